Context: an optimization exercise on an open-source flow, tuned for small area and a short achievable clock period. The choices shown serve that exercise and are no tape-out recipe.
At most, simulation tests tie the RTL to the original design; equivalence was not proved.
Runs are listed by start time; runs that overlapped did not see each other's results, and the first one shown may already differ from the original design.
Some runs may be left out. An edit can pass the tests and still lose a function that they never use.
The RTL of runs 2 to 14, 20 to 24, 26, 28, 29 and 31 was laid out without a check of its function.
The clock port is modelled as an ideal driver, which makes a skipped or thinned clock tree look cheaper than it is; a real chip needs a root buffer or a tree.
Power and IR drop assume default switching activity.

==> design.v <==
module alu (
        input logic [11:0] a_in,
        input logic [11:0] b_in,
        input logic carry_in,
        input logic [2:0] func_code,
        output logic [11:0] a_out,
        output logic carry_out,
        output logic equ_out,
        output logic overflow_out
    );
    wire [12:0] add_res, sub_res;
    wire add_overflow, sub_overflow;
    wire [11:0] rot_l, rot_r;
    assign equ_out = (a_in == b_in);
    assign add_res = {1'b0, a_in} + {1'b0, b_in} + carry_in;
    assign sub_res = {1'b0, a_in} - {1'b0, b_in} - carry_in;
    assign add_overflow = (a_in[11] & b_in[11] & ~add_res[11]) | 
                         (~a_in[11] & ~b_in[11] & add_res[11]);
    assign sub_overflow = (a_in[11] & ~b_in[11] & ~sub_res[11]) | 
                         (~a_in[11] & b_in[11] & sub_res[11]);
    assign rot_l = (a_in << b_in[3:0]) | (a_in >> (12 - b_in[3:0]));
    assign rot_r = (a_in >> b_in[3:0]) | (a_in << (12 - b_in[3:0]));
    always @(*) begin
        a_out = 12'd0;
        carry_out = 1'b0;
        overflow_out = 1'b0;
        case (func_code) 
            6'd0 : begin
                a_out = add_res[11:0];
                carry_out = add_res[12];
                overflow_out = add_overflow;
            end
            6'd1 : begin 
                a_out = sub_res[11:0];
                carry_out = sub_res[12];
                overflow_out = sub_overflow;
            end
            6'd2 : begin
                a_out = rot_l;
            end
            6'd3 : begin
                a_out = rot_r;
            end
            6'd4 : begin
                a_out = a_in ^ b_in;
            end
            6'd5 : begin 
                a_out = a_in & b_in;
            end
            6'd6 : begin 
                a_out = a_in | b_in;
            end
            6'd7 : begin 
                a_out = ~a_in;
            end
        endcase
    end
endmodule
module alu_top (
        input  logic        clk,
        input  logic [11:0] a_in,
        input  logic [11:0] b_in,
        input  logic        carry_in,
        input  logic [2:0]  func_code,
        output logic [11:0] a_out,
        output logic        carry_out,
        output logic        equ_out,
        output logic        overflow_out
    );
    logic [11:0] a_q, b_q;
    logic        carry_q;
    logic [2:0]  func_q;
    wire  [11:0] res;
    wire         res_carry, res_equ, res_overflow;
    always_ff @(posedge clk) begin
        a_q     <= a_in;
        b_q     <= b_in;
        carry_q <= carry_in;
        func_q  <= func_code;
    end
    alu core_alu (
        .a_in(a_q),
        .b_in(b_q),
        .carry_in(carry_q),
        .func_code(func_q),
        .a_out(res),
        .carry_out(res_carry),
        .equ_out(res_equ),
        .overflow_out(res_overflow)
    );
    always_ff @(posedge clk) begin
        a_out        <= res;
        carry_out    <= res_carry;
        equ_out      <= res_equ;
        overflow_out <= res_overflow;
    end
endmodule
==> run.sh <==
#!/bin/bash
# synth_recipe.tcl (not shown) runs the flow's synth.tcl, then flattens the netlist and writes it again
# the make line also repeats each setting of config.mk as NAME=value (left out here)
make -C /OpenROAD-flow-scripts/flow DESIGN_CONFIG=/design/flow/config.mk WORK_HOME=/design/flow/orfs CLKGATE_MAP_FILE= SYNTH_SCRIPT=/design/flow/synth_recipe.tcl finish
==> config.mk <==
export PLATFORM = sky130hd
export DESIGN_NAME = alu_top
export DESIGN_NICKNAME = alu_top
export VERILOG_FILES = /design/flow/design.v
export SDC_FILE = /design/flow/constraint.sdc
export NUM_CORES = 4
export LEC_CHECK = 0
export CAP_MARGIN = 20
export CORE_MARGIN = 2
export CORE_UTILIZATION = 40
export SLEW_MARGIN = 20
==> constraint.sdc <==
create_clock -name core_clock -period 4.0 [get_ports {clk}]
set_input_delay 0.8000 -clock core_clock [delete_from_list [all_inputs] [get_ports {clk}]]
set_output_delay 0.8000 -clock core_clock [all_outputs]
set_load 0.01 [all_outputs]
==> results.json, run 1 <==
{
  "crit_buf_inv": 2,
  "antenna_found_initial": 0,
  "path_delay_family": "adder cells",
  "antenna_left": 0,
  "postLayoutSetupSlackWorst_ns": 0.412,
  "status": "finished clean",
  "hpwl_um": 12700,
  "critPathKind": "register to register",
  "yosysUniqueCellTypes": 64,
  "final_cells": 816,
  "cts_setup_buffers": 0,
  "synth_mux_area_share_pct": 19.7,
  "synth_common_cells": "51 x nand2_1, 49 x ha_1, 49 x inv_1",
  "final_max_slew_viol_count": 0,
  "rows": 41,
  "placed_cell_area_sq_mm": 0.00575,
  "synth_top_cell_area_share_pct": 16.8,
  "worst_slew_pin_slew_ns": 0.886,
  "clkLatencyLatePin_ns": 0.30,
  "hold_path_class": "register to register",
  "synth_area_leader_cell": "dfxtp_1",
  "cp.required_ns": 4.23,
  "synth_simple_gate_area_share_pct": 12.6,
  "wirelength_um": 17800,
  "synth_edf_count": 0,
  "startpoint_type": "register",
  "synth_cells": 617,
  "max-slew-margin-rel_pct": 40.5,
  "ys_top_cells_by_area": "dfxtp_1 17%, mux4_2 14%, ha_1 12%",
  "synthMostInstantiatedCell": "nand2_1",
  "portBuffers": 43,
  "start_util_pct": 40.9,
  "ctsHoldBuffers": 0,
  "tns_ns": 0,
  "crit_path_max_incr_delay_ns": 0.61,
  "final-hold-violation-count": 0,
  "clockBufferDepth": 2,
  "synth_seq_area_share_pct": 16.8,
  "crit_path_top_delay_cell": "fa_1",
  "cts_resized": 0,
  "period_minus_slack_ns": 3.59,
  "ir_drop_v": 0.000234,
  "synth-seq-cells": 43,
  "io-pin-count": 44,
  "synth_top_family_by_area": "compound AO/OA/AOI/OAI gates",
  "finClkSkew_ns": 0.00597,
  "ys_async_sr_fraction_pct": 0,
  "overflow": 0,
  "setup_violations": 0,
  "synth_area_sq_mm": 0.00514,
  "period_share_pct": 89.7,
  "synth-xor-area-share_pct": 3.75,
  "endpoint_kind": "register",
  "grt_pass1_wl_um": 27600,
  "grt_max_degree": 64,
  "cts_num_sinks": 43,
  "intPower_uw": 1120,
  "syn_avg_cell_area_sq_um": 8.33,
  "clkTransAtPathRegs_ns": 0.06,
  "insertedDiodeCount": 0,
  "htreeDepth": 2,
  "post-place-cells": 808,
  "seqPwrFrac_pct": 28.5,
  "path_cells": "inv_1 > fa_1 > inv_1 > ha_1 > or2_4 > fa_1 > or2_2 > a31o_2 > a41oi_2 > o21bai_1 > a221oi_2 > xor2_1 > o2bb2ai_1",
  "dp_slack_ns": 0.472,
  "area_growth_pct": 15.3,
  "rsz0062_at_grt": "no",
  "fin_nets": 725,
  "first_iter_violations": 599,
  "clockRootBuffer": "clkbuf_16",
  "layout-drive-gt1-share_pct": 12.4,
  "synth_flop_cell": "dfxtp_1",
  "coreArea_sq_mm": 0.0126,
  "grt_usage_pct": 25.6,
  "numCtsBuffers": 5,
  "power_switching_uw": 643,
  "synth_compound_area_share_pct": 25.8,
  "sw_frac_of_total_pct": 36.5,
  "yosysWarnings": 2,
  "cap_violations": 0,
  "drt-wirelength-per-cell_um": 21.8,
  "firstDrtPassIters": 5,
  "synth_fa_ha_area_share_pct": 13.5,
  "via_per_inst": 6.19,
  "worstPathArrival_ns": 3.82,
  "place_congestion": 0.963,
  "design_area_sq_mm": 0.00592,
  "fmax_mhz": 279,
  "grt_pass1_vias": 4727,
  "die_area_sq_mm": 0.0138,
  "p_leak_uw": 0.00240,
  "drc": 0,
  "synthesis.nets": 699,
  "die_h_um": 117,
  "crit_fanout": 4,
  "pwr-share-comb_pct": 43.8,
  "fp.dieW_um": 117,
  "p_clk_share_pct": 27.8,
  "p_per_area_mw_per_mm2": 297,
  "cts_tree": "built",
  "vias": 5055
}
==> power groups by stage <==
| stage | combinational [uW] | clock [uW] | sequential [uW] |
|---|---|---|---|
| global placement | 747 | 0 | 510 |
| detailed placement | 749 | 0 | 511 |
| global route | 830 | 516 | 506 |
| floorplan | 512 | 0 | 508 |
| CTS | 756 | 501 | 501 |
| finish | 770 | 489 | 501 |
==> per-stage QoR <==
step                      hold WS, ns  power, uW  utilization, %
after floorplan                 0.639       1020               -
after global routing            0.813       1850            47.1
after global placement          0.734       1260            45.7
final                           0.777       1760            47.1
after CTS                       0.769       1760            47.1
after detailed placement        0.756       1260            45.7
==> area by class of cell <==
cell class	instances	area, sq um
fillers	1220	6650
multi-input cells	474	3870
flip-flops and latches	43	862
repair buffers	65	596
well taps	172	215
inverters	54	203
clock buffers	6	139
clock inverters	2	35.0
==> state kept, by name, summed over array words and instances, names as in the netlist <==
name          count
func_q            3
b_q              12
carry_q           1
overflow_out      1
a_out            12
a_q              12
equ_out           1
carry_out         1
==> path summary, 6_finish.rpt <==
check | from | end | slack [ns] | cells past startpoint
hold reg to reg | b_q[0] | a_out[0] | 0.78 | 3
hold / removal | b_q[0] | a_out[0] | 0.78 | 3
setup / recovery | a_q[0] | carry_out | 0.41 | 13
setup reg to reg | a_q[0] | carry_out | 0.41 | 13
==> routing by layer <==
layer  track usage (%)  vias up  wire length, um  share of wire (%)
li1                  -     2334                -                  -
met1              35.8     2376             7360                 41
met2              38.3      303             7820                 44
met3              5.06       42             1850                 10
met4              11.0        0              760                4.3
met5                 0        -                0                  0
==> layout by cell type, fill, tap and decap left out, drive strengths merged, types with 3 or more instances in the layout <==
cell / instances
mux2: 6
ha: 49
nor2b: 3
nor2: 43
nand2b: 7
dfxtp: 43
a211o: 4
a221oi: 9
o2bb2ai: 3
a32oi: 4
a22oi: 8
o21bai: 4
clkinv: 4
mux4: 33
xor2: 10
o211ai: 14
o21a: 6
nand3: 3
a211oi: 10
o22ai: 9
clkbuf: 6
buf: 22
nor4: 4
o21ai: 44
nand2: 51
mux2i: 20
nor3: 14
xnor2: 12
a21o: 5
inv: 51
or3: 5
clkdlybuf4s50: 43
fa: 4
a31oi: 11
a21oi: 45
and3: 4
or2: 3
o32ai: 3
==> worst min-delay path, stage by stage, from the launching register on <==
cell and delay, ns:
dfxtp_2 0.32, clkinv_1 0.07, fa_1 0.22, a32oi_1 0.11
==> cell families (layout without fill, tap and decap cells) <==
logic type               Yosys count  count (layout)
flip-flops                        43              43
XOR/XNOR                          22              22
multiplexers                      59              59
buffers and inverters            100             127
AND/OR/NAND/NOR                  143             143
AO/OA/AOI/OAI                    197             197
adder cells (fa/ha/maj)           53              53
==> run 2, diff against run 1 <==
==> design.v (replaced) <==
module alu (
        input logic [11:0] a_in,
        input logic [11:0] b_in,
        input logic carry_in,
        input logic [2:0] func_code,
        output logic [11:0] a_out,
        output logic carry_out,
        output logic equ_out,
        output logic overflow_out
    );
    wire sub = (func_code == 6'd1);
    wire arith = (func_code[2:1] == 2'b00);
    wire [11:0] bx = b_in ^ {12{sub}};
    wire [12:0] sum = {1'b0, a_in} + {1'b0, bx} + {12'd0, carry_in ^ sub};
    wire [3:0] n = b_in[3:0];
    logic [3:0] m;
    always_comb begin
        if (func_code[0] && n != 4'd0 && n <= 4'd11) m = 4'd12 - n;
        else if (!func_code[0] && n <= 4'd11) m = n;
        else m = 4'd0;
    end
    wire rot_zero = n[3] & n[2] & (n[1] | n[0]);
    wire [23:0] dbl = {a_in, a_in} << m;
    wire [11:0] rot = rot_zero ? 12'd0 : dbl[23:12];
    assign equ_out = (a_in == b_in);
    always_comb begin
        case (func_code)
            6'd0, 6'd1: a_out = sum[11:0];
            6'd2, 6'd3: a_out = rot;
            6'd4: a_out = a_in ^ b_in;
            6'd5: a_out = a_in & b_in;
            6'd6: a_out = a_in | b_in;
            default: a_out = ~a_in;
        endcase
    end
    assign carry_out = arith & (sum[12] ^ sub);
    assign overflow_out = arith & (a_in[11] == bx[11]) & (sum[11] != a_in[11]);
endmodule
module alu_top (
        input  logic        clk,
        input  logic [11:0] a_in,
        input  logic [11:0] b_in,
        input  logic        carry_in,
        input  logic [2:0]  func_code,
        output logic [11:0] a_out,
        output logic        carry_out,
        output logic        equ_out,
        output logic        overflow_out
    );
    logic [11:0] a_q, b_q;
    logic        carry_q;
    logic [2:0]  func_q;
    wire  [11:0] res;
    wire         res_carry, res_equ, res_overflow;
    always_ff @(posedge clk) begin
        a_q     <= a_in;
        b_q     <= b_in;
        carry_q <= carry_in;
        func_q  <= func_code;
    end
    alu core_alu (
        .a_in(a_q),
        .b_in(b_q),
        .carry_in(carry_q),
        .func_code(func_q),
        .a_out(res),
        .carry_out(res_carry),
        .equ_out(res_equ),
        .overflow_out(res_overflow)
    );
    always_ff @(posedge clk) begin
        a_out        <= res;
        carry_out    <= res_carry;
        equ_out      <= res_equ;
        overflow_out <= res_overflow;
    end
endmodule
==> run 2 against run 1 <==
Effect of this change:
- sequential share of layout area rose by 7.4 points
- total power fell by 24%
- combinational power fell by 43%
- synthesized area fell by 36%
- sequential cell count did not move
- non-clock buffer count fell by 15
- largest cell class unchanged
- die area fell by 35%
- via count fell by 45%
- core utilization rose by 1.2 points
- clock power fell by 18%
- still clean on timing, DRC and antenna
- worst setup slack improved by 0.47 ns
- sequential power fell by 1%
==> results.json, run 2 <==
{
  "period_share_pct": 78.0,
  "setup_violations": 0,
  "start_util_pct": 40.5,
  "first_iter_violations": 123,
  "via_per_inst": 5.50,
  "wirelength_um": 8330,
  "final_cells": 509,
  "clockBufferDepth": 2,
  "critPathKind": "register to register",
  "io-pin-count": 44,
  "synth_flop_cell": "dfxtp_1",
  "rows": 33,
  "final_cell_mix": "43 x dfxtp_1, 43 x clkdlybuf4s50_1, 36 x ha_1",
  "insertedDiodeCount": 0,
  "synth_area_sq_mm": 0.00328,
  "cts_num_sinks": 43,
  "antenna_found_initial": 0,
  "htreeDepth": 2,
  "hpwl_um": 6390,
  "synth_common_cells": "43 x dfxtp_1, 36 x ha_1, 31 x inv_1",
  "status": "finished clean",
  "fp.dieW_um": 94.5,
  "crit_cells": 12,
  "clkLatencyLatePin_ns": 0.30,
  "finClkSkew_ns": 0.00863,
  "grt_pass1_wl_um": 13600,
  "synth_cells": 361,
  "worstPathArrival_ns": 3.29,
  "synth_top_cell_area_share_pct": 26.3,
  "syn_avg_cell_area_sq_um": 9.08,
  "hold_path_class": "register to register",
  "synthesis.nets": 428,
  "place_congestion": 0.892,
  "final-hold-violation-count": 0,
  "endpoint_kind": "register",
  "cts_resized": 0,
  "path_cells": "inv_1 > nor3_2 > buf_4 > xnor2_1 > ha_1 > a21o_1 > o21ai_0 > a311o_1 > nor2b_1 > xnor2_1 > a221oi_1 > a22oi_2",
  "clkTransAtPathRegs_ns": 0.09,
  "period_minus_slack_ns": 3.12,
  "crit_path_top_delay_cell": "a221oi_1",
  "cts_setup_buffers": 0,
  "synth-seq-cells": 43,
  "p_per_area_mw_per_mm2": 342,
  "grt_usage_pct": 19.9,
  "ys_async_sr_fraction_pct": 0,
  "top_regs": "a_out (12), a_q (12), b_q (12)",
  "synth_seq_area_share_pct": 26.3,
  "tns_ns": 0,
  "yosysWarnings": 2,
  "coreArea_sq_mm": 0.00809,
  "nFillCells": 806,
  "cap_violations": 0,
  "cpMostUsedCell": "xnor2_1",
  "startpoint_type": "register",
  "synthMostInstantiatedCell": "dfxtp_1",
  "crit_fanout": 11,
  "firstDrtPassIters": 5,
  "crit_buf_inv": 2,
  "grt_pass1_vias": 2667,
  "max-slew-margin-rel_pct": 47.5,
  "numCtsBuffers": 5,
  "ys_top_cells_by_area": "dfxtp_1 26%, ha_1 14%, mux2i_1 7.0%",
  "portBuffers": 43,
  "final_max_slew_viol_count": 0,
  "die_area_sq_mm": 0.00893,
  "layout-drive-gt1-share_pct": 8.42,
  "cts_tree": "built",
  "p_leak_uw": 0.00170,
  "area_growth_pct": 19.4,
  "vias": 2801,
  "synth_edf_count": 0,
  "ctsHoldBuffers": 0,
  "ir_drop_v": 0.000151,
  "p_total_uw": 1340,
  "drt-wirelength-per-cell_um": 16.4,
  "worst_slew_pin_slew_ns": 0.786,
  "grt_max_degree": 30,
  "overflow": 0,
  "clockRootBuffer": "clkbuf_8",
  "crit_path_max_incr_delay_ns": 0.40,
  "cp.required_ns": 4.17,
  "path_delay_family": "compound AO/OA/AOI/OAI gates",
  "rsz0062_at_grt": "no",
  "post-place-cells": 501,
  "fmax_mhz": 320,
  "r2r.worst_path.cells": 12,
  "hold_depth": 1,
  "die_h_um": 94.5,
  "synth_area_leader_cell": "dfxtp_1",
  "fin_nets": 470,
  "yosysUniqueCellTypes": 60,
  "drc": 0,
  "antenna_left": 0
}
run 2: final cells by class:
cell class	instances	area, sq um	share of cell area, %
sequential	43	861	22.0
multi-input combinational	272	2190	55.9
clock buffer	6	72.6	1.85
tap	105	131	3.36
clock inverter	2	60.1	1.54
timing repair buffer	50	483	12.3
inverter	31	116	2.97
run 2: kinds of logic after synthesis:
group	Yosys count	share of synthesized area [%]
AND/OR/NAND/NOR	75	11.6
multiplexers	38	13.1
adder cells (fa/ha/maj)	38	15.0
buffers and inverters	46	6.95
XOR/XNOR	23	6.15
AO/OA/AOI/OAI	98	21.0
flip-flops	43	26.3
run 2: worst paths after layout:
check	start	endpoint	slack, ns
worst min register to register	a_q[8]	a_out[8]	0.60
worst max-delay path	func_q[0]	a_out[9]	0.88
worst max register to register	func_q[0]	a_out[9]	0.88
worst min-delay path	a_q[8]	a_out[8]	0.60
run 2: stage by stage:
stage	util, %	cell area [sq um]	hold WS, ns	setup slack, ns
after floorplan	-	3280	0.507	0.561
after global placement	46.7	3780	0.586	0.999
after detailed placement	46.7	3780	0.592	0.942
after CTS	48.3	3910	0.600	0.883
after global routing	48.3	3910	0.645	0.510
final	48.3	3910	0.605	0.879
run 2: metal layers:
metal	up-vias	part of all wire, %	wire length [um]	global-route usage, %
li1	1379	-	-	-
met1	1350	48	3990	27.7
met2	68	48	3960	32.6
met3	4	3.8	318	2.87
met4	0	0.65	54	4.47
met5	-	0	0	0
run 2: power by group:
part | switching [uW] | internal, uW
Clock | 153 | 250
Combinational | 219 | 219
Sequential | 29.8 | 466
Total | 402 | 935
==> run 3, diff against run 2 <==
--- a/config.mk
+++ b/config.mk
@@ -8,4 +8,5 @@
 export CAP_MARGIN = 20
 export CORE_MARGIN = 2
 export CORE_UTILIZATION = 40
+export SETUP_SLACK_MARGIN = 2.4
 export SLEW_MARGIN = 20
==> run 3 against run 2 <==
Effect of this change:
- sequential share of layout area decreased by 0.85 points
- die area unchanged
- count of clock-buffer cells in the layout unchanged
- synthesized cell count unchanged
- synthesized area unchanged
- fmax increased by 11%
- final cell count increased by 4.1%
- first-iteration DRC count increased by 46%
- non-clock buffer count grew 22
- worst hold slack better by 0.0035 ns
- largest cell class unchanged
- largest power group unchanged
- highest routed layer unchanged
==> results.json, run 3 <==
{
  "status": "finished clean",
  "nFillCells": 767,
  "postLayoutSetupSlackWorst_ns": 1.19,
  "portBuffers": 43,
  "use_met3_pct": 2.87,
  "grt.met1_usage_pct": 28.7,
  "antenna_found_initial": 0,
  "place_congestion": 0.898,
  "max-slew-margin-rel_pct": 57.0,
  "top_regs": "a_out (12), a_q (12), b_q (12)",
  "grt_pass1_wl_um": 14400,
  "clkTransAtPathRegs_ns": 0.09,
  "insertedDiodeCount": 0,
  "synth-seq-cells": 43,
  "layout-drive-gt1-share_pct": 26.6,
  "first_iter_violations": 179,
  "clockBufferDepth": 2,
  "final_util_pct": 51.2,
  "overflow": 0,
  "final_max_slew_viol_count": 0,
  "die_area_sq_mm": 0.00893,
  "synth_area_sq_mm": 0.00328,
  "busiest_layer": "met2",
  "start_util_pct": 40.5,
  "cts_num_sinks": 43,
  "coreArea_sq_mm": 0.00809,
  "hold_path_class": "register to register",
  "die_h_um": 94.5,
  "setup_violations": 0,
  "synth_seq_area_share_pct": 26.3,
  "vias": 2883,
  "via_per_inst": 5.44,
  "worst_slew_pin_slew_ns": 0.643,
  "syn_avg_cell_area_sq_um": 9.08,
  "endpoint_kind": "register",
  "ys_async_sr_fraction_pct": 0,
  "fin_nets": 492,
  "rows": 33,
  "numCtsBuffers": 5,
  "fp.dieW_um": 94.5,
  "area_growth_pct": 26.3,
  "hpwl_um": 6410,
  "period_minus_slack_ns": 2.81,
  "ir_drop_v": 0.000135,
  "drt-wirelength-per-cell_um": 16.6,
  "ctsHoldBuffers": 0,
  "worstPathArrival_ns": 2.97,
  "antenna_left": 0,
  "grt_usage_pct": 20.9,
  "clkLatencyLatePin_ns": 0.30,
  "io-pin-count": 44,
  "rsz0062_at_grt": "yes",
  "drc": 0,
  "p_leak_uw": 0.00184,
  "startpoint_type": "register",
  "period_share_pct": 70.2,
  "grt_max_degree": 30,
  "final-hold-violation-count": 0,
  "synth_area_leader_cell": "dfxtp_1",
  "synthesis.nets": 428,
  "htreeDepth": 2,
  "critPathKind": "register to register",
  "crit_fanout": 3,
  "cap_violations": 0,
  "synth_top_cell_area_share_pct": 26.3,
  "final_cell_mix": "33 x ha_1, 33 x dfxtp_1, 28 x clkdlybuf4s50_1",
  "finClkSkew_ns": 0.0104,
  "firstDrtPassIters": 5,
  "clockRootBuffer": "clkbuf_8",
  "fmax_mhz": 356,
  "synthMostInstantiatedCell": "dfxtp_1",
  "yosysWarnings": 2,
  "grt_use_met2_pct": 34.2,
  "synth_flop_cell": "dfxtp_1",
  "synth_cells": 361,
  "ys_top_cells_by_area": "dfxtp_1 26%, ha_1 14%, mux2i_1 7.0%",
  "grt_pass1_vias": 2795,
  "synth_common_cells": "43 x dfxtp_1, 36 x ha_1, 31 x inv_1",
  "fin_hold_ws_ns": 0.608,
  "yosysUniqueCellTypes": 60,
  "cp.required_ns": 4.16,
  "wirelength_um": 8780,
  "synth_edf_count": 0,
  "dp_slack_ns": 0.687,
  "cts_tree": "built",
  "p_per_area_mw_per_mm2": 307,
  "tns_ns": 0
}
## run 3: cell types whose count changed in the layout (fill, tap and decap cells not counted), sizes merged
| cell | change |
|---|---|
| clkinv | +1 |
| buf | +37 |
| clkdlybuf4s50 | -15 |
| bufinv | -2 |
## run 3: path summary, 6_finish.rpt
path                            startpoint         to  slack [ns]  cells past startpoint
worst max-delay path             func_q[1]  a_out[10]        1.19                     14
worst min-delay path                a_q[1]   a_out[1]        0.61                      1
worst max register to register   func_q[1]  a_out[10]        1.19                     14
worst min register to register      a_q[1]   a_out[1]        0.61                      1
## run 3: report_power, final
part,internal (uW),switching (uW)
sequential,467,31.0
clock,136,149
combinational,240,246
## run 3: layout make-up
type,count,area [sq um],share of cell area (%)
multi-input cells,272,2330,56.2
well taps,105,131,3.17
repair buffers,72,596,14.4
inverters,31,121,2.93
clock buffers,6,82.6,1.99
clock inverters,1,5.00,0.121
flip-flops and latches,43,876,21.2
## run 3: logic make-up (layout without fill, tap and decap cells)
group,after synthesis,count (layout),synth area share (%)
muxes,38,38,13.1
buffers and inverters,46,110,6.95
AOI/OAI and AO/OA,98,98,21.0
xor gates and xnor gates,23,23,6.15
and+or+nand+nor,75,75,11.6
adders and majority gates,38,38,15.0
DFF,43,43,26.3
## run 3: worst max-delay path, cell delays in order (launching register included)
cell and delay (ns):
dfxtp_2 0.34, nor3_4 0.26, buf_6 0.14, xor2_2 0.14, fa_2 0.22, inv_2 0.04, fa_2 0.34, nor2b_2 0.14
o211ai_1 0.14, a31oi_1 0.23, a31oi_1 0.14, buf_4 0.17, xnor2_2 0.13, a21oi_2 0.14, a32oi_1 0.10
## run 3: layer usage
| layer | vias up | part of all wire [%] |
|---|---|---|
| met2 | 74 | 47 |
| met4 | 0 | 1.3 |
| met1 | 1373 | 47 |
| met3 | 10 | 4.6 |
| li1 | 1426 | - |
| met5 | - | 0 |
## run 3: metrics by stage
stage / cell area [sq um] / std cells / total power [uW]
after floorplan: 3330 / 361 / 811
after global placement: 3810 / 500 / 945
after detailed placement: 3810 / 500 / 948
after CTS: 4080 / 528 / 1260
after global routing: 4140 / 530 / 1350
final: 4140 / 530 / 1270
## run 3: repair_timing
action / CTS / global route
setup endpoints to repair: 29 / 16
setup buffers: 21 / 2
resized for setup: 82 / 15
pin swaps: 30 / 30
==> run 4, diff against run 3 <==
--- a/design.v
+++ b/design.v
@@ -8,32 +8,64 @@
         output logic equ_out,
         output logic overflow_out
     );
-    wire sub = (func_code == 6'd1);
+    wire sub   = (func_code == 6'd1);
     wire arith = (func_code[2:1] == 2'b00);
     wire [11:0] bx = b_in ^ {12{sub}};
-    wire [12:0] sum = {1'b0, a_in} + {1'b0, bx} + {12'd0, carry_in ^ sub};
+    wire [11:0] g  = a_in & bx;
+    wire [11:0] p  = a_in ^ bx;
+    wire        c0 = carry_in ^ sub;
+    logic [11:0] gl [0:4];
+    logic [11:0] pl [0:4];
+    always_comb begin
+        gl[0] = g;
+        pl[0] = p;
+        gl[0][0] = g[0] | (p[0] & c0);
+        for (int l = 0; l < 4; l++) begin
+            for (int i = 0; i < 12; i++) begin
+                if ((i >> l) & 1) begin
+                    int j;
+                    j = ((i >> l) << l) - 1;
+                    gl[l+1][i] = gl[l][i] | (pl[l][i] & gl[l][j]);
+                    pl[l+1][i] = pl[l][i] & pl[l][j];
+                end else begin
+                    gl[l+1][i] = gl[l][i];
+                    pl[l+1][i] = pl[l][i];
+                end
+            end
+        end
+    end
+    wire [12:0] carry = {gl[4], c0};    
+    wire [11:0] sum = p ^ carry[11:0];
     wire [3:0] n = b_in[3:0];
     logic [3:0] m;
     always_comb begin
-        if (func_code[0] && n != 4'd0 && n <= 4'd11) m = 4'd12 - n;
-        else if (!func_code[0] && n <= 4'd11) m = n;
-        else m = 4'd0;
+        if (n >= 4'd12) m = 4'd0;
+        else if (func_code[0] && n != 4'd0) m = 4'd12 - n;
+        else m = n;
     end
     wire rot_zero = n[3] & n[2] & (n[1] | n[0]);
-    wire [23:0] dbl = {a_in, a_in} << m;
-    wire [11:0] rot = rot_zero ? 12'd0 : dbl[23:12];
+    wire [3:0] s1 = 4'b0001 << m[1:0];
+    wire [2:0] s2 = rot_zero ? 3'b000 : (3'b001 << m[3:2]);
+    logic [11:0] y, rot;
+    always_comb begin
+        for (int i = 0; i < 12; i++) begin
+            y[i] = (s1[0] & a_in[i]) | (s1[1] & a_in[(i + 11) % 12]) |
+                   (s1[2] & a_in[(i + 10) % 12]) | (s1[3] & a_in[(i + 9) % 12]);
+            rot[i] = (s2[0] & y[i]) | (s2[1] & y[(i + 8) % 12]) | (s2[2] & y[(i + 4) % 12]);
+        end
+    end
     assign equ_out = (a_in == b_in);
     always_comb begin
         case (func_code)
-            6'd0, 6'd1: a_out = sum[11:0];
+            6'd0, 6'd1: a_out = sum;
             6'd2, 6'd3: a_out = rot;
-            6'd4: a_out = a_in ^ b_in;
-            6'd5: a_out = a_in & b_in;
-            6'd6: a_out = a_in | b_in;
+            6'd4: a_out = p;
+            6'd5: a_out = g;
+            6'd6: a_out = p | g;
             default: a_out = ~a_in;
         endcase
     end
-    assign carry_out = arith & (sum[12] ^ sub);
+    assign carry_out = arith & (carry[12] ^ sub);
     assign overflow_out = arith & (a_in[11] == bx[11]) & (sum[11] != a_in[11]);
 endmodule
 module alu_top (
==> flow/run.sh (new file) <==
#!/bin/bash
# Own layout flow: the standard ORFS flow (standard.sh), unchanged synthesis,
# with the port buffers inserted as plain buffers (BUF_CELL) instead of the
# delay cells that buffer_ports picks by default. Each step's output goes to
# a log file in the work folder; ORFS's own logs stay under orfs/logs.
set -euo pipefail
BUF_CELL=${BUF_CELL:-sky130_fd_sc_hd__buf_1}
bash standard.sh synth > synth.log 2>&1
bash standard.sh "BUFFER_PORTS_ARGS=-buffer_cell $BUF_CELL" finish > layout.log 2>&1
==> standard.sh (new file) <==
#!/bin/bash
# synth_recipe.tcl (not shown) runs the flow's synth.tcl, then flattens the netlist and writes it again
# the make line also repeats each setting of config.mk as NAME=value (left out here)
make -C /OpenROAD-flow-scripts/flow DESIGN_CONFIG=/design/flow/config.mk WORK_HOME=/design/flow/orfs CLKGATE_MAP_FILE= SYNTH_SCRIPT=/design/flow/synth_recipe.tcl "${@:-finish}"
--- a/config.mk
+++ b/config.mk
@@ -8,5 +8,5 @@
 export CAP_MARGIN = 20
 export CORE_MARGIN = 2
 export CORE_UTILIZATION = 40
-export SETUP_SLACK_MARGIN = 2.4
+export SETUP_SLACK_MARGIN = 2.5
 export SLEW_MARGIN = 20
removed: run.sh
==> run 4 against run 3 <==
Effect of this change:
- largest power group is now combinational logic
- worst hold slack got worse by 0.028 ns
- critical endpoint is now a_out[9]
- via count increased by 8.1%
- clock power increased by 31%
- still clean
- largest cell class unchanged
- count of clock-buffer cells in the layout did not move
- final cell count is 2.3% higher
==> results.json, run 4 <==
{
  "status": "finished clean",
  "antenna_found_initial": 0,
  "cts_num_sinks": 43,
  "final_max_slew_viol_count": 0,
  "p_clk_share_pct": 25.8,
  "intPower_uw": 947,
  "final-hold-violation-count": 0,
  "power_switching_uw": 504,
  "clkTransAtPathRegs_ns": 0.09,
  "synth_simple_gate_area_share_pct": 13.9,
  "cp.required_ns": 4.22,
  "synth_mux_area_share_pct": 10.0,
  "clockRootBuffer": "clkbuf_8",
  "fin_nets": 498,
  "coreArea_sq_mm": 0.00777,
  "final_cell_mix": "34 x dfxtp_1, 29 x inv_1, 29 x buf_4",
  "setup_violations": 0,
  "synth_flop_cell": "dfxtp_1",
  "yosysWarnings": 4,
  "rows": 32,
  "synth_compound_area_share_pct": 21.2,
  "sw_frac_of_total_pct": 34.7,
  "r2r_end": "a_out[9]",
  "reg2reg_slack_ns": 0.84,
  "synth_cells": 360,
  "drt-wirelength-per-cell_um": 18.6,
  "fmax_mhz": 317,
  "syn_avg_cell_area_sq_um": 8.97,
  "via_per_inst": 5.75,
  "fp.dieW_um": 93.9,
  "clkLatencyLatePin_ns": 0.30,
  "synth-xor-area-share_pct": 8.41,
  "synth_area_leader_cell": "dfxtp_1",
  "critPathKind": "register to register",
  "worstPathArrival_ns": 3.38,
  "final_common_cell": "dfxtp_1",
  "p_per_area_mw_per_mm2": 324,
  "wirelength_um": 10100,
  "multi_input_area_sq_mm": 0.00258,
  "seqPwrFrac_pct": 34.6,
  "synth_area_sq_mm": 0.00323,
  "cts_tree": "built",
  "grt_pass1_vias": 3036,
  "post-place-cells": 496,
  "ys_top_cells_by_area": "dfxtp_1 27%, ha_1 9.7%, mux2i_1 7.4%",
  "endpoint_kind": "register",
  "crit_fanout": 4,
  "worst_slew_pin_slew_ns": 1.01,
  "endpoint": "a_out[9]",
  "register_area_sq_um": 875,
  "grt_pass1_wl_um": 15700,
  "drc": 0,
  "cp-startpoint": "func_q[2]",
  "numCtsBuffers": 5,
  "worstReg2RegStart": "func_q[2]",
  "clockBufferDepth": 2,
  "r2r.worst_path.cells": 17,
  "vias": 3116,
  "synth-seq-cells": 43,
  "p_leak_uw": 0.00193,
  "top_regs": "a_out (12), a_q (12), b_q (12)",
  "ys_async_sr_fraction_pct": 0,
  "final_cells": 542,
  "die_h_um": 93.9,
  "synth_top_family_by_area": "compound AO/OA/AOI/OAI gates",
  "overflow": 0,
  "synth_edf_count": 0,
  "ir_drop_v": 0.000169,
  "synthMostInstantiatedCell": "dfxtp_1",
  "portBuffers": 43,
  "place_congestion": 0.908,
  "first_iter_violations": 210,
  "grt_max_degree": 26,
  "pwr-share-comb_pct": 39.6,
  "cap_violations": 0,
  "io-pin-count": 44,
  "firstDrtPassIters": 5,
  "synth_top_cell_area_share_pct": 26.7,
  "die_area_sq_mm": 0.00881,
  "synthesis.nets": 419,
  "grt_usage_pct": 23.3,
  "start_util_pct": 41.6,
  "tns_ns": 0,
  "max-slew-margin-rel_pct": 31.9,
  "synth_seq_area_share_pct": 26.7,
  "hold_path_class": "primary input to register",
  "period_minus_slack_ns": 3.16,
  "nFillCells": 670,
  "htreeDepth": 2,
  "finClkSkew_ns": 0.00848,
  "hpwl_um": 7010,
  "startpoint_type": "register",
  "layout-drive-gt1-share_pct": 34.5,
  "area_growth_pct": 38.5,
  "synth_fa_ha_area_share_pct": 12.8,
  "antenna_left": 0,
  "yosysUniqueCellTypes": 62,
  "insertedDiodeCount": 0,
  "rsz0062_at_grt": "yes",
  "period_share_pct": 78.9,
  "synth_common_cells": "43 x dfxtp_1, 32 x inv_1, 25 x ha_1"
}
[run 4: cells by family (layout without fill, tap and decap cells)]
kind of cell    count (synthesis)  after routing
buf+inv                        50            130
simple gates                   88             88
xor+xnor                       31             31
fa+ha+maj                      30             30
compound gates                 90             90
mux                            28             28
flops                          43             43
[run 4: critical path, stage by stage, from the launching register on]
cell and delay, ns:
dfxtp_2 0.37, clkinv_4 0.06, nand2_4 0.06, nor2_4 0.04, buf_12 0.13, xor2_4 0.15, fa_2 0.37, fa_2 0.39
a21oi_2 0.16, nand4b_1 0.19, a21boi_2 0.09, o21ai_2 0.15, nor2b_4 0.16, fa_2 0.20, xnor2_1 0.12, a21o_1 0.16
inv_2 0.04, a221oi_2 0.23
[run 4: power by group through the flow]
stage	combinational (uW)	sequential [uW]	clock [uW]
floorplan	308	511	0
global route	618	506	399
detailed placement	415	508	0
finish	574	502	374
global placement	416	508	0
CTS	500	498	384
[run 4: how the worst min path moves through the flow]
stage | start | endpoint | slack, ns | depth (start not counted)
global route | a_in[5] | a_q[5] | 0.57 | 1
detailed placement | a_q[9] | a_out[9] | 0.57 | 1
finish | b_in[2] | b_q[2] | 0.58 | 1
floorplan | a_q[9] | a_out[9] | 0.50 | 1
CTS | b_in[3] | b_q[3] | 0.58 | 1
global placement | a_q[9] | a_out[9] | 0.57 | 1
[run 4: final cells by class]
class | instances | share of cell area (%)
Clock buffer | 6 | 1.85
Clock inverter | 2 | 0.867
Inverter | 34 | 3.16
Multi-Input combinational cell | 267 | 57.6
Sequential cell | 43 | 19.6
Tap cell | 102 | 2.85
Timing Repair Buffer | 88 | 14.1
[run 4: per-layer routing]
metal	track usage (%)	part of all wire, %
met1	30.2	43
met2	37.6	46
met3	5.38	7.8
met4	8.70	3.2
met5	0	0
[run 4: timing repair]
action,4_1_cts,5_1_grt
pin swaps,26,26
setup buffers,28,10
resized for setup,73,40
hold buffers,0,0
setup endpoints to repair,29,29
[run 4: stage by stage]
step                cell area [sq um]  hold WS (ns)  util (%)  total power, uW  worst slack, ns
floorplan                        3340         0.500         -              819            0.846
global placement                 3540         0.571      45.6              924            0.706
detailed placement               3540         0.570      45.6              924            0.623
CTS                              4200         0.576      54.1             1380            0.888
global route                     4470         0.567      57.6             1520            0.730
finish                           4470         0.580      57.6             1450            0.843
==> run 5, diff against run 4 <==
==> design.v (replaced) <==
module alu_prep (
        input  logic [11:0] b_in,
        input  logic        carry_in,
        input  logic [2:0]  func_code,
        output logic [11:0] bx,
        output logic        cx
    );
    wire sub   = (func_code == 6'd1);
    wire arith = (func_code[2:1] == 2'b00);
    assign bx = b_in ^ {12{sub}};
    assign cx = arith & (carry_in ^ sub);
endmodule
module alu_dec (
        input  logic [2:0] func_code,
        input  logic [3:0] n,
        output logic       sub,
        output logic       arith,
        output logic       sel_p,
        output logic       sel_g,
        output logic       sel_n,
        output logic [3:0] s1,
        output logic [2:0] s2
    );
    assign sub   = (func_code == 6'd1);
    assign arith = (func_code[2:1] == 2'b00);
    assign sel_p = arith | (func_code == 6'd4) | (func_code == 6'd6);
    assign sel_g = (func_code == 6'd5) | (func_code == 6'd6);
    assign sel_n = (func_code == 6'd7);
    wire rot = (func_code[2:1] == 2'b01);
    logic [3:0] m;
    always_comb begin
        if (n >= 4'd12) m = 4'd0;
        else if (func_code[0] && n != 4'd0) m = 4'd12 - n;
        else m = n;
    end
    wire rot_zero = n[3] & n[2] & (n[1] | n[0]);
    assign s1 = 4'b0001 << m[1:0];
    assign s2 = (rot && !rot_zero) ? (3'b001 << m[3:2]) : 3'b000;
endmodule
module alu_pg (
        input  logic a,
        input  logic b,
        input  logic arith,
        output logic p,
        output logic g,
        output logic gk
    );
    assign p  = a ^ b;
    assign g  = a & b;
    assign gk = g & arith;
endmodule
module alu_carry (
        input  logic [11:0] g,
        input  logic [11:0] p,
        input  logic        c0,
        output logic [12:0] carry
    );
    wire [12:0] gl [0:4];
    wire [12:0] pl [0:4];
    assign gl[0] = {g, c0};
    assign pl[0] = {p, 1'b0};
    genvar l, i;
    generate
        for (l = 0; l < 4; l++) begin : lvl
            for (i = 0; i < 13; i++) begin : pos
                if (i >= (1 << l)) begin : merge
                    assign gl[l+1][i] = gl[l][i] | (pl[l][i] & gl[l][i - (1 << l)]);
                    assign pl[l+1][i] = pl[l][i] & pl[l][i - (1 << l)];
                end else begin : pass
                    assign gl[l+1][i] = gl[l][i];
                    assign pl[l+1][i] = pl[l][i];
                end
            end
        end
    endgenerate
    assign carry = gl[4];
endmodule
module alu_mux4 (
        input  logic [3:0] d,
        input  logic [3:0] s,
        output logic       y
    );
    assign y = |(d & s);
endmodule
module alu_out (
        input  logic       p,
        input  logic       g,
        input  logic       a,
        input  logic       carry,
        input  logic       sel_p,
        input  logic       sel_g,
        input  logic       sel_n,
        input  logic [2:0] y,
        input  logic [2:0] s2,
        output logic       r
    );
    wire q = (p & sel_p) | (g & sel_g) | (~a & sel_n) | (|(y & s2));
    assign r = q ^ carry;
endmodule
module alu_equ (
        input  logic [11:0] p,
        input  logic        sub,
        output logic        equ
    );
    assign equ = sub ? (&p) : ~(|p);
endmodule
module alu (
        input logic [11:0] a_in,
        input logic [11:0] bx,
        input logic cx,
        input logic [2:0] func_code,
        output logic [11:0] a_out,
        output logic carry_out,
        output logic equ_out,
        output logic overflow_out
    );
    wire sub, arith, sel_p, sel_g, sel_n;
    wire [3:0] s1;
    wire [2:0] s2;
    alu_dec dec (
        .func_code(func_code), .n(bx[3:0]), .sub(sub), .arith(arith),
        .sel_p(sel_p), .sel_g(sel_g), .sel_n(sel_n), .s1(s1), .s2(s2)
    );
    wire [11:0] p, g, gk, y;
    wire [12:0] carry;
    genvar i;
    generate
        for (i = 0; i < 12; i++) begin : bit_pg
            alu_pg pg (.a(a_in[i]), .b(bx[i]), .arith(arith), .p(p[i]), .g(g[i]), .gk(gk[i]));
            alu_mux4 m1 (
                .d({a_in[(i + 9) % 12], a_in[(i + 10) % 12], a_in[(i + 11) % 12], a_in[i]}),
                .s(s1), .y(y[i])
            );
        end
    endgenerate
    alu_carry adder (.g(gk), .p(p), .c0(cx), .carry(carry));
    generate
        for (i = 0; i < 12; i++) begin : bit_out
            alu_out o (
                .p(p[i]), .g(g[i]), .a(a_in[i]), .carry(carry[i]),
                .sel_p(sel_p), .sel_g(sel_g), .sel_n(sel_n),
                .y({y[(i + 4) % 12], y[(i + 8) % 12], y[i]}), .s2(s2), .r(a_out[i])
            );
        end
    endgenerate
    alu_equ equ (.p(p), .sub(sub), .equ(equ_out));
    assign carry_out = carry[12] ^ sub;
    assign overflow_out = arith & ~p[11] & (carry[11] ^ a_in[11]);
endmodule
module alu_top (
        input  logic        clk,
        input  logic [11:0] a_in,
        input  logic [11:0] b_in,
        input  logic        carry_in,
        input  logic [2:0]  func_code,
        output logic [11:0] a_out,
        output logic        carry_out,
        output logic        equ_out,
        output logic        overflow_out
    );
    logic [11:0] a_q, b_q;
    logic        carry_q;
    logic [2:0]  func_q;
    wire  [11:0] bx;
    wire         cx;
    wire  [11:0] res;
    wire         res_carry, res_equ, res_overflow;
    alu_prep core_prep (
        .b_in(b_in),
        .carry_in(carry_in),
        .func_code(func_code),
        .bx(bx),
        .cx(cx)
    );
    always_ff @(posedge clk) begin
        a_q     <= a_in;
        b_q     <= bx;
        carry_q <= cx;
        func_q  <= func_code;
    end
    alu core_alu (
        .a_in(a_q),
        .bx(b_q),
        .cx(carry_q),
        .func_code(func_q),
        .a_out(res),
        .carry_out(res_carry),
        .equ_out(res_equ),
        .overflow_out(res_overflow)
    );
    always_ff @(posedge clk) begin
        a_out        <= res;
        carry_out    <= res_carry;
        equ_out      <= res_equ;
        overflow_out <= res_overflow;
    end
endmodule
--- a/config.mk
+++ b/config.mk
@@ -8,5 +8,6 @@
 export CAP_MARGIN = 20
 export CORE_MARGIN = 2
 export CORE_UTILIZATION = 40
-export SETUP_SLACK_MARGIN = 2.5
+export SETUP_SLACK_MARGIN = 2.4
 export SLEW_MARGIN = 20
+export SYNTH_HIERARCHICAL = 1
==> run 5 against run 4 <==
Effect of this change:
- fmax up 37%
- wire length shrank 18%
- synthesized cell count decreased by 20%
- clock power decreased by 11%
- core utilization rose by 1.0 points
- critical path depth is 5 lower
- worst hold slack got worse by 0.051 ns
- non-clock buffer count is 12 lower
- global-route usage is 1.5 points lower
- critical path type unchanged
- register-to-register slack gained 0.85 ns
- count of clock-buffer cells in the layout down 1
==> results.json, run 5 <==
{
  "grt_pass1_wl_um": 12500,
  "start_util_pct": 41.2,
  "htreeDepth": 2,
  "final_common_cell": "buf_1",
  "cap_violations": 0,
  "startpoint_type": "register",
  "drc": 0,
  "worst_slew_pin_slew_ns": 0.717,
  "synthesis.nets": 329,
  "synth_area_leader_cell": "dfxtp_1",
  "via_per_inst": 6.08,
  "fmax_mhz": 433,
  "max-slew-margin-rel_pct": 52.2,
  "worstPathArrival_ns": 2.50,
  "antenna_found_initial": 0,
  "synth_top_cell_area_share_pct": 32.9,
  "synth_cells": 287,
  "rsz0062_at_grt": "yes",
  "synth_seq_area_share_pct": 32.9,
  "insertedDiodeCount": 0,
  "period_share_pct": 57.8,
  "drt-wirelength-per-cell_um": 18.7,
  "synth_area_sq_mm": 0.00261,
  "ir_drop_v": 0.000194,
  "top_regs": "a_out (12), a_q (12), b_q (12)",
  "antenna_left": 0,
  "nFillCells": 538,
  "clockRootBuffer": "clkbuf_8",
  "tns_ns": 0,
  "place_congestion": 0.933,
  "period_minus_slack_ns": 2.31,
  "numCtsBuffers": 5,
  "ys_top_cells_by_area": "dfxtp_1 33%, a22oi_1 11%, xor2_1 8.7%",
  "hpwl_um": 5170,
  "vias": 2693,
  "final_max_slew_viol_count": 0,
  "fp.dieW_um": 84.8,
  "grt_usage_pct": 21.7,
  "crit_fanout": 6,
  "final_cell_mix": "42 x buf_1, 30 x a22oi_2, 29 x dfxtp_1",
  "setup_violations": 0,
  "synth_edf_count": 0,
  "grt_max_degree": 14,
  "synth_common_cells": "43 x dfxtp_1, 37 x a22oi_1, 36 x nand2_1",
  "firstDrtPassIters": 7,
  "status": "finished clean",
  "endpoint_kind": "register",
  "cts_tree": "built",
  "coreArea_sq_mm": 0.00635,
  "p_per_area_mw_per_mm2": 377,
  "clkLatencyLatePin_ns": 0.30,
  "hold_path_class": "register to register",
  "worstReg2RegStart": "b_q[0]",
  "cp.required_ns": 4.19,
  "area_growth_pct": 42.3,
  "fin_nets": 408,
  "cp-startpoint": "b_q[0]",
  "grt_pass1_vias": 2465,
  "overflow": 0,
  "synth_flop_cell": "dfxtp_1",
  "clockBufferDepth": 2,
  "final-hold-violation-count": 0,
  "ys_async_sr_fraction_pct": 0,
  "synthMostInstantiatedCell": "dfxtp_1",
  "min-delay-start": "carry_q",
  "die_area_sq_mm": 0.00720,
  "portBuffers": 43,
  "yosysWarnings": 9,
  "final_util_pct": 58.6,
  "rows": 29,
  "critPathKind": "register to register",
  "finClkSkew_ns": 0.00499,
  "p_leak_uw": 0.00144,
  "yosysUniqueCellTypes": 45,
  "synth-seq-cells": 43,
  "syn_avg_cell_area_sq_um": 9.11,
  "clkTransAtPathRegs_ns": 0.08,
  "wirelength_um": 8280,
  "io-pin-count": 44,
  "layout-drive-gt1-share_pct": 39.1,
  "first_iter_violations": 277,
  "cts_num_sinks": 43,
  "die_h_um": 84.8
}
-- run 5: path summary, 6_finish.rpt --
check | cells after the start | to | slack [ns]
worst min register to register | 1 | a_out[0] | 0.53
worst min-delay path | 1 | a_out[0] | 0.53
worst max-delay path | 12 | a_out[2] | 1.69
worst max register to register | 12 | a_out[2] | 1.69
-- run 5: layer usage --
| metal | GRT usage (%) | share of wire [%] | up-vias |
|---|---|---|---|
| li1 | - | - | 1242 |
| met1 | 30.8 | 42 | 1255 |
| met2 | 33.4 | 45 | 157 |
| met3 | 3.02 | 8.2 | 39 |
| met4 | 9.09 | 4.4 | 0 |
| met5 | 0 | 0 | - |
-- run 5: kinds of logic (layout without fill, tap and decap cells) --
group | Yosys count | in the layout | synth area share (%)
AND/OR/NAND/NOR | 111 | 112 | 23.6
AO/OA/AOI/OAI | 83 | 83 | 25.8
flip-flops | 43 | 43 | 32.9
XOR/XNOR | 28 | 28 | 9.38
adder cells (fa/ha/maj) | 13 | 13 | 6.22
buffers and inverters | 9 | 87 | 2.11
-- run 5: cell type report --
class / count / area (sq um) / area share (%)
multi-input combinational: 236 / 2090 / 56.2
sequential: 43 / 888 / 23.9
timing repair buffer: 76 / 524 / 14.1
tap: 77 / 96.3 / 2.59
clock buffer: 5 / 68.8 / 1.85
clock inverter: 2 / 37.5 / 1.01
inverter: 4 / 15.0 / 0.404
-- run 5: power by group --
part / internal (uW) / total [uW] / switching, uW
Combinational: 247 / 543 / 296
Sequential: 485 / 527 / 42.4
Clock: 183 / 333 / 151
Total: 914 / 1400 / 489
-- run 5: timing repair --
action,4_1_cts,5_1_grt
buffers inserted,20,10
setup endpoints to repair,27,16
gates resized for setup,60,26
pin swaps,45,27
hold buffers,0,0
cloned,2,1
-- run 5: Yosys stat by module (local to each module, per instance) --
| module | flip-flops and latches | cell area, sq um |
|---|---|---|
| alu_top | 43 | 861 |
| alu_dec | 0 | 272 |
| alu_carry | 0 | 251 |
| alu_prep | 0 | 149 |
| alu_equ | 0 | 60.1 |
| alu_out | 0 | 45.0 |
| alu | 0 | 30.0 |
| alu_mux4 | 0 | 18.8 |
| alu_pg | 0 | 18.8 |
-- run 5: critical path, cell delays in order (launching register included) --
cell and delay (ns):
dfxtp_2 0.35, inv_2 0.06, ha_4 0.24, nor2b_4 0.11, a21boi_4 0.21, buf_6 0.13, nor3_4 0.05, buf_16 0.17
a22oi_2 0.17, nand2_2 0.11, a22oi_2 0.22, nand4_1 0.19, xor2_1 0.19
-- run 5: through the flow --
| stage | total power (uW) | hold slack, ns | setup WS (ns) | cells | area (sq um) |
|---|---|---|---|---|---|
| final | 1400 | 0.529 | 1.69 | 443 | 3720 |
| after global placement | 910 | 0.498 | 1.68 | 403 | 2940 |
| after detailed placement | 910 | 0.504 | 1.68 | 403 | 2940 |
| after CTS | 1340 | 0.512 | 1.80 | 432 | 3510 |
| after global routing | 1470 | 0.539 | 1.62 | 443 | 3720 |
| after floorplan | 800 | 0.501 | 2.02 | 287 | 2720 |
==> run 6, diff against run 5 <==
--- a/config.mk
+++ b/config.mk
@@ -8,6 +8,5 @@
 export CAP_MARGIN = 20
 export CORE_MARGIN = 2
 export CORE_UTILIZATION = 40
-export SETUP_SLACK_MARGIN = 2.4
 export SLEW_MARGIN = 20
 export SYNTH_HIERARCHICAL = 1
==> run 6 against run 5 <==
Effect of this change:
- worst hold slack worse by 0.068 ns
- core utilization is 12 points lower
- clock power is 7.5% lower
- via count is 10% lower
- register-to-register slack worse by 0.41 ns
- clock skew hardly changed
- total power is 14% lower
- synthesized area stayed put
- wire length is 17% lower
- worst setup slack worse by 0.41 ns
- highest routed layer unchanged
==> results.json, run 6 <==
{
  "setup_violations": 0,
  "final_cell_mix": "43 x dfxtp_1, 43 x buf_1, 37 x a22oi_1",
  "die_area_sq_mm": 0.00720,
  "htreeDepth": 2,
  "worstReg2RegStart": "b_q[0]",
  "rsz0062_at_grt": "no",
  "overflow": 0,
  "ir_drop_v": 0.000189,
  "synthesis.nets": 329,
  "min-delay-start": "carry_q",
  "yosysWarnings": 9,
  "design_area_sq_mm": 0.00298,
  "postLayoutSetupSlackWorst_ns": 1.27,
  "io-pin-count": 44,
  "place_congestion": 0.914,
  "via_per_inst": 5.82,
  "numCtsBuffers": 5,
  "synth-seq-cells": 43,
  "crit_path_top_delay_cell": "a21oi_1",
  "cap_violations": 0,
  "fin_nets": 379,
  "post-place-cells": 407,
  "clkTransAtPathRegs_ns": 0.08,
  "startpoint_type": "register",
  "synth_edf_count": 0,
  "critPathKind": "register to register",
  "area_growth_pct": 13.8,
  "final-hold-violation-count": 0,
  "firstDrtPassIters": 5,
  "period_share_pct": 68.2,
  "coreArea_sq_mm": 0.00635,
  "cts_tree": "built",
  "fmax_mhz": 367,
  "register_area_sq_um": 861,
  "hpwl_um": 5250,
  "final_max_slew_viol_count": 0,
  "final_cells": 415,
  "worst_slew_pin_slew_ns": 0.891,
  "crit_path_max_incr_delay_ns": 0.72,
  "synth_seq_area_share_pct": 32.9,
  "layout-drive-gt1-share_pct": 10.7,
  "finClkSkew_ns": 0.00449,
  "cp-startpoint": "b_q[0]",
  "nFillCells": 618,
  "synth_cells": 287,
  "antenna_found_initial": 0,
  "multi_input_area_sq_mm": 0.00170,
  "portBuffers": 43,
  "cts_setup_buffers": 0,
  "grt_pass1_wl_um": 11300,
  "synth_common_cells": "43 x dfxtp_1, 37 x a22oi_1, 36 x nand2_1",
  "synth_flop_cell": "dfxtp_1",
  "fin_hold_ws_ns": 0.461,
  "p_leak_uw": 0.00124,
  "yosysUniqueCellTypes": 45,
  "clkLatencyLatePin_ns": 0.30,
  "dp_slack_ns": 1.32,
  "die_h_um": 84.8,
  "cp.required_ns": 4.23,
  "tns_ns": 0,
  "drt-wirelength-per-cell_um": 16.6,
  "ys_top_cells_by_area": "dfxtp_1 33%, a22oi_1 11%, xor2_1 8.7%",
  "endpoint_kind": "register",
  "synthMostInstantiatedCell": "dfxtp_1",
  "antenna_left": 0,
  "path_cells": "inv_1 > ha_1 > nand2b_1 > o31a_2 > a21oi_1 > a22oi_1 > nand2_1 > a22oi_2 > nand4_1 > xor2_1",
  "syn_avg_cell_area_sq_um": 9.11,
  "fp.dieW_um": 84.8,
  "rows": 29,
  "hold_path_class": "register to register",
  "crit_fanout": 12,
  "insertedDiodeCount": 0,
  "cts_resized": 0,
  "wirelength_um": 6900,
  "synth_area_leader_cell": "dfxtp_1",
  "start_util_pct": 41.2,
  "max-slew-margin-rel_pct": 40.6,
  "clockRootBuffer": "clkbuf_8",
  "ctsHoldBuffers": 0,
  "synth_top_cell_area_share_pct": 32.9,
  "placed_cell_area_sq_mm": 0.00288,
  "first_iter_violations": 240,
  "ys_async_sr_fraction_pct": 0,
  "worstPathArrival_ns": 2.96,
  "status": "finished clean",
  "grt_max_degree": 15,
  "drc": 0,
  "cts_num_sinks": 43,
  "vias": 2415,
  "grt_usage_pct": 19.8,
  "synth_area_sq_mm": 0.00261,
  "grt_pass1_vias": 2178,
  "p_per_area_mw_per_mm2": 404,
  "top_regs": "a_out (12), a_q (12), b_q (12)",
  "period_minus_slack_ns": 2.73,
  "clockBufferDepth": 2
}
[run 6: metal layers]
metal | share of wire, % | up-vias | GRT usage [%]
li1 | - | 1176 | -
met1 | 48 | 1123 | 28.4
met2 | 44 | 104 | 30.5
met3 | 6.0 | 12 | 3.40
met4 | 1.8 | 0 | 5.92
met5 | 0 | - | 0
[run 6: through the flow]
stage	total power (uW)	util [%]
6_report	1200	46.9
5_1_grt	1270	46.9
4_1_cts	1200	46.9
3_5_place_dp	897	45.3
3_3_place_gp	897	45.3
2_1_floorplan	778	-
[run 6: worst paths after layout]
check	endpoint	slack, ns	cells after the start
worst max-delay path	a_out[11]	1.27	10
worst min-delay path	a_out[0]	0.46	1
worst max register to register	a_out[11]	1.27	10
worst min register to register	a_out[0]	0.46	1
[run 6: cells by family (layout without fill, tap and decap cells)]
kind of cell | count (synthesis) | after routing | synth area share [%]
simple gates | 111 | 111 | 23.6
compound gates | 83 | 83 | 25.8
flops | 43 | 43 | 32.9
xor+xnor | 28 | 28 | 9.38
fa+ha+maj | 13 | 13 | 6.22
buf+inv | 9 | 60 | 2.11
[run 6: layout make-up]
type	instances	area share (%)
multi-input combinational	235	57.3
sequential	43	28.9
timing repair buffer	48	6.69
clock buffer	8	3.36
tap	77	3.24
inverter	4	0.505
[run 6: per-module statistics from Yosys, one instance, submodules excluded]
module | flops+latches | cells inside | cell area, sq um
alu_pg | 0 | 2 | 18.8
alu_carry | 0 | 40 | 251
alu_mux4 | 0 | 3 | 18.8
alu_prep | 0 | 16 | 149
alu_dec | 0 | 42 | 272
alu | 0 | 3 | 30.0
alu_top | 43 | 43 | 861
alu_out | 0 | 6 | 45.0
alu_equ | 0 | 11 | 60.1
[run 6: worst max-delay path: cells and delay by family (launching register included)]
family	cells	cell delay (ns)
AOI/OAI and AO/OA	4	1.33
xor gates and xnor gates	1	0.16
adders and majority gates	1	0.23
buffers and inverters	1	0.08
DFF	1	0.35
and+or+nand+nor	3	0.50
[run 6: power by group]
group / internal (uW) / total (uW) / leakage (uW) / switching, uW
Sequential: 483 / 521 / 0.000362 / 37.5
Clock: 158 / 308 / 0.0000515 / 151
Combinational: 143 / 372 / 0.000823 / 228
Total: 785 / 1200 / 0.00124 / 416
==> run 7, diff against run 6 <==
==> design.v (replaced) <==
module alu_dec (
        input  logic [2:0] func_code,
        input  logic [3:0] n,
        output logic       sub,
        output logic       ya,
        output logic       ys,
        output logic [3:0] k,
        output logic [3:0] s1,
        output logic [2:0] s2
    );
    wire arith = (func_code[2:1] == 2'b00);
    assign sub = (func_code == 6'd1);
    assign ya  = (func_code == 6'd0);
    assign ys  = sub;
    always_comb begin
        case (func_code)
            6'd4: k = 4'b0110;
            6'd5: k = 4'b1000;
            6'd6:  k = 4'b1110;
            6'd7: k = 4'b0011;
            default: k = arith ? 4'b1100 : 4'b0000;
        endcase
    end
    wire rot = (func_code[2:1] == 2'b01);
    logic [3:0] m;
    always_comb begin
        if (n >= 4'd12) m = 4'd0;
        else if (func_code[0] && n != 4'd0) m = 4'd12 - n;
        else m = n;
    end
    wire rot_zero = n[3] & n[2] & (n[1] | n[0]);
    assign s1 = 4'b0001 << m[1:0];
    assign s2 = (rot && !rot_zero) ? (3'b001 << m[3:2]) : 3'b000;
endmodule
module alu_mux4 (
        input  logic [3:0] d,
        input  logic [3:0] s,
        output logic       y
    );
    assign y = |(d & s);
endmodule
module alu_bit (
        input  logic       a,
        input  logic       b,
        input  logic [3:0] k,
        input  logic [2:0] r,
        input  logic [2:0] s2,
        input  logic       ya,
        input  logic       ys,
        output logic       x,
        output logic       y,
        output logic       d
    );
    assign x = k[{a, b}] | (|(r & s2));
    assign y = (b & ya) | (~b & ys);
    assign d = a ^ b;
endmodule
module alu_pre (
        input  logic [11:0] a_in,
        input  logic [11:0] b_in,
        input  logic        carry_in,
        input  logic [2:0]  func_code,
        output logic [11:0] x,
        output logic [11:0] y,
        output logic        c,
        output logic        sub,
        output logic        equ
    );
    wire ya, ys;
    wire [3:0] k, s1;
    wire [2:0] s2;
    alu_dec dec (
        .func_code(func_code), .n(b_in[3:0]), .sub(sub), .ya(ya), .ys(ys),
        .k(k), .s1(s1), .s2(s2)
    );
    wire [11:0] r, d;
    genvar i;
    generate
        for (i = 0; i < 12; i++) begin : bits
            alu_mux4 m1 (
                .d({a_in[(i + 9) % 12], a_in[(i + 10) % 12], a_in[(i + 11) % 12], a_in[i]}),
                .s(s1), .y(r[i])
            );
        end
        for (i = 0; i < 12; i++) begin : outs
            alu_bit bo (
                .a(a_in[i]), .b(b_in[i]), .k(k),
                .r({r[(i + 4) % 12], r[(i + 8) % 12], r[i]}), .s2(s2),
                .ya(ya), .ys(ys), .x(x[i]), .y(y[i]), .d(d[i])
            );
        end
    endgenerate
    assign c = (carry_in & ya) | (~carry_in & ys);
    assign equ = ~(|d);
endmodule
module pfx_rc (input logic [12:0] g, input logic [12:0] p, output logic [12:0] c);
    assign c[0] = g[0];
    assign c[1] = g[1] | (p[1] & c[0]);
    assign c[2] = g[2] | (p[2] & c[1]);
    assign c[3] = g[3] | (p[3] & c[2]);
    assign c[4] = g[4] | (p[4] & c[3]);
    assign c[5] = g[5] | (p[5] & c[4]);
    assign c[6] = g[6] | (p[6] & c[5]);
    assign c[7] = g[7] | (p[7] & c[6]);
    assign c[8] = g[8] | (p[8] & c[7]);
    assign c[9] = g[9] | (p[9] & c[8]);
    assign c[10] = g[10] | (p[10] & c[9]);
    assign c[11] = g[11] | (p[11] & c[10]);
    assign c[12] = g[12] | (p[12] & c[11]);
endmodule
module alu_pg (
        input  logic a,
        input  logic b,
        output logic p,
        output logic g
    );
    assign p = a ^ b;
    assign g = a & b;
endmodule
module alu_post (
        input  logic [11:0] x,
        input  logic [11:0] y,
        input  logic        c,
        input  logic        sub,
        output logic [11:0] s,
        output logic        carry_out,
        output logic        overflow_out
    );
    wire [11:0] p, g;
    wire [12:0] cy;
    genvar i;
    generate
        for (i = 0; i < 12; i++) begin : bits
            alu_pg pg (.a(x[i]), .b(y[i]), .p(p[i]), .g(g[i]));
        end
    endgenerate
    pfx_rc carries (.g({g, c}), .p({p, 1'b0}), .c(cy));
    assign s = p ^ cy[11:0];
    assign carry_out = cy[12] ^ sub;
    assign overflow_out = ~p[11] & (cy[11] ^ x[11]);
endmodule
module alu_top (
        input  logic        clk,
        input  logic [11:0] a_in,
        input  logic [11:0] b_in,
        input  logic        carry_in,
        input  logic [2:0]  func_code,
        output logic [11:0] a_out,
        output logic        carry_out,
        output logic        equ_out,
        output logic        overflow_out
    );
    wire  [11:0] x_d, y_d;
    wire         c_d, sub_d, equ_d;
    logic [11:0] x_q, y_q;
    logic        c_q, sub_q, equ_q;
    alu_pre pre (
        .a_in(a_in), .b_in(b_in), .carry_in(carry_in), .func_code(func_code),
        .x(x_d), .y(y_d), .c(c_d), .sub(sub_d), .equ(equ_d)
    );
    always_ff @(posedge clk) begin
        x_q   <= x_d;
        y_q   <= y_d;
        c_q   <= c_d;
        sub_q <= sub_d;
        equ_q <= equ_d;
    end
    wire [11:0] res;
    wire        res_carry, res_overflow;
    alu_post post (
        .x(x_q), .y(y_q), .c(c_q), .sub(sub_q),
        .s(res), .carry_out(res_carry), .overflow_out(res_overflow)
    );
    always_ff @(posedge clk) begin
        a_out        <= res;
        carry_out    <= res_carry;
        equ_out      <= equ_q;
        overflow_out <= res_overflow;
    end
endmodule
==> run 7 against run 6 <==
Effect of this change:
- global-route usage shrank 3.6 points
- core utilization is 0.50 points higher
- synthesized cell count shrank 15%
- via count is 11% lower
- critical endpoint is now x_q[1]
==> results.json, run 7 <==
{
  "drt-wirelength-per-cell_um": 15.3,
  "cts_num_sinks": 42,
  "clkLatencyLatePin_ns": 0.29,
  "finClkSkew_ns": 0.0108,
  "fmax_mhz": 339,
  "synth_cells": 244,
  "wirelength_um": 5710,
  "multi_input_area_sq_mm": 0.00169,
  "die_area_sq_mm": 0.00708,
  "place_congestion": 0.928,
  "cts_tree": "built",
  "clockRootBuffer": "clkbuf_8",
  "fp.dieW_um": 84.1,
  "startpoint_type": "primary input",
  "period_minus_slack_ns": 2.95,
  "die_h_um": 84.1,
  "worst_slew_pin_slew_ns": 0.900,
  "dp_slack_ns": 0.660,
  "area_growth_pct": 15.8,
  "coreArea_sq_mm": 0.00628,
  "grt_max_degree": 17,
  "antenna_found_initial": 0,
  "io-pin-count": 44,
  "status": "finished clean",
  "synthesis.nets": 286,
  "syn_avg_cell_area_sq_um": 10.5,
  "final_util_pct": 47.4,
  "cts_resized": 0,
  "final_cell_mix": "43 x buf_1, 42 x dfxtp_1, 25 x xor2_1",
  "final-hold-violation-count": 0,
  "start_util_pct": 40.9,
  "portBuffers": 43,
  "drc": 0,
  "overflow": 0,
  "setup_violations": 0,
  "cp.required_ns": 4.23,
  "sw_frac_of_total_pct": 30.1,
  "ir_drop_v": 0.000196,
  "max-slew-margin-rel_pct": 40.0,
  "antenna_left": 0,
  "grt_usage_pct": 16.2,
  "htreeDepth": 2,
  "endpoint_kind": "register",
  "clockBufferDepth": 2,
  "yosysWarnings": 8,
  "rows": 29,
  "insertedDiodeCount": 0,
  "pwr-share-comb_pct": 28.3,
  "postLayoutSetupSlackWorst_ns": 1.05,
  "grt_pass1_vias": 1852,
  "intPower_uw": 817,
  "vias": 2146,
  "nFillCells": 597,
  "cts_setup_buffers": 0,
  "power_switching_uw": 351,
  "p_clk_share_pct": 28.7,
  "layout-drive-gt1-share_pct": 14.8,
  "synth_area_sq_mm": 0.00257,
  "seqPwrFrac_pct": 43.0,
  "cap_violations": 0,
  "final_common_cell": "buf_1",
  "top_regs": "a_out (12), x_q (12), y_q (12)",
  "firstDrtPassIters": 7,
  "register_area_sq_um": 841,
  "ctsHoldBuffers": 0,
  "critPathKind": "primary input to register",
  "hpwl_um": 4360,
  "numCtsBuffers": 5,
  "p_leak_uw": 0.00130,
  "fin_hold_ws_ns": 0.334,
  "final_max_slew_viol_count": 0,
  "via_per_inst": 5.74,
  "clkTransAtPathRegs_ns": 0.09,
  "crit_fanout": 12,
  "period_share_pct": 73.8,
  "p_per_area_mw_per_mm2": 393,
  "hold_path_class": "register to register",
  "fin_nets": 338,
  "tns_ns": 0,
  "grt_pass1_wl_um": 9140,
  "worstPathArrival_ns": 3.18,
  "first_iter_violations": 220,
  "rsz0062_at_grt": "no"
}
==> run 7: cell types whose count changed in the layout (fill, tap and decap cells not counted), moves of 13 or more <==
| cell | before | now |
|---|---|---|
| a22oi_1 | 37 | 24 |
| and2_1 | 15 | 1 |
| mux2_2 | 0 | 13 |
| nand2_1 | 36 | 14 |
| nand4_1 | 16 | 0 |
==> run 7: power groups by stage <==
stage | logic (uW) | clock network, uW | registers [uW]
after floorplan | 206 | 0 | 532
after global placement | 325 | 0 | 513
after detailed placement | 327 | 0 | 513
after CTS | 329 | 349 | 503
after global routing | 368 | 364 | 509
final | 331 | 335 | 502
==> run 7: cell type report <==
cell class | instances | area share [%]
inverter | 6 | 0.758
clock inverter | 3 | 1.64
timing repair buffer | 49 | 6.94
tap | 77 | 3.24
clock buffer | 5 | 2.31
multi-input combinational | 192 | 56.8
sequential | 42 | 28.3
==> run 7: worst max-delay path, cell delays in order <==
cell and delay, ns:
buf_1 0.31, inv_1 0.11, ha_1 0.31, nor2b_1 0.14
o21ai_0 0.13, a21oi_1 0.72, a22oi_1 0.21, nand2_1 0.17
a222oi_1 0.12, nand2b_1 0.13
==> run 7: routing by layer <==
layer  GRT usage [%]  part of all wire, %  vias up
li1                -                    -     1064
met1            22.5                   45      990
met2            25.1                   47       88
met3            3.07                  6.6        4
met4            6.30                  1.4        0
met5               0                    0        -
==> run 7: stage by stage <==
step | power, uW | std cells | area (sq um)
finish | 1170 | 374 | 2970
CTS | 1180 | 374 | 2960
global placement | 838 | 366 | 2850
global route | 1240 | 374 | 2970
detailed placement | 840 | 366 | 2850
floorplan | 738 | 244 | 2570
==> run 7: worst paths after layout <==
path	startpoint	endpoint	slack, ns	cells past startpoint
min	equ_q	equ_out	0.33	0
max	b_in[0]	x_q[1]	1.05	10
min reg2reg	equ_q	equ_out	0.33	0
max reg2reg	x_q[0]	a_out[10]	1.99	6
==> run 8, diff against run 7 <==
--- a/design.v
+++ b/design.v
@@ -93,20 +93,107 @@
     assign c = (carry_in & ya) | (~carry_in & ys);
     assign equ = ~(|d);
 endmodule
-module pfx_rc (input logic [12:0] g, input logic [12:0] p, output logic [12:0] c);
-    assign c[0] = g[0];
-    assign c[1] = g[1] | (p[1] & c[0]);
-    assign c[2] = g[2] | (p[2] & c[1]);
-    assign c[3] = g[3] | (p[3] & c[2]);
-    assign c[4] = g[4] | (p[4] & c[3]);
-    assign c[5] = g[5] | (p[5] & c[4]);
-    assign c[6] = g[6] | (p[6] & c[5]);
-    assign c[7] = g[7] | (p[7] & c[6]);
-    assign c[8] = g[8] | (p[8] & c[7]);
-    assign c[9] = g[9] | (p[9] & c[8]);
-    assign c[10] = g[10] | (p[10] & c[9]);
-    assign c[11] = g[11] | (p[11] & c[10]);
-    assign c[12] = g[12] | (p[12] & c[11]);
+module pfx_ks (input logic [12:0] g, input logic [12:0] p, output logic [12:0] c);
+    wire g0_0 = g[0]; wire p0_0 = p[0];
+    wire g1_0 = g[1]; wire p1_0 = p[1];
+    wire g2_0 = g[2]; wire p2_0 = p[2];
+    wire g3_0 = g[3]; wire p3_0 = p[3];
+    wire g4_0 = g[4]; wire p4_0 = p[4];
+    wire g5_0 = g[5]; wire p5_0 = p[5];
+    wire g6_0 = g[6]; wire p6_0 = p[6];
+    wire g7_0 = g[7]; wire p7_0 = p[7];
+    wire g8_0 = g[8]; wire p8_0 = p[8];
+    wire g9_0 = g[9]; wire p9_0 = p[9];
+    wire g10_0 = g[10]; wire p10_0 = p[10];
+    wire g11_0 = g[11]; wire p11_0 = p[11];
+    wire g12_0 = g[12]; wire p12_0 = p[12];
+    wire g1_1 = g1_0 | (p1_0 & g0_0);
+    wire p1_1 = p1_0 & p0_0;
+    wire g2_1 = g2_0 | (p2_0 & g1_1);
+    wire p2_1 = p2_0 & p1_1;
+    wire g3_1 = g3_0 | (p3_0 & g2_1);
+    wire p3_1 = p3_0 & p2_1;
+    wire g4_1 = g4_0 | (p4_0 & g3_1);
+    wire p4_1 = p4_0 & p3_1;
+    wire g5_1 = g5_0 | (p5_0 & g4_1);
+    wire p5_1 = p5_0 & p4_1;
+    wire g6_1 = g6_0 | (p6_0 & g5_1);
+    wire p6_1 = p6_0 & p5_1;
+    wire g7_1 = g7_0 | (p7_0 & g6_1);
+    wire p7_1 = p7_0 & p6_1;
+    wire g8_1 = g8_0 | (p8_0 & g7_1);
+    wire p8_1 = p8_0 & p7_1;
+    wire g9_1 = g9_0 | (p9_0 & g8_1);
+    wire p9_1 = p9_0 & p8_1;
+    wire g10_1 = g10_0 | (p10_0 & g9_1);
+    wire p10_1 = p10_0 & p9_1;
+    wire g11_1 = g11_0 | (p11_0 & g10_1);
+    wire p11_1 = p11_0 & p10_1;
+    wire g12_1 = g12_0 | (p12_0 & g11_1);
+    wire p12_1 = p12_0 & p11_1;
+    wire g2_2 = g2_1 | (p2_1 & g0_0);
+    wire p2_2 = p2_1 & p0_0;
+    wire g3_2 = g3_1 | (p3_1 & g1_1);
+    wire p3_2 = p3_1 & p1_1;
+    wire g4_2 = g4_1 | (p4_1 & g2_2);
+    wire p4_2 = p4_1 & p2_2;
+    wire g5_2 = g5_1 | (p5_1 & g3_2);
+    wire p5_2 = p5_1 & p3_2;
+    wire g6_2 = g6_1 | (p6_1 & g4_2);
+    wire p6_2 = p6_1 & p4_2;
+    wire g7_2 = g7_1 | (p7_1 & g5_2);
+    wire p7_2 = p7_1 & p5_2;
+    wire g8_2 = g8_1 | (p8_1 & g6_2);
+    wire p8_2 = p8_1 & p6_2;
+    wire g9_2 = g9_1 | (p9_1 & g7_2);
+    wire p9_2 = p9_1 & p7_2;
+    wire g10_2 = g10_1 | (p10_1 & g8_2);
+    wire p10_2 = p10_1 & p8_2;
+    wire g11_2 = g11_1 | (p11_1 & g9_2);
+    wire p11_2 = p11_1 & p9_2;
+    wire g12_2 = g12_1 | (p12_1 & g10_2);
+    wire p12_2 = p12_1 & p10_2;
+    wire g4_3 = g4_2 | (p4_2 & g0_0);
+    wire p4_3 = p4_2 & p0_0;
+    wire g5_3 = g5_2 | (p5_2 & g1_1);
+    wire p5_3 = p5_2 & p1_1;
+    wire g6_3 = g6_2 | (p6_2 & g2_2);
+    wire p6_3 = p6_2 & p2_2;
+    wire g7_3 = g7_2 | (p7_2 & g3_2);
+    wire p7_3 = p7_2 & p3_2;
+    wire g8_3 = g8_2 | (p8_2 & g4_3);
+    wire p8_3 = p8_2 & p4_3;
+    wire g9_3 = g9_2 | (p9_2 & g5_3);
+    wire p9_3 = p9_2 & p5_3;
+    wire g10_3 = g10_2 | (p10_2 & g6_3);
+    wire p10_3 = p10_2 & p6_3;
+    wire g11_3 = g11_2 | (p11_2 & g7_3);
+    wire p11_3 = p11_2 & p7_3;
+    wire g12_3 = g12_2 | (p12_2 & g8_3);
+    wire p12_3 = p12_2 & p8_3;
+    wire g8_4 = g8_3 | (p8_3 & g0_0);
+    wire p8_4 = p8_3 & p0_0;
+    wire g9_4 = g9_3 | (p9_3 & g1_1);
+    wire p9_4 = p9_3 & p1_1;
+    wire g10_4 = g10_3 | (p10_3 & g2_2);
+    wire p10_4 = p10_3 & p2_2;
+    wire g11_4 = g11_3 | (p11_3 & g3_2);
+    wire p11_4 = p11_3 & p3_2;
+    wire g12_4 = g12_3 | (p12_3 & g4_3);
+    wire p12_4 = p12_3 & p4_3;
+    assign c[0] = g0_0;
+    assign c[1] = g1_1;
+    assign c[2] = g2_2;
+    assign c[3] = g3_2;
+    assign c[4] = g4_3;
+    assign c[5] = g5_3;
+    assign c[6] = g6_3;
+    assign c[7] = g7_3;
+    assign c[8] = g8_4;
+    assign c[9] = g9_4;
+    assign c[10] = g10_4;
+    assign c[11] = g11_4;
+    assign c[12] = g12_4;
 endmodule
 module alu_pg (
         input  logic a,
@@ -134,7 +221,7 @@
             alu_pg pg (.a(x[i]), .b(y[i]), .p(p[i]), .g(g[i]));
         end
     endgenerate
-    pfx_rc carries (.g({g, c}), .p({p, 1'b0}), .c(cy));
+    pfx_ks carries (.g({g, c}), .p({p, 1'b0}), .c(cy));
     assign s = p ^ cy[11:0];
     assign carry_out = cy[12] ^ sub;
     assign overflow_out = ~p[11] & (cy[11] ^ x[11]);
==> run 8 against run 7 <==
Effect of this change:
- still clean on timing, DRC and antenna
- die area rose by 2.0%
- sequential cell count stayed put
- combinational power hardly changed
- critical path type unchanged
- largest cell class unchanged
==> results.json, run 8 <==
{
  "p_leak_uw": 0.00127,
  "worstPathArrival_ns": 3.13,
  "period_minus_slack_ns": 2.90,
  "insertedDiodeCount": 0,
  "syn_avg_cell_area_sq_um": 10.5,
  "htreeDepth": 2,
  "design_area_sq_mm": 0.00290,
  "clockBufferDepth": 2,
  "nFillCells": 607,
  "portBuffers": 43,
  "wirelength_um": 6050,
  "grt_pass1_wl_um": 9920,
  "critPathKind": "primary input to register",
  "cts_tree": "built",
  "antenna_found_initial": 0,
  "synthesis.nets": 292,
  "clkLatencyLatePin_ns": 0.28,
  "hpwl_um": 4480,
  "hold_path_class": "register to register",
  "fp.dieW_um": 85.0,
  "rsz0062_at_grt": "no",
  "yosysWarnings": 8,
  "tns_ns": 0,
  "final_max_slew_viol_count": 0,
  "final-hold-violation-count": 0,
  "worst_slew_pin_slew_ns": 0.919,
  "first_iter_violations": 243,
  "layout-drive-gt1-share_pct": 13.4,
  "overflow": 0,
  "place_congestion": 0.860,
  "cts_num_sinks": 42,
  "coreArea_sq_mm": 0.00635,
  "clkTransAtPathRegs_ns": 0.07,
  "p_clk_share_pct": 23.1,
  "status": "finished clean",
  "fin_nets": 332,
  "endpoint_kind": "register",
  "die_h_um": 85.0,
  "antenna_left": 0,
  "clockRootBuffer": "clkbuf_8",
  "cts_resized": 0,
  "final_common_cell": "buf_1",
  "start_util_pct": 41.3,
  "numCtsBuffers": 5,
  "via_per_inst": 5.83,
  "period_share_pct": 72.5,
  "vias": 2138,
  "post-place-cells": 360,
  "rows": 29,
  "ir_drop_v": 0.000197,
  "area_growth_pct": 10.6,
  "synth_area_sq_mm": 0.00262,
  "grt_usage_pct": 17.2,
  "power_switching_uw": 339,
  "startpoint_type": "primary input",
  "firstDrtPassIters": 10,
  "pwr-share-comb_pct": 30.4,
  "crit_fanout": 12,
  "synth_cells": 250,
  "register_area_sq_um": 841,
  "grt_pass1_vias": 1976,
  "p_per_area_mw_per_mm2": 374,
  "seqPwrFrac_pct": 46.4,
  "final_cell_mix": "43 x buf_1, 42 x dfxtp_1, 25 x xor2_1",
  "placed_cell_area_sq_mm": 0.00281,
  "ctsHoldBuffers": 0,
  "sw_frac_of_total_pct": 31.2,
  "multi_input_area_sq_mm": 0.00167,
  "setup_violations": 0,
  "die_area_sq_mm": 0.00722,
  "cap_violations": 0,
  "fmax_mhz": 345,
  "intPower_uw": 745,
  "finClkSkew_ns": 0.00248,
  "drt-wirelength-per-cell_um": 16.5,
  "top_regs": "a_out (12), x_q (12), y_q (12)",
  "io-pin-count": 44,
  "cp.required_ns": 4.23,
  "drc": 0,
  "final_cells": 367,
  "cts_setup_buffers": 0,
  "max-slew-margin-rel_pct": 38.3,
  "grt_max_degree": 17
}
## run 8: worst paths after layout
check / startpoint / endpoint / slack, ns / cells past startpoint
worst max-delay path: b_in[1] / x_q[11] / 1.10 / 10
worst min-delay path: equ_q / equ_out / 0.34 / 0
worst max register to register: x_q[0] / a_out[7] / 1.83 / 7
worst min register to register: equ_q / equ_out / 0.34 / 0
## run 8: through the flow
step                      setup slack [ns]  util, %  power, uW  hold slack (ns)
after global placement               0.638     44.2        838            0.311
after CTS                            0.890     45.4       1090            0.339
after floorplan                       1.38        -        749            0.310
after global routing                 0.896     45.7       1160            0.343
final                                 1.10     45.7       1080            0.336
after detailed placement             0.600     44.2        839            0.322
## run 8: metal layers
| metal | track usage, % | up-vias | share of wire, % |
|---|---|---|---|
| li1 | - | 1038 | - |
| met2 | 28.3 | 117 | 48 |
| met3 | 3.21 | 11 | 8.2 |
| met1 | 22.4 | 972 | 42 |
| met5 | 0 | - | 0 |
| met4 | 6.93 | 0 | 2.2 |
## run 8: worst max-delay path, stage by stage
cell,delay [ns]
buf_1,0.32
inv_1,0.09
ha_1,0.28
nor2b_1,0.14
o21ai_0,0.13
a21oi_1,0.73
a22oi_1,0.18
nand2_1,0.18
a222oi_1,0.14
nand2b_1,0.13
## run 8: power by group through the flow
| stage | combinational [uW] | sequential (uW) | clock [uW] |
|---|---|---|---|
| 2_1_floorplan | 215 | 534 | 0 |
| 3_3_place_gp | 325 | 513 | 0 |
| 3_5_place_dp | 325 | 514 | 0 |
| 4_1_cts | 327 | 505 | 261 |
| 5_1_grt | 367 | 511 | 284 |
| 6_report | 330 | 504 | 251 |
## run 8: cell type report
class	instances	share of cell area, %
Multi-Input combinational cell	188	57.4
Clock buffer	7	2.63
Inverter	4	0.518
Sequential cell	42	29.0
Timing Repair Buffer	49	7.12
Tap cell	77	3.32
==> run 9, diff against run 8 <==
--- a/design.v
+++ b/design.v
@@ -1,13 +1,41 @@
-module alu_dec (
-        input  logic [2:0] func_code,
-        input  logic [3:0] n,
-        output logic       sub,
-        output logic       ya,
-        output logic       ys,
-        output logic [3:0] k,
-        output logic [3:0] s1,
-        output logic [2:0] s2
-    );
+module alu_mux4 (
+        input  logic [3:0] d,
+        input  logic [3:0] s,
+        output logic       y
+    );
+    assign y = |(d & s);
+endmodule
+module alu_bit (
+        input  logic       a,
+        input  logic       b,
+        input  logic [3:0] k,
+        input  logic [2:0] r,
+        input  logic [2:0] s2,
+        input  logic       ya,
+        input  logic       ys,
+        output logic       x,
+        output logic       y,
+        output logic       d
+    );
+    assign x = k[{a, b}] | (|(r & s2));
+    assign y = (b & ya) | (~b & ys);
+    assign d = a ^ b;
+endmodule
+module alu_pre (
+        input  logic [11:0] a_in,
+        input  logic [11:0] b_in,
+        input  logic        carry_in,
+        input  logic [2:0]  func_code,
+        output logic [11:0] x,
+        output logic [11:0] y,
+        output logic        c,
+        output logic        sub,
+        output logic        equ
+    );
+    wire ya, ys;
+    logic [3:0] k, s1;
+    logic [2:0] s2;
+    wire [3:0] n = b_in[3:0];
     wire arith = (func_code[2:1] == 2'b00);
     assign sub = (func_code == 6'd1);
     assign ya  = (func_code == 6'd0);
@@ -21,58 +49,30 @@
             default: k = arith ? 4'b1100 : 4'b0000;
         endcase
     end
-    wire rot = (func_code[2:1] == 2'b01);
-    logic [3:0] m;
+    wire       rot = (func_code[2:1] == 2'b01);
+    wire       dir = func_code[0];
+    wire [1:0] q = n[3:2];
+    wire [1:0] nr = n[1:0];
+    wire       nz = |nr;
+    wire [1:0] r1 = {nr[1] ^ (dir & nr[0]), nr[0]};
+    logic [1:0] q1;
     always_comb begin
-        if (n >= 4'd12) m = 4'd0;
-        else if (func_code[0] && n != 4'd0) m = 4'd12 - n;
-        else m = n;
-    end
-    wire rot_zero = n[3] & n[2] & (n[1] | n[0]);
-    assign s1 = 4'b0001 << m[1:0];
-    assign s2 = (rot && !rot_zero) ? (3'b001 << m[3:2]) : 3'b000;
-endmodule
-module alu_mux4 (
-        input  logic [3:0] d,
-        input  logic [3:0] s,
-        output logic       y
-    );
-    assign y = |(d & s);
-endmodule
-module alu_bit (
-        input  logic       a,
-        input  logic       b,
-        input  logic [3:0] k,
-        input  logic [2:0] r,
-        input  logic [2:0] s2,
-        input  logic       ya,
-        input  logic       ys,
-        output logic       x,
-        output logic       y,
-        output logic       d
-    );
-    assign x = k[{a, b}] | (|(r & s2));
-    assign y = (b & ya) | (~b & ys);
-    assign d = a ^ b;
-endmodule
-module alu_pre (
-        input  logic [11:0] a_in,
-        input  logic [11:0] b_in,
-        input  logic        carry_in,
-        input  logic [2:0]  func_code,
-        output logic [11:0] x,
-        output logic [11:0] y,
-        output logic        c,
-        output logic        sub,
-        output logic        equ
-    );
-    wire ya, ys;
-    wire [3:0] k, s1;
-    wire [2:0] s2;
-    alu_dec dec (
-        .func_code(func_code), .n(b_in[3:0]), .sub(sub), .ya(ya), .ys(ys),
-        .k(k), .s1(s1), .s2(s2)
-    );
+        case ({dir, nz, q})
+            4'b0000, 4'b0100: q1 = 2'd0;
+            4'b0001, 4'b0101: q1 = 2'd1;
+            4'b0010, 4'b0110: q1 = 2'd2;
+            4'b1000: q1 = 2'd0;
+            4'b1001: q1 = 2'd2;
+            4'b1010: q1 = 2'd1;
+            4'b1100: q1 = 2'd2;
+            4'b1101: q1 = 2'd1;
+            4'b1110: q1 = 2'd0;
+            default: q1 = 2'd0;    
+        endcase
+    end
+    wire rot_zero = (q == 2'd3) & nz;
+    assign s1 = 4'b0001 << r1;
+    assign s2 = (rot && !rot_zero) ? (3'b001 << q1) : 3'b000;
     wire [11:0] r, d;
     genvar i;
     generate
--- a/config.mk
+++ b/config.mk
@@ -8,5 +8,6 @@
 export CAP_MARGIN = 20
 export CORE_MARGIN = 2
 export CORE_UTILIZATION = 40
+export SETUP_SLACK_MARGIN = 1.8
 export SLEW_MARGIN = 20
 export SYNTH_HIERARCHICAL = 1
==> run 9 against run 8 <==
Effect of this change:
- still clean
- total power increased by 5.3%
- worst setup slack improved by 0.78 ns
- non-clock buffer count decreased by 2
- fmax increased by 37%
- wire length decreased by 3.4%
- core utilization increased by 0.79 points
- count of clock-buffer cells in the layout decreased by 2
- critical endpoint unchanged
- largest power group unchanged
==> results.json, run 9 <==
{
  "status": "finished clean",
  "grt_pass1_wl_um": 9680,
  "final-hold-violation-count": 0,
  "die_h_um": 84.0,
  "vias": 2088,
  "portBuffers": 43,
  "start_util_pct": 40.7,
  "fmax_mhz": 470,
  "syn_avg_cell_area_sq_um": 10.7,
  "hpwl_um": 4270,
  "grt_usage_pct": 16.8,
  "synth_area_sq_mm": 0.00256,
  "hold_path_class": "register to register",
  "rows": 29,
  "critPathKind": "primary input to register",
  "insertedDiodeCount": 0,
  "seqPwrFrac_pct": 44.0,
  "pwr-share-comb_pct": 27.9,
  "drt-wirelength-per-cell_um": 16.4,
  "p_leak_uw": 0.00126,
  "max-slew-margin-rel_pct": 65.6,
  "intPower_uw": 804,
  "final_cell_mix": "42 x dfxtp_1, 40 x buf_1, 25 x xor2_1",
  "top_regs": "a_out (12), x_q (12), y_q (12)",
  "placed_cell_area_sq_mm": 0.00272,
  "clockRootBuffer": "clkbuf_8",
  "die_area_sq_mm": 0.00705,
  "final_common_cell": "dfxtp_1",
  "endpoint_kind": "register",
  "sw_frac_of_total_pct": 29.6,
  "cp.required_ns": 4.23,
  "setup_violations": 0,
  "wirelength_um": 5840,
  "drc": 0,
  "yosysWarnings": 8,
  "overflow": 0,
  "final_max_slew_viol_count": 0,
  "clkTransAtPathRegs_ns": 0.07,
  "numCtsBuffers": 5,
  "worstPathArrival_ns": 2.36,
  "path_delay_family": "compound AO/OA/AOI/OAI gates",
  "p_per_area_mw_per_mm2": 391,
  "first_iter_violations": 156,
  "io-pin-count": 44,
  "cts_tree": "built",
  "p_clk_share_pct": 28.1,
  "power_switching_uw": 338,
  "via_per_inst": 5.85,
  "coreArea_sq_mm": 0.00628,
  "period_share_pct": 53.1,
  "startpoint_type": "primary input",
  "finClkSkew_ns": 0.00965,
  "firstDrtPassIters": 7,
  "synthesis.nets": 281,
  "crit_path_top_delay_cell": "mux2_2",
  "fp.dieW_um": 84.0,
  "fin_hold_ws_ns": 0.339,
  "r2r.worst_path.cells": 7,
  "crit_fanout": 12,
  "cts_num_sinks": 42,
  "p_total_uw": 1140,
  "period_minus_slack_ns": 2.13,
  "path_cells": "buf_1 > mux2_2 > o31ai_4 > a222oi_1 > nand2b_1",
  "area_growth_pct": 14.0,
  "ir_drop_v": 0.000159,
  "grt_max_degree": 15,
  "worst_slew_pin_slew_ns": 0.514,
  "synth_cells": 240,
  "rsz0062_at_grt": "yes",
  "design_area_sq_mm": 0.00292,
  "crit_cells": 5,
  "htreeDepth": 2,
  "crit_buf_inv": 1,
  "crit_path_max_incr_delay_ns": 0.43,
  "cap_violations": 0,
  "clkLatencyLatePin_ns": 0.29,
  "hold_depth": 0,
  "layout-drive-gt1-share_pct": 18.9,
  "fin_nets": 320,
  "clockBufferDepth": 2,
  "nFillCells": 616,
  "ctsHoldBuffers": 0,
  "tns_ns": 0,
  "antenna_found_initial": 0,
  "grt_pass1_vias": 1930,
  "antenna_left": 0,
  "place_congestion": 0.931
}
run 9: per-stage QoR:
step                utilization (%)  setup slack, ns  instances
finish                         46.5             1.87        357
global route                   46.5             1.78        357
CTS                            45.5             1.80        356
detailed placement             43.3             1.18        347
global placement               43.3             1.25        347
floorplan                         -             1.85        240
run 9: repair_timing:
action / 4_1_cts / 5_1_grt
endpoints found under the setup margin: 12 / 16
pin swaps: 1 / 6
resized for setup: 6 / 13
buffers inserted: 1 / 1
run 9: worst paths after layout:
check | from | endpoint | slack, ns
setup / recovery | b_in[3] | x_q[11] | 1.87
setup reg to reg | x_q[2] | a_out[7] | 1.90
hold / removal | equ_q | equ_out | 0.34
hold reg to reg | equ_q | equ_out | 0.34
run 9: power groups by stage:
stage / Sequential [uW] / Combinational (uW) / Clock [uW]
final: 502 / 319 / 321
after global routing: 509 / 351 / 350
after CTS: 504 / 309 / 335
after detailed placement: 513 / 303 / 0
after global placement: 513 / 301 / 0
after floorplan: 533 / 201 / 0
run 9: layout make-up:
cell class / instances / area (sq um) / area share, %
clock inverters: 3 / 40.0 / 1.37
flip-flops and latches: 42 / 841 / 28.8
inverters: 2 / 7.51 / 0.257
well taps: 77 / 96.3 / 3.30
multi-input cells: 181 / 1670 / 57.1
clock buffers: 5 / 68.8 / 2.36
repair buffers: 47 / 198 / 6.78
run 9: routing by layer:
metal,wire length [um],GRT usage [%],vias to the layer above
met1,2520,22.9,972
met3,425,3.36,9
met4,123,6.89,0
li1,-,-,1001
met5,0,0,-
met2,2780,26.3,106
==> run 10, diff against run 9 <==
--- a/config.mk
+++ b/config.mk
@@ -11,3 +11,4 @@
 export SETUP_SLACK_MARGIN = 1.8
 export SLEW_MARGIN = 20
 export SYNTH_HIERARCHICAL = 1
+export TNS_END_PERCENT = 5
==> run 10 against run 9 <==
Effect of this change:
- largest power group unchanged
- design area fell by 1.6%
- still clean
- count of clock-buffer cells in the layout did not move
- combinational power fell by 2%
- register-to-register slack got worse by 0.06 ns
- clock power barely moved
- sequential power hardly changed
- worst hold slack about the same
- total power shrank 0.51%
- critical path type is now register to register
- critical path depth rose by 2
- final cell count down 0.28%
- non-clock buffer count shrank 1
==> results.json, run 10 <==
{
  "worstPathArrival_ns": 2.35,
  "io-pin-count": 44,
  "fp.dieW_um": 84.0,
  "portBuffers": 43,
  "fmax_mhz": 462,
  "grt_max_degree": 15,
  "wl_met2_um": 2760,
  "crit_fanout": 4,
  "rsz0062_at_grt": "yes",
  "finClkSkew_ns": 0.00783,
  "die_h_um": 84.0,
  "cts_num_sinks": 42,
  "clockBufferDepth": 2,
  "insertedDiodeCount": 0,
  "max-slew-margin-rel_pct": 38.3,
  "overflow": 0,
  "htreeDepth": 2,
  "fin_nets": 319,
  "synth_cells": 240,
  "dr.max_layer_used": "met4",
  "worst_slew_pin_slew_ns": 0.919,
  "vias": 2075,
  "final_common_cell": "dfxtp_1",
  "wl_met3_um": 407,
  "final_util_pct": 45.7,
  "wirelength_um": 5810,
  "drc": 0,
  "period_share_pct": 54.1,
  "layout-drive-gt1-share_pct": 16.5,
  "clkTransAtPathRegs_ns": 0.08,
  "setup_violations": 0,
  "grt_pass1_wl_um": 9680,
  "cts_tree": "built",
  "cp.required_ns": 4.19,
  "syn_avg_cell_area_sq_um": 10.7,
  "antenna_found_initial": 0,
  "hold_path_class": "register to register",
  "p_total_uw": 1140,
  "rows": 29,
  "firstDrtPassIters": 8,
  "ctsHoldBuffers": 0,
  "start_util_pct": 40.7,
  "grt_usage_pct": 16.8,
  "path_cells": "ha_1 > a21o_1 > a311o_1 > a21o_1 > a21o_1 > a31o_1 > xor2_1",
  "endpoint_kind": "register",
  "via_per_inst": 5.83,
  "p_per_area_mw_per_mm2": 396,
  "tns_ns": 0,
  "clkLatencyLatePin_ns": 0.29,
  "numCtsBuffers": 5,
  "die_area_sq_mm": 0.00705,
  "status": "finished clean",
  "critPathKind": "register to register",
  "crit_path_top_delay_cell": "a311o_1",
  "ir_drop_v": 0.000158,
  "antenna_left": 0,
  "yosysWarnings": 8,
  "top_regs": "a_out (12), x_q (12), y_q (12)",
  "final-hold-violation-count": 0,
  "startpoint_type": "register",
  "period_minus_slack_ns": 2.16,
  "grt_pass1_vias": 1930,
  "path_delay_family": "compound AO/OA/AOI/OAI gates",
  "first_iter_violations": 219,
  "fin_hold_ws_ns": 0.339,
  "p_leak_uw": 0.00123,
  "final_max_slew_viol_count": 0,
  "crit_buf_inv": 0,
  "place_congestion": 0.931,
  "synth_area_sq_mm": 0.00256,
  "clockRootBuffer": "clkbuf_8",
  "synthesis.nets": 281,
  "area_growth_pct": 12.2,
  "routedLengthMet1_um": 2560,
  "coreArea_sq_mm": 0.00628,
  "crit_path_max_incr_delay_ns": 0.40,
  "final_cell_mix": "42 x dfxtp_1, 40 x buf_1, 25 x xor2_1",
  "hpwl_um": 4270,
  "cpMostUsedCell": "a21o_1",
  "drt-wirelength-per-cell_um": 16.3,
  "cap_violations": 0
}
-- run 10: cell types whose count changed in the layout (fill, tap and decap cells not counted), sizes merged --
cell	before	now
clkbuf	7	6
-- run 10: metal layers --
layer	track usage, %	vias to the layer above
met4	6.89	0
met1	22.9	984
met3	3.36	7
met2	26.3	88
met5	0	-
li1	-	996
-- run 10: area by class of cell --
class / count / area [sq um]
fillers: 625 / 3410
multi-input cells: 181 / 1630
clock inverters: 3 / 40.0
flip-flops and latches: 42 / 841
repair buffers: 46 / 188
inverters: 2 / 7.51
well taps: 77 / 96.3
clock buffers: 5 / 68.8
-- run 10: what timing repair did --
item | CTS | global route
endpoints found under the setup margin | 12 | 16
setup buffers | 1 | 0
pin swaps | 1 | 2
resized for setup | 6 | 4
-- run 10: worst paths after layout --
| kind | startpoint | slack, ns | endpoint | depth (start not counted) |
|---|---|---|---|---|
| setup / recovery | x_q[0] | 1.84 | a_out[7] | 7 |
| hold / removal | equ_q | 0.34 | equ_out | 0 |
| setup reg to reg | x_q[0] | 1.84 | a_out[7] | 7 |
| hold reg to reg | equ_q | 0.34 | equ_out | 0 |
-- run 10: stage by stage --
stage / cell area (sq um) / setup slack (ns) / std cells
3_3_place_gp: 2720 / 1.25 / 347
5_1_grt: 2870 / 1.69 / 356
2_1_floorplan: 2560 / 1.85 / 240
4_1_cts: 2860 / 1.80 / 356
6_report: 2870 / 1.84 / 356
3_5_place_dp: 2720 / 1.18 / 347
-- run 10: worst register-to-register path, stage by stage (launching register included) --
cell     delay, ns
dfxtp_1       0.31
ha_1          0.31
a21o_1        0.24
a311o_1       0.40
a21o_1        0.21
a21o_1        0.21
a31o_1        0.23
xor2_1        0.15
-- run 10: power breakdown --
part / leakage (uW) / switching [uW] / internal, uW
logic: 0.000826 / 180 / 132
clock network: 0.0000579 / 138 / 184
registers: 0.000350 / 17.9 / 484
==> run 11, diff against run 10 <==
--- a/config.mk
+++ b/config.mk
@@ -8,7 +8,6 @@
 export CAP_MARGIN = 20
 export CORE_MARGIN = 2
 export CORE_UTILIZATION = 40
-export SETUP_SLACK_MARGIN = 1.8
+export SETUP_SLACK_MARGIN = 2.4
 export SLEW_MARGIN = 20
 export SYNTH_HIERARCHICAL = 1
-export TNS_END_PERCENT = 5
==> run 11 against run 10 <==
Effect of this change:
- critical endpoint is now x_q[4]
- core utilization grew 9.8 points
- design area grew 21%
- critical path depth grew 1
- wire length grew 11%
- first-iteration DRC count grew 0.91%
- sequential cell count is the same
- still clean on timing, DRC and antenna
- register-to-register slack gained 0.27 ns
- clock skew shrank 0.0053 ns
- global-route usage grew 1.8 points
- worst setup slack gained 0.25 ns
- final cell count grew 5.9%
==> results.json, run 11 <==
{
  "cp.required_ns": 4.17,
  "grt_pass1_vias": 2053,
  "worstPathArrival_ns": 2.08,
  "insertedDiodeCount": 0,
  "synth_area_sq_mm": 0.00256,
  "hold_depth": 0,
  "crit_path_max_incr_delay_ns": 0.37,
  "grt_use_met2_pct": 29.8,
  "via_per_inst": 5.79,
  "antenna_left": 0,
  "io-pin-count": 44,
  "status": "finished clean",
  "drt-wirelength-per-cell_um": 17.2,
  "clockRootBuffer": "clkbuf_8",
  "worst_slew_pin_slew_ns": 0.545,
  "startpoint_type": "primary input",
  "setup_violations": 0,
  "area_growth_pct": 36.2,
  "max-slew-margin-rel_pct": 63.6,
  "grt.met1_usage_pct": 24.8,
  "tns_ns": 0,
  "grt_max_degree": 14,
  "crit_fanout": 5,
  "clkTransAtPathRegs_ns": 0.08,
  "place_congestion": 0.923,
  "post-place-cells": 345,
  "grt_pass1_wl_um": 10600,
  "endpoint_kind": "register",
  "hpwl_um": 4230,
  "vias": 2183,
  "final_cells": 377,
  "fin_hold_ws_ns": 0.332,
  "yosysWarnings": 8,
  "synth_cells": 240,
  "rsz0062_at_grt": "yes",
  "crit_buf_inv": 2,
  "htreeDepth": 2,
  "cap_violations": 0,
  "grt_usage_pct": 18.6,
  "period_minus_slack_ns": 1.91,
  "final_cell_mix": "38 x dfxtp_1, 31 x buf_1, 25 x xor2_1",
  "die_area_sq_mm": 0.00705,
  "layout-drive-gt1-share_pct": 40.3,
  "synthesis.nets": 281,
  "p_leak_uw": 0.00146,
  "critPathKind": "primary input to register",
  "rows": 29,
  "hold_path_class": "register to register",
  "ctsHoldBuffers": 0,
  "path_cells": "buf_12 > xnor2_4 > buf_6 > and2_4 > a22oi_2 > nand2_2 > a222oi_1 > nand2b_1",
  "portBuffers": 43,
  "fin_nets": 340,
  "period_share_pct": 47.9,
  "first_iter_violations": 221,
  "clkLatencyLatePin_ns": 0.29,
  "p_per_area_mw_per_mm2": 381,
  "ir_drop_v": 0.000306,
  "fmax_mhz": 522,
  "syn_avg_cell_area_sq_um": 10.7,
  "antenna_found_initial": 0,
  "overflow": 0,
  "p_total_uw": 1330,
  "crit_cells": 8,
  "wirelength_um": 6470,
  "final_util_pct": 55.5,
  "start_util_pct": 40.7,
  "die_h_um": 84.0,
  "crit_path_top_delay_cell": "a222oi_1",
  "numCtsBuffers": 5,
  "r2r.worst_path.cells": 7,
  "final_max_slew_viol_count": 0,
  "firstDrtPassIters": 8,
  "top_regs": "a_out (12), x_q (12), y_q (12)",
  "cts_num_sinks": 42,
  "cts_tree": "built",
  "drc": 0,
  "final-hold-violation-count": 0,
  "use_met3_pct": 3.36,
  "busiest_layer": "met2",
  "clockBufferDepth": 2,
  "fp.dieW_um": 84.0,
  "final_common_cell": "dfxtp_1",
  "path_delay_family": "compound AO/OA/AOI/OAI gates",
  "coreArea_sq_mm": 0.00628,
  "finClkSkew_ns": 0.00257
}
==> run 11: final cells by class <==
cell class / count / area [sq um]
inverters: 2 / 7.51
clock inverters: 2 / 60.1
well taps: 77 / 96.3
repair buffers: 65 / 445
multi-input cells: 183 / 1950
flip-flops and latches: 42 / 846
fillers: 556 / 2790
clock buffers: 6 / 82.6
==> run 11: worst paths after layout <==
path,slack (ns),endpoint,startpoint
hold reg to reg,0.33,equ_out,equ_q
setup / recovery,2.09,x_q[4],func_code[0]
hold / removal,0.33,equ_out,equ_q
setup reg to reg,2.11,a_out[6],y_q[0]
==> run 11: per-layer routing <==
layer / wire length, um / vias to the layer above
li1: - / 1047
met1: 2680 / 1013
met2: 3150 / 109
met3: 444 / 14
met4: 187 / 0
met5: 0 / -
==> run 11: timing repair <==
item,in CTS,in global routing
endpoints found under the hold margin,0,0
pin swaps,29,16
setup endpoints to repair,35,26
setup buffers,16,6
resized for setup,56,24
gates cloned,2,0
==> run 11: through the flow <==
step                setup WS [ns]  instance area (sq um)
CTS                          2.06                   3360
finish                       2.09                   3480
detailed placement           1.22                   2800
global route                 1.97                   3480
floorplan                    2.05                   2650
global placement             1.25                   2800
==> run 11: report_power, final <==
group | switching, uW | internal [uW] | leakage [uW] | total, uW
logic | 212 | 196 | 0.00104 | 409
registers | 24.1 | 486 | 0.000351 | 510
clock network | 142 | 266 | 0.0000714 | 408
total | 378 | 948 | 0.00146 | 1330
==> run 12, diff against run 11 <==
--- a/config.mk
+++ b/config.mk
@@ -8,6 +8,6 @@
 export CAP_MARGIN = 20
 export CORE_MARGIN = 2
 export CORE_UTILIZATION = 40
-export SETUP_SLACK_MARGIN = 2.4
+export SETUP_SLACK_MARGIN = 2.1
 export SLEW_MARGIN = 20
 export SYNTH_HIERARCHICAL = 1
==> run 12 against run 11 <==
Effect of this change:
- design area fell by 4.1%
- worst setup slack improved by 0.018 ns
- first-iteration DRC count fell by 30%
- sequential power barely moved
- critical endpoint is now x_q[2]
- largest power group unchanged
- core utilization fell by 2.3 points
- final cell count fell by 2.4%
- via count fell by 0.87%
==> results.json, run 12 <==
{
  "setup_violations": 0,
  "critPathKind": "primary input to register",
  "synthesis.nets": 281,
  "start_util_pct": 40.7,
  "first_iter_violations": 154,
  "vias": 2164,
  "cp.required_ns": 4.17,
  "coreArea_sq_mm": 0.00628,
  "grt_max_degree": 15,
  "grt_pass1_vias": 1957,
  "cts_tree": "built",
  "antenna_found_initial": 0,
  "place_congestion": 0.923,
  "worst_slew_pin_slew_ns": 0.750,
  "via_per_inst": 5.88,
  "insertedDiodeCount": 0,
  "rsz0062_at_grt": "yes",
  "drt-wirelength-per-cell_um": 17.1,
  "startpoint_type": "primary input",
  "drc": 0,
  "final_max_slew_viol_count": 0,
  "die_h_um": 84.0,
  "fmax_mhz": 528,
  "period_minus_slack_ns": 1.90,
  "hold_path_class": "register to register",
  "ir_drop_v": 0.000204,
  "final_cell_mix": "39 x dfxtp_1, 36 x buf_1, 25 x xor2_1",
  "clkLatencyLatePin_ns": 0.29,
  "fp.dieW_um": 84.0,
  "dp_slack_ns": 1.28,
  "antenna_left": 0,
  "postLayoutSetupSlackWorst_ns": 2.10,
  "max-slew-margin-rel_pct": 49.8,
  "rows": 29,
  "tns_ns": 0,
  "p_leak_uw": 0.00138,
  "finClkSkew_ns": 0.00858,
  "numCtsBuffers": 5,
  "final_util_pct": 53.2,
  "cts_num_sinks": 42,
  "final-hold-violation-count": 0,
  "yosysWarnings": 8,
  "wirelength_um": 6290,
  "clockRootBuffer": "clkbuf_8",
  "die_area_sq_mm": 0.00705,
  "hpwl_um": 4250,
  "firstDrtPassIters": 6,
  "synth_area_sq_mm": 0.00256,
  "syn_avg_cell_area_sq_um": 10.7,
  "crit_fanout": 10,
  "status": "finished clean",
  "layout-drive-gt1-share_pct": 36.1,
  "cap_violations": 0,
  "final_common_cell": "dfxtp_1",
  "p_per_area_mw_per_mm2": 386,
  "nFillCells": 563,
  "synth_cells": 240,
  "grt_pass1_wl_um": 9780,
  "period_share_pct": 47.4,
  "endpoint_kind": "register",
  "top_regs": "a_out (12), x_q (12), y_q (12)",
  "portBuffers": 43,
  "clkTransAtPathRegs_ns": 0.07,
  "clockBufferDepth": 2,
  "area_growth_pct": 30.6,
  "overflow": 0,
  "grt_usage_pct": 17.2,
  "io-pin-count": 44,
  "htreeDepth": 2,
  "fin_nets": 331,
  "worstPathArrival_ns": 2.06
}
run 12: path summary, 6_finish.rpt:
kind               to     from  cells after the start  slack (ns)
min reg2reg   equ_out    equ_q                      0        0.33
max reg2reg  a_out[7]   x_q[0]                      7        2.13
min           equ_out    equ_q                      0        0.33
max            x_q[2]  b_in[0]                      6        2.10
run 12: final cells by class:
| cell class | instances | area [sq um] | area share [%] |
|---|---|---|---|
| Multi-Input combinational cell | 184 | 1930 | 57.9 |
| Sequential cell | 42 | 845 | 25.3 |
| Timing Repair Buffer | 55 | 315 | 9.44 |
| Tap cell | 77 | 96.3 | 2.88 |
| Clock buffer | 6 | 82.6 | 2.47 |
| Clock inverter | 2 | 60.1 | 1.80 |
| Inverter | 2 | 7.51 | 0.225 |
run 12: repair_timing:
action | CTS | global route
gates cloned | 0 | 3
hold buffers | 0 | 0
gates resized for setup | 21 | 54
endpoints found under the setup margin | 30 | 18
pin swaps | 8 | 39
buffers inserted | 7 | 5
run 12: layer usage:
metal	routed length (um)	vias up	GRT usage, %	part of all wire, %
met2	3120	92	27.0	50
met1	2580	1033	23.4	41
li1	-	1027	-	-
met3	442	12	3.56	7.0
met4	143	0	6.16	2.3
met5	0	-	0	0
run 12: critical path, cell delays in order:
cell and delay [ns]:
buf_12 0.12, nor2_4 0.19, mux2i_4 0.35, o21ai_4 0.11
a222oi_1 0.38, nand2b_1 0.10
run 12: where the power goes:
part	total, uW	switching [uW]	internal (uW)
Clock	406	140	266
Combinational	377	205	172
Sequential	507	21.5	485
Total	1290	367	923
run 12: stage by stage:
step | cell area, sq um | hold WS (ns) | total power, uW | cells
global placement | 2740 | 0.311 | 819 | 345
finish | 3340 | 0.331 | 1290 | 368
global route | 3340 | 0.345 | 1370 | 368
floorplan | 2600 | 0.310 | 738 | 240
detailed placement | 2740 | 0.316 | 821 | 345
CTS | 3040 | 0.334 | 1250 | 360
==> run 13, diff against run 12 <==
==> design.v (replaced) <==
module c_inv (input logic a, output logic y);
    assign y = ~a;
endmodule
module c_nand3 (input logic a, input logic b, input logic c, output logic y);
    assign y = ~(a & b & c);
endmodule
module c_xor2 (input logic a, input logic b, output logic y);
    assign y = a ^ b;
endmodule
module c_xnor2 (input logic a, input logic b, output logic y);
    assign y = ~(a ^ b);
endmodule
module c_aoi22 (input logic a1, input logic a2, input logic b1, input logic b2, output logic y);
    assign y = ~((a1 & a2) | (b1 & b2));
endmodule
module c_aoi222 (
        input logic a1, input logic a2, input logic b1, input logic b2,
        input logic c1, input logic c2, output logic y
    );
    assign y = ~((a1 & a2) | (b1 & b2) | (c1 & c2));
endmodule
module c_merge_t (input logic g, input logic p, input logic gj, output logic gn);
    assign gn = ~(g | (p & gj));
endmodule
module c_merge_f (input logic gn, input logic pn, input logic gjn, output logic g);
    assign g = ~(gn & (pn | gjn));
endmodule
module c_nand2 (input logic a, input logic b, output logic y);
    assign y = ~(a & b);
endmodule
module c_nor2 (input logic a, input logic b, output logic y);
    assign y = ~(a | b);
endmodule
module c_ha (input logic a, input logic b, output logic p, output logic g);
    assign p = a ^ b;
    assign g = a & b;
endmodule
module c_mux2i (input logic a0, input logic a1, input logic s, output logic y);
    assign y = ~(s ? a1 : a0);
endmodule
module c_mux4 (input logic [3:0] t, input logic s1, input logic s0, output logic y);
    assign y = t[{s1, s0}];
endmodule
module alu_dec (
        input  logic [2:0] func_code,
        input  logic [3:0] n,
        input  logic       carry_in,
        output logic       sub,
        output logic       ya,
        output logic       ys,
        output logic       rot,
        output logic       c,
        output logic [3:0] kn,
        output logic [3:0] s1,
        output logic [2:0] s2
    );
    assign sub = (func_code == 6'd1);
    assign ya  = (func_code == 6'd0);
    assign ys  = sub;
    assign rot = (func_code[2:1] == 2'b01);
    assign c   = (ya & carry_in) | (ys & ~carry_in);
    logic [3:0] k;
    always_comb begin
        case (func_code)
            6'd0, 6'd1: k = 4'b1100;
            6'd4: k = 4'b0110;
            6'd5: k = 4'b1000;
            6'd6:  k = 4'b1110;
            6'd7: k = 4'b0011;
            default: k = 4'b0000;
        endcase
    end
    assign kn = ~k;
    wire       dir = func_code[0];
    wire [1:0] q = n[3:2];
    wire [1:0] nr = n[1:0];
    wire       nz = |nr;
    wire [1:0] r1 = {nr[1] ^ (dir & nr[0]), nr[0]};
    logic [1:0] q1;
    always_comb begin
        case ({dir, nz, q})
            4'b0001, 4'b0101: q1 = 2'd1;
            4'b0010, 4'b0110: q1 = 2'd2;
            4'b1001: q1 = 2'd2;
            4'b1010: q1 = 2'd1;
            4'b1100: q1 = 2'd2;
            4'b1101: q1 = 2'd1;
            default: q1 = 2'd0;
        endcase
    end
    wire rot_zero = (q == 2'd3) & nz;
    assign s1 = rot ? (4'b0001 << r1) : 4'b0000;
    assign s2 = (rot && !rot_zero) ? (3'b001 << q1) : 3'b000;
endmodule
module alu_ysel (input logic b, input logic ya, input logic ys, input logic s, output logic y);
    assign y = (b & ya) | (~b & ys) | s;
endmodule
module alu_y (input logic b, input logic ya, input logic ys, output logic y);
    assign y = (b & ya) | (~b & ys);
endmodule
module alu_equ (input logic [11:0] d, output logic equ);
    assign equ = ~(|d);
endmodule
module alu_pre (
        input  logic [11:0] a_in,
        input  logic [11:0] b_in,
        input  logic        carry_in,
        input  logic [2:0]  func_code,
        output logic [11:0] x,
        output logic [11:0] y,
        output logic        c,
        output logic        sub,
        output logic        rot,
        output logic        equ
    );
    wire ya, ys;
    wire [3:0] kn, s1;
    wire [2:0] s2;
    alu_dec dec (
        .func_code(func_code), .n(b_in[3:0]), .carry_in(carry_in),
        .sub(sub), .ya(ya), .ys(ys), .rot(rot), .c(c), .kn(kn), .s1(s1), .s2(s2)
    );
    wire [11:0] u, v, tn, d;
    genvar i;
    generate
        for (i = 0; i < 12; i++) begin : bits
            c_aoi22 ru (.a1(s1[0]), .a2(a_in[i]), .b1(s1[1]), .b2(a_in[(i + 11) % 12]), .y(u[i]));
            c_aoi22 rv (.a1(s1[2]), .a2(a_in[(i + 10) % 12]), .b1(s1[3]), .b2(a_in[(i + 9) % 12]), .y(v[i]));
            c_mux4 tab (.t(kn), .s1(a_in[i]), .s0(b_in[i]), .y(tn[i]));
            c_nand3 xo (.a(u[i]), .b(v[i]), .c(tn[i]), .y(x[i]));
            c_xor2 df (.a(a_in[i]), .b(b_in[i]), .y(d[i]));
            if (i < 3) begin : ys2
                alu_ysel yo (.b(b_in[i]), .ya(ya), .ys(ys), .s(s2[i]), .y(y[i]));
            end else begin : yb
                alu_y yo (.b(b_in[i]), .ya(ya), .ys(ys), .y(y[i]));
            end
        end
    endgenerate
    alu_equ eq (.d(d), .equ(equ));
endmodule
module alu_carry (
        input  logic [11:0] g,
        input  logic [11:0] p,
        input  logic        c,
        output logic [12:0] cy
    );
    wire gg1;
    c_merge_t u_gg1 (.g(g[0]), .p(p[0]), .gj(c), .gn(gg1));
    wire gg2;
    c_merge_t u_gg2 (.g(g[2]), .p(p[2]), .gj(g[1]), .gn(gg2));
    wire pp3;
    c_nand2 u_pp3 (.a(p[2]), .b(p[1]), .y(pp3));
    wire gg4;
    c_merge_t u_gg4 (.g(g[4]), .p(p[4]), .gj(g[3]), .gn(gg4));
    wire pp5;
    c_nand2 u_pp5 (.a(p[4]), .b(p[3]), .y(pp5));
    wire gg6;
    c_merge_t u_gg6 (.g(g[6]), .p(p[6]), .gj(g[5]), .gn(gg6));
    wire pp7;
    c_nand2 u_pp7 (.a(p[6]), .b(p[5]), .y(pp7));
    wire gg8;
    c_merge_t u_gg8 (.g(g[8]), .p(p[8]), .gj(g[7]), .gn(gg8));
    wire pp9;
    c_nand2 u_pp9 (.a(p[8]), .b(p[7]), .y(pp9));
    wire gg10;
    c_merge_t u_gg10 (.g(g[10]), .p(p[10]), .gj(g[9]), .gn(gg10));
    wire pp11;
    c_nand2 u_pp11 (.a(p[10]), .b(p[9]), .y(pp11));
    wire ni12;
    c_inv u_ni12 (.a(gg1), .y(ni12));
    wire gg13;
    c_merge_t u_gg13 (.g(g[1]), .p(p[1]), .gj(ni12), .gn(gg13));
    wire gg14;
    c_merge_f u_gg14 (.gn(gg2), .pn(pp3), .gjn(gg1), .g(gg14));
    wire ni15;
    c_inv u_ni15 (.a(gg4), .y(ni15));
    wire ni16;
    c_inv u_ni16 (.a(pp5), .y(ni16));
    wire gg17;
    c_merge_t u_gg17 (.g(g[5]), .p(p[5]), .gj(ni15), .gn(gg17));
    wire pp18;
    c_nand2 u_pp18 (.a(p[5]), .b(ni16), .y(pp18));
    wire gg19;
    c_merge_f u_gg19 (.gn(gg6), .pn(pp7), .gjn(gg4), .g(gg19));
    wire pp20;
    c_nor2 u_pp20 (.a(pp7), .b(pp5), .y(pp20));
    wire ni21;
    c_inv u_ni21 (.a(gg8), .y(ni21));
    wire ni22;
    c_inv u_ni22 (.a(pp9), .y(ni22));
    wire gg23;
    c_merge_t u_gg23 (.g(g[9]), .p(p[9]), .gj(ni21), .gn(gg23));
    wire pp24;
    c_nand2 u_pp24 (.a(p[9]), .b(ni22), .y(pp24));
    wire gg25;
    c_merge_f u_gg25 (.gn(gg10), .pn(pp11), .gjn(gg8), .g(gg25));
    wire pp26;
    c_nor2 u_pp26 (.a(pp11), .b(pp9), .y(pp26));
    wire gg27;
    c_merge_t u_gg27 (.g(g[3]), .p(p[3]), .gj(gg14), .gn(gg27));
    wire ni28;
    c_inv u_ni28 (.a(gg14), .y(ni28));
    wire gg29;
    c_merge_f u_gg29 (.gn(gg4), .pn(pp5), .gjn(ni28), .g(gg29));
    wire gg30;
    c_merge_f u_gg30 (.gn(gg17), .pn(pp18), .gjn(ni28), .g(gg30));
    wire gg31;
    c_merge_t u_gg31 (.g(gg19), .p(pp20), .gj(gg14), .gn(gg31));
    wire gg32;
    c_merge_t u_gg32 (.g(g[11]), .p(p[11]), .gj(gg25), .gn(gg32));
    wire pp33;
    c_nand2 u_pp33 (.a(p[11]), .b(pp26), .y(pp33));
    wire ni34;
    c_inv u_ni34 (.a(gg31), .y(ni34));
    wire gg35;
    c_merge_t u_gg35 (.g(g[7]), .p(p[7]), .gj(ni34), .gn(gg35));
    wire gg36;
    c_merge_f u_gg36 (.gn(gg8), .pn(pp9), .gjn(gg31), .g(gg36));
    wire gg37;
    c_merge_f u_gg37 (.gn(gg23), .pn(pp24), .gjn(gg31), .g(gg37));
    wire gg38;
    c_merge_t u_gg38 (.g(gg25), .p(pp26), .gj(ni34), .gn(gg38));
    wire gg39;
    c_merge_f u_gg39 (.gn(gg32), .pn(pp33), .gjn(gg31), .g(gg39));
    assign cy[0] = c;
    assign cy[1] = gg1;
    assign cy[2] = gg13;
    assign cy[3] = gg14;
    assign cy[4] = gg27;
    assign cy[5] = gg29;
    assign cy[6] = gg30;
    assign cy[7] = gg31;
    assign cy[8] = gg35;
    assign cy[9] = gg36;
    assign cy[10] = gg37;
    assign cy[11] = gg38;
    assign cy[12] = gg39;
endmodule
module alu_flags (
        input  logic c11,
        input  logic c12,
        input  logic sub,
        input  logic rot,
        output logic carry_out,
        output logic overflow_out
    );
    assign carry_out = ~rot & (c12 ^ sub);
    assign overflow_out = ~rot & (c11 ^ c12);
endmodule
module alu_post (
        input  logic [11:0] x,
        input  logic [11:0] y,
        input  logic        c,
        input  logic        sub,
        input  logic        rot,
        output logic [11:0] s,
        output logic        carry_out,
        output logic        overflow_out
    );
    localparam logic [12:0] CY_INV = 13'b0100110010110;
    wire [11:0] p, g, sn, rn;
    wire [12:0] cy;
    genvar i;
    generate
        for (i = 0; i < 12; i++) begin : pg
            c_ha h (.a(x[i]), .b(y[i]), .p(p[i]), .g(g[i]));
        end
    endgenerate
    alu_carry carries (.g(g), .p(p), .c(c), .cy(cy));
    generate
        begin : sums
            c_xnor2 sm0 (.a(p[0]), .b(cy[0]), .y(sn[0]));
            c_xor2 sm1 (.a(p[1]), .b(cy[1]), .y(sn[1]));
            c_xor2 sm2 (.a(p[2]), .b(cy[2]), .y(sn[2]));
            c_xnor2 sm3 (.a(p[3]), .b(cy[3]), .y(sn[3]));
            c_xor2 sm4 (.a(p[4]), .b(cy[4]), .y(sn[4]));
            c_xnor2 sm5 (.a(p[5]), .b(cy[5]), .y(sn[5]));
            c_xnor2 sm6 (.a(p[6]), .b(cy[6]), .y(sn[6]));
            c_xor2 sm7 (.a(p[7]), .b(cy[7]), .y(sn[7]));
            c_xor2 sm8 (.a(p[8]), .b(cy[8]), .y(sn[8]));
            c_xnor2 sm9 (.a(p[9]), .b(cy[9]), .y(sn[9]));
            c_xnor2 sm10 (.a(p[10]), .b(cy[10]), .y(sn[10]));
            c_xor2 sm11 (.a(p[11]), .b(cy[11]), .y(sn[11]));
        end
        for (i = 0; i < 12; i++) begin : outs
            c_aoi222 r2 (
                .a1(y[0]), .a2(x[i]), .b1(y[1]), .b2(x[(i + 8) % 12]),
                .c1(y[2]), .c2(x[(i + 4) % 12]), .y(rn[i])
            );
            c_mux2i o (.a0(sn[i]), .a1(rn[i]), .s(rot), .y(s[i]));
        end
    endgenerate
    alu_flags fl (
        .c11(cn11), .c12(cy[12]),
        .sub(sub), .rot(rot), .carry_out(carry_out), .overflow_out(overflow_out)
    );
    wire cn11;
    c_inv i11 (.a(cy[11]), .y(cn11));
endmodule
module alu_top (
        input  logic        clk,
        input  logic [11:0] a_in,
        input  logic [11:0] b_in,
        input  logic        carry_in,
        input  logic [2:0]  func_code,
        output logic [11:0] a_out,
        output logic        carry_out,
        output logic        equ_out,
        output logic        overflow_out
    );
    wire  [11:0] x_d, y_d;
    wire         c_d, sub_d, rot_d, equ_d;
    logic [11:0] x_q, y_q;
    logic        c_q, sub_q, rot_q, equ_q;
    alu_pre pre (
        .a_in(a_in), .b_in(b_in), .carry_in(carry_in), .func_code(func_code),
        .x(x_d), .y(y_d), .c(c_d), .sub(sub_d), .rot(rot_d), .equ(equ_d)
    );
    always_ff @(posedge clk) begin
        x_q   <= x_d;
        y_q   <= y_d;
        c_q   <= c_d;
        sub_q <= sub_d;
        rot_q <= rot_d;
        equ_q <= equ_d;
    end
    wire [11:0] res;
    wire        res_carry, res_overflow;
    alu_post post (
        .x(x_q), .y(y_q), .c(c_q), .sub(sub_q), .rot(rot_q),
        .s(res), .carry_out(res_carry), .overflow_out(res_overflow)
    );
    always_ff @(posedge clk) begin
        a_out        <= res;
        carry_out    <= res_carry;
        equ_out      <= equ_q;
        overflow_out <= res_overflow;
    end
endmodule
==> flow/run.sh (replaced) <==
#!/bin/bash
# Own layout flow: the standard ORFS flow (standard.sh) with the standard
# synthesis unchanged, and two changes to the layout steps:
#  - before floorplanning, flow/downsize.tcl removes synthesis's buffers and
#    sets each logic cell to its smallest size, for the repair steps to
#    upsize where timing needs it;
#  - the port buffers are plain buffers (BUF_CELL) instead of the delay
#    cells that buffer_ports picks by default.
# Each step's output goes to a log file in the work folder; ORFS's own logs
# stay under orfs/logs.
set -euo pipefail
HERE=$(cd "$(dirname "$0")" && pwd)
BUF_CELL=${BUF_CELL:-sky130_fd_sc_hd__buf_1}
bash standard.sh synth > synth.log 2>&1
bash standard.sh "PRE_FLOORPLAN_TCL=$HERE/downsize.tcl" \
  "BUFFER_PORTS_ARGS=-buffer_cell $BUF_CELL" finish > layout.log 2>&1
==> flow/downsize.tcl (new file) <==
# Before floorplanning: remove the buffers that synthesis inserted and set
# every combinational cell to the smallest library cell of the same function.
# The repair steps of the flow then buffer and upsize what the clock period
# needs. Registers keep their cells.
remove_buffers
set n_changed 0
foreach inst [[ord::get_db_block] getInsts] {
  set m [[$inst getMaster] getName]
  if {![regexp {^(sky130_fd_sc_hd__[a-z0-9]+)_([0-9]+)$} $m -> base drv]} { continue }
  if {[regexp {df|dl|sdf|edf|clk|conb|tap|fill|decap} $base]} { continue }
  set best ""
  set best_area 1e9
  foreach lc [get_lib_cells ${base}_*] {
    set name [get_name $lc]
    if {![regexp "^${base}_\[0-9\]+\$" $name]} { continue }
    if {[get_property $lc dont_use]} { continue }
    set a [get_property $lc area]
    if {$a < $best_area} { set best $name; set best_area $a }
  }
  if {$best ne "" && $best ne $m} {
    replace_cell [get_cells [$inst getName]] [get_lib_cells $best]
    incr n_changed
  }
}
puts "downsize: $n_changed cells changed"
--- a/config.mk
+++ b/config.mk
@@ -8,6 +8,6 @@
 export CAP_MARGIN = 20
 export CORE_MARGIN = 2
 export CORE_UTILIZATION = 40
-export SETUP_SLACK_MARGIN = 2.1
+export SETUP_SLACK_MARGIN = 2.4
 export SLEW_MARGIN = 20
 export SYNTH_HIERARCHICAL = 1
==> run 13 against run 12 <==
Effect of this change:
- final cell count rose by 9.0%
- global-route usage increased by 3.3 points
- still clean
- first-iteration DRC count rose by 60%
- sequential cell count rose by 1
- clock skew rose by 0.0022 ns
- worst hold slack better by 0.016 ns
==> results.json, run 13 <==
{
  "p_leak_uw": 0.00141,
  "overflow": 0,
  "cp.required_ns": 4.16,
  "numCtsBuffers": 5,
  "cpMostUsedCell": "a21oi_4",
  "vias": 2443,
  "worstPathArrival_ns": 1.93,
  "endpoint_kind": "register",
  "top_regs": "a_out (12), x_q (12), y_q (12)",
  "synth_area_sq_mm": 0.00254,
  "yosysWarnings": 8,
  "tns_ns": 0,
  "rsz0062_at_grt": "yes",
  "crit_buf_inv": 2,
  "clkTransAtPathRegs_ns": 0.09,
  "nFillCells": 517,
  "fp.dieW_um": 83.7,
  "synthesis.nets": 289,
  "area_growth_pct": 47.9,
  "period_minus_slack_ns": 1.77,
  "setup_violations": 0,
  "insertedDiodeCount": 0,
  "htreeDepth": 2,
  "clockBufferDepth": 2,
  "die_area_sq_mm": 0.00701,
  "io-pin-count": 44,
  "finClkSkew_ns": 0.0107,
  "grt_max_degree": 15,
  "reg2reg_slack_ns": 2.23,
  "clockRootBuffer": "clkbuf_8",
  "rows": 29,
  "antenna_found_initial": 0,
  "final_cell_mix": "32 x buf_1, 29 x dfxtp_1, 20 x buf_4",
  "postLayoutSetupSlackWorst_ns": 2.23,
  "synth_cells": 248,
  "drc": 0,
  "crit_fanout": 5,
  "clkLatencyLatePin_ns": 0.30,
  "p_total_uw": 1340,
  "first_iter_violations": 246,
  "final_max_slew_viol_count": 0,
  "portBuffers": 43,
  "final_util_pct": 60.3,
  "cap_violations": 0,
  "worstReg2RegStart": "x_q[0]",
  "startpoint_type": "register",
  "grt_pass1_vias": 2264,
  "critPathKind": "register to register",
  "period_share_pct": 44.2,
  "r2r_end": "overflow_out",
  "status": "finished clean",
  "coreArea_sq_mm": 0.00624,
  "hold_path_class": "register to register",
  "layout-drive-gt1-share_pct": 40.4,
  "max-slew-margin-rel_pct": 45.6,
  "grt_pass1_wl_um": 11600,
  "p_per_area_mw_per_mm2": 356,
  "r2r.worst_path.cells": 9,
  "fmax_mhz": 566,
  "syn_avg_cell_area_sq_um": 10.3,
  "place_congestion": 0.876,
  "via_per_inst": 6.09,
  "start_util_pct": 40.8,
  "grt_usage_pct": 20.5,
  "path_cells": "ha_4 > a21oi_4 > o21ai_4 > a21oi_4 > inv_2 > a21oi_2 > inv_1 > xnor2_1 > nor2_1",
  "final_common_cell": "buf_1",
  "hpwl_um": 4710,
  "crit_path_top_delay_cell": "dfxtp_4",
  "final-hold-violation-count": 0,
  "crit_path_max_incr_delay_ns": 0.38,
  "fin_nets": 364,
  "cts_num_sinks": 43,
  "cp-startpoint": "x_q[0]",
  "dp_slack_ns": 1.52,
  "wirelength_um": 7390,
  "antenna_left": 0,
  "endpoint": "overflow_out",
  "fin_hold_ws_ns": 0.346,
  "worst_slew_pin_slew_ns": 0.815,
  "crit_cells": 9,
  "cts_tree": "built",
  "drt-wirelength-per-cell_um": 18.4,
  "die_h_um": 83.7,
  "firstDrtPassIters": 5,
  "path_delay_family": "compound AO/OA/AOI/OAI gates",
  "ir_drop_v": 0.000184
}
[run 13: metrics by stage]
stage	instance area [sq um]	std cells
after detailed placement	3010	369
after CTS	3470	389
after global placement	3010	369
after floorplan	2740	248
after global routing	3760	401
final	3760	401
[run 13: where the power goes]
group	switching (uW)	internal, uW	leakage, uW
Sequential	53.2	500	0.000362
Clock	156	161	0.0000563
Combinational	241	230	0.000996
[run 13: cell type report]
type / instances / area (sq um) / area share, %
inverter: 10 / 53.8 / 1.43
multi-input combinational: 197 / 2170 / 57.7
clock buffer: 6 / 93.8 / 2.50
sequential: 43 / 896 / 23.8
timing repair buffer: 66 / 437 / 11.6
tap: 77 / 96.3 / 2.56
clock inverter: 2 / 13.8 / 0.366
[run 13: worst register-to-register path, stage by stage, from the launching register on]
cell and delay [ns]:
dfxtp_4 0.38, ha_4 0.23, a21oi_4 0.15, o21ai_4 0.10, a21oi_4 0.24, inv_2 0.09
a21oi_2 0.19, inv_1 0.07, xnor2_1 0.13, nor2_1 0.05
[run 13: layer usage]
metal / GRT usage [%] / vias up / part of all wire [%]
met1: 28.4 / 1164 / 44
met2: 33.5 / 131 / 47
li1: - / 1131 / -
met5: 0 / - / 0
met4: 4.84 / 0 / 2.1
met3: 3.46 / 17 / 6.5
[run 13: how the worst min path moves through the flow]
stage | startpoint | endpoint | depth (start not counted) | slack (ns)
after floorplan | equ_q | equ_out | 0 | 0.31
after global placement | equ_q | equ_out | 0 | 0.31
after detailed placement | equ_q | equ_out | 0 | 0.33
after CTS | equ_q | equ_out | 0 | 0.35
after global routing | equ_q | equ_out | 0 | 0.35
final | equ_q | equ_out | 0 | 0.35
[run 13: repair_timing]
item	in CTS	in global routing
pin swaps	10	17
buffers inserted	9	11
hold buffers	0	0
setup endpoints to repair	35	27
gates resized for setup	59	41
cloned	3	1
==> run 14, diff against run 13 <==
--- a/config.mk
+++ b/config.mk
@@ -8,6 +8,6 @@
 export CAP_MARGIN = 20
 export CORE_MARGIN = 2
 export CORE_UTILIZATION = 40
-export SETUP_SLACK_MARGIN = 2.4
+export SETUP_SLACK_MARGIN = 2.0
 export SLEW_MARGIN = 20
 export SYNTH_HIERARCHICAL = 1
==> run 14 against run 13 <==
Effect of this change:
- die area stayed put
- clock skew hardly changed
- largest cell class unchanged
- highest routed layer unchanged
- largest power group unchanged
- global-route usage is 1.5 points lower
- core utilization is 10 points lower
- count of clock-buffer cells in the layout stayed put
- non-clock buffer count is 12 lower
- worst hold slack worse by 0.015 ns
- sequential cell count stayed put
==> results.json, run 14 <==
{
  "overflow": 0,
  "nFillCells": 607,
  "r2r.worst_path.cells": 8,
  "hold_path_class": "register to register",
  "die_area_sq_mm": 0.00701,
  "portBuffers": 43,
  "first_iter_violations": 161,
  "cts_tree": "built",
  "fp.dieW_um": 83.7,
  "syn_avg_cell_area_sq_um": 10.3,
  "p_leak_uw": 0.00123,
  "final_cells": 387,
  "drc": 0,
  "htreeDepth": 2,
  "yosysWarnings": 8,
  "firstDrtPassIters": 6,
  "fin_nets": 350,
  "endpoint_kind": "register",
  "final_util_pct": 50.2,
  "insertedDiodeCount": 0,
  "cap_violations": 0,
  "tns_ns": 0,
  "max-slew-margin-rel_pct": 46.0,
  "post-place-cells": 371,
  "final_max_slew_viol_count": 0,
  "dp_slack_ns": 1.41,
  "period_share_pct": 49.2,
  "drt-wirelength-per-cell_um": 17.8,
  "grt_max_degree": 15,
  "finClkSkew_ns": 0.0111,
  "grt_pass1_wl_um": 10700,
  "final-hold-violation-count": 0,
  "antenna_found_initial": 0,
  "synth_area_sq_mm": 0.00254,
  "crit_fanout": 12,
  "wirelength_um": 6880,
  "clkLatencyLatePin_ns": 0.29,
  "critPathKind": "primary input to register",
  "synth_cells": 248,
  "setup_violations": 0,
  "final_common_cell": "buf_1",
  "grt_usage_pct": 19.0,
  "via_per_inst": 6.03,
  "cts_num_sinks": 43,
  "area_growth_pct": 23.1,
  "worst_slew_pin_slew_ns": 0.809,
  "vias": 2334,
  "hpwl_um": 4670,
  "startpoint_type": "primary input",
  "start_util_pct": 40.8,
  "rsz0062_at_grt": "yes",
  "die_h_um": 83.7,
  "numCtsBuffers": 5,
  "p_per_area_mw_per_mm2": 401,
  "antenna_left": 0,
  "worstPathArrival_ns": 2.13,
  "rows": 29,
  "path_cells": "buf_1 > nand2_1 > xnor2_2 > mux4_2 > nand3_1",
  "coreArea_sq_mm": 0.00624,
  "hold_depth": 0,
  "top_regs": "a_out (12), x_q (12), y_q (12)",
  "clockRootBuffer": "clkbuf_8",
  "final_cell_mix": "40 x buf_1, 38 x dfxtp_1, 24 x a22oi_1",
  "ctsHoldBuffers": 0,
  "postLayoutSetupSlackWorst_ns": 2.03,
  "crit_path_max_incr_delay_ns": 0.48,
  "period_minus_slack_ns": 1.97,
  "clockBufferDepth": 2,
  "grt_pass1_vias": 2132,
  "crit_path_top_delay_cell": "xnor2_2",
  "place_congestion": 0.842,
  "status": "finished clean",
  "clkTransAtPathRegs_ns": 0.09,
  "layout-drive-gt1-share_pct": 18.1,
  "synthesis.nets": 289,
  "ir_drop_v": 0.000167,
  "cp.required_ns": 4.16,
  "fmax_mhz": 508,
  "io-pin-count": 44
}
## run 14: layer usage
metal,track usage [%],vias to the layer above,share of wire (%)
met1,24.7,1112,42
met4,7.48,0,1.7
met3,3.86,6,7.7
li1,-,1095,-
met2,31.1,121,49
met5,0,-,0
## run 14: area by class of cell
type / count / area, sq um / share of cell area, %
Clock buffer: 6 / 82.6 / 2.64
Clock inverter: 2 / 35.0 / 1.12
Inverter: 10 / 37.5 / 1.20
Multi-Input combinational cell: 195 / 1760 / 56.2
Sequential cell: 43 / 872 / 27.9
Tap cell: 77 / 96.3 / 3.08
Timing Repair Buffer: 54 / 248 / 7.91
## run 14: worst paths after layout
check                     from  slack (ns)        to
setup / recovery  func_code[2]        2.03   x_q[11]
hold / removal           equ_q        0.33   equ_out
setup reg to reg        y_q[1]        2.13  a_out[9]
hold reg to reg          equ_q        0.33   equ_out
## run 14: critical path: cells and delay by family
kind / cells / cell delay (ns)
xor gates and xnor gates: 1 / 0.48
buffers and inverters: 1 / 0.28
muxes: 1 / 0.34
and+or+nand+nor: 2 / 0.24
## run 14: timing repair
action	in CTS	in global routing
resized for setup	17	17
pin swaps	2	4
endpoints found under the setup margin	21	18
setup buffers	2	6
## run 14: through the flow
step | cell area, sq um | power (uW) | hold WS, ns
5_1_grt | 3130 | 1320 | 0.344
3_5_place_dp | 2840 | 874 | 0.313
2_1_floorplan | 2560 | 759 | 0.310
3_3_place_gp | 2840 | 870 | 0.310
6_report | 3130 | 1250 | 0.332
4_1_cts | 3020 | 1230 | 0.333
## run 14: power by group
group / leakage [uW] / total [uW] / switching [uW] / internal, uW
Sequential: 0.000360 / 546 / 49.5 / 496
Clock: 0.0000612 / 351 / 149 / 202
Combinational: 0.000809 / 357 / 194 / 163
==> run 15, diff against run 14 <==
==> design.v (replaced) <==
module c_inv (input logic a, output logic y);
    assign y = ~a;
endmodule
module c_nand2 (input logic a, input logic b, output logic y);
    assign y = ~(a & b);
endmodule
module c_nor2 (input logic a, input logic b, output logic y);
    assign y = ~(a | b);
endmodule
module c_nand3 (input logic a, input logic b, input logic c, output logic y);
    assign y = ~(a & b & c);
endmodule
module c_xor2 (input logic a, input logic b, output logic y);
    assign y = a ^ b;
endmodule
module c_xnor2 (input logic a, input logic b, output logic y);
    assign y = ~(a ^ b);
endmodule
module c_aoi222 (
        input logic a1, input logic a2, input logic b1, input logic b2,
        input logic c1, input logic c2, output logic y
    );
    assign y = ~((a1 & a2) | (b1 & b2) | (c1 & c2));
endmodule
module c_aoi32 (
        input logic a1, input logic a2, input logic a3, input logic b1, input logic b2,
        output logic y
    );
    assign y = ~((a1 & a2 & a3) | (b1 & b2));
endmodule
module c_merge_t (input logic g, input logic p, input logic gj, output logic gn);
    assign gn = ~(g | (p & gj));
endmodule
module c_merge_f (input logic gn, input logic pn, input logic gjn, output logic g);
    assign g = ~(gn & (pn | gjn));
endmodule
module c_mux2i (input logic a0, input logic a1, input logic s, output logic y);
    assign y = ~(s ? a1 : a0);
endmodule
module alu_dec (
        input  logic [2:0] func_code,
        input  logic [3:0] n,
        input  logic       carry_in,
        output logic       sub,
        output logic       rot,
        output logic       ya,
        output logic       ys,
        output logic       cn,
        output logic       ta,
        output logic       td,
        output logic       tb,
        output logic       tg,
        output logic       tn,
        output logic [3:1] s1,
        output logic [2:0] s2
    );
    wire arith = (func_code[2:1] == 2'b00);
    assign sub = (func_code == 6'd1);
    assign rot = (func_code[2:1] == 2'b01);
    assign ya  = (func_code == 6'd0);
    assign ys  = sub;
    assign cn  = ~((ya & carry_in) | (ys & ~carry_in));
    assign td  = (func_code == 6'd4);
    assign tg  = (func_code == 6'd5);
    assign tb  = (func_code == 6'd6);
    assign tn  = (func_code == 6'd7);
    wire       dir = func_code[0];
    wire [1:0] q = n[3:2];
    wire [1:0] nr = n[1:0];
    wire       nz = |nr;
    wire [1:0] r1 = {nr[1] ^ (dir & nr[0]), nr[0]};
    logic [1:0] q1;
    always_comb begin
        case ({dir, nz, q})
            4'b0001, 4'b0101: q1 = 2'd1;
            4'b0010, 4'b0110: q1 = 2'd2;
            4'b1001: q1 = 2'd2;
            4'b1010: q1 = 2'd1;
            4'b1100: q1 = 2'd2;
            4'b1101: q1 = 2'd1;
            default: q1 = 2'd0;
        endcase
    end
    wire rot_zero = (q == 2'd3) & nz;
    wire [3:0] s1a = rot ? (4'b0001 << r1) : 4'b0000;
    assign ta = arith | tb | s1a[0];
    assign s1 = s1a[3:1];
    assign s2 = (rot && !rot_zero) ? (3'b001 << q1) : 3'b000;
endmodule
module alu_y (input logic b, input logic ya, input logic ys, output logic y);
    assign y = (b & ya) | (~b & ys);
endmodule
module alu_ys (input logic b, input logic ya, input logic ys, input logic s, output logic y);
    assign y = (b & ya) | (~b & ys) | s;
endmodule
module alu_equ (input logic [11:0] d, output logic equ);
    assign equ = ~(|d);
endmodule
module alu_pre (
        input  logic [11:0] a_in,
        input  logic [11:0] b_in,
        input  logic        carry_in,
        input  logic [2:0]  func_code,
        output logic [11:0] x,
        output logic [11:0] y,
        output logic        cn,
        output logic        sub,
        output logic        rot,
        output logic        equ
    );
    wire ya, ys, ta, td, tb, tg, tn;
    wire [3:1] s1;
    wire [2:0] s2;
    alu_dec dec (
        .func_code(func_code), .n(b_in[3:0]), .carry_in(carry_in),
        .sub(sub), .rot(rot), .ya(ya), .ys(ys), .cn(cn),
        .ta(ta), .td(td), .tb(tb), .tg(tg), .tn(tn), .s1(s1), .s2(s2)
    );
    wire [11:0] an, d, ua, ub, uc;
    genvar i;
    generate
        for (i = 0; i < 12; i++) begin : bits
            c_inv ai (.a(a_in[i]), .y(an[i]));
            c_xor2 df (.a(a_in[i]), .b(b_in[i]), .y(d[i]));
            c_aoi222 xa (
                .a1(ta), .a2(a_in[i]), .b1(s1[1]), .b2(a_in[(i + 11) % 12]),
                .c1(s1[2]), .c2(a_in[(i + 10) % 12]), .y(ua[i])
            );
            c_aoi222 xb (
                .a1(s1[3]), .a2(a_in[(i + 9) % 12]), .b1(td), .b2(d[i]),
                .c1(tb), .c2(b_in[i]), .y(ub[i])
            );
            c_aoi32 xc (.a1(tg), .a2(a_in[i]), .a3(b_in[i]), .b1(tn), .b2(an[i]), .y(uc[i]));
            c_nand3 xo (.a(ua[i]), .b(ub[i]), .c(uc[i]), .y(x[i]));
            if (i >= 9 && i < 12) begin : ysel
                alu_ys yo (.b(b_in[i]), .ya(ya), .ys(ys), .s(s2[i - 9]), .y(y[i]));
            end else begin : yb
                alu_y yo (.b(b_in[i]), .ya(ya), .ys(ys), .y(y[i]));
            end
        end
    endgenerate
    alu_equ eq (.d(d), .equ(equ));
endmodule
module alu_carry (
        input  logic [11:0] gn,
        input  logic [11:0] pn,
        input  logic        cn,
        output logic [12:0] cy
    );
    wire gg1;
    c_merge_f u_gg1 (.gn(gn[0]), .pn(pn[0]), .gjn(cn), .g(gg1));
    wire gg2;
    c_merge_f u_gg2 (.gn(gn[2]), .pn(pn[2]), .gjn(gn[1]), .g(gg2));
    wire pp3;
    c_nor2 u_pp3 (.a(pn[2]), .b(pn[1]), .y(pp3));
    wire gg4;
    c_merge_f u_gg4 (.gn(gn[4]), .pn(pn[4]), .gjn(gn[3]), .g(gg4));
    wire pp5;
    c_nor2 u_pp5 (.a(pn[4]), .b(pn[3]), .y(pp5));
    wire gg6;
    c_merge_f u_gg6 (.gn(gn[6]), .pn(pn[6]), .gjn(gn[5]), .g(gg6));
    wire pp7;
    c_nor2 u_pp7 (.a(pn[6]), .b(pn[5]), .y(pp7));
    wire gg8;
    c_merge_f u_gg8 (.gn(gn[8]), .pn(pn[8]), .gjn(gn[7]), .g(gg8));
    wire pp9;
    c_nor2 u_pp9 (.a(pn[8]), .b(pn[7]), .y(pp9));
    wire gg10;
    c_merge_f u_gg10 (.gn(gn[10]), .pn(pn[10]), .gjn(gn[9]), .g(gg10));
    wire pp11;
    c_nor2 u_pp11 (.a(pn[10]), .b(pn[9]), .y(pp11));
    wire ni12;
    c_inv u_ni12 (.a(gg1), .y(ni12));
    wire gg13;
    c_merge_f u_gg13 (.gn(gn[1]), .pn(pn[1]), .gjn(ni12), .g(gg13));
    wire gg14;
    c_merge_t u_gg14 (.g(gg2), .p(pp3), .gj(gg1), .gn(gg14));
    wire ni15;
    c_inv u_ni15 (.a(gg4), .y(ni15));
    wire ni16;
    c_inv u_ni16 (.a(pp5), .y(ni16));
    wire gg17;
    c_merge_f u_gg17 (.gn(gn[5]), .pn(pn[5]), .gjn(ni15), .g(gg17));
    wire pp18;
    c_nor2 u_pp18 (.a(pn[5]), .b(ni16), .y(pp18));
    wire gg19;
    c_merge_t u_gg19 (.g(gg6), .p(pp7), .gj(gg4), .gn(gg19));
    wire pp20;
    c_nand2 u_pp20 (.a(pp7), .b(pp5), .y(pp20));
    wire ni21;
    c_inv u_ni21 (.a(gg8), .y(ni21));
    wire ni22;
    c_inv u_ni22 (.a(pp9), .y(ni22));
    wire gg23;
    c_merge_f u_gg23 (.gn(gn[9]), .pn(pn[9]), .gjn(ni21), .g(gg23));
    wire pp24;
    c_nor2 u_pp24 (.a(pn[9]), .b(ni22), .y(pp24));
    wire gg25;
    c_merge_t u_gg25 (.g(gg10), .p(pp11), .gj(gg8), .gn(gg25));
    wire pp26;
    c_nand2 u_pp26 (.a(pp11), .b(pp9), .y(pp26));
    wire gg27;
    c_merge_f u_gg27 (.gn(gn[3]), .pn(pn[3]), .gjn(gg14), .g(gg27));
    wire ni28;
    c_inv u_ni28 (.a(gg14), .y(ni28));
    wire gg29;
    c_merge_t u_gg29 (.g(gg4), .p(pp5), .gj(ni28), .gn(gg29));
    wire gg30;
    c_merge_t u_gg30 (.g(gg17), .p(pp18), .gj(ni28), .gn(gg30));
    wire gg31;
    c_merge_f u_gg31 (.gn(gg19), .pn(pp20), .gjn(gg14), .g(gg31));
    wire gg32;
    c_merge_f u_gg32 (.gn(gn[11]), .pn(pn[11]), .gjn(gg25), .g(gg32));
    wire pp33;
    c_nor2 u_pp33 (.a(pn[11]), .b(pp26), .y(pp33));
    wire ni34;
    c_inv u_ni34 (.a(gg31), .y(ni34));
    wire gg35;
    c_merge_f u_gg35 (.gn(gn[7]), .pn(pn[7]), .gjn(ni34), .g(gg35));
    wire gg36;
    c_merge_t u_gg36 (.g(gg8), .p(pp9), .gj(gg31), .gn(gg36));
    wire gg37;
    c_merge_t u_gg37 (.g(gg23), .p(pp24), .gj(gg31), .gn(gg37));
    wire gg38;
    c_merge_f u_gg38 (.gn(gg25), .pn(pp26), .gjn(ni34), .g(gg38));
    wire gg39;
    c_merge_t u_gg39 (.g(gg32), .p(pp33), .gj(gg31), .gn(gg39));
    assign cy[0] = cn;
    assign cy[1] = gg1;
    assign cy[2] = gg13;
    assign cy[3] = gg14;
    assign cy[4] = gg27;
    assign cy[5] = gg29;
    assign cy[6] = gg30;
    assign cy[7] = gg31;
    assign cy[8] = gg35;
    assign cy[9] = gg36;
    assign cy[10] = gg37;
    assign cy[11] = gg38;
    assign cy[12] = gg39;
endmodule
module alu_flags (
        input  logic c11,
        input  logic c12,
        input  logic sub,
        input  logic rot,
        output logic carry_out,
        output logic overflow_out
    );
    assign carry_out = ~rot & (c12 ^ sub);
    assign overflow_out = ~rot & (c11 ^ c12);
endmodule
module alu_post (
        input  logic [11:0] x,
        input  logic [11:0] y,
        input  logic        cn,
        input  logic        sub,
        input  logic        rot,
        output logic [11:0] s,
        output logic        carry_out,
        output logic        overflow_out
    );
    localparam logic [12:0] CY_INV = 13'b1011001101001;
    wire [11:0] pn, gn, sn, rn;
    wire [12:0] cy;
    genvar i;
    generate
        for (i = 0; i < 12; i++) begin : pg
            c_xnor2 hp (.a(x[i]), .b(y[i]), .y(pn[i]));
            c_nand2 hg (.a(x[i]), .b(y[i]), .y(gn[i]));
        end
    endgenerate
    alu_carry carries (.gn(gn), .pn(pn), .cn(cn), .cy(cy));
    c_xnor2 sm0 (.a(pn[0]), .b(cy[0]), .y(sn[0]));
    c_xor2 sm1 (.a(pn[1]), .b(cy[1]), .y(sn[1]));
    c_xor2 sm2 (.a(pn[2]), .b(cy[2]), .y(sn[2]));
    c_xnor2 sm3 (.a(pn[3]), .b(cy[3]), .y(sn[3]));
    c_xor2 sm4 (.a(pn[4]), .b(cy[4]), .y(sn[4]));
    c_xnor2 sm5 (.a(pn[5]), .b(cy[5]), .y(sn[5]));
    c_xnor2 sm6 (.a(pn[6]), .b(cy[6]), .y(sn[6]));
    c_xor2 sm7 (.a(pn[7]), .b(cy[7]), .y(sn[7]));
    c_xor2 sm8 (.a(pn[8]), .b(cy[8]), .y(sn[8]));
    c_xnor2 sm9 (.a(pn[9]), .b(cy[9]), .y(sn[9]));
    c_xnor2 sm10 (.a(pn[10]), .b(cy[10]), .y(sn[10]));
    c_xor2 sm11 (.a(pn[11]), .b(cy[11]), .y(sn[11]));
    generate
        for (i = 0; i < 12; i++) begin : outs
            c_aoi222 r2 (
                .a1(y[9]), .a2(x[i]), .b1(y[10]), .b2(x[(i + 8) % 12]),
                .c1(y[11]), .c2(x[(i + 4) % 12]), .y(rn[i])
            );
            c_mux2i o (.a0(sn[i]), .a1(rn[i]), .s(rot), .y(s[i]));
        end
    endgenerate
    alu_flags fl (
        .c11(cy[11]), .c12(~cy[12]), .sub(sub), .rot(rot),
        .carry_out(carry_out), .overflow_out(overflow_out)
    );
endmodule
module alu_top (
        input  logic        clk,
        input  logic [11:0] a_in,
        input  logic [11:0] b_in,
        input  logic        carry_in,
        input  logic [2:0]  func_code,
        output logic [11:0] a_out,
        output logic        carry_out,
        output logic        equ_out,
        output logic        overflow_out
    );
    wire  [11:0] x_d, y_d;
    wire         cn_d, sub_d, rot_d, equ_d;
    logic [11:0] x_q, y_q;
    logic        cn_q, sub_q, rot_q, equ_q;
    alu_pre pre (
        .a_in(a_in), .b_in(b_in), .carry_in(carry_in), .func_code(func_code),
        .x(x_d), .y(y_d), .cn(cn_d), .sub(sub_d), .rot(rot_d), .equ(equ_d)
    );
    always_ff @(posedge clk) begin
        x_q   <= x_d;
        y_q   <= y_d;
        cn_q  <= cn_d;
        sub_q <= sub_d;
        rot_q <= rot_d;
        equ_q <= equ_d;
    end
    wire [11:0] res;
    wire        res_carry, res_overflow;
    alu_post post (
        .x(x_q), .y(y_q), .cn(cn_q), .sub(sub_q), .rot(rot_q),
        .s(res), .carry_out(res_carry), .overflow_out(res_overflow)
    );
    always_ff @(posedge clk) begin
        a_out        <= res;
        carry_out    <= res_carry;
        equ_out      <= equ_q;
        overflow_out <= res_overflow;
    end
endmodule
--- a/config.mk
+++ b/config.mk
@@ -8,6 +8,6 @@
 export CAP_MARGIN = 20
 export CORE_MARGIN = 2
 export CORE_UTILIZATION = 40
-export SETUP_SLACK_MARGIN = 2.0
+export SETUP_SLACK_MARGIN = 2.3
 export SLEW_MARGIN = 20
 export SYNTH_HIERARCHICAL = 1
==> run 15 against run 14 <==
Effect of this change:
- still clean on timing, DRC and antenna
- sequential share of layout area shrank 1.5 points
- combinational power grew 9.0%
- critical path depth grew 3
- clock power shrank 13%
- sequential cell count is the same
- sequential power grew 3%
- count of clock-buffer cells in the layout grew 2
- core utilization grew 6.6 points
- largest cell class unchanged
==> results.json, run 15 <==
{
  "grt_max_degree": 16,
  "p_clk_share_pct": 24.3,
  "clkLatencyLatePin_ns": 0.30,
  "period_share_pct": 43.0,
  "postLayoutSetupSlackWorst_ns": 2.28,
  "insertedDiodeCount": 0,
  "hold_depth": 0,
  "grt_pass1_wl_um": 11300,
  "final-hold-violation-count": 0,
  "die_area_sq_mm": 0.00686,
  "status": "finished clean",
  "cap_violations": 0,
  "place_congestion": 0.880,
  "intPower_uw": 841,
  "drc": 0,
  "overflow": 0,
  "hold_path_class": "register to register",
  "clkTransAtPathRegs_ns": 0.08,
  "vias": 2552,
  "top_regs": "a_out (12), x_q (12), y_q (12)",
  "seqPwrFrac_pct": 44.8,
  "finClkSkew_ns": 0.00587,
  "path_delay_family": "flip-flops",
  "p_per_area_mw_per_mm2": 373,
  "worst_slew_pin_slew_ns": 0.790,
  "dp_slack_ns": 1.37,
  "syn_avg_cell_area_sq_um": 9.16,
  "portBuffers": 43,
  "grt_usage_pct": 22.2,
  "clockBufferDepth": 2,
  "synth_cells": 271,
  "crit_buf_inv": 1,
  "cpMostUsedCell": "xnor2_1",
  "start_util_pct": 41.7,
  "setup_violations": 0,
  "power_switching_uw": 420,
  "via_per_inst": 6.22,
  "final_cell_mix": "36 x a222oi_1, 36 x buf_1, 28 x dfxtp_1",
  "ir_drop_v": 0.000188,
  "numCtsBuffers": 5,
  "cp.required_ns": 4.15,
  "antenna_found_initial": 0,
  "io-pin-count": 44,
  "worstPathArrival_ns": 1.88,
  "tns_ns": 0,
  "die_h_um": 82.8,
  "max-slew-margin-rel_pct": 47.2,
  "pwr-share-comb_pct": 30.9,
  "firstDrtPassIters": 6,
  "r2r_end": "a_out[9]",
  "grt_pass1_vias": 2202,
  "startpoint_type": "register",
  "yosysWarnings": 8,
  "rsz0062_at_grt": "yes",
  "rows": 28,
  "period_minus_slack_ns": 1.72,
  "hpwl_um": 4880,
  "r2r.worst_path.cells": 8,
  "cts_num_sinks": 43,
  "ctsHoldBuffers": 0,
  "path_cells": "xnor2_1 > nor2_1 > nand2_1 > o21ai_4 > buf_4 > a21oi_1 > xnor2_1 > mux2i_1",
  "sw_frac_of_total_pct": 33.3,
  "antenna_left": 0,
  "fin_nets": 363,
  "coreArea_sq_mm": 0.00596,
  "final_util_pct": 56.8,
  "cts_tree": "built",
  "clockRootBuffer": "clkbuf_8",
  "fp.dieW_um": 82.8,
  "htreeDepth": 2,
  "final_max_slew_viol_count": 0,
  "synthesis.nets": 300,
  "drt-wirelength-per-cell_um": 18.6,
  "design_area_sq_mm": 0.00338,
  "holdPathEnd": "equ_out",
  "layout-drive-gt1-share_pct": 23.3,
  "p_leak_uw": 0.00128,
  "first_iter_violations": 305,
  "wirelength_um": 7630,
  "crit_path_top_delay_cell": "dfxtp_2",
  "fmax_mhz": 581,
  "synth_area_sq_mm": 0.00248,
  "min-delay-start": "equ_q",
  "worstReg2RegStart": "x_q[3]",
  "endpoint_kind": "register",
  "area_growth_pct": 36.2,
  "crit_path_max_incr_delay_ns": 0.36,
  "crit_fanout": 5,
  "reg2reg_slack_ns": 2.28,
  "nFillCells": 557,
  "critPathKind": "register to register",
  "placed_cell_area_sq_mm": 0.00278
}
## run 15: repair_timing
item | CTS | global route
resized for setup | 49 | 47
cloned | 1 | 1
setup endpoints to repair | 35 | 21
pin swaps | 10 | 23
setup buffers | 3 | 8
## run 15: worst max path at each step
stage | startpoint | slack (ns) | cells after the start | to
final | x_q[3] | 2.28 | 8 | a_out[9]
after global routing | y_q[6] | 2.20 | 8 | a_out[9]
after CTS | x_q[0] | 2.27 | 8 | a_out[11]
after detailed placement | func_code[0] | 1.37 | 4 | y_q[10]
after global placement | func_code[0] | 1.53 | 4 | y_q[10]
after floorplan | b_in[1] | 2.29 | 4 | x_q[10]
## run 15: metrics by stage
stage	instances	total power (uW)	hold WS (ns)
floorplan	271	749	0.310
detailed placement	389	860	0.315
finish	410	1260	0.332
global placement	389	857	0.312
global route	410	1330	0.345
CTS	401	1200	0.335
## run 15: metal layers
metal | global-route usage (%) | wire, um | vias to the layer above
met4 | 9.51 | 220 | 0
li1 | - | - | 1206
met3 | 4.11 | 596 | 18
met1 | 30.2 | 3080 | 1193
met5 | 0 | 0 | -
met2 | 34.4 | 3730 | 135
## run 15: layout make-up
| cell class | count | area (sq um) | share of cell area, % |
|---|---|---|---|
| timing repair buffer | 54 | 335 | 9.91 |
| multi-input combinational | 209 | 1880 | 55.6 |
| sequential | 43 | 892 | 26.4 |
| tap | 75 | 93.8 | 2.77 |
| inverter | 21 | 81.3 | 2.40 |
| clock buffer | 8 | 100 | 2.96 |
## run 15: power by group through the flow
stage               Sequential, uW  Clock, uW  Combinational, uW
global placement               555          0                301
finish                         565        306                389
detailed placement             556          0                304
CTS                            554        315                333
floorplan                      563          0                187
global route                   577        335                423
==> run 16, diff against run 15 <==
--- a/config.mk
+++ b/config.mk
@@ -8,6 +8,6 @@
 export CAP_MARGIN = 20
 export CORE_MARGIN = 2
 export CORE_UTILIZATION = 40
-export SETUP_SLACK_MARGIN = 2.3
+export SETUP_SLACK_MARGIN = 2.1
 export SLEW_MARGIN = 20
 export SYNTH_HIERARCHICAL = 1
==> run 16 against run 15 <==
Effect of this change:
- combinational power down 15%
- critical path depth decreased by 1
- clock skew down 0.0028 ns
- worst hold slack lost 0.0013 ns
- sequential share of layout area increased by 2.3 points
- synthesized area is the same
- fmax decreased by 7.4%
- critical path type is now primary input to register
- largest power group unchanged
==> results.json, run 16 <==
{
  "hpwl_um": 4800,
  "final_max_slew_viol_count": 0,
  "drc": 0,
  "firstDrtPassIters": 7,
  "register_area_sq_um": 870,
  "ir_drop_v": 0.000215,
  "start_util_pct": 41.7,
  "worst_slew_pin_slew_ns": 0.796,
  "synthesis.nets": 300,
  "tns_ns": 0,
  "cp.required_ns": 4.22,
  "grt_pass1_vias": 2055,
  "path_delay_family": "simple AND/OR/NAND/NOR gates",
  "cp-startpoint": "func_code[2]",
  "layout-drive-gt1-share_pct": 13.3,
  "crit_fanout": 12,
  "reg2reg_slack_ns": 2.20,
  "coreArea_sq_mm": 0.00596,
  "die_area_sq_mm": 0.00686,
  "max-slew-margin-rel_pct": 46.9,
  "fin_nets": 353,
  "crit_path_top_delay_cell": "nor2_2",
  "rows": 28,
  "final_cell_mix": "38 x dfxtp_1, 38 x buf_1, 36 x a222oi_1",
  "period_share_pct": 46.5,
  "ctsHoldBuffers": 0,
  "worstReg2RegStart": "x_q[2]",
  "overflow": 0,
  "first_iter_violations": 345,
  "cts_tree": "built",
  "status": "finished clean",
  "antenna_found_initial": 0,
  "grt_max_degree": 16,
  "crit_buf_inv": 2,
  "via_per_inst": 6.13,
  "clkTransAtPathRegs_ns": 0.07,
  "drt-wirelength-per-cell_um": 17.0,
  "startpoint_type": "primary input",
  "setup_violations": 0,
  "synth_area_sq_mm": 0.00248,
  "p_per_area_mw_per_mm2": 397,
  "crit_cells": 7,
  "grt_pass1_wl_um": 10500,
  "top_regs": "a_out (12), x_q (12), y_q (12)",
  "rsz0062_at_grt": "no",
  "cap_violations": 0,
  "vias": 2447,
  "htreeDepth": 2,
  "path_cells": "clkbuf_4 > nand2b_4 > inv_1 > nand2_1 > nor2_2 > a222oi_1 > nand3_1",
  "final-hold-violation-count": 0,
  "numCtsBuffers": 5,
  "syn_avg_cell_area_sq_um": 9.16,
  "r2r_end": "carry_out",
  "synth_cells": 271,
  "cts_num_sinks": 43,
  "p_leak_uw": 0.00116,
  "insertedDiodeCount": 0,
  "r2r.worst_path.cells": 9,
  "place_congestion": 0.968,
  "wirelength_um": 6780,
  "area_growth_pct": 22.1,
  "endpoint_kind": "register",
  "finClkSkew_ns": 0.00304,
  "clockRootBuffer": "clkbuf_8",
  "hold_path_class": "register to register",
  "worstPathArrival_ns": 2.08,
  "grt_usage_pct": 20.2,
  "clkLatencyLatePin_ns": 0.29,
  "critPathKind": "primary input to register",
  "multi_input_area_sq_mm": 0.00169,
  "yosysWarnings": 8,
  "endpoint": "x_q[9]",
  "fmax_mhz": 538,
  "clockBufferDepth": 2,
  "io-pin-count": 44,
  "fp.dieW_um": 82.8,
  "die_h_um": 82.8,
  "design_area_sq_mm": 0.00303,
  "portBuffers": 43,
  "nFillCells": 570,
  "placed_cell_area_sq_mm": 0.00276,
  "period_minus_slack_ns": 1.86,
  "antenna_left": 0,
  "crit_path_max_incr_delay_ns": 0.42
}
## run 16: final cells by class
type	instances	share of cell area [%]
Tap cell	75	3.09
Multi-Input combinational cell	207	55.6
Clock buffer	5	2.27
Inverter	21	2.60
Timing Repair Buffer	46	6.52
Sequential cell	43	28.7
Clock inverter	2	1.24
## run 16: worst min path at each step
stage	end	startpoint	cells after the start
floorplan	equ_out	equ_q	0
global placement	equ_out	equ_q	0
detailed placement	equ_out	equ_q	0
CTS	equ_out	equ_q	0
global route	equ_out	equ_q	0
finish	equ_out	equ_q	0
## run 16: where the power goes
group | switching, uW | leakage [uW] | internal, uW
logic | 184 | 0.000746 | 146
registers | 56.5 | 0.000360 | 493
clock network | 142 | 0.0000502 | 182
total | 382 | 0.00116 | 821
## run 16: per-stage QoR
step,std cells,hold WS [ns],util [%],power (uW),worst slack (ns)
2_1_floorplan,271,0.310,-,747,2.08
3_3_place_gp,390,0.310,46.4,852,1.46
3_5_place_dp,390,0.313,46.4,856,1.47
4_1_cts,398,0.332,49.2,1190,2.11
5_1_grt,399,0.348,50.9,1270,2.09
6_report,399,0.331,50.9,1200,2.14
## run 16: what timing repair did
item / CTS / global route
endpoints found under the setup margin: 32 / 17
gates resized for setup: 19 / 24
pin swaps: 1 / 4
cloned: 0 / 0
setup buffers: 1 / 1
## run 16: per-layer routing
layer	vias up	share of wire, %	global-route usage, %
met5	-	0	0
met4	0	1.6	6.39
met3	8	7.4	2.60
met2	134	46	32.8
met1	1126	45	27.8
li1	1179	-	-
==> run 17, diff against run 16 <==
--- a/design.v
+++ b/design.v
@@ -37,38 +37,41 @@
 module c_mux2i (input logic a0, input logic a1, input logic s, output logic y);
     assign y = ~(s ? a1 : a0);
 endmodule
-module alu_dec (
+module d_and3nnp (input logic a, input logic b, input logic c, output logic y);
+    assign y = ~a & ~b & c;
+endmodule
+module d_and3npp (input logic a, input logic b, input logic c, output logic y);
+    assign y = ~a & b & c;
+endmodule
+module d_and3 (input logic a, input logic b, input logic c, output logic y);
+    assign y = a & b & c;
+endmodule
+module d_nor3 (input logic a, input logic b, input logic c, output logic y);
+    assign y = ~(a | b | c);
+endmodule
+module d_and4nnpp (input logic a, input logic b, input logic c, input logic d, output logic y);
+    assign y = ~a & ~b & c & d;
+endmodule
+module d_and4nppp (input logic a, input logic b, input logic c, input logic d, output logic y);
+    assign y = ~a & b & c & d;
+endmodule
+module d_ta (input logic [2:0] f, input logic n1, input logic n0, output logic y);
+    assign y = (~f[2] & ~f[1]) | (f[2] & f[1] & ~f[0]) | (~f[2] & f[1] & ~n1 & ~n0);
+endmodule
+module d_misc (
         input  logic [2:0] func_code,
         input  logic [3:0] n,
         input  logic       carry_in,
-        output logic       sub,
-        output logic       rot,
-        output logic       ya,
-        output logic       ys,
         output logic       cn,
-        output logic       ta,
-        output logic       td,
-        output logic       tb,
-        output logic       tg,
-        output logic       tn,
-        output logic [3:1] s1,
         output logic [2:0] s2
     );
-    wire arith = (func_code[2:1] == 2'b00);
-    assign sub = (func_code == 6'd1);
-    assign rot = (func_code[2:1] == 2'b01);
-    assign ya  = (func_code == 6'd0);
-    assign ys  = sub;
-    assign cn  = ~((ya & carry_in) | (ys & ~carry_in));
-    assign td  = (func_code == 6'd4);
-    assign tg  = (func_code == 6'd5);
-    assign tb  = (func_code == 6'd6);
-    assign tn  = (func_code == 6'd7);
+    wire ya = (func_code == 6'd0);
+    wire ys = (func_code == 6'd1);
+    assign cn = ~((ya & carry_in) | (ys & ~carry_in));
+    wire       rot = (func_code[2:1] == 2'b01);
     wire       dir = func_code[0];
     wire [1:0] q = n[3:2];
-    wire [1:0] nr = n[1:0];
-    wire       nz = |nr;
-    wire [1:0] r1 = {nr[1] ^ (dir & nr[0]), nr[0]};
+    wire       nz = |n[1:0];
     logic [1:0] q1;
     always_comb begin
         case ({dir, nz, q})
@@ -82,11 +85,42 @@
         endcase
     end
     wire rot_zero = (q == 2'd3) & nz;
-    wire [3:0] s1a = rot ? (4'b0001 << r1) : 4'b0000;
-    assign ta = arith | tb | s1a[0];
-    assign s1 = s1a[3:1];
     assign s2 = (rot && !rot_zero) ? (3'b001 << q1) : 3'b000;
 endmodule
+module alu_dec (
+        input  logic [2:0] func_code,
+        input  logic [3:0] n,
+        input  logic       carry_in,
+        output logic       sub,
+        output logic       rot,
+        output logic       ya,
+        output logic       ys,
+        output logic       cn,
+        output logic       ta,
+        output logic       td,
+        output logic       tb,
+        output logic       tg,
+        output logic       tn,
+        output logic [3:1] s1,
+        output logic [2:0] s2
+    );
+    wire [2:0] f = func_code;
+    d_nor3     dya (.a(f[2]), .b(f[1]), .c(f[0]), .y(ya));
+    d_and3nnp  dys (.a(f[2]), .b(f[1]), .c(f[0]), .y(ys));
+    d_and3nnp  dtd (.a(f[1]), .b(f[0]), .c(f[2]), .y(td));
+    d_and3npp  dtg (.a(f[1]), .b(f[2]), .c(f[0]), .y(tg));
+    d_and3npp  dtb (.a(f[0]), .b(f[2]), .c(f[1]), .y(tb));
+    d_and3     dtn (.a(f[2]), .b(f[1]), .c(f[0]), .y(tn));
+    d_ta       dta (.f(f), .n1(n[1]), .n0(n[0]), .y(ta));
+    wire e;
+    c_xor2     dex (.a(n[1]), .b(f[0]), .y(e));
+    d_and4nnpp ds1 (.a(f[2]), .b(e), .c(f[1]), .d(n[0]), .y(s1[1]));
+    d_and4nnpp ds2 (.a(f[2]), .b(n[0]), .c(f[1]), .d(n[1]), .y(s1[2]));
+    d_and4nppp ds3 (.a(f[2]), .b(f[1]), .c(n[0]), .d(e), .y(s1[3]));
+    assign sub = ys;
+    assign rot = ~f[2] & f[1];
+    d_misc     dmi (.func_code(f), .n(n), .carry_in(carry_in), .cn(cn), .s2(s2));
+endmodule
 module alu_y (input logic b, input logic ya, input logic ys, output logic y);
     assign y = (b & ya) | (~b & ys);
 endmodule
--- a/config.mk
+++ b/config.mk
@@ -8,6 +8,6 @@
 export CAP_MARGIN = 20
 export CORE_MARGIN = 2
 export CORE_UTILIZATION = 40
-export SETUP_SLACK_MARGIN = 2.1
+export SETUP_SLACK_MARGIN = 2.3
 export SLEW_MARGIN = 20
 export SYNTH_HIERARCHICAL = 1
==> run 17 against run 16 <==
Effect of this change:
- clock power decreased by 9.3%
- total power increased by 5.5%
- worst setup slack improved by 0.14 ns
- worst hold slack improved by 0.0095 ns
- fmax increased by 7.9%
- final cell count increased by 3.8%
- register-to-register slack improved by 0.16 ns
- design area increased by 13%
- die area increased by 1.8%
- largest power group unchanged
- sequential power increased by 3%
==> results.json, run 17 <==
{
  "status": "finished clean",
  "setup_violations": 0,
  "final-hold-violation-count": 0,
  "synth_area_sq_mm": 0.00253,
  "io-pin-count": 44,
  "via_per_inst": 6.27,
  "p_per_area_mw_per_mm2": 371,
  "grt_pass1_wl_um": 11600,
  "endpoint_kind": "register",
  "place_congestion": 0.920,
  "final_cell_mix": "37 x buf_1, 36 x a222oi_1, 25 x dfxtp_1",
  "tns_ns": 0,
  "drc": 0,
  "portBuffers": 43,
  "wl_met2_um": 3790,
  "ctsHoldBuffers": 0,
  "drt-wirelength-per-cell_um": 18.3,
  "fmax_mhz": 580,
  "ir_drop_v": 0.000153,
  "rsz0062_at_grt": "yes",
  "final_util_pct": 56.8,
  "finClkSkew_ns": 0.0129,
  "firstDrtPassIters": 8,
  "synth_cells": 273,
  "insertedDiodeCount": 0,
  "overflow": 0,
  "rows": 28,
  "cts_num_sinks": 43,
  "synthesis.nets": 302,
  "clockRootBuffer": "clkbuf_8",
  "path_cells": "buf_12 > xor2_4 > and4b_1 > a222oi_1 > nand3_1",
  "startpoint_type": "primary input",
  "cp.required_ns": 4.17,
  "grt_pass1_vias": 2287,
  "fin_nets": 367,
  "area_growth_pct": 35.3,
  "period_minus_slack_ns": 1.72,
  "coreArea_sq_mm": 0.00603,
  "hpwl_um": 4790,
  "start_util_pct": 42.0,
  "clockBufferDepth": 2,
  "yosysWarnings": 8,
  "grt_usage_pct": 20.2,
  "crit_buf_inv": 1,
  "syn_avg_cell_area_sq_um": 9.27,
  "path_delay_family": "simple AND/OR/NAND/NOR gates",
  "cap_violations": 0,
  "top_regs": "a_out (12), x_q (12), y_q (12)",
  "die_h_um": 83.5,
  "crit_fanout": 6,
  "worst_slew_pin_slew_ns": 0.793,
  "p_leak_uw": 0.00130,
  "dr.max_layer_used": "met4",
  "routedLengthMet1_um": 3070,
  "antenna_left": 0,
  "clkLatencyLatePin_ns": 0.31,
  "worstPathArrival_ns": 1.90,
  "grt_max_degree": 17,
  "wl_met3_um": 560,
  "numCtsBuffers": 5,
  "wirelength_um": 7590,
  "final_common_cell": "buf_1",
  "htreeDepth": 2,
  "layout-drive-gt1-share_pct": 25.7,
  "clkTransAtPathRegs_ns": 0.09,
  "vias": 2595,
  "first_iter_violations": 398,
  "die_area_sq_mm": 0.00698,
  "antenna_found_initial": 0,
  "cts_tree": "built",
  "fp.dieW_um": 83.5,
  "crit_path_top_delay_cell": "a222oi_1",
  "final_max_slew_viol_count": 0,
  "critPathKind": "primary input to register",
  "period_share_pct": 43.1,
  "max-slew-margin-rel_pct": 47.0,
  "crit_path_max_incr_delay_ns": 0.39,
  "hold_path_class": "register to register"
}
[run 17: area by class of cell]
type                    instances  area, sq um
fillers                       572         2600
multi-input cells             211         1950
flip-flops and latches         43          896
repair buffers                 56          312
well taps                      75         93.8
inverters                      21         78.8
clock buffers                   5         68.8
clock inverters                 3         26.3
[run 17: path summary, 6_finish.rpt]
path,endpoint,slack [ns],cells after the start,startpoint
worst max-delay path,x_q[4],2.28,5,b_in[1]
worst min-delay path,equ_out,0.34,0,equ_q
worst max register to register,a_out[10],2.36,8,x_q[2]
worst min register to register,equ_out,0.34,0,equ_q
[run 17: worst reg2reg max path, stage by stage, from the launching register on]
cell and delay, ns:
dfxtp_2 0.38, xnor2_4 0.22, o21ai_2 0.09, a21oi_4 0.21
o21ai_4 0.11, buf_4 0.15, a21oi_2 0.15, xnor2_1 0.13
mux2i_1 0.08
[run 17: metal layers]
metal | GRT usage, % | vias to the layer above
met4 | 6.74 | 0
met3 | 2.97 | 14
li1 | - | 1222
met5 | 0 | -
met2 | 34.3 | 146
met1 | 26.3 | 1213
[run 17: through the flow]
step,setup slack (ns),hold WS [ns],instances,power [uW],cell area (sq um)
after detailed placement,1.47,0.324,391,866,2800
after CTS,2.27,0.347,407,1200,3140
after global routing,2.23,0.351,414,1340,3420
after floorplan,2.25,0.310,273,754,2550
final,2.28,0.341,414,1270,3420
after global placement,1.46,0.311,391,860,2800
[run 17: what timing repair did]
item / 4_1_cts / 5_1_grt
gates resized for setup: 47 / 54
setup endpoints to repair: 35 / 22
pin swaps: 5 / 23
cloned: 1 / 1
buffers inserted: 7 / 6
[run 17: power by group]
group	leakage (uW)	internal [uW]	switching [uW]	total [uW]
clock network	0.0000491	128	166	294
registers	0.000363	498	67.3	565
logic	0.000884	196	215	411
total	0.00130	822	448	1270
==> run 18, diff against run 17 <==
--- a/config.mk
+++ b/config.mk
@@ -8,6 +8,6 @@
 export CAP_MARGIN = 20
 export CORE_MARGIN = 2
 export CORE_UTILIZATION = 40
-export SETUP_SLACK_MARGIN = 2.3
+export SETUP_SLACK_MARGIN = 2.2
 export SLEW_MARGIN = 20
 export SYNTH_HIERARCHICAL = 1
==> run 18 against run 17 <==
Effect of this change:
- still clean
- global-route usage down 0.69 points
- design area fell by 4.6%
- count of clock-buffer cells in the layout rose by 1
- non-clock buffer count decreased by 8
- clock skew down 0.0090 ns
- die area stayed put
- first-iteration DRC count down 20%
- clock power hardly changed
- synthesized area stayed put
- worst setup slack got worse by 0.041 ns
- sequential share of layout area increased by 1.2 points
- worst hold slack lost 0.0093 ns
- critical path type unchanged
- largest power group unchanged
- highest routed layer unchanged
==> results.json, run 18 <==
{
  "cts_num_sinks": 43,
  "layout-drive-gt1-share_pct": 19.0,
  "top_regs": "a_out (12), x_q (12), y_q (12)",
  "synth_cells": 273,
  "startpoint_type": "primary input",
  "cap_violations": 0,
  "drc": 0,
  "final_common_cell": "buf_1",
  "insertedDiodeCount": 0,
  "setup_violations": 0,
  "register_area_sq_um": 892,
  "final_max_slew_viol_count": 0,
  "min-delay-start": "equ_q",
  "max-slew-margin-rel_pct": 50.2,
  "firstDrtPassIters": 12,
  "period_share_pct": 44.1,
  "via_per_inst": 6.25,
  "worst_slew_pin_slew_ns": 0.746,
  "critPathKind": "primary input to register",
  "clockRootBuffer": "clkbuf_8",
  "numCtsBuffers": 5,
  "grt_pass1_vias": 2118,
  "area_growth_pct": 29.0,
  "nFillCells": 601,
  "rsz0062_at_grt": "yes",
  "cts_tree": "built",
  "final_cell_mix": "38 x buf_1, 36 x a222oi_1, 28 x dfxtp_1",
  "finClkSkew_ns": 0.00384,
  "p_total_uw": 1230,
  "clkTransAtPathRegs_ns": 0.08,
  "holdPathEnd": "equ_out",
  "fp.dieW_um": 83.5,
  "yosysWarnings": 8,
  "place_congestion": 0.932,
  "p_per_area_mw_per_mm2": 375,
  "overflow": 0,
  "final-hold-violation-count": 0,
  "crit_path_max_incr_delay_ns": 0.41,
  "cp-startpoint": "func_code[2]",
  "status": "finished clean",
  "clockBufferDepth": 2,
  "crit_fanout": 17,
  "tns_ns": 0,
  "drt-wirelength-per-cell_um": 17.6,
  "clkLatencyLatePin_ns": 0.29,
  "ctsHoldBuffers": 0,
  "grt_usage_pct": 19.5,
  "r2r.worst_path.cells": 8,
  "grt_pass1_wl_um": 11100,
  "p_leak_uw": 0.00122,
  "first_iter_violations": 318,
  "reg2reg_slack_ns": 2.35,
  "r2r_end": "a_out[11]",
  "coreArea_sq_mm": 0.00603,
  "wirelength_um": 7150,
  "cp.required_ns": 4.16,
  "antenna_left": 0,
  "synthesis.nets": 302,
  "multi_input_area_sq_mm": 0.00187,
  "period_minus_slack_ns": 1.76,
  "worstReg2RegStart": "x_q[0]",
  "ir_drop_v": 0.000166,
  "synth_area_sq_mm": 0.00253,
  "grt_max_degree": 16,
  "path_cells": "buf_4 > nand2b_4 > a2bb2oi_4 > a222oi_1 > nand3_1",
  "endpoint_kind": "register",
  "crit_path_top_delay_cell": "a222oi_1",
  "start_util_pct": 42.0,
  "path_delay_family": "compound AO/OA/AOI/OAI gates",
  "hold_path_class": "register to register",
  "portBuffers": 43,
  "fmax_mhz": 567,
  "rows": 28,
  "die_area_sq_mm": 0.00698,
  "io-pin-count": 44,
  "worstPathArrival_ns": 1.92,
  "htreeDepth": 2,
  "hpwl_um": 4760,
  "hold_depth": 0,
  "crit_buf_inv": 1,
  "die_h_um": 83.5,
  "fin_nets": 359,
  "antenna_found_initial": 0,
  "syn_avg_cell_area_sq_um": 9.27,
  "vias": 2537
}
-- run 18: layer usage --
layer / part of all wire [%] / routed length [um] / GRT usage, %
met5: 0 / 0 / 0
met4: 1.9 / 133 / 6.01
met3: 7.8 / 556 / 2.18
met2: 47 / 3390 / 30.9
met1: 43 / 3070 / 27.9
-- run 18: cell type report --
class | instances | share of cell area (%)
Inverter | 21 | 2.42
Multi-Input combinational cell | 211 | 57.4
Clock inverter | 2 | 0.498
Sequential cell | 43 | 27.3
Clock buffer | 6 | 2.53
Tap cell | 75 | 2.88
Timing Repair Buffer | 48 | 6.94
-- run 18: worst max-delay path by stage --
stage	cells past startpoint	to	slack [ns]
floorplan	8	a_out[11]	2.19
global placement	4	y_q[10]	1.51
detailed placement	4	y_q[11]	1.45
CTS	8	a_out[11]	2.19
global route	8	a_out[11]	2.17
finish	5	x_q[10]	2.24
-- run 18: power by group --
group	switching [uW]	internal, uW	total, uW
Combinational	196	175	371
Sequential	66.0	497	563
Clock	150	141	291
Total	412	813	1230
-- run 18: timing repair --
action,CTS,global route
resized for setup,20,59
pin swaps,2,15
buffers inserted,2,3
cloned,0,2
setup endpoints to repair,33,19
-- run 18: per-stage QoR --
stage / hold WS, ns / util [%] / cell area (sq um) / std cells / setup slack, ns
2_1_floorplan: 0.310 / - / 2540 / 273 / 2.19
3_3_place_gp: 0.310 / 46.5 / 2800 / 391 / 1.51
3_5_place_dp: 0.312 / 46.5 / 2800 / 391 / 1.45
4_1_cts: 0.332 / 49.4 / 2970 / 401 / 2.19
5_1_grt: 0.340 / 54.2 / 3260 / 406 / 2.17
6_report: 0.331 / 54.2 / 3260 / 406 / 2.24
-- run 18: worst register-to-register path, delay by kind of cell, from the launching register on --
kind | cells | cell delay, ns
buffers and inverters | 1 | 0.09
DFF | 1 | 0.39
AOI/OAI and AO/OA | 4 | 0.64
xor gates and xnor gates | 2 | 0.31
muxes | 1 | 0.09
==> run 19, diff against run 18 <==
--- a/config.mk
+++ b/config.mk
@@ -8,6 +8,6 @@
 export CAP_MARGIN = 20
 export CORE_MARGIN = 2
 export CORE_UTILIZATION = 40
-export SETUP_SLACK_MARGIN = 2.2
+export SETUP_SLACK_MARGIN = 2.1
 export SLEW_MARGIN = 20
 export SYNTH_HIERARCHICAL = 1
==> run 19 against run 18 <==
Effect of this change:
- final cell count fell by 0.99%
- worst hold slack hardly changed
- first-iteration DRC count fell by 3.1%
- fmax decreased by 4.2%
- combinational power is 12% lower
- core utilization down 3.9 points
- sequential share of layout area up 1.4 points
- synthesized area did not move
- non-clock buffer count down 2
- sequential cell count unchanged
- count of clock-buffer cells in the layout unchanged
- total power is 3.4% higher
- critical path type unchanged
- critical endpoint is now x_q[5]
- largest cell class unchanged
- largest power group unchanged
==> results.json, run 19 <==
{
  "hold_path_class": "register to register",
  "grt_pass1_vias": 2230,
  "cts_num_sinks": 43,
  "crit_fanout": 12,
  "crit_buf_inv": 1,
  "rows": 28,
  "routedLengthMet1_um": 2900,
  "wl_met3_um": 577,
  "layout-drive-gt1-share_pct": 10.4,
  "synth_cells": 273,
  "area_growth_pct": 19.6,
  "ctsHoldBuffers": 0,
  "syn_avg_cell_area_sq_um": 9.27,
  "crit_path_top_delay_cell": "and4bb_2",
  "dp_slack_ns": 1.37,
  "firstDrtPassIters": 7,
  "final_common_cell": "buf_1",
  "fmax_mhz": 543,
  "intPower_uw": 888,
  "dr.max_layer_used": "met4",
  "pwr-share-comb_pct": 25.7,
  "die_area_sq_mm": 0.00698,
  "io-pin-count": 44,
  "drt-wirelength-per-cell_um": 16.9,
  "place_congestion": 0.910,
  "antenna_left": 0,
  "p_per_area_mw_per_mm2": 419,
  "cp.required_ns": 4.17,
  "max-slew-margin-rel_pct": 50.1,
  "path_delay_family": "simple AND/OR/NAND/NOR gates",
  "yosysWarnings": 8,
  "rsz0062_at_grt": "yes",
  "clockBufferDepth": 2,
  "wl_met2_um": 3230,
  "htreeDepth": 2,
  "ir_drop_v": 0.000160,
  "clkTransAtPathRegs_ns": 0.08,
  "seqPwrFrac_pct": 43.4,
  "coreArea_sq_mm": 0.00603,
  "p_clk_share_pct": 30.9,
  "final_cell_mix": "38 x buf_1, 36 x a222oi_1, 36 x dfxtp_1",
  "grt_max_degree": 16,
  "die_h_um": 83.5,
  "antenna_found_initial": 0,
  "setup_violations": 0,
  "postLayoutSetupSlackWorst_ns": 2.16,
  "clockRootBuffer": "clkbuf_8",
  "final-hold-violation-count": 0,
  "overflow": 0,
  "synth_area_sq_mm": 0.00253,
  "worst_slew_pin_slew_ns": 0.748,
  "portBuffers": 43,
  "critPathKind": "primary input to register",
  "sw_frac_of_total_pct": 29.9,
  "start_util_pct": 42.0,
  "cap_violations": 0,
  "first_iter_violations": 308,
  "path_cells": "buf_2 > xor2_1 > and4bb_2 > a222oi_1 > nand3_1",
  "drc": 0,
  "top_regs": "a_out (12), x_q (12), y_q (12)",
  "period_minus_slack_ns": 1.84,
  "hpwl_um": 4950,
  "tns_ns": 0,
  "via_per_inst": 6.13,
  "insertedDiodeCount": 0,
  "power_switching_uw": 379,
  "finClkSkew_ns": 0.00333,
  "p_leak_uw": 0.00116,
  "synthesis.nets": 302,
  "final_max_slew_viol_count": 0,
  "crit_path_max_incr_delay_ns": 0.35,
  "grt_usage_pct": 19.0,
  "period_share_pct": 46.0,
  "grt_pass1_wl_um": 11000,
  "fin_hold_ws_ns": 0.331,
  "vias": 2464,
  "status": "finished clean",
  "wirelength_um": 6800,
  "fp.dieW_um": 83.5,
  "endpoint_kind": "register",
  "cts_tree": "built",
  "startpoint_type": "primary input",
  "clkLatencyLatePin_ns": 0.29,
  "worstPathArrival_ns": 2.01,
  "numCtsBuffers": 5,
  "fin_nets": 355
}
-- run 19: changes by cell type in the layout (fill, tap and decap cells not counted), sizes merged --
cell / change
buf: -3
bufinv: +2
clkinvlp: -1
and4b: -1
clkinv: -1
clkbuf: +1
and4bb: -1
-- run 19: worst paths after layout --
check,from,endpoint,slack [ns],cells after the start
setup / recovery,b_in[1],x_q[5],2.16,5
hold / removal,equ_q,equ_out,0.33,0
setup reg to reg,x_q[2],a_out[11],2.18,8
hold reg to reg,equ_q,equ_out,0.33,0
-- run 19: layer usage --
metal,vias to the layer above,track usage (%)
met5,-,0
met4,0,6.30
met3,10,3.46
met2,135,31.6
met1,1125,24.9
li1,1194,-
-- run 19: layout make-up --
class | instances | area [sq um]
fillers | 607 | 3000
repair buffers | 46 | 193
inverters | 21 | 78.8
well taps | 75 | 93.8
clock buffers | 6 | 72.6
flip-flops and latches | 43 | 870
multi-input cells | 209 | 1660
clock inverters | 2 | 60.1
-- run 19: metrics by stage --
| stage | power [uW] | area [sq um] | cells | util [%] |
|---|---|---|---|---|
| floorplan | 753 | 2530 | 273 | - |
| global placement | 859 | 2800 | 392 | 46.4 |
| detailed placement | 866 | 2810 | 392 | 46.6 |
| CTS | 1260 | 2970 | 401 | 49.2 |
| global route | 1340 | 3030 | 402 | 50.2 |
| finish | 1270 | 3030 | 402 | 50.2 |
-- run 19: repair_timing --
| action | CTS | global route |
|---|---|---|
| setup endpoints to repair | 21 | 17 |
| gates cloned | 0 | 0 |
| gates resized for setup | 9 | 18 |
| setup buffers | 1 | 1 |
| pin swaps | 1 | 2 |
-- run 19: power groups by stage --
stage | clock, uW | combinational, uW | sequential, uW
floorplan | 0 | 189 | 564
global placement | 0 | 305 | 554
detailed placement | 0 | 310 | 556
CTS | 401 | 316 | 546
global route | 418 | 361 | 560
finish | 391 | 325 | 550
==> run 20, diff against run 19 <==
==> design.v (replaced) <==
module c_inv (input logic a, output logic y);
    assign y = ~a;
endmodule
module c_and2 (input logic a, input logic b, output logic y);
    assign y = a & b;
endmodule
module c_nand2 (input logic a, input logic b, output logic y);
    assign y = ~(a & b);
endmodule
module c_nor2 (input logic a, input logic b, output logic y);
    assign y = ~(a | b);
endmodule
module c_nand3 (input logic a, input logic b, input logic c, output logic y);
    assign y = ~(a & b & c);
endmodule
module c_xor2 (input logic a, input logic b, output logic y);
    assign y = a ^ b;
endmodule
module c_xnor2 (input logic a, input logic b, output logic y);
    assign y = ~(a ^ b);
endmodule
module c_aoi22 (input logic a1, input logic a2, input logic b1, input logic b2, output logic y);
    assign y = ~((a1 & a2) | (b1 & b2));
endmodule
module c_aoi222 (
        input logic a1, input logic a2, input logic b1, input logic b2,
        input logic c1, input logic c2, output logic y
    );
    assign y = ~((a1 & a2) | (b1 & b2) | (c1 & c2));
endmodule
module c_merge_t (input logic g, input logic p, input logic gj, output logic gn);
    assign gn = ~(g | (p & gj));
endmodule
module c_merge_f (input logic gn, input logic pn, input logic gjn, output logic g);
    assign g = ~(gn & (pn | gjn));
endmodule
module d_and3nnp (input logic a, input logic b, input logic c, output logic y);
    assign y = ~a & ~b & c;
endmodule
module d_and2np (input logic a, input logic b, output logic y);
    assign y = ~a & b;
endmodule
module d_and3 (input logic a, input logic b, input logic c, output logic y);
    assign y = a & b & c;
endmodule
module d_nor2 (input logic a, input logic b, output logic y);
    assign y = ~(a | b);
endmodule
module d_and4nnnp (input logic a, input logic b, input logic c, input logic d, output logic y);
    assign y = ~a & ~b & ~c & d;
endmodule
module d_and4nnpp (input logic a, input logic b, input logic c, input logic d, output logic y);
    assign y = ~a & ~b & c & d;
endmodule
module d_and4nppp (input logic a, input logic b, input logic c, input logic d, output logic y);
    assign y = ~a & b & c & d;
endmodule
module alu_prep (
        input  logic [11:0] b_in,
        input  logic        carry_in,
        input  logic [2:0]  func_code,
        output logic [11:0] bx,
        output logic        cx
    );
    wire sub;
    d_and3nnp ds (.a(func_code[2]), .b(func_code[1]), .c(func_code[0]), .y(sub));
    genvar i;
    generate
        for (i = 0; i < 12; i++) begin : bits
            c_xor2 x (.a(b_in[i]), .b(sub), .y(bx[i]));
        end
    endgenerate
    c_xor2 xc (.a(carry_in), .b(sub), .y(cx));
endmodule
module alu_s2 (
        input  logic [2:0] func_code,
        input  logic [3:0] n,
        output logic [2:0] s2
    );
    wire       rot = (func_code[2:1] == 2'b01);
    wire       dir = func_code[0];
    wire [1:0] q = n[3:2];
    wire       nz = |n[1:0];
    logic [1:0] q1;
    always_comb begin
        case ({dir, nz, q})
            4'b0001, 4'b0101: q1 = 2'd1;
            4'b0010, 4'b0110: q1 = 2'd2;
            4'b1001: q1 = 2'd2;
            4'b1010: q1 = 2'd1;
            4'b1100: q1 = 2'd2;
            4'b1101: q1 = 2'd1;
            default: q1 = 2'd0;
        endcase
    end
    wire rot_zero = (q == 2'd3) & nz;
    assign s2 = (rot && !rot_zero) ? (3'b001 << q1) : 3'b000;
endmodule
module alu_dec (
        input  logic [2:0] func_code,
        input  logic [3:0] n,
        output logic       sub,
        output logic       arith,
        output logic       tp,
        output logic       tg,
        output logic       tn,
        output logic [3:0] s1,
        output logic [2:0] s2
    );
    wire [2:0] f = func_code;
    d_and3nnp  dsu (.a(f[2]), .b(f[1]), .c(f[0]), .y(sub));
    d_nor2     dar (.a(f[2]), .b(f[1]), .y(arith));
    d_and2np   dtp (.a(f[0]), .b(f[2]), .y(tp));
    wire e10;
    c_xor2     dx10 (.a(f[1]), .b(f[0]), .y(e10));
    c_and2     dtg (.a(f[2]), .b(e10), .y(tg));
    d_and3     dtn (.a(f[2]), .b(f[1]), .c(f[0]), .y(tn));
    wire e;
    c_xor2     dex (.a(n[1]), .b(f[0]), .y(e));
    d_and4nnnp ds0 (.a(f[2]), .b(n[1]), .c(n[0]), .d(f[1]), .y(s1[0]));
    d_and4nnpp ds1 (.a(f[2]), .b(e), .c(f[1]), .d(n[0]), .y(s1[1]));
    d_and4nnpp ds2 (.a(f[2]), .b(n[0]), .c(f[1]), .d(n[1]), .y(s1[2]));
    d_and4nppp ds3 (.a(f[2]), .b(f[1]), .c(n[0]), .d(e), .y(s1[3]));
    alu_s2     ds2s (.func_code(f), .n(n), .s2(s2));
endmodule
module alu_carry (
        input  logic [11:0] g,
        input  logic [11:0] p,
        input  logic        c,
        output logic [12:0] cy
    );
    wire gg1;
    c_merge_t u_gg1 (.g(g[0]), .p(p[0]), .gj(c), .gn(gg1));
    wire gg2;
    c_merge_t u_gg2 (.g(g[2]), .p(p[2]), .gj(g[1]), .gn(gg2));
    wire pp3;
    c_nand2 u_pp3 (.a(p[2]), .b(p[1]), .y(pp3));
    wire gg4;
    c_merge_t u_gg4 (.g(g[4]), .p(p[4]), .gj(g[3]), .gn(gg4));
    wire pp5;
    c_nand2 u_pp5 (.a(p[4]), .b(p[3]), .y(pp5));
    wire gg6;
    c_merge_t u_gg6 (.g(g[6]), .p(p[6]), .gj(g[5]), .gn(gg6));
    wire pp7;
    c_nand2 u_pp7 (.a(p[6]), .b(p[5]), .y(pp7));
    wire gg8;
    c_merge_t u_gg8 (.g(g[8]), .p(p[8]), .gj(g[7]), .gn(gg8));
    wire pp9;
    c_nand2 u_pp9 (.a(p[8]), .b(p[7]), .y(pp9));
    wire gg10;
    c_merge_t u_gg10 (.g(g[10]), .p(p[10]), .gj(g[9]), .gn(gg10));
    wire pp11;
    c_nand2 u_pp11 (.a(p[10]), .b(p[9]), .y(pp11));
    wire ni12;
    c_inv u_ni12 (.a(gg1), .y(ni12));
    wire gg13;
    c_merge_t u_gg13 (.g(g[1]), .p(p[1]), .gj(ni12), .gn(gg13));
    wire gg14;
    c_merge_f u_gg14 (.gn(gg2), .pn(pp3), .gjn(gg1), .g(gg14));
    wire ni15;
    c_inv u_ni15 (.a(gg4), .y(ni15));
    wire ni16;
    c_inv u_ni16 (.a(pp5), .y(ni16));
    wire gg17;
    c_merge_t u_gg17 (.g(g[5]), .p(p[5]), .gj(ni15), .gn(gg17));
    wire pp18;
    c_nand2 u_pp18 (.a(p[5]), .b(ni16), .y(pp18));
    wire gg19;
    c_merge_f u_gg19 (.gn(gg6), .pn(pp7), .gjn(gg4), .g(gg19));
    wire pp20;
    c_nor2 u_pp20 (.a(pp7), .b(pp5), .y(pp20));
    wire ni21;
    c_inv u_ni21 (.a(gg8), .y(ni21));
    wire ni22;
    c_inv u_ni22 (.a(pp9), .y(ni22));
    wire gg23;
    c_merge_t u_gg23 (.g(g[9]), .p(p[9]), .gj(ni21), .gn(gg23));
    wire pp24;
    c_nand2 u_pp24 (.a(p[9]), .b(ni22), .y(pp24));
    wire gg25;
    c_merge_f u_gg25 (.gn(gg10), .pn(pp11), .gjn(gg8), .g(gg25));
    wire pp26;
    c_nor2 u_pp26 (.a(pp11), .b(pp9), .y(pp26));
    wire gg27;
    c_merge_t u_gg27 (.g(g[3]), .p(p[3]), .gj(gg14), .gn(gg27));
    wire ni28;
    c_inv u_ni28 (.a(gg14), .y(ni28));
    wire gg29;
    c_merge_f u_gg29 (.gn(gg4), .pn(pp5), .gjn(ni28), .g(gg29));
    wire gg30;
    c_merge_f u_gg30 (.gn(gg17), .pn(pp18), .gjn(ni28), .g(gg30));
    wire gg31;
    c_merge_t u_gg31 (.g(gg19), .p(pp20), .gj(gg14), .gn(gg31));
    wire gg32;
    c_merge_t u_gg32 (.g(g[11]), .p(p[11]), .gj(gg25), .gn(gg32));
    wire pp33;
    c_nand2 u_pp33 (.a(p[11]), .b(pp26), .y(pp33));
    wire ni34;
    c_inv u_ni34 (.a(gg31), .y(ni34));
    wire gg35;
    c_merge_t u_gg35 (.g(g[7]), .p(p[7]), .gj(ni34), .gn(gg35));
    wire gg36;
    c_merge_f u_gg36 (.gn(gg8), .pn(pp9), .gjn(gg31), .g(gg36));
    wire gg37;
    c_merge_f u_gg37 (.gn(gg23), .pn(pp24), .gjn(gg31), .g(gg37));
    wire gg38;
    c_merge_t u_gg38 (.g(gg25), .p(pp26), .gj(ni34), .gn(gg38));
    wire gg39;
    c_merge_f u_gg39 (.gn(gg32), .pn(pp33), .gjn(gg31), .g(gg39));
    assign cy[0] = c;
    assign cy[1] = gg1;
    assign cy[2] = gg13;
    assign cy[3] = gg14;
    assign cy[4] = gg27;
    assign cy[5] = gg29;
    assign cy[6] = gg30;
    assign cy[7] = gg31;
    assign cy[8] = gg35;
    assign cy[9] = gg36;
    assign cy[10] = gg37;
    assign cy[11] = gg38;
    assign cy[12] = gg39;
endmodule
module alu_flags (
        input  logic c11,
        input  logic c12,
        input  logic sub,
        input  logic arith,
        output logic carry_out,
        output logic overflow_out
    );
    assign carry_out = arith & (c12 ^ sub);
    assign overflow_out = arith & (c11 ^ c12);
endmodule
module alu_equ (input logic [11:0] p, input logic sub, output logic equ);
    assign equ = sub ? (&p) : ~(|p);
endmodule
module alu (
        input logic [11:0] a_in,
        input logic [11:0] bx,
        input logic cx,
        input logic [2:0] func_code,
        output logic [11:0] a_out,
        output logic carry_out,
        output logic equ_out,
        output logic overflow_out
    );
    localparam logic [12:0] CY_INV = 13'b0100110010110;
    wire sub, arith, tp, tg, tn;
    wire [3:0] s1;
    wire [2:0] s2;
    alu_dec dec (
        .func_code(func_code), .n(bx[3:0]), .sub(sub), .arith(arith),
        .tp(tp), .tg(tg), .tn(tn), .s1(s1), .s2(s2)
    );
    wire [11:0] p, g, an, s, t, u, v, r1, rn, ln;
    wire [12:0] cy;
    genvar i;
    generate
        for (i = 0; i < 12; i++) begin : pg
            c_xor2 hp (.a(a_in[i]), .b(bx[i]), .y(p[i]));
            c_and2 hg (.a(a_in[i]), .b(bx[i]), .y(g[i]));
            c_inv  ai (.a(a_in[i]), .y(an[i]));
        end
    endgenerate
    alu_carry carries (.g(g), .p(p), .c(cx), .cy(cy));
    c_xor2 sm0 (.a(p[0]), .b(cy[0]), .y(s[0]));
    c_xnor2 sm1 (.a(p[1]), .b(cy[1]), .y(s[1]));
    c_xnor2 sm2 (.a(p[2]), .b(cy[2]), .y(s[2]));
    c_xor2 sm3 (.a(p[3]), .b(cy[3]), .y(s[3]));
    c_xnor2 sm4 (.a(p[4]), .b(cy[4]), .y(s[4]));
    c_xor2 sm5 (.a(p[5]), .b(cy[5]), .y(s[5]));
    c_xor2 sm6 (.a(p[6]), .b(cy[6]), .y(s[6]));
    c_xnor2 sm7 (.a(p[7]), .b(cy[7]), .y(s[7]));
    c_xnor2 sm8 (.a(p[8]), .b(cy[8]), .y(s[8]));
    c_xor2 sm9 (.a(p[9]), .b(cy[9]), .y(s[9]));
    c_xor2 sm10 (.a(p[10]), .b(cy[10]), .y(s[10]));
    c_xnor2 sm11 (.a(p[11]), .b(cy[11]), .y(s[11]));
    generate
        for (i = 0; i < 12; i++) begin : outs
            c_aoi22 ru (.a1(s1[0]), .a2(a_in[i]), .b1(s1[1]), .b2(a_in[(i + 11) % 12]), .y(u[i]));
            c_aoi22 rv (.a1(s1[2]), .a2(a_in[(i + 10) % 12]), .b1(s1[3]), .b2(a_in[(i + 9) % 12]), .y(v[i]));
            c_nand2 r1o (.a(u[i]), .b(v[i]), .y(r1[i]));
            c_aoi222 r2 (
                .a1(s2[0]), .a2(r1[i]), .b1(s2[1]), .b2(r1[(i + 8) % 12]),
                .c1(s2[2]), .c2(r1[(i + 4) % 12]), .y(rn[i])
            );
            c_aoi222 lg (.a1(tp), .a2(p[i]), .b1(tg), .b2(g[i]), .c1(tn), .c2(an[i]), .y(ln[i]));
            c_nand2 sg (.a(arith), .b(s[i]), .y(t[i]));
            c_nand3 o (.a(t[i]), .b(rn[i]), .c(ln[i]), .y(a_out[i]));
        end
    endgenerate
    alu_equ eq (.p(p), .sub(sub), .equ(equ_out));
    alu_flags fl (
        .c11(~cy[11]), .c12(cy[12]), .sub(sub), .arith(arith),
        .carry_out(carry_out), .overflow_out(overflow_out)
    );
endmodule
module alu_top (
        input  logic        clk,
        input  logic [11:0] a_in,
        input  logic [11:0] b_in,
        input  logic        carry_in,
        input  logic [2:0]  func_code,
        output logic [11:0] a_out,
        output logic        carry_out,
        output logic        equ_out,
        output logic        overflow_out
    );
    logic [11:0] a_q, b_q;
    logic        carry_q;
    logic [2:0]  func_q;
    wire  [11:0] bx;
    wire         cx;
    wire  [11:0] res;
    wire         res_carry, res_equ, res_overflow;
    alu_prep core_prep (
        .b_in(b_in), .carry_in(carry_in), .func_code(func_code), .bx(bx), .cx(cx)
    );
    always_ff @(posedge clk) begin
        a_q     <= a_in;
        b_q     <= bx;
        carry_q <= cx;
        func_q  <= func_code;
    end
    alu core_alu (
        .a_in(a_q), .bx(b_q), .cx(carry_q), .func_code(func_q),
        .a_out(res), .carry_out(res_carry), .equ_out(res_equ), .overflow_out(res_overflow)
    );
    always_ff @(posedge clk) begin
        a_out        <= res;
        carry_out    <= res_carry;
        equ_out      <= res_equ;
        overflow_out <= res_overflow;
    end
endmodule
--- a/config.mk
+++ b/config.mk
@@ -8,6 +8,6 @@
 export CAP_MARGIN = 20
 export CORE_MARGIN = 2
 export CORE_UTILIZATION = 40
-export SETUP_SLACK_MARGIN = 2.1
+export SETUP_SLACK_MARGIN = 2.2
 export SLEW_MARGIN = 20
 export SYNTH_HIERARCHICAL = 1
==> run 20 against run 19 <==
Effect of this change:
- worst hold slack gained 0.25 ns
- sequential cell count is the same
- first-iteration DRC count rose by 40%
- largest power group unchanged
- critical endpoint is now a_out[8]
- still clean
==> results.json, run 20 <==
{
  "fin_hold_ws_ns": 0.583,
  "critPathKind": "register to register",
  "synth_cells": 273,
  "area_growth_pct": 46.7,
  "ir_drop_v": 0.000199,
  "final_common_cell": "buf_1",
  "crit_fanout": 7,
  "period_minus_slack_ns": 1.86,
  "worstReg2RegStart": "b_q[1]",
  "portBuffers": 43,
  "path_cells": "xor2_4 > and4bb_4 > a22oi_2 > nand2_2 > a222oi_1 > nand3_1",
  "place_congestion": 0.852,
  "grt_max_degree": 15,
  "p_per_area_mw_per_mm2": 343,
  "cts_tree": "built",
  "overflow": 0,
  "tns_ns": 0,
  "finClkSkew_ns": 0.00900,
  "startpoint_type": "register",
  "rows": 27,
  "period_share_pct": 46.5,
  "setup_violations": 0,
  "worst_slew_pin_slew_ns": 1.11,
  "firstDrtPassIters": 9,
  "clkLatencyLatePin_ns": 0.30,
  "final_max_slew_viol_count": 0,
  "drc": 0,
  "status": "finished clean",
  "antenna_found_initial": 0,
  "worstPathArrival_ns": 2.03,
  "layout-drive-gt1-share_pct": 32.9,
  "hpwl_um": 4560,
  "endpoint_kind": "register",
  "path_delay_family": "compound AO/OA/AOI/OAI gates",
  "vias": 2533,
  "wirelength_um": 7570,
  "final_cells": 419,
  "io-pin-count": 44,
  "htreeDepth": 2,
  "cp.required_ns": 4.17,
  "nFillCells": 492,
  "synth_area_sq_mm": 0.00235,
  "syn_avg_cell_area_sq_um": 8.62,
  "via_per_inst": 6.05,
  "start_util_pct": 41.9,
  "post-place-cells": 388,
  "die_area_sq_mm": 0.00651,
  "clockBufferDepth": 2,
  "grt_pass1_wl_um": 11200,
  "p_leak_uw": 0.00132,
  "numCtsBuffers": 5,
  "crit_buf_inv": 0,
  "min-delay-start": "a_in[5]",
  "antenna_left": 0,
  "grt_usage_pct": 23.0,
  "first_iter_violations": 430,
  "cts_num_sinks": 43,
  "yosysWarnings": 8,
  "rsz0062_at_grt": "yes",
  "crit_path_max_incr_delay_ns": 0.45,
  "die_h_um": 80.7,
  "insertedDiodeCount": 0,
  "fin_nets": 376,
  "grt_pass1_vias": 2256,
  "cp-startpoint": "b_q[1]",
  "final_cell_mix": "43 x buf_1, 25 x nand2_1, 25 x dfxtp_1",
  "hold_path_class": "primary input to register",
  "top_regs": "a_out (12), a_q (12), b_q (12)",
  "clockRootBuffer": "clkbuf_8",
  "synthesis.nets": 302,
  "coreArea_sq_mm": 0.00561,
  "cap_violations": 0,
  "drt-wirelength-per-cell_um": 18.1,
  "fp.dieW_um": 80.7,
  "max-slew-margin-rel_pct": 25.6,
  "final-hold-violation-count": 0,
  "crit_path_top_delay_cell": "a222oi_1",
  "clkTransAtPathRegs_ns": 0.08,
  "fmax_mhz": 537
}
run 20: worst reg2reg max path, delay by kind of cell, from the launching register on:
family / cells / cell delay (ns)
compound gates: 2 / 0.63
xor+xnor: 1 / 0.20
flops: 1 / 0.42
simple gates: 3 / 0.48
run 20: path summary, 6_finish.rpt:
kind,end,slack [ns],cells past startpoint
setup / recovery,a_out[8],2.14,6
setup reg to reg,a_out[8],2.14,6
hold reg to reg,a_out[0],0.64,3
hold / removal,a_q[5],0.58,1
run 20: area by class of cell:
cell class / count / area, sq um / area share [%]
Tap cell: 72 / 90.1 / 2.61
Multi-Input combinational cell: 211 / 1920 / 55.6
Timing Repair Buffer: 65 / 363 / 10.5
Clock buffer: 6 / 82.6 / 2.39
Clock inverter: 1 / 5.00 / 0.145
Inverter: 21 / 78.8 / 2.28
Sequential cell: 43 / 913 / 26.5
run 20: metrics by stage:
step | setup slack [ns] | utilization, % | total power, uW | instance area [sq um]
global placement | 1.70 | 47.5 | 793 | 2660
global route | 2.07 | 61.5 | 1250 | 3450
detailed placement | 1.84 | 47.5 | 796 | 2660
CTS | 2.19 | 56.4 | 1140 | 3160
floorplan | 2.20 | - | 713 | 2410
finish | 2.14 | 61.5 | 1180 | 3450
run 20: what timing repair did:
action                                  4_1_cts  5_1_grt
gates cloned                                  2        0
gates resized for setup                      58       58
hold buffers                                  0        0
endpoints found under the setup margin       15       14
pin swaps                                    16       44
buffers inserted                             15        7
run 20: routing by layer:
metal / vias up / track usage (%) / part of all wire (%)
li1: 1168 / - / -
met1: 1174 / 30.6 / 40
met2: 171 / 35.6 / 47
met3: 20 / 5.17 / 9.7
met4: 0 / 9.66 / 2.6
met5: - / 0 / 0
run 20: power by group:
part | internal, uW | switching, uW | total [uW]
logic | 164 | 206 | 370
clock network | 136 | 149 | 284
registers | 473 | 56.4 | 529
total | 772 | 412 | 1180
==> run 21, diff against run 20 <==
--- a/design.v
+++ b/design.v
@@ -13,6 +13,12 @@
 module c_nand3 (input logic a, input logic b, input logic c, output logic y);
     assign y = ~(a & b & c);
 endmodule
+module c_nand4 (input logic a, input logic b, input logic c, input logic d, output logic y);
+    assign y = ~(a & b & c & d);
+endmodule
+module c_mux2 (input logic a0, input logic a1, input logic s, output logic y);
+    assign y = s ? a1 : a0;
+endmodule
 module c_xor2 (input logic a, input logic b, output logic y);
     assign y = a ^ b;
 endmodule
@@ -46,6 +52,9 @@
 module d_nor2 (input logic a, input logic b, output logic y);
     assign y = ~(a | b);
 endmodule
+module d_nor3 (input logic a, input logic b, input logic c, output logic y);
+    assign y = ~(a | b | c);
+endmodule
 module d_and4nnnp (input logic a, input logic b, input logic c, input logic d, output logic y);
     assign y = ~a & ~b & ~c & d;
 endmodule
@@ -101,6 +110,7 @@
         input  logic [3:0] n,
         output logic       sub,
         output logic       arith,
+        output logic       add,
         output logic       tp,
         output logic       tg,
         output logic       tn,
@@ -110,6 +120,7 @@
     wire [2:0] f = func_code;
     d_and3nnp  dsu (.a(f[2]), .b(f[1]), .c(f[0]), .y(sub));
     d_nor2     dar (.a(f[2]), .b(f[1]), .y(arith));
+    d_nor3     dad (.a(f[2]), .b(f[1]), .c(f[0]), .y(add));
     d_and2np   dtp (.a(f[0]), .b(f[2]), .y(tp));
     wire e10;
     c_xor2     dx10 (.a(f[1]), .b(f[0]), .y(e10));
@@ -132,105 +143,148 @@
     wire gg1;
     c_merge_t u_gg1 (.g(g[0]), .p(p[0]), .gj(c), .gn(gg1));
     wire gg2;
-    c_merge_t u_gg2 (.g(g[2]), .p(p[2]), .gj(g[1]), .gn(gg2));
+    c_merge_t u_gg2 (.g(g[1]), .p(p[1]), .gj(g[0]), .gn(gg2));
     wire pp3;
-    c_nand2 u_pp3 (.a(p[2]), .b(p[1]), .y(pp3));
+    c_nand2 u_pp3 (.a(p[1]), .b(p[0]), .y(pp3));
     wire gg4;
-    c_merge_t u_gg4 (.g(g[4]), .p(p[4]), .gj(g[3]), .gn(gg4));
+    c_merge_t u_gg4 (.g(g[2]), .p(p[2]), .gj(g[1]), .gn(gg4));
     wire pp5;
-    c_nand2 u_pp5 (.a(p[4]), .b(p[3]), .y(pp5));
+    c_nand2 u_pp5 (.a(p[2]), .b(p[1]), .y(pp5));
     wire gg6;
-    c_merge_t u_gg6 (.g(g[6]), .p(p[6]), .gj(g[5]), .gn(gg6));
+    c_merge_t u_gg6 (.g(g[3]), .p(p[3]), .gj(g[2]), .gn(gg6));
     wire pp7;
-    c_nand2 u_pp7 (.a(p[6]), .b(p[5]), .y(pp7));
+    c_nand2 u_pp7 (.a(p[3]), .b(p[2]), .y(pp7));
     wire gg8;
-    c_merge_t u_gg8 (.g(g[8]), .p(p[8]), .gj(g[7]), .gn(gg8));
+    c_merge_t u_gg8 (.g(g[4]), .p(p[4]), .gj(g[3]), .gn(gg8));
     wire pp9;
-    c_nand2 u_pp9 (.a(p[8]), .b(p[7]), .y(pp9));
+    c_nand2 u_pp9 (.a(p[4]), .b(p[3]), .y(pp9));
     wire gg10;
-    c_merge_t u_gg10 (.g(g[10]), .p(p[10]), .gj(g[9]), .gn(gg10));
+    c_merge_t u_gg10 (.g(g[5]), .p(p[5]), .gj(g[4]), .gn(gg10));
     wire pp11;
-    c_nand2 u_pp11 (.a(p[10]), .b(p[9]), .y(pp11));
-    wire ni12;
-    c_inv u_ni12 (.a(gg1), .y(ni12));
-    wire gg13;
-    c_merge_t u_gg13 (.g(g[1]), .p(p[1]), .gj(ni12), .gn(gg13));
+    c_nand2 u_pp11 (.a(p[5]), .b(p[4]), .y(pp11));
+    wire gg12;
+    c_merge_t u_gg12 (.g(g[6]), .p(p[6]), .gj(g[5]), .gn(gg12));
+    wire pp13;
+    c_nand2 u_pp13 (.a(p[6]), .b(p[5]), .y(pp13));
     wire gg14;
-    c_merge_f u_gg14 (.gn(gg2), .pn(pp3), .gjn(gg1), .g(gg14));
-    wire ni15;
-    c_inv u_ni15 (.a(gg4), .y(ni15));
-    wire ni16;
-    c_inv u_ni16 (.a(pp5), .y(ni16));
-    wire gg17;
-    c_merge_t u_gg17 (.g(g[5]), .p(p[5]), .gj(ni15), .gn(gg17));
-    wire pp18;
-    c_nand2 u_pp18 (.a(p[5]), .b(ni16), .y(pp18));
-    wire gg19;
-    c_merge_f u_gg19 (.gn(gg6), .pn(pp7), .gjn(gg4), .g(gg19));
-    wire pp20;
-    c_nor2 u_pp20 (.a(pp7), .b(pp5), .y(pp20));
-    wire ni21;
-    c_inv u_ni21 (.a(gg8), .y(ni21));
-    wire ni22;
-    c_inv u_ni22 (.a(pp9), .y(ni22));
-    wire gg23;
-    c_merge_t u_gg23 (.g(g[9]), .p(p[9]), .gj(ni21), .gn(gg23));
-    wire pp24;
-    c_nand2 u_pp24 (.a(p[9]), .b(ni22), .y(pp24));
+    c_merge_t u_gg14 (.g(g[7]), .p(p[7]), .gj(g[6]), .gn(gg14));
+    wire pp15;
+    c_nand2 u_pp15 (.a(p[7]), .b(p[6]), .y(pp15));
+    wire gg16;
+    c_merge_t u_gg16 (.g(g[8]), .p(p[8]), .gj(g[7]), .gn(gg16));
+    wire pp17;
+    c_nand2 u_pp17 (.a(p[8]), .b(p[7]), .y(pp17));
+    wire gg18;
+    c_merge_t u_gg18 (.g(g[9]), .p(p[9]), .gj(g[8]), .gn(gg18));
+    wire pp19;
+    c_nand2 u_pp19 (.a(p[9]), .b(p[8]), .y(pp19));
+    wire gg20;
+    c_merge_t u_gg20 (.g(g[10]), .p(p[10]), .gj(g[9]), .gn(gg20));
+    wire pp21;
+    c_nand2 u_pp21 (.a(p[10]), .b(p[9]), .y(pp21));
+    wire gg22;
+    c_merge_t u_gg22 (.g(g[11]), .p(p[11]), .gj(g[10]), .gn(gg22));
+    wire pp23;
+    c_nand2 u_pp23 (.a(p[11]), .b(p[10]), .y(pp23));
+    wire ni24;
+    c_inv u_ni24 (.a(c), .y(ni24));
     wire gg25;
-    c_merge_f u_gg25 (.gn(gg10), .pn(pp11), .gjn(gg8), .g(gg25));
-    wire pp26;
-    c_nor2 u_pp26 (.a(pp11), .b(pp9), .y(pp26));
+    c_merge_f u_gg25 (.gn(gg2), .pn(pp3), .gjn(ni24), .g(gg25));
+    wire gg26;
+    c_merge_f u_gg26 (.gn(gg4), .pn(pp5), .gjn(gg1), .g(gg26));
     wire gg27;
-    c_merge_t u_gg27 (.g(g[3]), .p(p[3]), .gj(gg14), .gn(gg27));
-    wire ni28;
-    c_inv u_ni28 (.a(gg14), .y(ni28));
+    c_merge_f u_gg27 (.gn(gg6), .pn(pp7), .gjn(gg2), .g(gg27));
+    wire pp28;
+    c_nor2 u_pp28 (.a(pp7), .b(pp3), .y(pp28));
     wire gg29;
-    c_merge_f u_gg29 (.gn(gg4), .pn(pp5), .gjn(ni28), .g(gg29));
-    wire gg30;
-    c_merge_f u_gg30 (.gn(gg17), .pn(pp18), .gjn(ni28), .g(gg30));
+    c_merge_f u_gg29 (.gn(gg8), .pn(pp9), .gjn(gg4), .g(gg29));
+    wire pp30;
+    c_nor2 u_pp30 (.a(pp9), .b(pp5), .y(pp30));
     wire gg31;
-    c_merge_t u_gg31 (.g(gg19), .p(pp20), .gj(gg14), .gn(gg31));
-    wire gg32;
-    c_merge_t u_gg32 (.g(g[11]), .p(p[11]), .gj(gg25), .gn(gg32));
-    wire pp33;
-    c_nand2 u_pp33 (.a(p[11]), .b(pp26), .y(pp33));
-    wire ni34;
-    c_inv u_ni34 (.a(gg31), .y(ni34));
+    c_merge_f u_gg31 (.gn(gg10), .pn(pp11), .gjn(gg6), .g(gg31));
+    wire pp32;
+    c_nor2 u_pp32 (.a(pp11), .b(pp7), .y(pp32));
+    wire gg33;
+    c_merge_f u_gg33 (.gn(gg12), .pn(pp13), .gjn(gg8), .g(gg33));
+    wire pp34;
+    c_nor2 u_pp34 (.a(pp13), .b(pp9), .y(pp34));
     wire gg35;
-    c_merge_t u_gg35 (.g(g[7]), .p(p[7]), .gj(ni34), .gn(gg35));
-    wire gg36;
-    c_merge_f u_gg36 (.gn(gg8), .pn(pp9), .gjn(gg31), .g(gg36));
+    c_merge_f u_gg35 (.gn(gg14), .pn(pp15), .gjn(gg10), .g(gg35));
+    wire pp36;
+    c_nor2 u_pp36 (.a(pp15), .b(pp11), .y(pp36));
     wire gg37;
-    c_merge_f u_gg37 (.gn(gg23), .pn(pp24), .gjn(gg31), .g(gg37));
-    wire gg38;
-    c_merge_t u_gg38 (.g(gg25), .p(pp26), .gj(ni34), .gn(gg38));
+    c_merge_f u_gg37 (.gn(gg16), .pn(pp17), .gjn(gg12), .g(gg37));
+    wire pp38;
+    c_nor2 u_pp38 (.a(pp17), .b(pp13), .y(pp38));
     wire gg39;
-    c_merge_f u_gg39 (.gn(gg32), .pn(pp33), .gjn(gg31), .g(gg39));
+    c_merge_f u_gg39 (.gn(gg18), .pn(pp19), .gjn(gg14), .g(gg39));
+    wire pp40;
+    c_nor2 u_pp40 (.a(pp19), .b(pp15), .y(pp40));
+    wire gg41;
+    c_merge_f u_gg41 (.gn(gg20), .pn(pp21), .gjn(gg16), .g(gg41));
+    wire pp42;
+    c_nor2 u_pp42 (.a(pp21), .b(pp17), .y(pp42));
+    wire gg43;
+    c_merge_f u_gg43 (.gn(gg22), .pn(pp23), .gjn(gg18), .g(gg43));
+    wire pp44;
+    c_nor2 u_pp44 (.a(pp23), .b(pp19), .y(pp44));
+    wire gg45;
+    c_merge_t u_gg45 (.g(gg27), .p(pp28), .gj(c), .gn(gg45));
+    wire ni46;
+    c_inv u_ni46 (.a(gg1), .y(ni46));
+    wire gg47;
+    c_merge_t u_gg47 (.g(gg29), .p(pp30), .gj(ni46), .gn(gg47));
+    wire gg48;
+    c_merge_t u_gg48 (.g(gg31), .p(pp32), .gj(gg25), .gn(gg48));
+    wire gg49;
+    c_merge_t u_gg49 (.g(gg33), .p(pp34), .gj(gg26), .gn(gg49));
+    wire gg50;
+    c_merge_t u_gg50 (.g(gg35), .p(pp36), .gj(gg27), .gn(gg50));
+    wire pp51;
+    c_nand2 u_pp51 (.a(pp36), .b(pp28), .y(pp51));
+    wire gg52;
+    c_merge_t u_gg52 (.g(gg37), .p(pp38), .gj(gg29), .gn(gg52));
+    wire pp53;
+    c_nand2 u_pp53 (.a(pp38), .b(pp30), .y(pp53));
+    wire gg54;
+    c_merge_t u_gg54 (.g(gg39), .p(pp40), .gj(gg31), .gn(gg54));
+    wire pp55;
+    c_nand2 u_pp55 (.a(pp40), .b(pp32), .y(pp55));
+    wire gg56;
+    c_merge_t u_gg56 (.g(gg41), .p(pp42), .gj(gg33), .gn(gg56));
+    wire pp57;
+    c_nand2 u_pp57 (.a(pp42), .b(pp34), .y(pp57));
+    wire gg58;
+    c_merge_t u_gg58 (.g(gg43), .p(pp44), .gj(gg35), .gn(gg58));
+    wire pp59;
+    c_nand2 u_pp59 (.a(pp44), .b(pp36), .y(pp59));
+    wire gg60;
+    c_merge_f u_gg60 (.gn(gg50), .pn(pp51), .gjn(ni24), .g(gg60));
+    wire gg61;
+    c_merge_f u_gg61 (.gn(gg52), .pn(pp53), .gjn(gg1), .g(gg61));
+    wire ni62;
+    c_inv u_ni62 (.a(gg25), .y(ni62));
+    wire gg63;
+    c_merge_f u_gg63 (.gn(gg54), .pn(pp55), .gjn(ni62), .g(gg63));
+    wire ni64;
+    c_inv u_ni64 (.a(gg26), .y(ni64));
+    wire gg65;
+    c_merge_f u_gg65 (.gn(gg56), .pn(pp57), .gjn(ni64), .g(gg65));
+    wire gg66;
+    c_merge_f u_gg66 (.gn(gg58), .pn(pp59), .gjn(gg45), .g(gg66));
     assign cy[0] = c;
     assign cy[1] = gg1;
-    assign cy[2] = gg13;
-    assign cy[3] = gg14;
-    assign cy[4] = gg27;
-    assign cy[5] = gg29;
-    assign cy[6] = gg30;
-    assign cy[7] = gg31;
-    assign cy[8] = gg35;
-    assign cy[9] = gg36;
-    assign cy[10] = gg37;
-    assign cy[11] = gg38;
-    assign cy[12] = gg39;
-endmodule
-module alu_flags (
-        input  logic c11,
-        input  logic c12,
-        input  logic sub,
-        input  logic arith,
-        output logic carry_out,
-        output logic overflow_out
-    );
-    assign carry_out = arith & (c12 ^ sub);
-    assign overflow_out = arith & (c11 ^ c12);
+    assign cy[2] = gg25;
+    assign cy[3] = gg26;
+    assign cy[4] = gg45;
+    assign cy[5] = gg47;
+    assign cy[6] = gg48;
+    assign cy[7] = gg49;
+    assign cy[8] = gg60;
+    assign cy[9] = gg61;
+    assign cy[10] = gg63;
+    assign cy[11] = gg65;
+    assign cy[12] = gg66;
 endmodule
 module alu_equ (input logic [11:0] p, input logic sub, output logic equ);
     assign equ = sub ? (&p) : ~(|p);
@@ -245,15 +299,15 @@
         output logic equ_out,
         output logic overflow_out
     );
-    localparam logic [12:0] CY_INV = 13'b0100110010110;
-    wire sub, arith, tp, tg, tn;
+    localparam logic [12:0] CY_INV = 13'b0000011110010;
+    wire sub, arith, add, tp, tg, tn;
     wire [3:0] s1;
     wire [2:0] s2;
     alu_dec dec (
-        .func_code(func_code), .n(bx[3:0]), .sub(sub), .arith(arith),
+        .func_code(func_code), .n(bx[3:0]), .sub(sub), .arith(arith), .add(add),
         .tp(tp), .tg(tg), .tn(tn), .s1(s1), .s2(s2)
     );
-    wire [11:0] p, g, an, s, t, u, v, r1, rn, ln;
+    wire [11:0] p, g, an, s, t, u, v, r1, rn, rm, ln;
     wire [12:0] cy;
     genvar i;
     generate
@@ -266,35 +320,34 @@
     alu_carry carries (.g(g), .p(p), .c(cx), .cy(cy));
     c_xor2 sm0 (.a(p[0]), .b(cy[0]), .y(s[0]));
     c_xnor2 sm1 (.a(p[1]), .b(cy[1]), .y(s[1]));
-    c_xnor2 sm2 (.a(p[2]), .b(cy[2]), .y(s[2]));
+    c_xor2 sm2 (.a(p[2]), .b(cy[2]), .y(s[2]));
     c_xor2 sm3 (.a(p[3]), .b(cy[3]), .y(s[3]));
     c_xnor2 sm4 (.a(p[4]), .b(cy[4]), .y(s[4]));
-    c_xor2 sm5 (.a(p[5]), .b(cy[5]), .y(s[5]));
-    c_xor2 sm6 (.a(p[6]), .b(cy[6]), .y(s[6]));
+    c_xnor2 sm5 (.a(p[5]), .b(cy[5]), .y(s[5]));
+    c_xnor2 sm6 (.a(p[6]), .b(cy[6]), .y(s[6]));
     c_xnor2 sm7 (.a(p[7]), .b(cy[7]), .y(s[7]));
-    c_xnor2 sm8 (.a(p[8]), .b(cy[8]), .y(s[8]));
+    c_xor2 sm8 (.a(p[8]), .b(cy[8]), .y(s[8]));
     c_xor2 sm9 (.a(p[9]), .b(cy[9]), .y(s[9]));
     c_xor2 sm10 (.a(p[10]), .b(cy[10]), .y(s[10]));
-    c_xnor2 sm11 (.a(p[11]), .b(cy[11]), .y(s[11]));
+    c_xor2 sm11 (.a(p[11]), .b(cy[11]), .y(s[11]));
     generate
         for (i = 0; i < 12; i++) begin : outs
             c_aoi22 ru (.a1(s1[0]), .a2(a_in[i]), .b1(s1[1]), .b2(a_in[(i + 11) % 12]), .y(u[i]));
             c_aoi22 rv (.a1(s1[2]), .a2(a_in[(i + 10) % 12]), .b1(s1[3]), .b2(a_in[(i + 9) % 12]), .y(v[i]));
             c_nand2 r1o (.a(u[i]), .b(v[i]), .y(r1[i]));
-            c_aoi222 r2 (
-                .a1(s2[0]), .a2(r1[i]), .b1(s2[1]), .b2(r1[(i + 8) % 12]),
-                .c1(s2[2]), .c2(r1[(i + 4) % 12]), .y(rn[i])
-            );
+            c_aoi22 r2a (.a1(s2[0]), .a2(r1[i]), .b1(s2[1]), .b2(r1[(i + 8) % 12]), .y(rn[i]));
+            c_nand2 r2b (.a(s2[2]), .b(r1[(i + 4) % 12]), .y(rm[i]));
             c_aoi222 lg (.a1(tp), .a2(p[i]), .b1(tg), .b2(g[i]), .c1(tn), .c2(an[i]), .y(ln[i]));
             c_nand2 sg (.a(arith), .b(s[i]), .y(t[i]));
-            c_nand3 o (.a(t[i]), .b(rn[i]), .c(ln[i]), .y(a_out[i]));
+            c_nand4 o (.a(t[i]), .b(rn[i]), .c(rm[i]), .d(ln[i]), .y(a_out[i]));
         end
     endgenerate
     alu_equ eq (.p(p), .sub(sub), .equ(equ_out));
-    alu_flags fl (
-        .c11(~cy[11]), .c12(cy[12]), .sub(sub), .arith(arith),
-        .carry_out(carry_out), .overflow_out(overflow_out)
-    );
+    wire ov0, ov1;
+    c_and2    ova (.a(arith), .b(g[11]), .y(ov0));
+    d_and3nnp ovb (.a(a_in[11]), .b(bx[11]), .c(arith), .y(ov1));
+    c_mux2    ovm (.a0(ov0), .a1(ov1), .s(cy[11]), .y(overflow_out));
+    c_mux2    com (.a0(sub), .a1(add), .s(cy[12]), .y(carry_out));
 endmodule
 module alu_top (
         input  logic        clk,
==> run 21 against run 20 <==
Effect of this change:
- still clean on timing, DRC and antenna
- clock skew down 0.0058 ns
- final cell count up 8.8%
- sequential power up 0.8%
- total power up 0.34%
==> results.json, run 21 <==
{
  "status": "finished clean",
  "first_iter_violations": 424,
  "overflow": 0,
  "tns_ns": 0,
  "grt_max_degree": 15,
  "synth_cells": 312,
  "wirelength_um": 7940,
  "crit_path_top_delay_cell": "dfxtp_4",
  "intPower_uw": 770,
  "synth_area_sq_mm": 0.00251,
  "firstDrtPassIters": 5,
  "final_common_cell": "nand2_1",
  "start_util_pct": 41.9,
  "antenna_found_initial": 0,
  "drc": 0,
  "worst_slew_pin_slew_ns": 0.778,
  "path_cells": "xor2_2 > nand2_1 > o21ai_2 > inv_1 > o21ai_2 > mux2_1",
  "portBuffers": 43,
  "synthesis.nets": 341,
  "fin_hold_ws_ns": 0.590,
  "cap_violations": 0,
  "seqPwrFrac_pct": 44.9,
  "crit_buf_inv": 1,
  "layout-drive-gt1-share_pct": 20.7,
  "ir_drop_v": 0.000176,
  "p_per_area_mw_per_mm2": 350,
  "clockBufferDepth": 2,
  "cp.required_ns": 4.18,
  "startpoint_type": "register",
  "cts_num_sinks": 43,
  "sw_frac_of_total_pct": 35.2,
  "path_delay_family": "flip-flops",
  "final_util_pct": 56.7,
  "period_minus_slack_ns": 1.77,
  "io-pin-count": 44,
  "max-slew-margin-rel_pct": 48.1,
  "syn_avg_cell_area_sq_um": 8.04,
  "htreeDepth": 2,
  "hpwl_um": 5440,
  "die_h_um": 83.2,
  "via_per_inst": 6.07,
  "hold_path_class": "primary input to register",
  "finClkSkew_ns": 0.00319,
  "rows": 28,
  "p_total_uw": 1190,
  "antenna_left": 0,
  "top_regs": "a_out (12), a_q (12), b_q (12)",
  "rsz0062_at_grt": "yes",
  "final-hold-violation-count": 0,
  "worstPathArrival_ns": 1.96,
  "p_leak_uw": 0.00129,
  "setup_violations": 0,
  "insertedDiodeCount": 0,
  "grt_pass1_wl_um": 12300,
  "cts_tree": "built",
  "p_clk_share_pct": 23.6,
  "vias": 2769,
  "cpMostUsedCell": "o21ai_2",
  "numCtsBuffers": 5,
  "crit_fanout": 7,
  "place_congestion": 0.948,
  "fin_nets": 410,
  "die_area_sq_mm": 0.00692,
  "design_area_sq_mm": 0.00339,
  "yosysWarnings": 8,
  "clkTransAtPathRegs_ns": 0.08,
  "coreArea_sq_mm": 0.00599,
  "grt_usage_pct": 21.9,
  "fmax_mhz": 563,
  "area_growth_pct": 35.2,
  "grt_pass1_vias": 2426,
  "fp.dieW_um": 83.2,
  "endpoint_kind": "register",
  "final_max_slew_viol_count": 0,
  "clkLatencyLatePin_ns": 0.30,
  "clockRootBuffer": "clkbuf_8",
  "critPathKind": "register to register",
  "power_switching_uw": 418,
  "pwr-share-comb_pct": 31.5,
  "drt-wirelength-per-cell_um": 17.4,
  "final_cell_mix": "55 x nand2_1, 43 x buf_1, 36 x a22oi_1",
  "placed_cell_area_sq_mm": 0.00283,
  "crit_path_max_incr_delay_ns": 0.42,
  "period_share_pct": 44.4
}
[run 21: changes by cell type in the layout (fill, tap and decap cells not counted), sizes merged, moves of 2 or more]
cell,before,now
a22oi,24,36
a222oi,24,12
buf,65,62
inv,21,17
o21ai,10,18
nand2,35,55
a21oi,15,22
nand4,5,17
nor2,6,13
nand3,14,2
mux2,1,3
[run 21: repair_timing]
action / in CTS / in global routing
buffers inserted: 7 / 11
hold buffers: 0 / 0
pin swaps: 3 / 7
setup endpoints to repair: 15 / 14
resized for setup: 44 / 38
[run 21: metal layers]
metal  vias to the layer above  part of all wire, %  track usage (%)
met2                       189                   47             35.0
li1                       1280                    -                -
met1                      1276                   40             29.2
met3                        24                   10             3.48
met5                         -                    0                0
met4                         0                  2.5             9.54
[run 21: metrics by stage]
| step | std cells | setup WS (ns) |
|---|---|---|
| finish | 456 | 2.23 |
| detailed placement | 431 | 1.82 |
| CTS | 445 | 2.20 |
| global route | 456 | 2.15 |
| global placement | 431 | 1.83 |
| floorplan | 312 | 2.23 |
[run 21: area by class of cell]
type / instances / area [sq um]
Clock inverter: 1 / 5.00
Clock buffer: 6 / 82.6
Fill cell: 527 / 2600
Inverter: 17 / 63.8
Tap cell: 75 / 93.8
Sequential cell: 43 / 917
Timing Repair Buffer: 62 / 329
Multi-Input combinational cell: 252 / 1900
[run 21: power by group through the flow]
stage	logic [uW]	clock network [uW]	registers, uW
6_report	374	281	533
5_1_grt	405	303	540
4_1_cts	325	287	530
3_5_place_dp	296	0	526
3_3_place_gp	297	0	525
2_1_floorplan	200	0	528
[run 21: final timing paths]
kind                            startpoint      endpoint  slack, ns  cells after the start
worst min-delay path               a_in[8]        a_q[8]       0.59                      1
worst max-delay path                b_q[1]  overflow_out       2.23                      6
worst max register to register      b_q[1]  overflow_out       2.23                      6
worst min register to register      a_q[1]      a_out[1]       0.67                      3
[run 21: worst register-to-register path, cell delays in order (launching register included)]
cell and delay [ns]:
dfxtp_4 0.42, xor2_2 0.29, nand2_1 0.15, o21ai_2 0.21
inv_1 0.08, o21ai_2 0.18, mux2_1 0.34
==> run 22, diff against run 21 <==
--- a/design.v
+++ b/design.v
@@ -143,148 +143,94 @@
     wire gg1;
     c_merge_t u_gg1 (.g(g[0]), .p(p[0]), .gj(c), .gn(gg1));
     wire gg2;
-    c_merge_t u_gg2 (.g(g[1]), .p(p[1]), .gj(g[0]), .gn(gg2));
+    c_merge_t u_gg2 (.g(g[2]), .p(p[2]), .gj(g[1]), .gn(gg2));
     wire pp3;
-    c_nand2 u_pp3 (.a(p[1]), .b(p[0]), .y(pp3));
+    c_nand2 u_pp3 (.a(p[2]), .b(p[1]), .y(pp3));
     wire gg4;
-    c_merge_t u_gg4 (.g(g[2]), .p(p[2]), .gj(g[1]), .gn(gg4));
+    c_merge_t u_gg4 (.g(g[4]), .p(p[4]), .gj(g[3]), .gn(gg4));
     wire pp5;
-    c_nand2 u_pp5 (.a(p[2]), .b(p[1]), .y(pp5));
+    c_nand2 u_pp5 (.a(p[4]), .b(p[3]), .y(pp5));
     wire gg6;
-    c_merge_t u_gg6 (.g(g[3]), .p(p[3]), .gj(g[2]), .gn(gg6));
+    c_merge_t u_gg6 (.g(g[6]), .p(p[6]), .gj(g[5]), .gn(gg6));
     wire pp7;
-    c_nand2 u_pp7 (.a(p[3]), .b(p[2]), .y(pp7));
+    c_nand2 u_pp7 (.a(p[6]), .b(p[5]), .y(pp7));
     wire gg8;
-    c_merge_t u_gg8 (.g(g[4]), .p(p[4]), .gj(g[3]), .gn(gg8));
+    c_merge_t u_gg8 (.g(g[8]), .p(p[8]), .gj(g[7]), .gn(gg8));
     wire pp9;
-    c_nand2 u_pp9 (.a(p[4]), .b(p[3]), .y(pp9));
+    c_nand2 u_pp9 (.a(p[8]), .b(p[7]), .y(pp9));
     wire gg10;
-    c_merge_t u_gg10 (.g(g[5]), .p(p[5]), .gj(g[4]), .gn(gg10));
+    c_merge_t u_gg10 (.g(g[10]), .p(p[10]), .gj(g[9]), .gn(gg10));
     wire pp11;
-    c_nand2 u_pp11 (.a(p[5]), .b(p[4]), .y(pp11));
-    wire gg12;
-    c_merge_t u_gg12 (.g(g[6]), .p(p[6]), .gj(g[5]), .gn(gg12));
-    wire pp13;
-    c_nand2 u_pp13 (.a(p[6]), .b(p[5]), .y(pp13));
+    c_nand2 u_pp11 (.a(p[10]), .b(p[9]), .y(pp11));
+    wire ni12;
+    c_inv u_ni12 (.a(gg1), .y(ni12));
+    wire gg13;
+    c_merge_t u_gg13 (.g(g[1]), .p(p[1]), .gj(ni12), .gn(gg13));
     wire gg14;
-    c_merge_t u_gg14 (.g(g[7]), .p(p[7]), .gj(g[6]), .gn(gg14));
-    wire pp15;
-    c_nand2 u_pp15 (.a(p[7]), .b(p[6]), .y(pp15));
-    wire gg16;
-    c_merge_t u_gg16 (.g(g[8]), .p(p[8]), .gj(g[7]), .gn(gg16));
-    wire pp17;
-    c_nand2 u_pp17 (.a(p[8]), .b(p[7]), .y(pp17));
-    wire gg18;
-    c_merge_t u_gg18 (.g(g[9]), .p(p[9]), .gj(g[8]), .gn(gg18));
-    wire pp19;
-    c_nand2 u_pp19 (.a(p[9]), .b(p[8]), .y(pp19));
-    wire gg20;
-    c_merge_t u_gg20 (.g(g[10]), .p(p[10]), .gj(g[9]), .gn(gg20));
-    wire pp21;
-    c_nand2 u_pp21 (.a(p[10]), .b(p[9]), .y(pp21));
-    wire gg22;
-    c_merge_t u_gg22 (.g(g[11]), .p(p[11]), .gj(g[10]), .gn(gg22));
-    wire pp23;
-    c_nand2 u_pp23 (.a(p[11]), .b(p[10]), .y(pp23));
-    wire ni24;
-    c_inv u_ni24 (.a(c), .y(ni24));
+    c_merge_f u_gg14 (.gn(gg2), .pn(pp3), .gjn(gg1), .g(gg14));
+    wire ni15;
+    c_inv u_ni15 (.a(gg4), .y(ni15));
+    wire ni16;
+    c_inv u_ni16 (.a(pp5), .y(ni16));
+    wire gg17;
+    c_merge_t u_gg17 (.g(g[5]), .p(p[5]), .gj(ni15), .gn(gg17));
+    wire pp18;
+    c_nand2 u_pp18 (.a(p[5]), .b(ni16), .y(pp18));
+    wire gg19;
+    c_merge_f u_gg19 (.gn(gg6), .pn(pp7), .gjn(gg4), .g(gg19));
+    wire pp20;
+    c_nor2 u_pp20 (.a(pp7), .b(pp5), .y(pp20));
+    wire ni21;
+    c_inv u_ni21 (.a(gg8), .y(ni21));
+    wire ni22;
+    c_inv u_ni22 (.a(pp9), .y(ni22));
+    wire gg23;
+    c_merge_t u_gg23 (.g(g[9]), .p(p[9]), .gj(ni21), .gn(gg23));
+    wire pp24;
+    c_nand2 u_pp24 (.a(p[9]), .b(ni22), .y(pp24));
     wire gg25;
-    c_merge_f u_gg25 (.gn(gg2), .pn(pp3), .gjn(ni24), .g(gg25));
-    wire gg26;
-    c_merge_f u_gg26 (.gn(gg4), .pn(pp5), .gjn(gg1), .g(gg26));
+    c_merge_f u_gg25 (.gn(gg10), .pn(pp11), .gjn(gg8), .g(gg25));
+    wire pp26;
+    c_nor2 u_pp26 (.a(pp11), .b(pp9), .y(pp26));
     wire gg27;
-    c_merge_f u_gg27 (.gn(gg6), .pn(pp7), .gjn(gg2), .g(gg27));
-    wire pp28;
-    c_nor2 u_pp28 (.a(pp7), .b(pp3), .y(pp28));
+    c_merge_t u_gg27 (.g(g[3]), .p(p[3]), .gj(gg14), .gn(gg27));
+    wire ni28;
+    c_inv u_ni28 (.a(gg14), .y(ni28));
     wire gg29;
-    c_merge_f u_gg29 (.gn(gg8), .pn(pp9), .gjn(gg4), .g(gg29));
-    wire pp30;
-    c_nor2 u_pp30 (.a(pp9), .b(pp5), .y(pp30));
+    c_merge_f u_gg29 (.gn(gg4), .pn(pp5), .gjn(ni28), .g(gg29));
+    wire gg30;
+    c_merge_f u_gg30 (.gn(gg17), .pn(pp18), .gjn(ni28), .g(gg30));
     wire gg31;
-    c_merge_f u_gg31 (.gn(gg10), .pn(pp11), .gjn(gg6), .g(gg31));
-    wire pp32;
-    c_nor2 u_pp32 (.a(pp11), .b(pp7), .y(pp32));
-    wire gg33;
-    c_merge_f u_gg33 (.gn(gg12), .pn(pp13), .gjn(gg8), .g(gg33));
-    wire pp34;
-    c_nor2 u_pp34 (.a(pp13), .b(pp9), .y(pp34));
+    c_merge_t u_gg31 (.g(gg19), .p(pp20), .gj(gg14), .gn(gg31));
+    wire gg32;
+    c_merge_t u_gg32 (.g(g[11]), .p(p[11]), .gj(gg25), .gn(gg32));
+    wire pp33;
+    c_nand2 u_pp33 (.a(p[11]), .b(pp26), .y(pp33));
+    wire ni34;
+    c_inv u_ni34 (.a(gg31), .y(ni34));
     wire gg35;
-    c_merge_f u_gg35 (.gn(gg14), .pn(pp15), .gjn(gg10), .g(gg35));
-    wire pp36;
-    c_nor2 u_pp36 (.a(pp15), .b(pp11), .y(pp36));
+    c_merge_t u_gg35 (.g(g[7]), .p(p[7]), .gj(ni34), .gn(gg35));
+    wire gg36;
+    c_merge_f u_gg36 (.gn(gg8), .pn(pp9), .gjn(gg31), .g(gg36));
     wire gg37;
-    c_merge_f u_gg37 (.gn(gg16), .pn(pp17), .gjn(gg12), .g(gg37));
-    wire pp38;
-    c_nor2 u_pp38 (.a(pp17), .b(pp13), .y(pp38));
+    c_merge_f u_gg37 (.gn(gg23), .pn(pp24), .gjn(gg31), .g(gg37));
+    wire gg38;
+    c_merge_t u_gg38 (.g(gg25), .p(pp26), .gj(ni34), .gn(gg38));
     wire gg39;
-    c_merge_f u_gg39 (.gn(gg18), .pn(pp19), .gjn(gg14), .g(gg39));
-    wire pp40;
-    c_nor2 u_pp40 (.a(pp19), .b(pp15), .y(pp40));
-    wire gg41;
-    c_merge_f u_gg41 (.gn(gg20), .pn(pp21), .gjn(gg16), .g(gg41));
-    wire pp42;
-    c_nor2 u_pp42 (.a(pp21), .b(pp17), .y(pp42));
-    wire gg43;
-    c_merge_f u_gg43 (.gn(gg22), .pn(pp23), .gjn(gg18), .g(gg43));
-    wire pp44;
-    c_nor2 u_pp44 (.a(pp23), .b(pp19), .y(pp44));
-    wire gg45;
-    c_merge_t u_gg45 (.g(gg27), .p(pp28), .gj(c), .gn(gg45));
-    wire ni46;
-    c_inv u_ni46 (.a(gg1), .y(ni46));
-    wire gg47;
-    c_merge_t u_gg47 (.g(gg29), .p(pp30), .gj(ni46), .gn(gg47));
-    wire gg48;
-    c_merge_t u_gg48 (.g(gg31), .p(pp32), .gj(gg25), .gn(gg48));
-    wire gg49;
-    c_merge_t u_gg49 (.g(gg33), .p(pp34), .gj(gg26), .gn(gg49));
-    wire gg50;
-    c_merge_t u_gg50 (.g(gg35), .p(pp36), .gj(gg27), .gn(gg50));
-    wire pp51;
-    c_nand2 u_pp51 (.a(pp36), .b(pp28), .y(pp51));
-    wire gg52;
-    c_merge_t u_gg52 (.g(gg37), .p(pp38), .gj(gg29), .gn(gg52));
-    wire pp53;
-    c_nand2 u_pp53 (.a(pp38), .b(pp30), .y(pp53));
-    wire gg54;
-    c_merge_t u_gg54 (.g(gg39), .p(pp40), .gj(gg31), .gn(gg54));
-    wire pp55;
-    c_nand2 u_pp55 (.a(pp40), .b(pp32), .y(pp55));
-    wire gg56;
-    c_merge_t u_gg56 (.g(gg41), .p(pp42), .gj(gg33), .gn(gg56));
-    wire pp57;
-    c_nand2 u_pp57 (.a(pp42), .b(pp34), .y(pp57));
-    wire gg58;
-    c_merge_t u_gg58 (.g(gg43), .p(pp44), .gj(gg35), .gn(gg58));
-    wire pp59;
-    c_nand2 u_pp59 (.a(pp44), .b(pp36), .y(pp59));
-    wire gg60;
-    c_merge_f u_gg60 (.gn(gg50), .pn(pp51), .gjn(ni24), .g(gg60));
-    wire gg61;
-    c_merge_f u_gg61 (.gn(gg52), .pn(pp53), .gjn(gg1), .g(gg61));
-    wire ni62;
-    c_inv u_ni62 (.a(gg25), .y(ni62));
-    wire gg63;
-    c_merge_f u_gg63 (.gn(gg54), .pn(pp55), .gjn(ni62), .g(gg63));
-    wire ni64;
-    c_inv u_ni64 (.a(gg26), .y(ni64));
-    wire gg65;
-    c_merge_f u_gg65 (.gn(gg56), .pn(pp57), .gjn(ni64), .g(gg65));
-    wire gg66;
-    c_merge_f u_gg66 (.gn(gg58), .pn(pp59), .gjn(gg45), .g(gg66));
+    c_merge_f u_gg39 (.gn(gg32), .pn(pp33), .gjn(gg31), .g(gg39));
     assign cy[0] = c;
     assign cy[1] = gg1;
-    assign cy[2] = gg25;
-    assign cy[3] = gg26;
-    assign cy[4] = gg45;
-    assign cy[5] = gg47;
-    assign cy[6] = gg48;
-    assign cy[7] = gg49;
-    assign cy[8] = gg60;
-    assign cy[9] = gg61;
-    assign cy[10] = gg63;
-    assign cy[11] = gg65;
-    assign cy[12] = gg66;
+    assign cy[2] = gg13;
+    assign cy[3] = gg14;
+    assign cy[4] = gg27;
+    assign cy[5] = gg29;
+    assign cy[6] = gg30;
+    assign cy[7] = gg31;
+    assign cy[8] = gg35;
+    assign cy[9] = gg36;
+    assign cy[10] = gg37;
+    assign cy[11] = gg38;
+    assign cy[12] = gg39;
 endmodule
 module alu_equ (input logic [11:0] p, input logic sub, output logic equ);
     assign equ = sub ? (&p) : ~(|p);
@@ -299,7 +245,7 @@
         output logic equ_out,
         output logic overflow_out
     );
-    localparam logic [12:0] CY_INV = 13'b0000011110010;
+    localparam logic [12:0] CY_INV = 13'b0100110010110;
     wire sub, arith, add, tp, tg, tn;
     wire [3:0] s1;
     wire [2:0] s2;
@@ -320,16 +266,16 @@
     alu_carry carries (.g(g), .p(p), .c(cx), .cy(cy));
     c_xor2 sm0 (.a(p[0]), .b(cy[0]), .y(s[0]));
     c_xnor2 sm1 (.a(p[1]), .b(cy[1]), .y(s[1]));
-    c_xor2 sm2 (.a(p[2]), .b(cy[2]), .y(s[2]));
+    c_xnor2 sm2 (.a(p[2]), .b(cy[2]), .y(s[2]));
     c_xor2 sm3 (.a(p[3]), .b(cy[3]), .y(s[3]));
     c_xnor2 sm4 (.a(p[4]), .b(cy[4]), .y(s[4]));
-    c_xnor2 sm5 (.a(p[5]), .b(cy[5]), .y(s[5]));
-    c_xnor2 sm6 (.a(p[6]), .b(cy[6]), .y(s[6]));
+    c_xor2 sm5 (.a(p[5]), .b(cy[5]), .y(s[5]));
+    c_xor2 sm6 (.a(p[6]), .b(cy[6]), .y(s[6]));
     c_xnor2 sm7 (.a(p[7]), .b(cy[7]), .y(s[7]));
-    c_xor2 sm8 (.a(p[8]), .b(cy[8]), .y(s[8]));
+    c_xnor2 sm8 (.a(p[8]), .b(cy[8]), .y(s[8]));
     c_xor2 sm9 (.a(p[9]), .b(cy[9]), .y(s[9]));
     c_xor2 sm10 (.a(p[10]), .b(cy[10]), .y(s[10]));
-    c_xor2 sm11 (.a(p[11]), .b(cy[11]), .y(s[11]));
+    c_xnor2 sm11 (.a(p[11]), .b(cy[11]), .y(s[11]));
     generate
         for (i = 0; i < 12; i++) begin : outs
             c_aoi22 ru (.a1(s1[0]), .a2(a_in[i]), .b1(s1[1]), .b2(a_in[(i + 11) % 12]), .y(u[i]));
@@ -346,7 +292,7 @@
     wire ov0, ov1;
     c_and2    ova (.a(arith), .b(g[11]), .y(ov0));
     d_and3nnp ovb (.a(a_in[11]), .b(bx[11]), .c(arith), .y(ov1));
-    c_mux2    ovm (.a0(ov0), .a1(ov1), .s(cy[11]), .y(overflow_out));
+    c_mux2    ovm (.a0(ov1), .a1(ov0), .s(cy[11]), .y(overflow_out));
     c_mux2    com (.a0(sub), .a1(add), .s(cy[12]), .y(carry_out));
 endmodule
 module alu_top (
==> run 22 against run 21 <==
Effect of this change:
- still clean on timing, DRC and antenna
- global-route usage shrank 0.060 points
- clock skew grew 0.0079 ns
- synthesized area shrank 4.8%
- synthesized cell count shrank 8.7%
- design area grew 0.26%
- sequential cell count is the same
- critical path depth grew 1
- register-to-register slack is essentially flat
- sequential power shrank 2%
- largest power group unchanged
==> results.json, run 22 <==
{
  "reg2reg_slack_ns": 2.24,
  "syn_avg_cell_area_sq_um": 8.39,
  "first_iter_violations": 229,
  "setup_violations": 0,
  "fin_hold_ws_ns": 0.591,
  "layout-drive-gt1-share_pct": 25.8,
  "die_area_sq_mm": 0.00661,
  "grt_pass1_wl_um": 10800,
  "fin_nets": 394,
  "grt_usage_pct": 21.9,
  "worst_slew_pin_slew_ns": 0.862,
  "p_per_area_mw_per_mm2": 344,
  "antenna_found_initial": 0,
  "worstReg2RegStart": "a_q[0]",
  "top_regs": "a_out (12), a_q (12), b_q (12)",
  "path_delay_family": "compound AO/OA/AOI/OAI gates",
  "nFillCells": 505,
  "min-delay-start": "a_in[0]",
  "finClkSkew_ns": 0.0111,
  "vias": 2501,
  "crit_path_top_delay_cell": "dfxtp_4",
  "period_share_pct": 44.0,
  "holdPathEnd": "a_q[0]",
  "hold_path_class": "primary input to register",
  "area_growth_pct": 42.4,
  "numCtsBuffers": 5,
  "drt-wirelength-per-cell_um": 16.0,
  "fmax_mhz": 568,
  "coreArea_sq_mm": 0.00585,
  "yosysWarnings": 8,
  "hpwl_um": 4690,
  "fp.dieW_um": 81.3,
  "crit_path_max_incr_delay_ns": 0.37,
  "final_common_cell": "nand2_1",
  "tns_ns": 0,
  "cap_violations": 0,
  "grt_pass1_vias": 2118,
  "startpoint_type": "register",
  "endpoint_kind": "register",
  "crit_buf_inv": 1,
  "clkTransAtPathRegs_ns": 0.08,
  "overflow": 0,
  "wirelength_um": 7040,
  "r2r.worst_path.cells": 7,
  "antenna_left": 0,
  "insertedDiodeCount": 0,
  "rows": 28,
  "hold_depth": 1,
  "final_cell_mix": "46 x nand2_1, 43 x buf_1, 36 x a22oi_1",
  "synthesis.nets": 314,
  "final_max_slew_viol_count": 0,
  "cts_num_sinks": 43,
  "rsz0062_at_grt": "no",
  "htreeDepth": 2,
  "die_h_um": 81.3,
  "max-slew-margin-rel_pct": 42.5,
  "clockRootBuffer": "clkbuf_8",
  "p_leak_uw": 0.00133,
  "period_minus_slack_ns": 1.76,
  "path_cells": "and2_1 > a21oi_4 > o21ai_4 > a21oi_4 > inv_2 > a21oi_2 > mux2_4",
  "clockBufferDepth": 2,
  "ir_drop_v": 0.000205,
  "via_per_inst": 5.68,
  "cp.required_ns": 4.19,
  "clkLatencyLatePin_ns": 0.30,
  "synth_area_sq_mm": 0.00239,
  "worstPathArrival_ns": 1.95,
  "portBuffers": 43,
  "cts_tree": "built",
  "place_congestion": 0.929,
  "r2r_end": "overflow_out",
  "critPathKind": "register to register",
  "final-hold-violation-count": 0,
  "grt_max_degree": 15,
  "start_util_pct": 40.8,
  "synth_cells": 285,
  "cpMostUsedCell": "a21oi_4",
  "crit_fanout": 4,
  "drc": 0,
  "status": "finished clean",
  "firstDrtPassIters": 6,
  "io-pin-count": 44
}
run 22: what timing repair did:
action	4_1_cts	5_1_grt
gates cloned	0	0
hold buffers	0	0
setup endpoints to repair	15	15
buffers inserted	9	20
pin swaps	9	14
gates resized for setup	56	34
run 22: final cells by class:
type	instances	area, sq um	area share (%)
Multi-Input combinational cell	222	1810	53.1
Sequential cell	43	927	27.2
Timing Repair Buffer	73	412	12.1
Tap cell	75	93.8	2.76
Clock buffer	6	82.6	2.43
Inverter	20	75.1	2.21
Clock inverter	1	5.00	0.147
run 22: how the worst max path moves through the flow:
stage / startpoint / endpoint / cells after the start
final: a_q[0] / overflow_out / 7
after global routing: b_q[0] / overflow_out / 7
after CTS: a_q[1] / overflow_out / 7
after detailed placement: a_q[4] / overflow_out / 7
after global placement: a_q[4] / carry_out / 6
after floorplan: a_q[4] / overflow_out / 7
run 22: per-layer routing:
layer  track usage (%)  vias to the layer above  routed length (um)
met5                 0                        -                   0
met4              7.12                        0                 101
met3              4.11                       12                 445
met2              33.9                      119                3460
met1              30.5                     1162                3030
li1                  -                     1208                   -
run 22: where the power goes:
group / switching [uW] / internal, uW
Clock: 141 / 135
Sequential: 50.4 / 472
Combinational: 202 / 172
Total: 394 / 779
run 22: worst register-to-register path, stage by stage, from the launching register on:
cell and delay (ns):
dfxtp_4 0.37, and2_1 0.20, a21oi_4 0.17, o21ai_4 0.11
a21oi_4 0.21, inv_2 0.07, a21oi_2 0.20, mux2_4 0.32
run 22: per-stage QoR:
stage,worst slack [ns],cells,util [%],cell area [sq um],total power (uW)
CTS,2.17,420,53.7,3140,1130
finish,2.24,440,58.2,3400,1170
global placement,1.81,404,46.4,2710,788
detailed placement,1.79,404,46.4,2710,792
global route,2.17,440,58.2,3400,1240
floorplan,2.20,285,-,2450,709
==> run 23, diff against run 22 <==
--- a/config.mk
+++ b/config.mk
@@ -8,6 +8,6 @@
 export CAP_MARGIN = 20
 export CORE_MARGIN = 2
 export CORE_UTILIZATION = 40
-export SETUP_SLACK_MARGIN = 2.2
+export SETUP_SLACK_MARGIN = 2.0
 export SLEW_MARGIN = 20
 export SYNTH_HIERARCHICAL = 1
==> run 23 against run 22 <==
Effect of this change:
- combinational power down 23%
- largest cell class unchanged
- sequential cell count unchanged
- critical path type unchanged
- first-iteration DRC count up 30%
- critical path depth down 1
- sequential power about the same
==> results.json, run 23 <==
{
  "status": "finished clean",
  "sw_frac_of_total_pct": 33.7,
  "pwr-share-comb_pct": 26.8,
  "antenna_left": 0,
  "firstDrtPassIters": 6,
  "final_cell_mix": "47 x nand2_1, 43 x buf_1, 36 x a22oi_1",
  "ctsHoldBuffers": 0,
  "power_switching_uw": 364,
  "via_per_inst": 5.71,
  "vias": 2362,
  "wirelength_um": 6540,
  "hpwl_um": 4700,
  "cts_setup_buffers": 0,
  "worst_slew_pin_slew_ns": 0.798,
  "cap_violations": 0,
  "hold_path_class": "primary input to register",
  "insertedDiodeCount": 0,
  "antenna_found_initial": 0,
  "p_total_uw": 1080,
  "ir_drop_v": 0.000184,
  "period_minus_slack_ns": 1.93,
  "cp.required_ns": 4.18,
  "die_area_sq_mm": 0.00661,
  "die_h_um": 81.3,
  "startpoint_type": "register",
  "synth_cells": 285,
  "area_growth_pct": 23.6,
  "tns_ns": 0,
  "synth_area_sq_mm": 0.00239,
  "grt_max_degree": 15,
  "numCtsBuffers": 5,
  "p_per_area_mw_per_mm2": 365,
  "place_congestion": 0.929,
  "setup_violations": 0,
  "synthesis.nets": 314,
  "finClkSkew_ns": 0.00777,
  "worstPathArrival_ns": 2.11,
  "top_regs": "a_out (12), a_q (12), b_q (12)",
  "final_common_cell": "nand2_1",
  "rows": 28,
  "p_clk_share_pct": 24.7,
  "first_iter_violations": 298,
  "layout-drive-gt1-share_pct": 12.7,
  "grt_pass1_wl_um": 10400,
  "clkTransAtPathRegs_ns": 0.08,
  "cts_num_sinks": 43,
  "htreeDepth": 2,
  "portBuffers": 43,
  "grt_usage_pct": 20.7,
  "rsz0062_at_grt": "yes",
  "cts_tree": "built",
  "clkLatencyLatePin_ns": 0.29,
  "final_max_slew_viol_count": 0,
  "crit_fanout": 7,
  "endpoint_kind": "register",
  "seqPwrFrac_pct": 48.5,
  "final-hold-violation-count": 0,
  "register_area_sq_um": 876,
  "syn_avg_cell_area_sq_um": 8.39,
  "clockBufferDepth": 2,
  "grt_pass1_vias": 2045,
  "intPower_uw": 715,
  "period_share_pct": 48.2,
  "clockRootBuffer": "clkbuf_8",
  "io-pin-count": 44,
  "fin_nets": 367,
  "overflow": 0,
  "fp.dieW_um": 81.3,
  "max-slew-margin-rel_pct": 46.8,
  "critPathKind": "register to register",
  "fmax_mhz": 519,
  "drt-wirelength-per-cell_um": 15.8,
  "yosysWarnings": 8,
  "nFillCells": 594,
  "start_util_pct": 40.8,
  "multi_input_area_sq_mm": 0.00164,
  "coreArea_sq_mm": 0.00585,
  "p_leak_uw": 0.00116,
  "drc": 0
}
## run 23: cell count changes in the layout (fill, tap and decap cells not counted), sizes merged
cell | before | now
buf | 73 | 46
clkbuf | 6 | 7
## run 23: layout make-up
type / count / share of cell area [%]
timing repair buffer: 46 / 6.23
inverter: 20 / 2.54
sequential: 43 / 29.6
tap: 75 / 3.18
clock buffer: 7 / 2.58
clock inverter: 1 / 0.169
multi-input combinational: 222 / 55.7
## run 23: metrics by stage
stage / area (sq um) / cells / hold WS, ns / utilization (%) / setup slack (ns)
6_report: 2950 / 414 / 0.590 / 50.5 / 2.07
5_1_grt: 2950 / 414 / 0.585 / 50.5 / 1.93
4_1_cts: 2850 / 414 / 0.585 / 48.6 / 1.97
3_5_place_dp: 2680 / 406 / 0.598 / 45.9 / 1.76
3_3_place_gp: 2680 / 406 / 0.614 / 45.9 / 1.83
2_1_floorplan: 2400 / 285 / 0.556 / - / 2.06
## run 23: worst paths after layout
check	from	end	slack, ns	cells past startpoint
setup / recovery	a_q[9]	carry_out	2.07	6
setup reg to reg	a_q[9]	carry_out	2.07	6
hold / removal	a_in[6]	a_q[6]	0.59	1
hold reg to reg	a_q[5]	a_out[5]	0.65	3
## run 23: repair_timing
action,in CTS,in global routing
gates resized for setup,16,23
pin swaps,1,1
setup endpoints to repair,14,14
## run 23: critical path, stage by stage (launching register included)
cell and delay [ns]:
dfxtp_1 0.52, xor2_2 0.35, nand2_1 0.11, o21ai_0 0.29, a21oi_1 0.11, o21ai_0 0.11
mux2_1 0.33
## run 23: power groups by stage
stage | combinational [uW] | clock [uW] | sequential, uW
5_1_grt | 321 | 292 | 531
6_report | 289 | 266 | 523
3_3_place_gp | 263 | 0 | 520
4_1_cts | 271 | 276 | 516
3_5_place_dp | 263 | 0 | 521
2_1_floorplan | 178 | 0 | 525
## run 23: layer usage
layer | part of all wire, % | wire, um | track usage [%] | vias to the layer above
met2 | 45 | 2970 | 31.0 | 103
met3 | 6.9 | 451 | 3.78 | 9
met1 | 46 | 3020 | 29.8 | 1103
met4 | 1.6 | 103 | 6.78 | 0
met5 | 0 | 0 | 0 | -
li1 | - | - | - | 1147
--- run 24: outline of the changes from run 23 ---
design.v: 335 -> 343 lines; modules unchanged: 21
  c_oai222: new, 6 lines
  c_nand4b: new, 3 lines
  d_or2np: new, 3 lines
  alu_prep: edited, 17 -> 17 lines, not shown
  alu_dec: edited, 29 -> 29 lines, not shown
  alu_carry: edited, 98 -> 98 lines, shown in part
  alu_equ: edited, 3 -> 3 lines
  alu: edited, 60 -> 59 lines, not shown
  alu_top: edited, 38 -> 38 lines, not shown
  removed: d_and3
==> module c_oai222 as of run 24 <==
module c_oai222 (
        input logic a1, input logic a2, input logic b1, input logic b2,
        input logic c1, input logic c2, output logic y
    );
    assign y = ~((a1 | a2) & (b1 | b2) & (c1 | c2));
endmodule
==> module c_nand4b as of run 24 <==
module c_nand4b (input logic an, input logic b, input logic c, input logic d, output logic y);
    assign y = ~(~an & b & c & d);
endmodule
==> module d_or2np as of run 24 <==
module d_or2np (input logic a, input logic b, output logic y);
    assign y = ~a | b;
endmodule
==> module alu_carry, changes in run 24, first 21 of 125 lines <==
@@ -1,88 +1,88 @@
 module alu_carry (
-        input  logic [11:0] g,
-        input  logic [11:0] p,
-        input  logic        c,
+        input  logic [11:0] gn,
+        input  logic [11:0] pn,
+        input  logic        cn,
         output logic [12:0] cy
     );
     wire gg1;
-    c_merge_t u_gg1 (.g(g[0]), .p(p[0]), .gj(c), .gn(gg1));
+    c_merge_f u_gg1 (.gn(gn[0]), .pn(pn[0]), .gjn(cn), .g(gg1));
     wire gg2;
-    c_merge_t u_gg2 (.g(g[2]), .p(p[2]), .gj(g[1]), .gn(gg2));
+    c_merge_f u_gg2 (.gn(gn[2]), .pn(pn[2]), .gjn(gn[1]), .g(gg2));
     wire pp3;
-    c_nand2 u_pp3 (.a(p[2]), .b(p[1]), .y(pp3));
+    c_nor2 u_pp3 (.a(pn[2]), .b(pn[1]), .y(pp3));
     wire gg4;
-    c_merge_t u_gg4 (.g(g[4]), .p(p[4]), .gj(g[3]), .gn(gg4));
==> module alu_equ as of run 24 <==
module alu_equ (input logic [11:0] pn, input logic sub, output logic equ);
    assign equ = sub ? ~(|pn) : (&pn);
endmodule
==> flow/run.sh (replaced) <==
#!/bin/bash
# Own layout flow: the standard ORFS flow (standard.sh) with the standard
# synthesis unchanged, and these changes to the layout steps:
#  - before floorplanning, flow/downsize.tcl removes synthesis's buffers and
#    sets each logic cell to its smallest size, for the repair steps to
#    upsize where timing needs it;
#  - the port buffers are plain buffers (BUF_CELL) instead of the delay
#    cells that buffer_ports picks by default;
#  - setup repair only resizes and swaps pins (MOVES), without inserting
#    buffers or cloning gates.
# Each step's output goes to a log file in the work folder; ORFS's own logs
# stay under orfs/logs.
set -euo pipefail
HERE=$(cd "$(dirname "$0")" && pwd)
BUF_CELL=${BUF_CELL:-sky130_fd_sc_hd__buf_1}
MOVES=${MOVES:-unbuffer,sizeup,swap}
bash standard.sh synth > synth.log 2>&1
bash standard.sh "PRE_FLOORPLAN_TCL=$HERE/downsize.tcl" \
  "BUFFER_PORTS_ARGS=-buffer_cell $BUF_CELL" \
  "SETUP_MOVE_SEQUENCE=$MOVES" SKIP_GATE_CLONING=1 finish > layout.log 2>&1
--- a/config.mk
+++ b/config.mk
@@ -8,6 +8,6 @@
 export CAP_MARGIN = 20
 export CORE_MARGIN = 2
 export CORE_UTILIZATION = 40
-export SETUP_SLACK_MARGIN = 2.0
+export SETUP_SLACK_MARGIN = 2.1
 export SLEW_MARGIN = 20
 export SYNTH_HIERARCHICAL = 1
==> run 24 against run 23 <==
Effect of this change:
- global-route usage fell by 0.32 points
- count of clock-buffer cells in the layout shrank 1
- wire length up 0.83%
- largest power group unchanged
- first-iteration DRC count is 28% lower
- synthesized area is the same
- critical path type unchanged
- worst setup slack improved by 0.046 ns
- largest cell class unchanged
- worst hold slack improved by 0.0029 ns
- design area rose by 3.3%
- final cell count is 0.48% lower
- sequential power grew 1%
- still clean
- combinational power grew 9.3%
==> results.json, run 24 <==
{
  "cp.required_ns": 4.17,
  "htreeDepth": 2,
  "setup_violations": 0,
  "vias": 2389,
  "cts_num_sinks": 43,
  "period_share_pct": 47.0,
  "grt.met1_usage_pct": 29.2,
  "clockRootBuffer": "clkbuf_8",
  "clkLatencyLatePin_ns": 0.29,
  "drc": 0,
  "fp.dieW_um": 81.3,
  "worstReg2RegStart": "a_q[1]",
  "grt_pass1_vias": 2023,
  "worstPathArrival_ns": 2.06,
  "cp-startpoint": "a_q[1]",
  "crit_path_max_incr_delay_ns": 0.46,
  "first_iter_violations": 215,
  "fin_nets": 365,
  "finClkSkew_ns": 0.00692,
  "tns_ns": 0,
  "final_max_slew_viol_count": 0,
  "area_growth_pct": 27.6,
  "final-hold-violation-count": 0,
  "startpoint_type": "register",
  "design_area_sq_mm": 0.00305,
  "synth_area_sq_mm": 0.00239,
  "portBuffers": 43,
  "hpwl_um": 4750,
  "final_common_cell": "nand2_1",
  "busiest_layer": "met2",
  "crit_path_top_delay_cell": "dfxtp_2",
  "grt_use_met2_pct": 31.7,
  "use_met3_pct": 2.78,
  "crit_fanout": 7,
  "firstDrtPassIters": 5,
  "worst_slew_pin_slew_ns": 0.920,
  "post-place-cells": 404,
  "endpoint_kind": "register",
  "grt_max_degree": 15,
  "grt_usage_pct": 20.4,
  "hold_path_class": "primary input to register",
  "rows": 28,
  "crit_buf_inv": 1,
  "ir_drop_v": 0.000177,
  "wirelength_um": 6600,
  "via_per_inst": 5.80,
  "final_cell_mix": "53 x nand2_1, 43 x buf_1, 35 x a22oi_1",
  "final_cells": 412,
  "start_util_pct": 40.8,
  "layout-drive-gt1-share_pct": 15.1,
  "synth_cells": 284,
  "p_per_area_mw_per_mm2": 365,
  "fmax_mhz": 531,
  "yosysWarnings": 8,
  "coreArea_sq_mm": 0.00585,
  "die_h_um": 81.3,
  "antenna_left": 0,
  "path_delay_family": "compound AO/OA/AOI/OAI gates",
  "max-slew-margin-rel_pct": 38.4,
  "rsz0062_at_grt": "no",
  "placed_cell_area_sq_mm": 0.00268,
  "insertedDiodeCount": 0,
  "cap_violations": 0,
  "antenna_found_initial": 0,
  "p_leak_uw": 0.00110,
  "place_congestion": 0.925,
  "clkTransAtPathRegs_ns": 0.08,
  "io-pin-count": 44,
  "overflow": 0,
  "syn_avg_cell_area_sq_um": 8.41,
  "status": "finished clean",
  "min-delay-start": "a_in[5]",
  "top_regs": "a_out (12), a_q (12), b_q (12)",
  "synthesis.nets": 313,
  "cts_tree": "built",
  "numCtsBuffers": 5,
  "die_area_sq_mm": 0.00661,
  "drt-wirelength-per-cell_um": 16.0,
  "critPathKind": "register to register",
  "path_cells": "nand2_1 > o21ai_1 > a21oi_4 > o21ai_4 > inv_2 > o21ai_2 > mux2_1",
  "clockBufferDepth": 2,
  "period_minus_slack_ns": 1.88,
  "grt_pass1_wl_um": 10200
}
run 24: worst paths after layout:
| kind | cells past startpoint | endpoint | slack, ns |
|---|---|---|---|
| max reg2reg | 7 | overflow_out | 2.12 |
| min reg2reg | 3 | equ_out | 0.73 |
| min | 1 | a_q[5] | 0.59 |
| max | 7 | overflow_out | 2.12 |
run 24: power by group:
| group | internal [uW] | switching, uW | total, uW |
|---|---|---|---|
| combinational | 137 | 178 | 316 |
| clock | 122 | 148 | 270 |
| sequential | 474 | 53.8 | 528 |
run 24: layout make-up:
cell class	count	area, sq um
Clock buffer	6	72.6
Clock inverter	2	12.5
Fill cell	545	2800
Inverter	8	30.0
Multi-Input combinational cell	233	1770
Sequential cell	43	898
Tap cell	75	93.8
Timing Repair Buffer	45	176
run 24: through the flow:
step                hold WS [ns]  power, uW  setup slack [ns]  util (%)
global route               0.588       1170              2.06      52.1
detailed placement         0.666        791              1.80      45.8
CTS                        0.585       1080              2.10      49.3
global placement           0.660        790              1.85      45.8
finish                     0.593       1110              2.12      52.1
floorplan                  0.572        707              2.09         -
run 24: what timing repair did:
item                                    CTS  global route
cloned                                    0             0
setup buffers                             0             0
endpoints found under the setup margin   14            13
pin swaps                                 2             3
hold buffers                              0             0
resized for setup                        31            31
run 24: layer usage:
layer	vias up	routed length [um]
met4	0	101
li1	1158	-
met5	-	0
met3	7	560
met1	1106	2940
met2	118	2990
run 24: worst reg2reg max path, cell delays in order, from the launching register on:
cell and delay, ns:
dfxtp_2 0.46, nand2_1 0.13, o21ai_1 0.28, a21oi_4 0.08
o21ai_4 0.23, inv_2 0.08, o21ai_2 0.17, mux2_1 0.35
==> run 25, diff against run 24 <==
==> design.v: back to that of run 17 <==
==> flow/run.sh (replaced) <==
#!/bin/bash
# Own layout flow: the standard ORFS flow (standard.sh) with the standard
# synthesis unchanged, and these changes to the layout steps:
#  - before floorplanning, flow/downsize.tcl removes synthesis's buffers and
#    sets each logic cell to its smallest size, for the repair steps to
#    upsize where timing needs it;
#  - the port buffers are plain buffers (BUF_CELL) instead of the delay
#    cells that buffer_ports picks by default;
#  - clock tree synthesis adds no dummy loads (CTS_ARGS).
# Each step's output goes to a log file in the work folder; ORFS's own logs
# stay under orfs/logs.
set -euo pipefail
HERE=$(cd "$(dirname "$0")" && pwd)
BUF_CELL=${BUF_CELL:-sky130_fd_sc_hd__buf_1}
CTS="-sink_clustering_enable -repair_clock_nets -dont_use_dummy_load"
bash standard.sh synth > synth.log 2>&1
bash standard.sh "PRE_FLOORPLAN_TCL=$HERE/downsize.tcl" \
  "BUFFER_PORTS_ARGS=-buffer_cell $BUF_CELL" "CTS_ARGS=$CTS" finish > layout.log 2>&1
--- a/config.mk
+++ b/config.mk
@@ -8,6 +8,6 @@
 export CAP_MARGIN = 20
 export CORE_MARGIN = 2
 export CORE_UTILIZATION = 40
-export SETUP_SLACK_MARGIN = 2.1
+export SETUP_SLACK_MARGIN = 2.0
 export SLEW_MARGIN = 20
 export SYNTH_HIERARCHICAL = 1
==> run 25 against run 24 <==
Effect of this change:
- still clean on timing, DRC and antenna
- die area up 5.6%
- via count rose by 1.5%
- total power down 0.14%
- synthesized area is 5.9% higher
- register-to-register slack gained 0.10 ns
- non-clock buffer count rose by 1
- sequential cell count unchanged
- first-iteration DRC count increased by 72%
- fmax down 0.54%
- critical path depth shrank 2
- worst setup slack got worse by 0.010 ns
- final cell count down 3.2%
- largest cell class unchanged
- highest routed layer unchanged
==> results.json, run 25 <==
{
  "final_common_cell": "dfxtp_1",
  "firstDrtPassIters": 8,
  "die_h_um": 83.5,
  "critPathKind": "primary input to register",
  "worstPathArrival_ns": 2.04,
  "htreeDepth": 2,
  "crit_path_top_delay_cell": "and4bb_2",
  "ir_drop_v": 0.000140,
  "first_iter_violations": 370,
  "via_per_inst": 6.08,
  "start_util_pct": 42.0,
  "dp_slack_ns": 1.39,
  "clockRootBuffer": "clkbuf_8",
  "use_met3_pct": 2.27,
  "worstReg2RegStart": "x_q[0]",
  "numCtsBuffers": 5,
  "portBuffers": 43,
  "coreArea_sq_mm": 0.00603,
  "grt.met1_usage_pct": 28.0,
  "r2r_end": "a_out[11]",
  "path_delay_family": "simple AND/OR/NAND/NOR gates",
  "hold_path_class": "register to register",
  "finClkSkew_ns": 0.0146,
  "period_minus_slack_ns": 1.89,
  "fp.dieW_um": 83.5,
  "clockBufferDepth": 2,
  "grt_pass1_vias": 2156,
  "fin_nets": 355,
  "seqPwrFrac_pct": 49.2,
  "final_max_slew_viol_count": 0,
  "antenna_found_initial": 0,
  "tns_ns": 0,
  "period_share_pct": 47.3,
  "register_area_sq_um": 866,
  "final-hold-violation-count": 0,
  "drt-wirelength-per-cell_um": 17.0,
  "wirelength_um": 6770,
  "fmax_mhz": 529,
  "power_switching_uw": 368,
  "busiest_layer": "met2",
  "synth_area_sq_mm": 0.00253,
  "cap_violations": 0,
  "p_clk_share_pct": 22.3,
  "cp.required_ns": 4.15,
  "rsz0062_at_grt": "yes",
  "setup_violations": 0,
  "nFillCells": 590,
  "intPower_uw": 744,
  "multi_input_area_sq_mm": 0.00162,
  "p_leak_uw": 0.00111,
  "endpoint": "x_q[0]",
  "synth_cells": 273,
  "fin_hold_ws_ns": 0.349,
  "ctsHoldBuffers": 0,
  "cp-startpoint": "func_code[0]",
  "crit_cells": 5,
  "final_cell_mix": "39 x dfxtp_1, 38 x buf_1, 36 x a222oi_1",
  "status": "finished clean",
  "rows": 28,
  "area_growth_pct": 15.4,
  "place_congestion": 0.879,
  "drc": 0,
  "synthesis.nets": 302,
  "yosysWarnings": 8,
  "antenna_left": 0,
  "worst_slew_pin_slew_ns": 0.767,
  "io-pin-count": 44,
  "startpoint_type": "primary input",
  "cts_num_sinks": 43,
  "crit_buf_inv": 1,
  "sw_frac_of_total_pct": 33.1,
  "cts_tree": "built",
  "overflow": 0,
  "crit_fanout": 15,
  "postLayoutSetupSlackWorst_ns": 2.11,
  "reg2reg_slack_ns": 2.22,
  "endpoint_kind": "register",
  "clkTransAtPathRegs_ns": 0.08,
  "top_regs": "a_out (12), x_q (12), y_q (12)",
  "p_per_area_mw_per_mm2": 381,
  "hold_depth": 0,
  "max-slew-margin-rel_pct": 48.8,
  "grt_usage_pct": 19.5,
  "vias": 2425,
  "die_area_sq_mm": 0.00698,
  "path_cells": "buf_2 > xor2_1 > and4bb_2 > a222oi_1 > nand3_1",
  "syn_avg_cell_area_sq_um": 9.27,
  "final_util_pct": 48.4,
  "grt_use_met2_pct": 30.5,
  "hpwl_um": 4860,
  "r2r.worst_path.cells": 8,
  "clkLatencyLatePin_ns": 0.29,
  "layout-drive-gt1-share_pct": 7.41,
  "grt_pass1_wl_um": 11300,
  "crit_path_max_incr_delay_ns": 0.35,
  "insertedDiodeCount": 0,
  "grt_max_degree": 16,
  "pwr-share-comb_pct": 28.5
}
run 25: cell types whose count changed in the layout (fill, tap and decap cells not counted), moves of 10 or more:
cell,change
a222oi_1,+36
a22oi_1,-35
a32oi_1,+12
dfxtp_1,+14
inv_1,+14
mux2i_1,+12
nand2_1,-38
nand3_1,+11
nand4b_1,-12
o21ai_0,-10
o22a_1,-12
xnor2_1,+13
run 25: through the flow:
step | power, uW | instances | cell area, sq um
2_1_floorplan | 752 | 273 | 2530
3_5_place_dp | 865 | 393 | 2810
5_1_grt | 1190 | 399 | 2920
6_report | 1110 | 399 | 2920
4_1_cts | 1110 | 399 | 2900
3_3_place_gp | 860 | 393 | 2800
run 25: how the worst min path moves through the flow:
stage	start	to	slack [ns]
5_1_grt	equ_q	equ_out	0.36
4_1_cts	equ_q	equ_out	0.35
3_5_place_dp	equ_q	equ_out	0.33
3_3_place_gp	equ_q	equ_out	0.31
6_report	equ_q	equ_out	0.35
2_1_floorplan	equ_q	equ_out	0.31
run 25: routing by layer:
layer	part of all wire, %	wire length [um]
met1	44	3010
met2	47	3190
met3	7.2	487
met4	1.2	82
met5	0	0
run 25: area by class of cell:
| type | instances | area share [%] |
|---|---|---|
| repair buffers | 46 | 6.52 |
| flip-flops and latches | 43 | 29.7 |
| multi-input cells | 209 | 55.6 |
| clock buffers | 5 | 2.36 |
| well taps | 75 | 3.21 |
| inverters | 21 | 2.70 |
run 25: repair_timing:
item / 4_1_cts / 5_1_grt
endpoints found under the setup margin: 19 / 19
resized for setup: 7 / 13
buffers inserted: 1 / 0
cloned: 0 / 0
hold endpoints to repair: 0 / 0
pin swaps: 1 / 1
run 25: power by group through the flow:
| stage | registers, uW | logic (uW) | clock network (uW) |
|---|---|---|---|
| 4_1_cts | 546 | 314 | 254 |
| 3_5_place_dp | 557 | 308 | 0 |
| 2_1_floorplan | 564 | 188 | 0 |
| 6_report | 547 | 318 | 248 |
| 3_3_place_gp | 555 | 304 | 0 |
| 5_1_grt | 558 | 353 | 276 |
==> run 26, diff against run 25 <==
--- a/design.v
+++ b/design.v
@@ -10,6 +10,12 @@
 module c_nand3 (input logic a, input logic b, input logic c, output logic y);
     assign y = ~(a & b & c);
 endmodule
+module c_nand4 (input logic a, input logic b, input logic c, input logic d, output logic y);
+    assign y = ~(a & b & c & d);
+endmodule
+module c_aoi22 (input logic a1, input logic a2, input logic b1, input logic b2, output logic y);
+    assign y = ~((a1 & a2) | (b1 & b2));
+endmodule
 module c_xor2 (input logic a, input logic b, output logic y);
     assign y = a ^ b;
 endmodule
@@ -150,22 +156,17 @@
         .sub(sub), .rot(rot), .ya(ya), .ys(ys), .cn(cn),
         .ta(ta), .td(td), .tb(tb), .tg(tg), .tn(tn), .s1(s1), .s2(s2)
     );
-    wire [11:0] an, d, ua, ub, uc;
+    wire [11:0] an, d, ua, ub, ud, uc;
     genvar i;
     generate
         for (i = 0; i < 12; i++) begin : bits
             c_inv ai (.a(a_in[i]), .y(an[i]));
             c_xor2 df (.a(a_in[i]), .b(b_in[i]), .y(d[i]));
-            c_aoi222 xa (
-                .a1(ta), .a2(a_in[i]), .b1(s1[1]), .b2(a_in[(i + 11) % 12]),
-                .c1(s1[2]), .c2(a_in[(i + 10) % 12]), .y(ua[i])
-            );
-            c_aoi222 xb (
-                .a1(s1[3]), .a2(a_in[(i + 9) % 12]), .b1(td), .b2(d[i]),
-                .c1(tb), .c2(b_in[i]), .y(ub[i])
-            );
+            c_aoi22 xa (.a1(s1[1]), .a2(a_in[(i + 11) % 12]), .b1(s1[2]), .b2(a_in[(i + 10) % 12]), .y(ua[i]));
+            c_aoi22 xb (.a1(s1[3]), .a2(a_in[(i + 9) % 12]), .b1(ta), .b2(a_in[i]), .y(ub[i]));
+            c_aoi22 xd (.a1(td), .a2(d[i]), .b1(tb), .b2(b_in[i]), .y(ud[i]));
             c_aoi32 xc (.a1(tg), .a2(a_in[i]), .a3(b_in[i]), .b1(tn), .b2(an[i]), .y(uc[i]));
-            c_nand3 xo (.a(ua[i]), .b(ub[i]), .c(uc[i]), .y(x[i]));
+            c_nand4 xo (.a(ua[i]), .b(ub[i]), .c(ud[i]), .d(uc[i]), .y(x[i]));
             if (i >= 9 && i < 12) begin : ysel
                 alu_ys yo (.b(b_in[i]), .ya(ya), .ys(ys), .s(s2[i - 9]), .y(y[i]));
             end else begin : yb
==> run 26 against run 25 <==
Effect of this change:
- first-iteration DRC count decreased by 37%
- clock power about the same
- register-to-register slack got worse by 0.10 ns
- critical endpoint is now x_q[6]
- largest cell class unchanged
==> results.json, run 26 <==
{
  "sw_frac_of_total_pct": 33.2,
  "wirelength_um": 6830,
  "final_max_slew_viol_count": 0,
  "area_growth_pct": 16.2,
  "startpoint_type": "primary input",
  "final_cell_mix": "42 x buf_1, 38 x dfxtp_1, 36 x a22oi_1",
  "die_area_sq_mm": 0.00710,
  "firstDrtPassIters": 6,
  "path_delay_family": "compound AO/OA/AOI/OAI gates",
  "critPathKind": "primary input to register",
  "final_common_cell": "buf_1",
  "grt_usage_pct": 18.7,
  "p_clk_share_pct": 22.1,
  "via_per_inst": 5.95,
  "dp_slack_ns": 1.45,
  "start_util_pct": 41.0,
  "overflow": 0,
  "io-pin-count": 44,
  "synthesis.nets": 314,
  "first_iter_violations": 233,
  "antenna_left": 0,
  "cts_tree": "built",
  "worstPathArrival_ns": 2.18,
  "fp.dieW_um": 84.2,
  "pwr-share-comb_pct": 28.7,
  "power_switching_uw": 370,
  "grt_pass1_vias": 2150,
  "layout-drive-gt1-share_pct": 7.67,
  "final-hold-violation-count": 0,
  "hpwl_um": 4910,
  "intPower_uw": 746,
  "top_regs": "a_out (12), x_q (12), y_q (12)",
  "fmax_mhz": 519,
  "clkTransAtPathRegs_ns": 0.10,
  "placed_cell_area_sq_mm": 0.00285,
  "synth_area_sq_mm": 0.00257,
  "yosysWarnings": 8,
  "endpoint_kind": "register",
  "numCtsBuffers": 5,
  "reg2reg_slack_ns": 2.12,
  "crit_buf_inv": 1,
  "hold_path_class": "register to register",
  "htreeDepth": 2,
  "clkLatencyLatePin_ns": 0.31,
  "synth_cells": 285,
  "seqPwrFrac_pct": 49.2,
  "max-slew-margin-rel_pct": 49.7,
  "crit_path_top_delay_cell": "a2bb2oi_2",
  "insertedDiodeCount": 0,
  "portBuffers": 43,
  "p_per_area_mw_per_mm2": 373,
  "path_cells": "buf_1 > nand2b_1 > a2bb2oi_2 > a22oi_1 > nand4_1",
  "cts_num_sinks": 43,
  "rsz0062_at_grt": "yes",
  "clockRootBuffer": "clkbuf_8",
  "place_congestion": 0.816,
  "setup_violations": 0,
  "ctsHoldBuffers": 0,
  "cp.required_ns": 4.25,
  "design_area_sq_mm": 0.00299,
  "drt-wirelength-per-cell_um": 16.4,
  "die_h_um": 84.2,
  "crit_fanout": 15,
  "rows": 29,
  "crit_path_max_incr_delay_ns": 0.50,
  "fin_nets": 370,
  "clockBufferDepth": 2,
  "antenna_found_initial": 0,
  "grt_pass1_wl_um": 10800,
  "ir_drop_v": 0.000185,
  "syn_avg_cell_area_sq_um": 9.03,
  "status": "finished clean",
  "cap_violations": 0,
  "drc": 0,
  "worst_slew_pin_slew_ns": 0.754,
  "vias": 2477,
  "tns_ns": 0,
  "period_share_pct": 48.2,
  "grt_max_degree": 17,
  "coreArea_sq_mm": 0.00628,
  "finClkSkew_ns": 0.0304,
  "postLayoutSetupSlackWorst_ns": 2.07,
  "period_minus_slack_ns": 1.93,
  "p_leak_uw": 0.00113
}
run 26: changes by cell type in the layout (fill, tap and decap cells not counted), sizes merged:
cell,before,now
nand4,2,14
nand3,13,1
buf,43,49
a222oi,36,12
clkbuf,8,5
a22oi,0,36
run 26: path summary, 6_finish.rpt:
check / end / depth (start not counted) / start
setup reg to reg: a_out[11] / 8 / x_q[4]
hold / removal: equ_out / 0 / equ_q
hold reg to reg: equ_out / 0 / equ_q
setup / recovery: x_q[6] / 5 / func_code[2]
run 26: per-stage QoR:
| stage | utilization, % | std cells | hold WS, ns | total power, uW |
|---|---|---|---|---|
| floorplan | - | 285 | 0.310 | 750 |
| global placement | 45.4 | 407 | 0.312 | 857 |
| detailed placement | 45.4 | 407 | 0.315 | 861 |
| CTS | 47.0 | 414 | 0.333 | 1110 |
| global route | 47.7 | 416 | 0.334 | 1190 |
| finish | 47.7 | 416 | 0.336 | 1120 |
run 26: timing repair:
item / 4_1_cts / 5_1_grt
pin swaps: 1 / 1
gates resized for setup: 7 / 10
buffers inserted: 2 / 2
endpoints found under the setup margin: 31 / 12
run 26: power by group through the flow:
stage	registers, uW	clock network [uW]	logic (uW)
floorplan	564	0	185
global placement	557	0	301
detailed placement	556	0	305
CTS	546	255	313
global route	559	274	354
finish	549	247	320
run 26: layout make-up:
cell class	instances	area (sq um)
fillers	639	3280
well taps	77	96.3
clock buffers	5	68.8
inverters	21	78.8
flip-flops and latches	43	867
multi-input cells	221	1670
repair buffers	49	208
run 26: per-layer routing:
metal | GRT usage, % | vias up | wire length (um)
met4 | 4.55 | 0 | 119
met2 | 30.7 | 112 | 3190
met5 | 0 | - | 0
met3 | 3.74 | 11 | 468
li1 | - | 1216 | -
met1 | 25.3 | 1138 | 3050
==> run 27, diff against run 26 <==
--- a/design.v
+++ b/design.v
@@ -10,12 +10,6 @@
 module c_nand3 (input logic a, input logic b, input logic c, output logic y);
     assign y = ~(a & b & c);
 endmodule
-module c_nand4 (input logic a, input logic b, input logic c, input logic d, output logic y);
-    assign y = ~(a & b & c & d);
-endmodule
-module c_aoi22 (input logic a1, input logic a2, input logic b1, input logic b2, output logic y);
-    assign y = ~((a1 & a2) | (b1 & b2));
-endmodule
 module c_xor2 (input logic a, input logic b, output logic y);
     assign y = a ^ b;
 endmodule
@@ -156,17 +150,22 @@
         .sub(sub), .rot(rot), .ya(ya), .ys(ys), .cn(cn),
         .ta(ta), .td(td), .tb(tb), .tg(tg), .tn(tn), .s1(s1), .s2(s2)
     );
-    wire [11:0] an, d, ua, ub, ud, uc;
+    wire [11:0] an, d, ua, ub, uc;
     genvar i;
     generate
         for (i = 0; i < 12; i++) begin : bits
             c_inv ai (.a(a_in[i]), .y(an[i]));
             c_xor2 df (.a(a_in[i]), .b(b_in[i]), .y(d[i]));
-            c_aoi22 xa (.a1(s1[1]), .a2(a_in[(i + 11) % 12]), .b1(s1[2]), .b2(a_in[(i + 10) % 12]), .y(ua[i]));
-            c_aoi22 xb (.a1(s1[3]), .a2(a_in[(i + 9) % 12]), .b1(ta), .b2(a_in[i]), .y(ub[i]));
-            c_aoi22 xd (.a1(td), .a2(d[i]), .b1(tb), .b2(b_in[i]), .y(ud[i]));
+            c_aoi222 xa (
+                .a1(ta), .a2(a_in[i]), .b1(s1[1]), .b2(a_in[(i + 11) % 12]),
+                .c1(s1[2]), .c2(a_in[(i + 10) % 12]), .y(ua[i])
+            );
+            c_aoi222 xb (
+                .a1(s1[3]), .a2(a_in[(i + 9) % 12]), .b1(td), .b2(d[i]),
+                .c1(tb), .c2(b_in[i]), .y(ub[i])
+            );
             c_aoi32 xc (.a1(tg), .a2(a_in[i]), .a3(b_in[i]), .b1(tn), .b2(an[i]), .y(uc[i]));
-            c_nand4 xo (.a(ua[i]), .b(ub[i]), .c(ud[i]), .d(uc[i]), .y(x[i]));
+            c_nand3 xo (.a(ua[i]), .b(ub[i]), .c(uc[i]), .y(x[i]));
             if (i >= 9 && i < 12) begin : ysel
                 alu_ys yo (.b(b_in[i]), .ya(ya), .ys(ys), .s(s2[i - 9]), .y(y[i]));
             end else begin : yb
==> flow/run.sh (replaced) <==
#!/bin/bash
# Own layout flow: the standard ORFS flow (standard.sh) with the standard
# synthesis unchanged, and two changes to the layout steps:
#  - before floorplanning, flow/downsize.tcl removes synthesis's buffers and
#    sets each logic cell to its smallest size, for the repair steps to
#    upsize where timing needs it;
#  - the port buffers are plain buffers (BUF_CELL) instead of the delay
#    cells that buffer_ports picks by default.
# Each step's output goes to a log file in the work folder; ORFS's own logs
# stay under orfs/logs.
set -euo pipefail
HERE=$(cd "$(dirname "$0")" && pwd)
BUF_CELL=${BUF_CELL:-sky130_fd_sc_hd__buf_1}
bash standard.sh synth > synth.log 2>&1
bash standard.sh "PRE_FLOORPLAN_TCL=$HERE/downsize.tcl" \
  "BUFFER_PORTS_ARGS=-buffer_cell $BUF_CELL" finish > layout.log 2>&1
==> run 27 against run 26 <==
Effect of this change:
- critical endpoint is now x_q[0]
- highest routed layer unchanged
- critical path depth stayed put
- synthesized area is 1.7% lower
- still clean
- design area is 1.9% lower
- synthesized cell count is 4.2% lower
- clock power is 13% higher
- register-to-register slack better by 0.07 ns
==> results.json, run 27 <==
{
  "startpoint_type": "primary input",
  "final_cells": 401,
  "vias": 2444,
  "r2r.worst_path.cells": 8,
  "fin_nets": 355,
  "start_util_pct": 42.0,
  "htreeDepth": 2,
  "cp.required_ns": 4.16,
  "post-place-cells": 393,
  "area_growth_pct": 16.1,
  "synth_area_sq_mm": 0.00253,
  "crit_fanout": 15,
  "rows": 28,
  "syn_avg_cell_area_sq_um": 9.27,
  "fp.dieW_um": 83.5,
  "final_max_slew_viol_count": 0,
  "clockBufferDepth": 2,
  "hold_depth": 0,
  "antenna_found_initial": 0,
  "cts_num_sinks": 43,
  "first_iter_violations": 329,
  "critPathKind": "primary input to register",
  "final-hold-violation-count": 0,
  "worstPathArrival_ns": 2.01,
  "hold_path_class": "register to register",
  "p_clk_share_pct": 24.5,
  "fmax_mhz": 540,
  "max-slew-margin-rel_pct": 48.7,
  "yosysWarnings": 8,
  "coreArea_sq_mm": 0.00603,
  "worst_slew_pin_slew_ns": 0.768,
  "antenna_left": 0,
  "status": "finished clean",
  "grt_usage_pct": 19.7,
  "power_switching_uw": 379,
  "period_share_pct": 46.3,
  "clkTransAtPathRegs_ns": 0.08,
  "r2r_end": "a_out[11]",
  "pwr-share-comb_pct": 27.8,
  "final_util_pct": 48.7,
  "final_cell_mix": "40 x dfxtp_1, 38 x buf_1, 36 x a222oi_1",
  "synth_cells": 273,
  "via_per_inst": 6.09,
  "sw_frac_of_total_pct": 33.1,
  "seqPwrFrac_pct": 47.7,
  "holdPathEnd": "equ_out",
  "firstDrtPassIters": 7,
  "intPower_uw": 767,
  "finClkSkew_ns": 0.00723,
  "drc": 0,
  "setup_violations": 0,
  "wirelength_um": 6810,
  "grt_pass1_wl_um": 11300,
  "p_leak_uw": 0.00112,
  "period_minus_slack_ns": 1.85,
  "die_area_sq_mm": 0.00698,
  "place_congestion": 0.879,
  "tns_ns": 0,
  "drt-wirelength-per-cell_um": 17.0,
  "ir_drop_v": 0.000139,
  "ctsHoldBuffers": 0,
  "grt_pass1_vias": 2183,
  "clkLatencyLatePin_ns": 0.29,
  "endpoint_kind": "register",
  "portBuffers": 43,
  "worstReg2RegStart": "x_q[1]",
  "final_common_cell": "dfxtp_1",
  "hpwl_um": 4860,
  "p_per_area_mw_per_mm2": 390,
  "top_regs": "a_out (12), x_q (12), y_q (12)",
  "rsz0062_at_grt": "yes",
  "insertedDiodeCount": 0,
  "layout-drive-gt1-share_pct": 7.67,
  "io-pin-count": 44,
  "min-delay-start": "equ_q",
  "cts_tree": "built",
  "grt_max_degree": 16,
  "numCtsBuffers": 5,
  "die_h_um": 83.5,
  "clockRootBuffer": "clkbuf_8",
  "synthesis.nets": 302,
  "cap_violations": 0,
  "reg2reg_slack_ns": 2.19,
  "overflow": 0
}
run 27: critical path, stage by stage:
cell      delay [ns]
buf_2           0.23
xor2_1          0.19
and4bb_2        0.35
a222oi_1        0.29
nand3_1         0.14
run 27: worst max path at each step:
stage                 start        end  slack [ns]  cells after the start
4_1_cts        func_code[2]     x_q[0]        2.04                      4
2_1_floorplan        x_q[0]  a_out[11]        2.02                      8
3_5_place_dp   func_code[2]     x_q[0]        1.39                      5
5_1_grt              x_q[1]   a_out[8]        1.99                      8
3_3_place_gp   func_code[2]     x_q[7]        1.39                      5
6_report       func_code[0]     x_q[0]        2.15                      5
run 27: through the flow:
stage / hold WS (ns) / setup slack [ns] / total power, uW / instance area [sq um]
6_report: 0.347 / 2.15 / 1150 / 2940
2_1_floorplan: 0.310 / 2.02 / 752 / 2530
5_1_grt: 0.357 / 1.99 / 1220 / 2940
4_1_cts: 0.350 / 2.04 / 1150 / 2920
3_5_place_dp: 0.331 / 1.39 / 865 / 2810
3_3_place_gp: 0.312 / 1.39 / 860 / 2800
run 27: layout make-up:
class,instances,area (sq um)
flip-flops and latches,43,865
inverters,21,78.8
clock buffers,6,82.6
multi-input cells,209,1620
fillers,592,3090
clock inverters,1,5.00
well taps,75,93.8
repair buffers,46,190
run 27: power groups by stage:
stage	Combinational, uW	Clock (uW)	Sequential (uW)
after floorplan	188	0	564
after global placement	304	0	555
after detailed placement	308	0	557
after CTS	314	286	546
after global routing	353	308	558
final	318	280	547
run 27: routing by layer:
layer | vias to the layer above | wire [um] | global-route usage (%)
met5 | - | 0 | 0
met4 | 0 | 82 | 6.74
met3 | 8 | 472 | 2.27
met2 | 123 | 3180 | 30.9
met1 | 1126 | 3080 | 27.9
li1 | 1187 | - | -
run 27: timing repair:
| action | in CTS | in global routing |
|---|---|---|
| resized for setup | 7 | 12 |
| buffers inserted | 1 | 0 |
| pin swaps | 1 | 1 |
| setup endpoints to repair | 18 | 19 |
## Run 28: large edit since run 27, in outline
design.v: 373 -> 428 lines; modules unchanged: 25
  c_nand4: new, 3 lines
  c_aoi22: new, 3 lines
  alu_pre: edited, 45 -> 40 lines, not shown
  alu_carry: edited, 98 -> 152 lines, not shown
  alu_post: edited, 47 -> 47 lines, not shown
==> module c_nand4 as of run 28 <==
module c_nand4 (input logic a, input logic b, input logic c, input logic d, output logic y);
    assign y = ~(a & b & c & d);
endmodule
==> module c_aoi22 as of run 28 <==
module c_aoi22 (input logic a1, input logic a2, input logic b1, input logic b2, output logic y);
    assign y = ~((a1 & a2) | (b1 & b2));
endmodule
==> flow/run.sh (replaced) <==
#!/bin/bash
# Own layout flow: the standard ORFS flow (standard.sh) with the standard
# synthesis unchanged, and these changes to the layout steps:
#  - before floorplanning, flow/downsize.tcl removes synthesis's buffers and
#    sets each logic cell to its smallest size, for the repair steps to
#    upsize where timing needs it;
#  - the port buffers are plain buffers (BUF_CELL) instead of the delay
#    cells that buffer_ports picks by default;
#  - clock tree synthesis adds no dummy loads (CTS_ARGS).
# Each step's output goes to a log file in the work folder; ORFS's own logs
# stay under orfs/logs.
set -euo pipefail
HERE=$(cd "$(dirname "$0")" && pwd)
BUF_CELL=${BUF_CELL:-sky130_fd_sc_hd__buf_1}
CTS="-sink_clustering_enable -repair_clock_nets -dont_use_dummy_load"
bash standard.sh synth > synth.log 2>&1
bash standard.sh "PRE_FLOORPLAN_TCL=$HERE/downsize.tcl" \
  "BUFFER_PORTS_ARGS=-buffer_cell $BUF_CELL" "CTS_ARGS=$CTS" finish > layout.log 2>&1
==> run 28 against run 27 <==
Effect of this change:
- wire length rose by 13%
- sequential share of layout area shrank 1.9 points
- synthesized cell count is 15% higher
- largest power group unchanged
==> results.json, run 28 <==
{
  "status": "finished clean",
  "fmax_mhz": 551,
  "critPathKind": "primary input to register",
  "crit_path_max_incr_delay_ns": 0.61,
  "syn_avg_cell_area_sq_um": 8.62,
  "final_cells": 439,
  "ir_drop_v": 0.000126,
  "path_cells": "buf_1 > and3_1 > a32oi_1 > nand4_1",
  "synth_area_sq_mm": 0.00270,
  "postLayoutSetupSlackWorst_ns": 2.19,
  "synthesis.nets": 342,
  "period_share_pct": 45.4,
  "period_minus_slack_ns": 1.81,
  "grt_pass1_vias": 2493,
  "firstDrtPassIters": 6,
  "rows": 29,
  "hold_path_class": "register to register",
  "reg2reg_slack_ns": 2.21,
  "p_leak_uw": 0.00119,
  "cap_violations": 0,
  "insertedDiodeCount": 0,
  "start_util_pct": 42.0,
  "use_met3_pct": 2.79,
  "wirelength_um": 7720,
  "place_congestion": 0.970,
  "final_common_cell": "buf_1",
  "antenna_found_initial": 0,
  "antenna_left": 0,
  "cts_tree": "built",
  "r2r_end": "carry_out",
  "post-place-cells": 434,
  "top_regs": "a_out (12), x_q (12), y_q (12)",
  "yosysWarnings": 8,
  "endpoint_kind": "register",
  "busiest_layer": "met2",
  "grt_max_degree": 16,
  "startpoint_type": "primary input",
  "holdPathEnd": "equ_out",
  "tns_ns": 0,
  "min-delay-start": "equ_q",
  "drt-wirelength-per-cell_um": 17.6,
  "hpwl_um": 5540,
  "clockBufferDepth": 2,
  "rsz0062_at_grt": "no",
  "setup_violations": 0,
  "clkTransAtPathRegs_ns": 0.08,
  "worst_slew_pin_slew_ns": 0.752,
  "grt.met1_usage_pct": 29.0,
  "cts_num_sinks": 43,
  "layout-drive-gt1-share_pct": 8.29,
  "clockRootBuffer": "clkbuf_8",
  "nFillCells": 657,
  "synth_cells": 313,
  "dp_slack_ns": 1.44,
  "crit_fanout": 15,
  "portBuffers": 43,
  "final-hold-violation-count": 0,
  "fin_nets": 393,
  "grt_use_met2_pct": 34.2,
  "worstReg2RegStart": "x_q[3]",
  "overflow": 0,
  "die_h_um": 86.1,
  "placed_cell_area_sq_mm": 0.00296,
  "max-slew-margin-rel_pct": 49.8,
  "final_cell_mix": "40 x buf_1, 39 x dfxtp_1, 36 x a22oi_1",
  "worstPathArrival_ns": 2.04,
  "hold_depth": 0,
  "p_per_area_mw_per_mm2": 369,
  "grt_pass1_wl_um": 12600,
  "final_max_slew_viol_count": 0,
  "finClkSkew_ns": 0.00665,
  "htreeDepth": 2,
  "cp.required_ns": 4.23,
  "r2r.worst_path.cells": 8,
  "via_per_inst": 6.25,
  "grt_usage_pct": 21.5,
  "fp.dieW_um": 86.1,
  "area_growth_pct": 16.6,
  "clkLatencyLatePin_ns": 0.29,
  "ctsHoldBuffers": 0,
  "die_area_sq_mm": 0.00742,
  "numCtsBuffers": 5,
  "design_area_sq_mm": 0.00315,
  "crit_path_top_delay_cell": "and3_1",
  "io-pin-count": 44,
  "coreArea_sq_mm": 0.00642,
  "first_iter_violations": 155,
  "vias": 2744,
  "drc": 0
}
run 28: how the worst max path moves through the flow:
stage / start / to / cells after the start
after floorplan: func_code[0] / x_q[0] / 3
after global placement: func_code[0] / y_q[11] / 4
after detailed placement: func_code[0] / y_q[11] / 4
after CTS: x_q[0] / overflow_out / 8
after global routing: y_q[9] / carry_out / 8
final: func_code[1] / x_q[7] / 4
run 28: per-layer routing:
metal | vias up | part of all wire [%]
met3 | 19 | 6.7
met2 | 134 | 46
met5 | - | 0
met4 | 0 | 3.1
met1 | 1283 | 44
li1 | 1308 | -
run 28: what timing repair did:
item / in CTS / in global routing
setup endpoints to repair: 27 / 21
buffers inserted: 0 / 0
pin swaps: 0 / 0
gates resized for setup: 6 / 20
run 28: through the flow:
stage	hold WS, ns	utilization (%)	total power, uW
2_1_floorplan	0.310	-	771
3_3_place_gp	0.314	46.2	892
3_5_place_dp	0.314	46.2	895
4_1_cts	0.333	47.7	1150
5_1_grt	0.352	49.0	1240
6_report	0.331	49.0	1160
run 28: critical path, delay by kind of cell:
family,cells,cell delay [ns]
buffers and inverters,1,0.39
AOI/OAI and AO/OA,1,0.11
and+or+nand+nor,2,0.74
run 28: final cells by class:
| class | instances | area, sq um | area share (%) |
|---|---|---|---|
| Multi-Input combinational cell | 251 | 1870 | 59.5 |
| Inverter | 19 | 71.3 | 2.27 |
| Sequential cell | 43 | 866 | 27.5 |
| Timing Repair Buffer | 44 | 173 | 5.49 |
| Tap cell | 77 | 96.3 | 3.06 |
| Clock buffer | 5 | 68.8 | 2.19 |
run 28: report_power, final:
part	internal (uW)	switching, uW
clock	113	136
combinational	149	207
sequential	494	62.1
## Run 29: large edit since run 28, in outline
design.v: 428 -> 349 lines; modules unchanged: 16
  c_and2: new, 3 lines
  c_mux2: new, 3 lines
  c_oai222: new, 6 lines, not shown
  c_nand4b: new, 3 lines, not shown
  d_and2np: new, 3 lines
  d_or2np: new, 3 lines
  d_nor2: new, 3 lines
  d_and4nnnp: new, 3 lines
  alu_prep: new, 17 lines, not shown
  alu_s2: new, 24 lines, not shown
  alu_dec: edited, 34 -> 29 lines, not shown
  alu_carry: edited, 152 -> 98 lines, not shown
  alu_equ: edited, 3 -> 3 lines
  alu: new, 62 lines, not shown
  alu_top: edited, 40 -> 38 lines, not shown
  removed: c_aoi32, d_and3npp, d_and3, d_ta, d_misc, alu_y, alu_ys, alu_pre, alu_flags, alu_post
==> module c_and2 as of run 29 <==
module c_and2 (input logic a, input logic b, output logic y);
    assign y = a & b;
endmodule
==> module c_mux2 as of run 29 <==
module c_mux2 (input logic a0, input logic a1, input logic s, output logic y);
    assign y = s ? a1 : a0;
endmodule
==> module d_and2np as of run 29 <==
module d_and2np (input logic a, input logic b, output logic y);
    assign y = ~a & b;
endmodule
==> module d_or2np as of run 29 <==
module d_or2np (input logic a, input logic b, output logic y);
    assign y = ~a | b;
endmodule
==> module d_nor2 as of run 29 <==
module d_nor2 (input logic a, input logic b, output logic y);
    assign y = ~(a | b);
endmodule
==> module d_and4nnnp as of run 29 <==
module d_and4nnnp (input logic a, input logic b, input logic c, input logic d, output logic y);
    assign y = ~a & ~b & ~c & d;
endmodule
==> module alu_equ as of run 29 <==
module alu_equ (input logic [11:0] pn, input logic sub, output logic equ);
    assign equ = sub ? ~(|pn) : (&pn);
endmodule
==> flow/run.sh (replaced) <==
#!/bin/bash
# Own layout flow: the standard ORFS flow (standard.sh) with the standard
# synthesis unchanged, and two changes to the layout steps:
#  - before floorplanning, flow/downsize.tcl removes synthesis's buffers and
#    sets each logic cell to its smallest size, for the repair steps to
#    upsize where timing needs it;
#  - the port buffers are plain buffers (BUF_CELL) instead of the delay
#    cells that buffer_ports picks by default.
# Each step's output goes to a log file in the work folder; ORFS's own logs
# stay under orfs/logs.
set -euo pipefail
HERE=$(cd "$(dirname "$0")" && pwd)
BUF_CELL=${BUF_CELL:-sky130_fd_sc_hd__buf_1}
bash standard.sh synth > synth.log 2>&1
bash standard.sh "PRE_FLOORPLAN_TCL=$HERE/downsize.tcl" \
  "BUFFER_PORTS_ARGS=-buffer_cell $BUF_CELL" finish > layout.log 2>&1
==> run 29 against run 28 <==
Effect of this change:
- still clean on timing, DRC and antenna
- clock power is 39% higher
- synthesized area is 9.7% lower
- via count is 9.3% lower
- non-clock buffer count is 6 higher
- critical endpoint is now a_out[3]
==> results.json, run 29 <==
{
  "area_growth_pct": 20.0,
  "die_area_sq_mm": 0.00673,
  "critPathKind": "register to register",
  "final_cell_mix": "54 x nand2_1, 43 x buf_1, 36 x a22oi_1",
  "top_regs": "a_out (12), a_q (12), b_q (12)",
  "cp.required_ns": 4.17,
  "grt_usage_pct": 21.5,
  "hpwl_um": 4940,
  "register_area_sq_um": 880,
  "wirelength_um": 6720,
  "portBuffers": 43,
  "worstReg2RegStart": "func_q[2]",
  "syn_avg_cell_area_sq_um": 8.17,
  "synth_cells": 298,
  "htreeDepth": 2,
  "layout-drive-gt1-share_pct": 9.83,
  "r2r_end": "a_out[3]",
  "fmax_mhz": 528,
  "grt_pass1_wl_um": 10900,
  "grt_pass1_vias": 2125,
  "sw_frac_of_total_pct": 30.9,
  "fp.dieW_um": 82.0,
  "tns_ns": 0,
  "worst_slew_pin_slew_ns": 0.953,
  "period_minus_slack_ns": 1.89,
  "holdPathEnd": "a_q[11]",
  "hold_path_class": "primary input to register",
  "finClkSkew_ns": 0.00376,
  "rows": 28,
  "final_common_cell": "nand2_1",
  "ir_drop_v": 0.000170,
  "clkLatencyLatePin_ns": 0.30,
  "setup_violations": 0,
  "fin_nets": 384,
  "final_util_pct": 49.4,
  "cap_violations": 0,
  "synthesis.nets": 327,
  "p_clk_share_pct": 30.2,
  "place_congestion": 0.863,
  "ctsHoldBuffers": 0,
  "cts_tree": "built",
  "hold_depth": 1,
  "overflow": 0,
  "clkTransAtPathRegs_ns": 0.08,
  "multi_input_area_sq_mm": 0.00158,
  "die_h_um": 82.0,
  "drc": 0,
  "crit_fanout": 12,
  "post-place-cells": 419,
  "firstDrtPassIters": 6,
  "intPower_uw": 795,
  "antenna_found_initial": 0,
  "final-hold-violation-count": 0,
  "insertedDiodeCount": 0,
  "grt_max_degree": 15,
  "io-pin-count": 44,
  "reg2reg_slack_ns": 2.11,
  "status": "finished clean",
  "endpoint_kind": "register",
  "p_per_area_mw_per_mm2": 394,
  "rsz0062_at_grt": "no",
  "p_leak_uw": 0.00111,
  "power_switching_uw": 356,
  "pwr-share-comb_pct": 24.8,
  "via_per_inst": 5.78,
  "clockRootBuffer": "clkbuf_8",
  "cts_num_sinks": 43,
  "max-slew-margin-rel_pct": 36.3,
  "worstPathArrival_ns": 2.06,
  "r2r.worst_path.cells": 5,
  "seqPwrFrac_pct": 45.1,
  "final_cells": 431,
  "antenna_left": 0,
  "vias": 2490,
  "synth_area_sq_mm": 0.00244,
  "coreArea_sq_mm": 0.00592,
  "startpoint_type": "register",
  "first_iter_violations": 495,
  "final_max_slew_viol_count": 0,
  "yosysWarnings": 8,
  "nFillCells": 601,
  "min-delay-start": "a_in[11]",
  "clockBufferDepth": 2,
  "start_util_pct": 41.1,
  "period_share_pct": 47.3,
  "numCtsBuffers": 5,
  "drt-wirelength-per-cell_um": 15.6
}
==> run 29: worst max-delay path by stage <==
| stage | start | slack (ns) | endpoint |
|---|---|---|---|
| floorplan | b_q[0] | 2.05 | a_out[11] |
| global route | b_q[0] | 1.99 | a_out[8] |
| finish | func_q[2] | 2.11 | a_out[3] |
| detailed placement | b_q[0] | 1.72 | a_out[11] |
| global placement | func_q[1] | 1.86 | a_out[1] |
| CTS | a_q[1] | 1.98 | a_out[11] |
==> run 29: stage by stage <==
| stage | hold WS (ns) | total power (uW) | cell area, sq um | worst slack (ns) |
|---|---|---|---|---|
| after floorplan | 0.560 | 708 | 2450 | 2.05 |
| after global placement | 0.596 | 792 | 2730 | 1.86 |
| after detailed placement | 0.614 | 793 | 2730 | 1.72 |
| after CTS | 0.580 | 1140 | 2860 | 1.98 |
| after global routing | 0.573 | 1220 | 2920 | 1.99 |
| final | 0.588 | 1150 | 2920 | 2.11 |
==> run 29: power by group through the flow <==
stage                     registers (uW)  logic [uW]  clock network [uW]
final                                519         285                 347
after global routing                 526         315                 375
after CTS                            518         270                 356
after detailed placement             526         268                   0
after global placement               524         268                   0
after floorplan                      530         179                   0
==> run 29: layer usage <==
layer	vias to the layer above	wire, um	GRT usage, %
li1	1207	-	-
met1	1125	3050	29.8
met2	141	2890	31.0
met3	17	568	5.27
met4	0	204	10.0
met5	-	0	0
==> run 29: final cells by class <==
type                       instances  area share [%]
clock inverter                     2            1.20
multi-input combinational        245            54.1
clock buffer                       6            2.82
tap                               75            3.21
sequential                        43            30.1
timing repair buffer              50            7.32
inverter                          10            1.28
==> run 29: repair_timing <==
| action | CTS | global route |
|---|---|---|
| hold endpoints to repair | 0 | 0 |
| resized for setup | 8 | 16 |
| pin swaps | 1 | 1 |
| setup buffers | 0 | 4 |
| setup endpoints to repair | 13 | 13 |
==> run 29: worst max-delay path, cell delays in order, from the launching register on <==
cell      delay [ns]
dfxtp_1         0.59
and4bb_1        0.42
a22oi_1         0.26
nand2_1         0.14
a22oi_1         0.21
nand4b_1        0.14
==> run 30, diff against run 29 <==
==> design.v: back to that of run 17 <==
--- a/config.mk
+++ b/config.mk
@@ -8,6 +8,6 @@
 export CAP_MARGIN = 20
 export CORE_MARGIN = 2
 export CORE_UTILIZATION = 40
-export SETUP_SLACK_MARGIN = 2.0
+export SETUP_SLACK_MARGIN = 1.9
 export SLEW_MARGIN = 20
 export SYNTH_HIERARCHICAL = 1
==> run 30 against run 29 <==
Effect of this change:
- clock power fell by about 20%
- still clean
- largest cell class unchanged
- worst hold slack got worse by 0.24 ns
- worst setup slack got worse by 0.090 ns
- critical endpoint is now x_q[0]
- die area rose by 3.7%
- wire length rose by 1.6%
- critical path depth did not move
- total power fell by 0.60%
==> results.json, run 30 <==
{
  "layout-drive-gt1-share_pct": 6.10,
  "area_growth_pct": 16.1,
  "firstDrtPassIters": 8,
  "tns_ns": 0,
  "p_total_uw": 1140,
  "final-hold-violation-count": 0,
  "synthesis.nets": 302,
  "rsz0062_at_grt": "no",
  "die_area_sq_mm": 0.00698,
  "fin_nets": 357,
  "grt_usage_pct": 19.6,
  "clkTransAtPathRegs_ns": 0.08,
  "worstPathArrival_ns": 2.14,
  "wl_met2_um": 3200,
  "yosysWarnings": 8,
  "synth_area_sq_mm": 0.00253,
  "intPower_uw": 767,
  "numCtsBuffers": 5,
  "place_congestion": 0.879,
  "overflow": 0,
  "clockBufferDepth": 2,
  "p_per_area_mw_per_mm2": 390,
  "worst_slew_pin_slew_ns": 0.777,
  "startpoint_type": "primary input",
  "sw_frac_of_total_pct": 32.9,
  "via_per_inst": 6.01,
  "clockRootBuffer": "clkbuf_8",
  "max-slew-margin-rel_pct": 48.1,
  "insertedDiodeCount": 0,
  "io-pin-count": 44,
  "grt_max_degree": 16,
  "grt_pass1_wl_um": 11300,
  "synth_cells": 273,
  "nFillCells": 592,
  "dr.max_layer_used": "met4",
  "finClkSkew_ns": 0.00764,
  "wirelength_um": 6830,
  "endpoint_kind": "register",
  "antenna_found_initial": 0,
  "drt-wirelength-per-cell_um": 16.9,
  "cts_num_sinks": 43,
  "fin_hold_ws_ns": 0.349,
  "cap_violations": 0,
  "rows": 28,
  "setup_violations": 0,
  "wl_met3_um": 429,
  "cts_tree": "built",
  "hpwl_um": 4860,
  "final_common_cell": "dfxtp_1",
  "placed_cell_area_sq_mm": 0.00281,
  "die_h_um": 83.5,
  "critPathKind": "primary input to register",
  "drc": 0,
  "period_share_pct": 49.6,
  "status": "finished clean",
  "fp.dieW_um": 83.5,
  "routedLengthMet1_um": 3120,
  "p_leak_uw": 0.00113,
  "ir_drop_v": 0.000138,
  "period_minus_slack_ns": 1.98,
  "p_clk_share_pct": 24.4,
  "final_max_slew_viol_count": 0,
  "portBuffers": 43,
  "power_switching_uw": 377,
  "first_iter_violations": 345,
  "start_util_pct": 42.0,
  "crit_fanout": 15,
  "cp.required_ns": 4.16,
  "pwr-share-comb_pct": 27.9,
  "antenna_left": 0,
  "final_util_pct": 48.7,
  "coreArea_sq_mm": 0.00603,
  "design_area_sq_mm": 0.00294,
  "hold_path_class": "register to register",
  "clkLatencyLatePin_ns": 0.29,
  "grt_pass1_vias": 2186,
  "top_regs": "a_out (12), x_q (12), y_q (12)",
  "syn_avg_cell_area_sq_um": 9.27,
  "seqPwrFrac_pct": 47.7,
  "fmax_mhz": 504,
  "htreeDepth": 2,
  "vias": 2424,
  "final_cell_mix": "43 x dfxtp_1, 40 x buf_1, 36 x a222oi_1"
}
[run 30: power groups by stage]
stage	logic [uW]	registers [uW]	clock network [uW]
after floorplan	188	564	0
after global placement	304	555	0
after detailed placement	308	557	0
after CTS	312	546	286
after global routing	354	558	308
final	319	546	279
[run 30: worst max-delay path, cell delays in order]
cell,delay [ns]
buf_1,0.40
nand2b_1,0.14
a2bb2oi_2,0.26
a222oi_1,0.39
nand3_1,0.14
[run 30: area by class of cell]
type / instances / area [sq um] / area share, %
clock buffer: 6 / 82.6 / 2.81
clock inverter: 1 / 5.00 / 0.170
inverter: 21 / 78.8 / 2.68
multi-input combinational: 209 / 1610 / 54.9
sequential: 43 / 861 / 29.3
tap: 75 / 93.8 / 3.20
timing repair buffer: 48 / 203 / 6.90
[run 30: through the flow]
step / std cells / setup WS (ns)
2_1_floorplan: 273 / 2.02
3_3_place_gp: 393 / 1.39
3_5_place_dp: 393 / 1.39
4_1_cts: 400 / 1.93
5_1_grt: 403 / 1.88
6_report: 403 / 2.02
[run 30: metal layers]
layer | vias up | GRT usage [%]
li1 | 1190 | -
met1 | 1119 | 27.9
met2 | 107 | 30.9
met3 | 8 | 2.27
met4 | 0 | 6.74
met5 | - | 0
[run 30: path summary, 6_finish.rpt]
path	depth (start not counted)	to	slack, ns	from
worst max-delay path	5	x_q[0]	2.02	func_code[1]
worst min-delay path	0	equ_out	0.35	equ_q
worst max register to register	8	a_out[11]	2.12	x_q[2]
worst min register to register	0	equ_out	0.35	equ_q
[run 30: repair_timing]
item / 4_1_cts / 5_1_grt
setup buffers: 0 / 3
gates resized for setup: 5 / 4
hold buffers: 0 / 0
endpoints found under the setup margin: 18 / 17
pin swaps: 0 / 1
==> run 31, diff against run 30 <==
--- a/design.v
+++ b/design.v
@@ -1,6 +1,12 @@
 module c_inv (input logic a, output logic y);
     assign y = ~a;
 endmodule
+module c_or2 (input logic a, input logic b, output logic y);
+    assign y = a | b;
+endmodule
+module c_or2n (input logic a, input logic b, output logic y);
+    assign y = a | ~b;
+endmodule
 module c_nand2 (input logic a, input logic b, output logic y);
     assign y = ~(a & b);
 endmodule
@@ -177,36 +183,36 @@
 endmodule
 module alu_carry (
         input  logic [11:0] gn,
-        input  logic [11:0] pn,
+        input  logic [11:0] tn,
         input  logic        cn,
         output logic [12:0] cy
     );
     wire gg1;
-    c_merge_f u_gg1 (.gn(gn[0]), .pn(pn[0]), .gjn(cn), .g(gg1));
+    c_merge_f u_gg1 (.gn(gn[0]), .pn(tn[0]), .gjn(cn), .g(gg1));
     wire gg2;
-    c_merge_f u_gg2 (.gn(gn[2]), .pn(pn[2]), .gjn(gn[1]), .g(gg2));
+    c_merge_f u_gg2 (.gn(gn[2]), .pn(tn[2]), .gjn(gn[1]), .g(gg2));
     wire pp3;
-    c_nor2 u_pp3 (.a(pn[2]), .b(pn[1]), .y(pp3));
+    c_nor2 u_pp3 (.a(tn[2]), .b(tn[1]), .y(pp3));
     wire gg4;
-    c_merge_f u_gg4 (.gn(gn[4]), .pn(pn[4]), .gjn(gn[3]), .g(gg4));
+    c_merge_f u_gg4 (.gn(gn[4]), .pn(tn[4]), .gjn(gn[3]), .g(gg4));
     wire pp5;
-    c_nor2 u_pp5 (.a(pn[4]), .b(pn[3]), .y(pp5));
+    c_nor2 u_pp5 (.a(tn[4]), .b(tn[3]), .y(pp5));
     wire gg6;
-    c_merge_f u_gg6 (.gn(gn[6]), .pn(pn[6]), .gjn(gn[5]), .g(gg6));
+    c_merge_f u_gg6 (.gn(gn[6]), .pn(tn[6]), .gjn(gn[5]), .g(gg6));
     wire pp7;
-    c_nor2 u_pp7 (.a(pn[6]), .b(pn[5]), .y(pp7));
+    c_nor2 u_pp7 (.a(tn[6]), .b(tn[5]), .y(pp7));
     wire gg8;
-    c_merge_f u_gg8 (.gn(gn[8]), .pn(pn[8]), .gjn(gn[7]), .g(gg8));
+    c_merge_f u_gg8 (.gn(gn[8]), .pn(tn[8]), .gjn(gn[7]), .g(gg8));
     wire pp9;
-    c_nor2 u_pp9 (.a(pn[8]), .b(pn[7]), .y(pp9));
+    c_nor2 u_pp9 (.a(tn[8]), .b(tn[7]), .y(pp9));
     wire gg10;
-    c_merge_f u_gg10 (.gn(gn[10]), .pn(pn[10]), .gjn(gn[9]), .g(gg10));
+    c_merge_f u_gg10 (.gn(gn[10]), .pn(tn[10]), .gjn(gn[9]), .g(gg10));
     wire pp11;
-    c_nor2 u_pp11 (.a(pn[10]), .b(pn[9]), .y(pp11));
+    c_nor2 u_pp11 (.a(tn[10]), .b(tn[9]), .y(pp11));
     wire ni12;
     c_inv u_ni12 (.a(gg1), .y(ni12));
     wire gg13;
-    c_merge_f u_gg13 (.gn(gn[1]), .pn(pn[1]), .gjn(ni12), .g(gg13));
+    c_merge_f u_gg13 (.gn(gn[1]), .pn(tn[1]), .gjn(ni12), .g(gg13));
     wire gg14;
     c_merge_t u_gg14 (.g(gg2), .p(pp3), .gj(gg1), .gn(gg14));
     wire ni15;
@@ -214,9 +220,9 @@
     wire ni16;
     c_inv u_ni16 (.a(pp5), .y(ni16));
     wire gg17;
-    c_merge_f u_gg17 (.gn(gn[5]), .pn(pn[5]), .gjn(ni15), .g(gg17));
+    c_merge_f u_gg17 (.gn(gn[5]), .pn(tn[5]), .gjn(ni15), .g(gg17));
     wire pp18;
-    c_nor2 u_pp18 (.a(pn[5]), .b(ni16), .y(pp18));
+    c_nor2 u_pp18 (.a(tn[5]), .b(ni16), .y(pp18));
     wire gg19;
     c_merge_t u_gg19 (.g(gg6), .p(pp7), .gj(gg4), .gn(gg19));
     wire pp20;
@@ -226,15 +232,15 @@
     wire ni22;
     c_inv u_ni22 (.a(pp9), .y(ni22));
     wire gg23;
-    c_merge_f u_gg23 (.gn(gn[9]), .pn(pn[9]), .gjn(ni21), .g(gg23));
+    c_merge_f u_gg23 (.gn(gn[9]), .pn(tn[9]), .gjn(ni21), .g(gg23));
     wire pp24;
-    c_nor2 u_pp24 (.a(pn[9]), .b(ni22), .y(pp24));
+    c_nor2 u_pp24 (.a(tn[9]), .b(ni22), .y(pp24));
     wire gg25;
     c_merge_t u_gg25 (.g(gg10), .p(pp11), .gj(gg8), .gn(gg25));
     wire pp26;
     c_nand2 u_pp26 (.a(pp11), .b(pp9), .y(pp26));
     wire gg27;
-    c_merge_f u_gg27 (.gn(gn[3]), .pn(pn[3]), .gjn(gg14), .g(gg27));
+    c_merge_f u_gg27 (.gn(gn[3]), .pn(tn[3]), .gjn(gg14), .g(gg27));
     wire ni28;
     c_inv u_ni28 (.a(gg14), .y(ni28));
     wire gg29;
@@ -244,13 +250,13 @@
     wire gg31;
     c_merge_f u_gg31 (.gn(gg19), .pn(pp20), .gjn(gg14), .g(gg31));
     wire gg32;
-    c_merge_f u_gg32 (.gn(gn[11]), .pn(pn[11]), .gjn(gg25), .g(gg32));
+    c_merge_f u_gg32 (.gn(gn[11]), .pn(tn[11]), .gjn(gg25), .g(gg32));
     wire pp33;
-    c_nor2 u_pp33 (.a(pn[11]), .b(pp26), .y(pp33));
+    c_nor2 u_pp33 (.a(tn[11]), .b(pp26), .y(pp33));
     wire ni34;
     c_inv u_ni34 (.a(gg31), .y(ni34));
     wire gg35;
-    c_merge_f u_gg35 (.gn(gn[7]), .pn(pn[7]), .gjn(ni34), .g(gg35));
+    c_merge_f u_gg35 (.gn(gn[7]), .pn(tn[7]), .gjn(ni34), .g(gg35));
     wire gg36;
     c_merge_t u_gg36 (.g(gg8), .p(pp9), .gj(gg31), .gn(gg36));
     wire gg37;
@@ -273,17 +279,6 @@
     assign cy[11] = gg38;
     assign cy[12] = gg39;
 endmodule
-module alu_flags (
-        input  logic c11,
-        input  logic c12,
-        input  logic sub,
-        input  logic rot,
-        output logic carry_out,
-        output logic overflow_out
-    );
-    assign carry_out = ~rot & (c12 ^ sub);
-    assign overflow_out = ~rot & (c11 ^ c12);
-endmodule
 module alu_post (
         input  logic [11:0] x,
         input  logic [11:0] y,
@@ -295,16 +290,17 @@
         output logic        overflow_out
     );
     localparam logic [12:0] CY_INV = 13'b1011001101001;
-    wire [11:0] pn, gn, sn, rn;
+    wire [11:0] pn, gn, tn, sn, rn;
     wire [12:0] cy;
     genvar i;
     generate
         for (i = 0; i < 12; i++) begin : pg
             c_xnor2 hp (.a(x[i]), .b(y[i]), .y(pn[i]));
             c_nand2 hg (.a(x[i]), .b(y[i]), .y(gn[i]));
+            c_nor2  ht (.a(x[i]), .b(y[i]), .y(tn[i]));
         end
     endgenerate
-    alu_carry carries (.gn(gn), .pn(pn), .cn(cn), .cy(cy));
+    alu_carry carries (.gn(gn), .tn(tn), .cn(cn), .cy(cy));
     c_xnor2 sm0 (.a(pn[0]), .b(cy[0]), .y(sn[0]));
     c_xor2 sm1 (.a(pn[1]), .b(cy[1]), .y(sn[1]));
     c_xor2 sm2 (.a(pn[2]), .b(cy[2]), .y(sn[2]));
@@ -326,10 +322,13 @@
             c_mux2i o (.a0(sn[i]), .a1(rn[i]), .s(rot), .y(s[i]));
         end
     endgenerate
-    alu_flags fl (
-        .c11(cy[11]), .c12(~cy[12]), .sub(sub), .rot(rot),
-        .carry_out(carry_out), .overflow_out(overflow_out)
-    );
+    wire ov0n, ov1n, co0n, co1n;
+    c_or2n  ova (.a(rot), .b(tn[11]), .y(ov1n));
+    c_or2   ovb (.a(rot), .b(gn[11]), .y(ov0n));
+    c_or2   coa (.a(rot), .b(sub), .y(co1n));
+    c_inv   cob (.a(sub), .y(co0n));
+    c_mux2i ovm (.a0(ov0n), .a1(ov1n), .s(cy[11]), .y(overflow_out));
+    c_mux2i com (.a0(co1n), .a1(co0n), .s(cy[12]), .y(carry_out));
 endmodule
 module alu_top (
         input  logic        clk,
--- a/config.mk
+++ b/config.mk
@@ -8,6 +8,6 @@
 export CAP_MARGIN = 20
 export CORE_MARGIN = 2
 export CORE_UTILIZATION = 40
-export SETUP_SLACK_MARGIN = 1.9
+export SETUP_SLACK_MARGIN = 2.0
 export SLEW_MARGIN = 20
 export SYNTH_HIERARCHICAL = 1
==> run 31 against run 30 <==
Effect of this change:
- first-iteration DRC count shrank 4.1%
- sequential power increased by 0.9%
- sequential cell count did not move
- worst setup slack better by 0.049 ns
- die area is 2.2% higher
- synthesized area rose by 2.3%
- worst hold slack got worse by 0.013 ns
- design area rose by 1.8%
- via count is 3.2% higher
- fmax up 2.5%
- still clean
- count of clock-buffer cells in the layout shrank 1
==> results.json, run 31 <==
{
  "final_max_slew_viol_count": 0,
  "period_share_pct": 48.3,
  "grt_pass1_wl_um": 11200,
  "drc": 0,
  "crit_fanout": 12,
  "rows": 29,
  "worstPathArrival_ns": 2.11,
  "clkLatencyLatePin_ns": 0.30,
  "htreeDepth": 2,
  "wirelength_um": 6940,
  "final-hold-violation-count": 0,
  "final_cell_mix": "40 x dfxtp_1, 39 x buf_1, 36 x a222oi_1",
  "fin_nets": 367,
  "final_cells": 416,
  "critPathKind": "primary input to register",
  "insertedDiodeCount": 0,
  "overflow": 0,
  "synthesis.nets": 315,
  "top_regs": "a_out (12), x_q (12), y_q (12)",
  "fp.dieW_um": 84.4,
  "place_congestion": 0.895,
  "cts_tree": "built",
  "crit_path_max_incr_delay_ns": 0.45,
  "via_per_inst": 6.01,
  "synth_cells": 286,
  "rsz0062_at_grt": "yes",
  "antenna_found_initial": 0,
  "start_util_pct": 41.0,
  "dp_slack_ns": 1.37,
  "cp.required_ns": 4.18,
  "nFillCells": 642,
  "grt_pass1_vias": 2231,
  "coreArea_sq_mm": 0.00631,
  "hpwl_um": 4930,
  "synth_area_sq_mm": 0.00259,
  "portBuffers": 43,
  "crit_path_top_delay_cell": "a222oi_1",
  "vias": 2501,
  "setup_violations": 0,
  "period_minus_slack_ns": 1.93,
  "max-slew-margin-rel_pct": 48.7,
  "grt_usage_pct": 19.5,
  "finClkSkew_ns": 0.00830,
  "firstDrtPassIters": 10,
  "io-pin-count": 44,
  "r2r.worst_path.cells": 8,
  "startpoint_type": "primary input",
  "clkTransAtPathRegs_ns": 0.10,
  "antenna_left": 0,
  "hold_path_class": "register to register",
  "tns_ns": 0,
  "first_iter_violations": 331,
  "cts_num_sinks": 43,
  "grt_max_degree": 17,
  "numCtsBuffers": 5,
  "path_cells": "buf_1 > and4bb_1 > a222oi_1 > nand3_1",
  "clockRootBuffer": "clkbuf_8",
  "postLayoutSetupSlackWorst_ns": 2.07,
  "drt-wirelength-per-cell_um": 16.7,
  "yosysWarnings": 8,
  "hold_depth": 0,
  "status": "finished clean",
  "area_growth_pct": 15.5,
  "ir_drop_v": 0.000163,
  "final_util_pct": 47.3,
  "worst_slew_pin_slew_ns": 0.769,
  "fmax_mhz": 517,
  "clockBufferDepth": 2,
  "final_common_cell": "dfxtp_1",
  "layout-drive-gt1-share_pct": 6.49,
  "p_leak_uw": 0.00115,
  "post-place-cells": 407,
  "die_h_um": 84.4,
  "ctsHoldBuffers": 0,
  "die_area_sq_mm": 0.00713,
  "cap_violations": 0,
  "p_per_area_mw_per_mm2": 388,
  "endpoint_kind": "register",
  "syn_avg_cell_area_sq_um": 9.05
}
[run 31: changes by cell type in the layout (fill, tap and decap cells not counted), sizes merged]
cell    before  now
nand2b       3    4
buf         46   42
mux2i       13   15
inv         21   23
or2          0    2
xnor2       21   19
nor2        13   23
[run 31: power by group]
| part | total (uW) | internal (uW) | switching, uW | leakage, uW |
|---|---|---|---|---|
| Clock | 294 | 129 | 166 | 0.0000491 |
| Sequential | 551 | 493 | 58.1 | 0.000359 |
| Combinational | 313 | 138 | 175 | 0.000743 |
| Total | 1160 | 760 | 399 | 0.00115 |
[run 31: area by class of cell]
type | instances | area, sq um | share of cell area [%]
multi-input combinational | 222 | 1670 | 56.0
sequential | 43 | 865 | 28.9
tap | 77 | 96.3 | 3.22
inverter | 21 | 78.8 | 2.64
timing repair buffer | 45 | 181 | 6.07
clock inverter | 3 | 26.3 | 0.879
clock buffer | 5 | 68.8 | 2.30
[run 31: timing repair]
action                                  in CTS  in global routing
setup buffers                                0                  1
gates cloned                                 0                  0
pin swaps                                    1                  2
resized for setup                            5                  8
endpoints found under the setup margin      17                 15
[run 31: worst max-delay path, delay by kind of cell]
family,cells,cell delay (ns)
and+or+nand+nor,2,0.52
buffers and inverters,1,0.34
AOI/OAI and AO/OA,1,0.45
[run 31: per-stage QoR]
step,area [sq um],power [uW],hold slack (ns)
6_report,2990,1160,0.336
3_5_place_dp,2860,867,0.316
4_1_cts,2970,1170,0.340
5_1_grt,2990,1230,0.351
3_3_place_gp,2850,863,0.312
2_1_floorplan,2590,755,0.310
[run 31: metal layers]
| metal | global-route usage (%) | share of wire (%) | vias up | wire, um |
|---|---|---|---|---|
| li1 | - | - | 1231 | - |
| met1 | 25.7 | 44 | 1121 | 3060 |
| met2 | 32.0 | 47 | 136 | 3260 |
| met3 | 3.24 | 7.2 | 13 | 499 |
| met4 | 7.94 | 1.7 | 0 | 118 |
| met5 | 0 | 0 | - | 0 |
[run 31: path summary, 6_finish.rpt]
kind                            startpoint        end  slack, ns
worst max-delay path               b_in[0]     x_q[6]       2.07
worst min-delay path                 equ_q    equ_out       0.34
worst max register to register      x_q[0]  a_out[11]       2.16
worst min register to register       equ_q    equ_out       0.34
==> run 32, diff against run 31 <==
==> design.v (replaced) <==
module c_inv (input logic a, output logic y);
    assign y = ~a;
endmodule
module c_and2 (input logic a, input logic b, output logic y);
    assign y = a & b;
endmodule
module c_nand2 (input logic a, input logic b, output logic y);
    assign y = ~(a & b);
endmodule
module c_nor2 (input logic a, input logic b, output logic y);
    assign y = ~(a | b);
endmodule
module c_nand3 (input logic a, input logic b, input logic c, output logic y);
    assign y = ~(a & b & c);
endmodule
module c_nand4 (input logic a, input logic b, input logic c, input logic d, output logic y);
    assign y = ~(a & b & c & d);
endmodule
module c_mux2i (input logic a0, input logic a1, input logic s, output logic y);
    assign y = ~(s ? a1 : a0);
endmodule
module c_mux2 (input logic a0, input logic a1, input logic s, output logic y);
    assign y = s ? a1 : a0;
endmodule
module c_xor2 (input logic a, input logic b, output logic y);
    assign y = a ^ b;
endmodule
module c_xnor2 (input logic a, input logic b, output logic y);
    assign y = ~(a ^ b);
endmodule
module c_aoi22 (input logic a1, input logic a2, input logic b1, input logic b2, output logic y);
    assign y = ~((a1 & a2) | (b1 & b2));
endmodule
module c_aoi222 (
        input logic a1, input logic a2, input logic b1, input logic b2,
        input logic c1, input logic c2, output logic y
    );
    assign y = ~((a1 & a2) | (b1 & b2) | (c1 & c2));
endmodule
module c_oai222 (
        input logic a1, input logic a2, input logic b1, input logic b2,
        input logic c1, input logic c2, output logic y
    );
    assign y = ~((a1 | a2) & (b1 | b2) & (c1 | c2));
endmodule
module c_nand4b (input logic an, input logic b, input logic c, input logic d, output logic y);
    assign y = ~(~an & b & c & d);
endmodule
module c_merge_t (input logic g, input logic p, input logic gj, output logic gn);
    assign gn = ~(g | (p & gj));
endmodule
module c_merge_f (input logic gn, input logic pn, input logic gjn, output logic g);
    assign g = ~(gn & (pn | gjn));
endmodule
module d_and3nnp (input logic a, input logic b, input logic c, output logic y);
    assign y = ~a & ~b & c;
endmodule
module d_and2np (input logic a, input logic b, output logic y);
    assign y = ~a & b;
endmodule
module d_or2np (input logic a, input logic b, output logic y);
    assign y = ~a | b;
endmodule
module d_nor2 (input logic a, input logic b, output logic y);
    assign y = ~(a | b);
endmodule
module d_nor3 (input logic a, input logic b, input logic c, output logic y);
    assign y = ~(a | b | c);
endmodule
module d_and4nnnp (input logic a, input logic b, input logic c, input logic d, output logic y);
    assign y = ~a & ~b & ~c & d;
endmodule
module d_and4nnpp (input logic a, input logic b, input logic c, input logic d, output logic y);
    assign y = ~a & ~b & c & d;
endmodule
module d_and4nppp (input logic a, input logic b, input logic c, input logic d, output logic y);
    assign y = ~a & b & c & d;
endmodule
module alu_prep (
        input  logic [11:0] b_in,
        input  logic        carry_in,
        input  logic [2:0]  func_code,
        output logic [11:0] bx,
        output logic        cxn
    );
    wire sub;
    d_and3nnp ds (.a(func_code[2]), .b(func_code[1]), .c(func_code[0]), .y(sub));
    genvar i;
    generate
        for (i = 0; i < 12; i++) begin : bits
            c_xor2 x (.a(b_in[i]), .b(sub), .y(bx[i]));
        end
    endgenerate
    wire arith, cn, e;
    d_nor2 da (.a(func_code[2]), .b(func_code[1]), .y(arith));
    c_xnor2 xc (.a(carry_in), .b(sub), .y(cn));
    c_xor2 xe (.a(b_in[1]), .b(func_code[0]), .y(e));
    c_mux2 xm (.a0(e), .a1(cn), .s(arith), .y(cxn));
endmodule
module alu_s2 (
        input  logic [2:0] func_code,
        input  logic [3:0] n,
        output logic [2:0] s2
    );
    wire       rot = (func_code[2:1] == 2'b01);
    wire       dir = func_code[0];
    wire [1:0] q = n[3:2];
    wire       nz = |n[1:0];
    logic [1:0] q1;
    always_comb begin
        case ({dir, nz, q})
            4'b0001, 4'b0101: q1 = 2'd1;
            4'b0010, 4'b0110: q1 = 2'd2;
            4'b1001: q1 = 2'd2;
            4'b1010: q1 = 2'd1;
            4'b1100: q1 = 2'd2;
            4'b1101: q1 = 2'd1;
            default: q1 = 2'd0;
        endcase
    end
    wire rot_zero = (q == 2'd3) & nz;
    assign s2 = (rot && !rot_zero) ? (3'b001 << q1) : 3'b000;
endmodule
module alu_dec (
        input  logic [2:0] func_code,
        input  logic [3:0] n,
        input  logic       e,
        output logic       sub,
        output logic       arith,
        output logic       add,
        output logic       tpn,
        output logic       tgn,
        output logic       tnn,
        output logic [3:0] s1,
        output logic [2:0] s2
    );
    wire [2:0] f = func_code;
    d_and3nnp  dsu (.a(f[2]), .b(f[1]), .c(f[0]), .y(sub));
    d_nor2     dar (.a(f[2]), .b(f[1]), .y(arith));
    d_nor3     dad (.a(f[2]), .b(f[1]), .c(f[0]), .y(add));
    d_or2np    dtp (.a(f[2]), .b(f[0]), .y(tpn));
    wire e10;
    c_xor2     dx10 (.a(f[1]), .b(f[0]), .y(e10));
    c_nand2    dtg (.a(f[2]), .b(e10), .y(tgn));
    c_nand3    dtn (.a(f[2]), .b(f[1]), .c(f[0]), .y(tnn));
    d_and4nnnp ds0 (.a(f[2]), .b(n[1]), .c(n[0]), .d(f[1]), .y(s1[0]));
    d_and4nnpp ds1 (.a(f[2]), .b(e), .c(f[1]), .d(n[0]), .y(s1[1]));
    d_and4nnpp ds2 (.a(f[2]), .b(n[0]), .c(f[1]), .d(n[1]), .y(s1[2]));
    d_and4nppp ds3 (.a(f[2]), .b(f[1]), .c(n[0]), .d(e), .y(s1[3]));
    alu_s2     ds2s (.func_code(f), .n(n), .s2(s2));
endmodule
module alu_carry (
        input  logic [11:0] gn,
        input  logic [11:0] tn,
        input  logic        cn,
        output logic [12:0] cy
    );
    wire gg1;
    c_merge_f u_gg1 (.gn(gn[0]), .pn(tn[0]), .gjn(cn), .g(gg1));
    wire gg2;
    c_merge_f u_gg2 (.gn(gn[2]), .pn(tn[2]), .gjn(gn[1]), .g(gg2));
    wire pp3;
    c_nor2 u_pp3 (.a(tn[2]), .b(tn[1]), .y(pp3));
    wire gg4;
    c_merge_f u_gg4 (.gn(gn[4]), .pn(tn[4]), .gjn(gn[3]), .g(gg4));
    wire pp5;
    c_nor2 u_pp5 (.a(tn[4]), .b(tn[3]), .y(pp5));
    wire gg6;
    c_merge_f u_gg6 (.gn(gn[6]), .pn(tn[6]), .gjn(gn[5]), .g(gg6));
    wire pp7;
    c_nor2 u_pp7 (.a(tn[6]), .b(tn[5]), .y(pp7));
    wire gg8;
    c_merge_f u_gg8 (.gn(gn[8]), .pn(tn[8]), .gjn(gn[7]), .g(gg8));
    wire pp9;
    c_nor2 u_pp9 (.a(tn[8]), .b(tn[7]), .y(pp9));
    wire gg10;
    c_merge_f u_gg10 (.gn(gn[10]), .pn(tn[10]), .gjn(gn[9]), .g(gg10));
    wire pp11;
    c_nor2 u_pp11 (.a(tn[10]), .b(tn[9]), .y(pp11));
    wire ni12;
    c_inv u_ni12 (.a(gg1), .y(ni12));
    wire gg13;
    c_merge_f u_gg13 (.gn(gn[1]), .pn(tn[1]), .gjn(ni12), .g(gg13));
    wire gg14;
    c_merge_t u_gg14 (.g(gg2), .p(pp3), .gj(gg1), .gn(gg14));
    wire ni15;
    c_inv u_ni15 (.a(gg4), .y(ni15));
    wire ni16;
    c_inv u_ni16 (.a(pp5), .y(ni16));
    wire gg17;
    c_merge_f u_gg17 (.gn(gn[5]), .pn(tn[5]), .gjn(ni15), .g(gg17));
    wire pp18;
    c_nor2 u_pp18 (.a(tn[5]), .b(ni16), .y(pp18));
    wire gg19;
    c_merge_t u_gg19 (.g(gg6), .p(pp7), .gj(gg4), .gn(gg19));
    wire pp20;
    c_nand2 u_pp20 (.a(pp7), .b(pp5), .y(pp20));
    wire ni21;
    c_inv u_ni21 (.a(gg8), .y(ni21));
    wire ni22;
    c_inv u_ni22 (.a(pp9), .y(ni22));
    wire gg23;
    c_merge_f u_gg23 (.gn(gn[9]), .pn(tn[9]), .gjn(ni21), .g(gg23));
    wire pp24;
    c_nor2 u_pp24 (.a(tn[9]), .b(ni22), .y(pp24));
    wire gg25;
    c_merge_t u_gg25 (.g(gg10), .p(pp11), .gj(gg8), .gn(gg25));
    wire pp26;
    c_nand2 u_pp26 (.a(pp11), .b(pp9), .y(pp26));
    wire gg27;
    c_merge_f u_gg27 (.gn(gn[3]), .pn(tn[3]), .gjn(gg14), .g(gg27));
    wire ni28;
    c_inv u_ni28 (.a(gg14), .y(ni28));
    wire gg29;
    c_merge_t u_gg29 (.g(gg4), .p(pp5), .gj(ni28), .gn(gg29));
    wire gg30;
    c_merge_t u_gg30 (.g(gg17), .p(pp18), .gj(ni28), .gn(gg30));
    wire gg31;
    c_merge_f u_gg31 (.gn(gg19), .pn(pp20), .gjn(gg14), .g(gg31));
    wire gg32;
    c_merge_f u_gg32 (.gn(gn[11]), .pn(tn[11]), .gjn(gg25), .g(gg32));
    wire pp33;
    c_nor2 u_pp33 (.a(tn[11]), .b(pp26), .y(pp33));
    wire ni34;
    c_inv u_ni34 (.a(gg31), .y(ni34));
    wire gg35;
    c_merge_f u_gg35 (.gn(gn[7]), .pn(tn[7]), .gjn(ni34), .g(gg35));
    wire gg36;
    c_merge_t u_gg36 (.g(gg8), .p(pp9), .gj(gg31), .gn(gg36));
    wire gg37;
    c_merge_t u_gg37 (.g(gg23), .p(pp24), .gj(gg31), .gn(gg37));
    wire gg38;
    c_merge_f u_gg38 (.gn(gg25), .pn(pp26), .gjn(ni34), .g(gg38));
    wire gg39;
    c_merge_t u_gg39 (.g(gg32), .p(pp33), .gj(gg31), .gn(gg39));
    assign cy[0] = cn;
    assign cy[1] = gg1;
    assign cy[2] = gg13;
    assign cy[3] = gg14;
    assign cy[4] = gg27;
    assign cy[5] = gg29;
    assign cy[6] = gg30;
    assign cy[7] = gg31;
    assign cy[8] = gg35;
    assign cy[9] = gg36;
    assign cy[10] = gg37;
    assign cy[11] = gg38;
    assign cy[12] = gg39;
endmodule
module alu_equ (input logic [11:0] pn, input logic sub, output logic equ);
    assign equ = sub ? ~(|pn) : (&pn);
endmodule
module alu (
        input logic [11:0] a_in,
        input logic [11:0] bx,
        input logic cxn,
        input logic [2:0] func_code,
        output logic [11:0] a_out,
        output logic carry_out,
        output logic equ_out,
        output logic overflow_out
    );
    localparam logic [12:0] CY_INV = 13'b1011001101001;
    wire sub, arith, add, tpn, tgn, tnn;
    wire [3:0] s1;
    wire [2:0] s2;
    alu_dec dec (
        .func_code(func_code), .n(bx[3:0]), .e(cxn), .sub(sub), .arith(arith), .add(add),
        .tpn(tpn), .tgn(tgn), .tnn(tnn), .s1(s1), .s2(s2)
    );
    wire [11:0] pn, gn, tn, s, t, u, v, r1, rn, rm, lg;
    wire [12:0] cy;
    genvar i;
    generate
        for (i = 0; i < 12; i++) begin : pg
            c_xnor2 hp (.a(a_in[i]), .b(bx[i]), .y(pn[i]));
            c_nand2 hg (.a(a_in[i]), .b(bx[i]), .y(gn[i]));
            c_nor2  ht (.a(a_in[i]), .b(bx[i]), .y(tn[i]));
        end
    endgenerate
    alu_carry carries (.gn(gn), .tn(tn), .cn(cxn), .cy(cy));
    c_xor2 sm0 (.a(pn[0]), .b(cy[0]), .y(s[0]));
    c_xnor2 sm1 (.a(pn[1]), .b(cy[1]), .y(s[1]));
    c_xnor2 sm2 (.a(pn[2]), .b(cy[2]), .y(s[2]));
    c_xor2 sm3 (.a(pn[3]), .b(cy[3]), .y(s[3]));
    c_xnor2 sm4 (.a(pn[4]), .b(cy[4]), .y(s[4]));
    c_xor2 sm5 (.a(pn[5]), .b(cy[5]), .y(s[5]));
    c_xor2 sm6 (.a(pn[6]), .b(cy[6]), .y(s[6]));
    c_xnor2 sm7 (.a(pn[7]), .b(cy[7]), .y(s[7]));
    c_xnor2 sm8 (.a(pn[8]), .b(cy[8]), .y(s[8]));
    c_xor2 sm9 (.a(pn[9]), .b(cy[9]), .y(s[9]));
    c_xor2 sm10 (.a(pn[10]), .b(cy[10]), .y(s[10]));
    c_xnor2 sm11 (.a(pn[11]), .b(cy[11]), .y(s[11]));
    generate
        for (i = 0; i < 12; i++) begin : outs
            c_aoi22 ru (.a1(s1[0]), .a2(a_in[i]), .b1(s1[1]), .b2(a_in[(i + 11) % 12]), .y(u[i]));
            c_aoi22 rv (.a1(s1[2]), .a2(a_in[(i + 10) % 12]), .b1(s1[3]), .b2(a_in[(i + 9) % 12]), .y(v[i]));
            c_nand2 r1o (.a(u[i]), .b(v[i]), .y(r1[i]));
            c_aoi22 r2a (.a1(s2[0]), .a2(r1[i]), .b1(s2[1]), .b2(r1[(i + 8) % 12]), .y(rn[i]));
            c_nand2 r2b (.a(s2[2]), .b(r1[(i + 4) % 12]), .y(rm[i]));
            c_oai222 lo (.a1(tpn), .a2(pn[i]), .b1(tgn), .b2(gn[i]), .c1(tnn), .c2(a_in[i]), .y(lg[i]));
            c_nand2 sg (.a(arith), .b(s[i]), .y(t[i]));
            c_nand4b o (.an(lg[i]), .b(t[i]), .c(rn[i]), .d(rm[i]), .y(a_out[i]));
        end
    endgenerate
    alu_equ eq (.pn(pn), .sub(sub), .equ(equ_out));
    wire ov0n, ov1n, addn, subn;
    c_nand2   ova (.a(arith), .b(tn[11]), .y(ov1n));
    d_or2np   ovb (.a(arith), .b(gn[11]), .y(ov0n));
    c_inv     cia (.a(add), .y(addn));
    c_inv     cis (.a(sub), .y(subn));
    c_mux2i   ovm (.a0(ov0n), .a1(ov1n), .s(cy[11]), .y(overflow_out));
    c_mux2i   com (.a0(addn), .a1(subn), .s(cy[12]), .y(carry_out));
endmodule
module alu_top (
        input  logic        clk,
        input  logic [11:0] a_in,
        input  logic [11:0] b_in,
        input  logic        carry_in,
        input  logic [2:0]  func_code,
        output logic [11:0] a_out,
        output logic        carry_out,
        output logic        equ_out,
        output logic        overflow_out
    );
    logic [11:0] a_q, b_q;
    logic        carry_q;
    logic [2:0]  func_q;
    wire  [11:0] bx;
    wire         cxn;
    wire  [11:0] res;
    wire         res_carry, res_equ, res_overflow;
    alu_prep core_prep (
        .b_in(b_in), .carry_in(carry_in), .func_code(func_code), .bx(bx), .cxn(cxn)
    );
    always_ff @(posedge clk) begin
        a_q     <= a_in;
        b_q     <= bx;
        carry_q <= cxn;
        func_q  <= func_code;
    end
    alu core_alu (
        .a_in(a_q), .bx(b_q), .cxn(carry_q), .func_code(func_q),
        .a_out(res), .carry_out(res_carry), .equ_out(res_equ), .overflow_out(res_overflow)
    );
    always_ff @(posedge clk) begin
        a_out        <= res;
        carry_out    <= res_carry;
        equ_out      <= res_equ;
        overflow_out <= res_overflow;
    end
endmodule
==> run 32 against run 31 <==
Effect of this change:
- design area is 1.9% lower
- sequential share of layout area increased by 0.91 points
- critical endpoint is now a_out[10]
- wire length shrank 2.6%
- global-route usage up 0.83 points
- register-to-register slack lost 0.03 ns
- clock skew down 0.0024 ns
- still clean on timing, DRC and antenna
- synthesized area fell by 5.3%
- total power increased by 0.17%
==> results.json, run 32 <==
{
  "status": "finished clean",
  "fp.dieW_um": 82.3,
  "ir_drop_v": 0.000172,
  "tns_ns": 0,
  "cp.required_ns": 4.17,
  "coreArea_sq_mm": 0.00592,
  "crit_path_max_incr_delay_ns": 0.44,
  "final_cells": 433,
  "crit_path_top_delay_cell": "dfxtp_2",
  "cts_num_sinks": 43,
  "die_h_um": 82.3,
  "via_per_inst": 5.70,
  "crit_fanout": 9,
  "sw_frac_of_total_pct": 31.2,
  "die_area_sq_mm": 0.00677,
  "p_per_area_mw_per_mm2": 396,
  "pwr-share-comb_pct": 24.9,
  "intPower_uw": 799,
  "setup_violations": 0,
  "final_cell_mix": "54 x nand2_1, 43 x buf_1, 36 x a22oi_1",
  "fin_hold_ws_ns": 0.582,
  "insertedDiodeCount": 0,
  "htreeDepth": 2,
  "clockBufferDepth": 2,
  "endpoint_kind": "register",
  "layout-drive-gt1-share_pct": 8.94,
  "path_delay_family": "simple AND/OR/NAND/NOR gates",
  "p_clk_share_pct": 30.4,
  "fmax_mhz": 534,
  "yosysWarnings": 8,
  "wirelength_um": 6760,
  "clkLatencyLatePin_ns": 0.30,
  "worst_slew_pin_slew_ns": 1.08,
  "p_total_uw": 1160,
  "vias": 2466,
  "power_switching_uw": 362,
  "clockRootBuffer": "clkbuf_8",
  "clkTransAtPathRegs_ns": 0.08,
  "place_congestion": 0.895,
  "placed_cell_area_sq_mm": 0.00274,
  "rsz0062_at_grt": "yes",
  "area_growth_pct": 19.6,
  "fin_nets": 386,
  "synthesis.nets": 329,
  "period_share_pct": 46.8,
  "portBuffers": 43,
  "final-hold-violation-count": 0,
  "max-slew-margin-rel_pct": 28.0,
  "synth_area_sq_mm": 0.00245,
  "hold_path_class": "primary input to register",
  "grt_usage_pct": 20.4,
  "period_minus_slack_ns": 1.87,
  "first_iter_violations": 301,
  "start_util_pct": 41.4,
  "worstPathArrival_ns": 2.04,
  "startpoint_type": "register",
  "finClkSkew_ns": 0.00592,
  "io-pin-count": 44,
  "post-place-cells": 420,
  "antenna_found_initial": 0,
  "path_cells": "nor2_1 > nor2_1 > nand2_1 > o21ai_2 > buf_4 > a21oi_1 > xor2_1 > nand2_1 > nand4b_1",
  "firstDrtPassIters": 4,
  "seqPwrFrac_pct": 44.6,
  "overflow": 0,
  "grt_pass1_wl_um": 10400,
  "design_area_sq_mm": 0.00293,
  "rows": 28,
  "crit_buf_inv": 1,
  "cts_tree": "built",
  "syn_avg_cell_area_sq_um": 8.17,
  "antenna_left": 0,
  "final_max_slew_viol_count": 0,
  "grt_max_degree": 15,
  "drc": 0,
  "p_leak_uw": 0.00112,
  "hpwl_um": 4910,
  "numCtsBuffers": 5,
  "critPathKind": "register to register",
  "grt_pass1_vias": 2138,
  "final_common_cell": "nand2_1",
  "cap_violations": 0,
  "drt-wirelength-per-cell_um": 15.6,
  "top_regs": "a_out (12), a_q (12), b_q (12)",
  "synth_cells": 300
}
==> run 32: final timing paths <==
path / startpoint / endpoint / slack (ns) / depth (start not counted)
hold / removal: a_in[5] / a_q[5] / 0.58 / 1
setup reg to reg: b_q[3] / a_out[10] / 2.13 / 9
setup / recovery: b_q[3] / a_out[10] / 2.13 / 9
hold reg to reg: b_q[11] / overflow_out / 0.62 / 3
==> run 32: area by class of cell <==
class,instances,area (sq um)
fillers,615,2990
multi-input cells,247,1590
flip-flops and latches,43,875
repair buffers,50,214
well taps,75,93.8
clock buffers,6,82.6
inverters,10,37.5
clock inverters,2,35.0
==> run 32: metrics by stage <==
step	setup slack (ns)	util, %
2_1_floorplan	2.05	-
3_3_place_gp	1.75	46.3
3_5_place_dp	1.68	46.3
4_1_cts	2.00	48.7
5_1_grt	1.96	49.5
6_report	2.13	49.5
==> run 32: timing repair <==
item	4_1_cts	5_1_grt
pin swaps	1	1
hold buffers	0	0
buffers inserted	1	4
endpoints found under the setup margin	13	7
resized for setup	7	12
==> run 32: power by group through the flow <==
stage	Combinational [uW]	Sequential, uW	Clock (uW)
final	289	518	353
after global routing	319	527	378
after CTS	276	516	362
after detailed placement	271	525	0
after global placement	272	525	0
after floorplan	181	530	0
==> run 32: routing by layer <==
metal  vias up  global-route usage (%)  part of all wire [%]
li1       1212                       -                     -
met3        12                    4.35                   6.5
met1      1146                    27.9                    46
met2        96                    31.5                    46
met4         0                    7.17                   1.4
met5         -                       0                     0
==> run 32: worst register-to-register path: cells and delay by family (launching register included) <==
family,cells,cell delay (ns)
flip-flops,1,0.44
AO/OA/AOI/OAI,2,0.32
XOR/XNOR,1,0.16
buffers and inverters,1,0.16
AND/OR/NAND/NOR,5,0.66
==> run 33, diff against run 32 <==
--- a/config.mk
+++ b/config.mk
@@ -8,6 +8,6 @@
 export CAP_MARGIN = 20
 export CORE_MARGIN = 2
 export CORE_UTILIZATION = 40
-export SETUP_SLACK_MARGIN = 2.0
+export SETUP_SLACK_MARGIN = 2.2
 export SLEW_MARGIN = 20
 export SYNTH_HIERARCHICAL = 1
==> run 33 against run 32 <==
Effect of this change:
- still clean on timing, DRC and antenna
- design area rose by 4.1%
- fmax up 7.2%
- sequential cell count is the same
- critical path type unchanged
- critical endpoint is now a_out[2]
- largest power group unchanged
==> results.json, run 33 <==
{
  "yosysWarnings": 8,
  "drc": 0,
  "rsz0062_at_grt": "yes",
  "path_delay_family": "simple AND/OR/NAND/NOR gates",
  "grt_usage_pct": 21.1,
  "nFillCells": 588,
  "p_per_area_mw_per_mm2": 385,
  "fin_nets": 388,
  "synth_cells": 300,
  "path_cells": "and4bb_2 > a22oi_1 > nand2_1 > a22oi_1 > nand4b_1",
  "wirelength_um": 6920,
  "reg2reg_slack_ns": 2.25,
  "holdPathEnd": "a_q[2]",
  "firstDrtPassIters": 6,
  "cts_num_sinks": 43,
  "post-place-cells": 419,
  "fin_hold_ws_ns": 0.585,
  "via_per_inst": 5.74,
  "worstReg2RegStart": "func_q[1]",
  "clkLatencyLatePin_ns": 0.30,
  "final_max_slew_viol_count": 0,
  "antenna_found_initial": 0,
  "r2r.worst_path.cells": 5,
  "ctsHoldBuffers": 0,
  "numCtsBuffers": 5,
  "portBuffers": 43,
  "period_share_pct": 43.7,
  "insertedDiodeCount": 0,
  "htreeDepth": 2,
  "drt-wirelength-per-cell_um": 15.9,
  "synthesis.nets": 329,
  "final_common_cell": "nand2_1",
  "cpMostUsedCell": "a22oi_1",
  "die_h_um": 82.3,
  "finClkSkew_ns": 0.00558,
  "die_area_sq_mm": 0.00677,
  "hold_depth": 1,
  "clkTransAtPathRegs_ns": 0.08,
  "min-delay-start": "a_in[2]",
  "cap_violations": 0,
  "syn_avg_cell_area_sq_um": 8.17,
  "startpoint_type": "register",
  "synth_area_sq_mm": 0.00245,
  "overflow": 0,
  "layout-drive-gt1-share_pct": 14.2,
  "final_cells": 435,
  "clockBufferDepth": 2,
  "grt_pass1_wl_um": 10800,
  "postLayoutSetupSlackWorst_ns": 2.25,
  "worst_slew_pin_slew_ns": 0.976,
  "hpwl_um": 4910,
  "cts_tree": "built",
  "worstPathArrival_ns": 1.93,
  "grt_max_degree": 15,
  "crit_path_max_incr_delay_ns": 0.44,
  "final_cell_mix": "53 x nand2_1, 43 x buf_1, 36 x a22oi_1",
  "setup_violations": 0,
  "fmax_mhz": 573,
  "place_congestion": 0.859,
  "crit_path_top_delay_cell": "dfxtp_1",
  "coreArea_sq_mm": 0.00592,
  "status": "finished clean",
  "vias": 2498,
  "dp_slack_ns": 1.77,
  "antenna_left": 0,
  "crit_cells": 5,
  "multi_input_area_sq_mm": 0.00165,
  "ir_drop_v": 0.000162,
  "io-pin-count": 44,
  "critPathKind": "register to register",
  "period_minus_slack_ns": 1.75,
  "first_iter_violations": 338,
  "endpoint_kind": "register",
  "final-hold-violation-count": 0,
  "clockRootBuffer": "clkbuf_8",
  "top_regs": "a_out (12), a_q (12), b_q (12)",
  "cp.required_ns": 4.19,
  "crit_fanout": 12,
  "area_growth_pct": 24.5,
  "start_util_pct": 41.4,
  "grt_pass1_vias": 2179,
  "max-slew-margin-rel_pct": 34.7,
  "fp.dieW_um": 82.3,
  "register_area_sq_um": 898,
  "r2r_end": "a_out[2]",
  "tns_ns": 0,
  "rows": 28,
  "p_leak_uw": 0.00114,
  "hold_path_class": "primary input to register",
  "crit_buf_inv": 0
}
[run 33: layer usage]
layer | vias up | part of all wire [%] | wire length, um | global-route usage, %
met2 | 145 | 45 | 3130 | 31.5
met3 | 20 | 9.2 | 635 | 5.00
met1 | 1116 | 43 | 2960 | 29.4
met5 | - | 0 | 0 | 0
met4 | 0 | 2.7 | 190 | 7.83
li1 | 1217 | - | - | -
[run 33: per-stage QoR]
step,util [%],instance area [sq um],total power [uW]
floorplan,-,2480,712
detailed placement,46.3,2740,797
global route,51.5,3050,1240
finish,51.5,3050,1180
global placement,46.3,2740,796
CTS,50.1,2970,1160
[run 33: worst max-delay path by stage]
stage          slack, ns   endpoint          from
3_5_place_dp        1.77    carry_q  func_code[0]
6_report            2.25   a_out[2]     func_q[1]
5_1_grt             2.15  a_out[10]        a_q[4]
3_3_place_gp        1.83    carry_q  func_code[0]
2_1_floorplan       2.12    carry_q  func_code[2]
4_1_cts             2.20  a_out[11]        a_q[1]
[run 33: timing repair]
item | in CTS | in global routing
endpoints found under the setup margin | 14 | 15
pin swaps | 2 | 2
resized for setup | 16 | 29
setup buffers | 6 | 2
[run 33: final cells by class]
type / count / share of cell area (%)
clock inverter: 2 / 1.15
sequential: 43 / 29.4
clock buffer: 6 / 2.71
tap: 75 / 3.08
timing repair buffer: 52 / 8.32
inverter: 10 / 1.23
multi-input combinational: 247 / 54.1
[run 33: power by group]
group	leakage, uW	switching (uW)	internal, uW	total [uW]
sequential	0.000364	46.9	474	521
combinational	0.000715	173	129	303
clock	0.0000612	151	202	353
==> run 34, diff against run 33 <==
==> flow/run.sh (replaced) <==
#!/bin/bash
# Own layout flow: the standard ORFS flow (standard.sh) with the standard
# synthesis unchanged, and these changes to the layout steps:
#  - before floorplanning, flow/downsize.tcl removes synthesis's buffers and
#    sets each logic cell to its smallest size, for the repair steps to
#    upsize where timing needs it;
#  - the port buffers are plain buffers (BUF_CELL) instead of the delay
#    cells that buffer_ports picks by default;
#  - clock tree synthesis adds no dummy loads (CTS_ARGS);
#  - after clock tree synthesis, flow/skew.tcl clocks the first register
#    stage from the root of the tree (useful skew for the paths between the
#    stages) and then runs the post-CTS timing repair itself.
# Each step's output goes to a log file in the work folder; ORFS's own logs
# stay under orfs/logs.
set -euo pipefail
HERE=$(cd "$(dirname "$0")" && pwd)
BUF_CELL=${BUF_CELL:-sky130_fd_sc_hd__buf_1}
CTS="-sink_clustering_enable -repair_clock_nets -dont_use_dummy_load"
export SKEW_CLOCK_NET=clk
bash standard.sh synth > synth.log 2>&1
bash standard.sh "PRE_FLOORPLAN_TCL=$HERE/downsize.tcl" \
  "BUFFER_PORTS_ARGS=-buffer_cell $BUF_CELL" "CTS_ARGS=$CTS" \
  SKIP_CTS_REPAIR_TIMING=1 "POST_CTS_TCL=$HERE/skew.tcl" finish > layout.log 2>&1
==> flow/skew.tcl (new file) <==
# After clock tree synthesis: useful skew for the paths between the two
# register stages. The first stage's registers (those that capture the
# inputs: names matching first_stage_re) take their clock from a buffer of
# their own, driven by the clock port, so that they launch earlier into the
# logic between the stages; the second stage (the output registers) keeps
# the tree that clock tree synthesis built. This makes the input paths'
# timing worse, never better, and leaves the output paths' clock as the
# tree made it. Then setup and hold are repaired as the standard flow does
# after clock tree synthesis.
set first_stage_re {^(a_q|b_q|carry_q|func_q)}
set buf_master sky130_fd_sc_hd__clkbuf_16
set db [ord::get_db]
set block [ord::get_db_block]
set clk_net [$block findNet $::env(SKEW_CLOCK_NET)]

# the first stage's registers, and their centre
set regs {}
set sx 0
set sy 0
foreach inst [$block getInsts] {
  if {![regexp $first_stage_re [$inst getName]]} { continue }
  set it [$inst findITerm CLK]
  if {$it eq "NULL" || $it eq ""} { continue }
  lappend regs $inst
  set loc [$inst getLocation]
  set sx [expr {$sx + [lindex $loc 0]}]
  set sy [expr {$sy + [lindex $loc 1]}]
}
set n [llength $regs]
if {$n == 0} { error "skew.tcl: no first-stage registers" }

set master [$db findMaster $buf_master]
set buf [odb::dbInst_create $block $master clkbuf_stage1]
$buf setLocation [expr {$sx / $n}] [expr {$sy / $n}]
$buf setPlacementStatus PLACED
set net [odb::dbNet_create $block clknet_stage1]
$net setSigType CLOCK
foreach it [$buf getITerms] {
  if {[$it getIoType] eq "INPUT" && [[$it getMTerm] getSigType] ne "POWER" && [[$it getMTerm] getSigType] ne "GROUND"} {
    $it connect $clk_net
  } elseif {[$it getIoType] eq "OUTPUT"} {
    $it connect $net
  }
}
foreach inst $regs {
  set it [$inst findITerm CLK]
  $it disconnect
  $it connect $net
}
puts "skew.tcl: $n first-stage registers clocked by clkbuf_stage1 ($buf_master)"

# clock buffers left without loads
set changed 1
while {$changed} {
  set changed 0
  foreach inst [$block getInsts] {
    if {![string match "*clkbuf*" [[$inst getMaster] getName]]} { continue }
    foreach ot [$inst getITerms] {
      if {[$ot getIoType] ne "OUTPUT"} { continue }
      set onet [$ot getNet]
      if {$onet eq "NULL" || $onet eq ""} { continue }
      if {[llength [$onet getITerms]] <= 1 && [llength [$onet getBTerms]] == 0} {
        puts "skew.tcl: removing unloaded clock buffer [$inst getName]"
        foreach t [$inst getITerms] { $t disconnect }
        odb::dbInst_destroy $inst
        odb::dbNet_destroy $onet
        set changed 1
        break
      }
    }
    if {$changed} { break }
  }
}

set result [catch { detailed_placement } msg]
if { $result != 0 } { error "skew.tcl: detailed placement failed: $msg" }
estimate_parasitics -placement
report_clock_skew
report_clock_latency
repair_timing_helper
set result [catch { detailed_placement } msg]
if { $result != 0 } { error "skew.tcl: detailed placement failed: $msg" }
check_placement -verbose
report_clock_skew
==> run 34 against run 33 <==
Effect of this change:
- still clean on timing, DRC and antenna
- final cell count fell by 0.92%
- synthesized cell count did not move
- die area did not move
==> results.json, run 34 <==
{
  "seqPwrFrac_pct": 48.2,
  "clkTransAtPathRegs_ns": 0.11,
  "place_congestion": 0.859,
  "start_util_pct": 41.4,
  "overflow": 0,
  "first_iter_violations": 381,
  "intPower_uw": 733,
  "worst_slew_pin_slew_ns": 0.975,
  "die_area_sq_mm": 0.00677,
  "grt_use_met2_pct": 31.9,
  "path_delay_family": "simple AND/OR/NAND/NOR gates",
  "period_share_pct": 43.7,
  "io-pin-count": 44,
  "final_max_slew_viol_count": 0,
  "final_common_cell": "nand2_1",
  "busiest_layer": "met2",
  "period_minus_slack_ns": 1.75,
  "firstDrtPassIters": 7,
  "top_regs": "a_out (12), a_q (12), b_q (12)",
  "max-slew-margin-rel_pct": 34.8,
  "area_growth_pct": 20.1,
  "crit_fanout": 9,
  "dp_slack_ns": 1.77,
  "critPathKind": "register to register",
  "via_per_inst": 5.80,
  "synthesis.nets": 329,
  "setup_violations": 0,
  "cp.required_ns": 4.14,
  "sw_frac_of_total_pct": 32.2,
  "crit_path_top_delay_cell": "dfxtp_2",
  "p_clk_share_pct": 24.6,
  "hold_path_class": "register to register",
  "pwr-share-comb_pct": 27.2,
  "portBuffers": 43,
  "p_leak_uw": 0.00111,
  "wirelength_um": 6750,
  "vias": 2498,
  "coreArea_sq_mm": 0.00592,
  "clkLatencyLatePin_ns": 0.26,
  "grt_usage_pct": 20.6,
  "synth_cells": 300,
  "fin_nets": 387,
  "grt_pass1_vias": 2162,
  "worstPathArrival_ns": 1.89,
  "tns_ns": 0,
  "grt_pass1_wl_um": 10700,
  "reg2reg_slack_ns": 2.25,
  "drt-wirelength-per-cell_um": 15.7,
  "path_cells": "nor2_1 > nor2_1 > a21oi_4 > o21ai_2 > buf_4 > a21oi_1 > xor2_1 > nand2_1 > nand4b_1",
  "crit_buf_inv": 1,
  "startpoint_type": "register",
  "layout-drive-gt1-share_pct": 10.4,
  "power_switching_uw": 348,
  "endpoint_kind": "register",
  "use_met3_pct": 4.13,
  "grt.met1_usage_pct": 28.8,
  "rsz0062_at_grt": "yes",
  "die_h_um": 82.3,
  "antenna_found_initial": 0,
  "grt_max_degree": 29,
  "finClkSkew_ns": 0.0967,
  "ir_drop_v": 0.000373,
  "p_per_area_mw_per_mm2": 368,
  "cpMostUsedCell": "nor2_1",
  "final-hold-violation-count": 0,
  "hpwl_um": 4910,
  "insertedDiodeCount": 0,
  "rows": 28,
  "crit_path_max_incr_delay_ns": 0.45,
  "final_cell_mix": "54 x nand2_1, 43 x buf_1, 36 x a22oi_1",
  "antenna_left": 0,
  "syn_avg_cell_area_sq_um": 8.17,
  "status": "finished clean",
  "yosysWarnings": 8,
  "cap_violations": 0,
  "cts_num_sinks": 43,
  "fmax_mhz": 572,
  "synth_area_sq_mm": 0.00245,
  "postLayoutSetupSlackWorst_ns": 2.25,
  "fp.dieW_um": 82.3,
  "drc": 0
}
-- run 34: per-stage QoR --
| step | util [%] | instances | hold slack [ns] | power, uW | instance area [sq um] |
|---|---|---|---|---|---|
| 2_1_floorplan | - | 300 | 0.560 | 712 | 2480 |
| 3_3_place_gp | 46.3 | 419 | 0.594 | 796 | 2740 |
| 3_5_place_dp | 46.3 | 419 | 0.595 | 797 | 2740 |
| 5_1_grt | 49.7 | 431 | 0.591 | 1140 | 2940 |
| 6_report | 49.7 | 431 | 0.530 | 1080 | 2940 |
-- run 34: tightest hold or removal path: cells and delay by family, from the launching register on --
family / cells / cell delay (ns)
DFF: 1 / 0.38
and+or+nand+nor: 2 / 0.14
muxes: 1 / 0.06
-- run 34: final cells by class, clock buffers not listed --
cell class	instances	area [sq um]
Timing Repair Buffer	51	221
Tap cell	75	93.8
Sequential cell	43	878
Multi-Input combinational cell	247	1630
Inverter	10	37.5
Fill cell	600	2980
Buffer	1	25.0
-- run 34: path summary, 6_finish.rpt --
check,from,endpoint,depth (start not counted)
worst min-delay path,b_q[11],overflow_out,3
worst max register to register,b_q[2],a_out[10],9
worst min register to register,b_q[11],overflow_out,3
worst max-delay path,b_q[2],a_out[10],9
-- run 34: routing by layer --
layer	up-vias	routed length (um)	share of wire [%]
li1	1212	-	-
met1	1129	3010	45
met2	143	3010	45
met3	14	587	8.7
met4	0	132	2.0
met5	-	0	0
-- run 34: power by group through the flow --
stage,clock network (uW),logic [uW],registers [uW]
after global placement,0,271,525
after floorplan,0,182,530
after detailed placement,0,270,527
final,266,294,521
after global routing,291,324,529
==> run 35, diff against run 34 <==
==> flow/run.sh (replaced) <==
#!/bin/bash
# Own layout flow: the standard ORFS flow (standard.sh) with the standard
# synthesis unchanged, and these changes to the layout steps:
#  - before floorplanning, flow/downsize.tcl removes synthesis's buffers and
#    sets each logic cell to its smallest size, for the repair steps to
#    upsize where timing needs it;
#  - the port buffers are plain buffers (BUF_CELL) instead of the delay
#    cells that buffer_ports picks by default;
#  - clock tree synthesis adds no dummy loads (CTS_ARGS).
# Each step's output goes to a log file in the work folder; ORFS's own logs
# stay under orfs/logs.
set -euo pipefail
HERE=$(cd "$(dirname "$0")" && pwd)
BUF_CELL=${BUF_CELL:-sky130_fd_sc_hd__buf_1}
CTS="-sink_clustering_enable -repair_clock_nets -dont_use_dummy_load"
bash standard.sh synth > synth.log 2>&1
bash standard.sh "PRE_FLOORPLAN_TCL=$HERE/downsize.tcl" \
  "BUFFER_PORTS_ARGS=-buffer_cell $BUF_CELL" "CTS_ARGS=$CTS" finish > layout.log 2>&1
--- a/config.mk
+++ b/config.mk
@@ -8,6 +8,6 @@
 export CAP_MARGIN = 20
 export CORE_MARGIN = 2
 export CORE_UTILIZATION = 40
-export SETUP_SLACK_MARGIN = 2.2
+export SETUP_SLACK_MARGIN = 2.35
 export SLEW_MARGIN = 20
 export SYNTH_HIERARCHICAL = 1
removed: flow/skew.tcl
==> run 35 against run 34 <==
Effect of this change:
- sequential power is 1% lower
- wire length grew 2.1%
- fmax rose by 8.1%
- combinational power rose by 14%
- sequential share of layout area down 1.3 points
- total power grew 1.2%
- largest cell class unchanged
- via count is 0.96% higher
==> results.json, run 35 <==
{
  "top_regs": "a_out (12), a_q (12), b_q (12)",
  "vias": 2522,
  "status": "finished clean",
  "synthesis.nets": 329,
  "period_minus_slack_ns": 1.62,
  "cts_tree": "built",
  "pwr-share-comb_pct": 30.7,
  "final_max_slew_viol_count": 0,
  "crit_fanout": 8,
  "firstDrtPassIters": 5,
  "fp.dieW_um": 82.3,
  "place_congestion": 0.893,
  "tns_ns": 0,
  "endpoint_kind": "register",
  "die_area_sq_mm": 0.00677,
  "numCtsBuffers": 5,
  "sw_frac_of_total_pct": 33.1,
  "coreArea_sq_mm": 0.00592,
  "worstPathArrival_ns": 1.79,
  "final-hold-violation-count": 0,
  "area_growth_pct": 30.4,
  "portBuffers": 43,
  "hpwl_um": 4850,
  "fmax_mhz": 618,
  "p_clk_share_pct": 22.2,
  "power_switching_uw": 363,
  "final_common_cell": "nand2_1",
  "clockBufferDepth": 2,
  "hold_path_class": "primary input to register",
  "seqPwrFrac_pct": 47.1,
  "insertedDiodeCount": 0,
  "crit_path_top_delay_cell": "dfxtp_4",
  "grt_max_degree": 15,
  "yosysWarnings": 8,
  "start_util_pct": 41.4,
  "clkLatencyLatePin_ns": 0.29,
  "p_leak_uw": 0.00119,
  "antenna_left": 0,
  "final_cell_mix": "53 x nand2_1, 43 x buf_1, 33 x a22oi_1",
  "p_per_area_mw_per_mm2": 343,
  "path_cells": "nand2_1 > o21ai_2 > a21oi_4 > o21ai_4 > inv_1 > o21ai_2 > xnor2_1 > nand2_1 > nand4b_1",
  "nFillCells": 571,
  "grt_usage_pct": 20.0,
  "io-pin-count": 44,
  "antenna_found_initial": 0,
  "drc": 0,
  "wirelength_um": 6890,
  "fin_nets": 400,
  "cp.required_ns": 4.17,
  "rows": 28,
  "syn_avg_cell_area_sq_um": 8.17,
  "synth_area_sq_mm": 0.00245,
  "ir_drop_v": 0.000182,
  "via_per_inst": 5.68,
  "startpoint_type": "register",
  "synth_cells": 300,
  "crit_path_max_incr_delay_ns": 0.39,
  "setup_violations": 0,
  "die_h_um": 82.3,
  "overflow": 0,
  "finClkSkew_ns": 0.00885,
  "cap_violations": 0,
  "grt_pass1_vias": 2021,
  "clockRootBuffer": "clkbuf_8",
  "first_iter_violations": 261,
  "rsz0062_at_grt": "yes",
  "layout-drive-gt1-share_pct": 20.9,
  "htreeDepth": 2,
  "max-slew-margin-rel_pct": 58.7,
  "worst_slew_pin_slew_ns": 0.620,
  "intPower_uw": 732,
  "period_share_pct": 40.5,
  "final_util_pct": 54.0,
  "cts_num_sinks": 43,
  "drt-wirelength-per-cell_um": 15.5,
  "clkTransAtPathRegs_ns": 0.07,
  "critPathKind": "register to register",
  "grt_pass1_wl_um": 10200
}
[run 35: cell type report]
| type | count | area (sq um) | share of cell area, % |
|---|---|---|---|
| clock buffer | 5 | 68.8 | 2.15 |
| sequential | 43 | 912 | 28.5 |
| multi-input combinational | 247 | 1740 | 54.4 |
| tap | 75 | 93.8 | 2.94 |
| inverter | 10 | 37.5 | 1.17 |
| timing repair buffer | 64 | 344 | 10.8 |
[run 35: what timing repair did]
action | in CTS | in global routing
endpoints found under the setup margin | 16 | 15
buffers inserted | 10 | 11
endpoints found under the hold margin | 0 | 0
resized for setup | 36 | 29
hold buffers | 0 | 0
pin swaps | 7 | 4
[run 35: per-layer routing]
metal	GRT usage [%]	up-vias	share of wire, %
li1	-	1243	-
met1	27.5	1146	44
met2	31.0	118	46
met3	3.48	15	8.0
met4	8.17	0	2.4
met5	0	-	0
[run 35: path summary, 6_finish.rpt]
path | from | endpoint | slack, ns | depth (start not counted)
max | a_q[1] | a_out[11] | 2.38 | 9
max reg2reg | a_q[1] | a_out[11] | 2.38 | 9
min reg2reg | b_q[11] | overflow_out | 0.62 | 3
min | a_in[4] | a_q[4] | 0.59 | 1
[run 35: power groups by stage]
stage / combinational, uW / clock (uW) / sequential [uW]
after floorplan: 186 / 0 / 532
after global placement: 269 / 0 / 528
after detailed placement: 271 / 0 / 529
after CTS: 301 / 253 / 518
after global routing: 367 / 270 / 523
final: 336 / 243 / 516
[run 35: critical path, delay by kind of cell (launching register included)]
family,cells,cell delay [ns]
flops,1,0.39
buf+inv,1,0.11
compound gates,4,0.62
xor+xnor,1,0.09
simple gates,3,0.29
[run 35: metrics by stage]
step	area (sq um)	hold WS (ns)	power [uW]	std cells	setup slack, ns
floorplan	2500	0.560	718	300	2.15
global placement	2760	0.607	797	418	1.88
detailed placement	2760	0.613	800	418	1.84
CTS	3030	0.588	1070	433	2.32
global route	3200	0.586	1160	444	2.28
finish	3200	0.592	1100	444	2.38
==> run 36, diff against run 35 <==
--- a/flow/run.sh
+++ b/flow/run.sh
@@ -6,13 +6,18 @@
 #    upsize where timing needs it;
 #  - the port buffers are plain buffers (BUF_CELL) instead of the delay
 #    cells that buffer_ports picks by default;
-#  - clock tree synthesis adds no dummy loads (CTS_ARGS).
+#  - clock tree synthesis adds no dummy loads (CTS_ARGS);
+#  - after clock tree synthesis, flow/skew.tcl clocks the first register
+#    stage from the root of the tree (useful skew for the paths between the
+#    stages) and then runs the post-CTS timing repair itself.
 # Each step's output goes to a log file in the work folder; ORFS's own logs
 # stay under orfs/logs.
 set -euo pipefail
 HERE=$(cd "$(dirname "$0")" && pwd)
 BUF_CELL=${BUF_CELL:-sky130_fd_sc_hd__buf_1}
 CTS="-sink_clustering_enable -repair_clock_nets -dont_use_dummy_load"
+export SKEW_CLOCK_NET=clk
 bash standard.sh synth > synth.log 2>&1
 bash standard.sh "PRE_FLOORPLAN_TCL=$HERE/downsize.tcl" \
-  "BUFFER_PORTS_ARGS=-buffer_cell $BUF_CELL" "CTS_ARGS=$CTS" finish > layout.log 2>&1
+  "BUFFER_PORTS_ARGS=-buffer_cell $BUF_CELL" "CTS_ARGS=$CTS" \
+  SKIP_CTS_REPAIR_TIMING=1 "POST_CTS_TCL=$HERE/skew.tcl" finish > layout.log 2>&1
==> flow/skew.tcl: back to that of run 34 <==
--- a/config.mk
+++ b/config.mk
@@ -8,6 +8,6 @@
 export CAP_MARGIN = 20
 export CORE_MARGIN = 2
 export CORE_UTILIZATION = 40
-export SETUP_SLACK_MARGIN = 2.35
+export SETUP_SLACK_MARGIN = 2.3
 export SLEW_MARGIN = 20
 export SYNTH_HIERARCHICAL = 1
==> run 36 against run 35 <==
Effect of this change:
- wire length fell by 2.9%
- worst hold slack lost 0.055 ns
- core utilization down 3.0 points
- still clean on timing, DRC and antenna
- first-iteration DRC count rose by 25%
- largest power group unchanged
- worst setup slack got worse by 0.043 ns
- combinational power down 9.8%
- total power decreased by 0.83%
==> results.json, run 36 <==
{
  "portBuffers": 43,
  "overflow": 0,
  "r2r_end": "a_out[8]",
  "r2r.worst_path.cells": 9,
  "fin_nets": 388,
  "startpoint_type": "register",
  "crit_buf_inv": 1,
  "reg2reg_slack_ns": 2.34,
  "hold_path_class": "register to register",
  "setup_violations": 0,
  "grt.met1_usage_pct": 27.8,
  "grt_use_met2_pct": 29.6,
  "firstDrtPassIters": 6,
  "hpwl_um": 4890,
  "period_share_pct": 41.5,
  "crit_path_max_incr_delay_ns": 0.43,
  "fp.dieW_um": 82.3,
  "critPathKind": "register to register",
  "ir_drop_v": 0.000295,
  "synthesis.nets": 329,
  "wirelength_um": 6690,
  "p_leak_uw": 0.00112,
  "status": "finished clean",
  "max-slew-margin-rel_pct": 28.3,
  "final_common_cell": "nand2_1",
  "worst_slew_pin_slew_ns": 1.07,
  "worstReg2RegStart": "b_q[0]",
  "clkTransAtPathRegs_ns": 0.10,
  "area_growth_pct": 23.2,
  "via_per_inst": 5.70,
  "antenna_found_initial": 0,
  "p_clk_share_pct": 24.2,
  "rsz0062_at_grt": "yes",
  "path_cells": "nor2_1 > o21ai_2 > a21oi_4 > o21ai_4 > inv_1 > o21ai_1 > xnor2_1 > nand2_1 > nand4b_1",
  "cts_num_sinks": 43,
  "intPower_uw": 736,
  "antenna_left": 0,
  "drt-wirelength-per-cell_um": 15.5,
  "synth_area_sq_mm": 0.00245,
  "cap_violations": 0,
  "grt_usage_pct": 20.0,
  "power_switching_uw": 350,
  "rows": 28,
  "grt_pass1_wl_um": 10400,
  "period_minus_slack_ns": 1.66,
  "worstPathArrival_ns": 1.87,
  "fmax_mhz": 602,
  "layout-drive-gt1-share_pct": 13.7,
  "endpoint_kind": "register",
  "pwr-share-comb_pct": 27.9,
  "crit_cells": 9,
  "insertedDiodeCount": 0,
  "syn_avg_cell_area_sq_um": 8.17,
  "first_iter_violations": 325,
  "final-hold-violation-count": 0,
  "final_max_slew_viol_count": 0,
  "busiest_layer": "met2",
  "top_regs": "a_out (12), a_q (12), b_q (12)",
  "cp-startpoint": "b_q[0]",
  "vias": 2464,
  "io-pin-count": 44,
  "finClkSkew_ns": 0.108,
  "clkLatencyLatePin_ns": 0.27,
  "coreArea_sq_mm": 0.00592,
  "path_delay_family": "compound AO/OA/AOI/OAI gates",
  "final_cell_mix": "54 x nand2_1, 43 x buf_1, 36 x a22oi_1",
  "endpoint": "a_out[8]",
  "synth_cells": 300,
  "yosysWarnings": 8,
  "sw_frac_of_total_pct": 32.2,
  "grt_pass1_vias": 2053,
  "cp.required_ns": 4.21,
  "die_h_um": 82.3,
  "crit_fanout": 9,
  "fin_hold_ws_ns": 0.537,
  "drc": 0,
  "seqPwrFrac_pct": 47.9,
  "tns_ns": 0,
  "start_util_pct": 41.4,
  "die_area_sq_mm": 0.00677,
  "crit_path_top_delay_cell": "dfxtp_4",
  "grt_max_degree": 29,
  "use_met3_pct": 4.46,
  "p_per_area_mw_per_mm2": 360,
  "place_congestion": 0.933
}
==> run 36: power groups by stage <==
stage | combinational (uW) | sequential, uW | clock [uW]
3_3_place_gp | 269 | 527 | 0
2_1_floorplan | 183 | 531 | 0
3_5_place_dp | 269 | 527 | 0
6_report | 303 | 520 | 263
5_1_grt | 332 | 528 | 289
==> run 36: how the worst min path moves through the flow <==
stage | startpoint | endpoint | slack (ns) | cells past startpoint
final | b_q[11] | overflow_out | 0.54 | 3
after global routing | b_q[11] | overflow_out | 0.56 | 3
after detailed placement | b_q[11] | overflow_out | 0.61 | 3
after global placement | b_q[11] | overflow_out | 0.61 | 3
after floorplan | b_q[11] | overflow_out | 0.56 | 3
==> run 36: tightest hold or removal path, cell delays in order, from the launching register on <==
cell,delay (ns)
dfxtp_1,0.39
nor2_1,0.09
nand2_1,0.06
mux2i_1,0.06
==> run 36: stage by stage <==
| stage | util [%] | cells | power [uW] | worst slack [ns] | area (sq um) |
|---|---|---|---|---|---|
| floorplan | - | 300 | 714 | 2.15 | 2480 |
| global placement | 46.2 | 418 | 796 | 1.87 | 2740 |
| detailed placement | 46.2 | 418 | 797 | 1.79 | 2740 |
| global route | 51.0 | 432 | 1150 | 2.25 | 3020 |
| finish | 51.0 | 432 | 1090 | 2.34 | 3020 |
==> run 36: cell type report, clock buffers not listed <==
type | instances | area (sq um)
fill | 594 | 2900
multi-input combinational | 247 | 1670
timing repair buffer | 52 | 229
inverter | 10 | 37.5
sequential | 43 | 905
tap | 75 | 93.8
buffer | 1 | 25.0
==> run 36: metal layers <==
metal	vias up	part of all wire, %
met5	-	0
met4	0	2.8
met3	15	7.7
met2	111	45
met1	1122	45
li1	1216	-
==> run 37, diff against run 36 <==
--- a/config.mk
+++ b/config.mk
@@ -8,6 +8,6 @@
 export CAP_MARGIN = 20
 export CORE_MARGIN = 2
 export CORE_UTILIZATION = 40
-export SETUP_SLACK_MARGIN = 2.3
+export SETUP_SLACK_MARGIN = 2.5
 export SLEW_MARGIN = 20
 export SYNTH_HIERARCHICAL = 1
==> run 37 against run 36 <==
Effect of this change:
- clock skew is 0.0066 ns lower
- wire length increased by 5.9%
- sequential cell count unchanged
==> results.json, run 37 <==
{
  "p_clk_share_pct": 23.2,
  "endpoint_kind": "register",
  "placed_cell_area_sq_mm": 0.00279,
  "drc": 0,
  "min-delay-start": "b_q[11]",
  "area_growth_pct": 38.6,
  "insertedDiodeCount": 0,
  "design_area_sq_mm": 0.00340,
  "cap_violations": 0,
  "rows": 28,
  "place_congestion": 0.871,
  "via_per_inst": 5.67,
  "grt_pass1_vias": 2203,
  "postLayoutSetupSlackWorst_ns": 2.41,
  "cts_num_sinks": 43,
  "layout-drive-gt1-share_pct": 32.9,
  "final_cells": 449,
  "busiest_layer": "met2",
  "finClkSkew_ns": 0.102,
  "post-place-cells": 418,
  "grt_max_degree": 29,
  "final_common_cell": "nand2_1",
  "max-slew-margin-rel_pct": 58.2,
  "die_h_um": 82.3,
  "synth_cells": 300,
  "drt-wirelength-per-cell_um": 15.8,
  "use_met3_pct": 3.15,
  "clkLatencyLatePin_ns": 0.27,
  "nFillCells": 537,
  "worstReg2RegStart": "b_q[0]",
  "r2r_end": "a_out[8]",
  "holdPathEnd": "overflow_out",
  "grt_pass1_wl_um": 10900,
  "multi_input_area_sq_mm": 0.00181,
  "register_area_sq_um": 927,
  "p_leak_uw": 0.00129,
  "overflow": 0,
  "status": "finished clean",
  "synth_area_sq_mm": 0.00245,
  "firstDrtPassIters": 5,
  "synthesis.nets": 329,
  "portBuffers": 43,
  "yosysWarnings": 8,
  "period_share_pct": 39.8,
  "start_util_pct": 41.4,
  "clkTransAtPathRegs_ns": 0.11,
  "setup_violations": 0,
  "final-hold-violation-count": 0,
  "fp.dieW_um": 82.3,
  "antenna_found_initial": 0,
  "startpoint_type": "register",
  "rsz0062_at_grt": "yes",
  "p_per_area_mw_per_mm2": 345,
  "r2r.worst_path.cells": 9,
  "wirelength_um": 7080,
  "cp.required_ns": 4.09,
  "die_area_sq_mm": 0.00677,
  "reg2reg_slack_ns": 2.41,
  "grt_usage_pct": 21.3,
  "final_cell_mix": "48 x nand2_1, 29 x a22oi_1, 25 x buf_1",
  "worstPathArrival_ns": 1.69,
  "critPathKind": "register to register",
  "fmax_mhz": 628,
  "pwr-share-comb_pct": 32.6,
  "crit_fanout": 7,
  "dp_slack_ns": 1.76,
  "vias": 2546,
  "worst_slew_pin_slew_ns": 0.626,
  "syn_avg_cell_area_sq_um": 8.17,
  "grt_use_met2_pct": 33.0,
  "antenna_left": 0,
  "final_max_slew_viol_count": 0,
  "period_minus_slack_ns": 1.59,
  "hold_depth": 3,
  "sw_frac_of_total_pct": 32.6,
  "tns_ns": 0,
  "fin_nets": 405,
  "grt.met1_usage_pct": 29.7,
  "intPower_uw": 789,
  "first_iter_violations": 326,
  "seqPwrFrac_pct": 44.2,
  "power_switching_uw": 382,
  "top_regs": "a_out (12), a_q (12), b_q (12)",
  "hold_path_class": "register to register",
  "coreArea_sq_mm": 0.00592,
  "ir_drop_v": 0.000232,
  "hpwl_um": 4800,
  "io-pin-count": 44
}
run 37: cell types whose count changed in the layout (fill, tap and decap cells not counted), moves of 7 or more:
| cell | previous run | this run |
|---|---|---|
| buf_1 | 43 | 25 |
| buf_4 | 9 | 23 |
| dfxtp_1 | 28 | 16 |
| buf_6 | 0 | 10 |
| buf_2 | 0 | 9 |
| dfxtp_2 | 5 | 14 |
| a22oi_1 | 36 | 29 |
| a22oi_2 | 0 | 7 |
| nor2_1 | 22 | 15 |
run 37: routing by layer:
layer / vias up / wire, um / part of all wire, %
met4: 0 / 164 / 2.3
met5: - / 0 / 0
met3: 14 / 409 / 5.8
met1: 1180 / 3160 / 45
li1: 1251 / - / -
met2: 101 / 3350 / 47
run 37: critical path, stage by stage (launching register included):
cell      delay, ns
dfxtp_4        0.42
nor2_4         0.05
o21ai_4        0.16
a21oi_4        0.10
o21ai_4        0.24
inv_2          0.09
o21ai_2        0.14
xnor2_1        0.09
nand2_1        0.07
nand4b_1       0.15
run 37: worst max path at each step:
stage / start / cells after the start / slack, ns / to
5_1_grt: b_q[0] / 9 / 2.33 / a_out[8]
2_1_floorplan: func_code[2] / 3 / 2.15 / carry_q
3_5_place_dp: func_code[0] / 4 / 1.76 / carry_q
6_report: b_q[0] / 9 / 2.41 / a_out[8]
3_3_place_gp: func_code[0] / 4 / 1.80 / carry_q
run 37: per-stage QoR:
stage,power [uW],util [%],hold slack (ns)
6_report,1170,57.4,0.563
2_1_floorplan,723,-,0.560
3_3_place_gp,803,47.1,0.588
5_1_grt,1240,57.4,0.608
3_5_place_dp,807,47.1,0.603
run 37: area by class of cell, clock buffers not listed:
type	count	area share [%]
multi-input combinational	247	53.3
buffer	1	0.736
inverter	10	1.10
tap	75	2.76
sequential	43	27.3
timing repair buffer	69	13.2
run 37: power groups by stage:
stage                     clock network, uW  registers (uW)  logic (uW)
final                                   272             518         382
after global routing                    293             525         417
after global placement                    0             529         274
after floorplan                           0             534         189
after detailed placement                  0             530         277
==> run 38, diff against run 37 <==
--- a/config.mk
+++ b/config.mk
@@ -8,6 +8,6 @@
 export CAP_MARGIN = 20
 export CORE_MARGIN = 2
 export CORE_UTILIZATION = 40
-export SETUP_SLACK_MARGIN = 2.5
+export SETUP_SLACK_MARGIN = 2.45
 export SLEW_MARGIN = 20
 export SYNTH_HIERARCHICAL = 1
==> run 38 against run 37 <==
Effect of this change:
- still clean
- register-to-register slack better by 0.03 ns
- design area down 2.5%
- clock skew increased by 0.0023 ns
- combinational power fell by 6.3%
- via count rose by 2.6%
- sequential cell count is the same
- critical path depth stayed put
- largest power group unchanged
- highest routed layer unchanged
==> results.json, run 38 <==
{
  "status": "finished clean",
  "via_per_inst": 5.80,
  "r2r_end": "a_out[8]",
  "period_share_pct": 39.0,
  "cts_num_sinks": 43,
  "cap_violations": 0,
  "postLayoutSetupSlackWorst_ns": 2.44,
  "synthesis.nets": 329,
  "rows": 28,
  "place_congestion": 0.903,
  "holdPathEnd": "carry_out",
  "tns_ns": 0,
  "rsz0062_at_grt": "yes",
  "worstReg2RegStart": "b_q[0]",
  "hpwl_um": 4850,
  "ir_drop_v": 0.000186,
  "crit_fanout": 7,
  "fp.dieW_um": 82.3,
  "min-delay-start": "func_q[0]",
  "portBuffers": 43,
  "firstDrtPassIters": 8,
  "grt_usage_pct": 20.5,
  "first_iter_violations": 212,
  "top_regs": "a_out (12), a_q (12), b_q (12)",
  "drc": 0,
  "period_minus_slack_ns": 1.56,
  "reg2reg_slack_ns": 2.44,
  "final_common_cell": "nand2_1",
  "finClkSkew_ns": 0.104,
  "final-hold-violation-count": 0,
  "max-slew-margin-rel_pct": 59.0,
  "clkTransAtPathRegs_ns": 0.11,
  "startpoint_type": "register",
  "drt-wirelength-per-cell_um": 15.7,
  "setup_violations": 0,
  "hold_depth": 3,
  "die_h_um": 82.3,
  "vias": 2611,
  "io-pin-count": 44,
  "endpoint_kind": "register",
  "antenna_found_initial": 0,
  "synth_cells": 300,
  "dp_slack_ns": 1.75,
  "start_util_pct": 41.4,
  "final_cell_mix": "49 x nand2_1, 37 x buf_1, 33 x a22oi_1",
  "antenna_left": 0,
  "p_leak_uw": 0.00124,
  "layout-drive-gt1-share_pct": 27.7,
  "grt_max_degree": 29,
  "overflow": 0,
  "cp.required_ns": 4.10,
  "area_growth_pct": 35.2,
  "worstPathArrival_ns": 1.66,
  "r2r.worst_path.cells": 9,
  "fin_nets": 406,
  "clkLatencyLatePin_ns": 0.26,
  "fmax_mhz": 641,
  "synth_area_sq_mm": 0.00245,
  "yosysWarnings": 8,
  "hold_path_class": "register to register",
  "wirelength_um": 7090,
  "grt_pass1_vias": 2157,
  "insertedDiodeCount": 0,
  "p_per_area_mw_per_mm2": 344,
  "coreArea_sq_mm": 0.00592,
  "grt_pass1_wl_um": 10500,
  "die_area_sq_mm": 0.00677,
  "syn_avg_cell_area_sq_um": 8.17,
  "critPathKind": "register to register",
  "worst_slew_pin_slew_ns": 0.614,
  "final_max_slew_viol_count": 0
}
run 38: per-layer routing:
metal	routed length [um]	track usage, %	vias to the layer above
met2	3410	32.7	105
met1	3040	27.2	1235
met3	514	3.70	15
met5	0	0	-
met4	116	8.17	0
li1	-	-	1256
run 38: how the worst max path moves through the flow:
stage | start | endpoint | slack [ns] | depth (start not counted)
floorplan | func_code[2] | carry_q | 2.15 | 3
global placement | func_code[0] | carry_q | 1.82 | 4
detailed placement | func_code[0] | carry_q | 1.75 | 4
global route | a_q[4] | a_out[8] | 2.40 | 9
finish | b_q[0] | a_out[8] | 2.44 | 9
run 38: report_power, final:
group          switching (uW)  internal [uW]  total (uW)  leakage [uW]
clock network             131            134         265     0.0000411
registers                42.5            473         515      0.000366
logic                     198            160         358      0.000836
total                     372            767        1140       0.00124
run 38: critical path, stage by stage (launching register included):
cell and delay, ns:
dfxtp_4 0.42, nor2_4 0.05, o21ai_4 0.17, a21oi_4 0.10, o21ai_4 0.20, inv_2 0.08
o21ai_2 0.14, xnor2_1 0.10, nand2_1 0.08, nand4b_1 0.15
run 38: through the flow:
stage          instances  hold WS, ns  utilization (%)  instance area [sq um]  total power [uW]
3_5_place_dp         418        0.612             46.9                   2780               806
3_3_place_gp         418        0.585             46.9                   2780               803
5_1_grt              450        0.619             56.0                   3310              1200
6_report             450        0.581             56.0                   3310              1140
2_1_floorplan        300        0.560                -                   2520               722
run 38: layout make-up, clock buffers not listed:
cell class,count,area [sq um]
flip-flops and latches,43,921
multi-input cells,247,1790
plain buffers,1,25.0
well taps,75,93.8
repair buffers,70,388
fillers,566,2610
inverters,10,37.5
==> run 39, diff against run 38 <==
--- a/config.mk
+++ b/config.mk
@@ -8,6 +8,6 @@
 export CAP_MARGIN = 20
 export CORE_MARGIN = 2
 export CORE_UTILIZATION = 40
-export SETUP_SLACK_MARGIN = 2.45
+export SETUP_SLACK_MARGIN = 2.4
 export SLEW_MARGIN = 20
 export SYNTH_HIERARCHICAL = 1
==> run 39 against run 38 <==
Effect of this change:
- synthesized cell count unchanged
- total power down 2.5%
- synthesized area stayed put
- sequential power about the same
- die area stayed put
- sequential cell count unchanged
- clock skew up 0.0081 ns
- critical endpoint is now a_out[5]
- largest power group unchanged
==> results.json, run 39 <==
{
  "via_per_inst": 5.78,
  "crit_path_max_incr_delay_ns": 0.40,
  "synthesis.nets": 329,
  "ir_drop_v": 0.000266,
  "setup_violations": 0,
  "syn_avg_cell_area_sq_um": 8.17,
  "cp.required_ns": 4.21,
  "startpoint_type": "register",
  "hpwl_um": 4870,
  "cts_num_sinks": 43,
  "dp_slack_ns": 1.85,
  "portBuffers": 43,
  "nFillCells": 580,
  "die_h_um": 82.3,
  "p_leak_uw": 0.00117,
  "grt_usage_pct": 20.9,
  "grt_pass1_vias": 2167,
  "period_share_pct": 38.8,
  "grt_max_degree": 29,
  "overflow": 0,
  "start_util_pct": 41.4,
  "postLayoutSetupSlackWorst_ns": 2.45,
  "crit_fanout": 8,
  "rows": 28,
  "area_growth_pct": 29.6,
  "synth_cells": 300,
  "synth_area_sq_mm": 0.00245,
  "yosysWarnings": 8,
  "io-pin-count": 44,
  "path_delay_family": "simple AND/OR/NAND/NOR gates",
  "grt_pass1_wl_um": 10900,
  "critPathKind": "register to register",
  "worstPathArrival_ns": 1.77,
  "p_clk_share_pct": 23.6,
  "final_common_cell": "nand2_1",
  "fin_nets": 396,
  "vias": 2542,
  "layout-drive-gt1-share_pct": 20.3,
  "coreArea_sq_mm": 0.00592,
  "top_regs": "a_out (12), a_q (12), b_q (12)",
  "period_minus_slack_ns": 1.55,
  "final-hold-violation-count": 0,
  "p_per_area_mw_per_mm2": 350,
  "intPower_uw": 752,
  "tns_ns": 0,
  "place_congestion": 0.889,
  "final_max_slew_viol_count": 0,
  "die_area_sq_mm": 0.00677,
  "cap_violations": 0,
  "post-place-cells": 418,
  "fmax_mhz": 645,
  "first_iter_violations": 157,
  "antenna_found_initial": 0,
  "seqPwrFrac_pct": 46.2,
  "power_switching_uw": 358,
  "hold_path_class": "register to register",
  "clkLatencyLatePin_ns": 0.27,
  "max-slew-margin-rel_pct": 57.7,
  "crit_path_top_delay_cell": "dfxtp_4",
  "cpMostUsedCell": "nor2_2",
  "rsz0062_at_grt": "yes",
  "fp.dieW_um": 82.3,
  "final_cells": 440,
  "worst_slew_pin_slew_ns": 0.634,
  "clkTransAtPathRegs_ns": 0.10,
  "antenna_left": 0,
  "crit_buf_inv": 1,
  "status": "finished clean",
  "path_cells": "nor2_2 > nor2_2 > a21oi_4 > inv_1 > a21oi_1 > xor2_1 > nand2_1 > nand4b_1",
  "final_cell_mix": "53 x nand2_1, 43 x buf_1, 34 x a22oi_1",
  "endpoint_kind": "register",
  "insertedDiodeCount": 0,
  "drt-wirelength-per-cell_um": 15.5,
  "finClkSkew_ns": 0.112,
  "drc": 0,
  "firstDrtPassIters": 5,
  "pwr-share-comb_pct": 30.1,
  "sw_frac_of_total_pct": 32.3,
  "wirelength_um": 6830
}
-- run 39: worst paths after layout --
path	slack [ns]	depth (start not counted)	end	from
worst min-delay path	0.56	3	overflow_out	b_q[11]
worst min register to register	0.56	3	overflow_out	b_q[11]
worst max-delay path	2.45	8	a_out[5]	b_q[2]
worst max register to register	2.45	8	a_out[5]	b_q[2]
-- run 39: area by class of cell, clock buffers not listed --
class	instances	area, sq um	share of cell area [%]
plain buffers	1	25.0	0.788
inverters	10	37.5	1.18
multi-input cells	247	1740	54.7
flip-flops and latches	43	912	28.7
well taps	75	93.8	2.96
repair buffers	60	314	9.89
-- run 39: metrics by stage --
stage | hold slack, ns | area [sq um] | utilization (%) | total power [uW]
final | 0.565 | 3180 | 53.6 | 1110
after global routing | 0.612 | 3180 | 53.6 | 1180
after floorplan | 0.560 | 2520 | - | 721
after global placement | 0.604 | 2770 | 46.8 | 801
after detailed placement | 0.611 | 2770 | 46.8 | 803
-- run 39: metal layers --
| metal | vias up | global-route usage (%) | share of wire, % |
|---|---|---|---|
| met5 | - | 0 | 0 |
| met4 | 0 | 8.67 | 1.8 |
| met1 | 1186 | 29.8 | 46 |
| met3 | 15 | 3.70 | 6.7 |
| li1 | 1227 | - | - |
| met2 | 114 | 31.0 | 45 |
-- run 39: power groups by stage --
stage,Clock [uW],Sequential [uW],Combinational [uW]
after global placement,0,528,273
after floorplan,0,533,188
final,262,514,335
after detailed placement,0,529,275
after global routing,295,520,365
-- run 39: tightest hold or removal path, cell delays in order (launching register included) --
cell and delay [ns]:
dfxtp_1 0.36, nand2_1 0.10, nand2b_1 0.10, mux2i_1 0.06
==> run 40, diff against run 39 <==
--- a/flow/run.sh
+++ b/flow/run.sh
@@ -8,16 +8,20 @@
 #    cells that buffer_ports picks by default;
 #  - clock tree synthesis adds no dummy loads (CTS_ARGS);
 #  - after clock tree synthesis, flow/skew.tcl clocks the first register
-#    stage from the root of the tree (useful skew for the paths between the
-#    stages) and then runs the post-CTS timing repair itself.
+#    stage from a buffer of its own (useful skew for the paths between the
+#    stages) and then runs the post-CTS timing repair itself;
+#  - setup repair only resizes and swaps pins (MOVES), without inserting
+#    buffers or cloning gates.
 # Each step's output goes to a log file in the work folder; ORFS's own logs
 # stay under orfs/logs.
 set -euo pipefail
 HERE=$(cd "$(dirname "$0")" && pwd)
 BUF_CELL=${BUF_CELL:-sky130_fd_sc_hd__buf_1}
+MOVES=${MOVES:-unbuffer,sizeup,swap}
 CTS="-sink_clustering_enable -repair_clock_nets -dont_use_dummy_load"
 export SKEW_CLOCK_NET=clk
 bash standard.sh synth > synth.log 2>&1
 bash standard.sh "PRE_FLOORPLAN_TCL=$HERE/downsize.tcl" \
   "BUFFER_PORTS_ARGS=-buffer_cell $BUF_CELL" "CTS_ARGS=$CTS" \
+  "SETUP_MOVE_SEQUENCE=$MOVES" SKIP_GATE_CLONING=1 \
   SKIP_CTS_REPAIR_TIMING=1 "POST_CTS_TCL=$HERE/skew.tcl" finish > layout.log 2>&1
==> run 40 against run 39 <==
Effect of this change:
- still clean on timing, DRC and antenna
- design area fell by 4.2%
- core utilization fell by 2.3 points
- clock power rose by 3%
- first-iteration DRC count rose by 64%
- highest routed layer unchanged
==> results.json, run 40 <==
{
  "grt_usage_pct": 20.7,
  "worstReg2RegStart": "func_q[2]",
  "status": "finished clean",
  "layout-drive-gt1-share_pct": 16.1,
  "top_regs": "a_out (12), a_q (12), b_q (12)",
  "final_cell_mix": "49 x nand2_1, 40 x buf_1, 29 x a22oi_1",
  "insertedDiodeCount": 0,
  "area_growth_pct": 24.1,
  "crit_cells": 4,
  "p_leak_uw": 0.00110,
  "overflow": 0,
  "synth_cells": 300,
  "start_util_pct": 41.4,
  "final_cells": 423,
  "finClkSkew_ns": 0.111,
  "rows": 28,
  "coreArea_sq_mm": 0.00592,
  "hold_path_class": "register to register",
  "antenna_left": 0,
  "endpoint_kind": "register",
  "cts_num_sinks": 43,
  "period_share_pct": 46.9,
  "clkLatencyLatePin_ns": 0.27,
  "grt_max_degree": 29,
  "ir_drop_v": 0.000272,
  "reg2reg_slack_ns": 2.31,
  "drc": 0,
  "final_max_slew_viol_count": 0,
  "antenna_found_initial": 0,
  "critPathKind": "primary input to register",
  "clkTransAtPathRegs_ns": 0.11,
  "final-hold-violation-count": 0,
  "endpoint": "carry_q",
  "first_iter_violations": 258,
  "register_area_sq_um": 897,
  "via_per_inst": 5.82,
  "die_h_um": 82.3,
  "cp.required_ns": 4.07,
  "drt-wirelength-per-cell_um": 15.7,
  "crit_path_top_delay_cell": "nor3b_4",
  "final_common_cell": "nand2_1",
  "fin_nets": 379,
  "grt_pass1_wl_um": 10700,
  "setup_violations": 0,
  "portBuffers": 43,
  "syn_avg_cell_area_sq_um": 8.17,
  "synthesis.nets": 329,
  "crit_path_max_incr_delay_ns": 0.64,
  "yosysWarnings": 8,
  "multi_input_area_sq_mm": 0.00174,
  "firstDrtPassIters": 5,
  "max-slew-margin-rel_pct": 32.7,
  "grt_pass1_vias": 2096,
  "hpwl_um": 4870,
  "r2r.worst_path.cells": 5,
  "period_minus_slack_ns": 1.87,
  "path_cells": "buf_8 > nor3b_4 > xnor2_1 > mux2_4",
  "fp.dieW_um": 82.3,
  "r2r_end": "a_out[4]",
  "tns_ns": 0,
  "die_area_sq_mm": 0.00677,
  "io-pin-count": 44,
  "cap_violations": 0,
  "synth_area_sq_mm": 0.00245,
  "worstPathArrival_ns": 1.94,
  "fmax_mhz": 533,
  "post-place-cells": 418,
  "wirelength_um": 6650,
  "place_congestion": 0.889,
  "nFillCells": 582,
  "vias": 2463,
  "worst_slew_pin_slew_ns": 1.01,
  "startpoint_type": "primary input",
  "cp-startpoint": "func_code[2]",
  "p_per_area_mw_per_mm2": 360,
  "crit_fanout": 13,
  "rsz0062_at_grt": "yes",
  "path_delay_family": "simple AND/OR/NAND/NOR gates",
  "crit_buf_inv": 1
}
## run 40: cell type report, clock buffers not listed
cell class	instances	share of cell area, %
Tap cell	75	3.09
Inverter	10	1.23
Multi-Input combinational cell	247	57.3
Timing Repair Buffer	43	6.29
Sequential cell	43	29.5
Buffer	1	0.823
## run 40: where the power goes
group          switching, uW  internal, uW  leakage (uW)
clock network            135           134     0.0000411
registers               46.6           475      0.000364
logic                    178           127      0.000698
## run 40: worst min path at each step
stage / slack [ns] / end / cells after the start / from
6_report: 0.57 / overflow_out / 3 / b_q[11]
3_3_place_gp: 0.60 / overflow_out / 3 / b_q[11]
3_5_place_dp: 0.61 / overflow_out / 3 / b_q[11]
2_1_floorplan: 0.56 / overflow_out / 3 / b_q[11]
5_1_grt: 0.61 / overflow_out / 3 / b_q[11]
## run 40: worst reg2reg max path: stages (launching register included)
cell,delay [ns]
dfxtp_4,0.41
nor4b_4,0.69
a22oi_1,0.22
nand2_1,0.19
a22oi_1,0.11
nand4b_1,0.10
## run 40: routing by layer
| layer | wire length [um] | global-route usage [%] |
|---|---|---|
| met1 | 3100 | 29.8 |
| met2 | 2940 | 31.2 |
| met3 | 506 | 2.83 |
| met4 | 99 | 8.00 |
| met5 | 0 | 0 |
## run 40: per-stage QoR
stage	area [sq um]	total power [uW]	hold slack, ns	utilization (%)	setup WS [ns]
after floorplan	2520	721	0.560	-	2.15
after global placement	2770	801	0.604	46.8	1.89
after detailed placement	2770	803	0.611	46.8	1.85
after global routing	3040	1160	0.611	51.4	2.05
final	3040	1100	0.569	51.4	2.13

afterwards: timing with drivers on the ports:
The results above use ideal ports. As a check the final layouts listed here were re-extracted and re-timed, cells and wires unchanged.
Step 1 assumes that a clkbuf_16 drives the clock port and a buf_2 every other input.
Step 2 times the ports against the registers' clock, not the clock port: input delays grow and output delays shrink by t, the midpoint of the rising clock arrivals with the driver on.
a / b / c = ideal / step 1 / step 2; a / b = the first two.
run	shift t [ns]	slack for setup (ns)	worst setup path after step 2
run 1	0.336	0.412 / 0.412 / 0.412	register to register
run 2	0.326	0.879 / 0.879 / 0.879	register to register
run 3	0.327	1.192 / 1.192 / 1.192	register to register
run 4	0.330	0.843 / 0.843 / 0.843	register to register
run 5	0.322	1.688 / 1.688 / 1.688	register to register
run 6	0.327	1.273 / 1.273 / 1.273	register to register
run 7	0.314	1.049 / 1.051 / 0.737	input to register
run 8	0.310	1.099 / 1.104 / 0.793	input to register
run 9	0.313	1.874 / 1.879 / 1.566	input to register
run 10	0.313	1.837 / 1.837 / 1.529	input to register
run 11	0.317	2.086 / 2.060 / 1.743	input to register
run 12	0.313	2.104 / 2.080 / 1.767	input to register
run 13	0.327	2.233 / 2.233 / 1.983	input to register
run 14	0.316	2.031 / 2.037 / 1.721	input to register
run 15	0.327	2.279 / 2.279 / 1.953	input to register
run 16	0.318	2.141 / 2.147 / 1.829	input to register
run 17	0.325	2.277 / 2.253 / 1.928	input to register
run 18	0.316	2.236 / 2.228 / 1.912	input to register
run 19	0.313	2.160 / 2.165 / 1.852	input to register
run 20	0.331	2.139 / 2.139 / 2.045	input to register
run 21	0.323	2.225 / 2.225 / 2.086	input to register
run 22	0.322	2.240 / 2.240 / 2.027	input to register
run 23	0.316	2.072 / 2.072 / 2.017	input to register
run 24	0.319	2.118 / 2.118 / 2.118	register to register
run 25	0.309	2.108 / 2.111 / 1.802	input to register
run 26	0.313	2.072 / 2.072 / 1.759	input to register
run 27	0.314	2.148 / 2.151 / 1.838	input to register
run 28	0.318	2.185 / 2.193 / 1.876	input to register
run 29	0.325	2.107 / 2.107 / 2.107	register to register
run 30	0.315	2.018 / 2.022 / 1.707	input to register
run 31	0.327	2.067 / 2.073 / 1.746	input to register
run 32	0.327	2.127 / 2.127 / 2.127	register to register
run 33	0.326	2.254 / 2.254 / 2.254	register to register
run 34	0.253	2.250 / 2.251 / 2.251	register to register
run 35	0.316	2.382 / 2.382 / 2.361	input to register
run 36	0.253	2.339 / 2.339 / 2.202	input to register
run 37	0.261	2.407 / 2.408 / 2.287	input to register
run 38	0.254	2.440 / 2.440 / 2.296	input to register
run 39	0.254	2.449 / 2.436 / 2.292	input to register
run 40	0.258	2.125 / 2.118 / 1.860	input to register
After both steps every run listed still meets setup and hold. For run 17, which loses most, drivers alone change the setup slack by -0.024 ns; drivers and shift together by -0.349 ns.
